What follows belongs to an exercise in optimizing a design on an open flow for small area; a production flow would make more cautious choices. At most, simulation tests tie the RTL to the original design; equivalence was not proved. Runs are listed by start time; runs that overlapped did not see each other's results, and the first one shown may already differ from the original design. Not every run is shown, and edits may drop behaviour that the tests do not exercise. Function not checked in runs 2 to 5: the RTL went through the layout flow alone.

==> flow/design.v <==
module crc32 (
  input         crc_en,
  input [511:0] data_in,
  output [31:0] crc_out,
  input         clk,
  input         rst
);
  reg [31:0] lfsr_q;
  reg [31:0] lfsr_c;
  assign crc_out = lfsr_q;
  always @(*) begin
    lfsr_c[0] = lfsr_q[0] ^ lfsr_q[1] ^ lfsr_q[2] ^ lfsr_q[3] ^ lfsr_q[6] ^ lfsr_q[8] ^ lfsr_q[9] ^ lfsr_q[10] ^ lfsr_q[11] ^ lfsr_q[12] ^ lfsr_q[13] ^ lfsr_q[14] ^ lfsr_q[15] ^ lfsr_q[20] ^ lfsr_q[21] ^ lfsr_q[22] ^ lfsr_q[26] ^ lfsr_q[27] ^ lfsr_q[28] ^ lfsr_q[30] ^ lfsr_q[31] ^ data_in[0] ^ data_in[6] ^ data_in[9] ^ data_in[10] ^ data_in[12] ^ data_in[16] ^ data_in[24] ^ data_in[25] ^ data_in[26] ^ data_in[28] ^ data_in[29] ^ data_in[30] ^ data_in[31] ^ data_in[32] ^ data_in[34] ^ data_in[37] ^ data_in[44] ^ data_in[45] ^ data_in[47] ^ data_in[48] ^ data_in[50] ^ data_in[53] ^ data_in[54] ^ data_in[55] ^ data_in[58] ^ data_in[60] ^ data_in[61] ^ data_in[63] ^ data_in[65] ^ data_in[66] ^ data_in[67] ^ data_in[68] ^ data_in[72] ^ data_in[73] ^ data_in[79] ^ data_in[81] ^ data_in[82] ^ data_in[83] ^ data_in[84] ^ data_in[85] ^ data_in[87] ^ data_in[94] ^ data_in[95] ^ data_in[96] ^ data_in[97] ^ data_in[98] ^ data_in[99] ^ data_in[101] ^ data_in[103] ^ data_in[104] ^ data_in[106] ^ data_in[110] ^ data_in[111] ^ data_in[113] ^ data_in[114] ^ data_in[116] ^ data_in[117] ^ data_in[118] ^ data_in[119] ^ data_in[123] ^ data_in[125] ^ data_in[126] ^ data_in[127] ^ data_in[128] ^ data_in[132] ^ data_in[134] ^ data_in[135] ^ data_in[136] ^ data_in[137] ^ data_in[143] ^ data_in[144] ^ data_in[149] ^ data_in[151] ^ data_in[155] ^ data_in[156] ^ data_in[158] ^ data_in[161] ^ data_in[162] ^ data_in[166] ^ data_in[167] ^ data_in[169] ^ data_in[170] ^ data_in[171] ^ data_in[172] ^ data_in[182] ^ data_in[183] ^ data_in[186] ^ data_in[188] ^ data_in[190] ^ data_in[191] ^ data_in[192] ^ data_in[193] ^ data_in[194] ^ data_in[197] ^ data_in[198] ^ data_in[199] ^ data_in[201] ^ data_in[202] ^ data_in[203] ^ data_in[207] ^ data_in[208] ^ data_in[209] ^ data_in[210] ^ data_in[212] ^ data_in[214] ^ data_in[216] ^ data_in[224] ^ data_in[226] ^ data_in[227] ^ data_in[228] ^ data_in[230] ^ data_in[234] ^ data_in[237] ^ data_in[243] ^ data_in[248] ^ data_in[252] ^ data_in[255] ^ data_in[257] ^ data_in[259] ^ data_in[261] ^ data_in[264] ^ data_in[265] ^ data_in[268] ^ data_in[269] ^ data_in[273] ^ data_in[274] ^ data_in[276] ^ data_in[277] ^ data_in[279] ^ data_in[283] ^ data_in[286] ^ data_in[287] ^ data_in[288] ^ data_in[290] ^ data_in[292] ^ data_in[294] ^ data_in[295] ^ data_in[296] ^ data_in[297] ^ data_in[298] ^ data_in[299] ^ data_in[300] ^ data_in[302] ^ data_in[303] ^ data_in[305] ^ data_in[309] ^ data_in[310] ^ data_in[312] ^ data_in[315] ^ data_in[317] ^ data_in[318] ^ data_in[319] ^ data_in[320] ^ data_in[321] ^ data_in[322] ^ data_in[327] ^ data_in[328] ^ data_in[333] ^ data_in[334] ^ data_in[335] ^ data_in[337] ^ data_in[338] ^ data_in[339] ^ data_in[341] ^ data_in[342] ^ data_in[344] ^ data_in[345] ^ data_in[347] ^ data_in[348] ^ data_in[349] ^ data_in[353] ^ data_in[357] ^ data_in[358] ^ data_in[359] ^ data_in[362] ^ data_in[363] ^ data_in[366] ^ data_in[368] ^ data_in[369] ^ data_in[372] ^ data_in[374] ^ data_in[376] ^ data_in[378] ^ data_in[381] ^ data_in[386] ^ data_in[387] ^ data_in[388] ^ data_in[390] ^ data_in[391] ^ data_in[392] ^ data_in[393] ^ data_in[396] ^ data_in[398] ^ data_in[399] ^ data_in[400] ^ data_in[404] ^ data_in[405] ^ data_in[407] ^ data_in[408] ^ data_in[409] ^ data_in[412] ^ data_in[414] ^ data_in[416] ^ data_in[418] ^ data_in[419] ^ data_in[422] ^ data_in[424] ^ data_in[433] ^ data_in[434] ^ data_in[436] ^ data_in[437] ^ data_in[444] ^ data_in[448] ^ data_in[449] ^ data_in[450] ^ data_in[452] ^ data_in[458] ^ data_in[461] ^ data_in[462] ^ data_in[464] ^ data_in[465] ^ data_in[468] ^ data_in[470] ^ data_in[472] ^ data_in[476] ^ data_in[477] ^ data_in[479] ^ data_in[480] ^ data_in[481] ^ data_in[482] ^ data_in[483] ^ data_in[486] ^ data_in[488] ^ data_in[489] ^ data_in[490] ^ data_in[491] ^ data_in[492] ^ data_in[493] ^ data_in[494] ^ data_in[495] ^ data_in[500] ^ data_in[501] ^ data_in[502] ^ data_in[506] ^ data_in[507] ^ data_in[508] ^ data_in[510] ^ data_in[511];
    lfsr_c[1] = lfsr_q[4] ^ lfsr_q[6] ^ lfsr_q[7] ^ lfsr_q[8] ^ lfsr_q[16] ^ lfsr_q[20] ^ lfsr_q[23] ^ lfsr_q[26] ^ lfsr_q[29] ^ lfsr_q[30] ^ data_in[0] ^ data_in[1] ^ data_in[6] ^ data_in[7] ^ data_in[9] ^ data_in[11] ^ data_in[12] ^ data_in[13] ^ data_in[16] ^ data_in[17] ^ data_in[24] ^ data_in[27] ^ data_in[28] ^ data_in[33] ^ data_in[34] ^ data_in[35] ^ data_in[37] ^ data_in[38] ^ data_in[44] ^ data_in[46] ^ data_in[47] ^ data_in[49] ^ data_in[50] ^ data_in[51] ^ data_in[53] ^ data_in[56] ^ data_in[58] ^ data_in[59] ^ data_in[60] ^ data_in[62] ^ data_in[63] ^ data_in[64] ^ data_in[65] ^ data_in[69] ^ data_in[72] ^ data_in[74] ^ data_in[79] ^ data_in[80] ^ data_in[81] ^ data_in[86] ^ data_in[87] ^ data_in[88] ^ data_in[94] ^ data_in[100] ^ data_in[101] ^ data_in[102] ^ data_in[103] ^ data_in[105] ^ data_in[106] ^ data_in[107] ^ data_in[110] ^ data_in[112] ^ data_in[113] ^ data_in[115] ^ data_in[116] ^ data_in[120] ^ data_in[123] ^ data_in[124] ^ data_in[125] ^ data_in[129] ^ data_in[132] ^ data_in[133] ^ data_in[134] ^ data_in[138] ^ data_in[143] ^ data_in[145] ^ data_in[149] ^ data_in[150] ^ data_in[151] ^ data_in[152] ^ data_in[155] ^ data_in[157] ^ data_in[158] ^ data_in[159] ^ data_in[161] ^ data_in[163] ^ data_in[166] ^ data_in[168] ^ data_in[169] ^ data_in[173] ^ data_in[182] ^ data_in[184] ^ data_in[186] ^ data_in[187] ^ data_in[188] ^ data_in[189] ^ data_in[190] ^ data_in[195] ^ data_in[197] ^ data_in[200] ^ data_in[201] ^ data_in[204] ^ data_in[207] ^ data_in[211] ^ data_in[212] ^ data_in[213] ^ data_in[214] ^ data_in[215] ^ data_in[216] ^ data_in[217] ^ data_in[224] ^ data_in[225] ^ data_in[226] ^ data_in[229] ^ data_in[230] ^ data_in[231] ^ data_in[234] ^ data_in[235] ^ data_in[237] ^ data_in[238] ^ data_in[243] ^ data_in[244] ^ data_in[248] ^ data_in[249] ^ data_in[252] ^ data_in[253] ^ data_in[255] ^ data_in[256] ^ data_in[257] ^ data_in[258] ^ data_in[259] ^ data_in[260] ^ data_in[261] ^ data_in[262] ^ data_in[264] ^ data_in[266] ^ data_in[268] ^ data_in[270] ^ data_in[273] ^ data_in[275] ^ data_in[276] ^ data_in[278] ^ data_in[279] ^ data_in[280] ^ data_in[283] ^ data_in[284] ^ data_in[286] ^ data_in[289] ^ data_in[290] ^ data_in[291] ^ data_in[292] ^ data_in[293] ^ data_in[294] ^ data_in[301] ^ data_in[302] ^ data_in[304] ^ data_in[305] ^ data_in[306] ^ data_in[309] ^ data_in[311] ^ data_in[312] ^ data_in[313] ^ data_in[315] ^ data_in[316] ^ data_in[317] ^ data_in[323] ^ data_in[327] ^ data_in[329] ^ data_in[333] ^ data_in[336] ^ data_in[337] ^ data_in[340] ^ data_in[341] ^ data_in[343] ^ data_in[344] ^ data_in[346] ^ data_in[347] ^ data_in[350] ^ data_in[353] ^ data_in[354] ^ data_in[357] ^ data_in[360] ^ data_in[362] ^ data_in[364] ^ data_in[366] ^ data_in[367] ^ data_in[368] ^ data_in[370] ^ data_in[372] ^ data_in[373] ^ data_in[374] ^ data_in[375] ^ data_in[376] ^ data_in[377] ^ data_in[378] ^ data_in[379] ^ data_in[381] ^ data_in[382] ^ data_in[386] ^ data_in[389] ^ data_in[390] ^ data_in[394] ^ data_in[396] ^ data_in[397] ^ data_in[398] ^ data_in[401] ^ data_in[404] ^ data_in[406] ^ data_in[407] ^ data_in[410] ^ data_in[412] ^ data_in[413] ^ data_in[414] ^ data_in[415] ^ data_in[416] ^ data_in[417] ^ data_in[418] ^ data_in[420] ^ data_in[422] ^ data_in[423] ^ data_in[424] ^ data_in[425] ^ data_in[433] ^ data_in[435] ^ data_in[436] ^ data_in[438] ^ data_in[444] ^ data_in[445] ^ data_in[448] ^ data_in[451] ^ data_in[452] ^ data_in[453] ^ data_in[458] ^ data_in[459] ^ data_in[461] ^ data_in[463] ^ data_in[464] ^ data_in[466] ^ data_in[468] ^ data_in[469] ^ data_in[470] ^ data_in[471] ^ data_in[472] ^ data_in[473] ^ data_in[476] ^ data_in[478] ^ data_in[479] ^ data_in[484] ^ data_in[486] ^ data_in[487] ^ data_in[488] ^ data_in[496] ^ data_in[500] ^ data_in[503] ^ data_in[506] ^ data_in[509] ^ data_in[510];
    lfsr_c[2] = lfsr_q[1] ^ lfsr_q[2] ^ lfsr_q[3] ^ lfsr_q[5] ^ lfsr_q[6] ^ lfsr_q[7] ^ lfsr_q[10] ^ lfsr_q[11] ^ lfsr_q[12] ^ lfsr_q[13] ^ lfsr_q[14] ^ lfsr_q[15] ^ lfsr_q[17] ^ lfsr_q[20] ^ lfsr_q[22] ^ lfsr_q[24] ^ lfsr_q[26] ^ lfsr_q[28] ^ data_in[0] ^ data_in[1] ^ data_in[2] ^ data_in[6] ^ data_in[7] ^ data_in[8] ^ data_in[9] ^ data_in[13] ^ data_in[14] ^ data_in[16] ^ data_in[17] ^ data_in[18] ^ data_in[24] ^ data_in[26] ^ data_in[30] ^ data_in[31] ^ data_in[32] ^ data_in[35] ^ data_in[36] ^ data_in[37] ^ data_in[38] ^ data_in[39] ^ data_in[44] ^ data_in[51] ^ data_in[52] ^ data_in[53] ^ data_in[55] ^ data_in[57] ^ data_in[58] ^ data_in[59] ^ data_in[64] ^ data_in[67] ^ data_in[68] ^ data_in[70] ^ data_in[72] ^ data_in[75] ^ data_in[79] ^ data_in[80] ^ data_in[83] ^ data_in[84] ^ data_in[85] ^ data_in[88] ^ data_in[89] ^ data_in[94] ^ data_in[96] ^ data_in[97] ^ data_in[98] ^ data_in[99] ^ data_in[102] ^ data_in[107] ^ data_in[108] ^ data_in[110] ^ data_in[118] ^ data_in[119] ^ data_in[121] ^ data_in[123] ^ data_in[124] ^ data_in[127] ^ data_in[128] ^ data_in[130] ^ data_in[132] ^ data_in[133] ^ data_in[136] ^ data_in[137] ^ data_in[139] ^ data_in[143] ^ data_in[146] ^ data_in[149] ^ data_in[150] ^ data_in[152] ^ data_in[153] ^ data_in[155] ^ data_in[159] ^ data_in[160] ^ data_in[161] ^ data_in[164] ^ data_in[166] ^ data_in[171] ^ data_in[172] ^ data_in[174] ^ data_in[182] ^ data_in[185] ^ data_in[186] ^ data_in[187] ^ data_in[189] ^ data_in[192] ^ data_in[193] ^ data_in[194] ^ data_in[196] ^ data_in[197] ^ data_in[199] ^ data_in[203] ^ data_in[205] ^ data_in[207] ^ data_in[209] ^ data_in[210] ^ data_in[213] ^ data_in[215] ^ data_in[217] ^ data_in[218] ^ data_in[224] ^ data_in[225] ^ data_in[228] ^ data_in[231] ^ data_in[232] ^ data_in[234] ^ data_in[235] ^ data_in[236] ^ data_in[237] ^ data_in[238] ^ data_in[239] ^ data_in[243] ^ data_in[244] ^ data_in[245] ^ data_in[248] ^ data_in[249] ^ data_in[250] ^ data_in[252] ^ data_in[253] ^ data_in[254] ^ data_in[255] ^ data_in[256] ^ data_in[258] ^ data_in[260] ^ data_in[262] ^ data_in[263] ^ data_in[264] ^ data_in[267] ^ data_in[268] ^ data_in[271] ^ data_in[273] ^ data_in[280] ^ data_in[281] ^ data_in[283] ^ data_in[284] ^ data_in[285] ^ data_in[286] ^ data_in[288] ^ data_in[291] ^ data_in[293] ^ data_in[296] ^ data_in[297] ^ data_in[298] ^ data_in[299] ^ data_in[300] ^ data_in[306] ^ data_in[307] ^ data_in[309] ^ data_in[313] ^ data_in[314] ^ data_in[315] ^ data_in[316] ^ data_in[319] ^ data_in[320] ^ data_in[321] ^ data_in[322] ^ data_in[324] ^ data_in[327] ^ data_in[330] ^ data_in[333] ^ data_in[335] ^ data_in[339] ^ data_in[349] ^ data_in[351] ^ data_in[353] ^ data_in[354] ^ data_in[355] ^ data_in[357] ^ data_in[359] ^ data_in[361] ^ data_in[362] ^ data_in[365] ^ data_in[366] ^ data_in[367] ^ data_in[371] ^ data_in[372] ^ data_in[373] ^ data_in[375] ^ data_in[377] ^ data_in[379] ^ data_in[380] ^ data_in[381] ^ data_in[382] ^ data_in[383] ^ data_in[386] ^ data_in[388] ^ data_in[392] ^ data_in[393] ^ data_in[395] ^ data_in[396] ^ data_in[397] ^ data_in[400] ^ data_in[402] ^ data_in[404] ^ data_in[409] ^ data_in[411] ^ data_in[412] ^ data_in[413] ^ data_in[415] ^ data_in[417] ^ data_in[421] ^ data_in[422] ^ data_in[423] ^ data_in[425] ^ data_in[426] ^ data_in[433] ^ data_in[439] ^ data_in[444] ^ data_in[445] ^ data_in[446] ^ data_in[448] ^ data_in[450] ^ data_in[453] ^ data_in[454] ^ data_in[458] ^ data_in[459] ^ data_in[460] ^ data_in[461] ^ data_in[467] ^ data_in[468] ^ data_in[469] ^ data_in[471] ^ data_in[473] ^ data_in[474] ^ data_in[476] ^ data_in[481] ^ data_in[482] ^ data_in[483] ^ data_in[485] ^ data_in[486] ^ data_in[487] ^ data_in[490] ^ data_in[491] ^ data_in[492] ^ data_in[493] ^ data_in[494] ^ data_in[495] ^ data_in[497] ^ data_in[500] ^ data_in[502] ^ data_in[504] ^ data_in[506] ^ data_in[508];
    lfsr_c[3] = lfsr_q[2] ^ lfsr_q[3] ^ lfsr_q[4] ^ lfsr_q[6] ^ lfsr_q[7] ^ lfsr_q[8] ^ lfsr_q[11] ^ lfsr_q[12] ^ lfsr_q[13] ^ lfsr_q[14] ^ lfsr_q[15] ^ lfsr_q[16] ^ lfsr_q[18] ^ lfsr_q[21] ^ lfsr_q[23] ^ lfsr_q[25] ^ lfsr_q[27] ^ lfsr_q[29] ^ data_in[1] ^ data_in[2] ^ data_in[3] ^ data_in[7] ^ data_in[8] ^ data_in[9] ^ data_in[10] ^ data_in[14] ^ data_in[15] ^ data_in[17] ^ data_in[18] ^ data_in[19] ^ data_in[25] ^ data_in[27] ^ data_in[31] ^ data_in[32] ^ data_in[33] ^ data_in[36] ^ data_in[37] ^ data_in[38] ^ data_in[39] ^ data_in[40] ^ data_in[45] ^ data_in[52] ^ data_in[53] ^ data_in[54] ^ data_in[56] ^ data_in[58] ^ data_in[59] ^ data_in[60] ^ data_in[65] ^ data_in[68] ^ data_in[69] ^ data_in[71] ^ data_in[73] ^ data_in[76] ^ data_in[80] ^ data_in[81] ^ data_in[84] ^ data_in[85] ^ data_in[86] ^ data_in[89] ^ data_in[90] ^ data_in[95] ^ data_in[97] ^ data_in[98] ^ data_in[99] ^ data_in[100] ^ data_in[103] ^ data_in[108] ^ data_in[109] ^ data_in[111] ^ data_in[119] ^ data_in[120] ^ data_in[122] ^ data_in[124] ^ data_in[125] ^ data_in[128] ^ data_in[129] ^ data_in[131] ^ data_in[133] ^ data_in[134] ^ data_in[137] ^ data_in[138] ^ data_in[140] ^ data_in[144] ^ data_in[147] ^ data_in[150] ^ data_in[151] ^ data_in[153] ^ data_in[154] ^ data_in[156] ^ data_in[160] ^ data_in[161] ^ data_in[162] ^ data_in[165] ^ data_in[167] ^ data_in[172] ^ data_in[173] ^ data_in[175] ^ data_in[183] ^ data_in[186] ^ data_in[187] ^ data_in[188] ^ data_in[190] ^ data_in[193] ^ data_in[194] ^ data_in[195] ^ data_in[197] ^ data_in[198] ^ data_in[200] ^ data_in[204] ^ data_in[206] ^ data_in[208] ^ data_in[210] ^ data_in[211] ^ data_in[214] ^ data_in[216] ^ data_in[218] ^ data_in[219] ^ data_in[225] ^ data_in[226] ^ data_in[229] ^ data_in[232] ^ data_in[233] ^ data_in[235] ^ data_in[236] ^ data_in[237] ^ data_in[238] ^ data_in[239] ^ data_in[240] ^ data_in[244] ^ data_in[245] ^ data_in[246] ^ data_in[249] ^ data_in[250] ^ data_in[251] ^ data_in[253] ^ data_in[254] ^ data_in[255] ^ data_in[256] ^ data_in[257] ^ data_in[259] ^ data_in[261] ^ data_in[263] ^ data_in[264] ^ data_in[265] ^ data_in[268] ^ data_in[269] ^ data_in[272] ^ data_in[274] ^ data_in[281] ^ data_in[282] ^ data_in[284] ^ data_in[285] ^ data_in[286] ^ data_in[287] ^ data_in[289] ^ data_in[292] ^ data_in[294] ^ data_in[297] ^ data_in[298] ^ data_in[299] ^ data_in[300] ^ data_in[301] ^ data_in[307] ^ data_in[308] ^ data_in[310] ^ data_in[314] ^ data_in[315] ^ data_in[316] ^ data_in[317] ^ data_in[320] ^ data_in[321] ^ data_in[322] ^ data_in[323] ^ data_in[325] ^ data_in[328] ^ data_in[331] ^ data_in[334] ^ data_in[336] ^ data_in[340] ^ data_in[350] ^ data_in[352] ^ data_in[354] ^ data_in[355] ^ data_in[356] ^ data_in[358] ^ data_in[360] ^ data_in[362] ^ data_in[363] ^ data_in[366] ^ data_in[367] ^ data_in[368] ^ data_in[372] ^ data_in[373] ^ data_in[374] ^ data_in[376] ^ data_in[378] ^ data_in[380] ^ data_in[381] ^ data_in[382] ^ data_in[383] ^ data_in[384] ^ data_in[387] ^ data_in[389] ^ data_in[393] ^ data_in[394] ^ data_in[396] ^ data_in[397] ^ data_in[398] ^ data_in[401] ^ data_in[403] ^ data_in[405] ^ data_in[410] ^ data_in[412] ^ data_in[413] ^ data_in[414] ^ data_in[416] ^ data_in[418] ^ data_in[422] ^ data_in[423] ^ data_in[424] ^ data_in[426] ^ data_in[427] ^ data_in[434] ^ data_in[440] ^ data_in[445] ^ data_in[446] ^ data_in[447] ^ data_in[449] ^ data_in[451] ^ data_in[454] ^ data_in[455] ^ data_in[459] ^ data_in[460] ^ data_in[461] ^ data_in[462] ^ data_in[468] ^ data_in[469] ^ data_in[470] ^ data_in[472] ^ data_in[474] ^ data_in[475] ^ data_in[477] ^ data_in[482] ^ data_in[483] ^ data_in[484] ^ data_in[486] ^ data_in[487] ^ data_in[488] ^ data_in[491] ^ data_in[492] ^ data_in[493] ^ data_in[494] ^ data_in[495] ^ data_in[496] ^ data_in[498] ^ data_in[501] ^ data_in[503] ^ data_in[505] ^ data_in[507] ^ data_in[509];
    lfsr_c[4] = lfsr_q[0] ^ lfsr_q[1] ^ lfsr_q[2] ^ lfsr_q[4] ^ lfsr_q[5] ^ lfsr_q[6] ^ lfsr_q[7] ^ lfsr_q[10] ^ lfsr_q[11] ^ lfsr_q[16] ^ lfsr_q[17] ^ lfsr_q[19] ^ lfsr_q[20] ^ lfsr_q[21] ^ lfsr_q[24] ^ lfsr_q[27] ^ lfsr_q[31] ^ data_in[0] ^ data_in[2] ^ data_in[3] ^ data_in[4] ^ data_in[6] ^ data_in[8] ^ data_in[11] ^ data_in[12] ^ data_in[15] ^ data_in[18] ^ data_in[19] ^ data_in[20] ^ data_in[24] ^ data_in[25] ^ data_in[29] ^ data_in[30] ^ data_in[31] ^ data_in[33] ^ data_in[38] ^ data_in[39] ^ data_in[40] ^ data_in[41] ^ data_in[44] ^ data_in[45] ^ data_in[46] ^ data_in[47] ^ data_in[48] ^ data_in[50] ^ data_in[57] ^ data_in[58] ^ data_in[59] ^ data_in[63] ^ data_in[65] ^ data_in[67] ^ data_in[68] ^ data_in[69] ^ data_in[70] ^ data_in[73] ^ data_in[74] ^ data_in[77] ^ data_in[79] ^ data_in[83] ^ data_in[84] ^ data_in[86] ^ data_in[90] ^ data_in[91] ^ data_in[94] ^ data_in[95] ^ data_in[97] ^ data_in[100] ^ data_in[103] ^ data_in[106] ^ data_in[109] ^ data_in[111] ^ data_in[112] ^ data_in[113] ^ data_in[114] ^ data_in[116] ^ data_in[117] ^ data_in[118] ^ data_in[119] ^ data_in[120] ^ data_in[121] ^ data_in[127] ^ data_in[128] ^ data_in[129] ^ data_in[130] ^ data_in[136] ^ data_in[137] ^ data_in[138] ^ data_in[139] ^ data_in[141] ^ data_in[143] ^ data_in[144] ^ data_in[145] ^ data_in[148] ^ data_in[149] ^ data_in[152] ^ data_in[154] ^ data_in[156] ^ data_in[157] ^ data_in[158] ^ data_in[163] ^ data_in[167] ^ data_in[168] ^ data_in[169] ^ data_in[170] ^ data_in[171] ^ data_in[172] ^ data_in[173] ^ data_in[174] ^ data_in[176] ^ data_in[182] ^ data_in[183] ^ data_in[184] ^ data_in[186] ^ data_in[187] ^ data_in[189] ^ data_in[190] ^ data_in[192] ^ data_in[193] ^ data_in[195] ^ data_in[196] ^ data_in[197] ^ data_in[202] ^ data_in[203] ^ data_in[205] ^ data_in[208] ^ data_in[210] ^ data_in[211] ^ data_in[214] ^ data_in[215] ^ data_in[216] ^ data_in[217] ^ data_in[219] ^ data_in[220] ^ data_in[224] ^ data_in[228] ^ data_in[233] ^ data_in[236] ^ data_in[238] ^ data_in[239] ^ data_in[240] ^ data_in[241] ^ data_in[243] ^ data_in[245] ^ data_in[246] ^ data_in[247] ^ data_in[248] ^ data_in[250] ^ data_in[251] ^ data_in[254] ^ data_in[256] ^ data_in[258] ^ data_in[259] ^ data_in[260] ^ data_in[261] ^ data_in[262] ^ data_in[266] ^ data_in[268] ^ data_in[270] ^ data_in[274] ^ data_in[275] ^ data_in[276] ^ data_in[277] ^ data_in[279] ^ data_in[282] ^ data_in[285] ^ data_in[292] ^ data_in[293] ^ data_in[294] ^ data_in[296] ^ data_in[297] ^ data_in[301] ^ data_in[303] ^ data_in[305] ^ data_in[308] ^ data_in[310] ^ data_in[311] ^ data_in[312] ^ data_in[316] ^ data_in[319] ^ data_in[320] ^ data_in[323] ^ data_in[324] ^ data_in[326] ^ data_in[327] ^ data_in[328] ^ data_in[329] ^ data_in[332] ^ data_in[333] ^ data_in[334] ^ data_in[338] ^ data_in[339] ^ data_in[342] ^ data_in[344] ^ data_in[345] ^ data_in[347] ^ data_in[348] ^ data_in[349] ^ data_in[351] ^ data_in[355] ^ data_in[356] ^ data_in[358] ^ data_in[361] ^ data_in[362] ^ data_in[364] ^ data_in[366] ^ data_in[367] ^ data_in[372] ^ data_in[373] ^ data_in[375] ^ data_in[376] ^ data_in[377] ^ data_in[378] ^ data_in[379] ^ data_in[382] ^ data_in[383] ^ data_in[384] ^ data_in[385] ^ data_in[386] ^ data_in[387] ^ data_in[391] ^ data_in[392] ^ data_in[393] ^ data_in[394] ^ data_in[395] ^ data_in[396] ^ data_in[397] ^ data_in[400] ^ data_in[402] ^ data_in[405] ^ data_in[406] ^ data_in[407] ^ data_in[408] ^ data_in[409] ^ data_in[411] ^ data_in[412] ^ data_in[413] ^ data_in[415] ^ data_in[416] ^ data_in[417] ^ data_in[418] ^ data_in[422] ^ data_in[423] ^ data_in[425] ^ data_in[427] ^ data_in[428] ^ data_in[433] ^ data_in[434] ^ data_in[435] ^ data_in[436] ^ data_in[437] ^ data_in[441] ^ data_in[444] ^ data_in[446] ^ data_in[447] ^ data_in[449] ^ data_in[455] ^ data_in[456] ^ data_in[458] ^ data_in[460] ^ data_in[463] ^ data_in[464] ^ data_in[465] ^ data_in[468] ^ data_in[469] ^ data_in[471] ^ data_in[472] ^ data_in[473] ^ data_in[475] ^ data_in[477] ^ data_in[478] ^ data_in[479] ^ data_in[480] ^ data_in[481] ^ data_in[482] ^ data_in[484] ^ data_in[485] ^ data_in[486] ^ data_in[487] ^ data_in[490] ^ data_in[491] ^ data_in[496] ^ data_in[497] ^ data_in[499] ^ data_in[500] ^ data_in[501] ^ data_in[504] ^ data_in[507] ^ data_in[511];
    lfsr_c[5] = lfsr_q[5] ^ lfsr_q[7] ^ lfsr_q[9] ^ lfsr_q[10] ^ lfsr_q[13] ^ lfsr_q[14] ^ lfsr_q[15] ^ lfsr_q[17] ^ lfsr_q[18] ^ lfsr_q[25] ^ lfsr_q[26] ^ lfsr_q[27] ^ lfsr_q[30] ^ lfsr_q[31] ^ data_in[0] ^ data_in[1] ^ data_in[3] ^ data_in[4] ^ data_in[5] ^ data_in[6] ^ data_in[7] ^ data_in[10] ^ data_in[13] ^ data_in[19] ^ data_in[20] ^ data_in[21] ^ data_in[24] ^ data_in[28] ^ data_in[29] ^ data_in[37] ^ data_in[39] ^ data_in[40] ^ data_in[41] ^ data_in[42] ^ data_in[44] ^ data_in[46] ^ data_in[49] ^ data_in[50] ^ data_in[51] ^ data_in[53] ^ data_in[54] ^ data_in[55] ^ data_in[59] ^ data_in[61] ^ data_in[63] ^ data_in[64] ^ data_in[65] ^ data_in[67] ^ data_in[69] ^ data_in[70] ^ data_in[71] ^ data_in[72] ^ data_in[73] ^ data_in[74] ^ data_in[75] ^ data_in[78] ^ data_in[79] ^ data_in[80] ^ data_in[81] ^ data_in[82] ^ data_in[83] ^ data_in[91] ^ data_in[92] ^ data_in[94] ^ data_in[97] ^ data_in[99] ^ data_in[103] ^ data_in[106] ^ data_in[107] ^ data_in[111] ^ data_in[112] ^ data_in[115] ^ data_in[116] ^ data_in[120] ^ data_in[121] ^ data_in[122] ^ data_in[123] ^ data_in[125] ^ data_in[126] ^ data_in[127] ^ data_in[129] ^ data_in[130] ^ data_in[131] ^ data_in[132] ^ data_in[134] ^ data_in[135] ^ data_in[136] ^ data_in[138] ^ data_in[139] ^ data_in[140] ^ data_in[142] ^ data_in[143] ^ data_in[145] ^ data_in[146] ^ data_in[150] ^ data_in[151] ^ data_in[153] ^ data_in[156] ^ data_in[157] ^ data_in[159] ^ data_in[161] ^ data_in[162] ^ data_in[164] ^ data_in[166] ^ data_in[167] ^ data_in[168] ^ data_in[173] ^ data_in[174] ^ data_in[175] ^ data_in[177] ^ data_in[182] ^ data_in[184] ^ data_in[185] ^ data_in[186] ^ data_in[187] ^ data_in[192] ^ data_in[196] ^ data_in[199] ^ data_in[201] ^ data_in[202] ^ data_in[204] ^ data_in[206] ^ data_in[207] ^ data_in[208] ^ data_in[210] ^ data_in[211] ^ data_in[214] ^ data_in[215] ^ data_in[217] ^ data_in[218] ^ data_in[220] ^ data_in[221] ^ data_in[224] ^ data_in[225] ^ data_in[226] ^ data_in[227] ^ data_in[228] ^ data_in[229] ^ data_in[230] ^ data_in[239] ^ data_in[240] ^ data_in[241] ^ data_in[242] ^ data_in[243] ^ data_in[244] ^ data_in[246] ^ data_in[247] ^ data_in[249] ^ data_in[251] ^ data_in[260] ^ data_in[262] ^ data_in[263] ^ data_in[264] ^ data_in[265] ^ data_in[267] ^ data_in[268] ^ data_in[271] ^ data_in[273] ^ data_in[274] ^ data_in[275] ^ data_in[278] ^ data_in[279] ^ data_in[280] ^ data_in[287] ^ data_in[288] ^ data_in[290] ^ data_in[292] ^ data_in[293] ^ data_in[296] ^ data_in[299] ^ data_in[300] ^ data_in[303] ^ data_in[304] ^ data_in[305] ^ data_in[306] ^ data_in[310] ^ data_in[311] ^ data_in[313] ^ data_in[315] ^ data_in[318] ^ data_in[319] ^ data_in[322] ^ data_in[324] ^ data_in[325] ^ data_in[329] ^ data_in[330] ^ data_in[337] ^ data_in[338] ^ data_in[340] ^ data_in[341] ^ data_in[342] ^ data_in[343] ^ data_in[344] ^ data_in[346] ^ data_in[347] ^ data_in[350] ^ data_in[352] ^ data_in[353] ^ data_in[356] ^ data_in[358] ^ data_in[365] ^ data_in[366] ^ data_in[367] ^ data_in[369] ^ data_in[372] ^ data_in[373] ^ data_in[377] ^ data_in[379] ^ data_in[380] ^ data_in[381] ^ data_in[383] ^ data_in[384] ^ data_in[385] ^ data_in[390] ^ data_in[391] ^ data_in[394] ^ data_in[395] ^ data_in[397] ^ data_in[399] ^ data_in[400] ^ data_in[401] ^ data_in[403] ^ data_in[404] ^ data_in[405] ^ data_in[406] ^ data_in[410] ^ data_in[413] ^ data_in[417] ^ data_in[422] ^ data_in[423] ^ data_in[426] ^ data_in[428] ^ data_in[429] ^ data_in[433] ^ data_in[435] ^ data_in[438] ^ data_in[442] ^ data_in[444] ^ data_in[445] ^ data_in[447] ^ data_in[449] ^ data_in[452] ^ data_in[456] ^ data_in[457] ^ data_in[458] ^ data_in[459] ^ data_in[462] ^ data_in[466] ^ data_in[468] ^ data_in[469] ^ data_in[473] ^ data_in[474] ^ data_in[477] ^ data_in[478] ^ data_in[485] ^ data_in[487] ^ data_in[489] ^ data_in[490] ^ data_in[493] ^ data_in[494] ^ data_in[495] ^ data_in[497] ^ data_in[498] ^ data_in[505] ^ data_in[506] ^ data_in[507] ^ data_in[510] ^ data_in[511];
    lfsr_c[6] = lfsr_q[6] ^ lfsr_q[8] ^ lfsr_q[10] ^ lfsr_q[11] ^ lfsr_q[14] ^ lfsr_q[15] ^ lfsr_q[16] ^ lfsr_q[18] ^ lfsr_q[19] ^ lfsr_q[26] ^ lfsr_q[27] ^ lfsr_q[28] ^ lfsr_q[31] ^ data_in[1] ^ data_in[2] ^ data_in[4] ^ data_in[5] ^ data_in[6] ^ data_in[7] ^ data_in[8] ^ data_in[11] ^ data_in[14] ^ data_in[20] ^ data_in[21] ^ data_in[22] ^ data_in[25] ^ data_in[29] ^ data_in[30] ^ data_in[38] ^ data_in[40] ^ data_in[41] ^ data_in[42] ^ data_in[43] ^ data_in[45] ^ data_in[47] ^ data_in[50] ^ data_in[51] ^ data_in[52] ^ data_in[54] ^ data_in[55] ^ data_in[56] ^ data_in[60] ^ data_in[62] ^ data_in[64] ^ data_in[65] ^ data_in[66] ^ data_in[68] ^ data_in[70] ^ data_in[71] ^ data_in[72] ^ data_in[73] ^ data_in[74] ^ data_in[75] ^ data_in[76] ^ data_in[79] ^ data_in[80] ^ data_in[81] ^ data_in[82] ^ data_in[83] ^ data_in[84] ^ data_in[92] ^ data_in[93] ^ data_in[95] ^ data_in[98] ^ data_in[100] ^ data_in[104] ^ data_in[107] ^ data_in[108] ^ data_in[112] ^ data_in[113] ^ data_in[116] ^ data_in[117] ^ data_in[121] ^ data_in[122] ^ data_in[123] ^ data_in[124] ^ data_in[126] ^ data_in[127] ^ data_in[128] ^ data_in[130] ^ data_in[131] ^ data_in[132] ^ data_in[133] ^ data_in[135] ^ data_in[136] ^ data_in[137] ^ data_in[139] ^ data_in[140] ^ data_in[141] ^ data_in[143] ^ data_in[144] ^ data_in[146] ^ data_in[147] ^ data_in[151] ^ data_in[152] ^ data_in[154] ^ data_in[157] ^ data_in[158] ^ data_in[160] ^ data_in[162] ^ data_in[163] ^ data_in[165] ^ data_in[167] ^ data_in[168] ^ data_in[169] ^ data_in[174] ^ data_in[175] ^ data_in[176] ^ data_in[178] ^ data_in[183] ^ data_in[185] ^ data_in[186] ^ data_in[187] ^ data_in[188] ^ data_in[193] ^ data_in[197] ^ data_in[200] ^ data_in[202] ^ data_in[203] ^ data_in[205] ^ data_in[207] ^ data_in[208] ^ data_in[209] ^ data_in[211] ^ data_in[212] ^ data_in[215] ^ data_in[216] ^ data_in[218] ^ data_in[219] ^ data_in[221] ^ data_in[222] ^ data_in[225] ^ data_in[226] ^ data_in[227] ^ data_in[228] ^ data_in[229] ^ data_in[230] ^ data_in[231] ^ data_in[240] ^ data_in[241] ^ data_in[242] ^ data_in[243] ^ data_in[244] ^ data_in[245] ^ data_in[247] ^ data_in[248] ^ data_in[250] ^ data_in[252] ^ data_in[261] ^ data_in[263] ^ data_in[264] ^ data_in[265] ^ data_in[266] ^ data_in[268] ^ data_in[269] ^ data_in[272] ^ data_in[274] ^ data_in[275] ^ data_in[276] ^ data_in[279] ^ data_in[280] ^ data_in[281] ^ data_in[288] ^ data_in[289] ^ data_in[291] ^ data_in[293] ^ data_in[294] ^ data_in[297] ^ data_in[300] ^ data_in[301] ^ data_in[304] ^ data_in[305] ^ data_in[306] ^ data_in[307] ^ data_in[311] ^ data_in[312] ^ data_in[314] ^ data_in[316] ^ data_in[319] ^ data_in[320] ^ data_in[323] ^ data_in[325] ^ data_in[326] ^ data_in[330] ^ data_in[331] ^ data_in[338] ^ data_in[339] ^ data_in[341] ^ data_in[342] ^ data_in[343] ^ data_in[344] ^ data_in[345] ^ data_in[347] ^ data_in[348] ^ data_in[351] ^ data_in[353] ^ data_in[354] ^ data_in[357] ^ data_in[359] ^ data_in[366] ^ data_in[367] ^ data_in[368] ^ data_in[370] ^ data_in[373] ^ data_in[374] ^ data_in[378] ^ data_in[380] ^ data_in[381] ^ data_in[382] ^ data_in[384] ^ data_in[385] ^ data_in[386] ^ data_in[391] ^ data_in[392] ^ data_in[395] ^ data_in[396] ^ data_in[398] ^ data_in[400] ^ data_in[401] ^ data_in[402] ^ data_in[404] ^ data_in[405] ^ data_in[406] ^ data_in[407] ^ data_in[411] ^ data_in[414] ^ data_in[418] ^ data_in[423] ^ data_in[424] ^ data_in[427] ^ data_in[429] ^ data_in[430] ^ data_in[434] ^ data_in[436] ^ data_in[439] ^ data_in[443] ^ data_in[445] ^ data_in[446] ^ data_in[448] ^ data_in[450] ^ data_in[453] ^ data_in[457] ^ data_in[458] ^ data_in[459] ^ data_in[460] ^ data_in[463] ^ data_in[467] ^ data_in[469] ^ data_in[470] ^ data_in[474] ^ data_in[475] ^ data_in[478] ^ data_in[479] ^ data_in[486] ^ data_in[488] ^ data_in[490] ^ data_in[491] ^ data_in[494] ^ data_in[495] ^ data_in[496] ^ data_in[498] ^ data_in[499] ^ data_in[506] ^ data_in[507] ^ data_in[508] ^ data_in[511];
    lfsr_c[7] = lfsr_q[1] ^ lfsr_q[2] ^ lfsr_q[3] ^ lfsr_q[6] ^ lfsr_q[7] ^ lfsr_q[8] ^ lfsr_q[10] ^ lfsr_q[13] ^ lfsr_q[14] ^ lfsr_q[16] ^ lfsr_q[17] ^ lfsr_q[19] ^ lfsr_q[21] ^ lfsr_q[22] ^ lfsr_q[26] ^ lfsr_q[29] ^ lfsr_q[30] ^ lfsr_q[31] ^ data_in[0] ^ data_in[2] ^ data_in[3] ^ data_in[5] ^ data_in[7] ^ data_in[8] ^ data_in[10] ^ data_in[15] ^ data_in[16] ^ data_in[21] ^ data_in[22] ^ data_in[23] ^ data_in[24] ^ data_in[25] ^ data_in[28] ^ data_in[29] ^ data_in[32] ^ data_in[34] ^ data_in[37] ^ data_in[39] ^ data_in[41] ^ data_in[42] ^ data_in[43] ^ data_in[45] ^ data_in[46] ^ data_in[47] ^ data_in[50] ^ data_in[51] ^ data_in[52] ^ data_in[54] ^ data_in[56] ^ data_in[57] ^ data_in[58] ^ data_in[60] ^ data_in[68] ^ data_in[69] ^ data_in[71] ^ data_in[74] ^ data_in[75] ^ data_in[76] ^ data_in[77] ^ data_in[79] ^ data_in[80] ^ data_in[87] ^ data_in[93] ^ data_in[95] ^ data_in[97] ^ data_in[98] ^ data_in[103] ^ data_in[104] ^ data_in[105] ^ data_in[106] ^ data_in[108] ^ data_in[109] ^ data_in[110] ^ data_in[111] ^ data_in[116] ^ data_in[119] ^ data_in[122] ^ data_in[124] ^ data_in[126] ^ data_in[129] ^ data_in[131] ^ data_in[133] ^ data_in[135] ^ data_in[138] ^ data_in[140] ^ data_in[141] ^ data_in[142] ^ data_in[143] ^ data_in[145] ^ data_in[147] ^ data_in[148] ^ data_in[149] ^ data_in[151] ^ data_in[152] ^ data_in[153] ^ data_in[156] ^ data_in[159] ^ data_in[162] ^ data_in[163] ^ data_in[164] ^ data_in[167] ^ data_in[168] ^ data_in[171] ^ data_in[172] ^ data_in[175] ^ data_in[176] ^ data_in[177] ^ data_in[179] ^ data_in[182] ^ data_in[183] ^ data_in[184] ^ data_in[187] ^ data_in[189] ^ data_in[190] ^ data_in[191] ^ data_in[192] ^ data_in[193] ^ data_in[197] ^ data_in[199] ^ data_in[202] ^ data_in[204] ^ data_in[206] ^ data_in[207] ^ data_in[213] ^ data_in[214] ^ data_in[217] ^ data_in[219] ^ data_in[220] ^ data_in[222] ^ data_in[223] ^ data_in[224] ^ data_in[229] ^ data_in[231] ^ data_in[232] ^ data_in[234] ^ data_in[237] ^ data_in[241] ^ data_in[242] ^ data_in[244] ^ data_in[245] ^ data_in[246] ^ data_in[249] ^ data_in[251] ^ data_in[252] ^ data_in[253] ^ data_in[255] ^ data_in[257] ^ data_in[259] ^ data_in[261] ^ data_in[262] ^ data_in[266] ^ data_in[267] ^ data_in[268] ^ data_in[270] ^ data_in[274] ^ data_in[275] ^ data_in[279] ^ data_in[280] ^ data_in[281] ^ data_in[282] ^ data_in[283] ^ data_in[286] ^ data_in[287] ^ data_in[288] ^ data_in[289] ^ data_in[296] ^ data_in[297] ^ data_in[299] ^ data_in[300] ^ data_in[301] ^ data_in[303] ^ data_in[306] ^ data_in[307] ^ data_in[308] ^ data_in[309] ^ data_in[310] ^ data_in[313] ^ data_in[318] ^ data_in[319] ^ data_in[322] ^ data_in[324] ^ data_in[326] ^ data_in[328] ^ data_in[331] ^ data_in[332] ^ data_in[333] ^ data_in[334] ^ data_in[335] ^ data_in[337] ^ data_in[338] ^ data_in[340] ^ data_in[341] ^ data_in[343] ^ data_in[346] ^ data_in[347] ^ data_in[352] ^ data_in[353] ^ data_in[354] ^ data_in[355] ^ data_in[357] ^ data_in[359] ^ data_in[360] ^ data_in[362] ^ data_in[363] ^ data_in[366] ^ data_in[367] ^ data_in[371] ^ data_in[372] ^ data_in[375] ^ data_in[376] ^ data_in[378] ^ data_in[379] ^ data_in[382] ^ data_in[383] ^ data_in[385] ^ data_in[388] ^ data_in[390] ^ data_in[391] ^ data_in[397] ^ data_in[398] ^ data_in[400] ^ data_in[401] ^ data_in[402] ^ data_in[403] ^ data_in[404] ^ data_in[406] ^ data_in[409] ^ data_in[414] ^ data_in[415] ^ data_in[416] ^ data_in[418] ^ data_in[422] ^ data_in[425] ^ data_in[428] ^ data_in[430] ^ data_in[431] ^ data_in[433] ^ data_in[434] ^ data_in[435] ^ data_in[436] ^ data_in[440] ^ data_in[446] ^ data_in[447] ^ data_in[448] ^ data_in[450] ^ data_in[451] ^ data_in[452] ^ data_in[454] ^ data_in[459] ^ data_in[460] ^ data_in[462] ^ data_in[465] ^ data_in[471] ^ data_in[472] ^ data_in[475] ^ data_in[477] ^ data_in[481] ^ data_in[482] ^ data_in[483] ^ data_in[486] ^ data_in[487] ^ data_in[488] ^ data_in[490] ^ data_in[493] ^ data_in[494] ^ data_in[496] ^ data_in[497] ^ data_in[499] ^ data_in[501] ^ data_in[502] ^ data_in[506] ^ data_in[509] ^ data_in[510] ^ data_in[511];
    lfsr_c[8] = lfsr_q[0] ^ lfsr_q[1] ^ lfsr_q[4] ^ lfsr_q[6] ^ lfsr_q[7] ^ lfsr_q[10] ^ lfsr_q[12] ^ lfsr_q[13] ^ lfsr_q[17] ^ lfsr_q[18] ^ lfsr_q[21] ^ lfsr_q[23] ^ lfsr_q[26] ^ lfsr_q[28] ^ data_in[0] ^ data_in[1] ^ data_in[3] ^ data_in[4] ^ data_in[8] ^ data_in[10] ^ data_in[11] ^ data_in[12] ^ data_in[17] ^ data_in[22] ^ data_in[23] ^ data_in[28] ^ data_in[31] ^ data_in[32] ^ data_in[33] ^ data_in[34] ^ data_in[35] ^ data_in[37] ^ data_in[38] ^ data_in[40] ^ data_in[42] ^ data_in[43] ^ data_in[45] ^ data_in[46] ^ data_in[50] ^ data_in[51] ^ data_in[52] ^ data_in[54] ^ data_in[57] ^ data_in[59] ^ data_in[60] ^ data_in[63] ^ data_in[65] ^ data_in[66] ^ data_in[67] ^ data_in[68] ^ data_in[69] ^ data_in[70] ^ data_in[73] ^ data_in[75] ^ data_in[76] ^ data_in[77] ^ data_in[78] ^ data_in[79] ^ data_in[80] ^ data_in[82] ^ data_in[83] ^ data_in[84] ^ data_in[85] ^ data_in[87] ^ data_in[88] ^ data_in[95] ^ data_in[97] ^ data_in[101] ^ data_in[103] ^ data_in[105] ^ data_in[107] ^ data_in[109] ^ data_in[112] ^ data_in[113] ^ data_in[114] ^ data_in[116] ^ data_in[118] ^ data_in[119] ^ data_in[120] ^ data_in[126] ^ data_in[128] ^ data_in[130] ^ data_in[135] ^ data_in[137] ^ data_in[139] ^ data_in[141] ^ data_in[142] ^ data_in[146] ^ data_in[148] ^ data_in[150] ^ data_in[151] ^ data_in[152] ^ data_in[153] ^ data_in[154] ^ data_in[155] ^ data_in[156] ^ data_in[157] ^ data_in[158] ^ data_in[160] ^ data_in[161] ^ data_in[162] ^ data_in[163] ^ data_in[164] ^ data_in[165] ^ data_in[166] ^ data_in[167] ^ data_in[168] ^ data_in[170] ^ data_in[171] ^ data_in[173] ^ data_in[176] ^ data_in[177] ^ data_in[178] ^ data_in[180] ^ data_in[182] ^ data_in[184] ^ data_in[185] ^ data_in[186] ^ data_in[197] ^ data_in[199] ^ data_in[200] ^ data_in[201] ^ data_in[202] ^ data_in[205] ^ data_in[209] ^ data_in[210] ^ data_in[212] ^ data_in[215] ^ data_in[216] ^ data_in[218] ^ data_in[220] ^ data_in[221] ^ data_in[223] ^ data_in[225] ^ data_in[226] ^ data_in[227] ^ data_in[228] ^ data_in[232] ^ data_in[233] ^ data_in[234] ^ data_in[235] ^ data_in[237] ^ data_in[238] ^ data_in[242] ^ data_in[245] ^ data_in[246] ^ data_in[247] ^ data_in[248] ^ data_in[250] ^ data_in[253] ^ data_in[254] ^ data_in[255] ^ data_in[256] ^ data_in[257] ^ data_in[258] ^ data_in[259] ^ data_in[260] ^ data_in[261] ^ data_in[262] ^ data_in[263] ^ data_in[264] ^ data_in[265] ^ data_in[267] ^ data_in[271] ^ data_in[273] ^ data_in[274] ^ data_in[275] ^ data_in[277] ^ data_in[279] ^ data_in[280] ^ data_in[281] ^ data_in[282] ^ data_in[284] ^ data_in[286] ^ data_in[289] ^ data_in[292] ^ data_in[294] ^ data_in[295] ^ data_in[296] ^ data_in[299] ^ data_in[301] ^ data_in[303] ^ data_in[304] ^ data_in[305] ^ data_in[307] ^ data_in[308] ^ data_in[311] ^ data_in[312] ^ data_in[314] ^ data_in[315] ^ data_in[317] ^ data_in[318] ^ data_in[321] ^ data_in[322] ^ data_in[323] ^ data_in[325] ^ data_in[328] ^ data_in[329] ^ data_in[332] ^ data_in[336] ^ data_in[337] ^ data_in[345] ^ data_in[349] ^ data_in[354] ^ data_in[355] ^ data_in[356] ^ data_in[357] ^ data_in[359] ^ data_in[360] ^ data_in[361] ^ data_in[362] ^ data_in[364] ^ data_in[366] ^ data_in[367] ^ data_in[369] ^ data_in[373] ^ data_in[374] ^ data_in[377] ^ data_in[378] ^ data_in[379] ^ data_in[380] ^ data_in[381] ^ data_in[383] ^ data_in[384] ^ data_in[387] ^ data_in[388] ^ data_in[389] ^ data_in[390] ^ data_in[393] ^ data_in[396] ^ data_in[400] ^ data_in[401] ^ data_in[402] ^ data_in[403] ^ data_in[408] ^ data_in[409] ^ data_in[410] ^ data_in[412] ^ data_in[414] ^ data_in[415] ^ data_in[417] ^ data_in[418] ^ data_in[422] ^ data_in[423] ^ data_in[424] ^ data_in[426] ^ data_in[429] ^ data_in[431] ^ data_in[432] ^ data_in[433] ^ data_in[435] ^ data_in[441] ^ data_in[444] ^ data_in[447] ^ data_in[450] ^ data_in[451] ^ data_in[453] ^ data_in[455] ^ data_in[458] ^ data_in[460] ^ data_in[462] ^ data_in[463] ^ data_in[464] ^ data_in[465] ^ data_in[466] ^ data_in[468] ^ data_in[470] ^ data_in[473] ^ data_in[477] ^ data_in[478] ^ data_in[479] ^ data_in[480] ^ data_in[481] ^ data_in[484] ^ data_in[486] ^ data_in[487] ^ data_in[490] ^ data_in[492] ^ data_in[493] ^ data_in[497] ^ data_in[498] ^ data_in[501] ^ data_in[503] ^ data_in[506] ^ data_in[508];
    lfsr_c[9] = lfsr_q[0] ^ lfsr_q[1] ^ lfsr_q[2] ^ lfsr_q[5] ^ lfsr_q[7] ^ lfsr_q[8] ^ lfsr_q[11] ^ lfsr_q[13] ^ lfsr_q[14] ^ lfsr_q[18] ^ lfsr_q[19] ^ lfsr_q[22] ^ lfsr_q[24] ^ lfsr_q[27] ^ lfsr_q[29] ^ data_in[1] ^ data_in[2] ^ data_in[4] ^ data_in[5] ^ data_in[9] ^ data_in[11] ^ data_in[12] ^ data_in[13] ^ data_in[18] ^ data_in[23] ^ data_in[24] ^ data_in[29] ^ data_in[32] ^ data_in[33] ^ data_in[34] ^ data_in[35] ^ data_in[36] ^ data_in[38] ^ data_in[39] ^ data_in[41] ^ data_in[43] ^ data_in[44] ^ data_in[46] ^ data_in[47] ^ data_in[51] ^ data_in[52] ^ data_in[53] ^ data_in[55] ^ data_in[58] ^ data_in[60] ^ data_in[61] ^ data_in[64] ^ data_in[66] ^ data_in[67] ^ data_in[68] ^ data_in[69] ^ data_in[70] ^ data_in[71] ^ data_in[74] ^ data_in[76] ^ data_in[77] ^ data_in[78] ^ data_in[79] ^ data_in[80] ^ data_in[81] ^ data_in[83] ^ data_in[84] ^ data_in[85] ^ data_in[86] ^ data_in[88] ^ data_in[89] ^ data_in[96] ^ data_in[98] ^ data_in[102] ^ data_in[104] ^ data_in[106] ^ data_in[108] ^ data_in[110] ^ data_in[113] ^ data_in[114] ^ data_in[115] ^ data_in[117] ^ data_in[119] ^ data_in[120] ^ data_in[121] ^ data_in[127] ^ data_in[129] ^ data_in[131] ^ data_in[136] ^ data_in[138] ^ data_in[140] ^ data_in[142] ^ data_in[143] ^ data_in[147] ^ data_in[149] ^ data_in[151] ^ data_in[152] ^ data_in[153] ^ data_in[154] ^ data_in[155] ^ data_in[156] ^ data_in[157] ^ data_in[158] ^ data_in[159] ^ data_in[161] ^ data_in[162] ^ data_in[163] ^ data_in[164] ^ data_in[165] ^ data_in[166] ^ data_in[167] ^ data_in[168] ^ data_in[169] ^ data_in[171] ^ data_in[172] ^ data_in[174] ^ data_in[177] ^ data_in[178] ^ data_in[179] ^ data_in[181] ^ data_in[183] ^ data_in[185] ^ data_in[186] ^ data_in[187] ^ data_in[198] ^ data_in[200] ^ data_in[201] ^ data_in[202] ^ data_in[203] ^ data_in[206] ^ data_in[210] ^ data_in[211] ^ data_in[213] ^ data_in[216] ^ data_in[217] ^ data_in[219] ^ data_in[221] ^ data_in[222] ^ data_in[224] ^ data_in[226] ^ data_in[227] ^ data_in[228] ^ data_in[229] ^ data_in[233] ^ data_in[234] ^ data_in[235] ^ data_in[236] ^ data_in[238] ^ data_in[239] ^ data_in[243] ^ data_in[246] ^ data_in[247] ^ data_in[248] ^ data_in[249] ^ data_in[251] ^ data_in[254] ^ data_in[255] ^ data_in[256] ^ data_in[257] ^ data_in[258] ^ data_in[259] ^ data_in[260] ^ data_in[261] ^ data_in[262] ^ data_in[263] ^ data_in[264] ^ data_in[265] ^ data_in[266] ^ data_in[268] ^ data_in[272] ^ data_in[274] ^ data_in[275] ^ data_in[276] ^ data_in[278] ^ data_in[280] ^ data_in[281] ^ data_in[282] ^ data_in[283] ^ data_in[285] ^ data_in[287] ^ data_in[290] ^ data_in[293] ^ data_in[295] ^ data_in[296] ^ data_in[297] ^ data_in[300] ^ data_in[302] ^ data_in[304] ^ data_in[305] ^ data_in[306] ^ data_in[308] ^ data_in[309] ^ data_in[312] ^ data_in[313] ^ data_in[315] ^ data_in[316] ^ data_in[318] ^ data_in[319] ^ data_in[322] ^ data_in[323] ^ data_in[324] ^ data_in[326] ^ data_in[329] ^ data_in[330] ^ data_in[333] ^ data_in[337] ^ data_in[338] ^ data_in[346] ^ data_in[350] ^ data_in[355] ^ data_in[356] ^ data_in[357] ^ data_in[358] ^ data_in[360] ^ data_in[361] ^ data_in[362] ^ data_in[363] ^ data_in[365] ^ data_in[367] ^ data_in[368] ^ data_in[370] ^ data_in[374] ^ data_in[375] ^ data_in[378] ^ data_in[379] ^ data_in[380] ^ data_in[381] ^ data_in[382] ^ data_in[384] ^ data_in[385] ^ data_in[388] ^ data_in[389] ^ data_in[390] ^ data_in[391] ^ data_in[394] ^ data_in[397] ^ data_in[401] ^ data_in[402] ^ data_in[403] ^ data_in[404] ^ data_in[409] ^ data_in[410] ^ data_in[411] ^ data_in[413] ^ data_in[415] ^ data_in[416] ^ data_in[418] ^ data_in[419] ^ data_in[423] ^ data_in[424] ^ data_in[425] ^ data_in[427] ^ data_in[430] ^ data_in[432] ^ data_in[433] ^ data_in[434] ^ data_in[436] ^ data_in[442] ^ data_in[445] ^ data_in[448] ^ data_in[451] ^ data_in[452] ^ data_in[454] ^ data_in[456] ^ data_in[459] ^ data_in[461] ^ data_in[463] ^ data_in[464] ^ data_in[465] ^ data_in[466] ^ data_in[467] ^ data_in[469] ^ data_in[471] ^ data_in[474] ^ data_in[478] ^ data_in[479] ^ data_in[480] ^ data_in[481] ^ data_in[482] ^ data_in[485] ^ data_in[487] ^ data_in[488] ^ data_in[491] ^ data_in[493] ^ data_in[494] ^ data_in[498] ^ data_in[499] ^ data_in[502] ^ data_in[504] ^ data_in[507] ^ data_in[509];
    lfsr_c[10] = lfsr_q[10] ^ lfsr_q[11] ^ lfsr_q[13] ^ lfsr_q[19] ^ lfsr_q[21] ^ lfsr_q[22] ^ lfsr_q[23] ^ lfsr_q[25] ^ lfsr_q[26] ^ lfsr_q[27] ^ lfsr_q[31] ^ data_in[0] ^ data_in[2] ^ data_in[3] ^ data_in[5] ^ data_in[9] ^ data_in[13] ^ data_in[14] ^ data_in[16] ^ data_in[19] ^ data_in[26] ^ data_in[28] ^ data_in[29] ^ data_in[31] ^ data_in[32] ^ data_in[33] ^ data_in[35] ^ data_in[36] ^ data_in[39] ^ data_in[40] ^ data_in[42] ^ data_in[50] ^ data_in[52] ^ data_in[55] ^ data_in[56] ^ data_in[58] ^ data_in[59] ^ data_in[60] ^ data_in[62] ^ data_in[63] ^ data_in[66] ^ data_in[69] ^ data_in[70] ^ data_in[71] ^ data_in[73] ^ data_in[75] ^ data_in[77] ^ data_in[78] ^ data_in[80] ^ data_in[83] ^ data_in[86] ^ data_in[89] ^ data_in[90] ^ data_in[94] ^ data_in[95] ^ data_in[96] ^ data_in[98] ^ data_in[101] ^ data_in[104] ^ data_in[105] ^ data_in[106] ^ data_in[107] ^ data_in[109] ^ data_in[110] ^ data_in[113] ^ data_in[115] ^ data_in[117] ^ data_in[119] ^ data_in[120] ^ data_in[121] ^ data_in[122] ^ data_in[123] ^ data_in[125] ^ data_in[126] ^ data_in[127] ^ data_in[130] ^ data_in[134] ^ data_in[135] ^ data_in[136] ^ data_in[139] ^ data_in[141] ^ data_in[148] ^ data_in[149] ^ data_in[150] ^ data_in[151] ^ data_in[152] ^ data_in[153] ^ data_in[154] ^ data_in[157] ^ data_in[159] ^ data_in[160] ^ data_in[161] ^ data_in[163] ^ data_in[164] ^ data_in[165] ^ data_in[168] ^ data_in[171] ^ data_in[173] ^ data_in[175] ^ data_in[178] ^ data_in[179] ^ data_in[180] ^ data_in[183] ^ data_in[184] ^ data_in[187] ^ data_in[190] ^ data_in[191] ^ data_in[192] ^ data_in[193] ^ data_in[194] ^ data_in[197] ^ data_in[198] ^ data_in[204] ^ data_in[208] ^ data_in[209] ^ data_in[210] ^ data_in[211] ^ data_in[216] ^ data_in[217] ^ data_in[218] ^ data_in[220] ^ data_in[222] ^ data_in[223] ^ data_in[224] ^ data_in[225] ^ data_in[226] ^ data_in[229] ^ data_in[235] ^ data_in[236] ^ data_in[239] ^ data_in[240] ^ data_in[243] ^ data_in[244] ^ data_in[247] ^ data_in[249] ^ data_in[250] ^ data_in[256] ^ data_in[258] ^ data_in[260] ^ data_in[262] ^ data_in[263] ^ data_in[266] ^ data_in[267] ^ data_in[268] ^ data_in[274] ^ data_in[275] ^ data_in[281] ^ data_in[282] ^ data_in[284] ^ data_in[287] ^ data_in[290] ^ data_in[291] ^ data_in[292] ^ data_in[295] ^ data_in[299] ^ data_in[300] ^ data_in[301] ^ data_in[302] ^ data_in[306] ^ data_in[307] ^ data_in[312] ^ data_in[313] ^ data_in[314] ^ data_in[315] ^ data_in[316] ^ data_in[318] ^ data_in[321] ^ data_in[322] ^ data_in[323] ^ data_in[324] ^ data_in[325] ^ data_in[328] ^ data_in[330] ^ data_in[331] ^ data_in[333] ^ data_in[335] ^ data_in[337] ^ data_in[341] ^ data_in[342] ^ data_in[344] ^ data_in[345] ^ data_in[348] ^ data_in[349] ^ data_in[351] ^ data_in[353] ^ data_in[356] ^ data_in[361] ^ data_in[364] ^ data_in[371] ^ data_in[372] ^ data_in[374] ^ data_in[375] ^ data_in[378] ^ data_in[379] ^ data_in[380] ^ data_in[382] ^ data_in[383] ^ data_in[385] ^ data_in[387] ^ data_in[388] ^ data_in[389] ^ data_in[393] ^ data_in[395] ^ data_in[396] ^ data_in[399] ^ data_in[400] ^ data_in[402] ^ data_in[403] ^ data_in[407] ^ data_in[408] ^ data_in[409] ^ data_in[410] ^ data_in[411] ^ data_in[417] ^ data_in[418] ^ data_in[420] ^ data_in[422] ^ data_in[425] ^ data_in[426] ^ data_in[428] ^ data_in[431] ^ data_in[435] ^ data_in[436] ^ data_in[443] ^ data_in[444] ^ data_in[446] ^ data_in[448] ^ data_in[450] ^ data_in[453] ^ data_in[455] ^ data_in[457] ^ data_in[458] ^ data_in[460] ^ data_in[461] ^ data_in[466] ^ data_in[467] ^ data_in[475] ^ data_in[476] ^ data_in[477] ^ data_in[490] ^ data_in[491] ^ data_in[493] ^ data_in[499] ^ data_in[501] ^ data_in[502] ^ data_in[503] ^ data_in[505] ^ data_in[506] ^ data_in[507] ^ data_in[511];
    lfsr_c[11] = lfsr_q[0] ^ lfsr_q[1] ^ lfsr_q[2] ^ lfsr_q[3] ^ lfsr_q[6] ^ lfsr_q[8] ^ lfsr_q[9] ^ lfsr_q[10] ^ lfsr_q[13] ^ lfsr_q[15] ^ lfsr_q[21] ^ lfsr_q[23] ^ lfsr_q[24] ^ lfsr_q[30] ^ lfsr_q[31] ^ data_in[0] ^ data_in[1] ^ data_in[3] ^ data_in[4] ^ data_in[9] ^ data_in[12] ^ data_in[14] ^ data_in[15] ^ data_in[16] ^ data_in[17] ^ data_in[20] ^ data_in[24] ^ data_in[25] ^ data_in[26] ^ data_in[27] ^ data_in[28] ^ data_in[31] ^ data_in[33] ^ data_in[36] ^ data_in[40] ^ data_in[41] ^ data_in[43] ^ data_in[44] ^ data_in[45] ^ data_in[47] ^ data_in[48] ^ data_in[50] ^ data_in[51] ^ data_in[54] ^ data_in[55] ^ data_in[56] ^ data_in[57] ^ data_in[58] ^ data_in[59] ^ data_in[64] ^ data_in[65] ^ data_in[66] ^ data_in[68] ^ data_in[70] ^ data_in[71] ^ data_in[73] ^ data_in[74] ^ data_in[76] ^ data_in[78] ^ data_in[82] ^ data_in[83] ^ data_in[85] ^ data_in[90] ^ data_in[91] ^ data_in[94] ^ data_in[98] ^ data_in[101] ^ data_in[102] ^ data_in[103] ^ data_in[104] ^ data_in[105] ^ data_in[107] ^ data_in[108] ^ data_in[113] ^ data_in[117] ^ data_in[119] ^ data_in[120] ^ data_in[121] ^ data_in[122] ^ data_in[124] ^ data_in[125] ^ data_in[131] ^ data_in[132] ^ data_in[134] ^ data_in[140] ^ data_in[142] ^ data_in[143] ^ data_in[144] ^ data_in[150] ^ data_in[152] ^ data_in[153] ^ data_in[154] ^ data_in[156] ^ data_in[160] ^ data_in[164] ^ data_in[165] ^ data_in[167] ^ data_in[170] ^ data_in[171] ^ data_in[174] ^ data_in[176] ^ data_in[179] ^ data_in[180] ^ data_in[181] ^ data_in[182] ^ data_in[183] ^ data_in[184] ^ data_in[185] ^ data_in[186] ^ data_in[190] ^ data_in[195] ^ data_in[197] ^ data_in[201] ^ data_in[202] ^ data_in[203] ^ data_in[205] ^ data_in[207] ^ data_in[208] ^ data_in[211] ^ data_in[214] ^ data_in[216] ^ data_in[217] ^ data_in[218] ^ data_in[219] ^ data_in[221] ^ data_in[223] ^ data_in[225] ^ data_in[228] ^ data_in[234] ^ data_in[236] ^ data_in[240] ^ data_in[241] ^ data_in[243] ^ data_in[244] ^ data_in[245] ^ data_in[250] ^ data_in[251] ^ data_in[252] ^ data_in[255] ^ data_in[263] ^ data_in[265] ^ data_in[267] ^ data_in[273] ^ data_in[274] ^ data_in[275] ^ data_in[277] ^ data_in[279] ^ data_in[282] ^ data_in[285] ^ data_in[286] ^ data_in[287] ^ data_in[290] ^ data_in[291] ^ data_in[293] ^ data_in[294] ^ data_in[295] ^ data_in[297] ^ data_in[298] ^ data_in[299] ^ data_in[301] ^ data_in[305] ^ data_in[307] ^ data_in[308] ^ data_in[309] ^ data_in[310] ^ data_in[312] ^ data_in[313] ^ data_in[314] ^ data_in[316] ^ data_in[318] ^ data_in[320] ^ data_in[321] ^ data_in[323] ^ data_in[324] ^ data_in[325] ^ data_in[326] ^ data_in[327] ^ data_in[328] ^ data_in[329] ^ data_in[331] ^ data_in[332] ^ data_in[333] ^ data_in[335] ^ data_in[336] ^ data_in[337] ^ data_in[339] ^ data_in[341] ^ data_in[343] ^ data_in[344] ^ data_in[346] ^ data_in[347] ^ data_in[348] ^ data_in[350] ^ data_in[352] ^ data_in[353] ^ data_in[354] ^ data_in[358] ^ data_in[359] ^ data_in[363] ^ data_in[365] ^ data_in[366] ^ data_in[368] ^ data_in[369] ^ data_in[373] ^ data_in[374] ^ data_in[375] ^ data_in[378] ^ data_in[379] ^ data_in[380] ^ data_in[383] ^ data_in[384] ^ data_in[387] ^ data_in[389] ^ data_in[391] ^ data_in[392] ^ data_in[393] ^ data_in[394] ^ data_in[397] ^ data_in[398] ^ data_in[399] ^ data_in[401] ^ data_in[403] ^ data_in[405] ^ data_in[407] ^ data_in[410] ^ data_in[411] ^ data_in[414] ^ data_in[416] ^ data_in[421] ^ data_in[422] ^ data_in[423] ^ data_in[424] ^ data_in[426] ^ data_in[427] ^ data_in[429] ^ data_in[432] ^ data_in[433] ^ data_in[434] ^ data_in[445] ^ data_in[447] ^ data_in[448] ^ data_in[450] ^ data_in[451] ^ data_in[452] ^ data_in[454] ^ data_in[456] ^ data_in[459] ^ data_in[464] ^ data_in[465] ^ data_in[467] ^ data_in[470] ^ data_in[472] ^ data_in[478] ^ data_in[479] ^ data_in[480] ^ data_in[481] ^ data_in[482] ^ data_in[483] ^ data_in[486] ^ data_in[488] ^ data_in[489] ^ data_in[490] ^ data_in[493] ^ data_in[495] ^ data_in[501] ^ data_in[503] ^ data_in[504] ^ data_in[510] ^ data_in[511];
    lfsr_c[12] = lfsr_q[4] ^ lfsr_q[6] ^ lfsr_q[7] ^ lfsr_q[8] ^ lfsr_q[12] ^ lfsr_q[13] ^ lfsr_q[15] ^ lfsr_q[16] ^ lfsr_q[20] ^ lfsr_q[21] ^ lfsr_q[24] ^ lfsr_q[25] ^ lfsr_q[26] ^ lfsr_q[27] ^ lfsr_q[28] ^ lfsr_q[30] ^ data_in[0] ^ data_in[1] ^ data_in[2] ^ data_in[4] ^ data_in[5] ^ data_in[6] ^ data_in[9] ^ data_in[12] ^ data_in[13] ^ data_in[15] ^ data_in[17] ^ data_in[18] ^ data_in[21] ^ data_in[24] ^ data_in[27] ^ data_in[30] ^ data_in[31] ^ data_in[41] ^ data_in[42] ^ data_in[46] ^ data_in[47] ^ data_in[49] ^ data_in[50] ^ data_in[51] ^ data_in[52] ^ data_in[53] ^ data_in[54] ^ data_in[56] ^ data_in[57] ^ data_in[59] ^ data_in[61] ^ data_in[63] ^ data_in[68] ^ data_in[69] ^ data_in[71] ^ data_in[73] ^ data_in[74] ^ data_in[75] ^ data_in[77] ^ data_in[81] ^ data_in[82] ^ data_in[85] ^ data_in[86] ^ data_in[87] ^ data_in[91] ^ data_in[92] ^ data_in[94] ^ data_in[96] ^ data_in[97] ^ data_in[98] ^ data_in[101] ^ data_in[102] ^ data_in[105] ^ data_in[108] ^ data_in[109] ^ data_in[110] ^ data_in[111] ^ data_in[113] ^ data_in[116] ^ data_in[117] ^ data_in[119] ^ data_in[120] ^ data_in[121] ^ data_in[122] ^ data_in[127] ^ data_in[128] ^ data_in[133] ^ data_in[134] ^ data_in[136] ^ data_in[137] ^ data_in[141] ^ data_in[145] ^ data_in[149] ^ data_in[153] ^ data_in[154] ^ data_in[156] ^ data_in[157] ^ data_in[158] ^ data_in[162] ^ data_in[165] ^ data_in[167] ^ data_in[168] ^ data_in[169] ^ data_in[170] ^ data_in[175] ^ data_in[177] ^ data_in[180] ^ data_in[181] ^ data_in[184] ^ data_in[185] ^ data_in[187] ^ data_in[188] ^ data_in[190] ^ data_in[192] ^ data_in[193] ^ data_in[194] ^ data_in[196] ^ data_in[197] ^ data_in[199] ^ data_in[201] ^ data_in[204] ^ data_in[206] ^ data_in[207] ^ data_in[210] ^ data_in[214] ^ data_in[215] ^ data_in[216] ^ data_in[217] ^ data_in[218] ^ data_in[219] ^ data_in[220] ^ data_in[222] ^ data_in[227] ^ data_in[228] ^ data_in[229] ^ data_in[230] ^ data_in[234] ^ data_in[235] ^ data_in[241] ^ data_in[242] ^ data_in[243] ^ data_in[244] ^ data_in[245] ^ data_in[246] ^ data_in[248] ^ data_in[251] ^ data_in[253] ^ data_in[255] ^ data_in[256] ^ data_in[257] ^ data_in[259] ^ data_in[261] ^ data_in[265] ^ data_in[266] ^ data_in[269] ^ data_in[273] ^ data_in[275] ^ data_in[277] ^ data_in[278] ^ data_in[279] ^ data_in[280] ^ data_in[290] ^ data_in[291] ^ data_in[297] ^ data_in[303] ^ data_in[305] ^ data_in[306] ^ data_in[308] ^ data_in[311] ^ data_in[312] ^ data_in[313] ^ data_in[314] ^ data_in[318] ^ data_in[320] ^ data_in[324] ^ data_in[325] ^ data_in[326] ^ data_in[329] ^ data_in[330] ^ data_in[332] ^ data_in[335] ^ data_in[336] ^ data_in[339] ^ data_in[340] ^ data_in[341] ^ data_in[351] ^ data_in[354] ^ data_in[355] ^ data_in[357] ^ data_in[358] ^ data_in[360] ^ data_in[362] ^ data_in[363] ^ data_in[364] ^ data_in[367] ^ data_in[368] ^ data_in[370] ^ data_in[372] ^ data_in[375] ^ data_in[378] ^ data_in[379] ^ data_in[380] ^ data_in[384] ^ data_in[385] ^ data_in[386] ^ data_in[387] ^ data_in[391] ^ data_in[394] ^ data_in[395] ^ data_in[396] ^ data_in[402] ^ data_in[405] ^ data_in[406] ^ data_in[407] ^ data_in[409] ^ data_in[411] ^ data_in[414] ^ data_in[415] ^ data_in[416] ^ data_in[417] ^ data_in[418] ^ data_in[419] ^ data_in[423] ^ data_in[425] ^ data_in[427] ^ data_in[428] ^ data_in[430] ^ data_in[435] ^ data_in[436] ^ data_in[437] ^ data_in[444] ^ data_in[446] ^ data_in[450] ^ data_in[451] ^ data_in[453] ^ data_in[455] ^ data_in[457] ^ data_in[458] ^ data_in[460] ^ data_in[461] ^ data_in[462] ^ data_in[464] ^ data_in[466] ^ data_in[470] ^ data_in[471] ^ data_in[472] ^ data_in[473] ^ data_in[476] ^ data_in[477] ^ data_in[484] ^ data_in[486] ^ data_in[487] ^ data_in[488] ^ data_in[492] ^ data_in[493] ^ data_in[495] ^ data_in[496] ^ data_in[500] ^ data_in[501] ^ data_in[504] ^ data_in[505] ^ data_in[506] ^ data_in[507] ^ data_in[508] ^ data_in[510];
    lfsr_c[13] = lfsr_q[5] ^ lfsr_q[7] ^ lfsr_q[8] ^ lfsr_q[9] ^ lfsr_q[13] ^ lfsr_q[14] ^ lfsr_q[16] ^ lfsr_q[17] ^ lfsr_q[21] ^ lfsr_q[22] ^ lfsr_q[25] ^ lfsr_q[26] ^ lfsr_q[27] ^ lfsr_q[28] ^ lfsr_q[29] ^ lfsr_q[31] ^ data_in[1] ^ data_in[2] ^ data_in[3] ^ data_in[5] ^ data_in[6] ^ data_in[7] ^ data_in[10] ^ data_in[13] ^ data_in[14] ^ data_in[16] ^ data_in[18] ^ data_in[19] ^ data_in[22] ^ data_in[25] ^ data_in[28] ^ data_in[31] ^ data_in[32] ^ data_in[42] ^ data_in[43] ^ data_in[47] ^ data_in[48] ^ data_in[50] ^ data_in[51] ^ data_in[52] ^ data_in[53] ^ data_in[54] ^ data_in[55] ^ data_in[57] ^ data_in[58] ^ data_in[60] ^ data_in[62] ^ data_in[64] ^ data_in[69] ^ data_in[70] ^ data_in[72] ^ data_in[74] ^ data_in[75] ^ data_in[76] ^ data_in[78] ^ data_in[82] ^ data_in[83] ^ data_in[86] ^ data_in[87] ^ data_in[88] ^ data_in[92] ^ data_in[93] ^ data_in[95] ^ data_in[97] ^ data_in[98] ^ data_in[99] ^ data_in[102] ^ data_in[103] ^ data_in[106] ^ data_in[109] ^ data_in[110] ^ data_in[111] ^ data_in[112] ^ data_in[114] ^ data_in[117] ^ data_in[118] ^ data_in[120] ^ data_in[121] ^ data_in[122] ^ data_in[123] ^ data_in[128] ^ data_in[129] ^ data_in[134] ^ data_in[135] ^ data_in[137] ^ data_in[138] ^ data_in[142] ^ data_in[146] ^ data_in[150] ^ data_in[154] ^ data_in[155] ^ data_in[157] ^ data_in[158] ^ data_in[159] ^ data_in[163] ^ data_in[166] ^ data_in[168] ^ data_in[169] ^ data_in[170] ^ data_in[171] ^ data_in[176] ^ data_in[178] ^ data_in[181] ^ data_in[182] ^ data_in[185] ^ data_in[186] ^ data_in[188] ^ data_in[189] ^ data_in[191] ^ data_in[193] ^ data_in[194] ^ data_in[195] ^ data_in[197] ^ data_in[198] ^ data_in[200] ^ data_in[202] ^ data_in[205] ^ data_in[207] ^ data_in[208] ^ data_in[211] ^ data_in[215] ^ data_in[216] ^ data_in[217] ^ data_in[218] ^ data_in[219] ^ data_in[220] ^ data_in[221] ^ data_in[223] ^ data_in[228] ^ data_in[229] ^ data_in[230] ^ data_in[231] ^ data_in[235] ^ data_in[236] ^ data_in[242] ^ data_in[243] ^ data_in[244] ^ data_in[245] ^ data_in[246] ^ data_in[247] ^ data_in[249] ^ data_in[252] ^ data_in[254] ^ data_in[256] ^ data_in[257] ^ data_in[258] ^ data_in[260] ^ data_in[262] ^ data_in[266] ^ data_in[267] ^ data_in[270] ^ data_in[274] ^ data_in[276] ^ data_in[278] ^ data_in[279] ^ data_in[280] ^ data_in[281] ^ data_in[291] ^ data_in[292] ^ data_in[298] ^ data_in[304] ^ data_in[306] ^ data_in[307] ^ data_in[309] ^ data_in[312] ^ data_in[313] ^ data_in[314] ^ data_in[315] ^ data_in[319] ^ data_in[321] ^ data_in[325] ^ data_in[326] ^ data_in[327] ^ data_in[330] ^ data_in[331] ^ data_in[333] ^ data_in[336] ^ data_in[337] ^ data_in[340] ^ data_in[341] ^ data_in[342] ^ data_in[352] ^ data_in[355] ^ data_in[356] ^ data_in[358] ^ data_in[359] ^ data_in[361] ^ data_in[363] ^ data_in[364] ^ data_in[365] ^ data_in[368] ^ data_in[369] ^ data_in[371] ^ data_in[373] ^ data_in[376] ^ data_in[379] ^ data_in[380] ^ data_in[381] ^ data_in[385] ^ data_in[386] ^ data_in[387] ^ data_in[388] ^ data_in[392] ^ data_in[395] ^ data_in[396] ^ data_in[397] ^ data_in[403] ^ data_in[406] ^ data_in[407] ^ data_in[408] ^ data_in[410] ^ data_in[412] ^ data_in[415] ^ data_in[416] ^ data_in[417] ^ data_in[418] ^ data_in[419] ^ data_in[420] ^ data_in[424] ^ data_in[426] ^ data_in[428] ^ data_in[429] ^ data_in[431] ^ data_in[436] ^ data_in[437] ^ data_in[438] ^ data_in[445] ^ data_in[447] ^ data_in[451] ^ data_in[452] ^ data_in[454] ^ data_in[456] ^ data_in[458] ^ data_in[459] ^ data_in[461] ^ data_in[462] ^ data_in[463] ^ data_in[465] ^ data_in[467] ^ data_in[471] ^ data_in[472] ^ data_in[473] ^ data_in[474] ^ data_in[477] ^ data_in[478] ^ data_in[485] ^ data_in[487] ^ data_in[488] ^ data_in[489] ^ data_in[493] ^ data_in[494] ^ data_in[496] ^ data_in[497] ^ data_in[501] ^ data_in[502] ^ data_in[505] ^ data_in[506] ^ data_in[507] ^ data_in[508] ^ data_in[509] ^ data_in[511];
    lfsr_c[14] = lfsr_q[6] ^ lfsr_q[8] ^ lfsr_q[9] ^ lfsr_q[10] ^ lfsr_q[14] ^ lfsr_q[15] ^ lfsr_q[17] ^ lfsr_q[18] ^ lfsr_q[22] ^ lfsr_q[23] ^ lfsr_q[26] ^ lfsr_q[27] ^ lfsr_q[28] ^ lfsr_q[29] ^ lfsr_q[30] ^ data_in[2] ^ data_in[3] ^ data_in[4] ^ data_in[6] ^ data_in[7] ^ data_in[8] ^ data_in[11] ^ data_in[14] ^ data_in[15] ^ data_in[17] ^ data_in[19] ^ data_in[20] ^ data_in[23] ^ data_in[26] ^ data_in[29] ^ data_in[32] ^ data_in[33] ^ data_in[43] ^ data_in[44] ^ data_in[48] ^ data_in[49] ^ data_in[51] ^ data_in[52] ^ data_in[53] ^ data_in[54] ^ data_in[55] ^ data_in[56] ^ data_in[58] ^ data_in[59] ^ data_in[61] ^ data_in[63] ^ data_in[65] ^ data_in[70] ^ data_in[71] ^ data_in[73] ^ data_in[75] ^ data_in[76] ^ data_in[77] ^ data_in[79] ^ data_in[83] ^ data_in[84] ^ data_in[87] ^ data_in[88] ^ data_in[89] ^ data_in[93] ^ data_in[94] ^ data_in[96] ^ data_in[98] ^ data_in[99] ^ data_in[100] ^ data_in[103] ^ data_in[104] ^ data_in[107] ^ data_in[110] ^ data_in[111] ^ data_in[112] ^ data_in[113] ^ data_in[115] ^ data_in[118] ^ data_in[119] ^ data_in[121] ^ data_in[122] ^ data_in[123] ^ data_in[124] ^ data_in[129] ^ data_in[130] ^ data_in[135] ^ data_in[136] ^ data_in[138] ^ data_in[139] ^ data_in[143] ^ data_in[147] ^ data_in[151] ^ data_in[155] ^ data_in[156] ^ data_in[158] ^ data_in[159] ^ data_in[160] ^ data_in[164] ^ data_in[167] ^ data_in[169] ^ data_in[170] ^ data_in[171] ^ data_in[172] ^ data_in[177] ^ data_in[179] ^ data_in[182] ^ data_in[183] ^ data_in[186] ^ data_in[187] ^ data_in[189] ^ data_in[190] ^ data_in[192] ^ data_in[194] ^ data_in[195] ^ data_in[196] ^ data_in[198] ^ data_in[199] ^ data_in[201] ^ data_in[203] ^ data_in[206] ^ data_in[208] ^ data_in[209] ^ data_in[212] ^ data_in[216] ^ data_in[217] ^ data_in[218] ^ data_in[219] ^ data_in[220] ^ data_in[221] ^ data_in[222] ^ data_in[224] ^ data_in[229] ^ data_in[230] ^ data_in[231] ^ data_in[232] ^ data_in[236] ^ data_in[237] ^ data_in[243] ^ data_in[244] ^ data_in[245] ^ data_in[246] ^ data_in[247] ^ data_in[248] ^ data_in[250] ^ data_in[253] ^ data_in[255] ^ data_in[257] ^ data_in[258] ^ data_in[259] ^ data_in[261] ^ data_in[263] ^ data_in[267] ^ data_in[268] ^ data_in[271] ^ data_in[275] ^ data_in[277] ^ data_in[279] ^ data_in[280] ^ data_in[281] ^ data_in[282] ^ data_in[292] ^ data_in[293] ^ data_in[299] ^ data_in[305] ^ data_in[307] ^ data_in[308] ^ data_in[310] ^ data_in[313] ^ data_in[314] ^ data_in[315] ^ data_in[316] ^ data_in[320] ^ data_in[322] ^ data_in[326] ^ data_in[327] ^ data_in[328] ^ data_in[331] ^ data_in[332] ^ data_in[334] ^ data_in[337] ^ data_in[338] ^ data_in[341] ^ data_in[342] ^ data_in[343] ^ data_in[353] ^ data_in[356] ^ data_in[357] ^ data_in[359] ^ data_in[360] ^ data_in[362] ^ data_in[364] ^ data_in[365] ^ data_in[366] ^ data_in[369] ^ data_in[370] ^ data_in[372] ^ data_in[374] ^ data_in[377] ^ data_in[380] ^ data_in[381] ^ data_in[382] ^ data_in[386] ^ data_in[387] ^ data_in[388] ^ data_in[389] ^ data_in[393] ^ data_in[396] ^ data_in[397] ^ data_in[398] ^ data_in[404] ^ data_in[407] ^ data_in[408] ^ data_in[409] ^ data_in[411] ^ data_in[413] ^ data_in[416] ^ data_in[417] ^ data_in[418] ^ data_in[419] ^ data_in[420] ^ data_in[421] ^ data_in[425] ^ data_in[427] ^ data_in[429] ^ data_in[430] ^ data_in[432] ^ data_in[437] ^ data_in[438] ^ data_in[439] ^ data_in[446] ^ data_in[448] ^ data_in[452] ^ data_in[453] ^ data_in[455] ^ data_in[457] ^ data_in[459] ^ data_in[460] ^ data_in[462] ^ data_in[463] ^ data_in[464] ^ data_in[466] ^ data_in[468] ^ data_in[472] ^ data_in[473] ^ data_in[474] ^ data_in[475] ^ data_in[478] ^ data_in[479] ^ data_in[486] ^ data_in[488] ^ data_in[489] ^ data_in[490] ^ data_in[494] ^ data_in[495] ^ data_in[497] ^ data_in[498] ^ data_in[502] ^ data_in[503] ^ data_in[506] ^ data_in[507] ^ data_in[508] ^ data_in[509] ^ data_in[510];
    lfsr_c[15] = lfsr_q[0] ^ lfsr_q[7] ^ lfsr_q[9] ^ lfsr_q[10] ^ lfsr_q[11] ^ lfsr_q[15] ^ lfsr_q[16] ^ lfsr_q[18] ^ lfsr_q[19] ^ lfsr_q[23] ^ lfsr_q[24] ^ lfsr_q[27] ^ lfsr_q[28] ^ lfsr_q[29] ^ lfsr_q[30] ^ lfsr_q[31] ^ data_in[3] ^ data_in[4] ^ data_in[5] ^ data_in[7] ^ data_in[8] ^ data_in[9] ^ data_in[12] ^ data_in[15] ^ data_in[16] ^ data_in[18] ^ data_in[20] ^ data_in[21] ^ data_in[24] ^ data_in[27] ^ data_in[30] ^ data_in[33] ^ data_in[34] ^ data_in[44] ^ data_in[45] ^ data_in[49] ^ data_in[50] ^ data_in[52] ^ data_in[53] ^ data_in[54] ^ data_in[55] ^ data_in[56] ^ data_in[57] ^ data_in[59] ^ data_in[60] ^ data_in[62] ^ data_in[64] ^ data_in[66] ^ data_in[71] ^ data_in[72] ^ data_in[74] ^ data_in[76] ^ data_in[77] ^ data_in[78] ^ data_in[80] ^ data_in[84] ^ data_in[85] ^ data_in[88] ^ data_in[89] ^ data_in[90] ^ data_in[94] ^ data_in[95] ^ data_in[97] ^ data_in[99] ^ data_in[100] ^ data_in[101] ^ data_in[104] ^ data_in[105] ^ data_in[108] ^ data_in[111] ^ data_in[112] ^ data_in[113] ^ data_in[114] ^ data_in[116] ^ data_in[119] ^ data_in[120] ^ data_in[122] ^ data_in[123] ^ data_in[124] ^ data_in[125] ^ data_in[130] ^ data_in[131] ^ data_in[136] ^ data_in[137] ^ data_in[139] ^ data_in[140] ^ data_in[144] ^ data_in[148] ^ data_in[152] ^ data_in[156] ^ data_in[157] ^ data_in[159] ^ data_in[160] ^ data_in[161] ^ data_in[165] ^ data_in[168] ^ data_in[170] ^ data_in[171] ^ data_in[172] ^ data_in[173] ^ data_in[178] ^ data_in[180] ^ data_in[183] ^ data_in[184] ^ data_in[187] ^ data_in[188] ^ data_in[190] ^ data_in[191] ^ data_in[193] ^ data_in[195] ^ data_in[196] ^ data_in[197] ^ data_in[199] ^ data_in[200] ^ data_in[202] ^ data_in[204] ^ data_in[207] ^ data_in[209] ^ data_in[210] ^ data_in[213] ^ data_in[217] ^ data_in[218] ^ data_in[219] ^ data_in[220] ^ data_in[221] ^ data_in[222] ^ data_in[223] ^ data_in[225] ^ data_in[230] ^ data_in[231] ^ data_in[232] ^ data_in[233] ^ data_in[237] ^ data_in[238] ^ data_in[244] ^ data_in[245] ^ data_in[246] ^ data_in[247] ^ data_in[248] ^ data_in[249] ^ data_in[251] ^ data_in[254] ^ data_in[256] ^ data_in[258] ^ data_in[259] ^ data_in[260] ^ data_in[262] ^ data_in[264] ^ data_in[268] ^ data_in[269] ^ data_in[272] ^ data_in[276] ^ data_in[278] ^ data_in[280] ^ data_in[281] ^ data_in[282] ^ data_in[283] ^ data_in[293] ^ data_in[294] ^ data_in[300] ^ data_in[306] ^ data_in[308] ^ data_in[309] ^ data_in[311] ^ data_in[314] ^ data_in[315] ^ data_in[316] ^ data_in[317] ^ data_in[321] ^ data_in[323] ^ data_in[327] ^ data_in[328] ^ data_in[329] ^ data_in[332] ^ data_in[333] ^ data_in[335] ^ data_in[338] ^ data_in[339] ^ data_in[342] ^ data_in[343] ^ data_in[344] ^ data_in[354] ^ data_in[357] ^ data_in[358] ^ data_in[360] ^ data_in[361] ^ data_in[363] ^ data_in[365] ^ data_in[366] ^ data_in[367] ^ data_in[370] ^ data_in[371] ^ data_in[373] ^ data_in[375] ^ data_in[378] ^ data_in[381] ^ data_in[382] ^ data_in[383] ^ data_in[387] ^ data_in[388] ^ data_in[389] ^ data_in[390] ^ data_in[394] ^ data_in[397] ^ data_in[398] ^ data_in[399] ^ data_in[405] ^ data_in[408] ^ data_in[409] ^ data_in[410] ^ data_in[412] ^ data_in[414] ^ data_in[417] ^ data_in[418] ^ data_in[419] ^ data_in[420] ^ data_in[421] ^ data_in[422] ^ data_in[426] ^ data_in[428] ^ data_in[430] ^ data_in[431] ^ data_in[433] ^ data_in[438] ^ data_in[439] ^ data_in[440] ^ data_in[447] ^ data_in[449] ^ data_in[453] ^ data_in[454] ^ data_in[456] ^ data_in[458] ^ data_in[460] ^ data_in[461] ^ data_in[463] ^ data_in[464] ^ data_in[465] ^ data_in[467] ^ data_in[469] ^ data_in[473] ^ data_in[474] ^ data_in[475] ^ data_in[476] ^ data_in[479] ^ data_in[480] ^ data_in[487] ^ data_in[489] ^ data_in[490] ^ data_in[491] ^ data_in[495] ^ data_in[496] ^ data_in[498] ^ data_in[499] ^ data_in[503] ^ data_in[504] ^ data_in[507] ^ data_in[508] ^ data_in[509] ^ data_in[510] ^ data_in[511];
    lfsr_c[16] = lfsr_q[2] ^ lfsr_q[3] ^ lfsr_q[6] ^ lfsr_q[9] ^ lfsr_q[13] ^ lfsr_q[14] ^ lfsr_q[15] ^ lfsr_q[16] ^ lfsr_q[17] ^ lfsr_q[19] ^ lfsr_q[21] ^ lfsr_q[22] ^ lfsr_q[24] ^ lfsr_q[25] ^ lfsr_q[26] ^ lfsr_q[27] ^ lfsr_q[29] ^ data_in[0] ^ data_in[4] ^ data_in[5] ^ data_in[8] ^ data_in[12] ^ data_in[13] ^ data_in[17] ^ data_in[19] ^ data_in[21] ^ data_in[22] ^ data_in[24] ^ data_in[26] ^ data_in[29] ^ data_in[30] ^ data_in[32] ^ data_in[35] ^ data_in[37] ^ data_in[44] ^ data_in[46] ^ data_in[47] ^ data_in[48] ^ data_in[51] ^ data_in[56] ^ data_in[57] ^ data_in[66] ^ data_in[68] ^ data_in[75] ^ data_in[77] ^ data_in[78] ^ data_in[82] ^ data_in[83] ^ data_in[84] ^ data_in[86] ^ data_in[87] ^ data_in[89] ^ data_in[90] ^ data_in[91] ^ data_in[94] ^ data_in[97] ^ data_in[99] ^ data_in[100] ^ data_in[102] ^ data_in[103] ^ data_in[104] ^ data_in[105] ^ data_in[109] ^ data_in[110] ^ data_in[111] ^ data_in[112] ^ data_in[115] ^ data_in[116] ^ data_in[118] ^ data_in[119] ^ data_in[120] ^ data_in[121] ^ data_in[124] ^ data_in[127] ^ data_in[128] ^ data_in[131] ^ data_in[134] ^ data_in[135] ^ data_in[136] ^ data_in[138] ^ data_in[140] ^ data_in[141] ^ data_in[143] ^ data_in[144] ^ data_in[145] ^ data_in[151] ^ data_in[153] ^ data_in[155] ^ data_in[156] ^ data_in[157] ^ data_in[160] ^ data_in[167] ^ data_in[170] ^ data_in[173] ^ data_in[174] ^ data_in[179] ^ data_in[181] ^ data_in[182] ^ data_in[183] ^ data_in[184] ^ data_in[185] ^ data_in[186] ^ data_in[189] ^ data_in[190] ^ data_in[193] ^ data_in[196] ^ data_in[199] ^ data_in[200] ^ data_in[202] ^ data_in[205] ^ data_in[207] ^ data_in[209] ^ data_in[211] ^ data_in[212] ^ data_in[216] ^ data_in[218] ^ data_in[219] ^ data_in[220] ^ data_in[221] ^ data_in[222] ^ data_in[223] ^ data_in[227] ^ data_in[228] ^ data_in[230] ^ data_in[231] ^ data_in[232] ^ data_in[233] ^ data_in[237] ^ data_in[238] ^ data_in[239] ^ data_in[243] ^ data_in[245] ^ data_in[246] ^ data_in[247] ^ data_in[249] ^ data_in[250] ^ data_in[260] ^ data_in[263] ^ data_in[264] ^ data_in[268] ^ data_in[270] ^ data_in[274] ^ data_in[276] ^ data_in[281] ^ data_in[282] ^ data_in[284] ^ data_in[286] ^ data_in[287] ^ data_in[288] ^ data_in[290] ^ data_in[292] ^ data_in[296] ^ data_in[297] ^ data_in[298] ^ data_in[299] ^ data_in[300] ^ data_in[301] ^ data_in[302] ^ data_in[303] ^ data_in[305] ^ data_in[307] ^ data_in[316] ^ data_in[319] ^ data_in[320] ^ data_in[321] ^ data_in[324] ^ data_in[327] ^ data_in[329] ^ data_in[330] ^ data_in[335] ^ data_in[336] ^ data_in[337] ^ data_in[338] ^ data_in[340] ^ data_in[341] ^ data_in[342] ^ data_in[343] ^ data_in[347] ^ data_in[348] ^ data_in[349] ^ data_in[353] ^ data_in[355] ^ data_in[357] ^ data_in[361] ^ data_in[363] ^ data_in[364] ^ data_in[367] ^ data_in[369] ^ data_in[371] ^ data_in[378] ^ data_in[379] ^ data_in[381] ^ data_in[382] ^ data_in[383] ^ data_in[384] ^ data_in[386] ^ data_in[387] ^ data_in[389] ^ data_in[392] ^ data_in[393] ^ data_in[395] ^ data_in[396] ^ data_in[404] ^ data_in[405] ^ data_in[406] ^ data_in[407] ^ data_in[408] ^ data_in[410] ^ data_in[411] ^ data_in[412] ^ data_in[413] ^ data_in[414] ^ data_in[415] ^ data_in[416] ^ data_in[420] ^ data_in[421] ^ data_in[423] ^ data_in[424] ^ data_in[427] ^ data_in[429] ^ data_in[431] ^ data_in[432] ^ data_in[433] ^ data_in[436] ^ data_in[437] ^ data_in[439] ^ data_in[440] ^ data_in[441] ^ data_in[444] ^ data_in[449] ^ data_in[452] ^ data_in[454] ^ data_in[455] ^ data_in[457] ^ data_in[458] ^ data_in[459] ^ data_in[466] ^ data_in[472] ^ data_in[474] ^ data_in[475] ^ data_in[479] ^ data_in[482] ^ data_in[483] ^ data_in[486] ^ data_in[489] ^ data_in[493] ^ data_in[494] ^ data_in[495] ^ data_in[496] ^ data_in[497] ^ data_in[499] ^ data_in[501] ^ data_in[502] ^ data_in[504] ^ data_in[505] ^ data_in[506] ^ data_in[507] ^ data_in[509];
    lfsr_c[17] = lfsr_q[0] ^ lfsr_q[3] ^ lfsr_q[4] ^ lfsr_q[7] ^ lfsr_q[10] ^ lfsr_q[14] ^ lfsr_q[15] ^ lfsr_q[16] ^ lfsr_q[17] ^ lfsr_q[18] ^ lfsr_q[20] ^ lfsr_q[22] ^ lfsr_q[23] ^ lfsr_q[25] ^ lfsr_q[26] ^ lfsr_q[27] ^ lfsr_q[28] ^ lfsr_q[30] ^ data_in[1] ^ data_in[5] ^ data_in[6] ^ data_in[9] ^ data_in[13] ^ data_in[14] ^ data_in[18] ^ data_in[20] ^ data_in[22] ^ data_in[23] ^ data_in[25] ^ data_in[27] ^ data_in[30] ^ data_in[31] ^ data_in[33] ^ data_in[36] ^ data_in[38] ^ data_in[45] ^ data_in[47] ^ data_in[48] ^ data_in[49] ^ data_in[52] ^ data_in[57] ^ data_in[58] ^ data_in[67] ^ data_in[69] ^ data_in[76] ^ data_in[78] ^ data_in[79] ^ data_in[83] ^ data_in[84] ^ data_in[85] ^ data_in[87] ^ data_in[88] ^ data_in[90] ^ data_in[91] ^ data_in[92] ^ data_in[95] ^ data_in[98] ^ data_in[100] ^ data_in[101] ^ data_in[103] ^ data_in[104] ^ data_in[105] ^ data_in[106] ^ data_in[110] ^ data_in[111] ^ data_in[112] ^ data_in[113] ^ data_in[116] ^ data_in[117] ^ data_in[119] ^ data_in[120] ^ data_in[121] ^ data_in[122] ^ data_in[125] ^ data_in[128] ^ data_in[129] ^ data_in[132] ^ data_in[135] ^ data_in[136] ^ data_in[137] ^ data_in[139] ^ data_in[141] ^ data_in[142] ^ data_in[144] ^ data_in[145] ^ data_in[146] ^ data_in[152] ^ data_in[154] ^ data_in[156] ^ data_in[157] ^ data_in[158] ^ data_in[161] ^ data_in[168] ^ data_in[171] ^ data_in[174] ^ data_in[175] ^ data_in[180] ^ data_in[182] ^ data_in[183] ^ data_in[184] ^ data_in[185] ^ data_in[186] ^ data_in[187] ^ data_in[190] ^ data_in[191] ^ data_in[194] ^ data_in[197] ^ data_in[200] ^ data_in[201] ^ data_in[203] ^ data_in[206] ^ data_in[208] ^ data_in[210] ^ data_in[212] ^ data_in[213] ^ data_in[217] ^ data_in[219] ^ data_in[220] ^ data_in[221] ^ data_in[222] ^ data_in[223] ^ data_in[224] ^ data_in[228] ^ data_in[229] ^ data_in[231] ^ data_in[232] ^ data_in[233] ^ data_in[234] ^ data_in[238] ^ data_in[239] ^ data_in[240] ^ data_in[244] ^ data_in[246] ^ data_in[247] ^ data_in[248] ^ data_in[250] ^ data_in[251] ^ data_in[261] ^ data_in[264] ^ data_in[265] ^ data_in[269] ^ data_in[271] ^ data_in[275] ^ data_in[277] ^ data_in[282] ^ data_in[283] ^ data_in[285] ^ data_in[287] ^ data_in[288] ^ data_in[289] ^ data_in[291] ^ data_in[293] ^ data_in[297] ^ data_in[298] ^ data_in[299] ^ data_in[300] ^ data_in[301] ^ data_in[302] ^ data_in[303] ^ data_in[304] ^ data_in[306] ^ data_in[308] ^ data_in[317] ^ data_in[320] ^ data_in[321] ^ data_in[322] ^ data_in[325] ^ data_in[328] ^ data_in[330] ^ data_in[331] ^ data_in[336] ^ data_in[337] ^ data_in[338] ^ data_in[339] ^ data_in[341] ^ data_in[342] ^ data_in[343] ^ data_in[344] ^ data_in[348] ^ data_in[349] ^ data_in[350] ^ data_in[354] ^ data_in[356] ^ data_in[358] ^ data_in[362] ^ data_in[364] ^ data_in[365] ^ data_in[368] ^ data_in[370] ^ data_in[372] ^ data_in[379] ^ data_in[380] ^ data_in[382] ^ data_in[383] ^ data_in[384] ^ data_in[385] ^ data_in[387] ^ data_in[388] ^ data_in[390] ^ data_in[393] ^ data_in[394] ^ data_in[396] ^ data_in[397] ^ data_in[405] ^ data_in[406] ^ data_in[407] ^ data_in[408] ^ data_in[409] ^ data_in[411] ^ data_in[412] ^ data_in[413] ^ data_in[414] ^ data_in[415] ^ data_in[416] ^ data_in[417] ^ data_in[421] ^ data_in[422] ^ data_in[424] ^ data_in[425] ^ data_in[428] ^ data_in[430] ^ data_in[432] ^ data_in[433] ^ data_in[434] ^ data_in[437] ^ data_in[438] ^ data_in[440] ^ data_in[441] ^ data_in[442] ^ data_in[445] ^ data_in[450] ^ data_in[453] ^ data_in[455] ^ data_in[456] ^ data_in[458] ^ data_in[459] ^ data_in[460] ^ data_in[467] ^ data_in[473] ^ data_in[475] ^ data_in[476] ^ data_in[480] ^ data_in[483] ^ data_in[484] ^ data_in[487] ^ data_in[490] ^ data_in[494] ^ data_in[495] ^ data_in[496] ^ data_in[497] ^ data_in[498] ^ data_in[500] ^ data_in[502] ^ data_in[503] ^ data_in[505] ^ data_in[506] ^ data_in[507] ^ data_in[508] ^ data_in[510];
    lfsr_c[18] = lfsr_q[1] ^ lfsr_q[4] ^ lfsr_q[5] ^ lfsr_q[8] ^ lfsr_q[11] ^ lfsr_q[15] ^ lfsr_q[16] ^ lfsr_q[17] ^ lfsr_q[18] ^ lfsr_q[19] ^ lfsr_q[21] ^ lfsr_q[23] ^ lfsr_q[24] ^ lfsr_q[26] ^ lfsr_q[27] ^ lfsr_q[28] ^ lfsr_q[29] ^ lfsr_q[31] ^ data_in[2] ^ data_in[6] ^ data_in[7] ^ data_in[10] ^ data_in[14] ^ data_in[15] ^ data_in[19] ^ data_in[21] ^ data_in[23] ^ data_in[24] ^ data_in[26] ^ data_in[28] ^ data_in[31] ^ data_in[32] ^ data_in[34] ^ data_in[37] ^ data_in[39] ^ data_in[46] ^ data_in[48] ^ data_in[49] ^ data_in[50] ^ data_in[53] ^ data_in[58] ^ data_in[59] ^ data_in[68] ^ data_in[70] ^ data_in[77] ^ data_in[79] ^ data_in[80] ^ data_in[84] ^ data_in[85] ^ data_in[86] ^ data_in[88] ^ data_in[89] ^ data_in[91] ^ data_in[92] ^ data_in[93] ^ data_in[96] ^ data_in[99] ^ data_in[101] ^ data_in[102] ^ data_in[104] ^ data_in[105] ^ data_in[106] ^ data_in[107] ^ data_in[111] ^ data_in[112] ^ data_in[113] ^ data_in[114] ^ data_in[117] ^ data_in[118] ^ data_in[120] ^ data_in[121] ^ data_in[122] ^ data_in[123] ^ data_in[126] ^ data_in[129] ^ data_in[130] ^ data_in[133] ^ data_in[136] ^ data_in[137] ^ data_in[138] ^ data_in[140] ^ data_in[142] ^ data_in[143] ^ data_in[145] ^ data_in[146] ^ data_in[147] ^ data_in[153] ^ data_in[155] ^ data_in[157] ^ data_in[158] ^ data_in[159] ^ data_in[162] ^ data_in[169] ^ data_in[172] ^ data_in[175] ^ data_in[176] ^ data_in[181] ^ data_in[183] ^ data_in[184] ^ data_in[185] ^ data_in[186] ^ data_in[187] ^ data_in[188] ^ data_in[191] ^ data_in[192] ^ data_in[195] ^ data_in[198] ^ data_in[201] ^ data_in[202] ^ data_in[204] ^ data_in[207] ^ data_in[209] ^ data_in[211] ^ data_in[213] ^ data_in[214] ^ data_in[218] ^ data_in[220] ^ data_in[221] ^ data_in[222] ^ data_in[223] ^ data_in[224] ^ data_in[225] ^ data_in[229] ^ data_in[230] ^ data_in[232] ^ data_in[233] ^ data_in[234] ^ data_in[235] ^ data_in[239] ^ data_in[240] ^ data_in[241] ^ data_in[245] ^ data_in[247] ^ data_in[248] ^ data_in[249] ^ data_in[251] ^ data_in[252] ^ data_in[262] ^ data_in[265] ^ data_in[266] ^ data_in[270] ^ data_in[272] ^ data_in[276] ^ data_in[278] ^ data_in[283] ^ data_in[284] ^ data_in[286] ^ data_in[288] ^ data_in[289] ^ data_in[290] ^ data_in[292] ^ data_in[294] ^ data_in[298] ^ data_in[299] ^ data_in[300] ^ data_in[301] ^ data_in[302] ^ data_in[303] ^ data_in[304] ^ data_in[305] ^ data_in[307] ^ data_in[309] ^ data_in[318] ^ data_in[321] ^ data_in[322] ^ data_in[323] ^ data_in[326] ^ data_in[329] ^ data_in[331] ^ data_in[332] ^ data_in[337] ^ data_in[338] ^ data_in[339] ^ data_in[340] ^ data_in[342] ^ data_in[343] ^ data_in[344] ^ data_in[345] ^ data_in[349] ^ data_in[350] ^ data_in[351] ^ data_in[355] ^ data_in[357] ^ data_in[359] ^ data_in[363] ^ data_in[365] ^ data_in[366] ^ data_in[369] ^ data_in[371] ^ data_in[373] ^ data_in[380] ^ data_in[381] ^ data_in[383] ^ data_in[384] ^ data_in[385] ^ data_in[386] ^ data_in[388] ^ data_in[389] ^ data_in[391] ^ data_in[394] ^ data_in[395] ^ data_in[397] ^ data_in[398] ^ data_in[406] ^ data_in[407] ^ data_in[408] ^ data_in[409] ^ data_in[410] ^ data_in[412] ^ data_in[413] ^ data_in[414] ^ data_in[415] ^ data_in[416] ^ data_in[417] ^ data_in[418] ^ data_in[422] ^ data_in[423] ^ data_in[425] ^ data_in[426] ^ data_in[429] ^ data_in[431] ^ data_in[433] ^ data_in[434] ^ data_in[435] ^ data_in[438] ^ data_in[439] ^ data_in[441] ^ data_in[442] ^ data_in[443] ^ data_in[446] ^ data_in[451] ^ data_in[454] ^ data_in[456] ^ data_in[457] ^ data_in[459] ^ data_in[460] ^ data_in[461] ^ data_in[468] ^ data_in[474] ^ data_in[476] ^ data_in[477] ^ data_in[481] ^ data_in[484] ^ data_in[485] ^ data_in[488] ^ data_in[491] ^ data_in[495] ^ data_in[496] ^ data_in[497] ^ data_in[498] ^ data_in[499] ^ data_in[501] ^ data_in[503] ^ data_in[504] ^ data_in[506] ^ data_in[507] ^ data_in[508] ^ data_in[509] ^ data_in[511];
    lfsr_c[19] = lfsr_q[2] ^ lfsr_q[5] ^ lfsr_q[6] ^ lfsr_q[9] ^ lfsr_q[12] ^ lfsr_q[16] ^ lfsr_q[17] ^ lfsr_q[18] ^ lfsr_q[19] ^ lfsr_q[20] ^ lfsr_q[22] ^ lfsr_q[24] ^ lfsr_q[25] ^ lfsr_q[27] ^ lfsr_q[28] ^ lfsr_q[29] ^ lfsr_q[30] ^ data_in[3] ^ data_in[7] ^ data_in[8] ^ data_in[11] ^ data_in[15] ^ data_in[16] ^ data_in[20] ^ data_in[22] ^ data_in[24] ^ data_in[25] ^ data_in[27] ^ data_in[29] ^ data_in[32] ^ data_in[33] ^ data_in[35] ^ data_in[38] ^ data_in[40] ^ data_in[47] ^ data_in[49] ^ data_in[50] ^ data_in[51] ^ data_in[54] ^ data_in[59] ^ data_in[60] ^ data_in[69] ^ data_in[71] ^ data_in[78] ^ data_in[80] ^ data_in[81] ^ data_in[85] ^ data_in[86] ^ data_in[87] ^ data_in[89] ^ data_in[90] ^ data_in[92] ^ data_in[93] ^ data_in[94] ^ data_in[97] ^ data_in[100] ^ data_in[102] ^ data_in[103] ^ data_in[105] ^ data_in[106] ^ data_in[107] ^ data_in[108] ^ data_in[112] ^ data_in[113] ^ data_in[114] ^ data_in[115] ^ data_in[118] ^ data_in[119] ^ data_in[121] ^ data_in[122] ^ data_in[123] ^ data_in[124] ^ data_in[127] ^ data_in[130] ^ data_in[131] ^ data_in[134] ^ data_in[137] ^ data_in[138] ^ data_in[139] ^ data_in[141] ^ data_in[143] ^ data_in[144] ^ data_in[146] ^ data_in[147] ^ data_in[148] ^ data_in[154] ^ data_in[156] ^ data_in[158] ^ data_in[159] ^ data_in[160] ^ data_in[163] ^ data_in[170] ^ data_in[173] ^ data_in[176] ^ data_in[177] ^ data_in[182] ^ data_in[184] ^ data_in[185] ^ data_in[186] ^ data_in[187] ^ data_in[188] ^ data_in[189] ^ data_in[192] ^ data_in[193] ^ data_in[196] ^ data_in[199] ^ data_in[202] ^ data_in[203] ^ data_in[205] ^ data_in[208] ^ data_in[210] ^ data_in[212] ^ data_in[214] ^ data_in[215] ^ data_in[219] ^ data_in[221] ^ data_in[222] ^ data_in[223] ^ data_in[224] ^ data_in[225] ^ data_in[226] ^ data_in[230] ^ data_in[231] ^ data_in[233] ^ data_in[234] ^ data_in[235] ^ data_in[236] ^ data_in[240] ^ data_in[241] ^ data_in[242] ^ data_in[246] ^ data_in[248] ^ data_in[249] ^ data_in[250] ^ data_in[252] ^ data_in[253] ^ data_in[263] ^ data_in[266] ^ data_in[267] ^ data_in[271] ^ data_in[273] ^ data_in[277] ^ data_in[279] ^ data_in[284] ^ data_in[285] ^ data_in[287] ^ data_in[289] ^ data_in[290] ^ data_in[291] ^ data_in[293] ^ data_in[295] ^ data_in[299] ^ data_in[300] ^ data_in[301] ^ data_in[302] ^ data_in[303] ^ data_in[304] ^ data_in[305] ^ data_in[306] ^ data_in[308] ^ data_in[310] ^ data_in[319] ^ data_in[322] ^ data_in[323] ^ data_in[324] ^ data_in[327] ^ data_in[330] ^ data_in[332] ^ data_in[333] ^ data_in[338] ^ data_in[339] ^ data_in[340] ^ data_in[341] ^ data_in[343] ^ data_in[344] ^ data_in[345] ^ data_in[346] ^ data_in[350] ^ data_in[351] ^ data_in[352] ^ data_in[356] ^ data_in[358] ^ data_in[360] ^ data_in[364] ^ data_in[366] ^ data_in[367] ^ data_in[370] ^ data_in[372] ^ data_in[374] ^ data_in[381] ^ data_in[382] ^ data_in[384] ^ data_in[385] ^ data_in[386] ^ data_in[387] ^ data_in[389] ^ data_in[390] ^ data_in[392] ^ data_in[395] ^ data_in[396] ^ data_in[398] ^ data_in[399] ^ data_in[407] ^ data_in[408] ^ data_in[409] ^ data_in[410] ^ data_in[411] ^ data_in[413] ^ data_in[414] ^ data_in[415] ^ data_in[416] ^ data_in[417] ^ data_in[418] ^ data_in[419] ^ data_in[423] ^ data_in[424] ^ data_in[426] ^ data_in[427] ^ data_in[430] ^ data_in[432] ^ data_in[434] ^ data_in[435] ^ data_in[436] ^ data_in[439] ^ data_in[440] ^ data_in[442] ^ data_in[443] ^ data_in[444] ^ data_in[447] ^ data_in[452] ^ data_in[455] ^ data_in[457] ^ data_in[458] ^ data_in[460] ^ data_in[461] ^ data_in[462] ^ data_in[469] ^ data_in[475] ^ data_in[477] ^ data_in[478] ^ data_in[482] ^ data_in[485] ^ data_in[486] ^ data_in[489] ^ data_in[492] ^ data_in[496] ^ data_in[497] ^ data_in[498] ^ data_in[499] ^ data_in[500] ^ data_in[502] ^ data_in[504] ^ data_in[505] ^ data_in[507] ^ data_in[508] ^ data_in[509] ^ data_in[510];
    lfsr_c[20] = lfsr_q[3] ^ lfsr_q[6] ^ lfsr_q[7] ^ lfsr_q[10] ^ lfsr_q[13] ^ lfsr_q[17] ^ lfsr_q[18] ^ lfsr_q[19] ^ lfsr_q[20] ^ lfsr_q[21] ^ lfsr_q[23] ^ lfsr_q[25] ^ lfsr_q[26] ^ lfsr_q[28] ^ lfsr_q[29] ^ lfsr_q[30] ^ lfsr_q[31] ^ data_in[4] ^ data_in[8] ^ data_in[9] ^ data_in[12] ^ data_in[16] ^ data_in[17] ^ data_in[21] ^ data_in[23] ^ data_in[25] ^ data_in[26] ^ data_in[28] ^ data_in[30] ^ data_in[33] ^ data_in[34] ^ data_in[36] ^ data_in[39] ^ data_in[41] ^ data_in[48] ^ data_in[50] ^ data_in[51] ^ data_in[52] ^ data_in[55] ^ data_in[60] ^ data_in[61] ^ data_in[70] ^ data_in[72] ^ data_in[79] ^ data_in[81] ^ data_in[82] ^ data_in[86] ^ data_in[87] ^ data_in[88] ^ data_in[90] ^ data_in[91] ^ data_in[93] ^ data_in[94] ^ data_in[95] ^ data_in[98] ^ data_in[101] ^ data_in[103] ^ data_in[104] ^ data_in[106] ^ data_in[107] ^ data_in[108] ^ data_in[109] ^ data_in[113] ^ data_in[114] ^ data_in[115] ^ data_in[116] ^ data_in[119] ^ data_in[120] ^ data_in[122] ^ data_in[123] ^ data_in[124] ^ data_in[125] ^ data_in[128] ^ data_in[131] ^ data_in[132] ^ data_in[135] ^ data_in[138] ^ data_in[139] ^ data_in[140] ^ data_in[142] ^ data_in[144] ^ data_in[145] ^ data_in[147] ^ data_in[148] ^ data_in[149] ^ data_in[155] ^ data_in[157] ^ data_in[159] ^ data_in[160] ^ data_in[161] ^ data_in[164] ^ data_in[171] ^ data_in[174] ^ data_in[177] ^ data_in[178] ^ data_in[183] ^ data_in[185] ^ data_in[186] ^ data_in[187] ^ data_in[188] ^ data_in[189] ^ data_in[190] ^ data_in[193] ^ data_in[194] ^ data_in[197] ^ data_in[200] ^ data_in[203] ^ data_in[204] ^ data_in[206] ^ data_in[209] ^ data_in[211] ^ data_in[213] ^ data_in[215] ^ data_in[216] ^ data_in[220] ^ data_in[222] ^ data_in[223] ^ data_in[224] ^ data_in[225] ^ data_in[226] ^ data_in[227] ^ data_in[231] ^ data_in[232] ^ data_in[234] ^ data_in[235] ^ data_in[236] ^ data_in[237] ^ data_in[241] ^ data_in[242] ^ data_in[243] ^ data_in[247] ^ data_in[249] ^ data_in[250] ^ data_in[251] ^ data_in[253] ^ data_in[254] ^ data_in[264] ^ data_in[267] ^ data_in[268] ^ data_in[272] ^ data_in[274] ^ data_in[278] ^ data_in[280] ^ data_in[285] ^ data_in[286] ^ data_in[288] ^ data_in[290] ^ data_in[291] ^ data_in[292] ^ data_in[294] ^ data_in[296] ^ data_in[300] ^ data_in[301] ^ data_in[302] ^ data_in[303] ^ data_in[304] ^ data_in[305] ^ data_in[306] ^ data_in[307] ^ data_in[309] ^ data_in[311] ^ data_in[320] ^ data_in[323] ^ data_in[324] ^ data_in[325] ^ data_in[328] ^ data_in[331] ^ data_in[333] ^ data_in[334] ^ data_in[339] ^ data_in[340] ^ data_in[341] ^ data_in[342] ^ data_in[344] ^ data_in[345] ^ data_in[346] ^ data_in[347] ^ data_in[351] ^ data_in[352] ^ data_in[353] ^ data_in[357] ^ data_in[359] ^ data_in[361] ^ data_in[365] ^ data_in[367] ^ data_in[368] ^ data_in[371] ^ data_in[373] ^ data_in[375] ^ data_in[382] ^ data_in[383] ^ data_in[385] ^ data_in[386] ^ data_in[387] ^ data_in[388] ^ data_in[390] ^ data_in[391] ^ data_in[393] ^ data_in[396] ^ data_in[397] ^ data_in[399] ^ data_in[400] ^ data_in[408] ^ data_in[409] ^ data_in[410] ^ data_in[411] ^ data_in[412] ^ data_in[414] ^ data_in[415] ^ data_in[416] ^ data_in[417] ^ data_in[418] ^ data_in[419] ^ data_in[420] ^ data_in[424] ^ data_in[425] ^ data_in[427] ^ data_in[428] ^ data_in[431] ^ data_in[433] ^ data_in[435] ^ data_in[436] ^ data_in[437] ^ data_in[440] ^ data_in[441] ^ data_in[443] ^ data_in[444] ^ data_in[445] ^ data_in[448] ^ data_in[453] ^ data_in[456] ^ data_in[458] ^ data_in[459] ^ data_in[461] ^ data_in[462] ^ data_in[463] ^ data_in[470] ^ data_in[476] ^ data_in[478] ^ data_in[479] ^ data_in[483] ^ data_in[486] ^ data_in[487] ^ data_in[490] ^ data_in[493] ^ data_in[497] ^ data_in[498] ^ data_in[499] ^ data_in[500] ^ data_in[501] ^ data_in[503] ^ data_in[505] ^ data_in[506] ^ data_in[508] ^ data_in[509] ^ data_in[510] ^ data_in[511];
    lfsr_c[21] = lfsr_q[0] ^ lfsr_q[4] ^ lfsr_q[7] ^ lfsr_q[8] ^ lfsr_q[11] ^ lfsr_q[14] ^ lfsr_q[18] ^ lfsr_q[19] ^ lfsr_q[20] ^ lfsr_q[21] ^ lfsr_q[22] ^ lfsr_q[24] ^ lfsr_q[26] ^ lfsr_q[27] ^ lfsr_q[29] ^ lfsr_q[30] ^ lfsr_q[31] ^ data_in[5] ^ data_in[9] ^ data_in[10] ^ data_in[13] ^ data_in[17] ^ data_in[18] ^ data_in[22] ^ data_in[24] ^ data_in[26] ^ data_in[27] ^ data_in[29] ^ data_in[31] ^ data_in[34] ^ data_in[35] ^ data_in[37] ^ data_in[40] ^ data_in[42] ^ data_in[49] ^ data_in[51] ^ data_in[52] ^ data_in[53] ^ data_in[56] ^ data_in[61] ^ data_in[62] ^ data_in[71] ^ data_in[73] ^ data_in[80] ^ data_in[82] ^ data_in[83] ^ data_in[87] ^ data_in[88] ^ data_in[89] ^ data_in[91] ^ data_in[92] ^ data_in[94] ^ data_in[95] ^ data_in[96] ^ data_in[99] ^ data_in[102] ^ data_in[104] ^ data_in[105] ^ data_in[107] ^ data_in[108] ^ data_in[109] ^ data_in[110] ^ data_in[114] ^ data_in[115] ^ data_in[116] ^ data_in[117] ^ data_in[120] ^ data_in[121] ^ data_in[123] ^ data_in[124] ^ data_in[125] ^ data_in[126] ^ data_in[129] ^ data_in[132] ^ data_in[133] ^ data_in[136] ^ data_in[139] ^ data_in[140] ^ data_in[141] ^ data_in[143] ^ data_in[145] ^ data_in[146] ^ data_in[148] ^ data_in[149] ^ data_in[150] ^ data_in[156] ^ data_in[158] ^ data_in[160] ^ data_in[161] ^ data_in[162] ^ data_in[165] ^ data_in[172] ^ data_in[175] ^ data_in[178] ^ data_in[179] ^ data_in[184] ^ data_in[186] ^ data_in[187] ^ data_in[188] ^ data_in[189] ^ data_in[190] ^ data_in[191] ^ data_in[194] ^ data_in[195] ^ data_in[198] ^ data_in[201] ^ data_in[204] ^ data_in[205] ^ data_in[207] ^ data_in[210] ^ data_in[212] ^ data_in[214] ^ data_in[216] ^ data_in[217] ^ data_in[221] ^ data_in[223] ^ data_in[224] ^ data_in[225] ^ data_in[226] ^ data_in[227] ^ data_in[228] ^ data_in[232] ^ data_in[233] ^ data_in[235] ^ data_in[236] ^ data_in[237] ^ data_in[238] ^ data_in[242] ^ data_in[243] ^ data_in[244] ^ data_in[248] ^ data_in[250] ^ data_in[251] ^ data_in[252] ^ data_in[254] ^ data_in[255] ^ data_in[265] ^ data_in[268] ^ data_in[269] ^ data_in[273] ^ data_in[275] ^ data_in[279] ^ data_in[281] ^ data_in[286] ^ data_in[287] ^ data_in[289] ^ data_in[291] ^ data_in[292] ^ data_in[293] ^ data_in[295] ^ data_in[297] ^ data_in[301] ^ data_in[302] ^ data_in[303] ^ data_in[304] ^ data_in[305] ^ data_in[306] ^ data_in[307] ^ data_in[308] ^ data_in[310] ^ data_in[312] ^ data_in[321] ^ data_in[324] ^ data_in[325] ^ data_in[326] ^ data_in[329] ^ data_in[332] ^ data_in[334] ^ data_in[335] ^ data_in[340] ^ data_in[341] ^ data_in[342] ^ data_in[343] ^ data_in[345] ^ data_in[346] ^ data_in[347] ^ data_in[348] ^ data_in[352] ^ data_in[353] ^ data_in[354] ^ data_in[358] ^ data_in[360] ^ data_in[362] ^ data_in[366] ^ data_in[368] ^ data_in[369] ^ data_in[372] ^ data_in[374] ^ data_in[376] ^ data_in[383] ^ data_in[384] ^ data_in[386] ^ data_in[387] ^ data_in[388] ^ data_in[389] ^ data_in[391] ^ data_in[392] ^ data_in[394] ^ data_in[397] ^ data_in[398] ^ data_in[400] ^ data_in[401] ^ data_in[409] ^ data_in[410] ^ data_in[411] ^ data_in[412] ^ data_in[413] ^ data_in[415] ^ data_in[416] ^ data_in[417] ^ data_in[418] ^ data_in[419] ^ data_in[420] ^ data_in[421] ^ data_in[425] ^ data_in[426] ^ data_in[428] ^ data_in[429] ^ data_in[432] ^ data_in[434] ^ data_in[436] ^ data_in[437] ^ data_in[438] ^ data_in[441] ^ data_in[442] ^ data_in[444] ^ data_in[445] ^ data_in[446] ^ data_in[449] ^ data_in[454] ^ data_in[457] ^ data_in[459] ^ data_in[460] ^ data_in[462] ^ data_in[463] ^ data_in[464] ^ data_in[471] ^ data_in[477] ^ data_in[479] ^ data_in[480] ^ data_in[484] ^ data_in[487] ^ data_in[488] ^ data_in[491] ^ data_in[494] ^ data_in[498] ^ data_in[499] ^ data_in[500] ^ data_in[501] ^ data_in[502] ^ data_in[504] ^ data_in[506] ^ data_in[507] ^ data_in[509] ^ data_in[510] ^ data_in[511];
    lfsr_c[22] = lfsr_q[2] ^ lfsr_q[3] ^ lfsr_q[5] ^ lfsr_q[6] ^ lfsr_q[10] ^ lfsr_q[11] ^ lfsr_q[13] ^ lfsr_q[14] ^ lfsr_q[19] ^ lfsr_q[23] ^ lfsr_q[25] ^ lfsr_q[26] ^ data_in[0] ^ data_in[9] ^ data_in[11] ^ data_in[12] ^ data_in[14] ^ data_in[16] ^ data_in[18] ^ data_in[19] ^ data_in[23] ^ data_in[24] ^ data_in[26] ^ data_in[27] ^ data_in[29] ^ data_in[31] ^ data_in[34] ^ data_in[35] ^ data_in[36] ^ data_in[37] ^ data_in[38] ^ data_in[41] ^ data_in[43] ^ data_in[44] ^ data_in[45] ^ data_in[47] ^ data_in[48] ^ data_in[52] ^ data_in[55] ^ data_in[57] ^ data_in[58] ^ data_in[60] ^ data_in[61] ^ data_in[62] ^ data_in[65] ^ data_in[66] ^ data_in[67] ^ data_in[68] ^ data_in[73] ^ data_in[74] ^ data_in[79] ^ data_in[82] ^ data_in[85] ^ data_in[87] ^ data_in[88] ^ data_in[89] ^ data_in[90] ^ data_in[92] ^ data_in[93] ^ data_in[94] ^ data_in[98] ^ data_in[99] ^ data_in[100] ^ data_in[101] ^ data_in[104] ^ data_in[105] ^ data_in[108] ^ data_in[109] ^ data_in[113] ^ data_in[114] ^ data_in[115] ^ data_in[119] ^ data_in[121] ^ data_in[122] ^ data_in[123] ^ data_in[124] ^ data_in[128] ^ data_in[130] ^ data_in[132] ^ data_in[133] ^ data_in[135] ^ data_in[136] ^ data_in[140] ^ data_in[141] ^ data_in[142] ^ data_in[143] ^ data_in[146] ^ data_in[147] ^ data_in[150] ^ data_in[155] ^ data_in[156] ^ data_in[157] ^ data_in[158] ^ data_in[159] ^ data_in[163] ^ data_in[167] ^ data_in[169] ^ data_in[170] ^ data_in[171] ^ data_in[172] ^ data_in[173] ^ data_in[176] ^ data_in[179] ^ data_in[180] ^ data_in[182] ^ data_in[183] ^ data_in[185] ^ data_in[186] ^ data_in[187] ^ data_in[189] ^ data_in[193] ^ data_in[194] ^ data_in[195] ^ data_in[196] ^ data_in[197] ^ data_in[198] ^ data_in[201] ^ data_in[203] ^ data_in[205] ^ data_in[206] ^ data_in[207] ^ data_in[209] ^ data_in[210] ^ data_in[211] ^ data_in[212] ^ data_in[213] ^ data_in[214] ^ data_in[215] ^ data_in[216] ^ data_in[217] ^ data_in[218] ^ data_in[222] ^ data_in[225] ^ data_in[229] ^ data_in[230] ^ data_in[233] ^ data_in[236] ^ data_in[238] ^ data_in[239] ^ data_in[244] ^ data_in[245] ^ data_in[248] ^ data_in[249] ^ data_in[251] ^ data_in[253] ^ data_in[256] ^ data_in[257] ^ data_in[259] ^ data_in[261] ^ data_in[264] ^ data_in[265] ^ data_in[266] ^ data_in[268] ^ data_in[270] ^ data_in[273] ^ data_in[277] ^ data_in[279] ^ data_in[280] ^ data_in[282] ^ data_in[283] ^ data_in[286] ^ data_in[293] ^ data_in[295] ^ data_in[297] ^ data_in[299] ^ data_in[300] ^ data_in[304] ^ data_in[306] ^ data_in[307] ^ data_in[308] ^ data_in[310] ^ data_in[311] ^ data_in[312] ^ data_in[313] ^ data_in[315] ^ data_in[317] ^ data_in[318] ^ data_in[319] ^ data_in[320] ^ data_in[321] ^ data_in[325] ^ data_in[326] ^ data_in[328] ^ data_in[330] ^ data_in[334] ^ data_in[336] ^ data_in[337] ^ data_in[338] ^ data_in[339] ^ data_in[343] ^ data_in[345] ^ data_in[346] ^ data_in[354] ^ data_in[355] ^ data_in[357] ^ data_in[358] ^ data_in[361] ^ data_in[362] ^ data_in[366] ^ data_in[367] ^ data_in[368] ^ data_in[370] ^ data_in[372] ^ data_in[373] ^ data_in[374] ^ data_in[375] ^ data_in[376] ^ data_in[377] ^ data_in[378] ^ data_in[381] ^ data_in[384] ^ data_in[385] ^ data_in[386] ^ data_in[389] ^ data_in[391] ^ data_in[395] ^ data_in[396] ^ data_in[400] ^ data_in[401] ^ data_in[402] ^ data_in[404] ^ data_in[405] ^ data_in[407] ^ data_in[408] ^ data_in[409] ^ data_in[410] ^ data_in[411] ^ data_in[413] ^ data_in[417] ^ data_in[420] ^ data_in[421] ^ data_in[424] ^ data_in[426] ^ data_in[427] ^ data_in[429] ^ data_in[430] ^ data_in[434] ^ data_in[435] ^ data_in[436] ^ data_in[438] ^ data_in[439] ^ data_in[442] ^ data_in[443] ^ data_in[444] ^ data_in[445] ^ data_in[446] ^ data_in[447] ^ data_in[448] ^ data_in[449] ^ data_in[452] ^ data_in[455] ^ data_in[460] ^ data_in[462] ^ data_in[463] ^ data_in[468] ^ data_in[470] ^ data_in[476] ^ data_in[477] ^ data_in[478] ^ data_in[479] ^ data_in[482] ^ data_in[483] ^ data_in[485] ^ data_in[486] ^ data_in[490] ^ data_in[491] ^ data_in[493] ^ data_in[494] ^ data_in[499] ^ data_in[503] ^ data_in[505] ^ data_in[506];
    lfsr_c[23] = lfsr_q[1] ^ lfsr_q[2] ^ lfsr_q[4] ^ lfsr_q[7] ^ lfsr_q[8] ^ lfsr_q[9] ^ lfsr_q[10] ^ lfsr_q[13] ^ lfsr_q[21] ^ lfsr_q[22] ^ lfsr_q[24] ^ lfsr_q[28] ^ lfsr_q[30] ^ lfsr_q[31] ^ data_in[0] ^ data_in[1] ^ data_in[6] ^ data_in[9] ^ data_in[13] ^ data_in[15] ^ data_in[16] ^ data_in[17] ^ data_in[19] ^ data_in[20] ^ data_in[26] ^ data_in[27] ^ data_in[29] ^ data_in[31] ^ data_in[34] ^ data_in[35] ^ data_in[36] ^ data_in[38] ^ data_in[39] ^ data_in[42] ^ data_in[46] ^ data_in[47] ^ data_in[49] ^ data_in[50] ^ data_in[54] ^ data_in[55] ^ data_in[56] ^ data_in[59] ^ data_in[60] ^ data_in[62] ^ data_in[65] ^ data_in[69] ^ data_in[72] ^ data_in[73] ^ data_in[74] ^ data_in[75] ^ data_in[79] ^ data_in[80] ^ data_in[81] ^ data_in[82] ^ data_in[84] ^ data_in[85] ^ data_in[86] ^ data_in[87] ^ data_in[88] ^ data_in[89] ^ data_in[90] ^ data_in[91] ^ data_in[93] ^ data_in[96] ^ data_in[97] ^ data_in[98] ^ data_in[100] ^ data_in[102] ^ data_in[103] ^ data_in[104] ^ data_in[105] ^ data_in[109] ^ data_in[111] ^ data_in[113] ^ data_in[115] ^ data_in[117] ^ data_in[118] ^ data_in[119] ^ data_in[120] ^ data_in[122] ^ data_in[124] ^ data_in[126] ^ data_in[127] ^ data_in[128] ^ data_in[129] ^ data_in[131] ^ data_in[132] ^ data_in[133] ^ data_in[135] ^ data_in[141] ^ data_in[142] ^ data_in[147] ^ data_in[148] ^ data_in[149] ^ data_in[155] ^ data_in[157] ^ data_in[159] ^ data_in[160] ^ data_in[161] ^ data_in[162] ^ data_in[164] ^ data_in[166] ^ data_in[167] ^ data_in[168] ^ data_in[169] ^ data_in[173] ^ data_in[174] ^ data_in[177] ^ data_in[180] ^ data_in[181] ^ data_in[182] ^ data_in[184] ^ data_in[187] ^ data_in[191] ^ data_in[192] ^ data_in[193] ^ data_in[195] ^ data_in[196] ^ data_in[201] ^ data_in[203] ^ data_in[204] ^ data_in[206] ^ data_in[209] ^ data_in[211] ^ data_in[213] ^ data_in[215] ^ data_in[217] ^ data_in[218] ^ data_in[219] ^ data_in[223] ^ data_in[224] ^ data_in[227] ^ data_in[228] ^ data_in[231] ^ data_in[239] ^ data_in[240] ^ data_in[243] ^ data_in[245] ^ data_in[246] ^ data_in[248] ^ data_in[249] ^ data_in[250] ^ data_in[254] ^ data_in[255] ^ data_in[258] ^ data_in[259] ^ data_in[260] ^ data_in[261] ^ data_in[262] ^ data_in[264] ^ data_in[266] ^ data_in[267] ^ data_in[268] ^ data_in[271] ^ data_in[273] ^ data_in[276] ^ data_in[277] ^ data_in[278] ^ data_in[279] ^ data_in[280] ^ data_in[281] ^ data_in[284] ^ data_in[286] ^ data_in[288] ^ data_in[290] ^ data_in[292] ^ data_in[295] ^ data_in[297] ^ data_in[299] ^ data_in[301] ^ data_in[302] ^ data_in[303] ^ data_in[307] ^ data_in[308] ^ data_in[310] ^ data_in[311] ^ data_in[313] ^ data_in[314] ^ data_in[315] ^ data_in[316] ^ data_in[317] ^ data_in[326] ^ data_in[328] ^ data_in[329] ^ data_in[331] ^ data_in[333] ^ data_in[334] ^ data_in[340] ^ data_in[341] ^ data_in[342] ^ data_in[345] ^ data_in[346] ^ data_in[348] ^ data_in[349] ^ data_in[353] ^ data_in[355] ^ data_in[356] ^ data_in[357] ^ data_in[366] ^ data_in[367] ^ data_in[371] ^ data_in[372] ^ data_in[373] ^ data_in[375] ^ data_in[377] ^ data_in[379] ^ data_in[381] ^ data_in[382] ^ data_in[385] ^ data_in[388] ^ data_in[391] ^ data_in[393] ^ data_in[397] ^ data_in[398] ^ data_in[399] ^ data_in[400] ^ data_in[401] ^ data_in[402] ^ data_in[403] ^ data_in[404] ^ data_in[406] ^ data_in[407] ^ data_in[410] ^ data_in[411] ^ data_in[416] ^ data_in[419] ^ data_in[421] ^ data_in[424] ^ data_in[425] ^ data_in[427] ^ data_in[428] ^ data_in[430] ^ data_in[431] ^ data_in[433] ^ data_in[434] ^ data_in[435] ^ data_in[439] ^ data_in[440] ^ data_in[443] ^ data_in[445] ^ data_in[446] ^ data_in[447] ^ data_in[452] ^ data_in[453] ^ data_in[456] ^ data_in[458] ^ data_in[462] ^ data_in[463] ^ data_in[465] ^ data_in[468] ^ data_in[469] ^ data_in[470] ^ data_in[471] ^ data_in[472] ^ data_in[476] ^ data_in[478] ^ data_in[481] ^ data_in[482] ^ data_in[484] ^ data_in[487] ^ data_in[488] ^ data_in[489] ^ data_in[490] ^ data_in[493] ^ data_in[501] ^ data_in[502] ^ data_in[504] ^ data_in[508] ^ data_in[510] ^ data_in[511];
    lfsr_c[24] = lfsr_q[2] ^ lfsr_q[3] ^ lfsr_q[5] ^ lfsr_q[8] ^ lfsr_q[9] ^ lfsr_q[10] ^ lfsr_q[11] ^ lfsr_q[14] ^ lfsr_q[22] ^ lfsr_q[23] ^ lfsr_q[25] ^ lfsr_q[29] ^ lfsr_q[31] ^ data_in[1] ^ data_in[2] ^ data_in[7] ^ data_in[10] ^ data_in[14] ^ data_in[16] ^ data_in[17] ^ data_in[18] ^ data_in[20] ^ data_in[21] ^ data_in[27] ^ data_in[28] ^ data_in[30] ^ data_in[32] ^ data_in[35] ^ data_in[36] ^ data_in[37] ^ data_in[39] ^ data_in[40] ^ data_in[43] ^ data_in[47] ^ data_in[48] ^ data_in[50] ^ data_in[51] ^ data_in[55] ^ data_in[56] ^ data_in[57] ^ data_in[60] ^ data_in[61] ^ data_in[63] ^ data_in[66] ^ data_in[70] ^ data_in[73] ^ data_in[74] ^ data_in[75] ^ data_in[76] ^ data_in[80] ^ data_in[81] ^ data_in[82] ^ data_in[83] ^ data_in[85] ^ data_in[86] ^ data_in[87] ^ data_in[88] ^ data_in[89] ^ data_in[90] ^ data_in[91] ^ data_in[92] ^ data_in[94] ^ data_in[97] ^ data_in[98] ^ data_in[99] ^ data_in[101] ^ data_in[103] ^ data_in[104] ^ data_in[105] ^ data_in[106] ^ data_in[110] ^ data_in[112] ^ data_in[114] ^ data_in[116] ^ data_in[118] ^ data_in[119] ^ data_in[120] ^ data_in[121] ^ data_in[123] ^ data_in[125] ^ data_in[127] ^ data_in[128] ^ data_in[129] ^ data_in[130] ^ data_in[132] ^ data_in[133] ^ data_in[134] ^ data_in[136] ^ data_in[142] ^ data_in[143] ^ data_in[148] ^ data_in[149] ^ data_in[150] ^ data_in[156] ^ data_in[158] ^ data_in[160] ^ data_in[161] ^ data_in[162] ^ data_in[163] ^ data_in[165] ^ data_in[167] ^ data_in[168] ^ data_in[169] ^ data_in[170] ^ data_in[174] ^ data_in[175] ^ data_in[178] ^ data_in[181] ^ data_in[182] ^ data_in[183] ^ data_in[185] ^ data_in[188] ^ data_in[192] ^ data_in[193] ^ data_in[194] ^ data_in[196] ^ data_in[197] ^ data_in[202] ^ data_in[204] ^ data_in[205] ^ data_in[207] ^ data_in[210] ^ data_in[212] ^ data_in[214] ^ data_in[216] ^ data_in[218] ^ data_in[219] ^ data_in[220] ^ data_in[224] ^ data_in[225] ^ data_in[228] ^ data_in[229] ^ data_in[232] ^ data_in[240] ^ data_in[241] ^ data_in[244] ^ data_in[246] ^ data_in[247] ^ data_in[249] ^ data_in[250] ^ data_in[251] ^ data_in[255] ^ data_in[256] ^ data_in[259] ^ data_in[260] ^ data_in[261] ^ data_in[262] ^ data_in[263] ^ data_in[265] ^ data_in[267] ^ data_in[268] ^ data_in[269] ^ data_in[272] ^ data_in[274] ^ data_in[277] ^ data_in[278] ^ data_in[279] ^ data_in[280] ^ data_in[281] ^ data_in[282] ^ data_in[285] ^ data_in[287] ^ data_in[289] ^ data_in[291] ^ data_in[293] ^ data_in[296] ^ data_in[298] ^ data_in[300] ^ data_in[302] ^ data_in[303] ^ data_in[304] ^ data_in[308] ^ data_in[309] ^ data_in[311] ^ data_in[312] ^ data_in[314] ^ data_in[315] ^ data_in[316] ^ data_in[317] ^ data_in[318] ^ data_in[327] ^ data_in[329] ^ data_in[330] ^ data_in[332] ^ data_in[334] ^ data_in[335] ^ data_in[341] ^ data_in[342] ^ data_in[343] ^ data_in[346] ^ data_in[347] ^ data_in[349] ^ data_in[350] ^ data_in[354] ^ data_in[356] ^ data_in[357] ^ data_in[358] ^ data_in[367] ^ data_in[368] ^ data_in[372] ^ data_in[373] ^ data_in[374] ^ data_in[376] ^ data_in[378] ^ data_in[380] ^ data_in[382] ^ data_in[383] ^ data_in[386] ^ data_in[389] ^ data_in[392] ^ data_in[394] ^ data_in[398] ^ data_in[399] ^ data_in[400] ^ data_in[401] ^ data_in[402] ^ data_in[403] ^ data_in[404] ^ data_in[405] ^ data_in[407] ^ data_in[408] ^ data_in[411] ^ data_in[412] ^ data_in[417] ^ data_in[420] ^ data_in[422] ^ data_in[425] ^ data_in[426] ^ data_in[428] ^ data_in[429] ^ data_in[431] ^ data_in[432] ^ data_in[434] ^ data_in[435] ^ data_in[436] ^ data_in[440] ^ data_in[441] ^ data_in[444] ^ data_in[446] ^ data_in[447] ^ data_in[448] ^ data_in[453] ^ data_in[454] ^ data_in[457] ^ data_in[459] ^ data_in[463] ^ data_in[464] ^ data_in[466] ^ data_in[469] ^ data_in[470] ^ data_in[471] ^ data_in[472] ^ data_in[473] ^ data_in[477] ^ data_in[479] ^ data_in[482] ^ data_in[483] ^ data_in[485] ^ data_in[488] ^ data_in[489] ^ data_in[490] ^ data_in[491] ^ data_in[494] ^ data_in[502] ^ data_in[503] ^ data_in[505] ^ data_in[509] ^ data_in[511];
    lfsr_c[25] = lfsr_q[0] ^ lfsr_q[3] ^ lfsr_q[4] ^ lfsr_q[6] ^ lfsr_q[9] ^ lfsr_q[10] ^ lfsr_q[11] ^ lfsr_q[12] ^ lfsr_q[15] ^ lfsr_q[23] ^ lfsr_q[24] ^ lfsr_q[26] ^ lfsr_q[30] ^ data_in[2] ^ data_in[3] ^ data_in[8] ^ data_in[11] ^ data_in[15] ^ data_in[17] ^ data_in[18] ^ data_in[19] ^ data_in[21] ^ data_in[22] ^ data_in[28] ^ data_in[29] ^ data_in[31] ^ data_in[33] ^ data_in[36] ^ data_in[37] ^ data_in[38] ^ data_in[40] ^ data_in[41] ^ data_in[44] ^ data_in[48] ^ data_in[49] ^ data_in[51] ^ data_in[52] ^ data_in[56] ^ data_in[57] ^ data_in[58] ^ data_in[61] ^ data_in[62] ^ data_in[64] ^ data_in[67] ^ data_in[71] ^ data_in[74] ^ data_in[75] ^ data_in[76] ^ data_in[77] ^ data_in[81] ^ data_in[82] ^ data_in[83] ^ data_in[84] ^ data_in[86] ^ data_in[87] ^ data_in[88] ^ data_in[89] ^ data_in[90] ^ data_in[91] ^ data_in[92] ^ data_in[93] ^ data_in[95] ^ data_in[98] ^ data_in[99] ^ data_in[100] ^ data_in[102] ^ data_in[104] ^ data_in[105] ^ data_in[106] ^ data_in[107] ^ data_in[111] ^ data_in[113] ^ data_in[115] ^ data_in[117] ^ data_in[119] ^ data_in[120] ^ data_in[121] ^ data_in[122] ^ data_in[124] ^ data_in[126] ^ data_in[128] ^ data_in[129] ^ data_in[130] ^ data_in[131] ^ data_in[133] ^ data_in[134] ^ data_in[135] ^ data_in[137] ^ data_in[143] ^ data_in[144] ^ data_in[149] ^ data_in[150] ^ data_in[151] ^ data_in[157] ^ data_in[159] ^ data_in[161] ^ data_in[162] ^ data_in[163] ^ data_in[164] ^ data_in[166] ^ data_in[168] ^ data_in[169] ^ data_in[170] ^ data_in[171] ^ data_in[175] ^ data_in[176] ^ data_in[179] ^ data_in[182] ^ data_in[183] ^ data_in[184] ^ data_in[186] ^ data_in[189] ^ data_in[193] ^ data_in[194] ^ data_in[195] ^ data_in[197] ^ data_in[198] ^ data_in[203] ^ data_in[205] ^ data_in[206] ^ data_in[208] ^ data_in[211] ^ data_in[213] ^ data_in[215] ^ data_in[217] ^ data_in[219] ^ data_in[220] ^ data_in[221] ^ data_in[225] ^ data_in[226] ^ data_in[229] ^ data_in[230] ^ data_in[233] ^ data_in[241] ^ data_in[242] ^ data_in[245] ^ data_in[247] ^ data_in[248] ^ data_in[250] ^ data_in[251] ^ data_in[252] ^ data_in[256] ^ data_in[257] ^ data_in[260] ^ data_in[261] ^ data_in[262] ^ data_in[263] ^ data_in[264] ^ data_in[266] ^ data_in[268] ^ data_in[269] ^ data_in[270] ^ data_in[273] ^ data_in[275] ^ data_in[278] ^ data_in[279] ^ data_in[280] ^ data_in[281] ^ data_in[282] ^ data_in[283] ^ data_in[286] ^ data_in[288] ^ data_in[290] ^ data_in[292] ^ data_in[294] ^ data_in[297] ^ data_in[299] ^ data_in[301] ^ data_in[303] ^ data_in[304] ^ data_in[305] ^ data_in[309] ^ data_in[310] ^ data_in[312] ^ data_in[313] ^ data_in[315] ^ data_in[316] ^ data_in[317] ^ data_in[318] ^ data_in[319] ^ data_in[328] ^ data_in[330] ^ data_in[331] ^ data_in[333] ^ data_in[335] ^ data_in[336] ^ data_in[342] ^ data_in[343] ^ data_in[344] ^ data_in[347] ^ data_in[348] ^ data_in[350] ^ data_in[351] ^ data_in[355] ^ data_in[357] ^ data_in[358] ^ data_in[359] ^ data_in[368] ^ data_in[369] ^ data_in[373] ^ data_in[374] ^ data_in[375] ^ data_in[377] ^ data_in[379] ^ data_in[381] ^ data_in[383] ^ data_in[384] ^ data_in[387] ^ data_in[390] ^ data_in[393] ^ data_in[395] ^ data_in[399] ^ data_in[400] ^ data_in[401] ^ data_in[402] ^ data_in[403] ^ data_in[404] ^ data_in[405] ^ data_in[406] ^ data_in[408] ^ data_in[409] ^ data_in[412] ^ data_in[413] ^ data_in[418] ^ data_in[421] ^ data_in[423] ^ data_in[426] ^ data_in[427] ^ data_in[429] ^ data_in[430] ^ data_in[432] ^ data_in[433] ^ data_in[435] ^ data_in[436] ^ data_in[437] ^ data_in[441] ^ data_in[442] ^ data_in[445] ^ data_in[447] ^ data_in[448] ^ data_in[449] ^ data_in[454] ^ data_in[455] ^ data_in[458] ^ data_in[460] ^ data_in[464] ^ data_in[465] ^ data_in[467] ^ data_in[470] ^ data_in[471] ^ data_in[472] ^ data_in[473] ^ data_in[474] ^ data_in[478] ^ data_in[480] ^ data_in[483] ^ data_in[484] ^ data_in[486] ^ data_in[489] ^ data_in[490] ^ data_in[491] ^ data_in[492] ^ data_in[495] ^ data_in[503] ^ data_in[504] ^ data_in[506] ^ data_in[510];
    lfsr_c[26] = lfsr_q[0] ^ lfsr_q[2] ^ lfsr_q[3] ^ lfsr_q[4] ^ lfsr_q[5] ^ lfsr_q[6] ^ lfsr_q[7] ^ lfsr_q[8] ^ lfsr_q[9] ^ lfsr_q[14] ^ lfsr_q[15] ^ lfsr_q[16] ^ lfsr_q[20] ^ lfsr_q[21] ^ lfsr_q[22] ^ lfsr_q[24] ^ lfsr_q[25] ^ lfsr_q[26] ^ lfsr_q[28] ^ lfsr_q[30] ^ data_in[0] ^ data_in[3] ^ data_in[4] ^ data_in[6] ^ data_in[10] ^ data_in[18] ^ data_in[19] ^ data_in[20] ^ data_in[22] ^ data_in[23] ^ data_in[24] ^ data_in[25] ^ data_in[26] ^ data_in[28] ^ data_in[31] ^ data_in[38] ^ data_in[39] ^ data_in[41] ^ data_in[42] ^ data_in[44] ^ data_in[47] ^ data_in[48] ^ data_in[49] ^ data_in[52] ^ data_in[54] ^ data_in[55] ^ data_in[57] ^ data_in[59] ^ data_in[60] ^ data_in[61] ^ data_in[62] ^ data_in[66] ^ data_in[67] ^ data_in[73] ^ data_in[75] ^ data_in[76] ^ data_in[77] ^ data_in[78] ^ data_in[79] ^ data_in[81] ^ data_in[88] ^ data_in[89] ^ data_in[90] ^ data_in[91] ^ data_in[92] ^ data_in[93] ^ data_in[95] ^ data_in[97] ^ data_in[98] ^ data_in[100] ^ data_in[104] ^ data_in[105] ^ data_in[107] ^ data_in[108] ^ data_in[110] ^ data_in[111] ^ data_in[112] ^ data_in[113] ^ data_in[117] ^ data_in[119] ^ data_in[120] ^ data_in[121] ^ data_in[122] ^ data_in[126] ^ data_in[128] ^ data_in[129] ^ data_in[130] ^ data_in[131] ^ data_in[137] ^ data_in[138] ^ data_in[143] ^ data_in[145] ^ data_in[149] ^ data_in[150] ^ data_in[152] ^ data_in[155] ^ data_in[156] ^ data_in[160] ^ data_in[161] ^ data_in[163] ^ data_in[164] ^ data_in[165] ^ data_in[166] ^ data_in[176] ^ data_in[177] ^ data_in[180] ^ data_in[182] ^ data_in[184] ^ data_in[185] ^ data_in[186] ^ data_in[187] ^ data_in[188] ^ data_in[191] ^ data_in[192] ^ data_in[193] ^ data_in[195] ^ data_in[196] ^ data_in[197] ^ data_in[201] ^ data_in[202] ^ data_in[203] ^ data_in[204] ^ data_in[206] ^ data_in[208] ^ data_in[210] ^ data_in[218] ^ data_in[220] ^ data_in[221] ^ data_in[222] ^ data_in[224] ^ data_in[228] ^ data_in[231] ^ data_in[237] ^ data_in[242] ^ data_in[246] ^ data_in[249] ^ data_in[251] ^ data_in[253] ^ data_in[255] ^ data_in[258] ^ data_in[259] ^ data_in[262] ^ data_in[263] ^ data_in[267] ^ data_in[268] ^ data_in[270] ^ data_in[271] ^ data_in[273] ^ data_in[277] ^ data_in[280] ^ data_in[281] ^ data_in[282] ^ data_in[284] ^ data_in[286] ^ data_in[288] ^ data_in[289] ^ data_in[290] ^ data_in[291] ^ data_in[292] ^ data_in[293] ^ data_in[294] ^ data_in[296] ^ data_in[297] ^ data_in[299] ^ data_in[303] ^ data_in[304] ^ data_in[306] ^ data_in[309] ^ data_in[311] ^ data_in[312] ^ data_in[313] ^ data_in[314] ^ data_in[315] ^ data_in[316] ^ data_in[321] ^ data_in[322] ^ data_in[327] ^ data_in[328] ^ data_in[329] ^ data_in[331] ^ data_in[332] ^ data_in[333] ^ data_in[335] ^ data_in[336] ^ data_in[338] ^ data_in[339] ^ data_in[341] ^ data_in[342] ^ data_in[343] ^ data_in[347] ^ data_in[351] ^ data_in[352] ^ data_in[353] ^ data_in[356] ^ data_in[357] ^ data_in[360] ^ data_in[362] ^ data_in[363] ^ data_in[366] ^ data_in[368] ^ data_in[370] ^ data_in[372] ^ data_in[375] ^ data_in[380] ^ data_in[381] ^ data_in[382] ^ data_in[384] ^ data_in[385] ^ data_in[386] ^ data_in[387] ^ data_in[390] ^ data_in[392] ^ data_in[393] ^ data_in[394] ^ data_in[398] ^ data_in[399] ^ data_in[401] ^ data_in[402] ^ data_in[403] ^ data_in[406] ^ data_in[408] ^ data_in[410] ^ data_in[412] ^ data_in[413] ^ data_in[416] ^ data_in[418] ^ data_in[427] ^ data_in[428] ^ data_in[430] ^ data_in[431] ^ data_in[438] ^ data_in[442] ^ data_in[443] ^ data_in[444] ^ data_in[446] ^ data_in[452] ^ data_in[455] ^ data_in[456] ^ data_in[458] ^ data_in[459] ^ data_in[462] ^ data_in[464] ^ data_in[466] ^ data_in[470] ^ data_in[471] ^ data_in[473] ^ data_in[474] ^ data_in[475] ^ data_in[476] ^ data_in[477] ^ data_in[480] ^ data_in[482] ^ data_in[483] ^ data_in[484] ^ data_in[485] ^ data_in[486] ^ data_in[487] ^ data_in[488] ^ data_in[489] ^ data_in[494] ^ data_in[495] ^ data_in[496] ^ data_in[500] ^ data_in[501] ^ data_in[502] ^ data_in[504] ^ data_in[505] ^ data_in[506] ^ data_in[508] ^ data_in[510];
    lfsr_c[27] = lfsr_q[1] ^ lfsr_q[3] ^ lfsr_q[4] ^ lfsr_q[5] ^ lfsr_q[6] ^ lfsr_q[7] ^ lfsr_q[8] ^ lfsr_q[9] ^ lfsr_q[10] ^ lfsr_q[15] ^ lfsr_q[16] ^ lfsr_q[17] ^ lfsr_q[21] ^ lfsr_q[22] ^ lfsr_q[23] ^ lfsr_q[25] ^ lfsr_q[26] ^ lfsr_q[27] ^ lfsr_q[29] ^ lfsr_q[31] ^ data_in[1] ^ data_in[4] ^ data_in[5] ^ data_in[7] ^ data_in[11] ^ data_in[19] ^ data_in[20] ^ data_in[21] ^ data_in[23] ^ data_in[24] ^ data_in[25] ^ data_in[26] ^ data_in[27] ^ data_in[29] ^ data_in[32] ^ data_in[39] ^ data_in[40] ^ data_in[42] ^ data_in[43] ^ data_in[45] ^ data_in[48] ^ data_in[49] ^ data_in[50] ^ data_in[53] ^ data_in[55] ^ data_in[56] ^ data_in[58] ^ data_in[60] ^ data_in[61] ^ data_in[62] ^ data_in[63] ^ data_in[67] ^ data_in[68] ^ data_in[74] ^ data_in[76] ^ data_in[77] ^ data_in[78] ^ data_in[79] ^ data_in[80] ^ data_in[82] ^ data_in[89] ^ data_in[90] ^ data_in[91] ^ data_in[92] ^ data_in[93] ^ data_in[94] ^ data_in[96] ^ data_in[98] ^ data_in[99] ^ data_in[101] ^ data_in[105] ^ data_in[106] ^ data_in[108] ^ data_in[109] ^ data_in[111] ^ data_in[112] ^ data_in[113] ^ data_in[114] ^ data_in[118] ^ data_in[120] ^ data_in[121] ^ data_in[122] ^ data_in[123] ^ data_in[127] ^ data_in[129] ^ data_in[130] ^ data_in[131] ^ data_in[132] ^ data_in[138] ^ data_in[139] ^ data_in[144] ^ data_in[146] ^ data_in[150] ^ data_in[151] ^ data_in[153] ^ data_in[156] ^ data_in[157] ^ data_in[161] ^ data_in[162] ^ data_in[164] ^ data_in[165] ^ data_in[166] ^ data_in[167] ^ data_in[177] ^ data_in[178] ^ data_in[181] ^ data_in[183] ^ data_in[185] ^ data_in[186] ^ data_in[187] ^ data_in[188] ^ data_in[189] ^ data_in[192] ^ data_in[193] ^ data_in[194] ^ data_in[196] ^ data_in[197] ^ data_in[198] ^ data_in[202] ^ data_in[203] ^ data_in[204] ^ data_in[205] ^ data_in[207] ^ data_in[209] ^ data_in[211] ^ data_in[219] ^ data_in[221] ^ data_in[222] ^ data_in[223] ^ data_in[225] ^ data_in[229] ^ data_in[232] ^ data_in[238] ^ data_in[243] ^ data_in[247] ^ data_in[250] ^ data_in[252] ^ data_in[254] ^ data_in[256] ^ data_in[259] ^ data_in[260] ^ data_in[263] ^ data_in[264] ^ data_in[268] ^ data_in[269] ^ data_in[271] ^ data_in[272] ^ data_in[274] ^ data_in[278] ^ data_in[281] ^ data_in[282] ^ data_in[283] ^ data_in[285] ^ data_in[287] ^ data_in[289] ^ data_in[290] ^ data_in[291] ^ data_in[292] ^ data_in[293] ^ data_in[294] ^ data_in[295] ^ data_in[297] ^ data_in[298] ^ data_in[300] ^ data_in[304] ^ data_in[305] ^ data_in[307] ^ data_in[310] ^ data_in[312] ^ data_in[313] ^ data_in[314] ^ data_in[315] ^ data_in[316] ^ data_in[317] ^ data_in[322] ^ data_in[323] ^ data_in[328] ^ data_in[329] ^ data_in[330] ^ data_in[332] ^ data_in[333] ^ data_in[334] ^ data_in[336] ^ data_in[337] ^ data_in[339] ^ data_in[340] ^ data_in[342] ^ data_in[343] ^ data_in[344] ^ data_in[348] ^ data_in[352] ^ data_in[353] ^ data_in[354] ^ data_in[357] ^ data_in[358] ^ data_in[361] ^ data_in[363] ^ data_in[364] ^ data_in[367] ^ data_in[369] ^ data_in[371] ^ data_in[373] ^ data_in[376] ^ data_in[381] ^ data_in[382] ^ data_in[383] ^ data_in[385] ^ data_in[386] ^ data_in[387] ^ data_in[388] ^ data_in[391] ^ data_in[393] ^ data_in[394] ^ data_in[395] ^ data_in[399] ^ data_in[400] ^ data_in[402] ^ data_in[403] ^ data_in[404] ^ data_in[407] ^ data_in[409] ^ data_in[411] ^ data_in[413] ^ data_in[414] ^ data_in[417] ^ data_in[419] ^ data_in[428] ^ data_in[429] ^ data_in[431] ^ data_in[432] ^ data_in[439] ^ data_in[443] ^ data_in[444] ^ data_in[445] ^ data_in[447] ^ data_in[453] ^ data_in[456] ^ data_in[457] ^ data_in[459] ^ data_in[460] ^ data_in[463] ^ data_in[465] ^ data_in[467] ^ data_in[471] ^ data_in[472] ^ data_in[474] ^ data_in[475] ^ data_in[476] ^ data_in[477] ^ data_in[478] ^ data_in[481] ^ data_in[483] ^ data_in[484] ^ data_in[485] ^ data_in[486] ^ data_in[487] ^ data_in[488] ^ data_in[489] ^ data_in[490] ^ data_in[495] ^ data_in[496] ^ data_in[497] ^ data_in[501] ^ data_in[502] ^ data_in[503] ^ data_in[505] ^ data_in[506] ^ data_in[507] ^ data_in[509] ^ data_in[511];
    lfsr_c[28] = lfsr_q[2] ^ lfsr_q[4] ^ lfsr_q[5] ^ lfsr_q[6] ^ lfsr_q[7] ^ lfsr_q[8] ^ lfsr_q[9] ^ lfsr_q[10] ^ lfsr_q[11] ^ lfsr_q[16] ^ lfsr_q[17] ^ lfsr_q[18] ^ lfsr_q[22] ^ lfsr_q[23] ^ lfsr_q[24] ^ lfsr_q[26] ^ lfsr_q[27] ^ lfsr_q[28] ^ lfsr_q[30] ^ data_in[2] ^ data_in[5] ^ data_in[6] ^ data_in[8] ^ data_in[12] ^ data_in[20] ^ data_in[21] ^ data_in[22] ^ data_in[24] ^ data_in[25] ^ data_in[26] ^ data_in[27] ^ data_in[28] ^ data_in[30] ^ data_in[33] ^ data_in[40] ^ data_in[41] ^ data_in[43] ^ data_in[44] ^ data_in[46] ^ data_in[49] ^ data_in[50] ^ data_in[51] ^ data_in[54] ^ data_in[56] ^ data_in[57] ^ data_in[59] ^ data_in[61] ^ data_in[62] ^ data_in[63] ^ data_in[64] ^ data_in[68] ^ data_in[69] ^ data_in[75] ^ data_in[77] ^ data_in[78] ^ data_in[79] ^ data_in[80] ^ data_in[81] ^ data_in[83] ^ data_in[90] ^ data_in[91] ^ data_in[92] ^ data_in[93] ^ data_in[94] ^ data_in[95] ^ data_in[97] ^ data_in[99] ^ data_in[100] ^ data_in[102] ^ data_in[106] ^ data_in[107] ^ data_in[109] ^ data_in[110] ^ data_in[112] ^ data_in[113] ^ data_in[114] ^ data_in[115] ^ data_in[119] ^ data_in[121] ^ data_in[122] ^ data_in[123] ^ data_in[124] ^ data_in[128] ^ data_in[130] ^ data_in[131] ^ data_in[132] ^ data_in[133] ^ data_in[139] ^ data_in[140] ^ data_in[145] ^ data_in[147] ^ data_in[151] ^ data_in[152] ^ data_in[154] ^ data_in[157] ^ data_in[158] ^ data_in[162] ^ data_in[163] ^ data_in[165] ^ data_in[166] ^ data_in[167] ^ data_in[168] ^ data_in[178] ^ data_in[179] ^ data_in[182] ^ data_in[184] ^ data_in[186] ^ data_in[187] ^ data_in[188] ^ data_in[189] ^ data_in[190] ^ data_in[193] ^ data_in[194] ^ data_in[195] ^ data_in[197] ^ data_in[198] ^ data_in[199] ^ data_in[203] ^ data_in[204] ^ data_in[205] ^ data_in[206] ^ data_in[208] ^ data_in[210] ^ data_in[212] ^ data_in[220] ^ data_in[222] ^ data_in[223] ^ data_in[224] ^ data_in[226] ^ data_in[230] ^ data_in[233] ^ data_in[239] ^ data_in[244] ^ data_in[248] ^ data_in[251] ^ data_in[253] ^ data_in[255] ^ data_in[257] ^ data_in[260] ^ data_in[261] ^ data_in[264] ^ data_in[265] ^ data_in[269] ^ data_in[270] ^ data_in[272] ^ data_in[273] ^ data_in[275] ^ data_in[279] ^ data_in[282] ^ data_in[283] ^ data_in[284] ^ data_in[286] ^ data_in[288] ^ data_in[290] ^ data_in[291] ^ data_in[292] ^ data_in[293] ^ data_in[294] ^ data_in[295] ^ data_in[296] ^ data_in[298] ^ data_in[299] ^ data_in[301] ^ data_in[305] ^ data_in[306] ^ data_in[308] ^ data_in[311] ^ data_in[313] ^ data_in[314] ^ data_in[315] ^ data_in[316] ^ data_in[317] ^ data_in[318] ^ data_in[323] ^ data_in[324] ^ data_in[329] ^ data_in[330] ^ data_in[331] ^ data_in[333] ^ data_in[334] ^ data_in[335] ^ data_in[337] ^ data_in[338] ^ data_in[340] ^ data_in[341] ^ data_in[343] ^ data_in[344] ^ data_in[345] ^ data_in[349] ^ data_in[353] ^ data_in[354] ^ data_in[355] ^ data_in[358] ^ data_in[359] ^ data_in[362] ^ data_in[364] ^ data_in[365] ^ data_in[368] ^ data_in[370] ^ data_in[372] ^ data_in[374] ^ data_in[377] ^ data_in[382] ^ data_in[383] ^ data_in[384] ^ data_in[386] ^ data_in[387] ^ data_in[388] ^ data_in[389] ^ data_in[392] ^ data_in[394] ^ data_in[395] ^ data_in[396] ^ data_in[400] ^ data_in[401] ^ data_in[403] ^ data_in[404] ^ data_in[405] ^ data_in[408] ^ data_in[410] ^ data_in[412] ^ data_in[414] ^ data_in[415] ^ data_in[418] ^ data_in[420] ^ data_in[429] ^ data_in[430] ^ data_in[432] ^ data_in[433] ^ data_in[440] ^ data_in[444] ^ data_in[445] ^ data_in[446] ^ data_in[448] ^ data_in[454] ^ data_in[457] ^ data_in[458] ^ data_in[460] ^ data_in[461] ^ data_in[464] ^ data_in[466] ^ data_in[468] ^ data_in[472] ^ data_in[473] ^ data_in[475] ^ data_in[476] ^ data_in[477] ^ data_in[478] ^ data_in[479] ^ data_in[482] ^ data_in[484] ^ data_in[485] ^ data_in[486] ^ data_in[487] ^ data_in[488] ^ data_in[489] ^ data_in[490] ^ data_in[491] ^ data_in[496] ^ data_in[497] ^ data_in[498] ^ data_in[502] ^ data_in[503] ^ data_in[504] ^ data_in[506] ^ data_in[507] ^ data_in[508] ^ data_in[510];
    lfsr_c[29] = lfsr_q[0] ^ lfsr_q[3] ^ lfsr_q[5] ^ lfsr_q[6] ^ lfsr_q[7] ^ lfsr_q[8] ^ lfsr_q[9] ^ lfsr_q[10] ^ lfsr_q[11] ^ lfsr_q[12] ^ lfsr_q[17] ^ lfsr_q[18] ^ lfsr_q[19] ^ lfsr_q[23] ^ lfsr_q[24] ^ lfsr_q[25] ^ lfsr_q[27] ^ lfsr_q[28] ^ lfsr_q[29] ^ lfsr_q[31] ^ data_in[3] ^ data_in[6] ^ data_in[7] ^ data_in[9] ^ data_in[13] ^ data_in[21] ^ data_in[22] ^ data_in[23] ^ data_in[25] ^ data_in[26] ^ data_in[27] ^ data_in[28] ^ data_in[29] ^ data_in[31] ^ data_in[34] ^ data_in[41] ^ data_in[42] ^ data_in[44] ^ data_in[45] ^ data_in[47] ^ data_in[50] ^ data_in[51] ^ data_in[52] ^ data_in[55] ^ data_in[57] ^ data_in[58] ^ data_in[60] ^ data_in[62] ^ data_in[63] ^ data_in[64] ^ data_in[65] ^ data_in[69] ^ data_in[70] ^ data_in[76] ^ data_in[78] ^ data_in[79] ^ data_in[80] ^ data_in[81] ^ data_in[82] ^ data_in[84] ^ data_in[91] ^ data_in[92] ^ data_in[93] ^ data_in[94] ^ data_in[95] ^ data_in[96] ^ data_in[98] ^ data_in[100] ^ data_in[101] ^ data_in[103] ^ data_in[107] ^ data_in[108] ^ data_in[110] ^ data_in[111] ^ data_in[113] ^ data_in[114] ^ data_in[115] ^ data_in[116] ^ data_in[120] ^ data_in[122] ^ data_in[123] ^ data_in[124] ^ data_in[125] ^ data_in[129] ^ data_in[131] ^ data_in[132] ^ data_in[133] ^ data_in[134] ^ data_in[140] ^ data_in[141] ^ data_in[146] ^ data_in[148] ^ data_in[152] ^ data_in[153] ^ data_in[155] ^ data_in[158] ^ data_in[159] ^ data_in[163] ^ data_in[164] ^ data_in[166] ^ data_in[167] ^ data_in[168] ^ data_in[169] ^ data_in[179] ^ data_in[180] ^ data_in[183] ^ data_in[185] ^ data_in[187] ^ data_in[188] ^ data_in[189] ^ data_in[190] ^ data_in[191] ^ data_in[194] ^ data_in[195] ^ data_in[196] ^ data_in[198] ^ data_in[199] ^ data_in[200] ^ data_in[204] ^ data_in[205] ^ data_in[206] ^ data_in[207] ^ data_in[209] ^ data_in[211] ^ data_in[213] ^ data_in[221] ^ data_in[223] ^ data_in[224] ^ data_in[225] ^ data_in[227] ^ data_in[231] ^ data_in[234] ^ data_in[240] ^ data_in[245] ^ data_in[249] ^ data_in[252] ^ data_in[254] ^ data_in[256] ^ data_in[258] ^ data_in[261] ^ data_in[262] ^ data_in[265] ^ data_in[266] ^ data_in[270] ^ data_in[271] ^ data_in[273] ^ data_in[274] ^ data_in[276] ^ data_in[280] ^ data_in[283] ^ data_in[284] ^ data_in[285] ^ data_in[287] ^ data_in[289] ^ data_in[291] ^ data_in[292] ^ data_in[293] ^ data_in[294] ^ data_in[295] ^ data_in[296] ^ data_in[297] ^ data_in[299] ^ data_in[300] ^ data_in[302] ^ data_in[306] ^ data_in[307] ^ data_in[309] ^ data_in[312] ^ data_in[314] ^ data_in[315] ^ data_in[316] ^ data_in[317] ^ data_in[318] ^ data_in[319] ^ data_in[324] ^ data_in[325] ^ data_in[330] ^ data_in[331] ^ data_in[332] ^ data_in[334] ^ data_in[335] ^ data_in[336] ^ data_in[338] ^ data_in[339] ^ data_in[341] ^ data_in[342] ^ data_in[344] ^ data_in[345] ^ data_in[346] ^ data_in[350] ^ data_in[354] ^ data_in[355] ^ data_in[356] ^ data_in[359] ^ data_in[360] ^ data_in[363] ^ data_in[365] ^ data_in[366] ^ data_in[369] ^ data_in[371] ^ data_in[373] ^ data_in[375] ^ data_in[378] ^ data_in[383] ^ data_in[384] ^ data_in[385] ^ data_in[387] ^ data_in[388] ^ data_in[389] ^ data_in[390] ^ data_in[393] ^ data_in[395] ^ data_in[396] ^ data_in[397] ^ data_in[401] ^ data_in[402] ^ data_in[404] ^ data_in[405] ^ data_in[406] ^ data_in[409] ^ data_in[411] ^ data_in[413] ^ data_in[415] ^ data_in[416] ^ data_in[419] ^ data_in[421] ^ data_in[430] ^ data_in[431] ^ data_in[433] ^ data_in[434] ^ data_in[441] ^ data_in[445] ^ data_in[446] ^ data_in[447] ^ data_in[449] ^ data_in[455] ^ data_in[458] ^ data_in[459] ^ data_in[461] ^ data_in[462] ^ data_in[465] ^ data_in[467] ^ data_in[469] ^ data_in[473] ^ data_in[474] ^ data_in[476] ^ data_in[477] ^ data_in[478] ^ data_in[479] ^ data_in[480] ^ data_in[483] ^ data_in[485] ^ data_in[486] ^ data_in[487] ^ data_in[488] ^ data_in[489] ^ data_in[490] ^ data_in[491] ^ data_in[492] ^ data_in[497] ^ data_in[498] ^ data_in[499] ^ data_in[503] ^ data_in[504] ^ data_in[505] ^ data_in[507] ^ data_in[508] ^ data_in[509] ^ data_in[511];
    lfsr_c[30] = lfsr_q[0] ^ lfsr_q[1] ^ lfsr_q[4] ^ lfsr_q[6] ^ lfsr_q[7] ^ lfsr_q[8] ^ lfsr_q[9] ^ lfsr_q[10] ^ lfsr_q[11] ^ lfsr_q[12] ^ lfsr_q[13] ^ lfsr_q[18] ^ lfsr_q[19] ^ lfsr_q[20] ^ lfsr_q[24] ^ lfsr_q[25] ^ lfsr_q[26] ^ lfsr_q[28] ^ lfsr_q[29] ^ lfsr_q[30] ^ data_in[4] ^ data_in[7] ^ data_in[8] ^ data_in[10] ^ data_in[14] ^ data_in[22] ^ data_in[23] ^ data_in[24] ^ data_in[26] ^ data_in[27] ^ data_in[28] ^ data_in[29] ^ data_in[30] ^ data_in[32] ^ data_in[35] ^ data_in[42] ^ data_in[43] ^ data_in[45] ^ data_in[46] ^ data_in[48] ^ data_in[51] ^ data_in[52] ^ data_in[53] ^ data_in[56] ^ data_in[58] ^ data_in[59] ^ data_in[61] ^ data_in[63] ^ data_in[64] ^ data_in[65] ^ data_in[66] ^ data_in[70] ^ data_in[71] ^ data_in[77] ^ data_in[79] ^ data_in[80] ^ data_in[81] ^ data_in[82] ^ data_in[83] ^ data_in[85] ^ data_in[92] ^ data_in[93] ^ data_in[94] ^ data_in[95] ^ data_in[96] ^ data_in[97] ^ data_in[99] ^ data_in[101] ^ data_in[102] ^ data_in[104] ^ data_in[108] ^ data_in[109] ^ data_in[111] ^ data_in[112] ^ data_in[114] ^ data_in[115] ^ data_in[116] ^ data_in[117] ^ data_in[121] ^ data_in[123] ^ data_in[124] ^ data_in[125] ^ data_in[126] ^ data_in[130] ^ data_in[132] ^ data_in[133] ^ data_in[134] ^ data_in[135] ^ data_in[141] ^ data_in[142] ^ data_in[147] ^ data_in[149] ^ data_in[153] ^ data_in[154] ^ data_in[156] ^ data_in[159] ^ data_in[160] ^ data_in[164] ^ data_in[165] ^ data_in[167] ^ data_in[168] ^ data_in[169] ^ data_in[170] ^ data_in[180] ^ data_in[181] ^ data_in[184] ^ data_in[186] ^ data_in[188] ^ data_in[189] ^ data_in[190] ^ data_in[191] ^ data_in[192] ^ data_in[195] ^ data_in[196] ^ data_in[197] ^ data_in[199] ^ data_in[200] ^ data_in[201] ^ data_in[205] ^ data_in[206] ^ data_in[207] ^ data_in[208] ^ data_in[210] ^ data_in[212] ^ data_in[214] ^ data_in[222] ^ data_in[224] ^ data_in[225] ^ data_in[226] ^ data_in[228] ^ data_in[232] ^ data_in[235] ^ data_in[241] ^ data_in[246] ^ data_in[250] ^ data_in[253] ^ data_in[255] ^ data_in[257] ^ data_in[259] ^ data_in[262] ^ data_in[263] ^ data_in[266] ^ data_in[267] ^ data_in[271] ^ data_in[272] ^ data_in[274] ^ data_in[275] ^ data_in[277] ^ data_in[281] ^ data_in[284] ^ data_in[285] ^ data_in[286] ^ data_in[288] ^ data_in[290] ^ data_in[292] ^ data_in[293] ^ data_in[294] ^ data_in[295] ^ data_in[296] ^ data_in[297] ^ data_in[298] ^ data_in[300] ^ data_in[301] ^ data_in[303] ^ data_in[307] ^ data_in[308] ^ data_in[310] ^ data_in[313] ^ data_in[315] ^ data_in[316] ^ data_in[317] ^ data_in[318] ^ data_in[319] ^ data_in[320] ^ data_in[325] ^ data_in[326] ^ data_in[331] ^ data_in[332] ^ data_in[333] ^ data_in[335] ^ data_in[336] ^ data_in[337] ^ data_in[339] ^ data_in[340] ^ data_in[342] ^ data_in[343] ^ data_in[345] ^ data_in[346] ^ data_in[347] ^ data_in[351] ^ data_in[355] ^ data_in[356] ^ data_in[357] ^ data_in[360] ^ data_in[361] ^ data_in[364] ^ data_in[366] ^ data_in[367] ^ data_in[370] ^ data_in[372] ^ data_in[374] ^ data_in[376] ^ data_in[379] ^ data_in[384] ^ data_in[385] ^ data_in[386] ^ data_in[388] ^ data_in[389] ^ data_in[390] ^ data_in[391] ^ data_in[394] ^ data_in[396] ^ data_in[397] ^ data_in[398] ^ data_in[402] ^ data_in[403] ^ data_in[405] ^ data_in[406] ^ data_in[407] ^ data_in[410] ^ data_in[412] ^ data_in[414] ^ data_in[416] ^ data_in[417] ^ data_in[420] ^ data_in[422] ^ data_in[431] ^ data_in[432] ^ data_in[434] ^ data_in[435] ^ data_in[442] ^ data_in[446] ^ data_in[447] ^ data_in[448] ^ data_in[450] ^ data_in[456] ^ data_in[459] ^ data_in[460] ^ data_in[462] ^ data_in[463] ^ data_in[466] ^ data_in[468] ^ data_in[470] ^ data_in[474] ^ data_in[475] ^ data_in[477] ^ data_in[478] ^ data_in[479] ^ data_in[480] ^ data_in[481] ^ data_in[484] ^ data_in[486] ^ data_in[487] ^ data_in[488] ^ data_in[489] ^ data_in[490] ^ data_in[491] ^ data_in[492] ^ data_in[493] ^ data_in[498] ^ data_in[499] ^ data_in[500] ^ data_in[504] ^ data_in[505] ^ data_in[506] ^ data_in[508] ^ data_in[509] ^ data_in[510];
    lfsr_c[31] = lfsr_q[0] ^ lfsr_q[1] ^ lfsr_q[2] ^ lfsr_q[5] ^ lfsr_q[7] ^ lfsr_q[8] ^ lfsr_q[9] ^ lfsr_q[10] ^ lfsr_q[11] ^ lfsr_q[12] ^ lfsr_q[13] ^ lfsr_q[14] ^ lfsr_q[19] ^ lfsr_q[20] ^ lfsr_q[21] ^ lfsr_q[25] ^ lfsr_q[26] ^ lfsr_q[27] ^ lfsr_q[29] ^ lfsr_q[30] ^ lfsr_q[31] ^ data_in[5] ^ data_in[8] ^ data_in[9] ^ data_in[11] ^ data_in[15] ^ data_in[23] ^ data_in[24] ^ data_in[25] ^ data_in[27] ^ data_in[28] ^ data_in[29] ^ data_in[30] ^ data_in[31] ^ data_in[33] ^ data_in[36] ^ data_in[43] ^ data_in[44] ^ data_in[46] ^ data_in[47] ^ data_in[49] ^ data_in[52] ^ data_in[53] ^ data_in[54] ^ data_in[57] ^ data_in[59] ^ data_in[60] ^ data_in[62] ^ data_in[64] ^ data_in[65] ^ data_in[66] ^ data_in[67] ^ data_in[71] ^ data_in[72] ^ data_in[78] ^ data_in[80] ^ data_in[81] ^ data_in[82] ^ data_in[83] ^ data_in[84] ^ data_in[86] ^ data_in[93] ^ data_in[94] ^ data_in[95] ^ data_in[96] ^ data_in[97] ^ data_in[98] ^ data_in[100] ^ data_in[102] ^ data_in[103] ^ data_in[105] ^ data_in[109] ^ data_in[110] ^ data_in[112] ^ data_in[113] ^ data_in[115] ^ data_in[116] ^ data_in[117] ^ data_in[118] ^ data_in[122] ^ data_in[124] ^ data_in[125] ^ data_in[126] ^ data_in[127] ^ data_in[131] ^ data_in[133] ^ data_in[134] ^ data_in[135] ^ data_in[136] ^ data_in[142] ^ data_in[143] ^ data_in[148] ^ data_in[150] ^ data_in[154] ^ data_in[155] ^ data_in[157] ^ data_in[160] ^ data_in[161] ^ data_in[165] ^ data_in[166] ^ data_in[168] ^ data_in[169] ^ data_in[170] ^ data_in[171] ^ data_in[181] ^ data_in[182] ^ data_in[185] ^ data_in[187] ^ data_in[189] ^ data_in[190] ^ data_in[191] ^ data_in[192] ^ data_in[193] ^ data_in[196] ^ data_in[197] ^ data_in[198] ^ data_in[200] ^ data_in[201] ^ data_in[202] ^ data_in[206] ^ data_in[207] ^ data_in[208] ^ data_in[209] ^ data_in[211] ^ data_in[213] ^ data_in[215] ^ data_in[223] ^ data_in[225] ^ data_in[226] ^ data_in[227] ^ data_in[229] ^ data_in[233] ^ data_in[236] ^ data_in[242] ^ data_in[247] ^ data_in[251] ^ data_in[254] ^ data_in[256] ^ data_in[258] ^ data_in[260] ^ data_in[263] ^ data_in[264] ^ data_in[267] ^ data_in[268] ^ data_in[272] ^ data_in[273] ^ data_in[275] ^ data_in[276] ^ data_in[278] ^ data_in[282] ^ data_in[285] ^ data_in[286] ^ data_in[287] ^ data_in[289] ^ data_in[291] ^ data_in[293] ^ data_in[294] ^ data_in[295] ^ data_in[296] ^ data_in[297] ^ data_in[298] ^ data_in[299] ^ data_in[301] ^ data_in[302] ^ data_in[304] ^ data_in[308] ^ data_in[309] ^ data_in[311] ^ data_in[314] ^ data_in[316] ^ data_in[317] ^ data_in[318] ^ data_in[319] ^ data_in[320] ^ data_in[321] ^ data_in[326] ^ data_in[327] ^ data_in[332] ^ data_in[333] ^ data_in[334] ^ data_in[336] ^ data_in[337] ^ data_in[338] ^ data_in[340] ^ data_in[341] ^ data_in[343] ^ data_in[344] ^ data_in[346] ^ data_in[347] ^ data_in[348] ^ data_in[352] ^ data_in[356] ^ data_in[357] ^ data_in[358] ^ data_in[361] ^ data_in[362] ^ data_in[365] ^ data_in[367] ^ data_in[368] ^ data_in[371] ^ data_in[373] ^ data_in[375] ^ data_in[377] ^ data_in[380] ^ data_in[385] ^ data_in[386] ^ data_in[387] ^ data_in[389] ^ data_in[390] ^ data_in[391] ^ data_in[392] ^ data_in[395] ^ data_in[397] ^ data_in[398] ^ data_in[399] ^ data_in[403] ^ data_in[404] ^ data_in[406] ^ data_in[407] ^ data_in[408] ^ data_in[411] ^ data_in[413] ^ data_in[415] ^ data_in[417] ^ data_in[418] ^ data_in[421] ^ data_in[423] ^ data_in[432] ^ data_in[433] ^ data_in[435] ^ data_in[436] ^ data_in[443] ^ data_in[447] ^ data_in[448] ^ data_in[449] ^ data_in[451] ^ data_in[457] ^ data_in[460] ^ data_in[461] ^ data_in[463] ^ data_in[464] ^ data_in[467] ^ data_in[469] ^ data_in[471] ^ data_in[475] ^ data_in[476] ^ data_in[478] ^ data_in[479] ^ data_in[480] ^ data_in[481] ^ data_in[482] ^ data_in[485] ^ data_in[487] ^ data_in[488] ^ data_in[489] ^ data_in[490] ^ data_in[491] ^ data_in[492] ^ data_in[493] ^ data_in[494] ^ data_in[499] ^ data_in[500] ^ data_in[501] ^ data_in[505] ^ data_in[506] ^ data_in[507] ^ data_in[509] ^ data_in[510] ^ data_in[511];
  end  
  always @(posedge clk, posedge rst) begin
    if(rst) begin
      lfsr_q <= {32{1'b1}};
    end
    else begin
      lfsr_q <= crc_en ? lfsr_c : lfsr_q;
    end
  end
endmodule  
==> flow/run.sh <==
#!/bin/bash
# synth_recipe.tcl (not shown) runs the flow's synth.tcl, then flattens the netlist and writes it again
# the make line also repeats each setting of config.mk as NAME=value (left out here)
make -C /OpenROAD-flow-scripts/flow DESIGN_CONFIG=/design/flow/config.mk WORK_HOME=/design/flow/orfs CLKGATE_MAP_FILE= SYNTH_SCRIPT=/design/flow/synth_recipe.tcl finish
==> flow/config.mk <==
export PLATFORM = sky130hd
export DESIGN_NAME = crc32
export DESIGN_NICKNAME = crc32
export VERILOG_FILES = /design/flow/design.v
export SDC_FILE = /design/flow/constraint.sdc
export NUM_CORES = 4
export LEC_CHECK = 0
export CAP_MARGIN = 45
export CORE_MARGIN = 2
export CORE_UTILIZATION = 25
export GPL_ROUTABILITY_DRIVEN = 1
export SLEW_MARGIN = 45
==> flow/constraint.sdc <==
create_clock -name core_clock -period 8.0 [get_ports {clk}]
set_input_delay 1.6000 -clock core_clock [delete_from_list [all_inputs] [get_ports {clk}]]
set_output_delay 1.6000 -clock core_clock [all_outputs]
set_load 0.01 [all_outputs]
==> results of run 1 <==
[routing by layer]
metal  routed length, um  vias up  global-route usage
met3               97100     2450               0.474
li1                    -    13837                   -
met4               71800       67               0.620
met1              186000    23067               0.627
met5                4440        -               0.192
met2              196000     6556               0.772
[layout make-up]
type	count	area [um^2]
clock buffers	6	129
inverters	4	15.0
well taps	2204	2760
repair buffers	1066	8620
fillers	17316	113000
flip-flops and latches	32	863
clock inverters	2	35.0
diodes	55	138
multi-input cells	3624	41600
[cells by family after synthesis]
group / after synthesis / synth area share
mux: 17 / 0.00447
compound gates: 15 / 0.00178
flops: 32 / 0.0199
simple gates: 15 / 0.00133
xor+xnor: 3577 / 0.921
buf+inv: 500 / 0.0511
[cell usage after synthesis, types with 7 or more instances]
master and instances:
sky130_fd_sc_hd__a21oi_1 15, sky130_fd_sc_hd__buf_2 169, sky130_fd_sc_hd__buf_4 12, sky130_fd_sc_hd__clkbuf_1 310
sky130_fd_sc_hd__dfstp_2 32, sky130_fd_sc_hd__mux2_2 15, sky130_fd_sc_hd__nor2_1 15, sky130_fd_sc_hd__xnor2_1 2520
sky130_fd_sc_hd__xnor2_2 7, sky130_fd_sc_hd__xnor3_1 530, sky130_fd_sc_hd__xor2_1 502, sky130_fd_sc_hd__xor3_1 12
[worst max-delay path: stages]
cell	delay [ps]
sky130_fd_sc_hd__clkdlybuf4s50_1	990
sky130_fd_sc_hd__buf_4	300
sky130_fd_sc_hd__xor2_1	600
sky130_fd_sc_hd__xnor3_1	830
sky130_fd_sc_hd__xnor3_1	650
sky130_fd_sc_hd__xnor3_1	670
sky130_fd_sc_hd__xnor2_1	480
sky130_fd_sc_hd__xnor3_1	470
sky130_fd_sc_hd__a21oi_1	190
[final timing paths]
path	from	end	slack (ps)	cells after the start
max reg2reg	lfsr_q[11]	lfsr_q[28]	2930	9
min reg2reg	lfsr_q[27]	lfsr_q[27]	530	2
max in group asynchronous	rst	lfsr_q[7]	5750	3
min in group asynchronous	rst	lfsr_q[24]	2200	3
max	data_in[126]	lfsr_q[21]	1480	9
min	lfsr_q[27]	lfsr_q[27]	530	2
[metrics by stage]
step,hold WS [ps],instance area [um^2],util
after global placement,510,52300,0.312
after CTS,527,53600,0.320
after floorplan,505,42200,-
after detailed placement,513,53400,0.319
after global routing,551,54000,0.322
final,526,54100,0.323
==> impl_metrics.ini, run 1 <==
[yosys]
netlist_top_cells_area = sky130_fd_sc_hd__xnor2_1 52%, sky130_fd_sc_hd__xnor3_1 28%, sky130_fd_sc_hd__xor2_1 10%
synth_cell_type_count = 21
syn_avg_cell_area_um2 = 10.2
largest_area_contributor_in_the_synthesized_netlist = sky130_fd_sc_hd__xnor2_1
synth_edf_count = 0
syn_area_um2 = 42200
synth.top_cell.area_share = 0.522
yosys_warnings = 1
ys_seq_area_frac = 0.0199
synth_cells = 4156
synth_seq_cells = 32
async_reset_ff_frac = 1.00
dominantRegCellSynth = sky130_fd_sc_hd__dfstp_2
syn-num-nets = 4671

[clock_network]
postCtsSetupBuffers = 0
cts-resized-gates = 0
holdBufCountCts = 0
clock-root-buffer = sky130_fd_sc_hd__clkbuf_16
clk_latency_ps = 350
cts_made_buffers = 5
tritoncts = yes
cts.sinks = 32
ctsLongestPathBuffers = 2
htreeDepth = 2
clock_transition_at_the_registers_of_the_reported_paths_ps = 90

[global_route]
grt_start_max_net_pins = 48
grt_first_pass_wirelength_mm = 639
number_of_global_route_vias_before_repair = 38503
grt_antenna_before_repair = 58
global_route.usage.total = 0.622
grt-ovfl-total = 0

[place]
port_buffers = 546
gpl.final_weighted_congestion = 1.32
dp.cells = 6923
detailed_place_hpwl_mm = 463
detailedPlace.worstSlack_ps = 1560

[cells_and_area]
biggest_registers_after_layout = lfsr_q x32
max_flop_register = lfsr_q
areaGrowthSynthToFinish_pct = 28.1
layout_nets = 5248
post_route_cells_drive_above_1_share = 0.219
final_common_cell = sky130_fd_sc_hd__xnor2_1
instances_no_fill = 6993
number_of_flip_flops_under_the_largest_register_name = 32
most_frequent_cells_in_the_layout = 2309 x sky130_fd_sc_hd__xnor2_1, 534 x sky130_fd_sc_hd__buf_4, 520 x sky130_fd_sc_hd__xnor3_1, 467 x sky130_fd_sc_hd__xor2_1, 353 x sky130_fd_sc_hd__clkdlybuf4s50_1

[job]
drv_cap = 0

[timing]
rsz_0062_raised_after_global_routing = false
finalHoldViolCount = 0
final_setup_fails = 0
setup_tns_ps = 0
final.period_utilization = 0.815
finalWorstPathRequiredPeriod_ps = 6520
report.final.slew_viol_count = 0
max_freq_ghz = 0.153
post-route-worst-setup-slack_ps = 1480
finalClockSkew_ps = 16.6
worst-slew-pin-transition_ps = 1330
worst_relative_slew_slack = 0.110

[drt]
drtIter0Drc = 10121
routed-via-count = 45977
final_antenna_net_count = 0
remaining_design_rule_violation_count = 0
detail_route.wirelength_mm = 555
dr.pass1.iters = 7
viasPerCell = 6.57
wl_per_cell_um = 79.4

[min_path]
min_path_type = reg2reg

[worst_setup_path]
crit_type = in2reg
critical_path.max_fanout = 3
cp-start-kind = primary input
timing.critical_path.to_type = flop
critical_path_arrival_ps = 6800
crit_required_ps = 8280

[die]
chip_height_um = 415
io-pin-count = 547
core_area_um2 = 168000
core.rowCount = 150
floorplan.initialDensity = 0.252
die-area_um2 = 172000
die_x_um = 415

[run_status]
outcome = finished clean
Power of run 1 is not shown: the default activity estimate is doubtful for this run.
--- run 2: outline of the changes from run 1 ---
flow/design.v: 53 -> 2945 lines; modules unchanged: 0
  crc32: edited, 53 -> 2938 lines, shown in part
  crc32_xor2: new, 7 lines
==> module crc32 as of run 2, first 36 of 2938 lines <==
module crc32 (
  input         crc_en,
  input [511:0] data_in,
  output [31:0] crc_out,
  input         clk,
  input         rst
);
  reg [31:0] lfsr_q;
  wire [31:0] lfsr_c;
  assign crc_out = lfsr_q;
  wire [2885:0] t;
  crc32_xor2 x0 (.a(lfsr_q[26]), .b(data_in[506]), .y(t[0]));
  crc32_xor2 x1 (.a(lfsr_q[10]), .b(data_in[490]), .y(t[1]));
  crc32_xor2 x2 (.a(lfsr_q[7]), .b(data_in[487]), .y(t[2]));
  crc32_xor2 x3 (.a(lfsr_q[6]), .b(data_in[486]), .y(t[3]));
  crc32_xor2 x4 (.a(lfsr_q[8]), .b(data_in[488]), .y(t[4]));
  crc32_xor2 x5 (.a(lfsr_q[27]), .b(data_in[507]), .y(t[5]));
  crc32_xor2 x6 (.a(data_in[113]), .b(data_in[187]), .y(t[6]));
  crc32_xor2 x7 (.a(data_in[121]), .b(data_in[186]), .y(t[7]));
  crc32_xor2 x8 (.a(lfsr_q[30]), .b(data_in[510]), .y(t[8]));
  crc32_xor2 x9 (.a(data_in[197]), .b(t[1]), .y(t[9]));
  crc32_xor2 x10 (.a(data_in[357]), .b(t[0]), .y(t[10]));
  crc32_xor2 x11 (.a(lfsr_q[29]), .b(data_in[509]), .y(t[11]));
  crc32_xor2 x12 (.a(lfsr_q[9]), .b(data_in[489]), .y(t[12]));
  crc32_xor2 x13 (.a(lfsr_q[11]), .b(data_in[491]), .y(t[13]));
  crc32_xor2 x14 (.a(lfsr_q[28]), .b(data_in[508]), .y(t[14]));
  crc32_xor2 x15 (.a(lfsr_q[31]), .b(data_in[511]), .y(t[15]));
  crc32_xor2 x16 (.a(data_in[119]), .b(data_in[193]), .y(t[16]));
  crc32_xor2 x17 (.a(lfsr_q[21]), .b(data_in[501]), .y(t[17]));
  crc32_xor2 x18 (.a(lfsr_q[13]), .b(data_in[493]), .y(t[18]));
  crc32_xor2 x19 (.a(data_in[98]), .b(data_in[122]), .y(t[19]));
  crc32_xor2 x20 (.a(data_in[24]), .b(data_in[94]), .y(t[20]));
  crc32_xor2 x21 (.a(data_in[268]), .b(data_in[316]), .y(t[21]));
  crc32_xor2 x22 (.a(data_in[292]), .b(data_in[342]), .y(t[22]));
  crc32_xor2 x23 (.a(lfsr_q[14]), .b(data_in[494]), .y(t[23]));
  crc32_xor2 x24 (.a(lfsr_q[24]), .b(data_in[504]), .y(t[24]));
==> module crc32_xor2 as of run 2 <==
module crc32_xor2 (
  input  a,
  input  b,
  output y
);
  assign y = a ^ b;
endmodule
==> flow/config.mk (replaced) <==
export PLATFORM = sky130hd
export DESIGN_NAME = crc32
export DESIGN_NICKNAME = crc32
export VERILOG_FILES = /design/flow/design.v
export SDC_FILE = /design/flow/constraint.sdc
export NUM_CORES = 4
export LEC_CHECK = 0
export CAP_MARGIN = 0
export CORE_MARGIN = 2
export CORE_UTILIZATION = 60
export GPL_ROUTABILITY_DRIVEN = 1
export SLEW_MARGIN = 0
export SYNTH_HIERARCHICAL = 1
export SYNTH_MINIMUM_KEEP_SIZE = 0
==> run 2 against run 1 <==
Net effect:
- the flow now stops in global routing
- synthesized cell count is 29% lower
- synthesized area is 37% lower
==> impl_metrics.ini, run 2 <==
[die]
io-pin-count = 547
die_x_um = 215
core.rowCount = 77
chip_height_um = 215
floorplan.initialDensity = 0.606

[yosys]
synthMuxAreaShare = 0.0177
largest_area_contributor_in_the_synthesized_netlist = sky130_fd_sc_hd__xor2_1
netlist_top_cells_area = sky130_fd_sc_hd__xor2_1 95%, sky130_fd_sc_hd__dfstp_2 3.2%, sky130_fd_sc_hd__mux2_4 1.7%
synth.top_cell.area_share = 0.948
synthAdderAreaFrac = 0
synth_edf_count = 0
syn-num-nets = 3470
ys_seq_area_frac = 0.0315
synth_top_cells_by_count = 2886 x sky130_fd_sc_hd__xor2_1, 32 x sky130_fd_sc_hd__dfstp_2, 30 x sky130_fd_sc_hd__mux2_4
synth-simple-area-share = 0
post-synth-top-count-cell = sky130_fd_sc_hd__xor2_1
synth_seq_cells = 32
synth_cells = 2955
synth_compound_area_frac = 0
dominantRegCellSynth = sky130_fd_sc_hd__dfstp_2
syn_area_um2 = 26700
async_reset_ff_frac = 1.00
synth-xor-area-share = 0.948
syn_avg_cell_area_um2 = 9.02
synth_cell_type_count = 7
yosys_warnings = 7
largest_family_of_logic_cells_by_synthesized_area = XOR/XNOR gates

[clock_network]
holdBufCountCts = 0
cts_made_buffers = 5
htreeDepth = 2
postCtsSetupBuffers = 0
cts.sinks = 32
clock-root-buffer = sky130_fd_sc_hd__clkbuf_16
cts-resized-gates = 0
ctsLongestPathBuffers = 2

[place]
dp.cells = 4193
detailed_place_hpwl_mm = 176
port_buffers = 546
gpl.final_weighted_congestion = 1.79

[run_status]
toolErrorMsg = [ERROR GRT-0116] Global routing finished with congestion. Check the congestion regions in the DRC Viewer.
flow.stopped_at = global routing
outcome = did not finish

[global_route]
grt_start_max_net_pins = 33
-- run 2: cell types whose count changed after synthesis, moves of 13 or more --
cell,before,now
sky130_fd_sc_hd__xnor3_1,530,0
sky130_fd_sc_hd__buf_2,169,0
sky130_fd_sc_hd__mux2_4,0,30
sky130_fd_sc_hd__clkbuf_1,310,0
sky130_fd_sc_hd__nor2_1,15,0
sky130_fd_sc_hd__xor2_1,502,2886
sky130_fd_sc_hd__xnor2_1,2520,0
sky130_fd_sc_hd__mux2_2,15,2
sky130_fd_sc_hd__a21oi_1,15,0
-- run 2: cell families after synthesis --
family,Yosys count
XOR/XNOR,2886
buffers and inverters,5
flip-flops,32
multiplexers,32
-- run 2: per-stage QoR --
stage | area, um^2 | util | hold WS (ps) | setup WS (ps)
floorplan | 26700 | - | 637 | 2750
global placement | 33600 | 0.763 | 626 | 276
detailed placement | 33600 | 0.763 | 626 | 197
CTS | 33800 | 0.767 | 635 | 446
-- run 2: per-module statistics from Yosys, one instance, submodules excluded --
module,cells inside,flops+latches,copies in the design
crc32_xor2,1,0,2886
crc32,69,32,1
-- run 2: how the worst max path moves through the flow --
stage	startpoint	to	slack, ps	cells past startpoint
2_1_floorplan	data_in[186]	lfsr_q[26]	2750	16
3_3_place_gp	data_in[186]	lfsr_q[5]	280	18
3_5_place_dp	data_in[186]	lfsr_q[5]	200	18
4_1_cts	data_in[186]	lfsr_q[5]	450	18
==> inputs of run 3 (changes only) <==
==> flow/config.mk (replaced) <==
export PLATFORM = sky130hd
export DESIGN_NAME = crc32
export DESIGN_NICKNAME = crc32
export VERILOG_FILES = /design/flow/design.v
export SDC_FILE = /design/flow/constraint.sdc
export NUM_CORES = 4
export LEC_CHECK = 0
export CAP_MARGIN = 20
export CORE_MARGIN = 2
export CORE_UTILIZATION = 40
export GPL_ROUTABILITY_DRIVEN = 1
export SLEW_MARGIN = 20
export SYNTH_HIERARCHICAL = 1
export SYNTH_MINIMUM_KEEP_SIZE = 0
==> run 3 against run 2 <==
Net effect:
- the flow again stops in global routing
- synthesized area did not move
- synthesized cell count did not move
==> impl_metrics.ini, run 3 <==
[yosys]
syn_area_um2 = 26700
post-synth-top-count-cell = sky130_fd_sc_hd__xor2_1
netlist_top_cells_area = sky130_fd_sc_hd__xor2_1 95%, sky130_fd_sc_hd__dfstp_2 3.2%, sky130_fd_sc_hd__mux2_4 1.7%
async_reset_ff_frac = 1.00
synth_top_cells_by_count = 2886 x sky130_fd_sc_hd__xor2_1, 32 x sky130_fd_sc_hd__dfstp_2, 30 x sky130_fd_sc_hd__mux2_4
dominantRegCellSynth = sky130_fd_sc_hd__dfstp_2
ys_seq_area_frac = 0.0315
yosys_warnings = 7
synth_edf_count = 0
synth.top_cell.area_share = 0.948
synth_cells = 2955
syn-num-nets = 3470
synth_seq_cells = 32
synth_cell_type_count = 7
syn_avg_cell_area_um2 = 9.02
largest_area_contributor_in_the_synthesized_netlist = sky130_fd_sc_hd__xor2_1

[die]
floorplan.initialDensity = 0.405
die_x_um = 262
core.rowCount = 94
io-pin-count = 547
chip_height_um = 262

[place]
dp.cells = 4601
port_buffers = 546
detailed_place_hpwl_mm = 225
gpl.final_weighted_congestion = 1.41

[clock_network]
htreeDepth = 2
holdBufCountCts = 0
ctsLongestPathBuffers = 2
cts_made_buffers = 5
postCtsSetupBuffers = 0
cts.sinks = 32
clock-root-buffer = sky130_fd_sc_hd__clkbuf_16

[run_status]
toolErrorMsg = [ERROR GRT-0116] Global routing finished with congestion. Check the congestion regions in the DRC Viewer.
outcome = did not finish
flow.stopped_at = global routing

[global_route]
grt_start_max_net_pins = 33
-- run 3: cell counts after synthesis --
Identical to the previous run, type by type.
-- run 3: stage by stage --
stage	setup TNS [ps]	area (um^2)	hold WS, ps	worst slack [ps]	util
2_1_floorplan	0	26700	637	2750	-
3_3_place_gp	-435	35000	623	-435	0.531
3_5_place_dp	-335	35000	625	-335	0.531
4_1_cts	0	35200	636	138	0.534
-- run 3: worst max path at each step --
stage	start	endpoint	slack [ps]	cells after the start
4_1_cts	data_in[496]	lfsr_q[3]	140	16
2_1_floorplan	data_in[186]	lfsr_q[26]	2750	16
3_3_place_gp	data_in[496]	lfsr_q[3]	-440	16
3_5_place_dp	data_in[496]	lfsr_q[3]	-340	16
-- run 3: kinds of logic after synthesis --
kind of cell	Yosys count	synth area share
DFF	32	0.0315
buffers and inverters	5	0.00282
muxes	32	0.0177
xor gates and xnor gates	2886	0.948
-- run 3: timing repair --
item,in CTS
endpoints found under the hold margin,0
gates resized for setup,1
pin swaps,0
endpoints found under the setup margin,1
-- run 3: per-module statistics from Yosys (local to each module, per instance) --
module / times used / flip-flops and latches
crc32: 1 / 32
crc32_xor2: 2886 / 0
==> inputs of run 4 (changes only) <==
--- a/flow/config.mk
+++ b/flow/config.mk
@@ -7,7 +7,7 @@
 export LEC_CHECK = 0
 export CAP_MARGIN = 20
 export CORE_MARGIN = 2
-export CORE_UTILIZATION = 40
+export CORE_UTILIZATION = 20
 export GPL_ROUTABILITY_DRIVEN = 1
 export SLEW_MARGIN = 20
 export SYNTH_HIERARCHICAL = 1
==> run 4 against run 3 <==
Net effect:
- the run now finishes clean
- synthesized area unchanged
- synthesized cell count stayed put
==> impl_metrics.ini, run 4 <==
[run_status]
outcome = finished clean

[drt]
drtIter0Drc = 4996
wl_per_cell_um = 59.1
routed-via-count = 29570
detail_route.wirelength_mm = 353
dr.pass1.iters = 5
remaining_design_rule_violation_count = 0
viasPerCell = 4.96
final_antenna_net_count = 0

[timing]
finalWorstPathRequiredPeriod_ps = 7200
worst_relative_slew_slack = 0.0801
max_freq_ghz = 0.139
worst-slew-pin-transition_ps = 1380
final.period_utilization = 0.901
final_setup_fails = 0
report.final.slew_viol_count = 0
finalHoldViolCount = 0
finalClockSkew_ps = 23.5
setup_tns_ps = 0
rsz_0062_raised_after_global_routing = false

[job]
drv_cap = 0

[cells_and_area]
nFillCells = 14250
final_common_cell = sky130_fd_sc_hd__xor2_1
instances_no_fill = 5961
biggest_registers_after_layout = lfsr_q x32
multiInputGateArea_um2 = 26200
areaGrowthSynthToFinish_pct = 50.5
layout_nets = 4710
number_of_flip_flops_under_the_largest_register_name = 32
most_frequent_cells_in_the_layout = 2824 x sky130_fd_sc_hd__xor2_1, 689 x sky130_fd_sc_hd__buf_4, 545 x sky130_fd_sc_hd__clkdlybuf4s50_1, 61 x sky130_fd_sc_hd__xor2_2, 32 x sky130_fd_sc_hd__dfstp_2
max_flop_register = lfsr_q
sequential_cell_area_um2 = 841
post_route_cells_drive_above_1_share = 0.197

[place]
port_buffers = 546
dp.cells = 5943
gpl.final_weighted_congestion = 1.18
detailed_place_hpwl_mm = 331

[worst_setup_path]
timing.critical_path.slowest_cell_delay_ps = 780
critical_path.max_fanout = 3
cp-start-kind = primary input
critical-path-top-cell-by-count = sky130_fd_sc_hd__xor2_1
worstRegToRegCells = 14
critical_path_arrival_ps = 7510
launch_instance_of_the_worst_register_to_register_path = lfsr_q[6]
crit_path_top_delay_cell = sky130_fd_sc_hd__clkdlybuf4s50_1
cp_top_family = XOR/XNOR gates
crit_path_end = lfsr_q[18]
critical_path_depth = 18
crit_required_ps = 8300
crit_chain = clkdlybuf4s50_1 > xor2_1 > xor2_1 > xor2_1 > xor2_1 > buf_4 > xor2_1 > xor2_1 > xor2_1 > xor2_1 > xor2_1 > buf_4 > xor2_1 > xor2_1 > xor2_1 > xor2_1 > xor2_1 > mux2_4
cp_num_buf_inv = 3
crit-reg2reg-capture = lfsr_q[12]
timing.critical_path.to_type = flop
launching_element_of_the_worst_setup_path = data_in[342]
rrSetupSlack_ps = 2190
crit_type = in2reg

[clock_network]
tritoncts = yes
cts.sinks = 32
clock-root-buffer = sky130_fd_sc_hd__clkbuf_16
cts-resized-gates = 0
holdBufCountCts = 0
clk_latency_ps = 360
postCtsSetupBuffers = 0
cts_made_buffers = 5
clock_transition_at_the_registers_of_the_reported_paths_ps = 100
ctsLongestPathBuffers = 2
htreeDepth = 2

[yosys]
synth_seq_cells = 32
synth_edf_count = 0
async_reset_ff_frac = 1.00
synth_cells = 2955
netlist_top_cells_area = sky130_fd_sc_hd__xor2_1 95%, sky130_fd_sc_hd__dfstp_2 3.2%, sky130_fd_sc_hd__mux2_4 1.7%
synth_compound_area_frac = 0
yosys_warnings = 7
synth_top_cells_by_count = 2886 x sky130_fd_sc_hd__xor2_1, 32 x sky130_fd_sc_hd__dfstp_2, 30 x sky130_fd_sc_hd__mux2_4
ys_seq_area_frac = 0.0315
largest_area_contributor_in_the_synthesized_netlist = sky130_fd_sc_hd__xor2_1
syn_avg_cell_area_um2 = 9.02
post-synth-top-count-cell = sky130_fd_sc_hd__xor2_1
synth-simple-area-share = 0
synth_cell_type_count = 7
synthAdderAreaFrac = 0
synth.top_cell.area_share = 0.948
syn-num-nets = 3470
dominantRegCellSynth = sky130_fd_sc_hd__dfstp_2
synthMuxAreaShare = 0.0177
syn_area_um2 = 26700
synth-xor-area-share = 0.948
largest_family_of_logic_cells_by_synthesized_area = XOR/XNOR gates

[die]
die_x_um = 369
die-area_um2 = 136000
core.rowCount = 133
chip_height_um = 369
core_area_um2 = 132000
floorplan.initialDensity = 0.202
io-pin-count = 547

[global_route]
grt_start_max_net_pins = 33
global_route.usage.total = 0.501
grt-ovfl-total = 0
grt_first_pass_wirelength_mm = 409
grt_antenna_before_repair = 17
number_of_global_route_vias_before_repair = 28002

[min_path]
min_path_type = reg2reg
==> run 4: cell counts after synthesis <==
No cell type changed its count.
==> run 4: logic make-up (layout without fill, tap and decap cells) <==
family | Yosys count | count (layout)
xor+xnor | 2886 | 2886
buf+inv | 5 | 1246
flops | 32 | 32
mux | 32 | 32
other cells | 0 | 10
==> run 4: how the worst min path moves through the flow <==
stage | start | end | slack, ps | cells past startpoint
after global placement | lfsr_q[12] | lfsr_q[12] | 630 | 1
after detailed placement | lfsr_q[19] | lfsr_q[19] | 630 | 1
final | lfsr_q[12] | lfsr_q[12] | 640 | 1
after CTS | lfsr_q[12] | lfsr_q[12] | 650 | 1
after global routing | lfsr_q[12] | lfsr_q[12] | 660 | 1
after floorplan | lfsr_q[11] | lfsr_q[11] | 640 | 1
==> run 4: final cells by class <==
class | instances | share of cell area
Clock buffer | 7 | 0.00380
Timing Repair Buffer | 1237 | 0.266
Sequential cell | 32 | 0.0209
Tap cell | 1755 | 0.0547
Antenna cell | 10 | 0.000623
Clock inverter | 1 | 0.000748
Inverter | 1 | 0.0000935
Multi-Input combinational cell | 2918 | 0.653
==> run 4: modules after synthesis, one instance, submodules excluded <==
module	times used	cell area, um^2	cells inside
crc32_xor2	2886	8.76	1
crc32	1	1390	69
==> run 4: per-layer routing <==
| metal | routed length (um) | share of wire | GRT usage | vias to the layer above |
|---|---|---|---|---|
| met1 | 147000 | 0.42 | 0.638 | 14919 |
| met2 | 137000 | 0.39 | 0.696 | 2589 |
| li1 | - | - | - | 11368 |
| met4 | 36200 | 0.10 | 0.419 | 18 |
| met3 | 32300 | 0.092 | 0.136 | 676 |
| met5 | 110 | 0.00031 | 0 | - |
==> run 4: through the flow <==
step                      utilization  instance area (um^2)  hold slack (ps)  worst slack, ps
after floorplan                     -                 26700              637             2750
after global placement          0.302                 39900              628              688
after detailed placement        0.303                 39900              634              703
after CTS                       0.304                 40100              646             1060
after global routing            0.304                 40100              656              870
final                           0.304                 40100              645              795
Power of run 4 is left out: the tool's default activity adds up to more than one toggle a clock period on the data nets, which glitch-free logic cannot reach.
==> inputs of run 5 (changes only) <==
--- a/flow/config.mk
+++ b/flow/config.mk
@@ -7,7 +7,7 @@
 export LEC_CHECK = 0
 export CAP_MARGIN = 20
 export CORE_MARGIN = 2
-export CORE_UTILIZATION = 20
+export CORE_UTILIZATION = 28
 export GPL_ROUTABILITY_DRIVEN = 1
 export SLEW_MARGIN = 20
 export SYNTH_HIERARCHICAL = 1
==> run 5 against run 4 <==
Net effect:
- now fails the layout checks on negative setup slack
- via count rose by 0.36%
- wire length down 16%
- cell count decreased by 12%
- largest cell class unchanged
==> impl_metrics.ini, run 5 <==
[worst_setup_path]
crit_type = in2reg
cp-start-kind = primary input
timing.critical_path.slowest_cell_delay_ps = 1110
crit_path_top_delay_cell = sky130_fd_sc_hd__xor2_1
crit_path_end = lfsr_q[2]
launching_element_of_the_worst_setup_path = data_in[486]
crit_required_ps = 8250
timing.critical_path.to_type = flop
launch_instance_of_the_worst_register_to_register_path = lfsr_q[6]
crit_chain = clkdlybuf4s50_1 > xor2_1 > xor2_1 > xor2_1 > xor2_1 > xor2_1 > xor2_1 > xor2_1 > xor2_1 > xor2_1 > xor2_1 > xor2_1 > xor2_1 > xor2_1 > xor2_1 > mux2_4
crit-reg2reg-capture = lfsr_q[2]
critical-path-top-cell-by-count = sky130_fd_sc_hd__xor2_1
critical_path_arrival_ps = 8430
critical_path.max_fanout = 3
rrSetupSlack_ps = 1010
worstRegToRegCells = 15

[yosys]
synth_cells = 2955
synth_seq_cells = 32
async_reset_ff_frac = 1.00
synth.top_cell.area_share = 0.948
synth_edf_count = 0
yosys_warnings = 7
post-synth-top-count-cell = sky130_fd_sc_hd__xor2_1
ys_seq_area_frac = 0.0315
syn_avg_cell_area_um2 = 9.02
dominantRegCellSynth = sky130_fd_sc_hd__dfstp_2
netlist_top_cells_area = sky130_fd_sc_hd__xor2_1 95%, sky130_fd_sc_hd__dfstp_2 3.2%, sky130_fd_sc_hd__mux2_4 1.7%
syn_area_um2 = 26700
syn-num-nets = 3470
synth_cell_type_count = 7
synth_top_cells_by_count = 2886 x sky130_fd_sc_hd__xor2_1, 32 x sky130_fd_sc_hd__dfstp_2, 30 x sky130_fd_sc_hd__mux2_4
largest_area_contributor_in_the_synthesized_netlist = sky130_fd_sc_hd__xor2_1

[cells_and_area]
layout_nets = 4474
max_flop_register = lfsr_q
final_common_cell = sky130_fd_sc_hd__xor2_1
design_area_um2 = 37500
finish.utilization = 0.396
instances_no_fill = 5233
biggest_registers_after_layout = lfsr_q x32
most_frequent_cells_in_the_layout = 2849 x sky130_fd_sc_hd__xor2_1, 545 x sky130_fd_sc_hd__clkdlybuf4s50_1, 453 x sky130_fd_sc_hd__buf_4, 37 x sky130_fd_sc_hd__xor2_2, 32 x sky130_fd_sc_hd__dfstp_2
number_of_flip_flops_under_the_largest_register_name = 32
post_route_cells_drive_above_1_share = 0.142
areaGrowthSynthToFinish_pct = 40.7

[run_status]
outcome = failed layout checks
check.faults = negative setup slack

[die]
die_x_um = 313
floorplan.initialDensity = 0.281
die-area_um2 = 97700
chip_height_um = 313
io-pin-count = 547
core.rowCount = 113
core_area_um2 = 94700

[drt]
dr.pass1.iters = 6
viasPerCell = 5.67
detail_route.wirelength_mm = 295
routed-via-count = 29677
drtIter0Drc = 4974
final_antenna_net_count = 0
wl_per_cell_um = 56.4
remaining_design_rule_violation_count = 0

[clock_network]
cts.sinks = 32
holdBufCountCts = 0
clock_transition_at_the_registers_of_the_reported_paths_ps = 70
postCtsSetupBuffers = 0
cts_made_buffers = 5
tritoncts = yes
cts-resized-gates = 0
htreeDepth = 2
clock-root-buffer = sky130_fd_sc_hd__clkbuf_16
clk_latency_ps = 320
ctsLongestPathBuffers = 2

[place]
port_buffers = 546
dp.cells = 5217
detailed_place_hpwl_mm = 269
post_dp_cell_area_um2 = 37300
gpl.final_weighted_congestion = 1.28

[global_route]
grt_antenna_before_repair = 15
number_of_global_route_vias_before_repair = 27779
grt-ovfl-total = 0
grt_first_pass_wirelength_mm = 351
grt_start_max_net_pins = 33
global_route.usage.total = 0.583

[timing]
setup_tns_ps = -289
report.final.slew_viol_count = 0
final.period_utilization = 1.02
final_setup_fails = 2
rsz_0062_raised_after_global_routing = false
worst-slew-pin-transition_ps = 1390
finalHoldViolCount = 0
max_freq_ghz = 0.122
post-route-worst-setup-slack_ps = -186
finalWorstPathRequiredPeriod_ps = 8190
worst_relative_slew_slack = 0.0729
finalClockSkew_ps = 10.6

[min_path]
min_path_type = reg2reg
worstHoldStart = lfsr_q[11]

[job]
drv_cap = 0
run 5: per-stage QoR:
stage | setup WS (ps) | hold WS, ps
after floorplan | 2750 | 637
after global placement | -68.2 | 630
after detailed placement | 95.8 | 628
after CTS | 396 | 639
after global routing | 214 | 651
final | -186 | 637
run 5: critical path, delay by kind of cell:
family	cells	cell delay [ps]
xor gates and xnor gates	14	6030
buffers and inverters	1	480
muxes	1	270
run 5: final cells by class:
| cell class | instances | area [um^2] |
|---|---|---|
| timing repair buffer | 1001 | 8900 |
| clock buffer | 6 | 129 |
| sequential | 32 | 841 |
| inverter | 1 | 3.75 |
| multi-input combinational | 2918 | 26000 |
| tap | 1265 | 1580 |
| fill | 9858 | 57200 |
| clock inverter | 1 | 5.00 |
| antenna | 9 | 22.5 |
run 5: cell families (layout without fill, tap and decap cells):
family	Yosys count	in the layout	share of synthesized area
flops	32	32	0.0315
xor+xnor	2886	2886	0.948
mux	32	32	0.0177
other cells	0	9	0
buf+inv	5	1009	0.00282
run 5: worst min-delay path by stage:
stage                 end  slack, ps  depth (start not counted)
3_3_place_gp   lfsr_q[12]        630                          1
2_1_floorplan  lfsr_q[11]        640                          1
3_5_place_dp   lfsr_q[11]        630                          1
6_report       lfsr_q[11]        640                          1
4_1_cts        lfsr_q[11]        640                          1
5_1_grt         lfsr_q[9]        650                          1
run 5: metal layers:
metal | vias to the layer above | track usage | wire, um
met2 | 3338 | 0.765 | 108000
met1 | 14277 | 0.637 | 105000
met5 | - | 0.00145 | 43
li1 | 10921 | - | -
met4 | 6 | 0.582 | 37000
met3 | 1135 | 0.333 | 44500
run 5: modules after synthesis, one instance, submodules excluded:
module      area [um^2]  cells inside  times used  flip-flops and latches
crc32_xor2         8.76             1        2886                       0
crc32              1390            69           1                      32
Power of run 5 is left out for the same reason.
## Run 6: large edit since run 5, in outline
flow/design.v: 2945 -> 2262 lines; modules unchanged: 1
  crc32: edited, 2938 -> 2255 lines, shown in part
==> module crc32 as of run 6, first 36 of 2255 lines <==
module crc32 (
  input         crc_en,
  input [511:0] data_in,
  output [31:0] crc_out,
  input         clk,
  input         rst
);
  reg [31:0] lfsr_q;
  wire [31:0] lfsr_c;
  assign crc_out = lfsr_q;
  wire [2202:0] t;
  crc32_xor2 x0 (.a(data_in[480]), .b(lfsr_q[0]), .y(t[0]));
  crc32_xor2 x1 (.a(data_in[481]), .b(lfsr_q[1]), .y(t[1]));
  crc32_xor2 x2 (.a(data_in[482]), .b(lfsr_q[2]), .y(t[2]));
  crc32_xor2 x3 (.a(data_in[483]), .b(lfsr_q[3]), .y(t[3]));
  crc32_xor2 x4 (.a(data_in[484]), .b(lfsr_q[4]), .y(t[4]));
  crc32_xor2 x5 (.a(data_in[485]), .b(lfsr_q[5]), .y(t[5]));
  crc32_xor2 x6 (.a(data_in[486]), .b(lfsr_q[6]), .y(t[6]));
  crc32_xor2 x7 (.a(data_in[487]), .b(lfsr_q[7]), .y(t[7]));
  crc32_xor2 x8 (.a(data_in[488]), .b(lfsr_q[8]), .y(t[8]));
  crc32_xor2 x9 (.a(data_in[489]), .b(lfsr_q[9]), .y(t[9]));
  crc32_xor2 x10 (.a(data_in[490]), .b(lfsr_q[10]), .y(t[10]));
  crc32_xor2 x11 (.a(data_in[491]), .b(lfsr_q[11]), .y(t[11]));
  crc32_xor2 x12 (.a(data_in[492]), .b(lfsr_q[12]), .y(t[12]));
  crc32_xor2 x13 (.a(data_in[493]), .b(lfsr_q[13]), .y(t[13]));
  crc32_xor2 x14 (.a(data_in[494]), .b(lfsr_q[14]), .y(t[14]));
  crc32_xor2 x15 (.a(data_in[495]), .b(lfsr_q[15]), .y(t[15]));
  crc32_xor2 x16 (.a(data_in[496]), .b(lfsr_q[16]), .y(t[16]));
  crc32_xor2 x17 (.a(data_in[497]), .b(lfsr_q[17]), .y(t[17]));
  crc32_xor2 x18 (.a(data_in[498]), .b(lfsr_q[18]), .y(t[18]));
  crc32_xor2 x19 (.a(data_in[499]), .b(lfsr_q[19]), .y(t[19]));
  crc32_xor2 x20 (.a(data_in[500]), .b(lfsr_q[20]), .y(t[20]));
  crc32_xor2 x21 (.a(data_in[501]), .b(lfsr_q[21]), .y(t[21]));
  crc32_xor2 x22 (.a(data_in[502]), .b(lfsr_q[22]), .y(t[22]));
  crc32_xor2 x23 (.a(data_in[503]), .b(lfsr_q[23]), .y(t[23]));
  crc32_xor2 x24 (.a(data_in[504]), .b(lfsr_q[24]), .y(t[24]));
--- a/flow/config.mk
+++ b/flow/config.mk
@@ -7,7 +7,7 @@
 export LEC_CHECK = 0
 export CAP_MARGIN = 20
 export CORE_MARGIN = 2
-export CORE_UTILIZATION = 28
+export CORE_UTILIZATION = 20
 export GPL_ROUTABILITY_DRIVEN = 1
 export SLEW_MARGIN = 20
 export SYNTH_HIERARCHICAL = 1
==> run 6 against run 5 <==
Net effect:
- now clean on timing, DRC and antenna
- via count fell by 32%
- maximum frequency grew 8.5%
- sequential share of layout area is 0.60 points higher
- clock-buffer cell count stayed put
- first-iteration DRC count down 53%
- hold slack improved by 3.9 ps
- critical path depth is 1 lower
- cell count fell by 16%
- critical path type unchanged
==> impl_metrics.ini, run 6 <==
[yosys]
synth_cell_type_count = 7
synth_edf_count = 0
async_reset_ff_frac = 1.00
synth-simple-area-share = 0
yosys_warnings = 7
synth.top_cell.area_share = 0.933
synth_cells = 2272
largest_area_contributor_in_the_synthesized_netlist = sky130_fd_sc_hd__xor2_1
syn_avg_cell_area_um2 = 9.10
syn-num-nets = 2787
synth_top_cells_by_count = 2203 x sky130_fd_sc_hd__xor2_1, 32 x sky130_fd_sc_hd__dfstp_2, 30 x sky130_fd_sc_hd__mux2_4
dominantRegCellSynth = sky130_fd_sc_hd__dfstp_2
ys_seq_area_frac = 0.0407
synth_compound_area_frac = 0
synth_seq_cells = 32
syn_area_um2 = 20700
synth-xor-area-share = 0.933
post-synth-top-count-cell = sky130_fd_sc_hd__xor2_1
netlist_top_cells_area = sky130_fd_sc_hd__xor2_1 93%, sky130_fd_sc_hd__dfstp_2 4.1%, sky130_fd_sc_hd__mux2_4 2.2%
synthAdderAreaFrac = 0
largest_family_of_logic_cells_by_synthesized_area = XOR/XNOR gates
synthMuxAreaShare = 0.0229

[clock_network]
cts.sinks = 32
cts-resized-gates = 0
tritoncts = yes
clk_latency_ps = 300
cts_made_buffers = 5
ctsLongestPathBuffers = 2
holdBufCountCts = 0
postCtsSetupBuffers = 0
htreeDepth = 2
clock_transition_at_the_registers_of_the_reported_paths_ps = 60
clock-root-buffer = sky130_fd_sc_hd__clkbuf_16

[cells_and_area]
most_frequent_cells_in_the_layout = 2200 x sky130_fd_sc_hd__xor2_1, 545 x sky130_fd_sc_hd__clkdlybuf4s50_1, 211 x sky130_fd_sc_hd__buf_4, 32 x sky130_fd_sc_hd__dfstp_2, 30 x sky130_fd_sc_hd__mux2_4
post_route_cells_drive_above_1_share = 0.0943
max_flop_register = lfsr_q
number_of_flip_flops_under_the_largest_register_name = 32
biggest_registers_after_layout = lfsr_q x32
sequential_cell_area_um2 = 841
areaGrowthSynthToFinish_pct = 42.9
nFillCells = 11194
layout_nets = 3547
multiInputGateArea_um2 = 19800
final_common_cell = sky130_fd_sc_hd__xor2_1
instances_no_fill = 4402

[timing]
worst_relative_slew_slack = 0.0849
setup_tns_ps = 0
worst-slew-pin-transition_ps = 1370
report.final.slew_viol_count = 0
finalWorstPathRequiredPeriod_ps = 7540
hold_slack_ps = 641
final.period_utilization = 0.943
rsz_0062_raised_after_global_routing = false
post-route-worst-setup-slack_ps = 455
final_setup_fails = 0
max_freq_ghz = 0.133
finalHoldViolCount = 0
finalClockSkew_ps = 12.1

[worst_setup_path]
crit_path_top_delay_cell = sky130_fd_sc_hd__clkdlybuf4s50_1
critical_path.max_fanout = 4
cp-start-kind = primary input
critical_path_arrival_ps = 7760
critical-path-top-cell-by-count = sky130_fd_sc_hd__xor2_1
timing.critical_path.to_type = flop
crit_type = in2reg
timing.critical_path.slowest_cell_delay_ps = 890
crit_chain = clkdlybuf4s50_1 > xor2_1 > xor2_1 > xor2_1 > xor2_1 > xor2_1 > xor2_1 > xor2_1 > xor2_1 > xor2_1 > xor2_1 > xor2_1 > xor2_1 > xor2_1 > mux2_4
crit_required_ps = 8220

[drt]
drtIter0Drc = 2346
remaining_design_rule_violation_count = 0
wl_per_cell_um = 46.1
top_signal_layer_used = met5
final_antenna_net_count = 0
viasPerCell = 4.57
route.layer.met1.wl_mm = 84.2
dr.pass1.iters = 5
routed-via-count = 20119
dr_wl_met3_mm = 15.0
met2RoutedLength_mm = 86.0
detail_route.wirelength_mm = 203

[global_route]
grt_first_pass_wirelength_mm = 245
grt_start_max_net_pins = 33
grt-ovfl-total = 0
global_route.usage.total = 0.370
number_of_global_route_vias_before_repair = 20422
grt_antenna_before_repair = 5

[die]
io-pin-count = 547
core_area_um2 = 102000
chip_height_um = 326
floorplan.initialDensity = 0.202
die-area_um2 = 106000
core.rowCount = 117
die_x_um = 326

[place]
gpl.final_weighted_congestion = 1.12
detailedPlace.worstSlack_ps = 426
detailed_place_hpwl_mm = 190
dp.cells = 4393
port_buffers = 546

[min_path]
min_path_type = reg2reg

[job]
drv_cap = 0

[run_status]
outcome = finished clean
## run 6: cell type report
cell class / instances / area share
Sequential cell: 32 / 0.0284
Antenna cell: 1 / 0.0000847
Clock inverter: 2 / 0.00119
Inverter: 1 / 0.000127
Tap cell: 1368 / 0.0579
Multi-Input combinational cell: 2235 / 0.670
Clock buffer: 6 / 0.00436
Timing Repair Buffer: 757 / 0.238
## run 6: worst max-delay path: cells and delay by family
family                    cells  cell delay [ps]
xor gates and xnor gates     13             4990
muxes                         1              260
buffers and inverters         1              890
## run 6: through the flow
step,utilization,area [um^2]
after CTS,0.289,29600
after detailed placement,0.288,29400
after global routing,0.289,29600
after floorplan,-,20700
final,0.289,29600
after global placement,0.288,29400
## run 6: final timing paths
path	startpoint	to	slack (ps)	cells past startpoint
setup / recovery	data_in[224]	lfsr_q[15]	460	15
max in group asynchronous	rst	lfsr_q[22]	5870	3
hold reg to reg	lfsr_q[10]	lfsr_q[10]	640	1
min in group asynchronous	rst	lfsr_q[3]	2060	3
hold / removal	lfsr_q[10]	lfsr_q[10]	640	1
setup reg to reg	lfsr_q[11]	lfsr_q[15]	1710	15
## run 6: cells by family after synthesis
kind of cell | Yosys count
buffers and inverters | 5
xor gates and xnor gates | 2203
DFF | 32
muxes | 32
## run 6: layer usage
layer | up-vias | track usage
met2 | 1477 | 0.563
met4 | 4 | 0.266
met1 | 9871 | 0.471
met3 | 371 | 0.0637
met5 | - | 0
li1 | 8396 | -
## run 6: per-module statistics from Yosys (local to each module, per instance)
module	flops+latches	cells
crc32	32	69
crc32_xor2	0	1
Power of run 6 is left out for the same reason.
==> inputs of run 7 (changes only) <==
--- a/flow/config.mk
+++ b/flow/config.mk
@@ -7,7 +7,7 @@
 export LEC_CHECK = 0
 export CAP_MARGIN = 20
 export CORE_MARGIN = 2
-export CORE_UTILIZATION = 20
+export CORE_UTILIZATION = 30
 export GPL_ROUTABILITY_DRIVEN = 1
 export SLEW_MARGIN = 20
 export SYNTH_HIERARCHICAL = 1
==> run 7 against run 6 <==
Net effect:
- register-to-register slack better by 180 ps
- critical path depth stayed put
- clock-buffer cell count is 2 higher
- sequential cell count stayed put
- hold slack worse by 8.6 ps
- via count is 1.1% higher
- die area is 33% lower
- largest cell class unchanged
- setup slack better by 63 ps
- synthesized area stayed put
==> impl_metrics.ini, run 7 <==
[cells_and_area]
design_area_um2 = 28300
biggest_registers_after_layout = lfsr_q x32
layout_nets = 3463
most_frequent_cells_in_the_layout = 2198 x sky130_fd_sc_hd__xor2_1, 545 x sky130_fd_sc_hd__clkdlybuf4s50_1, 126 x sky130_fd_sc_hd__buf_4, 32 x sky130_fd_sc_hd__dfstp_2, 30 x sky130_fd_sc_hd__mux2_4
post_route_cells_drive_above_1_share = 0.0688
number_of_flip_flops_under_the_largest_register_name = 32
areaGrowthSynthToFinish_pct = 36.9
max_flop_register = lfsr_q
final_common_cell = sky130_fd_sc_hd__xor2_1

[place]
gpl.final_weighted_congestion = 1.16
port_buffers = 546
detailed_place_hpwl_mm = 168
post_dp_cell_area_um2 = 28200

[clock_network]
tritoncts = yes
htreeDepth = 2
cts.sinks = 32
postCtsSetupBuffers = 0
cts_made_buffers = 5
clock_transition_at_the_registers_of_the_reported_paths_ps = 60
clock-root-buffer = sky130_fd_sc_hd__clkbuf_16
clk_latency_ps = 290
holdBufCountCts = 0
cts-resized-gates = 0
ctsLongestPathBuffers = 2

[run_status]
outcome = finished clean

[yosys]
netlist_top_cells_area = sky130_fd_sc_hd__xor2_1 93%, sky130_fd_sc_hd__dfstp_2 4.1%, sky130_fd_sc_hd__mux2_4 2.2%
dominantRegCellSynth = sky130_fd_sc_hd__dfstp_2
syn_avg_cell_area_um2 = 9.10
synth_cell_type_count = 7
ys_seq_area_frac = 0.0407
syn_area_um2 = 20700
largest_area_contributor_in_the_synthesized_netlist = sky130_fd_sc_hd__xor2_1
synth_edf_count = 0
synth_seq_cells = 32
async_reset_ff_frac = 1.00
synth_top_cells_by_count = 2203 x sky130_fd_sc_hd__xor2_1, 32 x sky130_fd_sc_hd__dfstp_2, 30 x sky130_fd_sc_hd__mux2_4
synth_cells = 2272
post-synth-top-count-cell = sky130_fd_sc_hd__xor2_1
yosys_warnings = 7
syn-num-nets = 2787
synth.top_cell.area_share = 0.933

[worst_setup_path]
critical_path_arrival_ps = 7700
crit_type = in2reg
timing.critical_path.to_type = flop
cp-start-kind = primary input
crit_path_top_delay_cell = sky130_fd_sc_hd__clkdlybuf4s50_1
critical_path.max_fanout = 4
timing.critical_path.slowest_cell_delay_ps = 840
crit_chain = clkdlybuf4s50_1 > xor2_1 > xor2_1 > xor2_1 > xor2_1 > xor2_1 > xor2_1 > xor2_1 > xor2_1 > xor2_1 > xor2_1 > xor2_1 > xor2_1 > xor2_1 > mux2_4
crit_required_ps = 8220
critical-path-top-cell-by-count = sky130_fd_sc_hd__xor2_1

[timing]
final_setup_fails = 0
finalClockSkew_ps = 10.6
finalHoldViolCount = 0
report.final.slew_viol_count = 0
setup_tns_ps = 0
rsz_0062_raised_after_global_routing = false
worst-slew-pin-transition_ps = 1280
final.period_utilization = 0.935
worst_relative_slew_slack = 0.145
max_freq_ghz = 0.134
finalWorstPathRequiredPeriod_ps = 7480

[global_route]
grt_use_met1 = 0.596
grt_start_max_net_pins = 33
grt_most_used_layer = met2
grt_antenna_before_repair = 3
global_route.usage.total = 0.497
grt_first_pass_wirelength_mm = 221
globalRouteMet2Util = 0.732
number_of_global_route_vias_before_repair = 20281
globalRouteMet3Util = 0.119
grt-ovfl-total = 0

[drt]
dr.pass1.iters = 5
detail_route.wirelength_mm = 182
wl_per_cell_um = 47.4
remaining_design_rule_violation_count = 0
drtIter0Drc = 3161
viasPerCell = 5.31
final_antenna_net_count = 0
routed-via-count = 20342

[min_path]
min_path_type = reg2reg

[die]
io-pin-count = 547
core.rowCount = 96
core_area_um2 = 68500
die_x_um = 267
chip_height_um = 267
floorplan.initialDensity = 0.302
die-area_um2 = 71100

[job]
drv_cap = 0
[run 7: cell count changes in the layout (fill, tap and decap cells not counted), sizes merged]
| cell | delta |
|---|---|
| clkinv | -1 |
| clkbuf | +2 |
| bufinv | -1 |
| buf | -84 |
[run 7: layout make-up]
cell class | instances | area (um^2)
fillers | 6911 | 40100
multi-input cells | 2235 | 19800
repair buffers | 673 | 6420
well taps | 882 | 1100
flip-flops and latches | 32 | 841
clock buffers | 8 | 146
inverters | 1 | 3.75
diodes | 1 | 2.50
[run 7: path summary, 6_finish.rpt]
path / depth (start not counted) / endpoint / slack, ps / startpoint
max in group asynchronous: 3 / lfsr_q[11] / 5910 / rst
max reg2reg: 15 / lfsr_q[0] / 1890 / lfsr_q[28]
min: 1 / lfsr_q[11] / 630 / lfsr_q[11]
min reg2reg: 1 / lfsr_q[11] / 630 / lfsr_q[11]
max: 15 / lfsr_q[0] / 520 / data_in[375]
min in group asynchronous: 3 / lfsr_q[5] / 2040 / rst
[run 7: logic make-up after synthesis]
logic type / count (synthesis) / share of synthesized area
xor gates and xnor gates: 2203 / 0.933
muxes: 32 / 0.0229
buffers and inverters: 5 / 0.00363
DFF: 32 / 0.0407
[run 7: Yosys stat by module, one instance, submodules excluded]
module	flip-flops and latches	cells	copies in the design
crc32_xor2	0	1	2203
crc32	32	69	1
[run 7: critical path: cells and delay by family]
| kind | cells | cell delay [ps] |
|---|---|---|
| buffers and inverters | 1 | 840 |
| XOR/XNOR | 13 | 4970 |
| multiplexers | 1 | 270 |
[run 7: through the flow]
step           utilization  cells  setup WS, ps  hold slack [ps]
6_report             0.414   3832           518              633
5_1_grt              0.414   3831           737              641
4_1_cts              0.413   3831           825              635
3_5_place_dp         0.411   3823           518              627
3_3_place_gp         0.411   3822           313              618
2_1_floorplan            -   2272          3180              637
[run 7: layer usage]
metal / routed length [um] / up-vias
li1: - / 8217
met1: 70100 / 9920
met2: 74100 / 1681
met3: 16900 / 520
met4: 20600 / 4
met5: 27 / -
Power of run 7 is left out for the same reason.
==> inputs of run 8 (changes only) <==
--- a/flow/config.mk
+++ b/flow/config.mk
@@ -7,7 +7,7 @@
 export LEC_CHECK = 0
 export CAP_MARGIN = 20
 export CORE_MARGIN = 2
-export CORE_UTILIZATION = 30
+export CORE_UTILIZATION = 40
 export GPL_ROUTABILITY_DRIVEN = 1
 export SLEW_MARGIN = 20
 export SYNTH_HIERARCHICAL = 1
==> run 8 against run 7 <==
Net effect:
- the layout now fails its checks (negative setup slack)
- register-to-register slack worse by 750 ps
- wire length down 10%
- clock skew shrank 1.3 ps
- largest cell class unchanged
- cell area fell by 2.6%
- critical path depth unchanged
- sequential cell count did not move
- first-iteration DRC count is 17% higher
- synthesized cell count is the same
- setup slack got worse by 610 ps
- sequential share of layout area grew 0.080 points
- clock-buffer cell count down 3
- cell count is 7.1% lower
==> impl_metrics.ini, run 8 <==
[yosys]
largest_area_contributor_in_the_synthesized_netlist = sky130_fd_sc_hd__xor2_1
synth_cells = 2272
syn-num-nets = 2787
syn_area_um2 = 20700
synth_top_cells_by_count = 2203 x sky130_fd_sc_hd__xor2_1, 32 x sky130_fd_sc_hd__dfstp_2, 30 x sky130_fd_sc_hd__mux2_4
netlist_top_cells_area = sky130_fd_sc_hd__xor2_1 93%, sky130_fd_sc_hd__dfstp_2 4.1%, sky130_fd_sc_hd__mux2_4 2.2%
syn_avg_cell_area_um2 = 9.10
synth_cell_type_count = 7
async_reset_ff_frac = 1.00
dominantRegCellSynth = sky130_fd_sc_hd__dfstp_2
post-synth-top-count-cell = sky130_fd_sc_hd__xor2_1
synth_seq_cells = 32
yosys_warnings = 7
ys_seq_area_frac = 0.0407
synth_edf_count = 0
synth.top_cell.area_share = 0.933

[clock_network]
clock_transition_at_the_registers_of_the_reported_paths_ps = 60
tritoncts = yes
clock-root-buffer = sky130_fd_sc_hd__clkbuf_16
postCtsSetupBuffers = 0
ctsLongestPathBuffers = 2
clk_latency_ps = 290
cts.sinks = 32
cts_made_buffers = 5
htreeDepth = 2
holdBufCountCts = 0
cts-resized-gates = 0

[min_path]
holdPathStages = 1
worstHoldStart = lfsr_q[11]
timing.hold.worst_endpoint = lfsr_q[11]
min_path_type = reg2reg

[die]
floorplan.initialDensity = 0.404
core_area_um2 = 51200
io-pin-count = 547
chip_height_um = 231
die_x_um = 231
die-area_um2 = 53500
core.rowCount = 83

[timing]
post-route-worst-setup-slack_ps = -90.3
setup_tns_ps = -90.3
report.final.slew_viol_count = 0
finalWorstPathRequiredPeriod_ps = 8090
worst-slew-pin-transition_ps = 1370
finalHoldViolCount = 0
finalClockSkew_ps = 9.31
rsz_0062_raised_after_global_routing = false
final.period_utilization = 1.01
worst_relative_slew_slack = 0.0823
max_freq_ghz = 0.124
final_setup_fails = 1

[cells_and_area]
areaGrowthSynthToFinish_pct = 33.3
post_route_cells_drive_above_1_share = 0.0479
most_frequent_cells_in_the_layout = 2197 x sky130_fd_sc_hd__xor2_1, 545 x sky130_fd_sc_hd__clkdlybuf4s50_1, 59 x sky130_fd_sc_hd__buf_4, 32 x sky130_fd_sc_hd__dfstp_2, 30 x sky130_fd_sc_hd__mux2_4
number_of_flip_flops_under_the_largest_register_name = 32
instances_no_fill = 3561
num_antenna_cells = 0
layout_nets = 3395
biggest_registers_after_layout = lfsr_q x32
finish.utilization = 0.539
final_common_cell = sky130_fd_sc_hd__xor2_1
max_flop_register = lfsr_q

[worst_setup_path]
timing.critical_path.to_type = flop
worstRegToRegCells = 14
crit-reg2reg-capture = lfsr_q[27]
cp_top_family = XOR/XNOR gates
cp_num_buf_inv = 1
launch_instance_of_the_worst_register_to_register_path = lfsr_q[24]
crit_required_ps = 8210
crit_path_top_delay_cell = sky130_fd_sc_hd__xor2_1
crit_chain = clkdlybuf4s50_1 > xor2_1 > xor2_1 > xor2_1 > xor2_1 > xor2_1 > xor2_1 > xor2_1 > xor2_1 > xor2_1 > xor2_1 > xor2_1 > xor2_1 > xor2_1 > mux2_4
crit_type = in2reg
critical-path-top-cell-by-count = sky130_fd_sc_hd__xor2_1
timing.critical_path.slowest_cell_delay_ps = 840
critical_path_arrival_ps = 8300
cp-start-kind = primary input
rrSetupSlack_ps = 1140
critical_path.max_fanout = 4

[global_route]
grt_first_pass_wirelength_mm = 202
global_route.usage.total = 0.590
number_of_global_route_vias_before_repair = 20439
grt_antenna_before_repair = 1
grt-ovfl-total = 0
grt_start_max_net_pins = 33

[place]
detailedPlace.worstSlack_ps = 384
gpl.final_weighted_congestion = 1.25
port_buffers = 546
detailed_place_hpwl_mm = 146
dp.cells = 3553

[job]
drv_cap = 0

[drt]
routed-via-count = 21205
remaining_design_rule_violation_count = 0
detail_route.wirelength_mm = 164
final_antenna_net_count = 0
dr.pass1.iters = 6
drtIter0Drc = 3687
wl_per_cell_um = 45.9
viasPerCell = 5.95

[run_status]
check.faults = negative setup slack
outcome = failed layout checks
-- run 8: cell families (layout without fill, tap and decap cells) --
logic type  count (synthesis)  in the layout  synth area share
xor+xnor                 2203           2203             0.933
buf+inv                     5            614           0.00363
flops                      32             32            0.0407
mux                        32             32            0.0229
-- run 8: stage by stage --
stage	hold slack, ps	cell area [um^2]
after floorplan	637	20700
after global placement	625	27400
after detailed placement	631	27400
after CTS	642	27600
after global routing	654	27600
final	646	27600
-- run 8: worst max path at each step --
| stage | start | to | cells past startpoint |
|---|---|---|---|
| 3_5_place_dp | data_in[504] | lfsr_q[27] | 15 |
| 4_1_cts | data_in[504] | lfsr_q[27] | 15 |
| 3_3_place_gp | data_in[504] | lfsr_q[27] | 15 |
| 5_1_grt | data_in[504] | lfsr_q[27] | 15 |
| 2_1_floorplan | data_in[495] | lfsr_q[19] | 14 |
| 6_report | data_in[504] | lfsr_q[27] | 15 |
-- run 8: per-module statistics from Yosys, one instance, submodules excluded --
module      copies in the design  cell area [um^2]  flip-flops and latches  cells inside
crc32                          1              1390                      32            69
crc32_xor2                  2203              8.76                       0             1
-- run 8: layout make-up --
class / instances / area [um^2]
sequential: 32 / 841
clock inverter: 3 / 42.5
clock buffer: 5 / 125
tap: 680 / 851
timing repair buffer: 605 / 5900
multi-input combinational: 2235 / 19800
inverter: 1 / 3.75
fill: 4765 / 23600
-- run 8: worst register-to-register path: stages, from the launching register on --
cell,delay [ps]
sky130_fd_sc_hd__dfstp_2,550
sky130_fd_sc_hd__xor2_1,690
sky130_fd_sc_hd__xor2_1,700
sky130_fd_sc_hd__xor2_1,850
sky130_fd_sc_hd__xor2_1,290
sky130_fd_sc_hd__xor2_1,690
sky130_fd_sc_hd__xor2_1,480
sky130_fd_sc_hd__xor2_1,380
sky130_fd_sc_hd__xor2_1,310
sky130_fd_sc_hd__xor2_1,340
sky130_fd_sc_hd__xor2_1,620
sky130_fd_sc_hd__xor2_1,250
sky130_fd_sc_hd__xor2_1,230
sky130_fd_sc_hd__xor2_1,150
sky130_fd_sc_hd__mux2_4,260
-- run 8: layer usage --
| layer | part of all wire | vias up | routed length (um) | global-route usage |
|---|---|---|---|---|
| met5 | 0.00056 | - | 91 | 0.0119 |
| met4 | 0.13 | 2 | 21000 | 0.593 |
| met1 | 0.34 | 9934 | 55000 | 0.630 |
| li1 | - | 8078 | - | - |
| met2 | 0.38 | 2378 | 62800 | 0.818 |
| met3 | 0.15 | 813 | 24700 | 0.298 |
Power of run 8 is left out for the same reason.
==> inputs of run 9 (changes only) <==
==> flow/flow/run.sh (new file) <==
#!/bin/bash
# The standard layout, with the port buffers made from the smallest buffer cell
# (every input and output port still gets its own buffer).
set -euo pipefail
export BUFFER_PORTS_ARGS="-buffer_cell sky130_fd_sc_hd__buf_1"
bash standard.sh finish > standard_finish.log 2>&1
==> flow/standard.sh (new file) <==
#!/bin/bash
# synth_recipe.tcl (not shown) runs the flow's synth.tcl, then flattens the netlist and writes it again
# the make line also repeats each setting of config.mk as NAME=value (left out here)
make -C /OpenROAD-flow-scripts/flow DESIGN_CONFIG=/design/flow/config.mk WORK_HOME=/design/flow/orfs CLKGATE_MAP_FILE= SYNTH_SCRIPT=/design/flow/synth_recipe.tcl "${@:-finish}"
--- a/flow/config.mk
+++ b/flow/config.mk
@@ -7,7 +7,7 @@
 export LEC_CHECK = 0
 export CAP_MARGIN = 20
 export CORE_MARGIN = 2
-export CORE_UTILIZATION = 40
+export CORE_UTILIZATION = 35
 export GPL_ROUTABILITY_DRIVEN = 1
 export SLEW_MARGIN = 20
 export SYNTH_HIERARCHICAL = 1
removed: flow/run.sh
==> run 9 against run 8 <==
Net effect:
- core utilization down 12 points
- first-iteration DRC count fell by 15%
- sequential cell count unchanged
- now clean on timing, DRC and antenna
==> impl_metrics.ini, run 9 <==
[run_status]
outcome = finished clean

[die]
floorplan.initialDensity = 0.352
core.rowCount = 89
io-pin-count = 547
core_area_um2 = 58700
die_x_um = 247
chip_height_um = 247
die-area_um2 = 61100

[worst_setup_path]
critical_path_arrival_ps = 7510
cp-start-kind = primary input
launch_instance_of_the_worst_register_to_register_path = lfsr_q[21]
critical_path.max_fanout = 4
launching_element_of_the_worst_setup_path = data_in[29]
rrSetupSlack_ps = 1720
timing.critical_path.to_type = flop
crit_required_ps = 8220
crit_type = in2reg

[timing]
finalClockSkew_ps = 4.97
final.period_utilization = 0.912
finalWorstPathRequiredPeriod_ps = 7300
worst_relative_slew_slack = 0.134
worst-slew-pin-transition_ps = 1290
finalHoldViolCount = 0
setup_tns_ps = 0
rsz_0062_raised_after_global_routing = false
max_freq_ghz = 0.137
hold_slack_ps = 637
final_setup_fails = 0
report.final.slew_viol_count = 0

[global_route]
global_route.usage.total = 0.552
number_of_global_route_vias_before_repair = 19424
grt-ovfl-total = 0
grt_antenna_before_repair = 2
grt_start_max_net_pins = 33
grt_first_pass_wirelength_mm = 210

[yosys]
yosys_warnings = 7
post-synth-top-count-cell = sky130_fd_sc_hd__xor2_1
dominantRegCellSynth = sky130_fd_sc_hd__dfstp_2
netlist_top_cells_area = sky130_fd_sc_hd__xor2_1 93%, sky130_fd_sc_hd__dfstp_2 4.1%, sky130_fd_sc_hd__mux2_4 2.2%
syn_area_um2 = 20700
syn_avg_cell_area_um2 = 9.10
synth_cell_type_count = 7
ys_seq_area_frac = 0.0407
synth_seq_cells = 32
syn-num-nets = 2787
async_reset_ff_frac = 1.00
synth.top_cell.area_share = 0.933
largest_area_contributor_in_the_synthesized_netlist = sky130_fd_sc_hd__xor2_1
synth_cells = 2272
synth_edf_count = 0
synth_top_cells_by_count = 2203 x sky130_fd_sc_hd__xor2_1, 32 x sky130_fd_sc_hd__dfstp_2, 30 x sky130_fd_sc_hd__mux2_4

[cells_and_area]
max_flop_register = lfsr_q
nFillCells = 6208
biggest_registers_after_layout = lfsr_q x32
layout_nets = 3439
instances_no_fill = 3700
final_common_cell = sky130_fd_sc_hd__xor2_1
number_of_flip_flops_under_the_largest_register_name = 32
post_route_cells_drive_above_1_share = 0.0615
areaGrowthSynthToFinish_pct = 19.0
most_frequent_cells_in_the_layout = 2198 x sky130_fd_sc_hd__xor2_1, 545 x sky130_fd_sc_hd__buf_1, 103 x sky130_fd_sc_hd__buf_4, 32 x sky130_fd_sc_hd__dfstp_2, 30 x sky130_fd_sc_hd__mux2_4

[place]
dp.cells = 3690
gpl.final_weighted_congestion = 1.18
port_buffers = 546
detailed_place_hpwl_mm = 160

[drt]
wl_per_cell_um = 46.9
final_antenna_net_count = 0
dr.pass1.iters = 5
remaining_design_rule_violation_count = 0
routed-via-count = 20323
drtIter0Drc = 3124
viasPerCell = 5.49
detail_route.wirelength_mm = 174

[clock_network]
cts.sinks = 32
ctsLongestPathBuffers = 2
cts_made_buffers = 5
clk_latency_ps = 290
clock-root-buffer = sky130_fd_sc_hd__clkbuf_16
holdBufCountCts = 0
clock_transition_at_the_registers_of_the_reported_paths_ps = 60
htreeDepth = 2
tritoncts = yes
postCtsSetupBuffers = 0
cts-resized-gates = 0

[job]
drv_cap = 0

[min_path]
worstHoldStart = lfsr_q[11]
min_path_type = reg2reg
==> run 9: cell counts after synthesis <==
No cell type changed its count.
==> run 9: modules after synthesis, one instance, submodules excluded <==
module / times used / area [um^2]
crc32_xor2: 2203 / 8.76
crc32: 1 / 1390
==> run 9: critical path, cell delays in order <==
cell and delay, ps:
sky130_fd_sc_hd__buf_1 400, sky130_fd_sc_hd__xor2_1 830, sky130_fd_sc_hd__xor2_1 360, sky130_fd_sc_hd__xor2_1 590, sky130_fd_sc_hd__xor2_1 230, sky130_fd_sc_hd__xor2_1 650
sky130_fd_sc_hd__xor2_1 650, sky130_fd_sc_hd__xor2_1 320, sky130_fd_sc_hd__xor2_1 600, sky130_fd_sc_hd__xor2_1 650, sky130_fd_sc_hd__xor2_1 160, sky130_fd_sc_hd__xor2_1 200
sky130_fd_sc_hd__mux2_4 260
==> run 9: cell type report <==
| type | instances | area [um^2] | area share |
|---|---|---|---|
| antenna | 2 | 5.00 | 0.000203 |
| clock buffer | 6 | 129 | 0.00524 |
| clock inverter | 2 | 35.0 | 0.00142 |
| timing repair buffer | 649 | 2820 | 0.115 |
| sequential | 32 | 841 | 0.0342 |
| tap | 773 | 967 | 0.0393 |
| inverter | 1 | 3.75 | 0.000153 |
| multi-input combinational | 2235 | 19800 | 0.805 |
==> run 9: metrics by stage <==
step	cell area (um^2)	setup slack (ps)	util
after global routing	24600	915	0.419
after global placement	24400	615	0.416
final	24600	704	0.419
after CTS	24600	1020	0.419
after floorplan	20700	3180	-
after detailed placement	24400	711	0.416
==> run 9: kinds of logic after synthesis <==
family,synth area share
flops,0.0407
xor+xnor,0.933
buf+inv,0.00363
mux,0.0229
==> run 9: per-layer routing <==
metal | GRT usage | vias up | part of all wire
met4 | 0.519 | 2 | 0.12
met5 | 0 | - | 0.000069
met2 | 0.789 | 1846 | 0.40
li1 | - | 8181 | -
met1 | 0.649 | 9762 | 0.37
met3 | 0.172 | 532 | 0.11
==> run 9: worst paths after layout <==
check | endpoint | cells past startpoint
max in group asynchronous | lfsr_q[28] | 3
worst min-delay path | lfsr_q[11] | 1
worst max register to register | lfsr_q[2] | 15
worst max-delay path | lfsr_q[29] | 13
min in group asynchronous | lfsr_q[9] | 3
worst min register to register | lfsr_q[11] | 1
Power of run 9 is left out for the same reason.
==> inputs of run 10 (changes only) <==
--- a/flow/config.mk
+++ b/flow/config.mk
@@ -7,7 +7,7 @@
 export LEC_CHECK = 0
 export CAP_MARGIN = 20
 export CORE_MARGIN = 2
-export CORE_UTILIZATION = 35
+export CORE_UTILIZATION = 30
 export GPL_ROUTABILITY_DRIVEN = 1
 export SLEW_MARGIN = 20
 export SYNTH_HIERARCHICAL = 1
==> run 10 against run 9 <==
Net effect:
- maximum frequency rose by 3.8%
- core utilization fell by 5.2 points
- non-clock buffer count rose by 51
- critical path type unchanged
- highest routed layer is now met4
- critical endpoint is now lfsr_q[8]
- clock skew rose by 4.3 ps
- sequential share of layout area fell by 0.070 points
==> impl_metrics.ini, run 10 <==
[yosys]
largest_family_of_logic_cells_by_synthesized_area = XOR/XNOR gates
syn-num-nets = 2787
synth_edf_count = 0
largest_area_contributor_in_the_synthesized_netlist = sky130_fd_sc_hd__xor2_1
syn_avg_cell_area_um2 = 9.10
yosys_warnings = 7
synthAdderAreaFrac = 0
dominantRegCellSynth = sky130_fd_sc_hd__dfstp_2
netlist_top_cells_area = sky130_fd_sc_hd__xor2_1 93%, sky130_fd_sc_hd__dfstp_2 4.1%, sky130_fd_sc_hd__mux2_4 2.2%
syn_area_um2 = 20700
async_reset_ff_frac = 1.00
synth_cell_type_count = 7
synth_compound_area_frac = 0
synth-simple-area-share = 0
post-synth-top-count-cell = sky130_fd_sc_hd__xor2_1
ys_seq_area_frac = 0.0407
synth_seq_cells = 32
synth.top_cell.area_share = 0.933
synthMuxAreaShare = 0.0229
synth_cells = 2272
synth_top_cells_by_count = 2203 x sky130_fd_sc_hd__xor2_1, 32 x sky130_fd_sc_hd__dfstp_2, 30 x sky130_fd_sc_hd__mux2_4
synth-xor-area-share = 0.933

[clock_network]
cts.sinks = 32
cts-resized-gates = 0
htreeDepth = 2
holdBufCountCts = 0
clk_latency_ps = 300
tritoncts = yes
ctsLongestPathBuffers = 2
clock_transition_at_the_registers_of_the_reported_paths_ps = 60
clock-root-buffer = sky130_fd_sc_hd__clkbuf_16
postCtsSetupBuffers = 0
cts_made_buffers = 5

[timing]
finalWorstPathRequiredPeriod_ps = 7030
finalClockSkew_ps = 9.26
setup_tns_ps = 0
worst_relative_slew_slack = 0.115
worst-slew-pin-transition_ps = 1320
finalHoldViolCount = 0
post-route-worst-setup-slack_ps = 970
max_freq_ghz = 0.142
report.final.slew_viol_count = 0
final_setup_fails = 0
rsz_0062_raised_after_global_routing = false
final.period_utilization = 0.879

[cells_and_area]
areaGrowthSynthToFinish_pct = 21.5
biggest_registers_after_layout = lfsr_q x32
final_common_cell = sky130_fd_sc_hd__xor2_1
most_frequent_cells_in_the_layout = 2199 x sky130_fd_sc_hd__xor2_1, 545 x sky130_fd_sc_hd__buf_1, 154 x sky130_fd_sc_hd__buf_4, 32 x sky130_fd_sc_hd__dfstp_2, 30 x sky130_fd_sc_hd__mux2_4
max_flop_register = lfsr_q
layout_nets = 3490
nFillCells = 7381
post_route_cells_drive_above_1_share = 0.0773
number_of_flip_flops_under_the_largest_register_name = 32

[global_route]
global_route.usage.total = 0.511
grt_antenna_before_repair = 6
grt_first_pass_wirelength_mm = 225
grt_start_max_net_pins = 33
grt-ovfl-total = 0
number_of_global_route_vias_before_repair = 19738

[run_status]
outcome = finished clean

[min_path]
min_path_type = reg2reg
worstHoldStart = lfsr_q[12]
holdPathStages = 1

[worst_setup_path]
cp-start-kind = primary input
crit_required_ps = 8230
timing.critical_path.to_type = flop
critical_path_arrival_ps = 7260
launching_element_of_the_worst_setup_path = data_in[192]
crit_type = in2reg
worstRegToRegCells = 13
launch_instance_of_the_worst_register_to_register_path = lfsr_q[3]
critical_path.max_fanout = 3

[drt]
remaining_design_rule_violation_count = 0
detail_route.wirelength_mm = 187
wl_per_cell_um = 48.4
drtIter0Drc = 2729
final_antenna_net_count = 0
viasPerCell = 5.28
routed-via-count = 20387
dr.pass1.iters = 5

[die]
core.rowCount = 96
io-pin-count = 547
chip_height_um = 267
floorplan.initialDensity = 0.302
die-area_um2 = 71100
core_area_um2 = 68500
die_x_um = 267

[place]
gpl.final_weighted_congestion = 1.11
port_buffers = 546
detailed_place_hpwl_mm = 174
detailedPlace.worstSlack_ps = 969

[job]
drv_cap = 0
[run 10: changes by cell type in the layout (fill, tap and decap cells not counted)]
cell	delta
sky130_fd_sc_hd__buf_4	+51
sky130_fd_sc_hd__diode_2	+2
sky130_fd_sc_hd__xor2_1	+1
sky130_fd_sc_hd__xor2_2	-1
[run 10: layer usage]
layer	wire, um	up-vias	part of all wire	track usage
met4	20900	0	0.11	0.459
met5	0	-	0	0
met3	16100	529	0.086	0.118
met2	77600	1690	0.41	0.766
li1	-	8274	-	-
met1	72400	9894	0.39	0.607
[run 10: metrics by stage]
stage               hold slack [ps]  cell area, um^2   util  std cells
CTS                             634            25100  0.367       3858
global route                    652            25100  0.367       3858
detailed placement              626            25000  0.364       3850
global placement                622            24900  0.364       3850
floorplan                       637            20700      -       2272
finish                          635            25100  0.367       3862
[run 10: layout make-up]
cell class              instances  area [um^2]  area share
repair buffers                700         3210       0.128
well taps                     882         1100      0.0439
multi-input cells            2235        19800       0.788
inverters                       1         3.75    0.000149
flip-flops and latches         32          841      0.0335
clock inverters                 2         35.0     0.00139
clock buffers                   6          129     0.00513
diodes                          4         10.0    0.000398
[run 10: path summary, 6_finish.rpt]
kind                               to  slack [ps]
max                         lfsr_q[8]         970
max reg2reg                lfsr_q[18]        2110
min                        lfsr_q[12]         640
min reg2reg                lfsr_q[12]         640
min in group asynchronous   lfsr_q[0]        1710
max in group asynchronous  lfsr_q[17]        6240
[run 10: cell families after synthesis]
family / count (synthesis)
xor+xnor: 2203
flops: 32
mux: 32
buf+inv: 5
[run 10: worst max-delay path: stages]
cell,delay (ps)
sky130_fd_sc_hd__buf_1,650
sky130_fd_sc_hd__xor2_1,230
sky130_fd_sc_hd__xor2_1,480
sky130_fd_sc_hd__xor2_1,530
sky130_fd_sc_hd__xor2_1,430
sky130_fd_sc_hd__xor2_1,850
sky130_fd_sc_hd__xor2_1,300
sky130_fd_sc_hd__xor2_1,410
sky130_fd_sc_hd__xor2_1,290
sky130_fd_sc_hd__xor2_1,650
sky130_fd_sc_hd__xor2_1,170
sky130_fd_sc_hd__xor2_1,210
sky130_fd_sc_hd__xor2_1,180
sky130_fd_sc_hd__mux2_4,250
[run 10: Yosys stat by module, one instance, submodules excluded]
| module | cell area (um^2) | copies in the design | cells inside |
|---|---|---|---|
| crc32 | 1390 | 1 | 69 |
| crc32_xor2 | 8.76 | 2203 | 1 |
Power of run 10 is left out for the same reason.
==> inputs of run 11 (changes only) <==
--- a/flow/config.mk
+++ b/flow/config.mk
@@ -9,6 +9,7 @@
 export CORE_MARGIN = 2
 export CORE_UTILIZATION = 30
 export GPL_ROUTABILITY_DRIVEN = 1
+export GPL_TIMING_DRIVEN = 0
 export SLEW_MARGIN = 20
 export SYNTH_HIERARCHICAL = 1
 export SYNTH_MINIMUM_KEEP_SIZE = 0
==> run 11 against run 10 <==
Net effect:
- global-route usage down 2.8 points
- setup slack worse by 730 ps
- sequential cell count unchanged
- wire length down 5.4%
- largest cell class unchanged
- die area unchanged
- synthesized area unchanged
- still clean on timing, DRC and antenna
- synthesized cell count unchanged
- sequential share of layout area up 0.14 points
- first-iteration DRC count down 10%
- clock skew about the same
- non-clock buffer count down 149
- maximum frequency down 9.4%
==> impl_metrics.ini, run 11 <==
[drt]
wl_per_cell_um = 47.7
final_antenna_net_count = 0
detail_route.wirelength_mm = 177
remaining_design_rule_violation_count = 0
drtIter0Drc = 2448
routed-via-count = 19056
dr.pass1.iters = 5
viasPerCell = 5.14

[yosys]
post-synth-top-count-cell = sky130_fd_sc_hd__xor2_1
syn-num-nets = 2787
dominantRegCellSynth = sky130_fd_sc_hd__dfstp_2
ys_seq_area_frac = 0.0407
largest_area_contributor_in_the_synthesized_netlist = sky130_fd_sc_hd__xor2_1
async_reset_ff_frac = 1.00
synth_cells = 2272
synth.top_cell.area_share = 0.933
synth_seq_cells = 32
synth_top_cells_by_count = 2203 x sky130_fd_sc_hd__xor2_1, 32 x sky130_fd_sc_hd__dfstp_2, 30 x sky130_fd_sc_hd__mux2_4
synth_cell_type_count = 7
syn_avg_cell_area_um2 = 9.10
yosys_warnings = 7
syn_area_um2 = 20700
netlist_top_cells_area = sky130_fd_sc_hd__xor2_1 93%, sky130_fd_sc_hd__dfstp_2 4.1%, sky130_fd_sc_hd__mux2_4 2.2%
synth_edf_count = 0

[clock_network]
cts-resized-gates = 0
clk_latency_ps = 300
holdBufCountCts = 0
ctsLongestPathBuffers = 2
clock_transition_at_the_registers_of_the_reported_paths_ps = 50
postCtsSetupBuffers = 0
cts.sinks = 32
htreeDepth = 2
cts_made_buffers = 5
clock-root-buffer = sky130_fd_sc_hd__clkbuf_16
tritoncts = yes

[cells_and_area]
nFillCells = 7412
layout_nets = 3341
final_common_cell = sky130_fd_sc_hd__xor2_1
most_frequent_cells_in_the_layout = 2190 x sky130_fd_sc_hd__xor2_1, 545 x sky130_fd_sc_hd__buf_1, 32 x sky130_fd_sc_hd__dfstp_2, 30 x sky130_fd_sc_hd__mux2_4, 13 x sky130_fd_sc_hd__xor2_2
post_route_cells_drive_above_1_share = 0.0325
areaGrowthSynthToFinish_pct = 16.7
number_of_flip_flops_under_the_largest_register_name = 32
biggest_registers_after_layout = lfsr_q x32
num_antenna_cells = 0
instances_no_fill = 3709
max_flop_register = lfsr_q

[place]
detailedPlace.worstSlack_ps = -65.1
dp.cells = 3701
gpl.final_weighted_congestion = 1.10
port_buffers = 545
detailed_place_hpwl_mm = 165

[worst_setup_path]
cp-start-kind = primary input
crit_type = in2reg
critical_path_arrival_ps = 7980
timing.critical_path.to_type = flop
crit_required_ps = 8220
critical_path.max_fanout = 3
rrSetupSlack_ps = 1080

[timing]
final.period_utilization = 0.969
max_freq_ghz = 0.129
final_setup_fails = 0
worst_relative_slew_slack = 0.126
post-route-worst-setup-slack_ps = 245
worst-slew-pin-transition_ps = 1310
finalWorstPathRequiredPeriod_ps = 7760
finalClockSkew_ps = 9.49
rsz_0062_raised_after_global_routing = false
report.final.slew_viol_count = 0
finalHoldViolCount = 0

[die]
floorplan.initialDensity = 0.302
io-pin-count = 547
core_area_um2 = 68500
die_x_um = 267
core.rowCount = 96
die-area_um2 = 71100
chip_height_um = 267

[run_status]
outcome = finished clean

[global_route]
global_route.usage.total = 0.483
grt-ovfl-total = 0
grt_antenna_before_repair = 2
number_of_global_route_vias_before_repair = 18237
grt_start_max_net_pins = 33
grt_first_pass_wirelength_mm = 211

[min_path]
min_path_type = reg2reg

[job]
drv_cap = 0
[run 11: cell type report]
cell class / instances / area [um^2] / share of cell area
multi-input combinational: 2235 / 19900 / 0.823
timing repair buffer: 547 / 2070 / 0.0859
tap: 882 / 1100 / 0.0457
sequential: 32 / 841 / 0.0348
clock buffer: 5 / 125 / 0.00519
buffer: 4 / 71.3 / 0.00296
clock inverter: 3 / 46.3 / 0.00192
inverter: 1 / 3.75 / 0.000156
[run 11: metal layers]
layer / up-vias / wire [um] / GRT usage
met2: 1405 / 75600 / 0.745
met3: 345 / 13400 / 0.0845
met4: 4 / 16000 / 0.358
met5: - / 27 / 0
met1: 9335 / 71700 / 0.600
li1: 7967 / - / -
[run 11: kinds of logic after synthesis]
logic type,share of synthesized area
xor gates and xnor gates,0.933
muxes,0.0229
DFF,0.0407
buffers and inverters,0.00363
[run 11: metrics by stage]
stage	cell area, um^2	hold slack, ps	setup TNS, ps	utilization
global placement	23800	624	0	0.348
finish	24100	635	0	0.352
global route	24100	646	0	0.352
floorplan	20700	637	0	-
CTS	24100	637	0	0.352
detailed placement	23900	629	-65.1	0.350
[run 11: path summary, 6_finish.rpt]
check                      cells after the start    startpoint    endpoint
min in group asynchronous                      2           rst  lfsr_q[29]
setup / recovery                              15  data_in[490]  lfsr_q[10]
hold / removal                                 1    lfsr_q[11]  lfsr_q[11]
max in group asynchronous                      2           rst  lfsr_q[14]
setup reg to reg                              14    lfsr_q[10]  lfsr_q[10]
hold reg to reg                                1    lfsr_q[11]  lfsr_q[11]
[run 11: modules after synthesis (local to each module, per instance)]
module / cell area (um^2) / cells inside / copies in the design
crc32: 1390 / 69 / 1
crc32_xor2: 8.76 / 1 / 2203
[run 11: critical path, cell delays in order]
cell	delay [ps]
sky130_fd_sc_hd__buf_1	80
sky130_fd_sc_hd__xor2_1	740
sky130_fd_sc_hd__xor2_1	230
sky130_fd_sc_hd__xor2_1	850
sky130_fd_sc_hd__xor2_1	230
sky130_fd_sc_hd__xor2_1	540
sky130_fd_sc_hd__xor2_1	650
sky130_fd_sc_hd__xor2_1	830
sky130_fd_sc_hd__xor2_1	290
sky130_fd_sc_hd__xor2_1	660
sky130_fd_sc_hd__xor2_1	300
sky130_fd_sc_hd__xor2_1	360
sky130_fd_sc_hd__xor2_1	150
sky130_fd_sc_hd__xor2_1	180
sky130_fd_sc_hd__mux2_4	260
Power of run 11 is left out for the same reason.
==> inputs of run 12 (changes only) <==
==> flow/flow/run.sh (replaced) <==
#!/bin/bash
set -euo pipefail
export BUFFER_PORTS_ARGS="-buffer_cell sky130_fd_sc_hd__buf_1"
R=orfs/results/sky130hd/crc32/base
bash standard.sh synth > standard_synth.log 2>&1
sed -i -E 's/sky130_fd_sc_hd__mux2_(2|4|8) /sky130_fd_sc_hd__mux2_1 /' $R/1_2_yosys.v
rm -f $R/1_synth.odb $R/1_synth.sdc
bash standard.sh finish > standard_finish.log 2>&1
==> run 12 against run 11 <==
Net effect:
- die area fell by 0.54%
- clock skew is 3.0 ps higher
- core utilization rose by 0.060 points
- synthesized area down 0.54%
- critical path depth shrank 1
- non-clock buffer count grew 1
- first-iteration DRC count rose by 1.9%
- hold slack improved by 16 ps
- cell count is essentially flat
- sequential cell count unchanged
==> impl_metrics.ini, run 12 <==
[yosys]
syn_avg_cell_area_um2 = 9.05
yosys_warnings = 7
netlist_top_cells_area = sky130_fd_sc_hd__xor2_1 93%, sky130_fd_sc_hd__dfstp_2 4.1%, sky130_fd_sc_hd__mux2_4 2.2%
synth_cell_type_count = 7
synth_cells = 2272
largest_area_contributor_in_the_synthesized_netlist = sky130_fd_sc_hd__xor2_1
post-synth-top-count-cell = sky130_fd_sc_hd__xor2_1
syn-num-nets = 2787
ys_seq_area_frac = 0.0407
dominantRegCellSynth = sky130_fd_sc_hd__dfstp_2
async_reset_ff_frac = 1.00
synth_seq_cells = 32
synth.top_cell.area_share = 0.933
ys_chip_area_um2 = 20700
synth_edf_count = 0
synth_top_cells_by_count = 2203 x sky130_fd_sc_hd__xor2_1, 32 x sky130_fd_sc_hd__dfstp_2, 30 x sky130_fd_sc_hd__mux2_4
syn_area_um2 = 20600

[global_route]
global_route.usage.total = 0.475
globalRouteMet2Util = 0.723
grt_start_max_net_pins = 33
grt_antenna_before_repair = 1
grt_first_pass_wirelength_mm = 208
grt_most_used_layer = met2
globalRouteMet3Util = 0.0790
number_of_global_route_vias_before_repair = 18283
grt-ovfl-total = 0
grt_use_met1 = 0.594

[cells_and_area]
most_frequent_cells_in_the_layout = 2186 x sky130_fd_sc_hd__xor2_1, 542 x sky130_fd_sc_hd__buf_1, 32 x sky130_fd_sc_hd__mux2_1, 32 x sky130_fd_sc_hd__dfstp_2, 16 x sky130_fd_sc_hd__xor2_2
areaGrowthSynthToFinish_pct = 17.1
nFillCells = 7430
num_antenna_cells = 0
layout_nets = 3342
post_route_cells_drive_above_1_share = 0.0240
biggest_registers_after_layout = lfsr_q x32
number_of_flip_flops_under_the_largest_register_name = 32
final_common_cell = sky130_fd_sc_hd__xor2_1
max_flop_register = lfsr_q

[job]
drv_cap = 0

[clock_network]
ctsLongestPathBuffers = 2
cts_made_buffers = 5
clk_latency_ps = 290
holdBufCountCts = 0
cts-resized-gates = 0
htreeDepth = 2
cts.sinks = 32
postCtsSetupBuffers = 0
clock_transition_at_the_registers_of_the_reported_paths_ps = 50
tritoncts = yes
clock-root-buffer = sky130_fd_sc_hd__clkbuf_16

[die]
die-area_um2 = 70700
chip_height_um = 266
die_x_um = 266
floorplan.initialDensity = 0.302
core_area_um2 = 68200
core.rowCount = 96
io-pin-count = 547

[worst_setup_path]
cp-start-kind = primary input
crit_type = in2reg
critical_path.max_fanout = 4
critical_path_arrival_ps = 7970
crit_required_ps = 8210
timing.critical_path.to_type = flop

[drt]
drtIter0Drc = 2495
remaining_design_rule_violation_count = 0
dr.pass1.iters = 5
detail_route.wirelength_mm = 173
wl_per_cell_um = 46.6
final_antenna_net_count = 0
viasPerCell = 5.13
routed-via-count = 19044

[timing]
max_freq_ghz = 0.129
worst-slew-pin-transition_ps = 1310
final.period_utilization = 0.970
final_setup_fails = 0
finalWorstPathRequiredPeriod_ps = 7760
rsz_0062_raised_after_global_routing = false
report.final.slew_viol_count = 0
hold_slack_ps = 650
worst_relative_slew_slack = 0.121
finalHoldViolCount = 0
finalClockSkew_ps = 12.5

[place]
gpl.final_weighted_congestion = 1.10
port_buffers = 545
detailed_place_hpwl_mm = 161

[min_path]
min_path_type = reg2reg

[run_status]
outcome = finished clean
==> run 12: cell count changes in the layout (fill, tap and decap cells not counted), sizes merged <==
cell,delta
inv,-1
clkinv,+1
buf,+1
==> run 12: path summary, 6_finish.rpt <==
check                        startpoint          to  slack [ps]  cells after the start
setup / recovery           data_in[144]  lfsr_q[21]         240                     14
max in group asynchronous           rst  lfsr_q[16]        6150                      2
min in group asynchronous           rst  lfsr_q[23]        1780                      2
hold reg to reg               lfsr_q[8]   lfsr_q[8]         650                      1
hold / removal                lfsr_q[8]   lfsr_q[8]         650                      1
setup reg to reg             lfsr_q[10]  lfsr_q[27]        1110                     14
==> run 12: per-stage QoR <==
step | utilization | setup TNS [ps] | cells | setup WS, ps | cell area, um^2
finish | 0.353 | 0 | 3710 | 239 | 24100
global route | 0.353 | 0 | 3710 | 505 | 24100
CTS | 0.353 | 0 | 3710 | 447 | 24100
detailed placement | 0.351 | 0 | 3702 | 158 | 23900
global placement | 0.348 | -561 | 3699 | -279 | 23700
floorplan | - | 0 | 2272 | 3140 | 20600
==> run 12: final cells by class <==
class | instances | area (um^2) | area share
clock buffers | 5 | 125 | 0.00520
well taps | 882 | 1100 | 0.0458
clock inverters | 3 | 42.5 | 0.00177
plain buffers | 4 | 71.3 | 0.00296
flip-flops and latches | 32 | 841 | 0.0349
inverters | 1 | 3.75 | 0.000156
repair buffers | 548 | 2100 | 0.0873
multi-input cells | 2235 | 19800 | 0.822
==> run 12: cells by family after synthesis <==
family | Yosys count | synth area share
xor gates and xnor gates | 2203 | 0.933
buffers and inverters | 5 | 0.00363
DFF | 32 | 0.0407
muxes | 32 | 0.0229
==> run 12: per-module statistics from Yosys (local to each module, per instance) <==
module | times used | cells | flops+latches
crc32 | 1 | 69 | 32
crc32_xor2 | 2203 | 1 | 0
==> run 12: per-layer routing <==
metal,part of all wire,routed length (um),vias up
met3,0.075,13000,378
met2,0.42,73300,1425
met5,0.000092,16,-
li1,-,-,7968
met4,0.096,16700,2
met1,0.41,70100,9271
==> run 12: critical path: stages <==
cell and delay, ps:
sky130_fd_sc_hd__buf_1 880, sky130_fd_sc_hd__xor2_1 220, sky130_fd_sc_hd__xor2_1 550, sky130_fd_sc_hd__xor2_1 220, sky130_fd_sc_hd__xor2_1 640, sky130_fd_sc_hd__xor2_1 560
sky130_fd_sc_hd__xor2_1 370, sky130_fd_sc_hd__xor2_1 590, sky130_fd_sc_hd__xor2_1 450, sky130_fd_sc_hd__xor2_1 710, sky130_fd_sc_hd__xor2_1 490, sky130_fd_sc_hd__xor2_1 150
sky130_fd_sc_hd__xor2_1 200, sky130_fd_sc_hd__mux2_1 300
Power of run 12 is left out for the same reason.
==> inputs of run 13 (changes only) <==
--- a/flow/flow/run.sh
+++ b/flow/flow/run.sh
@@ -1,6 +1,7 @@
 #!/bin/bash
 set -euo pipefail
 export BUFFER_PORTS_ARGS="-buffer_cell sky130_fd_sc_hd__buf_1"
+export GPL_KEEP_OVERFLOW=0
 R=orfs/results/sky130hd/crc32/base
 bash standard.sh synth > standard_synth.log 2>&1
 sed -i -E 's/sky130_fd_sc_hd__mux2_(2|4|8) /sky130_fd_sc_hd__mux2_1 /' $R/1_2_yosys.v
--- a/flow/config.mk
+++ b/flow/config.mk
@@ -9,7 +9,6 @@
 export CORE_MARGIN = 2
 export CORE_UTILIZATION = 30
 export GPL_ROUTABILITY_DRIVEN = 1
-export GPL_TIMING_DRIVEN = 0
 export SLEW_MARGIN = 20
 export SYNTH_HIERARCHICAL = 1
 export SYNTH_MINIMUM_KEEP_SIZE = 0
==> run 13 against run 12 <==
Net effect:
- still clean
- setup slack got worse by 150 ps
- clock skew decreased by 0.64 ps
- register-to-register slack improved by 510 ps
- critical path depth decreased by 1
- synthesized cell count unchanged
==> impl_metrics.ini, run 13 <==
[run_status]
outcome = finished clean

[cells_and_area]
post_route_cells_drive_above_1_share = 0.0247
layout_nets = 3345
max_flop_register = lfsr_q
final_common_cell = sky130_fd_sc_hd__xor2_1
instances_no_fill = 3715
areaGrowthSynthToFinish_pct = 17.0
biggest_registers_after_layout = lfsr_q x32
most_frequent_cells_in_the_layout = 2187 x sky130_fd_sc_hd__xor2_1, 541 x sky130_fd_sc_hd__buf_1, 32 x sky130_fd_sc_hd__mux2_1, 32 x sky130_fd_sc_hd__dfstp_2, 16 x sky130_fd_sc_hd__xor2_2
number_of_flip_flops_under_the_largest_register_name = 32

[clock_network]
cts-resized-gates = 0
tritoncts = yes
postCtsSetupBuffers = 0
clock_transition_at_the_registers_of_the_reported_paths_ps = 60
holdBufCountCts = 0
htreeDepth = 2
cts_made_buffers = 5
cts.sinks = 32
ctsLongestPathBuffers = 2
clk_latency_ps = 300
clock-root-buffer = sky130_fd_sc_hd__clkbuf_16

[worst_setup_path]
critical_path.max_fanout = 4
crit_required_ps = 8220
timing.critical_path.to_type = flop
crit_type = in2reg
critical_path_arrival_ps = 8130
cp-start-kind = primary input
worstRegToRegCells = 14

[die]
io-pin-count = 547
floorplan.initialDensity = 0.302
die-area_um2 = 70700
core.rowCount = 96
core_area_um2 = 68200
die_x_um = 266
chip_height_um = 266

[timing]
worst_relative_slew_slack = 0.0682
setup_tns_ps = 0
worst-slew-pin-transition_ps = 1400
finalWorstPathRequiredPeriod_ps = 7910
finalClockSkew_ps = 11.8
max_freq_ghz = 0.126
final_setup_fails = 0
finalHoldViolCount = 0
rsz_0062_raised_after_global_routing = false
final.period_utilization = 0.989
report.final.slew_viol_count = 0

[min_path]
holdPathStages = 1
min_path_type = reg2reg

[drt]
viasPerCell = 5.24
detail_route.wirelength_mm = 181
routed-via-count = 19485
remaining_design_rule_violation_count = 0
wl_per_cell_um = 48.7
final_antenna_net_count = 0
drtIter0Drc = 2506
dr.pass1.iters = 5

[place]
detailed_place_hpwl_mm = 167
port_buffers = 546
dp.cells = 3705
gpl.final_weighted_congestion = 1.12

[yosys]
synth_edf_count = 0
async_reset_ff_frac = 1.00
synth_seq_cells = 32
yosys_warnings = 7
synth_cell_type_count = 7
post-synth-top-count-cell = sky130_fd_sc_hd__xor2_1
synth_cells = 2272
syn_area_um2 = 20600
syn-num-nets = 2787
ys_seq_area_frac = 0.0407
netlist_top_cells_area = sky130_fd_sc_hd__xor2_1 93%, sky130_fd_sc_hd__dfstp_2 4.1%, sky130_fd_sc_hd__mux2_4 2.2%
dominantRegCellSynth = sky130_fd_sc_hd__dfstp_2
ys_chip_area_um2 = 20700
synth_top_cells_by_count = 2203 x sky130_fd_sc_hd__xor2_1, 32 x sky130_fd_sc_hd__dfstp_2, 30 x sky130_fd_sc_hd__mux2_4
synth.top_cell.area_share = 0.933
largest_area_contributor_in_the_synthesized_netlist = sky130_fd_sc_hd__xor2_1
syn_avg_cell_area_um2 = 9.05

[global_route]
number_of_global_route_vias_before_repair = 19177
grt_start_max_net_pins = 29
grt_antenna_before_repair = 3
grt_first_pass_wirelength_mm = 218
global_route.usage.total = 0.497
grt-ovfl-total = 0

[job]
drv_cap = 0
[run 13: cell counts after synthesis]
No cell type changed its count.
[run 13: through the flow]
step | instance area (um^2) | utilization | worst slack, ps | hold WS, ps
after floorplan | 20600 | - | 3140 | 659
after global placement | 23700 | 0.347 | -96.1 | 643
after detailed placement | 23900 | 0.350 | 47.6 | 650
after CTS | 24100 | 0.353 | 346 | 658
after global routing | 24100 | 0.353 | 380 | 671
final | 24100 | 0.353 | 86.2 | 655
[run 13: final timing paths]
kind                                   from          to  slack (ps)
worst max-delay path            data_in[25]   lfsr_q[9]          90
worst min-delay path             lfsr_q[24]  lfsr_q[24]         650
worst max register to register    lfsr_q[3]  lfsr_q[22]        1620
worst min register to register   lfsr_q[24]  lfsr_q[24]         650
max in group asynchronous               rst   lfsr_q[9]        6380
min in group asynchronous               rst  lfsr_q[23]        1360
[run 13: per-module statistics from Yosys (local to each module, per instance)]
module / copies in the design / cell area (um^2) / flops+latches
crc32_xor2: 2203 / 8.76 / 0
crc32: 1 / 1390 / 32
[run 13: cells by family after synthesis]
group / count (synthesis) / synth area share
buffers and inverters: 5 / 0.00363
multiplexers: 32 / 0.0229
flip-flops: 32 / 0.0407
XOR/XNOR: 2203 / 0.933
[run 13: routing by layer]
layer / wire length [um] / GRT usage
met5: 25 / 0
met1: 69500 / 0.590
met2: 74800 / 0.735
met4: 19600 / 0.445
met3: 16900 / 0.132
[run 13: area by class of cell]
type	count	area, um^2
antenna	2	5.00
tap	882	1100
inverter	1	3.75
sequential	32	841
timing repair buffer	555	2180
clock buffer	6	129
clock inverter	2	35.0
multi-input combinational	2235	19800
fill	7410	44200
[run 13: worst max-delay path, cell delays in order]
cell and delay (ps):
sky130_fd_sc_hd__buf_1 430, sky130_fd_sc_hd__xor2_1 940, sky130_fd_sc_hd__xor2_2 660, sky130_fd_sc_hd__xor2_1 760, sky130_fd_sc_hd__xor2_1 780, sky130_fd_sc_hd__xor2_1 700, sky130_fd_sc_hd__xor2_1 730, sky130_fd_sc_hd__xor2_1 420
sky130_fd_sc_hd__xor2_1 290, sky130_fd_sc_hd__xor2_1 220, sky130_fd_sc_hd__xor2_1 190, sky130_fd_sc_hd__xor2_1 100, sky130_fd_sc_hd__mux2_1 290
Power of run 13 is left out for the same reason.
==> inputs of run 14 (changes only) <==
==> flow/flow/run.sh (replaced) <==
#!/bin/bash
set -euo pipefail
export BUFFER_PORTS_ARGS="-buffer_cell sky130_fd_sc_hd__buf_1"
R=orfs/results/sky130hd/crc32/base
bash standard.sh synth > standard_synth.log 2>&1
sed -i -E 's/sky130_fd_sc_hd__mux2_(2|4|8) /sky130_fd_sc_hd__mux2_1 /' $R/1_2_yosys.v
rm -f $R/1_synth.odb $R/1_synth.sdc
bash standard.sh finish > standard_finish.log 2>&1
--- a/flow/config.mk
+++ b/flow/config.mk
@@ -8,7 +8,9 @@
 export CAP_MARGIN = 20
 export CORE_MARGIN = 2
 export CORE_UTILIZATION = 30
+export CTS_BUF_LIST = sky130_fd_sc_hd__clkbuf_8
 export GPL_ROUTABILITY_DRIVEN = 1
+export GPL_TIMING_DRIVEN = 0
 export SLEW_MARGIN = 20
 export SYNTH_HIERARCHICAL = 1
 export SYNTH_MINIMUM_KEEP_SIZE = 0
==> run 14 against run 13 <==
Net effect:
- still clean on timing, DRC and antenna
- die area is the same
- cell area shrank 0.15%
- global-route usage shrank 2.1 points
- core utilization shrank 0.053 points
- first-iteration DRC count grew 2.3%
- sequential share of layout area is essentially flat
- wire length shrank 4.2%
- critical path depth grew 2
- register-to-register slack lost 630 ps
- cell count shrank 0.11%
- non-clock buffer count shrank 3
- hold slack lost 2.8 ps
- largest cell class unchanged
==> impl_metrics.ini, run 14 <==
[drt]
dr.pass1.iters = 7
routed-via-count = 18973
remaining_design_rule_violation_count = 0
viasPerCell = 5.11
drtIter0Drc = 2563
final_antenna_net_count = 0
detail_route.wirelength_mm = 173
wl_per_cell_um = 46.7

[clock_network]
clk_latency_ps = 320
cts.sinks = 32
postCtsSetupBuffers = 0
htreeDepth = 2
clock_transition_at_the_registers_of_the_reported_paths_ps = 80
ctsLongestPathBuffers = 2
cts_made_buffers = 5
holdBufCountCts = 0
cts-resized-gates = 0
clock-root-buffer = sky130_fd_sc_hd__clkbuf_8
tritoncts = yes

[cells_and_area]
max_flop_register = lfsr_q
biggest_registers_after_layout = lfsr_q x32
nFillCells = 7438
areaGrowthSynthToFinish_pct = 16.9
final_common_cell = sky130_fd_sc_hd__xor2_1
number_of_flip_flops_under_the_largest_register_name = 32
finish.utilization = 0.352
layout_nets = 3342
post_route_cells_drive_above_1_share = 0.0244
most_frequent_cells_in_the_layout = 2185 x sky130_fd_sc_hd__xor2_1, 542 x sky130_fd_sc_hd__buf_1, 32 x sky130_fd_sc_hd__mux2_1, 32 x sky130_fd_sc_hd__dfstp_2, 17 x sky130_fd_sc_hd__xor2_2
design_area_um2 = 24000

[die]
io-pin-count = 547
die-area_um2 = 70700
core.rowCount = 96
chip_height_um = 266
die_x_um = 266
core_area_um2 = 68200
floorplan.initialDensity = 0.302

[place]
post_dp_cell_area_um2 = 23900
gpl.final_weighted_congestion = 1.10
port_buffers = 545
detailed_place_hpwl_mm = 161

[timing]
rsz_0062_raised_after_global_routing = false
worst_relative_slew_slack = 0.0911
max_freq_ghz = 0.128
finalWorstPathRequiredPeriod_ps = 7830
report.final.slew_viol_count = 0
finalHoldViolCount = 0
final_setup_fails = 0
worst-slew-pin-transition_ps = 1360
finalClockSkew_ps = 16.7
final.period_utilization = 0.979

[min_path]
worstHoldStart = lfsr_q[8]
min_path_type = reg2reg

[yosys]
post-synth-top-count-cell = sky130_fd_sc_hd__xor2_1
syn_area_um2 = 20600
synth.top_cell.area_share = 0.933
synthMuxAreaShare = 0.0229
syn-num-nets = 2787
synth-simple-area-share = 0
synth-xor-area-share = 0.933
synth_cells = 2272
largest_area_contributor_in_the_synthesized_netlist = sky130_fd_sc_hd__xor2_1
largest_family_of_logic_cells_by_synthesized_area = XOR/XNOR gates
syn_avg_cell_area_um2 = 9.05
synthAdderAreaFrac = 0
synth_edf_count = 0
ys_chip_area_um2 = 20700
async_reset_ff_frac = 1.00
yosys_warnings = 7
synth_seq_cells = 32
synth_compound_area_frac = 0
netlist_top_cells_area = sky130_fd_sc_hd__xor2_1 93%, sky130_fd_sc_hd__dfstp_2 4.1%, sky130_fd_sc_hd__mux2_4 2.2%
synth_cell_type_count = 7
synth_top_cells_by_count = 2203 x sky130_fd_sc_hd__xor2_1, 32 x sky130_fd_sc_hd__dfstp_2, 30 x sky130_fd_sc_hd__mux2_4
ys_seq_area_frac = 0.0407
dominantRegCellSynth = sky130_fd_sc_hd__dfstp_2

[worst_setup_path]
launching_element_of_the_worst_setup_path = data_in[490]
cp-start-kind = primary input
launch_instance_of_the_worst_register_to_register_path = lfsr_q[10]
crit_type = in2reg
critical_path_arrival_ps = 8080
crit_required_ps = 8250
timing.critical_path.to_type = flop
critical_path.max_fanout = 3

[global_route]
grt-ovfl-total = 0
grt_first_pass_wirelength_mm = 208
grt_start_max_net_pins = 33
grt_antenna_before_repair = 1
number_of_global_route_vias_before_repair = 18273
global_route.usage.total = 0.476

[job]
drv_cap = 0

[run_status]
outcome = finished clean
[run 14: changes by cell type in the layout (fill, tap and decap cells not counted), sizes merged]
cell      delta
clkbuf       -2
diode        -1
buf          -2
clkinvlp     +1
[run 14: area by class of cell]
| class | instances | area [um^2] | area share |
|---|---|---|---|
| Tap cell | 882 | 1100 | 0.0459 |
| Sequential cell | 32 | 841 | 0.0350 |
| Antenna cell | 1 | 2.50 | 0.000104 |
| Timing Repair Buffer | 548 | 2100 | 0.0875 |
| Buffer | 4 | 71.3 | 0.00297 |
| Clock buffer | 5 | 68.8 | 0.00286 |
| Inverter | 1 | 3.75 | 0.000156 |
| Multi-Input combinational cell | 2235 | 19800 | 0.824 |
| Clock inverter | 3 | 42.5 | 0.00177 |
[run 14: cells by family after synthesis]
| family | count (synthesis) |
|---|---|
| xor gates and xnor gates | 2203 |
| buffers and inverters | 5 |
| DFF | 32 |
| muxes | 32 |
[run 14: stage by stage]
| stage | setup slack (ps) | TNS [ps] | cells | hold slack [ps] |
|---|---|---|---|---|
| after floorplan | 3140 | 0 | 2272 | 659 |
| after global placement | -279 | -561 | 3699 | 642 |
| after detailed placement | 158 | 0 | 3702 | 647 |
| after CTS | 481 | 0 | 3710 | 656 |
| after global routing | 461 | 0 | 3710 | 673 |
| final | 168 | 0 | 3711 | 652 |
[run 14: path summary, 6_finish.rpt]
check / end / slack, ps / depth (start not counted)
worst max register to register: lfsr_q[27] / 990 / 14
worst min register to register: lfsr_q[8] / 650 / 1
min in group asynchronous: lfsr_q[23] / 1750 / 2
worst min-delay path: lfsr_q[8] / 650 / 1
max in group asynchronous: lfsr_q[16] / 6180 / 2
worst max-delay path: lfsr_q[27] / 170 / 15
[run 14: critical path: stages]
cell                     delay, ps
sky130_fd_sc_hd__buf_1          80
sky130_fd_sc_hd__xor2_1        730
sky130_fd_sc_hd__xor2_1        380
sky130_fd_sc_hd__xor2_1       1040
sky130_fd_sc_hd__xor2_1        250
sky130_fd_sc_hd__xor2_1        410
sky130_fd_sc_hd__xor2_1        380
sky130_fd_sc_hd__xor2_1        860
sky130_fd_sc_hd__xor2_1        420
sky130_fd_sc_hd__xor2_1        550
sky130_fd_sc_hd__xor2_1        490
sky130_fd_sc_hd__xor2_1        290
sky130_fd_sc_hd__xor2_1        200
sky130_fd_sc_hd__xor2_1         80
sky130_fd_sc_hd__mux2_1        290
[run 14: per-module statistics from Yosys, one instance, submodules excluded]
module      flip-flops and latches  cells inside  times used  area (um^2)
crc32                           32            69           1         1390
crc32_xor2                       0             1        2203         8.76
[run 14: metal layers]
| metal | up-vias | share of wire | track usage |
|---|---|---|---|
| met4 | 2 | 0.098 | 0.389 |
| met2 | 1391 | 0.42 | 0.717 |
| met1 | 9232 | 0.41 | 0.596 |
| met3 | 377 | 0.075 | 0.0777 |
| met5 | - | 0.000092 | 0 |
| li1 | 7971 | - | - |
Power of run 14 is left out for the same reason.
--- run 15: outline of the changes from run 14 ---
flow/design.v: 2262 -> 2230 lines; modules unchanged: 1
  crc32: edited, 2255 -> 2223 lines, shown in part
==> module crc32 as of run 15, first 36 of 2223 lines <==
module crc32 (
  input         crc_en,
  input [511:0] data_in,
  output [31:0] crc_out,
  input         clk,
  input         rst
);
  reg [31:0] lfsr_q;
  wire [31:0] lfsr_c;
  assign crc_out = lfsr_q;
  wire [2170:0] t;
  crc32_xor2 x0 (.a(data_in[480]), .b(lfsr_q[0]), .y(t[0]));
  crc32_xor2 x1 (.a(data_in[481]), .b(lfsr_q[1]), .y(t[1]));
  crc32_xor2 x2 (.a(data_in[482]), .b(lfsr_q[2]), .y(t[2]));
  crc32_xor2 x3 (.a(data_in[483]), .b(lfsr_q[3]), .y(t[3]));
  crc32_xor2 x4 (.a(data_in[484]), .b(lfsr_q[4]), .y(t[4]));
  crc32_xor2 x5 (.a(data_in[485]), .b(lfsr_q[5]), .y(t[5]));
  crc32_xor2 x6 (.a(data_in[486]), .b(lfsr_q[6]), .y(t[6]));
  crc32_xor2 x7 (.a(data_in[487]), .b(lfsr_q[7]), .y(t[7]));
  crc32_xor2 x8 (.a(data_in[488]), .b(lfsr_q[8]), .y(t[8]));
  crc32_xor2 x9 (.a(data_in[489]), .b(lfsr_q[9]), .y(t[9]));
  crc32_xor2 x10 (.a(data_in[490]), .b(lfsr_q[10]), .y(t[10]));
  crc32_xor2 x11 (.a(data_in[491]), .b(lfsr_q[11]), .y(t[11]));
  crc32_xor2 x12 (.a(data_in[492]), .b(lfsr_q[12]), .y(t[12]));
  crc32_xor2 x13 (.a(data_in[493]), .b(lfsr_q[13]), .y(t[13]));
  crc32_xor2 x14 (.a(data_in[494]), .b(lfsr_q[14]), .y(t[14]));
  crc32_xor2 x15 (.a(data_in[495]), .b(lfsr_q[15]), .y(t[15]));
  crc32_xor2 x16 (.a(data_in[496]), .b(lfsr_q[16]), .y(t[16]));
  crc32_xor2 x17 (.a(data_in[497]), .b(lfsr_q[17]), .y(t[17]));
  crc32_xor2 x18 (.a(data_in[498]), .b(lfsr_q[18]), .y(t[18]));
  crc32_xor2 x19 (.a(data_in[499]), .b(lfsr_q[19]), .y(t[19]));
  crc32_xor2 x20 (.a(data_in[500]), .b(lfsr_q[20]), .y(t[20]));
  crc32_xor2 x21 (.a(data_in[501]), .b(lfsr_q[21]), .y(t[21]));
  crc32_xor2 x22 (.a(data_in[502]), .b(lfsr_q[22]), .y(t[22]));
  crc32_xor2 x23 (.a(data_in[503]), .b(lfsr_q[23]), .y(t[23]));
  crc32_xor2 x24 (.a(data_in[504]), .b(lfsr_q[24]), .y(t[24]));
==> run 15 against run 14 <==
Net effect:
- still clean on timing, DRC and antenna
- non-clock buffer count rose by 4
- via count fell by 0.80%
- maximum frequency rose by 3.0%
- cell count fell by 1.0%
- highest routed layer unchanged
- synthesized area fell by 1.4%
- core utilization rose by 0.30 points
==> impl_metrics.ini, run 15 <==
[place]
post_dp_cell_area_um2 = 23700
detailed_place_hpwl_mm = 162
gpl.final_weighted_congestion = 1.11
port_buffers = 545
detailedPlace.worstSlack_ps = 379
dp.cells = 3665

[global_route]
grt_start_max_net_pins = 33
global_route.usage.total = 0.482
grt_first_pass_wirelength_mm = 209
grt-ovfl-total = 0
grt_antenna_before_repair = 2
number_of_global_route_vias_before_repair = 18403

[worst_setup_path]
critical_path.max_fanout = 4
timing.critical_path.slowest_cell_delay_ps = 960
critical-path-top-cell-by-count = sky130_fd_sc_hd__xor2_1
rrSetupSlack_ps = 1420
crit-reg2reg-capture = lfsr_q[31]
cp_top_family = XOR/XNOR gates
cp_num_buf_inv = 1
crit_type = in2reg
timing.critical_path.to_type = flop
launch_instance_of_the_worst_register_to_register_path = lfsr_q[7]
crit_required_ps = 8250
critical_path_arrival_ps = 7850
crit_path_top_delay_cell = sky130_fd_sc_hd__xor2_1
worstRegToRegCells = 14
critical_path_depth = 14
crit_chain = buf_1 > xor2_1 > xor2_1 > xor2_1 > xor2_1 > xor2_1 > xor2_1 > xor2_1 > xor2_1 > xor2_1 > xor2_1 > xor2_1 > xor2_1 > mux2_1
cp-start-kind = primary input

[timing]
finalHoldViolCount = 0
max_freq_ghz = 0.132
post-route-worst-setup-slack_ps = 396
worst_relative_slew_slack = 0.0886
finalClockSkew_ps = 22.1
report.final.slew_viol_count = 0
finalWorstPathRequiredPeriod_ps = 7600
final_setup_fails = 0
worst-slew-pin-transition_ps = 1360
final.period_utilization = 0.950
rsz_0062_raised_after_global_routing = false

[drt]
routed-via-count = 18822
dr.pass1.iters = 8
detail_route.wirelength_mm = 174
wl_per_cell_um = 47.2
drtIter0Drc = 2304
remaining_design_rule_violation_count = 0
final_antenna_net_count = 0
viasPerCell = 5.12

[die]
io-pin-count = 547
floorplan.initialDensity = 0.303
core.rowCount = 95
chip_height_um = 264
core_area_um2 = 67000
die-area_um2 = 69700
die_x_um = 264

[yosys]
yosys_warnings = 7
dominantRegCellSynth = sky130_fd_sc_hd__dfstp_2
ys_seq_area_frac = 0.0412
syn_avg_cell_area_um2 = 9.06
largest_area_contributor_in_the_synthesized_netlist = sky130_fd_sc_hd__xor2_1
netlist_top_cells_area = sky130_fd_sc_hd__xor2_1 93%, sky130_fd_sc_hd__dfstp_2 4.1%, sky130_fd_sc_hd__mux2_4 2.2%
synth_edf_count = 0
synth_top_cells_by_count = 2171 x sky130_fd_sc_hd__xor2_1, 32 x sky130_fd_sc_hd__dfstp_2, 30 x sky130_fd_sc_hd__mux2_4
synth_cells = 2240
post-synth-top-count-cell = sky130_fd_sc_hd__xor2_1
ys_chip_area_um2 = 20400
synth_cell_type_count = 7
async_reset_ff_frac = 1.00
syn_area_um2 = 20300
synth.top_cell.area_share = 0.932
synth_seq_cells = 32
syn-num-nets = 2755

[min_path]
holdPathStages = 1
min_path_type = reg2reg
timing.hold.worst_endpoint = lfsr_q[9]
worstHoldStart = lfsr_q[9]

[cells_and_area]
number_of_flip_flops_under_the_largest_register_name = 32
layout_nets = 3314
biggest_registers_after_layout = lfsr_q x32
nFillCells = 7312
finish.utilization = 0.355
max_flop_register = lfsr_q
post_route_cells_drive_above_1_share = 0.0282
final_common_cell = sky130_fd_sc_hd__xor2_1
areaGrowthSynthToFinish_pct = 17.4
multiInputGateArea_um2 = 19600
instances_no_fill = 3674
most_frequent_cells_in_the_layout = 2144 x sky130_fd_sc_hd__xor2_1, 545 x sky130_fd_sc_hd__buf_1, 32 x sky130_fd_sc_hd__mux2_1, 32 x sky130_fd_sc_hd__dfstp_2, 26 x sky130_fd_sc_hd__xor2_2
design_area_um2 = 23800
sequential_cell_area_um2 = 841

[clock_network]
clock_transition_at_the_registers_of_the_reported_paths_ps = 90
htreeDepth = 2
clock-root-buffer = sky130_fd_sc_hd__clkbuf_8
cts.sinks = 32
ctsLongestPathBuffers = 2
cts-resized-gates = 0
holdBufCountCts = 0
postCtsSetupBuffers = 0
tritoncts = yes
clk_latency_ps = 320
cts_made_buffers = 5

[run_status]
outcome = finished clean

[job]
drv_cap = 0
==> run 15: final cells by class <==
cell class                      count  share of cell area
Buffer                              4             0.00299
Clock inverter                      3            0.000788
Sequential cell                    32              0.0353
Multi-Input combinational cell   2203               0.822
Inverter                            1            0.000158
Antenna cell                        1            0.000105
Tap cell                          873              0.0459
Timing Repair Buffer              552              0.0895
Clock buffer                        5             0.00289
==> run 15: logic make-up (layout without fill, tap and decap cells) <==
logic type | after synthesis | in the layout | share of synthesized area
other cells | 0 | 1 | 0
xor+xnor | 2171 | 2171 | 0.932
flops | 32 | 32 | 0.0412
buf+inv | 5 | 565 | 0.00368
mux | 32 | 32 | 0.0232
==> run 15: per-layer routing <==
layer  GRT usage  vias to the layer above  part of all wire
li1            -                     7860                 -
met1       0.595                     9198              0.40
met2       0.740                     1400              0.43
met3      0.0900                      360             0.082
met4       0.375                        4             0.093
met5           0                        -           0.00013
==> run 15: how the worst max path moves through the flow <==
| stage | start | endpoint | slack, ps |
|---|---|---|---|
| finish | data_in[178] | lfsr_q[1] | 400 |
| global route | data_in[178] | lfsr_q[1] | 580 |
| CTS | data_in[487] | lfsr_q[31] | 720 |
| detailed placement | data_in[178] | lfsr_q[1] | 380 |
| global placement | data_in[499] | lfsr_q[1] | -360 |
| floorplan | data_in[487] | lfsr_q[30] | 3220 |
==> run 15: Yosys stat by module (local to each module, per instance) <==
module / copies in the design / flip-flops and latches
crc32: 1 / 32
crc32_xor2: 2171 / 0
==> run 15: worst register-to-register path, cell delays in order, from the launching register on <==
cell,delay (ps)
sky130_fd_sc_hd__dfstp_2,560
sky130_fd_sc_hd__xor2_2,550
sky130_fd_sc_hd__buf_6,250
sky130_fd_sc_hd__xor2_1,190
sky130_fd_sc_hd__xor2_1,940
sky130_fd_sc_hd__xor2_1,220
sky130_fd_sc_hd__xor2_1,610
sky130_fd_sc_hd__xor2_1,260
sky130_fd_sc_hd__xor2_1,530
sky130_fd_sc_hd__xor2_1,810
sky130_fd_sc_hd__xor2_1,710
sky130_fd_sc_hd__xor2_1,220
sky130_fd_sc_hd__xor2_1,220
sky130_fd_sc_hd__xor2_1,170
sky130_fd_sc_hd__mux2_1,300
==> run 15: stage by stage <==
stage | setup TNS, ps | hold WS [ps]
global placement | -1500 | 642
floorplan | 0 | 659
CTS | 0 | 660
finish | 0 | 659
detailed placement | 0 | 649
global route | 0 | 671
Power of run 15 is left out for the same reason.
==> inputs of run 16 (changes only) <==
--- a/flow/config.mk
+++ b/flow/config.mk
@@ -5,12 +5,12 @@
 export SDC_FILE = /design/flow/constraint.sdc
 export NUM_CORES = 4
 export LEC_CHECK = 0
-export CAP_MARGIN = 20
+export CAP_MARGIN = 10
 export CORE_MARGIN = 2
 export CORE_UTILIZATION = 30
 export CTS_BUF_LIST = sky130_fd_sc_hd__clkbuf_8
 export GPL_ROUTABILITY_DRIVEN = 1
 export GPL_TIMING_DRIVEN = 0
-export SLEW_MARGIN = 20
+export SLEW_MARGIN = 10
 export SYNTH_HIERARCHICAL = 1
 export SYNTH_MINIMUM_KEEP_SIZE = 0
==> run 16 against run 15 <==
Net effect:
- wire length fell by 0.16%
- via count decreased by 0.78%
- first-iteration DRC count grew 1.9%
- synthesized area unchanged
- setup slack got worse by 71 ps
- die area unchanged
- register-to-register slack better by 100 ps
- cell area down 0.41%
- now fails the layout checks on max-capacitance violations, max-slew violations
- critical path depth is 1 lower
==> impl_metrics.ini, run 16 <==
[yosys]
synth.top_cell.area_share = 0.932
yosys_warnings = 7
async_reset_ff_frac = 1.00
syn_area_um2 = 20300
largest_area_contributor_in_the_synthesized_netlist = sky130_fd_sc_hd__xor2_1
synth_top_cells_by_count = 2171 x sky130_fd_sc_hd__xor2_1, 32 x sky130_fd_sc_hd__dfstp_2, 30 x sky130_fd_sc_hd__mux2_4
synth_edf_count = 0
synth_cell_type_count = 7
synth_cells = 2240
post-synth-top-count-cell = sky130_fd_sc_hd__xor2_1
syn-num-nets = 2755
dominantRegCellSynth = sky130_fd_sc_hd__dfstp_2
ys_seq_area_frac = 0.0412
netlist_top_cells_area = sky130_fd_sc_hd__xor2_1 93%, sky130_fd_sc_hd__dfstp_2 4.1%, sky130_fd_sc_hd__mux2_4 2.2%
ys_chip_area_um2 = 20400
syn_avg_cell_area_um2 = 9.06
synth_seq_cells = 32

[timing]
final.period_utilization = 0.959
finalClockSkew_ps = 21.4
max_freq_ghz = 0.130
hold_slack_ps = 656
report.final.slew_viol_count = 3
setup_tns_ps = 0
finalHoldViolCount = 0
worst-slew-pin-transition_ps = 1640
final_setup_fails = 0
rsz_0062_raised_after_global_routing = false
post-route-worst-setup-slack_ps = 325
worst_relative_slew_slack = -0.0955
finalWorstPathRequiredPeriod_ps = 7670

[global_route]
grt_start_max_net_pins = 33
global_route.usage.total = 0.482
grt_antenna_before_repair = 2
grt-ovfl-total = 0
grt_first_pass_wirelength_mm = 209
number_of_global_route_vias_before_repair = 18275

[drt]
routed-via-count = 18675
wl_per_cell_um = 47.1
drtIter0Drc = 2347
detail_route.wirelength_mm = 173
remaining_design_rule_violation_count = 0
final_antenna_net_count = 0
dr.pass1.iters = 5
viasPerCell = 5.08

[cells_and_area]
max_flop_register = lfsr_q
areaGrowthSynthToFinish_pct = 16.9
most_frequent_cells_in_the_layout = 2159 x sky130_fd_sc_hd__xor2_1, 545 x sky130_fd_sc_hd__buf_1, 32 x sky130_fd_sc_hd__mux2_1, 32 x sky130_fd_sc_hd__dfstp_2, 12 x sky130_fd_sc_hd__xor2_2
final_common_cell = sky130_fd_sc_hd__xor2_1
post_route_cells_drive_above_1_share = 0.0232
layout_nets = 3315
nFillCells = 7281
biggest_registers_after_layout = lfsr_q x32
number_of_flip_flops_under_the_largest_register_name = 32

[clock_network]
clk_latency_ps = 310
tritoncts = yes
cts.sinks = 32
cts-resized-gates = 0
postCtsSetupBuffers = 0
holdBufCountCts = 0
clock-root-buffer = sky130_fd_sc_hd__clkbuf_8
htreeDepth = 2
cts_made_buffers = 5
ctsLongestPathBuffers = 2
clock_transition_at_the_registers_of_the_reported_paths_ps = 60

[worst_setup_path]
cp-start-kind = primary input
crit_required_ps = 8220
critical_path.max_fanout = 4
critical_path_arrival_ps = 7900
crit_type = in2reg
timing.critical_path.to_type = flop

[run_status]
check.faults = max-capacitance violations, max-slew violations
outcome = failed layout checks

[die]
io-pin-count = 547
chip_height_um = 264
floorplan.initialDensity = 0.303
core_area_um2 = 67000
die-area_um2 = 69700
die_x_um = 264
core.rowCount = 95

[place]
detailedPlace.worstSlack_ps = 364
port_buffers = 545
detailed_place_hpwl_mm = 162
gpl.final_weighted_congestion = 1.11

[min_path]
min_path_type = reg2reg

[job]
drv_cap = 2
-- run 16: cell counts after synthesis --
No cell type changed its count.
-- run 16: logic make-up after synthesis --
group                     after synthesis  synth area share
DFF                                    32            0.0412
muxes                                  32            0.0232
buffers and inverters                   5           0.00368
xor gates and xnor gates             2171             0.932
-- run 16: path summary, 6_finish.rpt --
path	start	endpoint	slack, ps	cells past startpoint
worst max-delay path	data_in[178]	lfsr_q[15]	330	13
worst min-delay path	lfsr_q[9]	lfsr_q[9]	660	1
worst max register to register	lfsr_q[6]	lfsr_q[31]	1520	14
worst min register to register	lfsr_q[9]	lfsr_q[9]	660	1
max in group asynchronous	rst	lfsr_q[15]	6180	2
min in group asynchronous	rst	lfsr_q[4]	1740	2
-- run 16: per-module statistics from Yosys, one instance, submodules excluded --
module | area (um^2) | cells inside | flops+latches | copies in the design
crc32 | 1390 | 69 | 32 | 1
crc32_xor2 | 8.76 | 1 | 0 | 2171
-- run 16: per-layer routing --
layer / vias up / share of wire / GRT usage
li1: 7892 / - / -
met1: 9033 / 0.40 / 0.598
met2: 1367 / 0.43 / 0.738
met3: 381 / 0.078 / 0.0854
met4: 2 / 0.096 / 0.377
met5: - / 0.000069 / 0
-- run 16: critical path, stage by stage --
cell and delay, ps:
sky130_fd_sc_hd__buf_1 860, sky130_fd_sc_hd__xor2_1 250, sky130_fd_sc_hd__xor2_1 920, sky130_fd_sc_hd__xor2_1 230, sky130_fd_sc_hd__xor2_1 590, sky130_fd_sc_hd__xor2_1 300
sky130_fd_sc_hd__xor2_1 1270, sky130_fd_sc_hd__xor2_1 460, sky130_fd_sc_hd__xor2_1 450, sky130_fd_sc_hd__xor2_1 210, sky130_fd_sc_hd__xor2_1 310, sky130_fd_sc_hd__xor2_1 110
sky130_fd_sc_hd__mux2_1 300
-- run 16: final cells by class --
| class | count | area [um^2] | area share |
|---|---|---|---|
| Multi-Input combinational cell | 2203 | 19500 | 0.821 |
| Timing Repair Buffer | 553 | 2160 | 0.0910 |
| Tap cell | 873 | 1090 | 0.0460 |
| Sequential cell | 32 | 841 | 0.0354 |
| Buffer | 4 | 71.3 | 0.00301 |
| Clock buffer | 5 | 68.8 | 0.00290 |
| Clock inverter | 3 | 18.8 | 0.000791 |
| Inverter | 1 | 3.75 | 0.000158 |
| Antenna cell | 1 | 2.50 | 0.000105 |
-- run 16: through the flow --
stage / cell area [um^2] / instances / util
after floorplan: 20300 / 2240 / -
after global placement: 23400 / 3658 / 0.349
after detailed placement: 23600 / 3665 / 0.352
after CTS: 23700 / 3673 / 0.354
after global routing: 23700 / 3674 / 0.354
final: 23700 / 3675 / 0.354
Power of run 16 is left out for the same reason.
==> inputs of run 17 (changes only) <==
==> flow/config.mk (replaced) <==
export PLATFORM = sky130hd
export DESIGN_NAME = crc32
export DESIGN_NICKNAME = crc32
export VERILOG_FILES = /design/flow/design.v
export SDC_FILE = /design/flow/constraint.sdc
export NUM_CORES = 4
export LEC_CHECK = 0
export CAP_MARGIN = 20
export CORE_MARGIN = 2
export CORE_UTILIZATION = 40
export CTS_BUF_LIST = sky130_fd_sc_hd__clkbuf_8
export GPL_ROUTABILITY_DRIVEN = 1
export GPL_TIMING_DRIVEN = 0
export SLEW_MARGIN = 20
export SYNTH_HIERARCHICAL = 1
export SYNTH_MINIMUM_KEEP_SIZE = 0
==> run 17 against run 16 <==
Net effect:
- largest cell class unchanged
- cell area is 1.3% lower
- non-clock buffer count is 5 lower
- die area is 25% lower
- critical endpoint is now lfsr_q[30]
- sequential cell count stayed put
- now clean on timing, DRC and antenna
- setup slack worse by 37 ps
- synthesized cell count stayed put
- wire length is 12% lower
- critical path depth is 2 higher
- hold slack better by 3.5 ps
==> impl_metrics.ini, run 17 <==
[die]
die_x_um = 229
core_area_um2 = 50100
floorplan.initialDensity = 0.405
core.rowCount = 82
die-area_um2 = 52500
io-pin-count = 547
chip_height_um = 229

[worst_setup_path]
timing.critical_path.slowest_cell_delay_ps = 960
rrSetupSlack_ps = 1310
critical_path.max_fanout = 4
critical_path_arrival_ps = 7940
cp_num_buf_inv = 1
worstRegToRegCells = 14
cp_top_family = XOR/XNOR gates
cp-start-kind = primary input
crit_chain = buf_1 > xor2_1 > xor2_1 > xor2_1 > xor2_1 > xor2_1 > xor2_1 > xor2_1 > xor2_1 > xor2_1 > xor2_1 > xor2_1 > xor2_1 > xor2_1 > mux2_1
launch_instance_of_the_worst_register_to_register_path = lfsr_q[28]
crit_path_top_delay_cell = sky130_fd_sc_hd__xor2_1
crit_required_ps = 8230
timing.critical_path.to_type = flop
critical-path-top-cell-by-count = sky130_fd_sc_hd__xor2_1
crit-reg2reg-capture = lfsr_q[9]
crit_type = in2reg

[yosys]
synth_seq_cells = 32
post-synth-top-count-cell = sky130_fd_sc_hd__xor2_1
largest_area_contributor_in_the_synthesized_netlist = sky130_fd_sc_hd__xor2_1
largest_family_of_logic_cells_by_synthesized_area = XOR/XNOR gates
netlist_top_cells_area = sky130_fd_sc_hd__xor2_1 93%, sky130_fd_sc_hd__dfstp_2 4.1%, sky130_fd_sc_hd__mux2_4 2.2%
dominantRegCellSynth = sky130_fd_sc_hd__dfstp_2
synthAdderAreaFrac = 0
synth_top_cells_by_count = 2171 x sky130_fd_sc_hd__xor2_1, 32 x sky130_fd_sc_hd__dfstp_2, 30 x sky130_fd_sc_hd__mux2_4
synth_edf_count = 0
synth_cells = 2240
synth_compound_area_frac = 0
ys_chip_area_um2 = 20400
syn_avg_cell_area_um2 = 9.06
syn-num-nets = 2755
async_reset_ff_frac = 1.00
synth.top_cell.area_share = 0.932
ys_seq_area_frac = 0.0412
synth-simple-area-share = 0
synthMuxAreaShare = 0.0232
yosys_warnings = 7
synth-xor-area-share = 0.932
syn_area_um2 = 20300
synth_cell_type_count = 7

[clock_network]
htreeDepth = 2
clock_transition_at_the_registers_of_the_reported_paths_ps = 80
cts.sinks = 32
tritoncts = yes
postCtsSetupBuffers = 0
cts_made_buffers = 5
clock-root-buffer = sky130_fd_sc_hd__clkbuf_8
cts-resized-gates = 0
clk_latency_ps = 300
ctsLongestPathBuffers = 2
holdBufCountCts = 0

[min_path]
holdPathStages = 1
worstHoldStart = lfsr_q[17]
min_path_type = reg2reg
timing.hold.worst_endpoint = lfsr_q[17]

[timing]
setup_tns_ps = 0
final.period_utilization = 0.964
finalClockSkew_ps = 9.31
rsz_0062_raised_after_global_routing = false
max_freq_ghz = 0.130
worst-slew-pin-transition_ps = 1380
worst_relative_slew_slack = 0.0795
report.final.slew_viol_count = 0
finalHoldViolCount = 0
finalWorstPathRequiredPeriod_ps = 7710
final_setup_fails = 0

[cells_and_area]
nFillCells = 5216
post_route_cells_drive_above_1_share = 0.0215
layout_nets = 3310
biggest_registers_after_layout = lfsr_q x32
final_common_cell = sky130_fd_sc_hd__xor2_1
finish.utilization = 0.468
areaGrowthSynthToFinish_pct = 15.4
number_of_flip_flops_under_the_largest_register_name = 32
most_frequent_cells_in_the_layout = 2158 x sky130_fd_sc_hd__xor2_1, 545 x sky130_fd_sc_hd__buf_1, 32 x sky130_fd_sc_hd__mux2_1, 32 x sky130_fd_sc_hd__dfstp_2, 13 x sky130_fd_sc_hd__xor2_2
max_flop_register = lfsr_q

[drt]
dr.pass1.iters = 5
remaining_design_rule_violation_count = 0
routed-via-count = 19440
final_antenna_net_count = 0
viasPerCell = 5.61
wl_per_cell_um = 43.9
drtIter0Drc = 3132
detail_route.wirelength_mm = 152

[run_status]
outcome = finished clean

[place]
detailed_place_hpwl_mm = 140
gpl.final_weighted_congestion = 1.19
port_buffers = 545

[global_route]
number_of_global_route_vias_before_repair = 19002
global_route.usage.total = 0.559
grt-ovfl-total = 0
grt_first_pass_wirelength_mm = 188
grt_antenna_before_repair = 2
grt_start_max_net_pins = 33

[job]
drv_cap = 0
==> run 17: layout make-up <==
class	instances	area (um^2)	share of cell area
inverter	1	3.75	0.000160
clock buffer	7	96.3	0.00412
tap	672	841	0.0359
multi-input combinational	2203	19500	0.832
antenna	1	2.50	0.000107
timing repair buffer	548	2080	0.0890
buffer	4	71.3	0.00305
sequential	32	841	0.0359
==> run 17: through the flow <==
stage	cell area, um^2	hold WS (ps)	instances	worst slack (ps)
floorplan	20300	659	2240	3220
global placement	23200	642	3457	84.9
detailed placement	23300	650	3460	515
CTS	23400	660	3467	818
global route	23400	669	3467	669
finish	23400	660	3468	288
==> run 17: metal layers <==
layer / global-route usage / vias up / part of all wire / wire length (um)
met1: 0.654 / 9322 / 0.37 / 56200
met2: 0.802 / 1747 / 0.40 / 61000
li1: - / 7871 / - / -
met4: 0.542 / 4 / 0.12 / 18000
met5: 0 / - / 0.00022 / 34
met3: 0.169 / 496 / 0.11 / 17100
==> run 17: cell families after synthesis <==
logic type | Yosys count
buffers and inverters | 5
xor gates and xnor gates | 2171
muxes | 32
DFF | 32
==> run 17: worst max-delay path by stage <==
stage | from | endpoint | slack [ps] | cells after the start
6_report | data_in[247] | lfsr_q[30] | 290 | 15
3_5_place_dp | data_in[247] | lfsr_q[30] | 510 | 15
2_1_floorplan | data_in[487] | lfsr_q[30] | 3220 | 14
3_3_place_gp | data_in[511] | lfsr_q[9] | 80 | 14
5_1_grt | data_in[496] | lfsr_q[15] | 670 | 14
4_1_cts | data_in[247] | lfsr_q[30] | 820 | 15
==> run 17: per-module statistics from Yosys, one instance, submodules excluded <==
module      flip-flops and latches  cells inside  area, um^2  times used
crc32_xor2                       0             1        8.76        2171
crc32                           32            69        1390           1
==> run 17: worst register-to-register path, cell delays in order, from the launching register on <==
cell                      delay, ps
sky130_fd_sc_hd__dfstp_2        560
sky130_fd_sc_hd__xor2_1         900
sky130_fd_sc_hd__xor2_1         230
sky130_fd_sc_hd__xor2_1         670
sky130_fd_sc_hd__xor2_1         330
sky130_fd_sc_hd__xor2_1         220
sky130_fd_sc_hd__xor2_1         580
sky130_fd_sc_hd__xor2_1         450
sky130_fd_sc_hd__xor2_1         910
sky130_fd_sc_hd__xor2_1         380
sky130_fd_sc_hd__xor2_1         390
sky130_fd_sc_hd__xor2_1         280
sky130_fd_sc_hd__xor2_1         310
sky130_fd_sc_hd__xor2_1         110
sky130_fd_sc_hd__mux2_1         300
Power of run 17 is left out for the same reason.
==> inputs of run 18 (changes only) <==
--- a/flow/config.mk
+++ b/flow/config.mk
@@ -7,7 +7,7 @@
 export LEC_CHECK = 0
 export CAP_MARGIN = 20
 export CORE_MARGIN = 2
-export CORE_UTILIZATION = 40
+export CORE_UTILIZATION = 25
 export CTS_BUF_LIST = sky130_fd_sc_hd__clkbuf_8
 export GPL_ROUTABILITY_DRIVEN = 1
 export GPL_TIMING_DRIVEN = 0
==> run 18 against run 17 <==
Net effect:
- sequential share of layout area fell by 0.096 points
- synthesized cell count did not move
- critical endpoint is now lfsr_q[6]
- hold slack worse by 5.1 ps
- sequential cell count unchanged
- wire length up 16%
==> impl_metrics.ini, run 18 <==
[run_status]
outcome = finished clean

[die]
io-pin-count = 547
chip_height_um = 289
core_area_um2 = 80400
floorplan.initialDensity = 0.252
core.rowCount = 104
die_x_um = 289
die-area_um2 = 83500

[timing]
max_freq_ghz = 0.134
rsz_0062_raised_after_global_routing = false
final_setup_fails = 0
hold_slack_ps = 655
report.final.slew_viol_count = 0
post-route-worst-setup-slack_ps = 511
finalWorstPathRequiredPeriod_ps = 7490
final.period_utilization = 0.936
finalClockSkew_ps = 8.35
finalHoldViolCount = 0
worst_relative_slew_slack = 0.138
worst-slew-pin-transition_ps = 1290

[drt]
wl_per_cell_um = 45.7
remaining_design_rule_violation_count = 0
detail_route.wirelength_mm = 176
routed-via-count = 18626
final_antenna_net_count = 0
drtIter0Drc = 2147
viasPerCell = 4.82
dr.pass1.iters = 5

[cells_and_area]
areaGrowthSynthToFinish_pct = 18.5
layout_nets = 3313
instances_no_fill = 3862
post_route_cells_drive_above_1_share = 0.0264
final_common_cell = sky130_fd_sc_hd__xor2_1
biggest_registers_after_layout = lfsr_q x32
max_flop_register = lfsr_q
most_frequent_cells_in_the_layout = 2148 x sky130_fd_sc_hd__xor2_1, 543 x sky130_fd_sc_hd__buf_1, 32 x sky130_fd_sc_hd__mux2_1, 32 x sky130_fd_sc_hd__dfstp_2, 21 x sky130_fd_sc_hd__xor2_2
number_of_flip_flops_under_the_largest_register_name = 32

[clock_network]
cts_made_buffers = 5
cts.sinks = 32
postCtsSetupBuffers = 0
htreeDepth = 2
clock-root-buffer = sky130_fd_sc_hd__clkbuf_8
holdBufCountCts = 0
tritoncts = yes
ctsLongestPathBuffers = 2
cts-resized-gates = 0
clock_transition_at_the_registers_of_the_reported_paths_ps = 60
clk_latency_ps = 290

[yosys]
synth_cells = 2240
synth_cell_type_count = 7
ys_seq_area_frac = 0.0412
netlist_top_cells_area = sky130_fd_sc_hd__xor2_1 93%, sky130_fd_sc_hd__dfstp_2 4.1%, sky130_fd_sc_hd__mux2_4 2.2%
async_reset_ff_frac = 1.00
syn_area_um2 = 20300
synth.top_cell.area_share = 0.932
synth_edf_count = 0
syn_avg_cell_area_um2 = 9.06
synth_seq_cells = 32
syn-num-nets = 2755
synth_top_cells_by_count = 2171 x sky130_fd_sc_hd__xor2_1, 32 x sky130_fd_sc_hd__dfstp_2, 30 x sky130_fd_sc_hd__mux2_4
yosys_warnings = 7
post-synth-top-count-cell = sky130_fd_sc_hd__xor2_1
ys_chip_area_um2 = 20400
largest_area_contributor_in_the_synthesized_netlist = sky130_fd_sc_hd__xor2_1
dominantRegCellSynth = sky130_fd_sc_hd__dfstp_2

[job]
drv_cap = 0

[place]
dp.cells = 3851
detailedPlace.worstSlack_ps = 566
gpl.final_weighted_congestion = 1.11
port_buffers = 545
detailed_place_hpwl_mm = 165

[global_route]
grt_first_pass_wirelength_mm = 212
global_route.usage.total = 0.411
grt_start_max_net_pins = 33
number_of_global_route_vias_before_repair = 18435
grt_antenna_before_repair = 5
grt-ovfl-total = 0

[worst_setup_path]
critical_path.max_fanout = 3
crit_required_ps = 8220
timing.critical_path.to_type = flop
crit_type = in2reg
critical_path_arrival_ps = 7710
cp-start-kind = primary input

[min_path]
min_path_type = reg2reg
run 18: cell counts after synthesis:
No cell type changed its count.
run 18: per-layer routing:
layer | up-vias | routed length (um) | global-route usage
li1 | 7880 | - | -
met1 | 9120 | 71200 | 0.512
met2 | 1273 | 76300 | 0.637
met3 | 345 | 12600 | 0.0638
met4 | 8 | 16200 | 0.313
met5 | - | 56 | 0
run 18: layout make-up:
cell class,count,area [um^2]
multi-input cells,2203,19600
repair buffers,551,2140
inverters,1,3.75
clock inverters,2,7.51
plain buffers,4,71.3
diodes,3,7.51
clock buffers,6,82.6
flip-flops and latches,32,841
fillers,8936,56400
well taps,1060,1330
run 18: per-stage QoR:
stage                util  setup TNS, ps  cell area [um^2]
floorplan               -              0             20300
global placement    0.294          -6100             23700
detailed placement  0.298              0             24000
CTS                 0.299              0             24000
global route        0.299              0             24000
finish              0.299              0             24100
run 18: worst paths after layout:
path | from | to | slack (ps) | cells past startpoint
min reg2reg | lfsr_q[29] | lfsr_q[29] | 650 | 1
min | lfsr_q[29] | lfsr_q[29] | 650 | 1
max | data_in[133] | lfsr_q[6] | 510 | 15
max reg2reg | lfsr_q[7] | lfsr_q[13] | 1600 | 14
min in group asynchronous | rst | lfsr_q[21] | 1790 | 2
max in group asynchronous | rst | lfsr_q[30] | 6160 | 2
run 18: modules after synthesis (local to each module, per instance):
| module | flops+latches | cells |
|---|---|---|
| crc32_xor2 | 0 | 1 |
| crc32 | 32 | 69 |
run 18: logic make-up after synthesis:
group	count (synthesis)	share of synthesized area
muxes	32	0.0232
buffers and inverters	5	0.00368
DFF	32	0.0412
xor gates and xnor gates	2171	0.932
run 18: worst max-delay path, cell delays in order:
cell	delay, ps
sky130_fd_sc_hd__buf_1	440
sky130_fd_sc_hd__xor2_1	220
sky130_fd_sc_hd__xor2_1	870
sky130_fd_sc_hd__xor2_1	220
sky130_fd_sc_hd__xor2_1	380
sky130_fd_sc_hd__xor2_1	210
sky130_fd_sc_hd__xor2_1	710
sky130_fd_sc_hd__xor2_1	790
sky130_fd_sc_hd__xor2_1	320
sky130_fd_sc_hd__xor2_1	290
sky130_fd_sc_hd__xor2_1	480
sky130_fd_sc_hd__xor2_1	450
sky130_fd_sc_hd__xor2_1	270
sky130_fd_sc_hd__xor2_1	120
sky130_fd_sc_hd__mux2_1	300
Power of run 18 is left out for the same reason.
==> run 19: too many edits to list; what changed since run 18 <==
flow/design.v: 2230 -> 2204 lines; modules unchanged: 1
  crc32: edited, 2223 -> 2197 lines, shown in part
==> module crc32 as of run 19, first 36 of 2197 lines <==
module crc32 (
  input         crc_en,
  input [511:0] data_in,
  output [31:0] crc_out,
  input         clk,
  input         rst
);
  reg [31:0] lfsr_q;
  wire [31:0] lfsr_c;
  assign crc_out = lfsr_q;
  wire [2144:0] t;
  crc32_xor2 x0 (.a(data_in[480]), .b(lfsr_q[0]), .y(t[0]));
  crc32_xor2 x1 (.a(data_in[481]), .b(lfsr_q[1]), .y(t[1]));
  crc32_xor2 x2 (.a(data_in[482]), .b(lfsr_q[2]), .y(t[2]));
  crc32_xor2 x3 (.a(data_in[483]), .b(lfsr_q[3]), .y(t[3]));
  crc32_xor2 x4 (.a(data_in[484]), .b(lfsr_q[4]), .y(t[4]));
  crc32_xor2 x5 (.a(data_in[485]), .b(lfsr_q[5]), .y(t[5]));
  crc32_xor2 x6 (.a(data_in[486]), .b(lfsr_q[6]), .y(t[6]));
  crc32_xor2 x7 (.a(data_in[487]), .b(lfsr_q[7]), .y(t[7]));
  crc32_xor2 x8 (.a(data_in[488]), .b(lfsr_q[8]), .y(t[8]));
  crc32_xor2 x9 (.a(data_in[489]), .b(lfsr_q[9]), .y(t[9]));
  crc32_xor2 x10 (.a(data_in[490]), .b(lfsr_q[10]), .y(t[10]));
  crc32_xor2 x11 (.a(data_in[491]), .b(lfsr_q[11]), .y(t[11]));
  crc32_xor2 x12 (.a(data_in[492]), .b(lfsr_q[12]), .y(t[12]));
  crc32_xor2 x13 (.a(data_in[493]), .b(lfsr_q[13]), .y(t[13]));
  crc32_xor2 x14 (.a(data_in[494]), .b(lfsr_q[14]), .y(t[14]));
  crc32_xor2 x15 (.a(data_in[495]), .b(lfsr_q[15]), .y(t[15]));
  crc32_xor2 x16 (.a(data_in[496]), .b(lfsr_q[16]), .y(t[16]));
  crc32_xor2 x17 (.a(data_in[497]), .b(lfsr_q[17]), .y(t[17]));
  crc32_xor2 x18 (.a(data_in[498]), .b(lfsr_q[18]), .y(t[18]));
  crc32_xor2 x19 (.a(data_in[499]), .b(lfsr_q[19]), .y(t[19]));
  crc32_xor2 x20 (.a(data_in[500]), .b(lfsr_q[20]), .y(t[20]));
  crc32_xor2 x21 (.a(data_in[501]), .b(lfsr_q[21]), .y(t[21]));
  crc32_xor2 x22 (.a(data_in[502]), .b(lfsr_q[22]), .y(t[22]));
  crc32_xor2 x23 (.a(data_in[503]), .b(lfsr_q[23]), .y(t[23]));
  crc32_xor2 x24 (.a(data_in[504]), .b(lfsr_q[24]), .y(t[24]));
--- a/flow/config.mk
+++ b/flow/config.mk
@@ -7,7 +7,7 @@
 export LEC_CHECK = 0
 export CAP_MARGIN = 20
 export CORE_MARGIN = 2
-export CORE_UTILIZATION = 25
+export CORE_UTILIZATION = 40
 export CTS_BUF_LIST = sky130_fd_sc_hd__clkbuf_8
 export GPL_ROUTABILITY_DRIVEN = 1
 export GPL_TIMING_DRIVEN = 0
==> run 19 against run 18 <==
Net effect:
- synthesized area shrank 1.1%
- core utilization grew 16 points
- clock-buffer cell count grew 1
- critical path type unchanged
- non-clock buffer count shrank 4
- hold slack gained 0.74 ps
- the layout now fails its checks (negative setup slack)
- clock skew grew 6.1 ps
- cell count shrank 11%
==> impl_metrics.ini, run 19 <==
[run_status]
outcome = failed layout checks
check.faults = negative setup slack

[cells_and_area]
design_area_um2 = 23100
areaGrowthSynthToFinish_pct = 15.3
final_common_cell = sky130_fd_sc_hd__xor2_1
biggest_registers_after_layout = lfsr_q x32
most_frequent_cells_in_the_layout = 2137 x sky130_fd_sc_hd__xor2_1, 544 x sky130_fd_sc_hd__buf_1, 32 x sky130_fd_sc_hd__mux2_1, 32 x sky130_fd_sc_hd__dfstp_2, 8 x sky130_fd_sc_hd__xor2_2
layout_nets = 3283
num_antenna_cells = 0
finish.utilization = 0.464
post_route_cells_drive_above_1_share = 0.0199
number_of_flip_flops_under_the_largest_register_name = 32
max_flop_register = lfsr_q
nFillCells = 5214

[yosys]
syn_area_um2 = 20100
yosys_warnings = 7
synth_cell_type_count = 7
ys_chip_area_um2 = 20200
dominantRegCellSynth = sky130_fd_sc_hd__dfstp_2
ys_seq_area_frac = 0.0417
syn-num-nets = 2729
syn_avg_cell_area_um2 = 9.06
synth_edf_count = 0
synth.top_cell.area_share = 0.931
post-synth-top-count-cell = sky130_fd_sc_hd__xor2_1
async_reset_ff_frac = 1.00
synth_cells = 2214
largest_area_contributor_in_the_synthesized_netlist = sky130_fd_sc_hd__xor2_1
synth_seq_cells = 32
synth_top_cells_by_count = 2145 x sky130_fd_sc_hd__xor2_1, 32 x sky130_fd_sc_hd__dfstp_2, 30 x sky130_fd_sc_hd__mux2_4
netlist_top_cells_area = sky130_fd_sc_hd__xor2_1 93%, sky130_fd_sc_hd__dfstp_2 4.2%, sky130_fd_sc_hd__mux2_4 2.2%

[worst_setup_path]
critical_path_depth = 15
timing.critical_path.to_type = flop
critical-path-top-cell-by-count = sky130_fd_sc_hd__xor2_1
worstRegToRegCells = 14
cp_top_family = XOR/XNOR gates
critical_path_arrival_ps = 8530
crit_chain = buf_1 > xor2_1 > xor2_1 > xor2_1 > xor2_2 > xor2_1 > xor2_1 > xor2_1 > xor2_1 > xor2_1 > xor2_1 > xor2_1 > xor2_1 > xor2_1 > mux2_1
crit_path_top_delay_cell = sky130_fd_sc_hd__xor2_1
crit_type = in2reg
rrSetupSlack_ps = 550
crit_required_ps = 8240
cp_num_buf_inv = 1
timing.critical_path.slowest_cell_delay_ps = 1130
critical_path.max_fanout = 3
cp-start-kind = primary input

[job]
drv_cap = 0

[timing]
final.period_utilization = 1.04
finalWorstPathRequiredPeriod_ps = 8290
post-route-worst-setup-slack_ps = -293
worst-slew-pin-transition_ps = 1420
finalClockSkew_ps = 14.4
rsz_0062_raised_after_global_routing = false
worst_relative_slew_slack = 0.0515
setup_tns_ps = -404
final_setup_fails = 3
report.final.slew_viol_count = 0
max_freq_ghz = 0.121
finalHoldViolCount = 0

[clock_network]
clock_transition_at_the_registers_of_the_reported_paths_ps = 80
cts.sinks = 32
tritoncts = yes
clk_latency_ps = 310
cts_made_buffers = 5
postCtsSetupBuffers = 0
clock-root-buffer = sky130_fd_sc_hd__clkbuf_8
holdBufCountCts = 0
ctsLongestPathBuffers = 2
cts-resized-gates = 0
htreeDepth = 2

[die]
die-area_um2 = 52000
chip_height_um = 228
core_area_um2 = 49900
die_x_um = 228
core.rowCount = 82
floorplan.initialDensity = 0.402
io-pin-count = 547

[place]
gpl.final_weighted_congestion = 1.21
detailed_place_hpwl_mm = 140
port_buffers = 545
post_dp_cell_area_um2 = 23000

[drt]
final_antenna_net_count = 0
drtIter0Drc = 2848
wl_per_cell_um = 44.3
viasPerCell = 5.61
detail_route.wirelength_mm = 152
dr.pass1.iters = 6
remaining_design_rule_violation_count = 0
routed-via-count = 19314

[global_route]
global_route.usage.total = 0.564
number_of_global_route_vias_before_repair = 18894
grt-ovfl-total = 0
grt_first_pass_wirelength_mm = 189
grt_antenna_before_repair = 1
grt_start_max_net_pins = 33

[min_path]
holdPathStages = 1
min_path_type = reg2reg
[run 19: cell count changes in the layout (fill, tap and decap cells not counted), moves of 2 or more]
cell,before,now
sky130_fd_sc_hd__buf_8,3,0
sky130_fd_sc_hd__xor2_1,2148,2137
sky130_fd_sc_hd__xor2_4,2,0
sky130_fd_sc_hd__buf_2,2,0
sky130_fd_sc_hd__inv_1,2,0
sky130_fd_sc_hd__xor2_2,21,8
sky130_fd_sc_hd__diode_2,3,0
[run 19: cells by family after synthesis]
kind of cell  after synthesis  synth area share
xor+xnor                 2145             0.931
buf+inv                     5           0.00372
flops                      32            0.0417
mux                        32            0.0234
[run 19: per-stage QoR]
step | hold slack (ps) | setup WS (ps) | std cells
2_1_floorplan | 659 | 3150 | 2214
3_3_place_gp | 641 | -323 | 3431
3_5_place_dp | 648 | 304 | 3433
4_1_cts | 657 | 583 | 3440
5_1_grt | 670 | 161 | 3440
6_report | 656 | -293 | 3440
[run 19: worst register-to-register path, delay by kind of cell (launching register included)]
family	cells	cell delay (ps)
xor gates and xnor gates	13	6490
DFF	1	550
muxes	1	320
[run 19: area by class of cell]
class                           count  area, um^2  share of cell area
Timing Repair Buffer              547        2070              0.0895
Sequential cell                    32         841              0.0364
Tap cell                          672         841              0.0364
Clock buffer                        7        96.3             0.00417
Inverter                            1        3.75            0.000162
Multi-Input combinational cell   2177       19200               0.830
Buffer                              4        71.3             0.00308
[run 19: layer usage]
layer	global-route usage	vias to the layer above	share of wire
met1	0.633	9187	0.36
met2	0.795	1721	0.39
met5	0	-	0
met4	0.568	0	0.13
li1	-	7803	-
met3	0.221	603	0.13
[run 19: final timing paths]
kind                         startpoint         end
min in group asynchronous           rst  lfsr_q[23]
setup reg to reg             lfsr_q[11]  lfsr_q[26]
max in group asynchronous           rst   lfsr_q[7]
hold / removal                lfsr_q[8]   lfsr_q[8]
hold reg to reg               lfsr_q[8]   lfsr_q[8]
setup / recovery           data_in[491]  lfsr_q[26]
[run 19: per-module statistics from Yosys (local to each module, per instance)]
| module | cells inside | flip-flops and latches |
|---|---|---|
| crc32 | 69 | 32 |
| crc32_xor2 | 1 | 0 |
Power of run 19 is left out for the same reason.
==> inputs of run 20 (changes only) <==
--- a/flow/config.mk
+++ b/flow/config.mk
@@ -7,7 +7,7 @@
 export LEC_CHECK = 0
 export CAP_MARGIN = 20
 export CORE_MARGIN = 2
-export CORE_UTILIZATION = 40
+export CORE_UTILIZATION = 50
 export CTS_BUF_LIST = sky130_fd_sc_hd__clkbuf_8
 export GPL_ROUTABILITY_DRIVEN = 1
 export GPL_TIMING_DRIVEN = 0
==> run 20 against run 19 <==
Net effect:
- the run now finishes clean
- synthesized area stayed put
- clock skew shrank 2.2 ps
- cell area fell by 0.73%
- first-iteration DRC count grew 22%
- non-clock buffer count is 1 lower
- wire length decreased by 9.1%
- global-route usage increased by 8.6 points
- register-to-register slack better by 880 ps
- die area decreased by 20%
- cell count down 4.3%
- synthesized cell count is the same
- critical endpoint is now lfsr_q[16]
- highest routed layer is now met5
==> impl_metrics.ini, run 20 <==
[yosys]
syn_area_um2 = 20100
synth_top_cells_by_count = 2145 x sky130_fd_sc_hd__xor2_1, 32 x sky130_fd_sc_hd__dfstp_2, 30 x sky130_fd_sc_hd__mux2_4
syn_avg_cell_area_um2 = 9.06
dominantRegCellSynth = sky130_fd_sc_hd__dfstp_2
synth_seq_cells = 32
largest_area_contributor_in_the_synthesized_netlist = sky130_fd_sc_hd__xor2_1
yosys_warnings = 7
synth_cell_type_count = 7
synth_edf_count = 0
post-synth-top-count-cell = sky130_fd_sc_hd__xor2_1
ys_seq_area_frac = 0.0417
synth.top_cell.area_share = 0.931
ys_chip_area_um2 = 20200
synth_cells = 2214
async_reset_ff_frac = 1.00
netlist_top_cells_area = sky130_fd_sc_hd__xor2_1 93%, sky130_fd_sc_hd__dfstp_2 4.2%, sky130_fd_sc_hd__mux2_4 2.2%
syn-num-nets = 2729

[drt]
dr.pass1.iters = 9
remaining_design_rule_violation_count = 0
detail_route.wirelength_mm = 139
drtIter0Drc = 3482
wl_per_cell_um = 42.1
final_antenna_net_count = 0
routed-via-count = 20394
viasPerCell = 6.19

[cells_and_area]
final_common_cell = sky130_fd_sc_hd__xor2_1
biggest_registers_after_layout = lfsr_q x32
most_frequent_cells_in_the_layout = 2138 x sky130_fd_sc_hd__xor2_1, 544 x sky130_fd_sc_hd__buf_1, 32 x sky130_fd_sc_hd__mux2_1, 32 x sky130_fd_sc_hd__dfstp_2
design_area_um2 = 23000
num_antenna_cells = 0
max_flop_register = lfsr_q
multiInputGateArea_um2 = 19200
layout_nets = 3282
post_route_cells_drive_above_1_share = 0.0195
nFillCells = 3821
sequential_cell_area_um2 = 841
areaGrowthSynthToFinish_pct = 14.4
number_of_flip_flops_under_the_largest_register_name = 32

[clock_network]
clock-root-buffer = sky130_fd_sc_hd__clkbuf_8
ctsLongestPathBuffers = 2
clock_transition_at_the_registers_of_the_reported_paths_ps = 70
htreeDepth = 2
cts.sinks = 32
postCtsSetupBuffers = 0
holdBufCountCts = 0
clk_latency_ps = 300
tritoncts = yes
cts_made_buffers = 5
cts-resized-gates = 0

[timing]
rsz_0062_raised_after_global_routing = false
finalHoldViolCount = 0
hold_slack_ps = 656
report.final.slew_viol_count = 0
worst_relative_slew_slack = 0.0584
final.period_utilization = 0.931
final_setup_fails = 0
finalWorstPathRequiredPeriod_ps = 7440
worst-slew-pin-transition_ps = 1410
max_freq_ghz = 0.134
finalClockSkew_ps = 12.2
setup_tns_ps = 0

[run_status]
outcome = finished clean

[min_path]
min_path_type = reg2reg
timing.hold.worst_endpoint = lfsr_q[12]
worstHoldStart = lfsr_q[12]
holdPathStages = 1

[worst_setup_path]
rrSetupSlack_ps = 1430
crit-reg2reg-capture = lfsr_q[16]
timing.critical_path.to_type = flop
critical_path.max_fanout = 4
critical_path_arrival_ps = 7670
cp-start-kind = primary input
launch_instance_of_the_worst_register_to_register_path = lfsr_q[30]
worstRegToRegCells = 14
crit_required_ps = 8230
crit_type = in2reg

[place]
port_buffers = 545
detailed_place_hpwl_mm = 123
gpl.final_weighted_congestion = 1.25
post_dp_cell_area_um2 = 22800

[global_route]
global_route.usage.total = 0.650
grt_first_pass_wirelength_mm = 178
grt_start_max_net_pins = 33
grt-ovfl-total = 0
number_of_global_route_vias_before_repair = 19559
grt_antenna_before_repair = 3

[die]
die-area_um2 = 41700
core.rowCount = 73
floorplan.initialDensity = 0.506
chip_height_um = 204
die_x_um = 204
core_area_um2 = 39600
io-pin-count = 547

[job]
drv_cap = 0
[run 20: logic make-up after synthesis]
logic type | share of synthesized area
multiplexers | 0.0234
flip-flops | 0.0417
XOR/XNOR | 0.931
buffers and inverters | 0.00372
[run 20: final cells by class]
| cell class | count | share of cell area |
|---|---|---|
| Multi-Input combinational cell | 2177 | 0.836 |
| Sequential cell | 32 | 0.0366 |
| Buffer | 4 | 0.00311 |
| Timing Repair Buffer | 546 | 0.0898 |
| Clock buffer | 7 | 0.00420 |
| Clock inverter | 1 | 0.00131 |
| Inverter | 1 | 0.000163 |
| Tap cell | 525 | 0.0286 |
[run 20: stage by stage]
step,util,cells,setup WS (ps)
global placement,0.574,3284,478
CTS,0.579,3293,1080
global route,0.579,3293,797
detailed placement,0.576,3285,776
floorplan,-,2214,3150
finish,0.579,3293,555
[run 20: worst max-delay path: stages]
cell	delay (ps)
sky130_fd_sc_hd__buf_1	110
sky130_fd_sc_hd__xor2_2	920
sky130_fd_sc_hd__xor2_1	230
sky130_fd_sc_hd__xor2_1	540
sky130_fd_sc_hd__xor2_1	540
sky130_fd_sc_hd__xor2_1	780
sky130_fd_sc_hd__xor2_1	220
sky130_fd_sc_hd__xor2_1	180
sky130_fd_sc_hd__xor2_1	630
sky130_fd_sc_hd__xor2_1	230
sky130_fd_sc_hd__xor2_1	300
sky130_fd_sc_hd__xor2_1	430
sky130_fd_sc_hd__xor2_1	490
sky130_fd_sc_hd__xor2_1	140
sky130_fd_sc_hd__mux2_1	310
[run 20: worst max path at each step]
stage	start	to	slack (ps)	cells after the start
after floorplan	data_in[487]	lfsr_q[8]	3150	14
after global placement	data_in[510]	lfsr_q[16]	480	15
after detailed placement	data_in[279]	lfsr_q[16]	780	15
after CTS	data_in[279]	lfsr_q[16]	1080	15
after global routing	data_in[279]	lfsr_q[16]	800	15
final	data_in[510]	lfsr_q[16]	560	15
[run 20: layer usage]
metal / vias to the layer above / share of wire / wire (um) / global-route usage
met5: - / 0.00049 / 68 / 0.0250
met4: 6 / 0.13 / 18200 / 0.645
met3: 936 / 0.16 / 22000 / 0.360
met2: 2285 / 0.38 / 52900 / 0.892
met1: 9369 / 0.33 / 45400 / 0.686
li1: 7798 / - / - / -
[run 20: modules after synthesis, one instance, submodules excluded]
module	flops+latches	cell area (um^2)	times used
crc32_xor2	0	8.76	2145
crc32	32	1390	1
Power of run 20 is left out for the same reason.
==> inputs of run 21 (changes only) <==
--- a/flow/flow/run.sh
+++ b/flow/flow/run.sh
@@ -1,6 +1,7 @@
 #!/bin/bash
 set -euo pipefail
 export BUFFER_PORTS_ARGS="-buffer_cell sky130_fd_sc_hd__buf_1"
+export GPL_KEEP_OVERFLOW=0
 R=orfs/results/sky130hd/crc32/base
 bash standard.sh synth > standard_synth.log 2>&1
 sed -i -E 's/sky130_fd_sc_hd__mux2_(2|4|8) /sky130_fd_sc_hd__mux2_1 /' $R/1_2_yosys.v
--- a/flow/config.mk
+++ b/flow/config.mk
@@ -10,7 +10,6 @@
 export CORE_UTILIZATION = 50
 export CTS_BUF_LIST = sky130_fd_sc_hd__clkbuf_8
 export GPL_ROUTABILITY_DRIVEN = 1
-export GPL_TIMING_DRIVEN = 0
 export SLEW_MARGIN = 20
 export SYNTH_HIERARCHICAL = 1
 export SYNTH_MINIMUM_KEEP_SIZE = 0
==> run 21 against run 20 <==
Net effect:
- the flow now stops in global routing
- synthesized area stayed put
- synthesized cell count did not move
==> impl_metrics.ini, run 21 <==
[yosys]
netlist_top_cells_area = sky130_fd_sc_hd__xor2_1 93%, sky130_fd_sc_hd__dfstp_2 4.2%, sky130_fd_sc_hd__mux2_4 2.2%
synth_edf_count = 0
synth.top_cell.area_share = 0.931
largest_area_contributor_in_the_synthesized_netlist = sky130_fd_sc_hd__xor2_1
synth_cells = 2214
dominantRegCellSynth = sky130_fd_sc_hd__dfstp_2
yosys_warnings = 7
synth_top_cells_by_count = 2145 x sky130_fd_sc_hd__xor2_1, 32 x sky130_fd_sc_hd__dfstp_2, 30 x sky130_fd_sc_hd__mux2_4
syn_area_um2 = 20100
syn-num-nets = 2729
post-synth-top-count-cell = sky130_fd_sc_hd__xor2_1
synth_cell_type_count = 7
ys_chip_area_um2 = 20200
synth_seq_cells = 32
async_reset_ff_frac = 1.00
syn_avg_cell_area_um2 = 9.06
ys_seq_area_frac = 0.0417

[die]
io-pin-count = 547
core.rowCount = 73
chip_height_um = 204
floorplan.initialDensity = 0.506
die_x_um = 204

[place]
detailed_place_hpwl_mm = 127
gpl.final_weighted_congestion = 1.31
port_buffers = 546
dp.cells = 3284
post_dp_cell_area_um2 = 22800

[clock_network]
postCtsSetupBuffers = 0
htreeDepth = 2
holdBufCountCts = 0
cts-resized-gates = 0
clock-root-buffer = sky130_fd_sc_hd__clkbuf_8
ctsLongestPathBuffers = 2
cts_made_buffers = 5
cts.sinks = 32

[run_status]
toolErrorMsg = [ERROR GRT-0116] Global routing finished with congestion. Check the congestion regions in the DRC Viewer.
outcome = did not finish
flow.stopped_at = global routing

[global_route]
grt_start_max_net_pins = 33
-- run 21: cell counts after synthesis --
No cell type changed its count.
-- run 21: per-module statistics from Yosys, one instance, submodules excluded --
module,cells,copies in the design,flops+latches,cell area (um^2)
crc32,69,1,32,1390
crc32_xor2,1,2145,0,8.76
-- run 21: kinds of logic after synthesis --
group                     Yosys count  synth area share
DFF                                32            0.0417
xor gates and xnor gates         2145             0.931
muxes                              32            0.0234
buffers and inverters               5           0.00372
-- run 21: worst min path at each step --
stage	to	slack [ps]	cells past startpoint
after detailed placement	lfsr_q[4]	650	1
after CTS	lfsr_q[14]	670	1
after floorplan	lfsr_q[0]	660	1
after global placement	lfsr_q[7]	640	1
-- run 21: stage by stage --
step / hold slack [ps] / setup slack (ps)
4_1_cts: 665 / 1340
3_5_place_dp: 652 / 1010
3_3_place_gp: 641 / 239
2_1_floorplan: 659 / 3150
==> inputs of run 22 (changes only) <==
--- a/flow/config.mk
+++ b/flow/config.mk
@@ -7,7 +7,7 @@
 export LEC_CHECK = 0
 export CAP_MARGIN = 20
 export CORE_MARGIN = 2
-export CORE_UTILIZATION = 50
+export CORE_UTILIZATION = 40
 export CTS_BUF_LIST = sky130_fd_sc_hd__clkbuf_8
 export GPL_ROUTABILITY_DRIVEN = 1
 export SLEW_MARGIN = 20
==> run 22 against run 21 <==
Net effect:
- synthesized cell count is the same
- the run now finishes clean
- synthesized area is the same
==> impl_metrics.ini, run 22 <==
[clock_network]
tritoncts = yes
ctsLongestPathBuffers = 2
clock-root-buffer = sky130_fd_sc_hd__clkbuf_8
htreeDepth = 2
cts.sinks = 32
holdBufCountCts = 0
cts_made_buffers = 5
clock_transition_at_the_registers_of_the_reported_paths_ps = 60
postCtsSetupBuffers = 0
cts-resized-gates = 0
clk_latency_ps = 300

[yosys]
async_reset_ff_frac = 1.00
post-synth-top-count-cell = sky130_fd_sc_hd__xor2_1
ys_seq_area_frac = 0.0417
synth_top_cells_by_count = 2145 x sky130_fd_sc_hd__xor2_1, 32 x sky130_fd_sc_hd__dfstp_2, 30 x sky130_fd_sc_hd__mux2_4
largest_area_contributor_in_the_synthesized_netlist = sky130_fd_sc_hd__xor2_1
syn_avg_cell_area_um2 = 9.06
syn-num-nets = 2729
yosys_warnings = 7
synth_cells = 2214
synth.top_cell.area_share = 0.931
netlist_top_cells_area = sky130_fd_sc_hd__xor2_1 93%, sky130_fd_sc_hd__dfstp_2 4.2%, sky130_fd_sc_hd__mux2_4 2.2%
ys_chip_area_um2 = 20200
synth_seq_cells = 32
dominantRegCellSynth = sky130_fd_sc_hd__dfstp_2
synth_cell_type_count = 7
syn_area_um2 = 20100
synth_edf_count = 0

[global_route]
grt-ovfl-total = 0
grt_first_pass_wirelength_mm = 191
global_route.usage.total = 0.571
grt_antenna_before_repair = 1
number_of_global_route_vias_before_repair = 19246
grt_start_max_net_pins = 33

[place]
detailed_place_hpwl_mm = 141
dp.cells = 3432
port_buffers = 546
gpl.final_weighted_congestion = 1.23

[worst_setup_path]
timing.critical_path.to_type = flop
critical-path-top-cell-by-count = sky130_fd_sc_hd__xor2_1
crit_type = in2reg
crit_path_top_delay_cell = sky130_fd_sc_hd__xor2_1
critical_path.max_fanout = 3
cp-start-kind = primary input
cp_top_family = XOR/XNOR gates
rrSetupSlack_ps = 1410
critical_path_arrival_ps = 7860
crit_chain = buf_1 > xor2_1 > xor2_1 > xor2_1 > xor2_1 > xor2_1 > xor2_1 > xor2_1 > xor2_1 > xor2_1 > xor2_1 > xor2_1 > xor2_1 > mux2_1
cp_num_buf_inv = 1
timing.critical_path.slowest_cell_delay_ps = 920
crit_required_ps = 8220

[cells_and_area]
finish.utilization = 0.463
num_antenna_cells = 0
areaGrowthSynthToFinish_pct = 15.0
nFillCells = 5251
most_frequent_cells_in_the_layout = 2137 x sky130_fd_sc_hd__xor2_1, 544 x sky130_fd_sc_hd__buf_1, 32 x sky130_fd_sc_hd__mux2_1, 32 x sky130_fd_sc_hd__dfstp_2, 8 x sky130_fd_sc_hd__xor2_2
biggest_registers_after_layout = lfsr_q x32
layout_nets = 3282
max_flop_register = lfsr_q
post_route_cells_drive_above_1_share = 0.0188
final_common_cell = sky130_fd_sc_hd__xor2_1
instances_no_fill = 3437
number_of_flip_flops_under_the_largest_register_name = 32

[drt]
routed-via-count = 19762
wl_per_cell_um = 44.9
detail_route.wirelength_mm = 154
viasPerCell = 5.75
drtIter0Drc = 3003
top_signal_layer_used = met5
met2RoutedLength_mm = 61.4
route.layer.met1.wl_mm = 54.0
remaining_design_rule_violation_count = 0
dr.pass1.iters = 6
final_antenna_net_count = 0
dr_wl_met3_mm = 19.7

[die]
floorplan.initialDensity = 0.402
core_area_um2 = 49900
die_x_um = 228
core.rowCount = 82
io-pin-count = 547
die-area_um2 = 52000
chip_height_um = 228

[timing]
max_freq_ghz = 0.131
setup_tns_ps = 0
hold_slack_ps = 656
finalClockSkew_ps = 4.87
worst-slew-pin-transition_ps = 1370
rsz_0062_raised_after_global_routing = false
finalWorstPathRequiredPeriod_ps = 7630
final.period_utilization = 0.954
final_setup_fails = 0
report.final.slew_viol_count = 0
worst_relative_slew_slack = 0.0862
finalHoldViolCount = 0

[min_path]
min_path_type = reg2reg

[job]
drv_cap = 0

[run_status]
outcome = finished clean
run 22: logic make-up (layout without fill, tap and decap cells):
logic type / after synthesis / in the layout / share of synthesized area
multiplexers: 32 / 32 / 0.0234
buffers and inverters: 5 / 556 / 0.00372
XOR/XNOR: 2145 / 2145 / 0.931
flip-flops: 32 / 32 / 0.0417
run 22: final timing paths:
| check | from | depth (start not counted) | to |
|---|---|---|---|
| worst max-delay path | data_in[284] | 14 | lfsr_q[8] |
| worst min-delay path | lfsr_q[8] | 1 | lfsr_q[8] |
| worst max register to register | lfsr_q[2] | 12 | lfsr_q[22] |
| worst min register to register | lfsr_q[8] | 1 | lfsr_q[8] |
| max in group asynchronous | rst | 2 | lfsr_q[9] |
| min in group asynchronous | rst | 2 | lfsr_q[23] |
run 22: per-module statistics from Yosys, one instance, submodules excluded:
module	cells inside	times used	cell area (um^2)
crc32_xor2	1	2145	8.76
crc32	69	1	1390
run 22: area by class of cell:
cell class,count,area (um^2),area share
Clock buffer,5,68.8,0.00298
Inverter,1,3.75,0.000163
Multi-Input combinational cell,2177,19200,0.833
Sequential cell,32,841,0.0365
Tap cell,672,841,0.0365
Timing Repair Buffer,550,2110,0.0913
run 22: metrics by stage:
step	setup WS (ps)	area [um^2]
final	366	23100
after global routing	595	23100
after CTS	974	23100
after detailed placement	656	23000
after global placement	375	22900
after floorplan	3150	20100
run 22: metal layers:
metal | track usage | vias up
met5 | 0.0165 | -
met4 | 0.558 | 4
met3 | 0.221 | 621
met2 | 0.824 | 1905
met1 | 0.633 | 9446
li1 | - | 7786
Power of run 22 is left out for the same reason.
## Run 23: large edit since run 22, in outline
flow/design.v: 2204 -> 2196 lines; modules unchanged: 1
  crc32: edited, 2197 -> 2189 lines, shown in part
==> module crc32 as of run 23, first 36 of 2189 lines <==
module crc32 (
  input         crc_en,
  input [511:0] data_in,
  output [31:0] crc_out,
  input         clk,
  input         rst
);
  reg [31:0] lfsr_q;
  wire [31:0] lfsr_c;
  assign crc_out = lfsr_q;
  wire [2136:0] t;
  crc32_xor2 x0 (.a(data_in[480]), .b(lfsr_q[0]), .y(t[0]));
  crc32_xor2 x1 (.a(data_in[481]), .b(lfsr_q[1]), .y(t[1]));
  crc32_xor2 x2 (.a(data_in[482]), .b(lfsr_q[2]), .y(t[2]));
  crc32_xor2 x3 (.a(data_in[483]), .b(lfsr_q[3]), .y(t[3]));
  crc32_xor2 x4 (.a(data_in[484]), .b(lfsr_q[4]), .y(t[4]));
  crc32_xor2 x5 (.a(data_in[485]), .b(lfsr_q[5]), .y(t[5]));
  crc32_xor2 x6 (.a(data_in[486]), .b(lfsr_q[6]), .y(t[6]));
  crc32_xor2 x7 (.a(data_in[487]), .b(lfsr_q[7]), .y(t[7]));
  crc32_xor2 x8 (.a(data_in[488]), .b(lfsr_q[8]), .y(t[8]));
  crc32_xor2 x9 (.a(data_in[489]), .b(lfsr_q[9]), .y(t[9]));
  crc32_xor2 x10 (.a(data_in[490]), .b(lfsr_q[10]), .y(t[10]));
  crc32_xor2 x11 (.a(data_in[491]), .b(lfsr_q[11]), .y(t[11]));
  crc32_xor2 x12 (.a(data_in[492]), .b(lfsr_q[12]), .y(t[12]));
  crc32_xor2 x13 (.a(data_in[493]), .b(lfsr_q[13]), .y(t[13]));
  crc32_xor2 x14 (.a(data_in[494]), .b(lfsr_q[14]), .y(t[14]));
  crc32_xor2 x15 (.a(data_in[495]), .b(lfsr_q[15]), .y(t[15]));
  crc32_xor2 x16 (.a(data_in[496]), .b(lfsr_q[16]), .y(t[16]));
  crc32_xor2 x17 (.a(data_in[497]), .b(lfsr_q[17]), .y(t[17]));
  crc32_xor2 x18 (.a(data_in[498]), .b(lfsr_q[18]), .y(t[18]));
  crc32_xor2 x19 (.a(data_in[499]), .b(lfsr_q[19]), .y(t[19]));
  crc32_xor2 x20 (.a(data_in[500]), .b(lfsr_q[20]), .y(t[20]));
  crc32_xor2 x21 (.a(data_in[501]), .b(lfsr_q[21]), .y(t[21]));
  crc32_xor2 x22 (.a(data_in[502]), .b(lfsr_q[22]), .y(t[22]));
  crc32_xor2 x23 (.a(data_in[503]), .b(lfsr_q[23]), .y(t[23]));
  crc32_xor2 x24 (.a(data_in[504]), .b(lfsr_q[24]), .y(t[24]));
==> run 23 against run 22 <==
Net effect:
- still clean on timing, DRC and antenna
- setup slack got worse by 150 ps
- synthesized area decreased by 0.35%
- cell area decreased by 0.33%
- via count decreased by 0.62%
- sequential share of layout area about the same
- clock skew increased by 6.5 ps
- hold slack about the same
- largest cell class unchanged
- highest routed layer is now met4
==> impl_metrics.ini, run 23 <==
[timing]
worst-slew-pin-transition_ps = 1410
finalHoldViolCount = 0
finalClockSkew_ps = 11.3
worst_relative_slew_slack = 0.0536
max_freq_ghz = 0.128
final.period_utilization = 0.973
setup_tns_ps = 0
report.final.slew_viol_count = 0
final_setup_fails = 0
rsz_0062_raised_after_global_routing = false
finalWorstPathRequiredPeriod_ps = 7790

[drt]
dr.pass1.iters = 5
routed-via-count = 19639
dr_wl_met3_mm = 18.3
route.layer.met1.wl_mm = 53.4
viasPerCell = 5.74
drtIter0Drc = 3361
remaining_design_rule_violation_count = 0
wl_per_cell_um = 44.3
detail_route.wirelength_mm = 151
met2RoutedLength_mm = 60.5
top_signal_layer_used = met4
final_antenna_net_count = 0

[clock_network]
clock_transition_at_the_registers_of_the_reported_paths_ps = 70
cts_made_buffers = 5
clock-root-buffer = sky130_fd_sc_hd__clkbuf_8
clk_latency_ps = 310
cts.sinks = 32
holdBufCountCts = 0
cts-resized-gates = 0
ctsLongestPathBuffers = 2
postCtsSetupBuffers = 0
htreeDepth = 2
tritoncts = yes

[yosys]
async_reset_ff_frac = 1.00
ys_seq_area_frac = 0.0418
post-synth-top-count-cell = sky130_fd_sc_hd__xor2_1
yosys_warnings = 7
largest_area_contributor_in_the_synthesized_netlist = sky130_fd_sc_hd__xor2_1
syn_avg_cell_area_um2 = 9.06
synth_edf_count = 0
syn-num-nets = 2721
synth_cells = 2206
dominantRegCellSynth = sky130_fd_sc_hd__dfstp_2
synth_top_cells_by_count = 2137 x sky130_fd_sc_hd__xor2_1, 32 x sky130_fd_sc_hd__dfstp_2, 30 x sky130_fd_sc_hd__mux2_4
synth_seq_cells = 32
synth.top_cell.area_share = 0.931
ys_chip_area_um2 = 20100
netlist_top_cells_area = sky130_fd_sc_hd__xor2_1 93%, sky130_fd_sc_hd__dfstp_2 4.2%, sky130_fd_sc_hd__mux2_4 2.2%
syn_area_um2 = 20000
synth_cell_type_count = 7

[worst_setup_path]
cp-start-kind = primary input
worstRegToRegCells = 14
timing.critical_path.to_type = flop
launching_element_of_the_worst_setup_path = data_in[493]
timing.critical_path.slowest_cell_delay_ps = 790
rrSetupSlack_ps = 1060
critical_path_depth = 15
crit_type = in2reg
crit_path_top_delay_cell = sky130_fd_sc_hd__xor2_1
critical-path-top-cell-by-count = sky130_fd_sc_hd__xor2_1
crit_required_ps = 8240
cp_top_family = XOR/XNOR gates
critical_path.max_fanout = 3
crit_chain = buf_1 > xor2_1 > xor2_1 > xor2_1 > xor2_1 > xor2_1 > xor2_1 > xor2_1 > xor2_1 > xor2_1 > xor2_1 > xor2_1 > xor2_1 > xor2_1 > mux2_1
critical_path_arrival_ps = 8030
cp_num_buf_inv = 1
launch_instance_of_the_worst_register_to_register_path = lfsr_q[13]

[min_path]
holdPathStages = 1
worstHoldStart = lfsr_q[12]
min_path_type = reg2reg

[cells_and_area]
biggest_registers_after_layout = lfsr_q x32
nFillCells = 5020
post_route_cells_drive_above_1_share = 0.0192
design_area_um2 = 23000
number_of_flip_flops_under_the_largest_register_name = 32
areaGrowthSynthToFinish_pct = 15.0
final_common_cell = sky130_fd_sc_hd__xor2_1
layout_nets = 3271
most_frequent_cells_in_the_layout = 2125 x sky130_fd_sc_hd__xor2_1, 545 x sky130_fd_sc_hd__buf_1, 32 x sky130_fd_sc_hd__mux2_1, 32 x sky130_fd_sc_hd__dfstp_2, 12 x sky130_fd_sc_hd__xor2_2
num_antenna_cells = 0
max_flop_register = lfsr_q

[global_route]
grt_start_max_net_pins = 33
grt_antenna_before_repair = 2
grt-ovfl-total = 0
grt_first_pass_wirelength_mm = 186
number_of_global_route_vias_before_repair = 19119
global_route.usage.total = 0.570

[place]
detailed_place_hpwl_mm = 139
post_dp_cell_area_um2 = 22900
port_buffers = 546
gpl.final_weighted_congestion = 1.22

[job]
drv_cap = 0

[die]
floorplan.initialDensity = 0.407
die-area_um2 = 51800
io-pin-count = 547
chip_height_um = 228
core_area_um2 = 49200
die_x_um = 228
core.rowCount = 81

[run_status]
outcome = finished clean
run 23: cell types whose count changed in the layout (fill, tap and decap cells not counted), sizes merged:
cell,before,now
xor2,2145,2137
clkinv,0,1
inv,1,2
buf,550,547
run 23: layout make-up:
type,instances,area [um^2],share of cell area
clock inverters,2,8.76,0.000381
inverters,1,3.75,0.000163
multi-input cells,2169,19200,0.834
well taps,664,831,0.0361
flip-flops and latches,32,841,0.0366
clock buffers,5,68.8,0.00299
repair buffers,547,2070,0.0901
run 23: per-layer routing:
metal | up-vias | GRT usage
met1 | 9340 | 0.634
met5 | - | 0.00474
li1 | 7749 | -
met3 | 644 | 0.207
met4 | 0 | 0.585
met2 | 1906 | 0.816
run 23: modules after synthesis, one instance, submodules excluded:
module / copies in the design / flip-flops and latches / cells inside
crc32_xor2: 2137 / 0 / 1
crc32: 1 / 32 / 69
run 23: cells by family after synthesis:
logic type,after synthesis,share of synthesized area
XOR/XNOR,2137,0.931
multiplexers,32,0.0235
flip-flops,32,0.0418
buffers and inverters,5,0.00373
run 23: final timing paths:
path                                    to
min in group asynchronous        lfsr_q[1]
worst min register to register  lfsr_q[12]
max in group asynchronous       lfsr_q[30]
worst max register to register  lfsr_q[12]
worst min-delay path            lfsr_q[12]
worst max-delay path            lfsr_q[12]
run 23: stage by stage:
stage          std cells  setup WS, ps  hold slack [ps]   util
2_1_floorplan       2206          3070              659      -
3_3_place_gp        3412           213              642  0.464
3_5_place_dp        3413           290              649  0.466
4_1_cts             3420           582              660  0.467
5_1_grt             3420           338              671  0.468
6_report            3420           212              657  0.468
Power of run 23 is left out for the same reason.

## re-timing with driven ports
The flow's constraints put no driver on any port. The routed layouts listed below were extracted and timed again, unchanged, in two steps.
Step 1 sets driving cells, clkbuf_16 on the clock port and buf_2 on the other inputs (assumed; they add their load-dependent delay and slew).
Step 2, shift: input delay + t, output delay - t, t = (earliest + latest rising clock arrival at the registers) / 2. This alone moves slack from input paths to output paths.
Slacks: ideal / step 1 / step 2; pairs: ideal / step 1.
run | t, ns | slack for setup (ns) | hold WS [ns] | clock arrival spread, ns | slew at the worst register clock pin (ns)
run 1 | 0.398 | 1.480 / 1.508 / 1.110 | 0.526 / 0.526 / 0.526 | 0.017 / 0.016 | 0.09 / 0.09
run 4 | 0.408 | 0.795 / 0.826 / 0.418 | 0.645 / 0.645 / 0.645 | 0.024 / 0.024 | 0.10 / 0.10
run 5 | 0.370 | -0.186 / -0.178 / -0.548 | 0.637 / 0.637 / 0.637 | 0.011 / 0.010 | 0.07 / 0.07
run 6 | 0.336 | 0.455 / 0.469 / 0.133 | 0.641 / 0.641 / 0.641 | 0.012 / 0.012 | 0.07 / 0.07
run 7 | 0.332 | 0.518 / 0.536 / 0.204 | 0.633 / 0.633 / 0.633 | 0.010 / 0.010 | 0.06 / 0.06
run 8 | 0.327 | -0.090 / -0.083 / -0.409 | 0.646 / 0.646 / 0.646 | 0.010 / 0.009 | 0.06 / 0.06
run 9 | 0.323 | 0.704 / 0.710 / 0.388 | 0.637 / 0.637 / 0.637 | 0.005 / 0.005 | 0.06 / 0.06
run 10 | 0.332 | 0.970 / 0.985 / 0.653 | 0.635 / 0.635 / 0.635 | 0.010 / 0.009 | 0.06 / 0.06
run 11 | 0.336 | 0.245 / 0.255 / -0.081 | 0.635 / 0.635 / 0.635 | 0.009 / 0.010 | 0.06 / 0.06
run 12 | 0.328 | 0.239 / 0.246 / -0.081 | 0.650 / 0.650 / 0.650 | 0.012 / 0.013 | 0.06 / 0.06
run 13 | 0.337 | 0.086 / 0.110 / -0.227 | 0.655 / 0.655 / 0.655 | 0.011 / 0.012 | 0.06 / 0.06
run 14 | 0.344 | 0.168 / 0.180 / -0.164 | 0.652 / 0.652 / 0.652 | 0.017 / 0.017 | 0.08 / 0.08
run 15 | 0.340 | 0.396 / 0.391 / 0.051 | 0.659 / 0.659 / 0.659 | 0.022 / 0.022 | 0.09 / 0.09
run 16 | 0.338 | 0.325 / 0.328 / -0.010 | 0.656 / 0.656 / 0.656 | 0.022 / 0.021 | 0.09 / 0.09
run 17 | 0.329 | 0.288 / 0.294 / -0.035 | 0.660 / 0.660 / 0.660 | 0.010 / 0.010 | 0.08 / 0.08
run 18 | 0.330 | 0.511 / 0.523 / 0.193 | 0.655 / 0.655 / 0.655 | 0.008 / 0.008 | 0.07 / 0.07
run 19 | 0.329 | -0.293 / -0.292 / -0.621 | 0.656 / 0.656 / 0.656 | 0.014 / 0.015 | 0.08 / 0.08
run 20 | 0.336 | 0.555 / 0.567 / 0.231 | 0.656 / 0.656 / 0.656 | 0.012 / 0.012 | 0.08 / 0.08
run 22 | 0.329 | 0.366 / 0.376 / 0.047 | 0.656 / 0.656 / 0.656 | 0.005 / 0.005 | 0.07 / 0.07
run 23 | 0.331 | 0.212 / 0.219 / -0.112 | 0.657 / 0.657 / 0.657 | 0.012 / 0.012 | 0.08 / 0.08
The setup slack of run 4, which loses most, moves by +0.031 ns with the drivers and by -0.377 ns with both steps.
